This is an optimization exercise on Yosys and OpenROAD, whose aim is small area, not a production implementation.
RTL that was checked went through simulation tests only; none was proved equivalent to the original.
Order is by start time. A run may have started before the one above it ended, and the first run may already hold edits.
Some runs may be left out. An edit can pass the tests and still lose a function that they never use.
No functional check of the RTL was part of runs 2, 16 and 19.
No activity file was given, so power comes from the tool's default toggle rates.

==> design/flow/design.v <==
module Adder #
(
	parameter data_width = 32
)
(
	output reg [data_width-1:0] out,
	input wire [data_width-1:0] A,B
);
	always @(A or B) begin
		out <= A + B;
	end
endmodule
module Multiplier #
(
	parameter data_width = 32
)
(
	output reg [data_width-1:0] out,
	input wire [data_width-1:0] A,B
);
	always @(A or B) begin
		out <= A * B;
	end
endmodule
module RTL_Register #(
	parameter data_width = 8
)
(
	input wire clk,load,rst,
	input wire [data_width-1:0] d,
	output reg [data_width-1:0] q
);
	always @(posedge clk or posedge rst) begin
		if (rst) q <= 0;
		else if (load) q <= d;
	end
endmodule
module Datapath #(
	parameter a = 2,
	parameter b = 4,
	parameter c = 6,
	parameter data_width = 16
)
(
	output wire [data_width-1:0] y,
	input wire clk,rst,
	input wire load0,load1,load2,
	input wire [data_width-1:0] x
);
	wire [data_width-1:0] x_rtl;
	RTL_Register #(data_width) rtl0 (.clk(clk),.load(load0),.rst(rst),.d(x),.q(x_rtl));
	wire [data_width-1:0] ax;
	wire [data_width-1:0] x1,y1;
	wire [data_width-1:0] x1_rtl,y1_rtl;
	Multiplier #(data_width) mult1(.out(ax),.A(a),.B(x_rtl));						 
	Adder #(data_width) adder1(.out(y1),.A(ax),.B(b));									 
	RTL_Register #(data_width) rtlx1 (.clk(clk),.load(load1),.rst(rst),.d(x_rtl),.q(x1_rtl));
	RTL_Register #(data_width) rtly1 (.clk(clk),.load(load1),.rst(rst),.d(y1),.q(y1_rtl));
	wire [data_width-1:0] x1y1;
	wire [data_width-1:0] y_wire;
	Multiplier #(data_width) mult2(.out(x1y1),.A(x1_rtl),.B(y1_rtl));				 
	Adder #(data_width) adder2(.out(y_wire),.A(x1y1),.B(c));							 
	RTL_Register #(data_width) rtly (.clk(clk),.load(load2),.rst(rst),.d(y_wire),.q(y));
endmodule
module Controller(
	input wire clk,rst,in_valid,
	output reg load0,load1,load2,out_valid,
	output reg [1:0] state
);
	parameter state0 = 2'd0;	 
	parameter state1 = 2'd1;	 
	parameter state2 = 2'd2;	 
	parameter on = 1'd1;
	parameter off = 1'd0;
	always @(posedge clk) begin
		if (rst) begin
			state <= state0;
			load0 <= on;
			load1 <= off;
			load2 <= off;
			out_valid <= off;
		end
		else begin
			case(state)
				state0: begin
						load0 <= on;
						load1 <= off;
						load2 <= off;
						out_valid <= off;
					if (in_valid) begin
						state <= state1;
						load1 <= on;
					end
				end
				state1: begin
					load0 <= on;
					load1 <= on;
					load2 <= off;
					out_valid <= off;
					if (in_valid) begin
						state <= state2;
						load2 <= on;
					end
					else begin
						state <= state0;
					end
				end
				state2: begin
					load0 <= on;
					load1 <= on;
					load2 <= on;
					out_valid <= on;
					if (in_valid) begin
						state <= state2;
					end
					else begin
						state <= state0;
						out_valid <= off;
					end
				end
			endcase
		end
	end
endmodule
module poly_top #(
	parameter a = 2,
	parameter b = 4,
	parameter c = 6,
	parameter data_width = 32
)
(
	input wire clk,rst,
	input wire [data_width-1:0] x,
	input wire in_valid,
	output wire [data_width-1:0] y,
	output wire out_valid,
	output wire [1:0] state
);
	wire load0,load1,load2;
	Controller ctrl(.clk(clk),.rst(rst),.in_valid(in_valid),.load0(load0),.load1(load1),.load2(load2),.out_valid(out_valid),.state(state));
	Datapath #(a,b,c,data_width) dtp(.clk(clk),.rst(rst),.load0(load0),.load1(load1),.load2(load2),.x(x),.y(y));
endmodule
==> design/flow/run.sh <==
#!/bin/bash
# synth_recipe.tcl (not shown) runs the flow's synth.tcl, then flattens the netlist and writes it again
# the make line also repeats each setting of config.mk as NAME=value (left out here)
make -C /OpenROAD-flow-scripts/flow DESIGN_CONFIG=/design/flow/config.mk WORK_HOME=/design/flow/orfs CLKGATE_MAP_FILE= SYNTH_SCRIPT=/design/flow/synth_recipe.tcl finish
==> design/flow/config.mk <==
export PLATFORM = sky130hd
export DESIGN_NAME = poly_top
export DESIGN_NICKNAME = poly_top
export VERILOG_FILES = /design/flow/design.v
export SDC_FILE = /design/flow/constraint.sdc
export NUM_CORES = 4
export LEC_CHECK = 0
export CAP_MARGIN = 20
export CORE_MARGIN = 2
export CORE_UTILIZATION = 40
export SLEW_MARGIN = 20
==> design/flow/constraint.sdc <==
create_clock -name core_clock -period 9.0 [get_ports {clk}]
set_input_delay 1.8000 -clock core_clock [delete_from_list [all_inputs] [get_ports {clk}]]
set_output_delay 1.8000 -clock core_clock [all_outputs]
set_load 0.01 [all_outputs]
==> reports/results.ini, run 1 <==
[cells_and_area]
mostFrequentLayoutCells=inv_1, fa_1, and2_1
seqCellArea_sq_mm=0.00318
drive_gt1_frac=0.0580
final_cells=2879
fin_nets=2763
layout_commonest_cell=inv_1
multi_input_area_sq_mm=0.0151
diodes=0
fill_cells=4782
area_growth_pct=9.87

[sta]
slew_headroom=0.359
hold_viol_final=0
rsz0062_at_grt=false
finalSetupViolations=0
fin_crit_ns=7.49
fin_crit_sh=0.833
setup_tns_ns=0
finalClockSkew_ns=0.0127
fmax_mhz=133
final_max_slew_viol_count=0
worstMarginPinSlew_ns=0.962

[synth]
seq_area_frac_synth=0.155
synth_area_sq_mm=0.0205
synth.area.mux_share=0.0285
synth-compound-area-share=0.0383
syn-num-nets=2751
synth-simple-area-share=0.157
synthXorXnorAreaFrac=0.0451
synth_top_family_by_area=adder cells
avgSynthCellArea_sq_um=9.40
syn_inst=2182
ys_types=57
async_reset_ff_frac=0.961
synth_adder_area_share=0.465
synth-main-ff-cell=dfrtp_1
synth-seq-cells=128
yosys_warnings=4
synth-edff-count=0

[worst_setup_path]
worstSetupStartpointType=flop
worstSetupEndpointType=flop
path_class=reg2reg
worst-endpoint-required_ns=9.32
reg2reg_to=dtp.rtly.q[31]$_DFFE_PP0P_
critical_path_arrival_ns=7.81
ff2ff_setup_slack_ns=1.51
r2r_cells=25
r2r-start=dtp.rtly1.q[8]$_DFFE_PP0P_
critPathMaxFanout=16
startpoint=dtp.rtly1.q[8]$_DFFE_PP0P_

[global_routing]
antenna_found_initial=1
grt-ovfl-total=0
grt_pass1_vias=15129
grt_max_degree=88
grt_pass1_wl_microns=82500
grt.total_usage=0.200

[routing]
vias_per_cell=4.83
firstDrtPassIters=5
routedWlPerCell_microns=17.2
finalWirelength_microns=49600
drt_iter0_markers=775
drc_errors=0
antenna_left=0
num_vias=13893

[flow_run]
max_cap_viol_count=0

[cts]
clockBufferDepth=2
holdBufCountCts=0
h-tree-depth=4
tritoncts.num_buffers=17
clk_pin_slew_ns=0.07
ctsResizeCount=0
root_buffer=clkbuf_16
cts_setup_buffers=0
clk_latency_ns=0.46
clkSinkCount=128
cts_tree=yes

[die]
core-area_sq_mm=0.0504
fp.dieH_microns=230
start_util=0.407
die-area_sq_mm=0.0531
die_x_microns=230
rows=82
num_io_pins=70

[worst_hold_path]
hold_path_startpoint=ctrl.load1$_SDFFE_PP0P_
min_path_type=reg2reg
holdPathEnd=dtp.rtly1.q[7]$_DFFE_PP0P_
min_path_cells=1

[place]
port_buffers=67
dp_hpwl_microns=40000
globalplace.congestion=0.857
placed_cells=2847

[status]
status=no timing/DRC/antenna violations

-- worst max path at each step --
| stage | to | slack, ns | depth (start not counted) |
|---|---|---|---|
| global placement | dtp.rtly.q[31]$_DFFE_PP0P_ | 1.52 | 25 |
| finish | dtp.rtly.q[31]$_DFFE_PP0P_ | 1.51 | 25 |
| floorplan | dtp.rtly.q[31]$_DFFE_PP0P_ | 1.97 | 25 |
| detailed placement | dtp.rtly.q[31]$_DFFE_PP0P_ | 1.44 | 25 |
| global route | dtp.rtly.q[31]$_DFFE_PP0P_ | 1.11 | 25 |
| CTS | dtp.rtly.q[31]$_DFFE_PP0P_ | 1.44 | 25 |
-- registers in the layout (all words and copies together), names as in the netlist --
register,flops
ctrl.load1,1
ctrl.load2,1
ctrl.out_valid,1
ctrl.state,2
dtp.rtl0.q,31
dtp.rtlx1.q,31
dtp.rtly.q,31
dtp.rtly1.q,30
-- cell families after synthesis --
family | after synthesis
AO/OA/AOI/OAI | 115
flip-flops | 128
XOR/XNOR | 104
AND/OR/NAND/NOR | 645
buffers and inverters | 603
adder cells (fa/ha/maj) | 534
multiplexers | 52
other | 1
-- routing by layer --
layer	wire length, microns	track usage	vias to the layer above
met5	0	0	-
met4	1040	0.0504	0
met3	2410	0.0279	54
met2	22800	0.324	329
met1	23300	0.282	7082
li1	-	-	6428
-- area by class of cell --
cell class / count / share of cell area
multi-input cells: 1451 / 0.668
clock buffers: 17 / 0.0189
well taps: 672 / 0.0373
repair buffers: 96 / 0.0400
clock inverters: 15 / 0.0108
flip-flops and latches: 128 / 0.141
inverters: 500 / 0.0834
-- synth_stat cells (9+ instances only) --
master    instances  area (sq um)
inv_1           500          1880
mux2_2           51           574
xor2_1           30           263
nor2_1           60           225
ha_1            153          1910
xnor2_1          73           639
nand3_1          15          75.1
nand2_1         261           980
a21oi_1          49           245
and2_1          271          1700
and3_1           12          75.1
dfrtp_1         123          3080
clkbuf_1        101           379
o21ai_0           9          45.0
fa_1            381          7630
-- metrics by stage --
stage	hold slack (ns)	setup WS (ns)	area (sq um)	utilization
finish	0.461	1.51	22500	0.447
global route	0.495	1.11	22500	0.447
CTS	0.462	1.44	22500	0.447
detailed placement	0.463	1.44	21900	0.434
global placement	0.452	1.52	21900	0.434
floorplan	0.454	1.97	20500	-
-- critical path: stages, from the launching register on --
cell and delay [ns]:
dfrtp_1 0.81, nand2_1 0.18, fa_1 0.44, inv_1 0.07, fa_1 0.43, fa_1 0.51, inv_1 0.05, fa_1 0.49
inv_1 0.06, fa_1 0.50, inv_1 0.05, fa_1 0.53, inv_1 0.05, fa_1 0.47, inv_1 0.05, fa_1 0.47
inv_1 0.04, ha_1 0.36, a211oi_2 0.21, nor2_1 0.09, or4_4 0.46, a311oi_4 0.31, a21oi_2 0.14, o311ai_4 0.31
and3_1 0.21, o31ai_2 0.06
Power of run 1 is not shown: default switching activity piles up to over one toggle a cycle in this logic, so the estimate is an artifact.
==> run 2, diff against run 1 <==
==> design/flow/design.v (replaced) <==
module Multiplier (
	input wire [29:0] u,
	output wire [30:0] sq
);
	wire n1 = u[1] & ~u[0];
	wire n2 = u[0] & u[1];
	wire n3 = u[2] & ~u[1];
	wire n4 = u[1] & u[2];
	wire n5 = u[3] & ~u[2];
	wire n6 = u[2] & u[3];
	wire n7 = u[4] & ~u[3];
	wire n8 = u[3] & u[4];
	wire n9 = u[5] & ~u[4];
	wire n10 = u[4] & u[5];
	wire n11 = u[6] & ~u[5];
	wire n12 = u[5] & u[6];
	wire n13 = u[7] & ~u[6];
	wire n14 = u[6] & u[7];
	wire n15 = u[8] & ~u[7];
	wire n16 = u[7] & u[8];
	wire n17 = u[9] & ~u[8];
	wire n18 = u[8] & u[9];
	wire n19 = u[10] & ~u[9];
	wire n20 = u[9] & u[10];
	wire n21 = u[11] & ~u[10];
	wire n22 = u[10] & u[11];
	wire n23 = u[12] & ~u[11];
	wire n24 = u[11] & u[12];
	wire n25 = u[13] & ~u[12];
	wire n26 = u[12] & u[13];
	wire n27 = u[14] & ~u[13];
	wire n28 = u[13] & u[14];
	wire n29 = u[15] & ~u[14];
	wire n30 = u[0] & u[2];
	wire n31 = u[0] & u[3];
	wire n32 = u[0] & u[4];
	wire n33 = u[0] & u[5];
	wire n34 = u[0] & u[6];
	wire n35 = u[0] & u[7];
	wire n36 = u[0] & u[8];
	wire n37 = u[0] & u[9];
	wire n38 = u[0] & u[10];
	wire n39 = u[0] & u[11];
	wire n40 = u[0] & u[12];
	wire n41 = u[0] & u[13];
	wire n42 = u[0] & u[14];
	wire n43 = u[0] & u[15];
	wire n44 = u[0] & u[16];
	wire n45 = u[0] & u[17];
	wire n46 = u[0] & u[18];
	wire n47 = u[0] & u[19];
	wire n48 = u[0] & u[20];
	wire n49 = u[0] & u[21];
	wire n50 = u[0] & u[22];
	wire n51 = u[0] & u[23];
	wire n52 = u[0] & u[24];
	wire n53 = u[0] & u[25];
	wire n54 = u[0] & u[26];
	wire n55 = u[0] & u[27];
	wire n56 = u[0] & u[28];
	wire n57 = u[0] & u[29];
	wire n58 = u[1] & u[3];
	wire n59 = u[1] & u[4];
	wire n60 = u[1] & u[5];
	wire n61 = u[1] & u[6];
	wire n62 = u[1] & u[7];
	wire n63 = u[1] & u[8];
	wire n64 = u[1] & u[9];
	wire n65 = u[1] & u[10];
	wire n66 = u[1] & u[11];
	wire n67 = u[1] & u[12];
	wire n68 = u[1] & u[13];
	wire n69 = u[1] & u[14];
	wire n70 = u[1] & u[15];
	wire n71 = u[1] & u[16];
	wire n72 = u[1] & u[17];
	wire n73 = u[1] & u[18];
	wire n74 = u[1] & u[19];
	wire n75 = u[1] & u[20];
	wire n76 = u[1] & u[21];
	wire n77 = u[1] & u[22];
	wire n78 = u[1] & u[23];
	wire n79 = u[1] & u[24];
	wire n80 = u[1] & u[25];
	wire n81 = u[1] & u[26];
	wire n82 = u[1] & u[27];
	wire n83 = u[1] & u[28];
	wire n84 = u[2] & u[4];
	wire n85 = u[2] & u[5];
	wire n86 = u[2] & u[6];
	wire n87 = u[2] & u[7];
	wire n88 = u[2] & u[8];
	wire n89 = u[2] & u[9];
	wire n90 = u[2] & u[10];
	wire n91 = u[2] & u[11];
	wire n92 = u[2] & u[12];
	wire n93 = u[2] & u[13];
	wire n94 = u[2] & u[14];
	wire n95 = u[2] & u[15];
	wire n96 = u[2] & u[16];
	wire n97 = u[2] & u[17];
	wire n98 = u[2] & u[18];
	wire n99 = u[2] & u[19];
	wire n100 = u[2] & u[20];
	wire n101 = u[2] & u[21];
	wire n102 = u[2] & u[22];
	wire n103 = u[2] & u[23];
	wire n104 = u[2] & u[24];
	wire n105 = u[2] & u[25];
	wire n106 = u[2] & u[26];
	wire n107 = u[2] & u[27];
	wire n108 = u[3] & u[5];
	wire n109 = u[3] & u[6];
	wire n110 = u[3] & u[7];
	wire n111 = u[3] & u[8];
	wire n112 = u[3] & u[9];
	wire n113 = u[3] & u[10];
	wire n114 = u[3] & u[11];
	wire n115 = u[3] & u[12];
	wire n116 = u[3] & u[13];
	wire n117 = u[3] & u[14];
	wire n118 = u[3] & u[15];
	wire n119 = u[3] & u[16];
	wire n120 = u[3] & u[17];
	wire n121 = u[3] & u[18];
	wire n122 = u[3] & u[19];
	wire n123 = u[3] & u[20];
	wire n124 = u[3] & u[21];
	wire n125 = u[3] & u[22];
	wire n126 = u[3] & u[23];
	wire n127 = u[3] & u[24];
	wire n128 = u[3] & u[25];
	wire n129 = u[3] & u[26];
	wire n130 = u[4] & u[6];
	wire n131 = u[4] & u[7];
	wire n132 = u[4] & u[8];
	wire n133 = u[4] & u[9];
	wire n134 = u[4] & u[10];
	wire n135 = u[4] & u[11];
	wire n136 = u[4] & u[12];
	wire n137 = u[4] & u[13];
	wire n138 = u[4] & u[14];
	wire n139 = u[4] & u[15];
	wire n140 = u[4] & u[16];
	wire n141 = u[4] & u[17];
	wire n142 = u[4] & u[18];
	wire n143 = u[4] & u[19];
	wire n144 = u[4] & u[20];
	wire n145 = u[4] & u[21];
	wire n146 = u[4] & u[22];
	wire n147 = u[4] & u[23];
	wire n148 = u[4] & u[24];
	wire n149 = u[4] & u[25];
	wire n150 = u[5] & u[7];
	wire n151 = u[5] & u[8];
	wire n152 = u[5] & u[9];
	wire n153 = u[5] & u[10];
	wire n154 = u[5] & u[11];
	wire n155 = u[5] & u[12];
	wire n156 = u[5] & u[13];
	wire n157 = u[5] & u[14];
	wire n158 = u[5] & u[15];
	wire n159 = u[5] & u[16];
	wire n160 = u[5] & u[17];
	wire n161 = u[5] & u[18];
	wire n162 = u[5] & u[19];
	wire n163 = u[5] & u[20];
	wire n164 = u[5] & u[21];
	wire n165 = u[5] & u[22];
	wire n166 = u[5] & u[23];
	wire n167 = u[5] & u[24];
	wire n168 = u[6] & u[8];
	wire n169 = u[6] & u[9];
	wire n170 = u[6] & u[10];
	wire n171 = u[6] & u[11];
	wire n172 = u[6] & u[12];
	wire n173 = u[6] & u[13];
	wire n174 = u[6] & u[14];
	wire n175 = u[6] & u[15];
	wire n176 = u[6] & u[16];
	wire n177 = u[6] & u[17];
	wire n178 = u[6] & u[18];
	wire n179 = u[6] & u[19];
	wire n180 = u[6] & u[20];
	wire n181 = u[6] & u[21];
	wire n182 = u[6] & u[22];
	wire n183 = u[6] & u[23];
	wire n184 = u[7] & u[9];
	wire n185 = u[7] & u[10];
	wire n186 = u[7] & u[11];
	wire n187 = u[7] & u[12];
	wire n188 = u[7] & u[13];
	wire n189 = u[7] & u[14];
	wire n190 = u[7] & u[15];
	wire n191 = u[7] & u[16];
	wire n192 = u[7] & u[17];
	wire n193 = u[7] & u[18];
	wire n194 = u[7] & u[19];
	wire n195 = u[7] & u[20];
	wire n196 = u[7] & u[21];
	wire n197 = u[7] & u[22];
	wire n198 = u[8] & u[10];
	wire n199 = u[8] & u[11];
	wire n200 = u[8] & u[12];
	wire n201 = u[8] & u[13];
	wire n202 = u[8] & u[14];
	wire n203 = u[8] & u[15];
	wire n204 = u[8] & u[16];
	wire n205 = u[8] & u[17];
	wire n206 = u[8] & u[18];
	wire n207 = u[8] & u[19];
	wire n208 = u[8] & u[20];
	wire n209 = u[8] & u[21];
	wire n210 = u[9] & u[11];
	wire n211 = u[9] & u[12];
	wire n212 = u[9] & u[13];
	wire n213 = u[9] & u[14];
	wire n214 = u[9] & u[15];
	wire n215 = u[9] & u[16];
	wire n216 = u[9] & u[17];
	wire n217 = u[9] & u[18];
	wire n218 = u[9] & u[19];
	wire n219 = u[9] & u[20];
	wire n220 = u[10] & u[12];
	wire n221 = u[10] & u[13];
	wire n222 = u[10] & u[14];
	wire n223 = u[10] & u[15];
	wire n224 = u[10] & u[16];
	wire n225 = u[10] & u[17];
	wire n226 = u[10] & u[18];
	wire n227 = u[10] & u[19];
	wire n228 = u[11] & u[13];
	wire n229 = u[11] & u[14];
	wire n230 = u[11] & u[15];
	wire n231 = u[11] & u[16];
	wire n232 = u[11] & u[17];
	wire n233 = u[11] & u[18];
	wire n234 = u[12] & u[14];
	wire n235 = u[12] & u[15];
	wire n236 = u[12] & u[16];
	wire n237 = u[12] & u[17];
	wire n238 = u[13] & u[15];
	wire n239 = u[13] & u[16];
	wire s240 = n26 ^ n54;
	wire c241 = n26 & n54;
	wire s242 = n27 ^ n55 ^ n81;
	wire c243 = (n27 & n55) | (n27 & n81) | (n55 & n81);
	wire s244 = n28 ^ n56 ^ n82;
	wire c245 = (n28 & n56) | (n28 & n82) | (n56 & n82);
	wire s246 = n106 ^ n128;
	wire c247 = n106 & n128;
	wire s248 = n29 ^ n57 ^ n83;
	wire c249 = (n29 & n57) | (n29 & n83) | (n57 & n83);
	wire s250 = n107 ^ n129 ^ n149;
	wire c251 = (n107 & n129) | (n107 & n149) | (n129 & n149);
	wire s252 = n18 ^ n46;
	wire c253 = n18 & n46;
	wire s254 = n19 ^ n47 ^ n73;
	wire c255 = (n19 & n47) | (n19 & n73) | (n47 & n73);
	wire s256 = n20 ^ n48 ^ n74;
	wire c257 = (n20 & n48) | (n20 & n74) | (n48 & n74);
	wire s258 = n98 ^ n120;
	wire c259 = n98 & n120;
	wire s260 = n21 ^ n49 ^ n75;
	wire c261 = (n21 & n49) | (n21 & n75) | (n49 & n75);
	wire s262 = n99 ^ n121 ^ n141;
	wire c263 = (n99 & n121) | (n99 & n141) | (n121 & n141);
	wire s264 = n22 ^ n50 ^ n76;
	wire c265 = (n22 & n50) | (n22 & n76) | (n50 & n76);
	wire s266 = n100 ^ n122 ^ n142;
	wire c267 = (n100 & n122) | (n100 & n142) | (n122 & n142);
	wire s268 = n160 ^ n176;
	wire c269 = n160 & n176;
	wire s270 = n23 ^ n51 ^ n77;
	wire c271 = (n23 & n51) | (n23 & n77) | (n51 & n77);
	wire s272 = n101 ^ n123 ^ n143;
	wire c273 = (n101 & n123) | (n101 & n143) | (n123 & n143);
	wire s274 = n161 ^ n177 ^ n191;
	wire c275 = (n161 & n177) | (n161 & n191) | (n177 & n191);
	wire s276 = n24 ^ n52 ^ n78;
	wire c277 = (n24 & n52) | (n24 & n78) | (n52 & n78);
	wire s278 = n102 ^ n124 ^ n144;
	wire c279 = (n102 & n124) | (n102 & n144) | (n124 & n144);
	wire s280 = n162 ^ n178 ^ n192;
	wire c281 = (n162 & n178) | (n162 & n192) | (n178 & n192);
	wire s282 = n204 ^ n214;
	wire c283 = n204 & n214;
	wire s284 = n25 ^ n53 ^ n79;
	wire c285 = (n25 & n53) | (n25 & n79) | (n53 & n79);
	wire s286 = n103 ^ n125 ^ n145;
	wire c287 = (n103 & n125) | (n103 & n145) | (n125 & n145);
	wire s288 = n163 ^ n179 ^ n193;
	wire c289 = (n163 & n179) | (n163 & n193) | (n179 & n193);
	wire s290 = n205 ^ n215 ^ n223;
	wire c291 = (n205 & n215) | (n205 & n223) | (n215 & n223);
	wire s292 = n80 ^ n104 ^ n126;
	wire c293 = (n80 & n104) | (n80 & n126) | (n104 & n126);
	wire s294 = n146 ^ n164 ^ n180;
	wire c295 = (n146 & n164) | (n146 & n180) | (n164 & n180);
	wire s296 = n194 ^ n206 ^ n216;
	wire c297 = (n194 & n206) | (n194 & n216) | (n206 & n216);
	wire s298 = n224 ^ n230 ^ n234;
	wire c299 = (n224 & n230) | (n224 & n234) | (n230 & n234);
	wire s300 = n105 ^ n127 ^ n147;
	wire c301 = (n105 & n127) | (n105 & n147) | (n127 & n147);
	wire s302 = n165 ^ n181 ^ n195;
	wire c303 = (n165 & n181) | (n165 & n195) | (n181 & n195);
	wire s304 = n207 ^ n217 ^ n225;
	wire c305 = (n207 & n217) | (n207 & n225) | (n217 & n225);
	wire s306 = n231 ^ n235 ^ c241;
	wire c307 = (n231 & n235) | (n231 & c241) | (n235 & c241);
	wire s308 = n148 ^ n166 ^ n182;
	wire c309 = (n148 & n166) | (n148 & n182) | (n166 & n182);
	wire s310 = n196 ^ n208 ^ n218;
	wire c311 = (n196 & n208) | (n196 & n218) | (n208 & n218);
	wire s312 = n226 ^ n232 ^ n236;
	wire c313 = (n226 & n232) | (n226 & n236) | (n232 & n236);
	wire s314 = n238 ^ c243 ^ s244;
	wire c315 = (n238 & c243) | (n238 & s244) | (c243 & s244);
	wire s316 = n167 ^ n183 ^ n197;
	wire c317 = (n167 & n183) | (n167 & n197) | (n183 & n197);
	wire s318 = n209 ^ n219 ^ n227;
	wire c319 = (n209 & n219) | (n209 & n227) | (n219 & n227);
	wire s320 = n233 ^ n237 ^ n239;
	wire c321 = (n233 & n237) | (n233 & n239) | (n237 & n239);
	wire s322 = c245 ^ c247 ^ s248;
	wire c323 = (c245 & c247) | (c245 & s248) | (c247 & s248);
	wire s324 = n12 ^ n40;
	wire c325 = n12 & n40;
	wire s326 = n13 ^ n41 ^ n67;
	wire c327 = (n13 & n41) | (n13 & n67) | (n41 & n67);
	wire s328 = n14 ^ n42 ^ n68;
	wire c329 = (n14 & n42) | (n14 & n68) | (n42 & n68);
	wire s330 = n92 ^ n114;
	wire c331 = n92 & n114;
	wire s332 = n15 ^ n43 ^ n69;
	wire c333 = (n15 & n43) | (n15 & n69) | (n43 & n69);
	wire s334 = n93 ^ n115 ^ n135;
	wire c335 = (n93 & n115) | (n93 & n135) | (n115 & n135);
	wire s336 = n16 ^ n44 ^ n70;
	wire c337 = (n16 & n44) | (n16 & n70) | (n44 & n70);
	wire s338 = n94 ^ n116 ^ n136;
	wire c339 = (n94 & n116) | (n94 & n136) | (n116 & n136);
	wire s340 = n154 ^ n170;
	wire c341 = n154 & n170;
	wire s342 = n17 ^ n45 ^ n71;
	wire c343 = (n17 & n45) | (n17 & n71) | (n45 & n71);
	wire s344 = n95 ^ n117 ^ n137;
	wire c345 = (n95 & n117) | (n95 & n137) | (n117 & n137);
	wire s346 = n155 ^ n171 ^ n185;
	wire c347 = (n155 & n171) | (n155 & n185) | (n171 & n185);
	wire s348 = n72 ^ n96 ^ n118;
	wire c349 = (n72 & n96) | (n72 & n118) | (n96 & n118);
	wire s350 = n138 ^ n156 ^ n172;
	wire c351 = (n138 & n156) | (n138 & n172) | (n156 & n172);
	wire s352 = n186 ^ n198 ^ s252;
	wire c353 = (n186 & n198) | (n186 & s252) | (n198 & s252);
	wire s354 = n97 ^ n119 ^ n139;
	wire c355 = (n97 & n119) | (n97 & n139) | (n119 & n139);
	wire s356 = n157 ^ n173 ^ n187;
	wire c357 = (n157 & n173) | (n157 & n187) | (n173 & n187);
	wire s358 = n199 ^ c253 ^ s254;
	wire c359 = (n199 & c253) | (n199 & s254) | (c253 & s254);
	wire s360 = n140 ^ n158 ^ n174;
	wire c361 = (n140 & n158) | (n140 & n174) | (n158 & n174);
	wire s362 = n188 ^ n200 ^ n210;
	wire c363 = (n188 & n200) | (n188 & n210) | (n200 & n210);
	wire s364 = c255 ^ s256 ^ s258;
	wire c365 = (c255 & s256) | (c255 & s258) | (s256 & s258);
	wire s366 = n159 ^ n175 ^ n189;
	wire c367 = (n159 & n175) | (n159 & n189) | (n175 & n189);
	wire s368 = n201 ^ n211 ^ c257;
	wire c369 = (n201 & n211) | (n201 & c257) | (n211 & c257);
	wire s370 = c259 ^ s260 ^ s262;
	wire c371 = (c259 & s260) | (c259 & s262) | (s260 & s262);
	wire s372 = n190 ^ n202 ^ n212;
	wire c373 = (n190 & n202) | (n190 & n212) | (n202 & n212);
	wire s374 = n220 ^ c261 ^ c263;
	wire c375 = (n220 & c261) | (n220 & c263) | (c261 & c263);
	wire s376 = s264 ^ s266 ^ s268;
	wire c377 = (s264 & s266) | (s264 & s268) | (s266 & s268);
	wire s378 = n203 ^ n213 ^ n221;
	wire c379 = (n203 & n213) | (n203 & n221) | (n213 & n221);
	wire s380 = c265 ^ c267 ^ c269;
	wire c381 = (c265 & c267) | (c265 & c269) | (c267 & c269);
	wire s382 = s270 ^ s272 ^ s274;
	wire c383 = (s270 & s272) | (s270 & s274) | (s272 & s274);
	wire s384 = n222 ^ n228 ^ c271;
	wire c385 = (n222 & n228) | (n222 & c271) | (n228 & c271);
	wire s386 = c273 ^ c275 ^ s276;
	wire c387 = (c273 & c275) | (c273 & s276) | (c275 & s276);
	wire s388 = s278 ^ s280 ^ s282;
	wire c389 = (s278 & s280) | (s278 & s282) | (s280 & s282);
	wire s390 = n229 ^ c277 ^ c279;
	wire c391 = (n229 & c277) | (n229 & c279) | (c277 & c279);
	wire s392 = c281 ^ c283 ^ s284;
	wire c393 = (c281 & c283) | (c281 & s284) | (c283 & s284);
	wire s394 = s286 ^ s288 ^ s290;
	wire c395 = (s286 & s288) | (s286 & s290) | (s288 & s290);
	wire s396 = s240 ^ c285 ^ c287;
	wire c397 = (s240 & c285) | (s240 & c287) | (c285 & c287);
	wire s398 = c289 ^ c291 ^ s292;
	wire c399 = (c289 & c291) | (c289 & s292) | (c291 & s292);
	wire s400 = s294 ^ s296 ^ s298;
	wire c401 = (s294 & s296) | (s294 & s298) | (s296 & s298);
	wire s402 = s242 ^ c293 ^ c295;
	wire c403 = (s242 & c293) | (s242 & c295) | (c293 & c295);
	wire s404 = c297 ^ c299 ^ s300;
	wire c405 = (c297 & c299) | (c297 & s300) | (c299 & s300);
	wire s406 = s302 ^ s304 ^ s306;
	wire c407 = (s302 & s304) | (s302 & s306) | (s304 & s306);
	wire s408 = s246 ^ c301 ^ c303;
	wire c409 = (s246 & c301) | (s246 & c303) | (c301 & c303);
	wire s410 = c305 ^ c307 ^ s308;
	wire c411 = (c305 & c307) | (c305 & s308) | (c307 & s308);
	wire s412 = s310 ^ s312 ^ s314;
	wire c413 = (s310 & s312) | (s310 & s314) | (s312 & s314);
	wire s414 = s250 ^ c309 ^ c311;
	wire c415 = (s250 & c309) | (s250 & c311) | (c309 & c311);
	wire s416 = c313 ^ c315 ^ s316;
	wire c417 = (c313 & c315) | (c313 & s316) | (c315 & s316);
	wire s418 = s318 ^ s320 ^ s322;
	wire c419 = (s318 & s320) | (s318 & s322) | (s320 & s322);
	wire s420 = n8 ^ n36;
	wire c421 = n8 & n36;
	wire s422 = n9 ^ n37 ^ n63;
	wire c423 = (n9 & n37) | (n9 & n63) | (n37 & n63);
	wire s424 = n10 ^ n38 ^ n64;
	wire c425 = (n10 & n38) | (n10 & n64) | (n38 & n64);
	wire s426 = n88 ^ n110;
	wire c427 = n88 & n110;
	wire s428 = n11 ^ n39 ^ n65;
	wire c429 = (n11 & n39) | (n11 & n65) | (n39 & n65);
	wire s430 = n89 ^ n111 ^ n131;
	wire c431 = (n89 & n111) | (n89 & n131) | (n111 & n131);
	wire s432 = n66 ^ n90 ^ n112;
	wire c433 = (n66 & n90) | (n66 & n112) | (n90 & n112);
	wire s434 = n132 ^ n150 ^ s324;
	wire c435 = (n132 & n150) | (n132 & s324) | (n150 & s324);
	wire s436 = n91 ^ n113 ^ n133;
	wire c437 = (n91 & n113) | (n91 & n133) | (n113 & n133);
	wire s438 = n151 ^ c325 ^ s326;
	wire c439 = (n151 & c325) | (n151 & s326) | (c325 & s326);
	wire s440 = n134 ^ n152 ^ n168;
	wire c441 = (n134 & n152) | (n134 & n168) | (n152 & n168);
	wire s442 = c327 ^ s328 ^ s330;
	wire c443 = (c327 & s328) | (c327 & s330) | (s328 & s330);
	wire s444 = n153 ^ n169 ^ c329;
	wire c445 = (n153 & n169) | (n153 & c329) | (n169 & c329);
	wire s446 = c331 ^ s332 ^ s334;
	wire c447 = (c331 & s332) | (c331 & s334) | (s332 & s334);
	wire s448 = n184 ^ c333 ^ c335;
	wire c449 = (n184 & c333) | (n184 & c335) | (c333 & c335);
	wire s450 = s336 ^ s338 ^ s340;
	wire c451 = (s336 & s338) | (s336 & s340) | (s338 & s340);
	wire s452 = c337 ^ c339 ^ c341;
	wire c453 = (c337 & c339) | (c337 & c341) | (c339 & c341);
	wire s454 = s342 ^ s344 ^ s346;
	wire c455 = (s342 & s344) | (s342 & s346) | (s344 & s346);
	wire s456 = c343 ^ c345 ^ c347;
	wire c457 = (c343 & c345) | (c343 & c347) | (c345 & c347);
	wire s458 = s348 ^ s350 ^ s352;
	wire c459 = (s348 & s350) | (s348 & s352) | (s350 & s352);
	wire s460 = c349 ^ c351 ^ c353;
	wire c461 = (c349 & c351) | (c349 & c353) | (c351 & c353);
	wire s462 = s354 ^ s356 ^ s358;
	wire c463 = (s354 & s356) | (s354 & s358) | (s356 & s358);
	wire s464 = c355 ^ c357 ^ c359;
	wire c465 = (c355 & c357) | (c355 & c359) | (c357 & c359);
	wire s466 = s360 ^ s362 ^ s364;
	wire c467 = (s360 & s362) | (s360 & s364) | (s362 & s364);
	wire s468 = c361 ^ c363 ^ c365;
	wire c469 = (c361 & c363) | (c361 & c365) | (c363 & c365);
	wire s470 = s366 ^ s368 ^ s370;
	wire c471 = (s366 & s368) | (s366 & s370) | (s368 & s370);
	wire s472 = c367 ^ c369 ^ c371;
	wire c473 = (c367 & c369) | (c367 & c371) | (c369 & c371);
	wire s474 = s372 ^ s374 ^ s376;
	wire c475 = (s372 & s374) | (s372 & s376) | (s374 & s376);
	wire s476 = c373 ^ c375 ^ c377;
	wire c477 = (c373 & c375) | (c373 & c377) | (c375 & c377);
	wire s478 = s378 ^ s380 ^ s382;
	wire c479 = (s378 & s380) | (s378 & s382) | (s380 & s382);
	wire s480 = c379 ^ c381 ^ c383;
	wire c481 = (c379 & c381) | (c379 & c383) | (c381 & c383);
	wire s482 = s384 ^ s386 ^ s388;
	wire c483 = (s384 & s386) | (s384 & s388) | (s386 & s388);
	wire s484 = c385 ^ c387 ^ c389;
	wire c485 = (c385 & c387) | (c385 & c389) | (c387 & c389);
	wire s486 = s390 ^ s392 ^ s394;
	wire c487 = (s390 & s392) | (s390 & s394) | (s392 & s394);
	wire s488 = c391 ^ c393 ^ c395;
	wire c489 = (c391 & c393) | (c391 & c395) | (c393 & c395);
	wire s490 = s396 ^ s398 ^ s400;
	wire c491 = (s396 & s398) | (s396 & s400) | (s398 & s400);
	wire s492 = c397 ^ c399 ^ c401;
	wire c493 = (c397 & c399) | (c397 & c401) | (c399 & c401);
	wire s494 = s402 ^ s404 ^ s406;
	wire c495 = (s402 & s404) | (s402 & s406) | (s404 & s406);
	wire s496 = c403 ^ c405 ^ c407;
	wire c497 = (c403 & c405) | (c403 & c407) | (c405 & c407);
	wire s498 = s408 ^ s410 ^ s412;
	wire c499 = (s408 & s410) | (s408 & s412) | (s410 & s412);
	wire s500 = c409 ^ c411 ^ c413;
	wire c501 = (c409 & c411) | (c409 & c413) | (c411 & c413);
	wire s502 = s414 ^ s416 ^ s418;
	wire c503 = (s414 & s416) | (s414 & s418) | (s416 & s418);
	wire s504 = n6 ^ n34;
	wire c505 = n6 & n34;
	wire s506 = n7 ^ n35 ^ n61;
	wire c507 = (n7 & n35) | (n7 & n61) | (n35 & n61);
	wire s508 = n62 ^ n86 ^ n108;
	wire c509 = (n62 & n86) | (n62 & n108) | (n86 & n108);
	wire s510 = n87 ^ n109 ^ c421;
	wire c511 = (n87 & n109) | (n87 & c421) | (n109 & c421);
	wire s512 = n130 ^ c423 ^ s424;
	wire c513 = (n130 & c423) | (n130 & s424) | (c423 & s424);
	wire s514 = c425 ^ c427 ^ s428;
	wire c515 = (c425 & c427) | (c425 & s428) | (c427 & s428);
	wire s516 = c429 ^ c431 ^ s432;
	wire c517 = (c429 & c431) | (c429 & s432) | (c431 & s432);
	wire s518 = c433 ^ c435 ^ s436;
	wire c519 = (c433 & c435) | (c433 & s436) | (c435 & s436);
	wire s520 = c437 ^ c439 ^ s440;
	wire c521 = (c437 & c439) | (c437 & s440) | (c439 & s440);
	wire s522 = c441 ^ c443 ^ s444;
	wire c523 = (c441 & c443) | (c441 & s444) | (c443 & s444);
	wire s524 = c445 ^ c447 ^ s448;
	wire c525 = (c445 & c447) | (c445 & s448) | (c447 & s448);
	wire s526 = c449 ^ c451 ^ s452;
	wire c527 = (c449 & c451) | (c449 & s452) | (c451 & s452);
	wire s528 = c453 ^ c455 ^ s456;
	wire c529 = (c453 & c455) | (c453 & s456) | (c455 & s456);
	wire s530 = c457 ^ c459 ^ s460;
	wire c531 = (c457 & c459) | (c457 & s460) | (c459 & s460);
	wire s532 = c461 ^ c463 ^ s464;
	wire c533 = (c461 & c463) | (c461 & s464) | (c463 & s464);
	wire s534 = c465 ^ c467 ^ s468;
	wire c535 = (c465 & c467) | (c465 & s468) | (c467 & s468);
	wire s536 = c469 ^ c471 ^ s472;
	wire c537 = (c469 & c471) | (c469 & s472) | (c471 & s472);
	wire s538 = c473 ^ c475 ^ s476;
	wire c539 = (c473 & c475) | (c473 & s476) | (c475 & s476);
	wire s540 = c477 ^ c479 ^ s480;
	wire c541 = (c477 & c479) | (c477 & s480) | (c479 & s480);
	wire s542 = c481 ^ c483 ^ s484;
	wire c543 = (c481 & c483) | (c481 & s484) | (c483 & s484);
	wire s544 = c485 ^ c487 ^ s488;
	wire c545 = (c485 & c487) | (c485 & s488) | (c487 & s488);
	wire s546 = c489 ^ c491 ^ s492;
	wire c547 = (c489 & c491) | (c489 & s492) | (c491 & s492);
	wire s548 = c493 ^ c495 ^ s496;
	wire c549 = (c493 & c495) | (c493 & s496) | (c495 & s496);
	wire s550 = c497 ^ c499 ^ s500;
	wire c551 = (c497 & c499) | (c497 & s500) | (c499 & s500);
	wire s552 = n4 ^ n32;
	wire c553 = n4 & n32;
	wire s554 = n5 ^ n33 ^ n59;
	wire c555 = (n5 & n33) | (n5 & n59) | (n33 & n59);
	wire s556 = n60 ^ n84 ^ s504;
	wire c557 = (n60 & n84) | (n60 & s504) | (n84 & s504);
	wire s558 = n85 ^ c505 ^ s506;
	wire c559 = (n85 & c505) | (n85 & s506) | (c505 & s506);
	wire s560 = s420 ^ c507 ^ s508;
	wire c561 = (s420 & c507) | (s420 & s508) | (c507 & s508);
	wire s562 = s422 ^ c509 ^ s510;
	wire c563 = (s422 & c509) | (s422 & s510) | (c509 & s510);
	wire s564 = s426 ^ c511 ^ s512;
	wire c565 = (s426 & c511) | (s426 & s512) | (c511 & s512);
	wire s566 = s430 ^ c513 ^ s514;
	wire c567 = (s430 & c513) | (s430 & s514) | (c513 & s514);
	wire s568 = s434 ^ c515 ^ s516;
	wire c569 = (s434 & c515) | (s434 & s516) | (c515 & s516);
	wire s570 = s438 ^ c517 ^ s518;
	wire c571 = (s438 & c517) | (s438 & s518) | (c517 & s518);
	wire s572 = s442 ^ c519 ^ s520;
	wire c573 = (s442 & c519) | (s442 & s520) | (c519 & s520);
	wire s574 = s446 ^ c521 ^ s522;
	wire c575 = (s446 & c521) | (s446 & s522) | (c521 & s522);
	wire s576 = s450 ^ c523 ^ s524;
	wire c577 = (s450 & c523) | (s450 & s524) | (c523 & s524);
	wire s578 = s454 ^ c525 ^ s526;
	wire c579 = (s454 & c525) | (s454 & s526) | (c525 & s526);
	wire s580 = s458 ^ c527 ^ s528;
	wire c581 = (s458 & c527) | (s458 & s528) | (c527 & s528);
	wire s582 = s462 ^ c529 ^ s530;
	wire c583 = (s462 & c529) | (s462 & s530) | (c529 & s530);
	wire s584 = s466 ^ c531 ^ s532;
	wire c585 = (s466 & c531) | (s466 & s532) | (c531 & s532);
	wire s586 = s470 ^ c533 ^ s534;
	wire c587 = (s470 & c533) | (s470 & s534) | (c533 & s534);
	wire s588 = s474 ^ c535 ^ s536;
	wire c589 = (s474 & c535) | (s474 & s536) | (c535 & s536);
	wire s590 = s478 ^ c537 ^ s538;
	wire c591 = (s478 & c537) | (s478 & s538) | (c537 & s538);
	wire s592 = s482 ^ c539 ^ s540;
	wire c593 = (s482 & c539) | (s482 & s540) | (c539 & s540);
	wire s594 = s486 ^ c541 ^ s542;
	wire c595 = (s486 & c541) | (s486 & s542) | (c541 & s542);
	wire s596 = s490 ^ c543 ^ s544;
	wire c597 = (s490 & c543) | (s490 & s544) | (c543 & s544);
	wire s598 = s494 ^ c545 ^ s546;
	wire c599 = (s494 & c545) | (s494 & s546) | (c545 & s546);
	wire s600 = s498 ^ c547 ^ s548;
	wire c601 = (s498 & c547) | (s498 & s548) | (c547 & s548);
	wire s602 = s502 ^ c549 ^ s550;
	wire c603 = (s502 & c549) | (s502 & s550) | (c549 & s550);
	wire s604 = n2 ^ n30;
	wire c605 = n2 & n30;
	wire s606 = n3 ^ n31 ^ c605;
	wire c607 = (n3 & n31) | (n3 & c605) | (n31 & c605);
	wire s608 = n58 ^ s552 ^ c607;
	wire c609 = (n58 & s552) | (n58 & c607) | (s552 & c607);
	wire s610 = c553 ^ s554 ^ c609;
	wire c611 = (c553 & s554) | (c553 & c609) | (s554 & c609);
	wire s612 = c555 ^ s556 ^ c611;
	wire c613 = (c555 & s556) | (c555 & c611) | (s556 & c611);
	wire s614 = c557 ^ s558 ^ c613;
	wire c615 = (c557 & s558) | (c557 & c613) | (s558 & c613);
	wire s616 = c559 ^ s560 ^ c615;
	wire c617 = (c559 & s560) | (c559 & c615) | (s560 & c615);
	wire s618 = c561 ^ s562 ^ c617;
	wire c619 = (c561 & s562) | (c561 & c617) | (s562 & c617);
	wire s620 = c563 ^ s564 ^ c619;
	wire c621 = (c563 & s564) | (c563 & c619) | (s564 & c619);
	wire s622 = c565 ^ s566 ^ c621;
	wire c623 = (c565 & s566) | (c565 & c621) | (s566 & c621);
	wire s624 = c567 ^ s568 ^ c623;
	wire c625 = (c567 & s568) | (c567 & c623) | (s568 & c623);
	wire s626 = c569 ^ s570 ^ c625;
	wire c627 = (c569 & s570) | (c569 & c625) | (s570 & c625);
	wire s628 = c571 ^ s572 ^ c627;
	wire c629 = (c571 & s572) | (c571 & c627) | (s572 & c627);
	wire s630 = c573 ^ s574 ^ c629;
	wire c631 = (c573 & s574) | (c573 & c629) | (s574 & c629);
	wire s632 = c575 ^ s576 ^ c631;
	wire c633 = (c575 & s576) | (c575 & c631) | (s576 & c631);
	wire s634 = c577 ^ s578 ^ c633;
	wire c635 = (c577 & s578) | (c577 & c633) | (s578 & c633);
	wire s636 = c579 ^ s580 ^ c635;
	wire c637 = (c579 & s580) | (c579 & c635) | (s580 & c635);
	wire s638 = c581 ^ s582 ^ c637;
	wire c639 = (c581 & s582) | (c581 & c637) | (s582 & c637);
	wire s640 = c583 ^ s584 ^ c639;
	wire c641 = (c583 & s584) | (c583 & c639) | (s584 & c639);
	wire s642 = c585 ^ s586 ^ c641;
	wire c643 = (c585 & s586) | (c585 & c641) | (s586 & c641);
	wire s644 = c587 ^ s588 ^ c643;
	wire c645 = (c587 & s588) | (c587 & c643) | (s588 & c643);
	wire s646 = c589 ^ s590 ^ c645;
	wire c647 = (c589 & s590) | (c589 & c645) | (s590 & c645);
	wire s648 = c591 ^ s592 ^ c647;
	wire c649 = (c591 & s592) | (c591 & c647) | (s592 & c647);
	wire s650 = c593 ^ s594 ^ c649;
	wire c651 = (c593 & s594) | (c593 & c649) | (s594 & c649);
	wire s652 = c595 ^ s596 ^ c651;
	wire c653 = (c595 & s596) | (c595 & c651) | (s596 & c651);
	wire s654 = c597 ^ s598 ^ c653;
	wire c655 = (c597 & s598) | (c597 & c653) | (s598 & c653);
	wire s656 = c599 ^ s600 ^ c655;
	wire c657 = (c599 & s600) | (c599 & c655) | (s600 & c655);
	wire s658 = c601 ^ s602 ^ c657;
	wire c659 = (c601 & s602) | (c601 & c657) | (s602 & c657);
	assign sq = {s658, s656, s654, s652, s650, s648, s646, s644, s642, s640, s638, s636, s634, s632, s630, s628, s626, s624, s622, s620, s618, s616, s614, s612, s610, s608, s606, s604, n1, 1'b0, u[0]};
endmodule
module Datapath (
	input wire clk,
	input wire [29:0] x,
	output wire [31:0] y
);
	reg [29:0] u0, u1;
	reg [29:0] r;
	wire [30:0] sq;
	Multiplier sqr (.u(u1), .sq(sq));
	always @(posedge clk) begin
		u0 <= x + 30'd1;
		u1 <= u0;
		r <= {sq[30:2], sq[0]};
	end
	assign y = {r[29:1], 1'b1, r[0], 1'b0};
endmodule
module Controller (
	input wire clk, rst, in_valid,
	output wire out_valid,
	output wire [1:0] state
);
	reg [1:0] q;
	always @(posedge clk) begin
		if (rst | ~in_valid) q <= 2'b00;
		else q <= {q[1] | q[0], q[1] | ~q[0]};
	end
	assign state = {q[1], q[0] & ~q[1]};
	assign out_valid = q[1] & q[0];
endmodule
module poly_top #(
	parameter a = 2,
	parameter b = 4,
	parameter c = 6,
	parameter data_width = 32
)
(
	input wire clk,rst,
	input wire [data_width-1:0] x,
	input wire in_valid,
	output wire [data_width-1:0] y,
	output wire out_valid,
	output wire [1:0] state
);
	Controller ctrl (.clk(clk), .rst(rst), .in_valid(in_valid), .out_valid(out_valid), .state(state));
	Datapath dtp (.clk(clk), .x(x[29:0]), .y(y));
endmodule
==> run 2 against run 1 <==
  * The layout now fails its checks (setup timing)
  * Synthesized cell count decreased by 62%
  * Via count down 61%
  * Global-route usage fell by 1.8 points
  * First-iteration DRC count decreased by 63%
  * Sequential share of layout area increased by 4.2 points
  * Routed wire length shrank 62%
  * Non-clock buffer count is the same
  * Flip-flop and latch count shrank 36
  * Synthesized area fell by 58%
  * Utilization up 3.3 points
  * Die area decreased by 57%
==> reports/results.ini, run 2 <==
[worst_setup_path]
startpoint=dtp.u1[0]$_DFF_P_
reg2reg_to=dtp.r[29]$_DFF_P_
path_common_cell=fa_2
worstSetupStartpointType=flop
worst-endpoint-required_ns=9.23
crit_slowest_cell=fa_1
worstSetupEndpointType=flop
r2r_cells=33
critical_path_arrival_ns=10.73
path_class=reg2reg
cp-endpoint=dtp.r[29]$_DFF_P_
critPathMaxFanout=8
cpPeakStageDelay_ns=0.49
ff2ff_setup_slack_ns=-1.50
r2r-start=dtp.u1[0]$_DFF_P_

[die]
die-area_sq_mm=0.0228
num_io_pins=70
core-area_sq_mm=0.0211
start_util=0.409
rows=53
fp.dieH_microns=151
die_x_microns=151

[global_routing]
grt_pass1_vias=5883
antenna_found_initial=0
grt_max_degree=24
grt.total_usage=0.182
grt-ovfl-total=0
grt_pass1_wl_microns=30900

[synth]
avgSynthCellArea_sq_um=10.3
async_reset_ff_frac=0
syn_inst=837
synthXorXnorAreaFrac=0.0609
seq_area_frac_synth=0.213
synth_adder_area_share=0.444
synth.most_common_cell=fa_1
synth-edff-count=0
yosys_warnings=2
synth.area.top_cells=fa_1, dfxtp_1, and2_1, inv_1, xnor2_1
synth_top_cell_by_area=fa_1
syn-num-nets=1069
synth-main-ff-cell=dfxtp_1
synth-compound-area-share=0
yosys-top-cells-count=fa_1, and2_1, inv_1
synth.area.mux_share=0
synth_top_family_by_area=adder cells
synth_area_sq_mm=0.00863
synth-simple-area-share=0.192
synth.top_cell.area_share=0.422
ys_types=28
synth-seq-cells=92

[sta]
finalSetupViolations=3
final_max_slew_viol_count=0
worstMarginPinSlew_ns=0.527
fin_crit_sh=1.17
fin_crit_ns=10.50
hold_viol_final=0
rsz0062_at_grt=true
fin_ws_ns=-1.50
fmax_mhz=95.3
whs_ns=0.313
slew_headroom=0.648
finalClockSkew_ns=0.0131

[cts]
h-tree-depth=3
clockBufferDepth=2
clk_pin_slew_ns=0.08
cts_tree=yes
tritoncts.num_buffers=9
clkSinkCount=92
holdBufCountCts=0
root_buffer=clkbuf_16
clk_latency_ns=0.36

[cells_and_area]
layout_commonest_cell=and2_1
drive_gt1_frac=0.106
mostFrequentLayoutCells=and2_1, inv_1, fa_1
area_growth_pct=17.4
final_core_util=0.480
reg_top3=dtp.r x30, dtp.u0 x30, dtp.u1 x30
diodes=0
fill_cells=1995
fin_nets=1138

[power_and_ir_drop]
internal-power_mw=1.58
peakVddDrop_mv=0.144
combPwrFrac=0.627
power_frac_seq=0.216
p_leak_nw=4.48
switching_share=0.391
power.density_mw_per_mm2=256
p_sw_mw=1.01
clkPwrFrac=0.157

[status]
check.faults=setup timing
status=finished with violations

[worst_hold_path]
min_path_cells=0
min_path_type=reg2reg

[place]
globalplace.congestion=0.812
dp_hpwl_microns=14000
port_buffers=65

[routing]
num_vias=5454
firstDrtPassIters=5
vias_per_cell=4.60
antenna_left=0
routedWlPerCell_microns=15.7
drt_iter0_markers=284
finalWirelength_microns=18600
drc_errors=0

[flow_run]
max_cap_viol_count=0

-- run 2: changes by cell type in the layout (fill, tap and decap cells not counted), sizes merged, moves of 12 or more --
cell,before,now
o21ai,12,0
dfxtp,5,92
dfrtp,123,0
xor2,30,10
ha,153,15
nor2,60,7
nand2,261,70
and2,271,167
fa,381,182
xnor2,73,44
inv,507,165
mux2,51,0
a21oi,52,0
-- run 2: cell type report --
type                    count  area (sq um)  area share
inverters                 164           616      0.0608
clock inverters             4          55.1     0.00543
clock buffers              12           256      0.0253
repair buffers             96           881      0.0870
multi-input cells         543          6120       0.604
flip-flops and latches     92          1860       0.183
well taps                 275           344      0.0340
-- run 2: repair_timing --
action,4_1_cts,5_1_grt
pin swaps,1,5
resized for setup,7,10
gates cloned,0,0
buffers inserted,3,0
endpoints found under the setup margin,4,4
-- run 2: worst min path at each step --
stage,start,end,slack (ns)
2_1_floorplan,dtp.u0[2]$_DFF_P_,dtp.u1[2]$_DFF_P_,0.31
3_3_place_gp,dtp.u0[21]$_DFF_P_,dtp.u1[21]$_DFF_P_,0.31
3_5_place_dp,dtp.u0[18]$_DFF_P_,dtp.u1[18]$_DFF_P_,0.31
4_1_cts,dtp.u0[19]$_DFF_P_,dtp.u1[19]$_DFF_P_,0.32
5_1_grt,dtp.u0[19]$_DFF_P_,dtp.u1[19]$_DFF_P_,0.31
6_report,dtp.u0[19]$_DFF_P_,dtp.u1[19]$_DFF_P_,0.31
-- run 2: worst max-delay path: cells and delay by family, from the launching register on --
| kind | cells | cell delay, ns |
|---|---|---|
| AND/OR/NAND/NOR | 1 | 0.14 |
| buffers and inverters | 2 | 0.07 |
| flip-flops | 1 | 0.37 |
| XOR/XNOR | 5 | 0.88 |
| adder cells (fa/ha/maj) | 25 | 8.91 |
-- run 2: logic make-up (layout without fill, tap and decap cells) --
| kind of cell | count (synthesis) | in the layout |
|---|---|---|
| fa+ha+maj | 197 | 197 |
| other cells | 2 | 2 |
| buf+inv | 202 | 276 |
| simple gates | 289 | 289 |
| flops | 92 | 92 |
| xor+xnor | 55 | 55 |
-- run 2: power by group through the flow --
stage                     sequential, mW  clock (mW)  combinational [mW]
after floorplan                    0.592           0                1.14
after global placement             0.571           0                1.69
after detailed placement           0.571           0                1.71
after CTS                          0.561       0.417                1.72
after global routing               0.568       0.432                1.91
final                              0.559       0.407                1.63
-- run 2: metrics by stage --
step	std cells	setup slack [ns]	TNS, ns	cell area, sq um	total power [mW]
floorplan	837	-1.43	-2.19	8740	1.73
global placement	1167	-1.61	-2.64	9760	2.26
detailed placement	1167	-1.70	-2.86	9760	2.28
CTS	1186	-1.64	-2.65	10100	2.70
global route	1186	-1.82	-3.46	10100	2.91
finish	1186	-1.50	-2.55	10100	2.59
-- run 2: metal layers --
metal  wire length (microns)  global-route usage  vias up
li1                        -                   -     2515
met5                       0                   0        -
met1                    8540               0.247     2805
met2                    8880               0.300      113
met3                     863              0.0367       21
met4                     359              0.0449        0
==> run 3, diff against run 2 <==
==> design/flow/design.v (replaced) <==
module FA (
	input wire a, b, c,
	output wire s, co
);
	assign s = a ^ b ^ c;
	assign co = (a & b) | (a & c) | (b & c);
endmodule
module HA (
	input wire a, b,
	output wire s, co
);
	assign s = a ^ b;
	assign co = a & b;
endmodule
module Multiplier (
	input wire [29:0] x,
	output wire [18:0] lo,
	output wire [11:0] hi,
	output wire ck
);
	wire [29:0] un = ~x;
	wire u0 = un[0];
	wire u1 = un[1];
	wire u2 = un[2];
	wire u3 = un[3];
	wire u4 = un[4];
	wire u5 = un[5];
	wire u6 = un[6];
	wire u7 = un[7];
	wire u8 = un[8];
	wire u9 = un[9];
	wire u10 = un[10];
	wire u11 = un[11];
	wire u12 = un[12];
	wire u13 = un[13];
	wire u14 = un[14];
	wire u15 = un[15];
	wire u16 = un[16];
	wire u17 = un[17];
	wire u18 = un[18];
	wire u19 = un[19];
	wire u20 = un[20];
	wire u21 = un[21];
	wire u22 = un[22];
	wire u23 = un[23];
	wire u24 = un[24];
	wire u25 = un[25];
	wire u26 = un[26];
	wire u27 = un[27];
	wire u28 = un[28];
	wire u29 = un[29];
	wire p1 = u1 & ~u0;
	wire p2 = u0 & u1;
	wire p3 = u2 & ~u1;
	wire p4 = u1 & u2;
	wire p5 = u3 & ~u2;
	wire p6 = u2 & u3;
	wire p7 = u4 & ~u3;
	wire p8 = u3 & u4;
	wire p9 = u5 & ~u4;
	wire p10 = u4 & u5;
	wire p11 = u6 & ~u5;
	wire p12 = u5 & u6;
	wire p13 = u7 & ~u6;
	wire p14 = u6 & u7;
	wire p15 = u8 & ~u7;
	wire p16 = u7 & u8;
	wire p17 = u9 & ~u8;
	wire p18 = u8 & u9;
	wire p19 = u10 & ~u9;
	wire p20 = u9 & u10;
	wire p21 = u11 & ~u10;
	wire p22 = u10 & u11;
	wire p23 = u12 & ~u11;
	wire p24 = u11 & u12;
	wire p25 = u13 & ~u12;
	wire p26 = u12 & u13;
	wire p27 = u14 & ~u13;
	wire p28 = u13 & u14;
	wire p29 = u15 & ~u14;
	wire p30 = u0 & u2;
	wire p31 = u0 & u3;
	wire p32 = u0 & u4;
	wire p33 = u0 & u5;
	wire p34 = u0 & u6;
	wire p35 = u0 & u7;
	wire p36 = u0 & u8;
	wire p37 = u0 & u9;
	wire p38 = u0 & u10;
	wire p39 = u0 & u11;
	wire p40 = u0 & u12;
	wire p41 = u0 & u13;
	wire p42 = u0 & u14;
	wire p43 = u0 & u15;
	wire p44 = u0 & u16;
	wire p45 = u0 & u17;
	wire p46 = u0 & u18;
	wire p47 = u0 & u19;
	wire p48 = u0 & u20;
	wire p49 = u0 & u21;
	wire p50 = u0 & u22;
	wire p51 = u0 & u23;
	wire p52 = u0 & u24;
	wire p53 = u0 & u25;
	wire p54 = u0 & u26;
	wire p55 = u0 & u27;
	wire p56 = u0 & u28;
	wire p57 = u0 & u29;
	wire p58 = u1 & u3;
	wire p59 = u1 & u4;
	wire p60 = u1 & u5;
	wire p61 = u1 & u6;
	wire p62 = u1 & u7;
	wire p63 = u1 & u8;
	wire p64 = u1 & u9;
	wire p65 = u1 & u10;
	wire p66 = u1 & u11;
	wire p67 = u1 & u12;
	wire p68 = u1 & u13;
	wire p69 = u1 & u14;
	wire p70 = u1 & u15;
	wire p71 = u1 & u16;
	wire p72 = u1 & u17;
	wire p73 = u1 & u18;
	wire p74 = u1 & u19;
	wire p75 = u1 & u20;
	wire p76 = u1 & u21;
	wire p77 = u1 & u22;
	wire p78 = u1 & u23;
	wire p79 = u1 & u24;
	wire p80 = u1 & u25;
	wire p81 = u1 & u26;
	wire p82 = u1 & u27;
	wire p83 = u1 & u28;
	wire p84 = u2 & u4;
	wire p85 = u2 & u5;
	wire p86 = u2 & u6;
	wire p87 = u2 & u7;
	wire p88 = u2 & u8;
	wire p89 = u2 & u9;
	wire p90 = u2 & u10;
	wire p91 = u2 & u11;
	wire p92 = u2 & u12;
	wire p93 = u2 & u13;
	wire p94 = u2 & u14;
	wire p95 = u2 & u15;
	wire p96 = u2 & u16;
	wire p97 = u2 & u17;
	wire p98 = u2 & u18;
	wire p99 = u2 & u19;
	wire p100 = u2 & u20;
	wire p101 = u2 & u21;
	wire p102 = u2 & u22;
	wire p103 = u2 & u23;
	wire p104 = u2 & u24;
	wire p105 = u2 & u25;
	wire p106 = u2 & u26;
	wire p107 = u2 & u27;
	wire p108 = u3 & u5;
	wire p109 = u3 & u6;
	wire p110 = u3 & u7;
	wire p111 = u3 & u8;
	wire p112 = u3 & u9;
	wire p113 = u3 & u10;
	wire p114 = u3 & u11;
	wire p115 = u3 & u12;
	wire p116 = u3 & u13;
	wire p117 = u3 & u14;
	wire p118 = u3 & u15;
	wire p119 = u3 & u16;
	wire p120 = u3 & u17;
	wire p121 = u3 & u18;
	wire p122 = u3 & u19;
	wire p123 = u3 & u20;
	wire p124 = u3 & u21;
	wire p125 = u3 & u22;
	wire p126 = u3 & u23;
	wire p127 = u3 & u24;
	wire p128 = u3 & u25;
	wire p129 = u3 & u26;
	wire p130 = u4 & u6;
	wire p131 = u4 & u7;
	wire p132 = u4 & u8;
	wire p133 = u4 & u9;
	wire p134 = u4 & u10;
	wire p135 = u4 & u11;
	wire p136 = u4 & u12;
	wire p137 = u4 & u13;
	wire p138 = u4 & u14;
	wire p139 = u4 & u15;
	wire p140 = u4 & u16;
	wire p141 = u4 & u17;
	wire p142 = u4 & u18;
	wire p143 = u4 & u19;
	wire p144 = u4 & u20;
	wire p145 = u4 & u21;
	wire p146 = u4 & u22;
	wire p147 = u4 & u23;
	wire p148 = u4 & u24;
	wire p149 = u4 & u25;
	wire p150 = u5 & u7;
	wire p151 = u5 & u8;
	wire p152 = u5 & u9;
	wire p153 = u5 & u10;
	wire p154 = u5 & u11;
	wire p155 = u5 & u12;
	wire p156 = u5 & u13;
	wire p157 = u5 & u14;
	wire p158 = u5 & u15;
	wire p159 = u5 & u16;
	wire p160 = u5 & u17;
	wire p161 = u5 & u18;
	wire p162 = u5 & u19;
	wire p163 = u5 & u20;
	wire p164 = u5 & u21;
	wire p165 = u5 & u22;
	wire p166 = u5 & u23;
	wire p167 = u5 & u24;
	wire p168 = u6 & u8;
	wire p169 = u6 & u9;
	wire p170 = u6 & u10;
	wire p171 = u6 & u11;
	wire p172 = u6 & u12;
	wire p173 = u6 & u13;
	wire p174 = u6 & u14;
	wire p175 = u6 & u15;
	wire p176 = u6 & u16;
	wire p177 = u6 & u17;
	wire p178 = u6 & u18;
	wire p179 = u6 & u19;
	wire p180 = u6 & u20;
	wire p181 = u6 & u21;
	wire p182 = u6 & u22;
	wire p183 = u6 & u23;
	wire p184 = u7 & u9;
	wire p185 = u7 & u10;
	wire p186 = u7 & u11;
	wire p187 = u7 & u12;
	wire p188 = u7 & u13;
	wire p189 = u7 & u14;
	wire p190 = u7 & u15;
	wire p191 = u7 & u16;
	wire p192 = u7 & u17;
	wire p193 = u7 & u18;
	wire p194 = u7 & u19;
	wire p195 = u7 & u20;
	wire p196 = u7 & u21;
	wire p197 = u7 & u22;
	wire p198 = u8 & u10;
	wire p199 = u8 & u11;
	wire p200 = u8 & u12;
	wire p201 = u8 & u13;
	wire p202 = u8 & u14;
	wire p203 = u8 & u15;
	wire p204 = u8 & u16;
	wire p205 = u8 & u17;
	wire p206 = u8 & u18;
	wire p207 = u8 & u19;
	wire p208 = u8 & u20;
	wire p209 = u8 & u21;
	wire p210 = u9 & u11;
	wire p211 = u9 & u12;
	wire p212 = u9 & u13;
	wire p213 = u9 & u14;
	wire p214 = u9 & u15;
	wire p215 = u9 & u16;
	wire p216 = u9 & u17;
	wire p217 = u9 & u18;
	wire p218 = u9 & u19;
	wire p219 = u9 & u20;
	wire p220 = u10 & u12;
	wire p221 = u10 & u13;
	wire p222 = u10 & u14;
	wire p223 = u10 & u15;
	wire p224 = u10 & u16;
	wire p225 = u10 & u17;
	wire p226 = u10 & u18;
	wire p227 = u10 & u19;
	wire p228 = u11 & u13;
	wire p229 = u11 & u14;
	wire p230 = u11 & u15;
	wire p231 = u11 & u16;
	wire p232 = u11 & u17;
	wire p233 = u11 & u18;
	wire p234 = u12 & u14;
	wire p235 = u12 & u15;
	wire p236 = u12 & u16;
	wire p237 = u12 & u17;
	wire p238 = u13 & u15;
	wire p239 = u13 & u16;
	wire s240, c241;
	HA hs240 (.a(p26), .b(p54), .s(s240), .co(c241));
	wire s242, c243;
	FA fs242 (.a(p27), .b(p55), .c(p81), .s(s242), .co(c243));
	wire s244, c245;
	FA fs244 (.a(p28), .b(p56), .c(p82), .s(s244), .co(c245));
	wire s246, c247;
	HA hs246 (.a(p106), .b(p128), .s(s246), .co(c247));
	wire s248 = p29 ^ p57 ^ p83;
	wire s249 = p107 ^ p129 ^ p149;
	wire s250, c251;
	HA hs250 (.a(p18), .b(p46), .s(s250), .co(c251));
	wire s252, c253;
	FA fs252 (.a(p19), .b(p47), .c(p73), .s(s252), .co(c253));
	wire s254, c255;
	FA fs254 (.a(p20), .b(p48), .c(p74), .s(s254), .co(c255));
	wire s256, c257;
	HA hs256 (.a(p98), .b(p120), .s(s256), .co(c257));
	wire s258, c259;
	FA fs258 (.a(p21), .b(p49), .c(p75), .s(s258), .co(c259));
	wire s260, c261;
	FA fs260 (.a(p99), .b(p121), .c(p141), .s(s260), .co(c261));
	wire s262, c263;
	FA fs262 (.a(p22), .b(p50), .c(p76), .s(s262), .co(c263));
	wire s264, c265;
	FA fs264 (.a(p100), .b(p122), .c(p142), .s(s264), .co(c265));
	wire s266, c267;
	HA hs266 (.a(p160), .b(p176), .s(s266), .co(c267));
	wire s268, c269;
	FA fs268 (.a(p23), .b(p51), .c(p77), .s(s268), .co(c269));
	wire s270, c271;
	FA fs270 (.a(p101), .b(p123), .c(p143), .s(s270), .co(c271));
	wire s272, c273;
	FA fs272 (.a(p161), .b(p177), .c(p191), .s(s272), .co(c273));
	wire s274, c275;
	FA fs274 (.a(p24), .b(p52), .c(p78), .s(s274), .co(c275));
	wire s276, c277;
	FA fs276 (.a(p102), .b(p124), .c(p144), .s(s276), .co(c277));
	wire s278, c279;
	FA fs278 (.a(p162), .b(p178), .c(p192), .s(s278), .co(c279));
	wire s280, c281;
	HA hs280 (.a(p204), .b(p214), .s(s280), .co(c281));
	wire s282, c283;
	FA fs282 (.a(p25), .b(p53), .c(p79), .s(s282), .co(c283));
	wire s284, c285;
	FA fs284 (.a(p103), .b(p125), .c(p145), .s(s284), .co(c285));
	wire s286, c287;
	FA fs286 (.a(p163), .b(p179), .c(p193), .s(s286), .co(c287));
	wire s288, c289;
	FA fs288 (.a(p205), .b(p215), .c(p223), .s(s288), .co(c289));
	wire s290, c291;
	FA fs290 (.a(p80), .b(p104), .c(p126), .s(s290), .co(c291));
	wire s292, c293;
	FA fs292 (.a(p146), .b(p164), .c(p180), .s(s292), .co(c293));
	wire s294, c295;
	FA fs294 (.a(p194), .b(p206), .c(p216), .s(s294), .co(c295));
	wire s296, c297;
	FA fs296 (.a(p224), .b(p230), .c(p234), .s(s296), .co(c297));
	wire s298, c299;
	FA fs298 (.a(p105), .b(p127), .c(p147), .s(s298), .co(c299));
	wire s300, c301;
	FA fs300 (.a(p165), .b(p181), .c(p195), .s(s300), .co(c301));
	wire s302, c303;
	FA fs302 (.a(p207), .b(p217), .c(p225), .s(s302), .co(c303));
	wire s304, c305;
	FA fs304 (.a(p231), .b(p235), .c(c241), .s(s304), .co(c305));
	wire s306, c307;
	FA fs306 (.a(p148), .b(p166), .c(p182), .s(s306), .co(c307));
	wire s308, c309;
	FA fs308 (.a(p196), .b(p208), .c(p218), .s(s308), .co(c309));
	wire s310, c311;
	FA fs310 (.a(p226), .b(p232), .c(p236), .s(s310), .co(c311));
	wire s312, c313;
	FA fs312 (.a(p238), .b(c243), .c(s244), .s(s312), .co(c313));
	wire s314 = p167 ^ p183 ^ p197;
	wire s315 = p209 ^ p219 ^ p227;
	wire s316 = p233 ^ p237 ^ p239;
	wire s317 = c245 ^ c247 ^ s248;
	wire s318, c319;
	HA hs318 (.a(p12), .b(p40), .s(s318), .co(c319));
	wire s320, c321;
	FA fs320 (.a(p13), .b(p41), .c(p67), .s(s320), .co(c321));
	wire s322, c323;
	FA fs322 (.a(p14), .b(p42), .c(p68), .s(s322), .co(c323));
	wire s324, c325;
	HA hs324 (.a(p92), .b(p114), .s(s324), .co(c325));
	wire s326, c327;
	FA fs326 (.a(p15), .b(p43), .c(p69), .s(s326), .co(c327));
	wire s328, c329;
	FA fs328 (.a(p93), .b(p115), .c(p135), .s(s328), .co(c329));
	wire s330, c331;
	FA fs330 (.a(p16), .b(p44), .c(p70), .s(s330), .co(c331));
	wire s332, c333;
	FA fs332 (.a(p94), .b(p116), .c(p136), .s(s332), .co(c333));
	wire s334, c335;
	HA hs334 (.a(p154), .b(p170), .s(s334), .co(c335));
	wire s336, c337;
	FA fs336 (.a(p17), .b(p45), .c(p71), .s(s336), .co(c337));
	wire s338, c339;
	FA fs338 (.a(p95), .b(p117), .c(p137), .s(s338), .co(c339));
	wire s340, c341;
	FA fs340 (.a(p155), .b(p171), .c(p185), .s(s340), .co(c341));
	wire s342, c343;
	FA fs342 (.a(p72), .b(p96), .c(p118), .s(s342), .co(c343));
	wire s344, c345;
	FA fs344 (.a(p138), .b(p156), .c(p172), .s(s344), .co(c345));
	wire s346, c347;
	FA fs346 (.a(p186), .b(p198), .c(s250), .s(s346), .co(c347));
	wire s348, c349;
	FA fs348 (.a(p97), .b(p119), .c(p139), .s(s348), .co(c349));
	wire s350, c351;
	FA fs350 (.a(p157), .b(p173), .c(p187), .s(s350), .co(c351));
	wire s352, c353;
	FA fs352 (.a(p199), .b(c251), .c(s252), .s(s352), .co(c353));
	wire s354, c355;
	FA fs354 (.a(p140), .b(p158), .c(p174), .s(s354), .co(c355));
	wire s356, c357;
	FA fs356 (.a(p188), .b(p200), .c(p210), .s(s356), .co(c357));
	wire s358, c359;
	FA fs358 (.a(c253), .b(s254), .c(s256), .s(s358), .co(c359));
	wire s360, c361;
	FA fs360 (.a(p159), .b(p175), .c(p189), .s(s360), .co(c361));
	wire s362, c363;
	FA fs362 (.a(p201), .b(p211), .c(c255), .s(s362), .co(c363));
	wire s364, c365;
	FA fs364 (.a(c257), .b(s258), .c(s260), .s(s364), .co(c365));
	wire s366, c367;
	FA fs366 (.a(p190), .b(p202), .c(p212), .s(s366), .co(c367));
	wire s368, c369;
	FA fs368 (.a(p220), .b(c259), .c(c261), .s(s368), .co(c369));
	wire s370, c371;
	FA fs370 (.a(s262), .b(s264), .c(s266), .s(s370), .co(c371));
	wire s372, c373;
	FA fs372 (.a(p203), .b(p213), .c(p221), .s(s372), .co(c373));
	wire s374, c375;
	FA fs374 (.a(c263), .b(c265), .c(c267), .s(s374), .co(c375));
	wire s376, c377;
	FA fs376 (.a(s268), .b(s270), .c(s272), .s(s376), .co(c377));
	wire s378, c379;
	FA fs378 (.a(p222), .b(p228), .c(c269), .s(s378), .co(c379));
	wire s380, c381;
	FA fs380 (.a(c271), .b(c273), .c(s274), .s(s380), .co(c381));
	wire s382, c383;
	FA fs382 (.a(s276), .b(s278), .c(s280), .s(s382), .co(c383));
	wire s384, c385;
	FA fs384 (.a(p229), .b(c275), .c(c277), .s(s384), .co(c385));
	wire s386, c387;
	FA fs386 (.a(c279), .b(c281), .c(s282), .s(s386), .co(c387));
	wire s388, c389;
	FA fs388 (.a(s284), .b(s286), .c(s288), .s(s388), .co(c389));
	wire s390, c391;
	FA fs390 (.a(s240), .b(c283), .c(c285), .s(s390), .co(c391));
	wire s392, c393;
	FA fs392 (.a(c287), .b(c289), .c(s290), .s(s392), .co(c393));
	wire s394, c395;
	FA fs394 (.a(s292), .b(s294), .c(s296), .s(s394), .co(c395));
	wire s396, c397;
	FA fs396 (.a(s242), .b(c291), .c(c293), .s(s396), .co(c397));
	wire s398, c399;
	FA fs398 (.a(c295), .b(c297), .c(s298), .s(s398), .co(c399));
	wire s400, c401;
	FA fs400 (.a(s300), .b(s302), .c(s304), .s(s400), .co(c401));
	wire s402, c403;
	FA fs402 (.a(s246), .b(c299), .c(c301), .s(s402), .co(c403));
	wire s404, c405;
	FA fs404 (.a(c303), .b(c305), .c(s306), .s(s404), .co(c405));
	wire s406, c407;
	FA fs406 (.a(s308), .b(s310), .c(s312), .s(s406), .co(c407));
	wire s408 = s249 ^ c307 ^ c309;
	wire s409 = c311 ^ c313 ^ s314;
	wire s410 = s315 ^ s316 ^ s317;
	wire s411, c412;
	HA hs411 (.a(p8), .b(p36), .s(s411), .co(c412));
	wire s413, c414;
	FA fs413 (.a(p9), .b(p37), .c(p63), .s(s413), .co(c414));
	wire s415, c416;
	FA fs415 (.a(p10), .b(p38), .c(p64), .s(s415), .co(c416));
	wire s417, c418;
	HA hs417 (.a(p88), .b(p110), .s(s417), .co(c418));
	wire s419, c420;
	FA fs419 (.a(p11), .b(p39), .c(p65), .s(s419), .co(c420));
	wire s421, c422;
	FA fs421 (.a(p89), .b(p111), .c(p131), .s(s421), .co(c422));
	wire s423, c424;
	FA fs423 (.a(p66), .b(p90), .c(p112), .s(s423), .co(c424));
	wire s425, c426;
	FA fs425 (.a(p132), .b(p150), .c(s318), .s(s425), .co(c426));
	wire s427, c428;
	FA fs427 (.a(p91), .b(p113), .c(p133), .s(s427), .co(c428));
	wire s429, c430;
	FA fs429 (.a(p151), .b(c319), .c(s320), .s(s429), .co(c430));
	wire s431, c432;
	FA fs431 (.a(p134), .b(p152), .c(p168), .s(s431), .co(c432));
	wire s433, c434;
	FA fs433 (.a(c321), .b(s322), .c(s324), .s(s433), .co(c434));
	wire s435, c436;
	FA fs435 (.a(p153), .b(p169), .c(c323), .s(s435), .co(c436));
	wire s437, c438;
	FA fs437 (.a(c325), .b(s326), .c(s328), .s(s437), .co(c438));
	wire s439, c440;
	FA fs439 (.a(p184), .b(c327), .c(c329), .s(s439), .co(c440));
	wire s441, c442;
	FA fs441 (.a(s330), .b(s332), .c(s334), .s(s441), .co(c442));
	wire s443, c444;
	FA fs443 (.a(c331), .b(c333), .c(c335), .s(s443), .co(c444));
	wire s445, c446;
	FA fs445 (.a(s336), .b(s338), .c(s340), .s(s445), .co(c446));
	wire s447, c448;
	FA fs447 (.a(c337), .b(c339), .c(c341), .s(s447), .co(c448));
	wire s449, c450;
	FA fs449 (.a(s342), .b(s344), .c(s346), .s(s449), .co(c450));
	wire s451, c452;
	FA fs451 (.a(c343), .b(c345), .c(c347), .s(s451), .co(c452));
	wire s453, c454;
	FA fs453 (.a(s348), .b(s350), .c(s352), .s(s453), .co(c454));
	wire s455, c456;
	FA fs455 (.a(c349), .b(c351), .c(c353), .s(s455), .co(c456));
	wire s457, c458;
	FA fs457 (.a(s354), .b(s356), .c(s358), .s(s457), .co(c458));
	wire s459, c460;
	FA fs459 (.a(c355), .b(c357), .c(c359), .s(s459), .co(c460));
	wire s461, c462;
	FA fs461 (.a(s360), .b(s362), .c(s364), .s(s461), .co(c462));
	wire s463, c464;
	FA fs463 (.a(c361), .b(c363), .c(c365), .s(s463), .co(c464));
	wire s465, c466;
	FA fs465 (.a(s366), .b(s368), .c(s370), .s(s465), .co(c466));
	wire s467, c468;
	FA fs467 (.a(c367), .b(c369), .c(c371), .s(s467), .co(c468));
	wire s469, c470;
	FA fs469 (.a(s372), .b(s374), .c(s376), .s(s469), .co(c470));
	wire s471, c472;
	FA fs471 (.a(c373), .b(c375), .c(c377), .s(s471), .co(c472));
	wire s473, c474;
	FA fs473 (.a(s378), .b(s380), .c(s382), .s(s473), .co(c474));
	wire s475, c476;
	FA fs475 (.a(c379), .b(c381), .c(c383), .s(s475), .co(c476));
	wire s477, c478;
	FA fs477 (.a(s384), .b(s386), .c(s388), .s(s477), .co(c478));
	wire s479, c480;
	FA fs479 (.a(c385), .b(c387), .c(c389), .s(s479), .co(c480));
	wire s481, c482;
	FA fs481 (.a(s390), .b(s392), .c(s394), .s(s481), .co(c482));
	wire s483, c484;
	FA fs483 (.a(c391), .b(c393), .c(c395), .s(s483), .co(c484));
	wire s485, c486;
	FA fs485 (.a(s396), .b(s398), .c(s400), .s(s485), .co(c486));
	wire s487, c488;
	FA fs487 (.a(c397), .b(c399), .c(c401), .s(s487), .co(c488));
	wire s489, c490;
	FA fs489 (.a(s402), .b(s404), .c(s406), .s(s489), .co(c490));
	wire s491 = c403 ^ c405 ^ c407;
	wire s492 = s408 ^ s409 ^ s410;
	wire s493, c494;
	HA hs493 (.a(p6), .b(p34), .s(s493), .co(c494));
	wire s495, c496;
	FA fs495 (.a(p7), .b(p35), .c(p61), .s(s495), .co(c496));
	wire s497, c498;
	FA fs497 (.a(p62), .b(p86), .c(p108), .s(s497), .co(c498));
	wire s499, c500;
	FA fs499 (.a(p87), .b(p109), .c(c412), .s(s499), .co(c500));
	wire s501, c502;
	FA fs501 (.a(p130), .b(c414), .c(s415), .s(s501), .co(c502));
	wire s503, c504;
	FA fs503 (.a(c416), .b(c418), .c(s419), .s(s503), .co(c504));
	wire s505, c506;
	FA fs505 (.a(c420), .b(c422), .c(s423), .s(s505), .co(c506));
	wire s507, c508;
	FA fs507 (.a(c424), .b(c426), .c(s427), .s(s507), .co(c508));
	wire s509, c510;
	FA fs509 (.a(c428), .b(c430), .c(s431), .s(s509), .co(c510));
	wire s511, c512;
	FA fs511 (.a(c432), .b(c434), .c(s435), .s(s511), .co(c512));
	wire s513, c514;
	FA fs513 (.a(c436), .b(c438), .c(s439), .s(s513), .co(c514));
	wire s515, c516;
	FA fs515 (.a(c440), .b(c442), .c(s443), .s(s515), .co(c516));
	wire s517, c518;
	FA fs517 (.a(c444), .b(c446), .c(s447), .s(s517), .co(c518));
	wire s519, c520;
	FA fs519 (.a(c448), .b(c450), .c(s451), .s(s519), .co(c520));
	wire s521, c522;
	FA fs521 (.a(c452), .b(c454), .c(s455), .s(s521), .co(c522));
	wire s523, c524;
	FA fs523 (.a(c456), .b(c458), .c(s459), .s(s523), .co(c524));
	wire s525, c526;
	FA fs525 (.a(c460), .b(c462), .c(s463), .s(s525), .co(c526));
	wire s527, c528;
	FA fs527 (.a(c464), .b(c466), .c(s467), .s(s527), .co(c528));
	wire s529, c530;
	FA fs529 (.a(c468), .b(c470), .c(s471), .s(s529), .co(c530));
	wire s531, c532;
	FA fs531 (.a(c472), .b(c474), .c(s475), .s(s531), .co(c532));
	wire s533, c534;
	FA fs533 (.a(c476), .b(c478), .c(s479), .s(s533), .co(c534));
	wire s535, c536;
	FA fs535 (.a(c480), .b(c482), .c(s483), .s(s535), .co(c536));
	wire s537, c538;
	FA fs537 (.a(c484), .b(c486), .c(s487), .s(s537), .co(c538));
	wire s539 = c488 ^ c490 ^ s491;
	wire s540, c541;
	HA hs540 (.a(p4), .b(p32), .s(s540), .co(c541));
	wire s542, c543;
	FA fs542 (.a(p5), .b(p33), .c(p59), .s(s542), .co(c543));
	wire s544, c545;
	FA fs544 (.a(p60), .b(p84), .c(s493), .s(s544), .co(c545));
	wire s546, c547;
	FA fs546 (.a(p85), .b(c494), .c(s495), .s(s546), .co(c547));
	wire s548, c549;
	FA fs548 (.a(s411), .b(c496), .c(s497), .s(s548), .co(c549));
	wire s550, c551;
	FA fs550 (.a(s413), .b(c498), .c(s499), .s(s550), .co(c551));
	wire s552, c553;
	FA fs552 (.a(s417), .b(c500), .c(s501), .s(s552), .co(c553));
	wire s554, c555;
	FA fs554 (.a(s421), .b(c502), .c(s503), .s(s554), .co(c555));
	wire s556, c557;
	FA fs556 (.a(s425), .b(c504), .c(s505), .s(s556), .co(c557));
	wire s558, c559;
	FA fs558 (.a(s429), .b(c506), .c(s507), .s(s558), .co(c559));
	wire s560, c561;
	FA fs560 (.a(s433), .b(c508), .c(s509), .s(s560), .co(c561));
	wire s562, c563;
	FA fs562 (.a(s437), .b(c510), .c(s511), .s(s562), .co(c563));
	wire s564, c565;
	FA fs564 (.a(s441), .b(c512), .c(s513), .s(s564), .co(c565));
	wire s566, c567;
	FA fs566 (.a(s445), .b(c514), .c(s515), .s(s566), .co(c567));
	wire s568, c569;
	FA fs568 (.a(s449), .b(c516), .c(s517), .s(s568), .co(c569));
	wire s570, c571;
	FA fs570 (.a(s453), .b(c518), .c(s519), .s(s570), .co(c571));
	wire s572, c573;
	FA fs572 (.a(s457), .b(c520), .c(s521), .s(s572), .co(c573));
	wire s574, c575;
	FA fs574 (.a(s461), .b(c522), .c(s523), .s(s574), .co(c575));
	wire s576, c577;
	FA fs576 (.a(s465), .b(c524), .c(s525), .s(s576), .co(c577));
	wire s578, c579;
	FA fs578 (.a(s469), .b(c526), .c(s527), .s(s578), .co(c579));
	wire s580, c581;
	FA fs580 (.a(s473), .b(c528), .c(s529), .s(s580), .co(c581));
	wire s582, c583;
	FA fs582 (.a(s477), .b(c530), .c(s531), .s(s582), .co(c583));
	wire s584, c585;
	FA fs584 (.a(s481), .b(c532), .c(s533), .s(s584), .co(c585));
	wire s586, c587;
	FA fs586 (.a(s485), .b(c534), .c(s535), .s(s586), .co(c587));
	wire s588, c589;
	FA fs588 (.a(s489), .b(c536), .c(s537), .s(s588), .co(c589));
	wire s590 = s492 ^ c538 ^ s539;
	wire s591, c592;
	HA hs591 (.a(p2), .b(p30), .s(s591), .co(c592));
	wire s593, c594;
	FA fs593 (.a(p3), .b(p31), .c(c592), .s(s593), .co(c594));
	wire s595, c596;
	FA fs595 (.a(p58), .b(s540), .c(c594), .s(s595), .co(c596));
	wire s597, c598;
	FA fs597 (.a(c541), .b(s542), .c(c596), .s(s597), .co(c598));
	wire s599, c600;
	FA fs599 (.a(c543), .b(s544), .c(c598), .s(s599), .co(c600));
	wire s601, c602;
	FA fs601 (.a(c545), .b(s546), .c(c600), .s(s601), .co(c602));
	wire s603, c604;
	FA fs603 (.a(c547), .b(s548), .c(c602), .s(s603), .co(c604));
	wire s605, c606;
	FA fs605 (.a(c549), .b(s550), .c(c604), .s(s605), .co(c606));
	wire s607, c608;
	FA fs607 (.a(c551), .b(s552), .c(c606), .s(s607), .co(c608));
	wire s609, c610;
	FA fs609 (.a(c553), .b(s554), .c(c608), .s(s609), .co(c610));
	wire s611, c612;
	FA fs611 (.a(c555), .b(s556), .c(c610), .s(s611), .co(c612));
	wire s613, c614;
	FA fs613 (.a(c557), .b(s558), .c(c612), .s(s613), .co(c614));
	wire s615, c616;
	FA fs615 (.a(c559), .b(s560), .c(c614), .s(s615), .co(c616));
	wire s617, c618;
	FA fs617 (.a(c561), .b(s562), .c(c616), .s(s617), .co(c618));
	wire s619, c620;
	FA fs619 (.a(c563), .b(s564), .c(c618), .s(s619), .co(c620));
	wire s621, c622;
	FA fs621 (.a(c565), .b(s566), .c(c620), .s(s621), .co(c622));
	wire s623, c624;
	HA hs623 (.a(c567), .b(s568), .s(s623), .co(c624));
	wire s625, c626;
	FA fs625 (.a(c569), .b(s570), .c(c624), .s(s625), .co(c626));
	wire s627, c628;
	FA fs627 (.a(c571), .b(s572), .c(c626), .s(s627), .co(c628));
	wire s629, c630;
	FA fs629 (.a(c573), .b(s574), .c(c628), .s(s629), .co(c630));
	wire s631, c632;
	FA fs631 (.a(c575), .b(s576), .c(c630), .s(s631), .co(c632));
	wire s633, c634;
	FA fs633 (.a(c577), .b(s578), .c(c632), .s(s633), .co(c634));
	wire s635, c636;
	FA fs635 (.a(c579), .b(s580), .c(c634), .s(s635), .co(c636));
	wire s637, c638;
	FA fs637 (.a(c581), .b(s582), .c(c636), .s(s637), .co(c638));
	wire s639, c640;
	FA fs639 (.a(c583), .b(s584), .c(c638), .s(s639), .co(c640));
	wire s641, c642;
	FA fs641 (.a(c585), .b(s586), .c(c640), .s(s641), .co(c642));
	wire s643, c644;
	FA fs643 (.a(c587), .b(s588), .c(c642), .s(s643), .co(c644));
	wire s645 = c589 ^ s590 ^ c644;
	assign lo = {s621, s619, s617, s615, s613, s611, s609, s607, s605, s603, s601, s599, s597, s595, s593, s591, p1, 1'b0, u0};
	assign hi = {s645, s643, s641, s639, s637, s635, s633, s631, s629, s627, s625, s623};
	assign ck = c622;
endmodule
module poly_top #(
	parameter a = 2,
	parameter b = 4,
	parameter c = 6,
	parameter data_width = 32
)
(
	input wire clk,rst,
	input wire [data_width-1:0] x,
	input wire in_valid,
	output wire [data_width-1:0] y,
	output wire out_valid,
	output wire [1:0] state
);
	localparam K = 19;
	reg [1:0] q;
	always @(posedge clk) begin
		if (rst | ~in_valid) q <= 2'b00;
		else q <= {q[1] | q[0], q[1] | ~q[0]};
	end
	assign state = {q[1], q[0] & ~q[1]};
	assign out_valid = q[1] & q[0];
	reg [29:0] x0, x1;
	reg [K-1:0] rlo;
	reg [30-K:0] rhi;
	reg rck;
	wire [K-1:0] lo;
	wire [30-K:0] hi;
	wire ck;
	Multiplier sqr (.x(x1), .lo(lo), .hi(hi), .ck(ck));
	always @(posedge clk) begin
		x0 <= x[29:0];
		x1 <= x0;
		rlo <= lo;
		rhi <= hi;
		rck <= ck;
	end
	wire [30-K:0] shi = rhi + rck;
	assign y = {shi, rlo[K-1:2], 1'b1, rlo[0], 1'b0};
endmodule
--- a/design/flow/config.mk
+++ b/design/flow/config.mk
@@ -10,2 +10,4 @@
 export CORE_UTILIZATION = 40
 export SLEW_MARGIN = 20
+export SYNTH_HIERARCHICAL = 1
+export SYNTH_MINIMUM_KEEP_SIZE = 0
==> run 3 against run 2 <==
  * Now clean on timing, DRC and antenna
  * Utilization shrank 1.9 points
  * Combinational power shrank 19%
  * Clock skew shrank 0.0016 ns
  * Die area shrank 11%
  * Sequential share of layout area grew 3.3 points
  * Final cell count shrank 21%
  * Worst hold slack gained 0.0059 ns
  * Count of clock-buffer cells in the layout shrank 3
  * Synthesized area shrank 12%
  * Largest cell class unchanged
  * Highest routed layer unchanged
==> reports/results.ini, run 3 <==
[die]
die-area_sq_mm=0.0202
core-area_sq_mm=0.0187
fp.dieH_microns=142
num_io_pins=70
die_x_microns=142
start_util=0.407
rows=50

[global_routing]
grt.total_usage=0.182
grt_pass1_vias=5353
grt-ovfl-total=0
grt_max_degree=26
grt_pass1_wl_microns=27800
antenna_found_initial=0

[routing]
drt_iter0_markers=375
drc_errors=0
routedWlPerCell_microns=18.1
antenna_left=0
firstDrtPassIters=5
vias_per_cell=5.09
finalWirelength_microns=16900
num_vias=4757

[place]
place_ws_ns=0.577
globalplace.congestion=0.879
port_buffers=65
dp_hpwl_microns=13000

[cts]
clk_latency_ns=0.36
clockBufferDepth=2
h-tree-depth=3
clkSinkCount=93
root_buffer=clkbuf_16
holdBufCountCts=0
tritoncts.num_buffers=9
cts_tree=yes
clk_pin_slew_ns=0.07
cts_setup_buffers=0
ctsResizeCount=0

[worst_setup_path]
worstSetupStartpointType=flop
critPathMaxFanout=12
worst-endpoint-required_ns=9.22
r2r_cells=21
path_class=reg2reg
critical_path_arrival_ns=8.59
worstSetupEndpointType=flop

[sta]
final_max_slew_viol_count=0
fmax_mhz=120
fin_crit_sh=0.930
fin_crit_ns=8.37
fin_ws_ns=0.632
rsz0062_at_grt=false
worstMarginPinSlew_ns=0.591
setup_tns_ns=0
hold_viol_final=0
finalClockSkew_ns=0.0115
finalSetupViolations=0
slew_headroom=0.605

[cells_and_area]
area_growth_pct=13.2
reg_top3=x0 x30, x1 x30, rlo x18
diodes=0
fin_nets=930
drive_gt1_frac=0.0756
mostFrequentLayoutCells=nor2_1, fa_1, dfxtp_1
fill_cells=1695
layout_commonest_cell=nor2_1
final_core_util=0.461

[flow_run]
max_cap_viol_count=0

[synth]
syn-num-nets=904
yosys_warnings=7
synth_area_sq_mm=0.00761
avgSynthCellArea_sq_um=11.4
syn_inst=670

[worst_hold_path]
min_path_type=reg2reg
min_path_cells=0

[power_and_ir_drop]
p_leak_nw=3.76
peakVddDrop_mv=0.207
power.density_mw_per_mm2=264
power_mw=2.27

[status]
status=no timing/DRC/antenna violations

-- run 3: path summary, 6_finish.rpt --
kind | start | end | slack (ns)
setup / recovery | x1[8]$_DFF_P_ | rhi[11]$_DFF_P_ | 0.63
hold / removal | x0[24]$_DFF_P_ | x1[24]$_DFF_P_ | 0.32
setup reg to reg | x1[8]$_DFF_P_ | rhi[11]$_DFF_P_ | 0.63
hold reg to reg | x0[24]$_DFF_P_ | x1[24]$_DFF_P_ | 0.32
-- run 3: layer usage --
layer / global-route usage / wire length [microns] / up-vias
met3: 0.0434 / 1220 / 37
met5: 0 / 0 / -
li1: - / - / 2018
met2: 0.306 / 8410 / 239
met1: 0.232 / 6830 / 2463
met4: 0.0663 / 445 / 0
-- run 3: worst max-delay path: stages (launching register included) --
cell	delay (ns)
dfxtp_1	0.70
nor2b_1	0.26
fa_1	0.46
fa_1	0.47
fa_1	0.55
fa_1	0.44
ha_1	0.21
fa_1	0.38
fa_1	0.41
fa_1	0.41
fa_1	0.39
fa_1	0.38
fa_1	0.39
fa_1	0.40
fa_1	0.39
fa_1	0.39
fa_1	0.42
xnor2_1	0.21
xnor2_1	0.11
xnor2_1	0.22
xnor2_1	0.16
xnor3_1	0.48
-- run 3: cell type report --
class	instances	area [sq um]	area share
clock buffers	9	225	0.0261
clock inverters	7	73.8	0.00856
inverters	3	11.3	0.00131
multi-input cells	498	5310	0.616
flip-flops and latches	93	1860	0.216
well taps	234	293	0.0340
repair buffers	91	846	0.0981
-- run 3: stage by stage --
step | std cells | hold slack (ns) | area [sq um]
after global placement | 919 | 0.310 | 8320
after detailed placement | 919 | 0.312 | 8320
after floorplan | 670 | 0.310 | 7610
after CTS | 935 | 0.316 | 8620
final | 935 | 0.319 | 8620
after global routing | 935 | 0.323 | 8620
-- run 3: power by group --
part | internal (mW) | leakage [nW] | switching (mW) | total (mW)
clock network | 0.196 | 0.147 | 0.183 | 0.379
registers | 0.518 | 0.784 | 0.0583 | 0.576
logic | 0.686 | 2.83 | 0.631 | 1.32
==> run 4, diff against run 3 <==
--- a/design/flow/config.mk
+++ b/design/flow/config.mk
@@ -6,8 +6,11 @@
 export NUM_CORES = 4
 export LEC_CHECK = 0
-export CAP_MARGIN = 20
+export CAP_MARGIN = 0
 export CORE_MARGIN = 2
-export CORE_UTILIZATION = 40
-export SLEW_MARGIN = 20
+export CORE_UTILIZATION = 60
+export CTS_BUF_LIST = sky130_fd_sc_hd__clkbuf_8
+export CTS_CLUSTER_SIZE = 20
+export GPL_TIMING_DRIVEN = 0
+export SLEW_MARGIN = 0
 export SYNTH_HIERARCHICAL = 1
 export SYNTH_MINIMUM_KEEP_SIZE = 0
==> run 4 against run 3 <==
  * Clock skew is 0.0012 ns higher
  * Final cell count down 1.8%
  * Clock power is 23% lower
  * Register-to-register slack worse by 0.30 ns
  * Via count is 2.8% higher
  * Critical endpoint unchanged
  * Worst hold slack better by 0.013 ns
  * Critical path depth is 2 higher
  * Setup slack worse by 0.30 ns
  * Sequential share of layout area is 0.14 points lower
  * Total power increased by 15%
==> reports/results.ini, run 4 <==
[die]
die_x_microns=117
fp.dieH_microns=117
core-area_sq_mm=0.0125
rows=41
die-area_sq_mm=0.0136
num_io_pins=70
start_util=0.608

[global_routing]
antenna_found_initial=0
grt.total_usage=0.265
grt-ovfl-total=0
grt_pass1_wl_microns=26600
grt_pass1_vias=5261
grt_max_degree=21

[worst_setup_path]
path_class=reg2reg
worstSetupStartpointType=flop
crit_chain=clkbuf_1, nor2_1, fa_1, fa_1, fa_1, fa_1, ha_1, fa_1, fa_1, fa_1, fa_1, fa_1, fa_1, fa_1, fa_1, fa_1, fa_1, xnor2_1, xnor2_1, xnor2_1, xnor2_1, xnor3_1, buf_4
worstSetupEndpointType=flop
cp_top_family=adder cells
ff2ff_setup_slack_ns=0.33
crit_buf_inv=2
path_common_cell=fa_1
cpPeakStageDelay_ns=0.54
crit_slowest_cell=dfxtp_1
critPathMaxFanout=10
critical_path_arrival_ns=8.97
worst-endpoint-required_ns=9.30

[sta]
fin_crit_ns=8.67
slew_headroom=0.576
rsz0062_at_grt=false
fin_crit_sh=0.963
finalSetupViolations=0
setup_tns_ns=0
hold_viol_final=0
worstMarginPinSlew_ns=0.637
finalClockSkew_ns=0.0127
final_max_slew_viol_count=0
fmax_mhz=115

[cts]
ctsResizeCount=0
clk_latency_ns=0.39
cts_tree=yes
root_buffer=clkbuf_8
clk_pin_slew_ns=0.11
h-tree-depth=3
cts_setup_buffers=0
clockBufferDepth=2
tritoncts.num_buffers=9
holdBufCountCts=0
clkSinkCount=93

[synth]
syn-num-nets=904
synth_area_sq_mm=0.00761
avgSynthCellArea_sq_um=11.4
syn_inst=670
yosys_warnings=7

[cells_and_area]
drive_gt1_frac=0.0992
layout_commonest_cell=nor2_1
fin_area_sq_mm=0.00868
mostFrequentLayoutCells=nor2_1, fa_1, dfxtp_1
area_growth_pct=14.1
reg_top3=x0 x30, x1 x30, rlo x18
fin_nets=975
fill_cells=994
diodes=0

[routing]
finalWirelength_microns=16000
num_vias=4889
drc_errors=0
firstDrtPassIters=5
antenna_left=0
drt_iter0_markers=296
vias_per_cell=5.33
routedWlPerCell_microns=17.5

[flow_run]
max_cap_viol_count=0

[place]
globalplace.congestion=0.920
port_buffers=65
dpl_cell_area_sq_mm=0.00848
dp_hpwl_microns=12700

[power_and_ir_drop]
combPwrFrac=0.671
peakVddDrop_mv=0.265
p_leak_nw=3.84
power_mw=2.62
internal-power_mw=1.68
clkPwrFrac=0.111
power_frac_seq=0.218
switching_share=0.359
p_sw_uw=939
power.density_mw_per_mm2=301

[status]
status=no timing/DRC/antenna violations

[worst_hold_path]
min_path_type=reg2reg

## run 4: worst paths after layout
kind | start | to | depth (start not counted)
setup reg to reg | x1[16]$_DFF_P_ | rhi[11]$_DFF_P_ | 23
hold reg to reg | x0[26]$_DFF_P_ | x1[26]$_DFF_P_ | 0
setup / recovery | x1[16]$_DFF_P_ | rhi[11]$_DFF_P_ | 23
hold / removal | x0[26]$_DFF_P_ | x1[26]$_DFF_P_ | 0
## run 4: area by class of cell
type | instances | area, sq um | area share
Tap cell | 172 | 215 | 0.0248
Inverter | 3 | 11.3 | 0.00130
Multi-Input combinational cell | 498 | 5310 | 0.612
Timing Repair Buffer | 65 | 651 | 0.0749
Buffer | 71 | 419 | 0.0483
Sequential cell | 93 | 1860 | 0.215
Clock inverter | 7 | 88.8 | 0.0102
Clock buffer | 9 | 124 | 0.0143
## run 4: per-stage QoR
stage	setup WS, ns	hold slack (ns)	util	cells
floorplan	0.987	0.310	-	670
global placement	0.0589	0.310	0.677	907
detailed placement	0.0330	0.312	0.677	907
CTS	0.000139	0.336	0.694	923
global route	0.00542	0.337	0.694	918
finish	0.331	0.332	0.694	918
## run 4: metal layers
metal	vias up	routed length, microns	global-route usage
met5	-	0	0
met1	2511	6410	0.353
met3	30	1330	0.0721
li1	2107	-	-
met4	0	419	0.0910
met2	241	7880	0.427
## run 4: power by group through the flow
stage / clock [mW] / sequential [mW] / combinational, mW
finish: 0.290 / 0.572 / 1.76
global route: 0.317 / 0.582 / 1.98
CTS: 0.302 / 0.569 / 1.80
detailed placement: 0 / 0.578 / 1.80
global placement: 0 / 0.576 / 1.75
floorplan: 0 / 0.585 / 1.34
==> run 5, diff against run 4 <==
--- a/design/flow/design.v
+++ b/design/flow/design.v
@@ -736,5 +736,14 @@
 		rck <= ck;
 	end
-	wire [30-K:0] shi = rhi + rck;
+	wire [30-K:0] shi;
+	wire [31-K:0] inc;
+	assign inc[0] = rck;
+	genvar i;
+	generate
+		for (i = 0; i < 30 - K; i = i + 1) begin : incr
+			HA h (.a(rhi[i]), .b(inc[i]), .s(shi[i]), .co(inc[i+1]));
+		end
+	endgenerate
+	assign shi[30-K] = rhi[30-K] ^ inc[30-K];
 	assign y = {shi, rlo[K-1:2], 1'b1, rlo[0], 1'b0};
 endmodule
==> design/flow/flow/run.sh (new file) <==
#!/bin/bash
# The standard layout (standard.sh, with the standard synthesis) with two changes:
# the port buffers use the smallest buffer cell, and clock tree synthesis adds no
# dummy loads.  Each make run's full output goes to its own log file here.
set -euo pipefail
bash standard.sh synth > synth.log 2>&1
bash standard.sh \
	"BUFFER_PORTS_ARGS=-buffer_cell sky130_fd_sc_hd__buf_1" \
	"CTS_ARGS=-sink_clustering_enable -repair_clock_nets -sink_clustering_size 20 -buf_list sky130_fd_sc_hd__clkbuf_8 -dont_use_dummy_load" \
	finish > layout.log 2>&1
==> design/flow/standard.sh (new file) <==
#!/bin/bash
# synth_recipe.tcl (not shown) runs the flow's synth.tcl, then flattens the netlist and writes it again
# the make line also repeats each setting of config.mk as NAME=value (left out here)
make -C /OpenROAD-flow-scripts/flow DESIGN_CONFIG=/design/flow/config.mk WORK_HOME=/design/flow/orfs CLKGATE_MAP_FILE= SYNTH_SCRIPT=/design/flow/synth_recipe.tcl "${@:-finish}"
--- a/design/flow/config.mk
+++ b/design/flow/config.mk
@@ -11,5 +11,4 @@
 export CTS_BUF_LIST = sky130_fd_sc_hd__clkbuf_8
 export CTS_CLUSTER_SIZE = 20
-export GPL_TIMING_DRIVEN = 0
 export SLEW_MARGIN = 0
 export SYNTH_HIERARCHICAL = 1
removed: design/flow/run.sh
==> run 5 against run 4 <==
  * Die area down 1.1%
  * Utilization shrank 4.3 points
  * Critical path type unchanged
  * Sequential share of layout area up 2.2 points
  * Synthesized cell count is 2.7% lower
  * Count of clock-buffer cells in the layout is the same
  * Non-clock buffer count decreased by 44
  * Sequential power shrank 3%
  * Largest power group unchanged
  * Combinational power down 36%
  * Total power decreased by 27%
  * Synthesized area is 1.1% lower
  * Highest routed layer unchanged
  * Critical endpoint unchanged
  * Via count down 8.6%
  * Flip-flop and latch count unchanged
==> reports/results.ini, run 5 <==
[status]
status=no timing/DRC/antenna violations

[worst_setup_path]
critPathMaxFanout=14
crit_slowest_cell=dfxtp_1
crit_buf_inv=0
crit_chain=nor2_1, fa_1, fa_1, fa_1, fa_1, ha_1, fa_1, fa_1, fa_1, fa_1, fa_1, fa_1, fa_1, fa_1, fa_1, fa_1, xnor2_1, xnor2_1, xnor2_1, xnor2_1, xnor3_1
reg2reg_to=rhi[11]$_DFF_P_
path_class=reg2reg
r2r_cells=21
worstSetupEndpointType=flop
cpPeakStageDelay_ns=0.75
cp_top_family=adder cells
path_common_cell=fa_1
ff2ff_setup_slack_ns=0.80
critical_path_arrival_ns=8.45
worstSetupStartpointType=flop
worst-endpoint-required_ns=9.25
r2r-start=x1[4]$_DFF_P_

[routing]
num_vias=4468
firstDrtPassIters=4
drc_errors=0
finalWirelength_microns=15300
antenna_left=0
routedWlPerCell_microns=18.1
vias_per_cell=5.29
drt_iter0_markers=308

[sta]
worstMarginPinSlew_ns=0.650
hold_viol_final=0
setup_tns_ns=0
fin_crit_ns=8.20
rsz0062_at_grt=false
finalClockSkew_ns=0.0289
fin_ws_ns=0.799
finalSetupViolations=0
fmax_mhz=122
slew_headroom=0.566
final_max_slew_viol_count=0
fin_crit_sh=0.911

[cts]
clkSinkCount=93
holdBufCountCts=0
clockBufferDepth=2
tritoncts.num_buffers=9
cts_tree=yes
clk_latency_ns=0.39
root_buffer=clkbuf_8
ctsResizeCount=0
h-tree-depth=3
clk_pin_slew_ns=0.10
cts_setup_buffers=0

[power_and_ir_drop]
p_sw_uw=738
combPwrFrac=0.592
switching_share=0.386
power_frac_seq=0.292
p_leak_nw=3.52
internal-power_mw=1.17
power.density_mw_per_mm2=243
peakVddDrop_mv=0.171
clkPwrFrac=0.117

[cells_and_area]
diodes=0
area_growth_pct=4.67
drive_gt1_frac=0.0694
layout_commonest_cell=nor2_1
final_core_util=0.651
reg_top3=x0 x30, x1 x30, rlo x18
fin_nets=921
mostFrequentLayoutCells=nor2_1, fa_1, dfxtp_1

[synth]
yosys_warnings=7
avgSynthCellArea_sq_um=11.5
syn_inst=652
syn-num-nets=894
synth_area_sq_mm=0.00753

[place]
place_ws_ns=0.778
dp_hpwl_microns=12200
globalplace.congestion=0.892
port_buffers=65

[die]
fp.dieH_microns=116
start_util=0.622
die-area_sq_mm=0.0135
num_io_pins=70
rows=40
core-area_sq_mm=0.0121
die_x_microns=116

[global_routing]
antenna_found_initial=0
grt-ovfl-total=0
grt_pass1_vias=4912
grt_pass1_wl_microns=25300
grt_max_degree=23
grt.total_usage=0.257

[worst_hold_path]
hold_path_startpoint=x0[17]$_DFF_P_
holdPathEnd=x1[17]$_DFF_P_
min_path_cells=0
min_path_type=reg2reg

[flow_run]
max_cap_viol_count=0

-- run 5: area by class of cell --
class	instances	area, sq um
Clock buffer	9	124
Fill cell	995	4230
Inverter	1	3.75
Multi-Input combinational cell	482	5230
Sequential cell	93	1860
Tap cell	168	210
Timing Repair Buffer	92	447
-- run 5: per-layer routing --
metal,GRT usage,share of wire,vias to the layer above
li1,-,-,1954
met2,0.408,0.49,189
met5,0,0,-
met1,0.360,0.42,2296
met3,0.0418,0.068,29
met4,0.104,0.028,0
-- run 5: worst reg2reg max path, stage by stage (launching register included) --
cell	delay (ns)
dfxtp_1	0.75
nor2_1	0.14
fa_1	0.49
fa_1	0.43
fa_1	0.53
fa_1	0.41
ha_1	0.21
fa_1	0.39
fa_1	0.40
fa_1	0.39
fa_1	0.38
fa_1	0.39
fa_1	0.41
fa_1	0.40
fa_1	0.40
fa_1	0.39
fa_1	0.45
xnor2_1	0.16
xnor2_1	0.20
xnor2_1	0.17
xnor2_1	0.16
xnor3_1	0.41
-- run 5: worst max-delay path by stage --
stage,start,end,cells after the start
final,x1[4]$_DFF_P_,rhi[11]$_DFF_P_,21
after floorplan,x1[2]$_DFF_P_,rhi[11]$_DFF_P_,24
after detailed placement,x1[0]$_DFF_P_,rhi[11]$_DFF_P_,21
after CTS,x1[4]$_DFF_P_,rhi[11]$_DFF_P_,21
after global placement,x1[0]$_DFF_P_,rhi[11]$_DFF_P_,21
after global routing,x1[0]$_DFF_P_,rhi[11]$_DFF_P_,21
-- run 5: power by group through the flow --
stage / clock, mW / combinational, mW / sequential (mW)
after global routing: 0.250 / 1.32 / 0.566
final: 0.223 / 1.13 / 0.557
after detailed placement: 0 / 1.17 / 0.568
after global placement: 0 / 1.13 / 0.566
after floorplan: 0 / 1.32 / 0.566
after CTS: 0.232 / 1.18 / 0.558
-- run 5: through the flow --
step	hold WS, ns	total power, mW	instances	cell area (sq um)
2_1_floorplan	0.310	1.89	652	7530
3_3_place_gp	0.310	1.70	836	7760
3_5_place_dp	0.312	1.74	836	7760
4_1_cts	0.328	1.97	845	7880
5_1_grt	0.336	2.13	845	7880
6_report	0.329	1.91	845	7880
==> run 6, diff against run 5 <==
==> design/flow/run.sh (new file) <==
#!/bin/bash
# synth_recipe.tcl (not shown) runs the flow's synth.tcl, then flattens the netlist and writes it again
# the make line also repeats each setting of config.mk as NAME=value (left out here)
make -C /OpenROAD-flow-scripts/flow DESIGN_CONFIG=/design/flow/config.mk WORK_HOME=/design/flow/orfs CLKGATE_MAP_FILE= SYNTH_SCRIPT=/design/flow/synth_recipe.tcl finish
removed: design/flow/flow/run.sh
removed: design/flow/standard.sh
==> run 6 against run 5 <==
  * Design area rose by 6.2%
  * Setup slack improved by 0.027 ns
  * Global-route usage rose by 0.37 points
  * Register-to-register slack improved by 0.03 ns
  * Critical endpoint unchanged
  * Largest cell class unchanged
  * Largest power group unchanged
==> reports/results.ini, run 6 <==
[status]
status=no timing/DRC/antenna violations

[sta]
fmax_mhz=122
fin_ws_ns=0.826
finalClockSkew_ns=0.0124
hold_viol_final=0
setup_tns_ns=0
finalSetupViolations=0
rsz0062_at_grt=false
slew_headroom=0.557
fin_crit_sh=0.908
fin_crit_ns=8.17
worstMarginPinSlew_ns=0.663
final_max_slew_viol_count=0

[worst_setup_path]
worstSetupEndpointType=flop
crit_slowest_cell=dfxtp_1
critPathMaxFanout=14
cpPeakStageDelay_ns=0.76
crit_buf_inv=0
crit_chain=nor2_1, fa_1, fa_1, fa_1, fa_1, ha_1, fa_1, fa_1, fa_1, fa_1, fa_1, fa_1, fa_1, fa_1, fa_1, fa_1, xnor2_1, xnor2_1, xnor2_1, xnor2_1, xnor3_1
cp_top_family=adder cells
critical_path_arrival_ns=8.45
path_common_cell=fa_1
worst-endpoint-required_ns=9.27
path_class=reg2reg
worstSetupStartpointType=flop

[power_and_ir_drop]
p_sw_uw=791
power_frac_seq=0.268
switching_share=0.380
clkPwrFrac=0.142
p_leak_nw=3.73
internal-power_mw=1.29
combPwrFrac=0.591
peakVddDrop_mv=0.156
power.density_mw_per_mm2=249

[cts]
cts_setup_buffers=0
clkSinkCount=93
clk_latency_ns=0.38
ctsResizeCount=0
clk_pin_slew_ns=0.11
holdBufCountCts=0
clockBufferDepth=2
h-tree-depth=3
tritoncts.num_buffers=9
cts_tree=yes
root_buffer=clkbuf_8

[routing]
drc_errors=0
num_vias=4535
drt_iter0_markers=344
finalWirelength_microns=15500
firstDrtPassIters=5
routedWlPerCell_microns=18.2
antenna_left=0
vias_per_cell=5.33

[cells_and_area]
fin_area_sq_mm=0.00837
layout_commonest_cell=nor2_1
reg_top3=x0 x30, x1 x30, rlo x18
diodes=0
fin_nets=920
mostFrequentLayoutCells=nor2_1, fa_1, dfxtp_1
drive_gt1_frac=0.0776
final_core_util=0.691
area_growth_pct=11.2

[synth]
syn_inst=652
syn-num-nets=894
synth_area_sq_mm=0.00753
yosys_warnings=7
avgSynthCellArea_sq_um=11.5

[global_routing]
grt.total_usage=0.261
grt_pass1_wl_microns=25800
antenna_found_initial=0
grt_max_degree=23
grt_pass1_vias=5044
grt-ovfl-total=0

[die]
die_x_microns=116
start_util=0.622
core-area_sq_mm=0.0121
num_io_pins=70
rows=40
fp.dieH_microns=116
die-area_sq_mm=0.0135

[place]
port_buffers=65
dp_hpwl_microns=12300
dpl_cell_area_sq_mm=0.00816
place_ws_ns=0.792
globalplace.congestion=0.892

[flow_run]
max_cap_viol_count=0

[worst_hold_path]
min_path_type=reg2reg

## run 6: per-stage QoR
stage                     hold WS (ns)  std cells  power (mW)
final                            0.335        851        2.08
after global routing             0.344        851        2.29
after CTS                        0.335        851        2.13
after detailed placement         0.312        835        1.83
after global placement           0.310        835        1.79
after floorplan                  0.310        652        1.89
## run 6: final timing paths
check / from / endpoint / slack, ns / depth (start not counted)
worst max-delay path: x1[1]$_DFF_P_ / rhi[11]$_DFF_P_ / 0.83 / 21
worst min-delay path: x0[3]$_DFF_P_ / x1[3]$_DFF_P_ / 0.33 / 0
worst max register to register: x1[1]$_DFF_P_ / rhi[11]$_DFF_P_ / 0.83 / 21
worst min register to register: x0[3]$_DFF_P_ / x1[3]$_DFF_P_ / 0.33 / 0
## run 6: area by class of cell
class | count | area [sq um]
clock buffers | 9 | 124
clock inverters | 7 | 91.3
fillers | 947 | 3740
inverters | 1 | 3.75
multi-input cells | 482 | 5230
flip-flops and latches | 93 | 1860
well taps | 168 | 210
repair buffers | 91 | 846
## run 6: routing by layer
layer / global-route usage / wire [microns] / part of all wire
met5: 0 / 0 / 0
met3: 0.0502 / 1200 / 0.078
met2: 0.422 / 7710 / 0.50
met4: 0.102 / 423 / 0.027
met1: 0.354 / 6190 / 0.40
## run 6: power groups by stage
| stage | combinational [mW] | sequential, mW | clock, mW |
|---|---|---|---|
| final | 1.23 | 0.557 | 0.295 |
| after global routing | 1.41 | 0.565 | 0.320 |
| after CTS | 1.27 | 0.557 | 0.303 |
| after detailed placement | 1.26 | 0.567 | 0 |
| after global placement | 1.22 | 0.565 | 0 |
| after floorplan | 1.32 | 0.566 | 0 |
==> run 7, diff against run 6 <==
==> design/flow/flow/run.sh (new file) <==
#!/bin/bash
# The standard layout (standard.sh, with the standard synthesis) with two changes:
# the port buffers use the smallest buffer cell, and clock tree synthesis adds no
# dummy loads.  Each make run's full output goes to its own log file here.
set -euo pipefail
bash standard.sh synth > synth.log 2>&1
bash standard.sh \
	"BUFFER_PORTS_ARGS=-buffer_cell sky130_fd_sc_hd__buf_1" \
	"CTS_ARGS=-sink_clustering_enable -repair_clock_nets -sink_clustering_size 30 -buf_list sky130_fd_sc_hd__clkbuf_8 -dont_use_dummy_load" \
	finish > layout.log 2>&1
==> design/flow/standard.sh (new file) <==
#!/bin/bash
# synth_recipe.tcl (not shown) runs the flow's synth.tcl, then flattens the netlist and writes it again
# the make line also repeats each setting of config.mk as NAME=value (left out here)
make -C /OpenROAD-flow-scripts/flow DESIGN_CONFIG=/design/flow/config.mk WORK_HOME=/design/flow/orfs CLKGATE_MAP_FILE= SYNTH_SCRIPT=/design/flow/synth_recipe.tcl "${@:-finish}"
--- a/design/flow/config.mk
+++ b/design/flow/config.mk
@@ -8,5 +8,5 @@
 export CAP_MARGIN = 0
 export CORE_MARGIN = 2
-export CORE_UTILIZATION = 60
+export CORE_UTILIZATION = 75
 export CTS_BUF_LIST = sky130_fd_sc_hd__clkbuf_8
 export CTS_CLUSTER_SIZE = 20
removed: design/flow/run.sh
==> run 7 against run 6 <==
  * Utilization increased by 11 points
  * Routed wire length increased by 1.1%
  * Register-to-register slack got worse by 0.14 ns
  * Largest power group unchanged
  * Clock power decreased by 26%
  * Count of clock-buffer cells in the layout unchanged
==> reports/results.ini, run 7 <==
[cts]
tritoncts.num_buffers=9
clkSinkCount=93
clk_latency_ns=0.35
root_buffer=clkbuf_8
ctsResizeCount=0
clockBufferDepth=2
cts_setup_buffers=0
cts_tree=yes
clk_pin_slew_ns=0.08
h-tree-depth=3
holdBufCountCts=0

[sta]
hold_viol_final=0
setup_tns_ns=0
fin_crit_sh=0.924
finalClockSkew_ns=0.0247
fin_crit_ns=8.31
fin_ws_ns=0.688
rsz0062_at_grt=false
slew_headroom=0.585
finalSetupViolations=0
worstMarginPinSlew_ns=0.622
fmax_mhz=120
final_max_slew_viol_count=0

[worst_hold_path]
min_path_type=reg2reg
holdPathEnd=x1[23]$_DFF_P_
hold_path_startpoint=x0[23]$_DFF_P_
min_path_cells=0

[power_and_ir_drop]
power.density_mw_per_mm2=246
peakVddDrop_mv=0.328
p_leak_nw=3.51

[synth]
syn-num-nets=894
syn_inst=652
avgSynthCellArea_sq_um=11.5
yosys_warnings=7
synth_area_sq_mm=0.00753

[die]
die-area_sq_mm=0.0109
core-area_sq_mm=0.00977
fp.dieH_microns=104
die_x_microns=104
rows=36
num_io_pins=70
start_util=0.770

[global_routing]
grt-ovfl-total=0
grt_max_degree=25
grt_pass1_vias=5452
antenna_found_initial=0
grt.total_usage=0.324
grt_pass1_wl_microns=26500

[cells_and_area]
final_cells=808
area_growth_pct=3.89
drive_gt1_frac=0.0667
mostFrequentLayoutCells=nor2_1, fa_1, dfxtp_1
reg_top3=x0 x30, x1 x30, rlo x18
fin_area_sq_mm=0.00782
final_core_util=0.800
layout_commonest_cell=nor2_1
fill_cells=636
fin_nets=919
multi_input_area_sq_mm=0.00523
diodes=0
seqCellArea_sq_mm=0.00186

[worst_setup_path]
r2r_cells=21
worstSetupStartpointType=flop
r2r-start=x1[7]$_DFF_P_
reg2reg_to=rhi[11]$_DFF_P_
critical_path_arrival_ns=8.55
path_class=reg2reg
worstSetupEndpointType=flop
ff2ff_setup_slack_ns=0.69
worst-endpoint-required_ns=9.24
critPathMaxFanout=13

[place]
globalplace.congestion=0.944
dpl_cell_area_sq_mm=0.00770
place_ws_ns=0.737
port_buffers=65
placed_cells=799
dp_hpwl_microns=12300

[routing]
num_vias=4713
drc_errors=0
antenna_left=0
routedWlPerCell_microns=19.4
vias_per_cell=5.83
finalWirelength_microns=15700
drt_iter0_markers=286
firstDrtPassIters=6

[flow_run]
max_cap_viol_count=0

[status]
status=no timing/DRC/antenna violations

==> run 7: cell type report <==
class	instances	area share
inverter	1	0.000480
clock buffer	9	0.0158
timing repair buffer	90	0.0552
sequential	93	0.238
tap	133	0.0213
multi-input combinational	482	0.669
==> run 7: routing by layer <==
metal	wire length, microns	global-route usage	vias to the layer above	part of all wire
met3	1490	0.0890	72	0.095
met5	0	0	-	0
met4	665	0.154	0	0.042
li1	-	-	1949	-
met2	7870	0.524	296	0.50
met1	5660	0.411	2396	0.36
==> run 7: how the worst max path moves through the flow <==
stage | from | end | depth (start not counted)
6_report | x1[7]$_DFF_P_ | rhi[11]$_DFF_P_ | 21
2_1_floorplan | x1[2]$_DFF_P_ | rhi[11]$_DFF_P_ | 24
4_1_cts | x1[7]$_DFF_P_ | rhi[11]$_DFF_P_ | 21
3_5_place_dp | x1[7]$_DFF_P_ | rhi[11]$_DFF_P_ | 21
5_1_grt | x1[7]$_DFF_P_ | rhi[11]$_DFF_P_ | 21
3_3_place_gp | x1[7]$_DFF_P_ | rhi[11]$_DFF_P_ | 21
==> run 7: critical path, cell delays in order (launching register included) <==
cell and delay, ns:
dfxtp_1 0.67, nor2_1 0.15, fa_1 0.51, fa_1 0.50, fa_1 0.57, fa_1 0.41, ha_1 0.21, fa_1 0.38
fa_1 0.39, fa_1 0.38, fa_1 0.38, fa_1 0.39, fa_1 0.40, fa_1 0.39, fa_1 0.39, fa_1 0.39
fa_1 0.42, xnor2_1 0.16, xnor2_1 0.30, xnor2_1 0.15, xnor2_1 0.23, xnor3_1 0.42
==> run 7: through the flow <==
step           hold slack (ns)  total power [mW]
2_1_floorplan            0.310              1.89
3_3_place_gp             0.311              1.67
3_5_place_dp             0.312              1.74
4_1_cts                  0.318              1.96
5_1_grt                  0.322              2.16
6_report                 0.314              1.93
==> run 7: where the power goes <==
group / internal, mW / switching [mW] / total [mW] / leakage [nW]
logic: 0.569 / 0.584 / 1.15 / 2.66
clock network: 0.0898 / 0.127 / 0.217 / 0.0647
registers: 0.517 / 0.0387 / 0.556 / 0.784
total: 1.18 / 0.750 / 1.93 / 3.51
==> run 8, diff against run 7 <==
==> design/flow/flow/run.sh (replaced) <==
#!/bin/bash
# The standard layout (standard.sh, with the standard synthesis) with three changes:
# the port buffers use the smallest buffer cell, clock tree synthesis adds no
# dummy loads, and the flip-flops of x1 get a stronger drive before placement.
# Each make run's full output goes to its own log file here.
set -euo pipefail
bash standard.sh synth > synth.log 2>&1
bash standard.sh \
	"POST_FLOORPLAN_TCL=$PWD/flow/upsize.tcl" \
	"BUFFER_PORTS_ARGS=-buffer_cell sky130_fd_sc_hd__buf_1" \
	"CTS_ARGS=-sink_clustering_enable -repair_clock_nets -sink_clustering_size 20 -buf_list sky130_fd_sc_hd__clkbuf_8 -dont_use_dummy_load" \
	finish > layout.log 2>&1
==> design/flow/flow/upsize.tcl (new file) <==
foreach inst [get_cells {x1*}] {
  replace_cell $inst sky130_fd_sc_hd__dfxtp_2
}
--- a/design/flow/config.mk
+++ b/design/flow/config.mk
@@ -8,5 +8,5 @@
 export CAP_MARGIN = 0
 export CORE_MARGIN = 2
-export CORE_UTILIZATION = 75
+export CORE_UTILIZATION = 60
 export CTS_BUF_LIST = sky130_fd_sc_hd__clkbuf_8
 export CTS_CLUSTER_SIZE = 20
==> run 8 against run 7 <==
  * Clock power grew 2%
  * Register-to-register slack better by 0.18 ns
  * Utilization shrank 15 points
  * Synthesized cell count did not move
  * First-iteration DRC count is 13% lower
  * Critical path type unchanged
  * Largest power group unchanged
  * Via count fell by 5.5%
  * Design area up 0.46%
  * Worst hold slack got worse by 0.015 ns
  * Highest routed layer unchanged
  * Still clean on timing, DRC and antenna
  * Routed wire length is 1.6% lower
==> reports/results.ini, run 8 <==
[cts]
clockBufferDepth=2
clkSinkCount=93
holdBufCountCts=0
cts_setup_buffers=0
root_buffer=clkbuf_8
tritoncts.num_buffers=9
ctsResizeCount=0
clk_latency_ns=0.38
clk_pin_slew_ns=0.11
cts_tree=yes
h-tree-depth=3

[sta]
finalClockSkew_ns=0.0309
rsz0062_at_grt=false
setup_tns_ns=0
fin_crit_sh=0.904
fin_crit_ns=8.13
hold_viol_final=0
finalSetupViolations=0
final_max_slew_viol_count=0
fmax_mhz=123

[place]
port_buffers=65
placed_cells=828
dp_hpwl_microns=11900
globalplace.congestion=0.891

[synth]
avgSynthCellArea_sq_um=11.5
synth_area_sq_mm=0.00753
syn-num-nets=894
yosys_warnings=7
syn_inst=652

[die]
die_x_microns=116
start_util=0.622
fp.dieH_microns=116
rows=40
num_io_pins=70
core-area_sq_mm=0.0121
die-area_sq_mm=0.0135

[worst_setup_path]
path_class=reg2reg
critPathMaxFanout=16
worst-endpoint-required_ns=9.23
worstSetupEndpointType=flop
worstSetupStartpointType=flop
critical_path_arrival_ns=8.36

[routing]
num_vias=4454
vias_per_cell=5.32
antenna_left=0
drc_errors=0
firstDrtPassIters=5
drt_iter0_markers=248
finalWirelength_microns=15400
routedWlPerCell_microns=18.4

[flow_run]
max_cap_viol_count=0

[global_routing]
grt-ovfl-total=0
grt_pass1_wl_microns=25500
grt_max_degree=23
grt_pass1_vias=5055
grt.total_usage=0.258
antenna_found_initial=0

[worst_hold_path]
min_path_type=reg2reg

[power_and_ir_drop]
peakVddDrop_mv=0.199
p_leak_nw=3.48
power.density_mw_per_mm2=248

[cells_and_area]
mostFrequentLayoutCells=nor2_1, fa_1, buf_1
final_cells=837
fin_nets=913
layout_commonest_cell=nor2_1
area_growth_pct=4.37
diodes=0
final_core_util=0.649
drive_gt1_frac=0.103
reg_top3=x0 x30, x1 x30, rlo x18

[status]
status=no timing/DRC/antenna violations

## run 8: area by class of cell
type	instances	area, sq um
clock buffers	9	124
fillers	970	4250
inverters	1	3.75
multi-input cells	482	5230
flip-flops and latches	93	1900
well taps	168	210
repair buffers	84	387
## run 8: metal layers
metal  wire length (microns)  part of all wire  track usage
met4                     261             0.017       0.0905
met2                    7840              0.51        0.433
met1                    6070              0.39        0.343
met3                    1270             0.082       0.0481
met5                       0                 0            0
## run 8: worst paths after layout
check                    end  depth (start not counted)     startpoint  slack [ns]
max          rhi[11]$_DFF_P_                         21  x1[8]$_DFF_P_        0.87
max reg2reg  rhi[11]$_DFF_P_                         21  x1[8]$_DFF_P_        0.87
min            x1[3]$_DFF_P_                          0  x0[3]$_DFF_P_        0.30
min reg2reg    x1[3]$_DFF_P_                          0  x0[3]$_DFF_P_        0.30
## run 8: stage by stage
| step | worst slack, ns | power, mW | cell area, sq um | hold slack [ns] |
|---|---|---|---|---|
| global route | 0.566 | 2.18 | 7860 | 0.311 |
| finish | 0.866 | 1.95 | 7860 | 0.299 |
| detailed placement | 0.788 | 1.78 | 7730 | 0.312 |
| floorplan | 0.987 | 1.89 | 7530 | 0.310 |
| CTS | 0.785 | 2.01 | 7860 | 0.304 |
| global placement | 0.830 | 1.73 | 7730 | 0.309 |
## run 8: where the power goes
group	total [mW]	internal [mW]	switching, mW
clock network	0.222	0.0898	0.132
registers	0.562	0.519	0.0426
logic	1.16	0.577	0.587
## run 8: critical path, stage by stage (launching register included)
cell	delay (ns)
dfxtp_2	0.59
nor2b_1	0.26
fa_1	0.44
fa_1	0.46
fa_1	0.54
fa_1	0.42
ha_1	0.21
fa_1	0.38
fa_1	0.39
fa_1	0.38
fa_1	0.40
fa_1	0.39
fa_1	0.39
fa_1	0.39
fa_1	0.39
fa_1	0.39
fa_1	0.42
xnor2_1	0.21
xnor2_1	0.16
xnor2_1	0.15
xnor2_1	0.15
xnor3_1	0.47
==> run 9, diff against run 8 <==
--- a/design/flow/flow/run.sh
+++ b/design/flow/flow/run.sh
@@ -7,5 +7,5 @@
 bash standard.sh synth > synth.log 2>&1
 bash standard.sh \
-	"POST_FLOORPLAN_TCL=$PWD/flow/upsize.tcl" \
+	"POST_FLOORPLAN_TCL=$PWD/flow/upsize.tcl" "GPL_KEEP_OVERFLOW=0" "RECOVER_POWER=100" \
 	"BUFFER_PORTS_ARGS=-buffer_cell sky130_fd_sc_hd__buf_1" \
 	"CTS_ARGS=-sink_clustering_enable -repair_clock_nets -sink_clustering_size 20 -buf_list sky130_fd_sc_hd__clkbuf_8 -dont_use_dummy_load" \
==> run 9 against run 8 <==
  * Still clean
  * Total power is 1.6% lower
  * Clock skew is 0.0019 ns higher
  * Largest power group unchanged
  * Sequential share of layout area is 0.48 points higher
  * Worst hold slack better by 0.028 ns
  * Via count is 1.5% lower
  * Critical path type unchanged
==> reports/results.ini, run 9 <==
[routing]
wl_met1_microns=6040
finalWirelength_microns=14700
wl_met2_microns=7460
num_vias=4389
routedWlPerCell_microns=18.0
antenna_left=0
drt_iter0_markers=239
wl_met3_microns=863
vias_per_cell=5.37
firstDrtPassIters=4
top_layer=met4
drc_errors=0

[sta]
worstMarginPinSlew_ns=0.702
setup_tns_ns=0
fin_crit_ns=8.33
rsz0062_at_grt=false
slew_headroom=0.532
finalSetupViolations=0
hold_viol_final=0
fmax_mhz=120
fin_crit_sh=0.926
final_max_slew_viol_count=0
finalClockSkew_ns=0.0328

[power_and_ir_drop]
p_leak_nw=3.39
peakVddDrop_mv=0.299
power.density_mw_per_mm2=249
power_mw=1.92

[status]
status=no timing/DRC/antenna violations

[global_routing]
grt_max_degree=31
grt_pass1_wl_microns=24800
grt.total_usage=0.250
grt-ovfl-total=0
antenna_found_initial=0
grt_pass1_vias=4913

[worst_hold_path]
min_path_type=reg2reg
min_path_cells=0

[cts]
cts_setup_buffers=0
cts_tree=yes
tritoncts.num_buffers=9
clockBufferDepth=2
root_buffer=clkbuf_8
clkSinkCount=93
clk_latency_ns=0.38
holdBufCountCts=0
ctsResizeCount=0
clk_pin_slew_ns=0.11
h-tree-depth=3

[worst_setup_path]
cpPeakStageDelay_ns=0.79
reg2reg_to=rhi[11]$_DFF_P_
ff2ff_setup_slack_ns=0.67
worstSetupEndpointType=flop
path_common_cell=fa_1
worst-endpoint-required_ns=9.21
cp-endpoint=rhi[11]$_DFF_P_
crit_slowest_cell=dfxtp_2
worstSetupStartpointType=flop
critical_path_arrival_ns=8.54
startpoint=x1[2]$_DFF_P_
critPathMaxFanout=29
r2r_cells=21
crit_chain=nor2_1, fa_1, fa_1, fa_1, fa_1, ha_1, fa_1, fa_1, fa_1, fa_1, fa_1, fa_1, fa_1, fa_1, fa_1, fa_1, xnor2_1, xnor2_1, xnor2_1, xnor2_1, xnor3_1
path_class=reg2reg
r2r-start=x1[2]$_DFF_P_

[cells_and_area]
layout_commonest_cell=nor2_1
final_core_util=0.636
diodes=0
fin_nets=894
area_growth_pct=2.34
drive_gt1_frac=0.0738
reg_top3=x0 x30, x1 x30, rlo x18
fin_area_sq_mm=0.00770
mostFrequentLayoutCells=nor2_1, fa_1, buf_1

[synth]
yosys_warnings=7
synth_area_sq_mm=0.00753
avgSynthCellArea_sq_um=11.5
syn_inst=652
syn-num-nets=894

[die]
die-area_sq_mm=0.0135
core-area_sq_mm=0.0121
rows=40
num_io_pins=70
die_x_microns=116
fp.dieH_microns=116
start_util=0.622

[place]
dpl_cell_area_sq_mm=0.00759
dp_hpwl_microns=10500
port_buffers=65
globalplace.congestion=0.837

[flow_run]
max_cap_viol_count=0

-- run 9: metal layers --
metal / track usage / vias up
li1: - / 1898
met1: 0.333 / 2312
met2: 0.418 / 158
met3: 0.0387 / 21
met4: 0.102 / 0
met5: 0 / -
-- run 9: worst min-delay path by stage --
stage | from | endpoint | slack, ns
after floorplan | x0[0]$_DFF_P_ | x1[0]$_DFF_P_ | 0.31
after global placement | x0[11]$_DFF_P_ | x1[11]$_DFF_P_ | 0.31
after detailed placement | x0[0]$_DFF_P_ | x1[0]$_DFF_P_ | 0.31
after CTS | x0[21]$_DFF_P_ | x1[21]$_DFF_P_ | 0.33
after global routing | x0[7]$_DFF_P_ | x1[7]$_DFF_P_ | 0.33
final | x0[21]$_DFF_P_ | x1[21]$_DFF_P_ | 0.33
-- run 9: worst max-delay path, delay by kind of cell (launching register included) --
family	cells	cell delay (ns)
adders and majority gates	15	6.05
DFF	1	0.79
xor gates and xnor gates	5	1.13
and+or+nand+nor	1	0.14
-- run 9: cell type report --
cell class	instances	area (sq um)
clock buffer	9	124
sequential	93	1900
timing repair buffer	65	244
multi-input combinational	482	5220
inverter	1	3.75
fill	1004	4410
tap	168	210
-- run 9: power by group --
part	internal, mW	leakage, nW	total, mW	switching (mW)
clock network	0.0897	0.0647	0.214	0.124
registers	0.519	0.784	0.580	0.0613
logic	0.564	2.54	1.12	0.557
total	1.17	3.39	1.92	0.743
-- run 9: through the flow --
stage	cells	setup WS, ns	hold WS, ns
finish	818	0.666	0.327
floorplan	652	0.987	0.310
CTS	818	0.589	0.327
global placement	809	0.676	0.310
global route	818	0.380	0.332
detailed placement	809	0.647	0.312
==> run 10, diff against run 9 <==
--- a/design/flow/flow/run.sh
+++ b/design/flow/flow/run.sh
@@ -7,5 +7,5 @@
 bash standard.sh synth > synth.log 2>&1
 bash standard.sh \
-	"POST_FLOORPLAN_TCL=$PWD/flow/upsize.tcl" "GPL_KEEP_OVERFLOW=0" "RECOVER_POWER=100" \
+	"GPL_KEEP_OVERFLOW=0" "RECOVER_POWER=100" \
 	"BUFFER_PORTS_ARGS=-buffer_cell sky130_fd_sc_hd__buf_1" \
 	"CTS_ARGS=-sink_clustering_enable -repair_clock_nets -sink_clustering_size 20 -buf_list sky130_fd_sc_hd__clkbuf_8 -dont_use_dummy_load" \
removed: design/flow/flow/upsize.tcl
==> run 10 against run 9 <==
  * Flip-flop and latch count unchanged
  * Sequential share of layout area down 0.28 points
  * Synthesized area unchanged
  * Combinational power barely moved
  * Non-clock buffer count stayed put
  * Register-to-register slack got worse by 0.32 ns
  * Highest routed layer unchanged
==> reports/results.ini, run 10 <==
[status]
status=no timing/DRC/antenna violations

[cts]
clockBufferDepth=2
root_buffer=clkbuf_8
clkSinkCount=93
cts_tree=yes
holdBufCountCts=0
clk_latency_ns=0.39
clk_pin_slew_ns=0.10
h-tree-depth=3
tritoncts.num_buffers=9

[worst_setup_path]
critPathMaxFanout=27
critical_path_arrival_ns=8.91
r2r_cells=21
crit_slowest_cell=dfxtp_1
path_common_cell=fa_1
worstSetupStartpointType=flop
reg2reg_to=rhi[11]$_DFF_P_
cpPeakStageDelay_ns=1.20
path_class=reg2reg
startpoint=x1[4]$_DFF_P_
worst-endpoint-required_ns=9.26
crit_chain=nor2_1, fa_1, fa_1, fa_1, fa_1, ha_1, fa_1, fa_1, fa_1, fa_1, fa_1, fa_1, fa_1, fa_1, fa_1, fa_1, xnor2_1, xnor2_1, xnor2_1, xnor2_1, xnor3_1
r2r-start=x1[4]$_DFF_P_
worstSetupEndpointType=flop
ff2ff_setup_slack_ns=0.35

[sta]
rsz0062_at_grt=false
finalClockSkew_ns=0.0286
final_max_slew_viol_count=0
fin_crit_ns=8.65
worstMarginPinSlew_ns=1.29
fin_ws_ns=0.351
setup_tns_ns=0
fmax_mhz=116
fin_crit_sh=0.961
hold_viol_final=0
finalSetupViolations=0
slew_headroom=0.137

[place]
dp_hpwl_microns=10900
dpl_cell_area_sq_mm=0.00755
placed_cells=809
place_ws_ns=0.218
port_buffers=65
globalplace.congestion=0.856

[cells_and_area]
layout_commonest_cell=nor2_1
reg_top3=x0 x30, x1 x30, rlo x18
final_cells=818
mostFrequentLayoutCells=nor2_1, fa_1, dfxtp_1
diodes=0
fin_area_sq_mm=0.00767
fin_nets=894
drive_gt1_frac=0.0338
final_core_util=0.633
area_growth_pct=1.83

[global_routing]
grt_pass1_vias=5175
grt_max_degree=31
grt-ovfl-total=0
grt_pass1_wl_microns=26300
antenna_found_initial=0
grt.total_usage=0.268

[flow_run]
max_cap_viol_count=0

[power_and_ir_drop]
p_leak_nw=3.38
power.density_mw_per_mm2=251
peakVddDrop_mv=0.233

[routing]
routedWlPerCell_microns=19.2
finalWirelength_microns=15700
num_vias=4415
drt_iter0_markers=273
firstDrtPassIters=4
drc_errors=0
vias_per_cell=5.40
antenna_left=0

[die]
die-area_sq_mm=0.0135
start_util=0.622
die_x_microns=116
num_io_pins=70
fp.dieH_microns=116
rows=40
core-area_sq_mm=0.0121

[synth]
syn-num-nets=894
syn_inst=652
avgSynthCellArea_sq_um=11.5
synth_area_sq_mm=0.00753
yosys_warnings=7

[worst_hold_path]
min_path_type=reg2reg
hold_path_startpoint=x0[28]$_DFF_P_
min_path_cells=0
holdPathEnd=x1[28]$_DFF_P_

-- run 10: worst max-delay path by stage --
stage,endpoint,slack (ns),cells after the start
floorplan,rhi[11]$_DFF_P_,0.99,24
global route,rhi[11]$_DFF_P_,0.008,21
finish,rhi[11]$_DFF_P_,0.35,21
detailed placement,rhi[11]$_DFF_P_,0.22,21
global placement,rhi[11]$_DFF_P_,0.32,21
CTS,rhi[11]$_DFF_P_,0.19,21
-- run 10: critical path: cells and delay by family, from the launching register on --
| family | cells | cell delay, ns |
|---|---|---|
| xor+xnor | 5 | 1.13 |
| fa+ha+maj | 15 | 5.99 |
| simple gates | 1 | 0.17 |
| flops | 1 | 1.20 |
-- run 10: through the flow --
| stage | total power, mW | hold WS (ns) |
|---|---|---|
| finish | 1.93 | 0.312 |
| CTS | 1.99 | 0.312 |
| detailed placement | 1.76 | 0.312 |
| global route | 2.14 | 0.325 |
| global placement | 1.70 | 0.310 |
| floorplan | 1.89 | 0.310 |
-- run 10: layout make-up --
class / count / area (sq um)
fill: 1008 / 4450
multi-input combinational: 482 / 5220
tap: 168 / 210
inverter: 1 / 3.75
timing repair buffer: 65 / 244
clock buffer: 9 / 124
sequential: 93 / 1870
-- run 10: layer usage --
| layer | wire length (microns) | vias to the layer above | GRT usage |
|---|---|---|---|
| met5 | 0 | - | 0 |
| met4 | 399 | 0 | 0.118 |
| met2 | 8010 | 172 | 0.453 |
| met1 | 6190 | 2314 | 0.350 |
| met3 | 1100 | 29 | 0.0377 |
| li1 | - | 1900 | - |
-- run 10: what timing repair did --
action                     4_1_cts  5_1_grt
gates resized for setup          0        5
buffers inserted                 0        0
setup endpoints to repair        0        1
-- run 10: power breakdown --
group | switching [mW] | internal [mW]
clock network | 0.136 | 0.0898
logic | 0.551 | 0.569
registers | 0.0638 | 0.517
total | 0.751 | 1.18
==> run 11, diff against run 10 <==
--- a/design/flow/flow/run.sh
+++ b/design/flow/flow/run.sh
@@ -9,4 +9,4 @@
 	"GPL_KEEP_OVERFLOW=0" "RECOVER_POWER=100" \
 	"BUFFER_PORTS_ARGS=-buffer_cell sky130_fd_sc_hd__buf_1" \
-	"CTS_ARGS=-sink_clustering_enable -repair_clock_nets -sink_clustering_size 20 -buf_list sky130_fd_sc_hd__clkbuf_8 -dont_use_dummy_load" \
+	"CTS_ARGS=-sink_clustering_enable -repair_clock_nets -sink_clustering_size 60 -sink_clustering_max_diameter 300 -buf_list sky130_fd_sc_hd__clkbuf_8 -dont_use_dummy_load" \
 	finish > layout.log 2>&1
==> run 11 against run 10 <==
  * Still clean
  * Via count stayed put
  * Sequential share of layout area is the same
  * Routed wire length did not move
  * Die area stayed put
  * Non-clock buffer count did not move
  * Clock skew did not move
  * Synthesized cell count is the same
  * Critical path depth unchanged
  * Setup slack stayed put
  * Final cell count stayed put
  * Combinational power about the same
  * Register-to-register slack about the same
  * Largest power group unchanged
  * Highest routed layer unchanged
==> reports/results.ini, run 11 <==
[die]
start_util=0.622
rows=40
num_io_pins=70
die-area_sq_mm=0.0135
fp.dieH_microns=116
die_x_microns=116
core-area_sq_mm=0.0121

[global_routing]
antenna_found_initial=0
grt_pass1_wl_microns=26300
grt_max_degree=31
grt_pass1_vias=5175
grt.total_usage=0.268
grt-ovfl-total=0

[cells_and_area]
drive_gt1_frac=0.0338
layout_commonest_cell=nor2_1
reg_top3=x0 x30, x1 x30, rlo x18
area_growth_pct=1.83
fin_nets=894
fin_area_sq_mm=0.00767
diodes=0
mostFrequentLayoutCells=nor2_1, fa_1, dfxtp_1

[sta]
slew_headroom=0.137
finalClockSkew_ns=0.0286
fin_crit_sh=0.961
rsz0062_at_grt=false
worstMarginPinSlew_ns=1.29
fmax_mhz=116
hold_viol_final=0
final_max_slew_viol_count=0
finalSetupViolations=0
setup_tns_ns=0
fin_crit_ns=8.65

[worst_setup_path]
worst-endpoint-required_ns=9.26
worstSetupStartpointType=flop
path_common_cell=fa_1
worstSetupEndpointType=flop
cp_top_family=adder cells
critPathMaxFanout=27
path_class=reg2reg
crit_slowest_cell=dfxtp_1
cpPeakStageDelay_ns=1.20
critical_path_arrival_ns=8.91
crit_chain=nor2_1, fa_1, fa_1, fa_1, fa_1, ha_1, fa_1, fa_1, fa_1, fa_1, fa_1, fa_1, fa_1, fa_1, fa_1, fa_1, xnor2_1, xnor2_1, xnor2_1, xnor2_1, xnor3_1
crit_buf_inv=0

[routing]
finalWirelength_microns=15700
drc_errors=0
firstDrtPassIters=4
routedWlPerCell_microns=19.2
vias_per_cell=5.40
antenna_left=0
drt_iter0_markers=273
num_vias=4415

[power_and_ir_drop]
p_leak_nw=3.38
power.density_mw_per_mm2=251
peakVddDrop_mv=0.233

[cts]
h-tree-depth=3
cts_tree=yes
holdBufCountCts=0
clk_pin_slew_ns=0.10
clockBufferDepth=2
clkSinkCount=93
clk_latency_ns=0.39
ctsResizeCount=0
root_buffer=clkbuf_8
cts_setup_buffers=0
tritoncts.num_buffers=9

[synth]
avgSynthCellArea_sq_um=11.5
synth_area_sq_mm=0.00753
syn-num-nets=894
syn_inst=652
yosys_warnings=7

[place]
globalplace.congestion=0.856
port_buffers=65
dp_hpwl_microns=10900
dpl_cell_area_sq_mm=0.00755

[status]
status=no timing/DRC/antenna violations

[worst_hold_path]
min_path_type=reg2reg

[flow_run]
max_cap_viol_count=0

run 11: through the flow:
stage / worst slack, ns / total power, mW / instances / utilization / hold WS [ns]
after global placement: 0.317 / 1.70 / 809 / 0.624 / 0.310
after CTS: 0.188 / 1.99 / 818 / 0.634 / 0.312
after detailed placement: 0.218 / 1.76 / 809 / 0.624 / 0.312
after floorplan: 0.987 / 1.89 / 652 / - / 0.310
after global routing: 0.00780 / 2.14 / 818 / 0.633 / 0.325
final: 0.351 / 1.93 / 818 / 0.633 / 0.312
run 11: worst paths after layout:
| path | endpoint | start | cells past startpoint | slack (ns) |
|---|---|---|---|---|
| max | rhi[11]$_DFF_P_ | x1[4]$_DFF_P_ | 21 | 0.35 |
| min | x1[28]$_DFF_P_ | x0[28]$_DFF_P_ | 0 | 0.31 |
| max reg2reg | rhi[11]$_DFF_P_ | x1[4]$_DFF_P_ | 21 | 0.35 |
| min reg2reg | x1[28]$_DFF_P_ | x0[28]$_DFF_P_ | 0 | 0.31 |
run 11: report_power, final:
group	leakage [nW]	switching [mW]	total (mW)	internal [mW]
Clock	0.0647	0.136	0.226	0.0898
Sequential	0.784	0.0638	0.581	0.517
Combinational	2.54	0.551	1.12	0.569
run 11: routing by layer:
| layer | vias to the layer above | routed length [microns] | GRT usage |
|---|---|---|---|
| met2 | 172 | 8010 | 0.453 |
| met5 | - | 0 | 0 |
| met3 | 29 | 1100 | 0.0377 |
| met4 | 0 | 399 | 0.118 |
| li1 | 1900 | - | - |
| met1 | 2314 | 6190 | 0.350 |
run 11: area by class of cell:
type / count / area, sq um
Sequential cell: 93 / 1870
Clock buffer: 9 / 124
Inverter: 1 / 3.75
Timing Repair Buffer: 65 / 244
Fill cell: 1008 / 4450
Multi-Input combinational cell: 482 / 5220
Tap cell: 168 / 210
==> run 12, diff against run 11 <==
--- a/design/flow/flow/run.sh
+++ b/design/flow/flow/run.sh
@@ -9,4 +9,4 @@
 	"GPL_KEEP_OVERFLOW=0" "RECOVER_POWER=100" \
 	"BUFFER_PORTS_ARGS=-buffer_cell sky130_fd_sc_hd__buf_1" \
-	"CTS_ARGS=-sink_clustering_enable -repair_clock_nets -sink_clustering_size 60 -sink_clustering_max_diameter 300 -buf_list sky130_fd_sc_hd__clkbuf_8 -dont_use_dummy_load" \
+	"CTS_ARGS=-sink_clustering_enable -repair_clock_nets -sink_clustering_size 100 -sink_clustering_max_diameter 500 -buf_list sky130_fd_sc_hd__clkbuf_16 -dont_use_dummy_load" \
 	finish > layout.log 2>&1
==> run 12 against run 11 <==
  * Still clean on timing, DRC and antenna
  * Utilization up 0.83 points
  * Global-route usage decreased by 0.15 points
  * Setup slack worse by 0.034 ns
  * Sequential power hardly changed
  * Critical path depth stayed put
  * Critical endpoint unchanged
==> reports/results.ini, run 12 <==
[cells_and_area]
layout_commonest_cell=nor2_1
fin_nets=894
mostFrequentLayoutCells=nor2_1, fa_1, dfxtp_1
drive_gt1_frac=0.0323
area_growth_pct=3.16
reg_top3=x0 x30, x1 x30, rlo x18
diodes=0

[power_and_ir_drop]
power_mw=2.03
internal-power_mw=1.26
peakVddDrop_mv=0.234
power_frac_seq=0.287
p_leak_nw=3.43
power.density_mw_per_mm2=261
p_sw_uw=762
combPwrFrac=0.554
switching_share=0.376
clkPwrFrac=0.159

[worst_setup_path]
path_class=reg2reg
worst-endpoint-required_ns=9.22
critPathMaxFanout=26
worstSetupEndpointType=flop
r2r_cells=21
worstSetupStartpointType=flop
critical_path_arrival_ns=8.90

[routing]
vias_per_cell=5.40
drt_iter0_markers=217
drc_errors=0
antenna_left=0
num_vias=4419
firstDrtPassIters=4
finalWirelength_microns=15700
routedWlPerCell_microns=19.2

[sta]
fmax_mhz=115
slew_headroom=0.140
rsz0062_at_grt=false
fin_crit_ns=8.68
worstMarginPinSlew_ns=1.29
fin_ws_ns=0.317
hold_viol_final=0
finalClockSkew_ns=0.0184
setup_tns_ns=0
finalSetupViolations=0
final_max_slew_viol_count=0
fin_crit_sh=0.965
whs_ns=0.316

[cts]
clk_pin_slew_ns=0.07
clkSinkCount=93
clk_latency_ns=0.35
cts_tree=yes
clockBufferDepth=2
tritoncts.num_buffers=9
root_buffer=clkbuf_16
holdBufCountCts=0
h-tree-depth=3
cts_setup_buffers=0

[synth]
syn_inst=652
synth_area_sq_mm=0.00753
yosys_warnings=7
avgSynthCellArea_sq_um=11.5
syn-num-nets=894

[worst_hold_path]
min_path_cells=0
min_path_type=reg2reg

[global_routing]
grt_max_degree=31
antenna_found_initial=0
grt-ovfl-total=0
grt_pass1_vias=5178
grt.total_usage=0.267
grt_pass1_wl_microns=26400

[die]
fp.dieH_microns=116
die_x_microns=116
rows=40
core-area_sq_mm=0.0121
start_util=0.622
die-area_sq_mm=0.0135
num_io_pins=70

[flow_run]
max_cap_viol_count=0

[place]
globalplace.congestion=0.856
dp_hpwl_microns=10900
place_ws_ns=0.218
port_buffers=65

[status]
status=no timing/DRC/antenna violations

run 12: final timing paths:
check,endpoint,from,slack [ns]
worst max-delay path,rhi[11]$_DFF_P_,x1[5]$_DFF_P_,0.32
worst min-delay path,x1[28]$_DFF_P_,x0[28]$_DFF_P_,0.32
worst max register to register,rhi[11]$_DFF_P_,x1[5]$_DFF_P_,0.32
worst min register to register,x1[28]$_DFF_P_,x0[28]$_DFF_P_,0.32
run 12: power by group through the flow:
stage | logic [mW] | registers [mW] | clock network [mW]
after floorplan | 1.32 | 0.566 | 0
after global placement | 1.11 | 0.589 | 0
after detailed placement | 1.17 | 0.590 | 0
after CTS | 1.17 | 0.581 | 0.331
after global routing | 1.30 | 0.590 | 0.345
final | 1.12 | 0.582 | 0.322
run 12: stage by stage:
step,util,cells,cell area (sq um)
global placement,0.624,809,7550
CTS,0.642,818,7780
floorplan,-,652,7530
detailed placement,0.624,809,7550
global route,0.641,818,7770
finish,0.641,818,7770
run 12: per-layer routing:
layer  part of all wire  track usage
met4              0.019        0.107
met1               0.41        0.350
met2               0.52        0.455
met3              0.059       0.0350
met5                  0            0
run 12: repair_timing:
action,CTS,global route
hold endpoints to repair,0,0
endpoints found under the setup margin,0,1
resized for setup,0,4
run 12: final cells by class:
cell class | instances | area [sq um]
well taps | 168 | 210
clock buffers | 9 | 225
multi-input cells | 482 | 5220
repair buffers | 65 | 244
fillers | 993 | 4350
inverters | 1 | 3.75
flip-flops and latches | 93 | 1870
run 12: worst max-delay path, stage by stage (launching register included):
cell	delay [ns]
dfxtp_1	1.16
nor2_1	0.18
fa_1	0.56
fa_1	0.41
fa_1	0.53
fa_1	0.41
ha_1	0.21
fa_1	0.39
fa_1	0.39
fa_1	0.38
fa_1	0.39
fa_1	0.38
fa_1	0.39
fa_1	0.39
fa_1	0.39
fa_1	0.38
fa_1	0.43
xnor2_1	0.16
xnor2_1	0.21
xnor2_1	0.11
xnor2_1	0.23
xnor3_1	0.42
==> run 13, diff against run 12 <==
==> design/flow/design.v (replaced) <==
module FA (
	input wire a, b, c,
	output wire s, co
);
	assign s = a ^ b ^ c;
	assign co = (a & b) | (a & c) | (b & c);
endmodule
module HA (
	input wire a, b,
	output wire s, co
);
	assign s = a ^ b;
	assign co = a & b;
endmodule
module Multiplier (
	input wire [29:0] x,
	output wire [18:0] lo,
	output wire [11:0] hi,
	output wire ck
);
	wire [29:0] un = ~x;
	wire u0 = un[0];
	wire u1 = un[1];
	wire u2 = un[2];
	wire u3 = un[3];
	wire u4 = un[4];
	wire u5 = un[5];
	wire u6 = un[6];
	wire u7 = un[7];
	wire u8 = un[8];
	wire u9 = un[9];
	wire u10 = un[10];
	wire u11 = un[11];
	wire u12 = un[12];
	wire u13 = un[13];
	wire u14 = un[14];
	wire u15 = un[15];
	wire u16 = un[16];
	wire u17 = un[17];
	wire u18 = un[18];
	wire u19 = un[19];
	wire u20 = un[20];
	wire u21 = un[21];
	wire u22 = un[22];
	wire u23 = un[23];
	wire u24 = un[24];
	wire u25 = un[25];
	wire u26 = un[26];
	wire u27 = un[27];
	wire u28 = un[28];
	wire u29 = un[29];
	wire e1 = ~x[0] | x[1];
	wire e2 = ~x[1];
	wire e3 = ~x[0];
	wire e4 = ~e1;
	wire p5;
	BSEL0 sp5 (.one_n(x[0]), .xf(x[2]), .neg(e2), .pp(p5));
	wire p6;
	BSEL sp6 (.one_n(x[0]), .two_n(e1), .xf(x[3]), .xf1(x[2]), .neg(e2), .pp(p6));
	wire p7;
	BSEL sp7 (.one_n(x[0]), .two_n(e1), .xf(x[4]), .xf1(x[3]), .neg(e2), .pp(p7));
	wire p8;
	BSEL sp8 (.one_n(x[0]), .two_n(e1), .xf(x[5]), .xf1(x[4]), .neg(e2), .pp(p8));
	wire p9;
	BSEL sp9 (.one_n(x[0]), .two_n(e1), .xf(x[6]), .xf1(x[5]), .neg(e2), .pp(p9));
	wire p10;
	BSEL sp10 (.one_n(x[0]), .two_n(e1), .xf(x[7]), .xf1(x[6]), .neg(e2), .pp(p10));
	wire p11;
	BSEL sp11 (.one_n(x[0]), .two_n(e1), .xf(x[8]), .xf1(x[7]), .neg(e2), .pp(p11));
	wire p12;
	BSEL sp12 (.one_n(x[0]), .two_n(e1), .xf(x[9]), .xf1(x[8]), .neg(e2), .pp(p12));
	wire p13;
	BSEL sp13 (.one_n(x[0]), .two_n(e1), .xf(x[10]), .xf1(x[9]), .neg(e2), .pp(p13));
	wire p14;
	BSEL sp14 (.one_n(x[0]), .two_n(e1), .xf(x[11]), .xf1(x[10]), .neg(e2), .pp(p14));
	wire p15;
	BSEL sp15 (.one_n(x[0]), .two_n(e1), .xf(x[12]), .xf1(x[11]), .neg(e2), .pp(p15));
	wire p16;
	BSEL sp16 (.one_n(x[0]), .two_n(e1), .xf(x[13]), .xf1(x[12]), .neg(e2), .pp(p16));
	wire p17;
	BSEL sp17 (.one_n(x[0]), .two_n(e1), .xf(x[14]), .xf1(x[13]), .neg(e2), .pp(p17));
	wire p18;
	BSEL sp18 (.one_n(x[0]), .two_n(e1), .xf(x[15]), .xf1(x[14]), .neg(e2), .pp(p18));
	wire p19;
	BSEL sp19 (.one_n(x[0]), .two_n(e1), .xf(x[16]), .xf1(x[15]), .neg(e2), .pp(p19));
	wire p20;
	BSEL sp20 (.one_n(x[0]), .two_n(e1), .xf(x[17]), .xf1(x[16]), .neg(e2), .pp(p20));
	wire p21;
	BSEL sp21 (.one_n(x[0]), .two_n(e1), .xf(x[18]), .xf1(x[17]), .neg(e2), .pp(p21));
	wire p22;
	BSEL sp22 (.one_n(x[0]), .two_n(e1), .xf(x[19]), .xf1(x[18]), .neg(e2), .pp(p22));
	wire p23;
	BSEL sp23 (.one_n(x[0]), .two_n(e1), .xf(x[20]), .xf1(x[19]), .neg(e2), .pp(p23));
	wire p24;
	BSEL sp24 (.one_n(x[0]), .two_n(e1), .xf(x[21]), .xf1(x[20]), .neg(e2), .pp(p24));
	wire p25;
	BSEL sp25 (.one_n(x[0]), .two_n(e1), .xf(x[22]), .xf1(x[21]), .neg(e2), .pp(p25));
	wire p26;
	BSEL sp26 (.one_n(x[0]), .two_n(e1), .xf(x[23]), .xf1(x[22]), .neg(e2), .pp(p26));
	wire p27;
	BSEL sp27 (.one_n(x[0]), .two_n(e1), .xf(x[24]), .xf1(x[23]), .neg(e2), .pp(p27));
	wire p28;
	BSEL sp28 (.one_n(x[0]), .two_n(e1), .xf(x[25]), .xf1(x[24]), .neg(e2), .pp(p28));
	wire p29;
	BSEL sp29 (.one_n(x[0]), .two_n(e1), .xf(x[26]), .xf1(x[25]), .neg(e2), .pp(p29));
	wire p30;
	BSEL sp30 (.one_n(x[0]), .two_n(e1), .xf(x[27]), .xf1(x[26]), .neg(e2), .pp(p30));
	wire p31;
	BSEL sp31 (.one_n(x[0]), .two_n(e1), .xf(x[28]), .xf1(x[27]), .neg(e2), .pp(p31));
	wire p32;
	BSEL sp32 (.one_n(x[0]), .two_n(e1), .xf(x[29]), .xf1(x[28]), .neg(e2), .pp(p32));
	wire onen33, twon34, neg35, zn36;
	ONEN o1 (.xa(x[2]), .xb(x[1]), .y(onen33));
	TWON t1 (.xa(x[2]), .xb(x[1]), .xc(x[3]), .y(twon34));
	NEG n1 (.xa(x[2]), .xb(x[1]), .xc(x[3]), .y(neg35));
	ZN z1 (.xa(x[2]), .xb(x[1]), .xc(x[3]), .y(zn36));
	wire e37 = ~onen33;
	wire e38 = ~twon34;
	wire p39;
	BSEL0 sp39 (.one_n(onen33), .xf(x[4]), .neg(neg35), .pp(p39));
	wire p40;
	BSEL sp40 (.one_n(onen33), .two_n(twon34), .xf(x[5]), .xf1(x[4]), .neg(neg35), .pp(p40));
	wire p41;
	BSEL sp41 (.one_n(onen33), .two_n(twon34), .xf(x[6]), .xf1(x[5]), .neg(neg35), .pp(p41));
	wire p42;
	BSEL sp42 (.one_n(onen33), .two_n(twon34), .xf(x[7]), .xf1(x[6]), .neg(neg35), .pp(p42));
	wire p43;
	BSEL sp43 (.one_n(onen33), .two_n(twon34), .xf(x[8]), .xf1(x[7]), .neg(neg35), .pp(p43));
	wire p44;
	BSEL sp44 (.one_n(onen33), .two_n(twon34), .xf(x[9]), .xf1(x[8]), .neg(neg35), .pp(p44));
	wire p45;
	BSEL sp45 (.one_n(onen33), .two_n(twon34), .xf(x[10]), .xf1(x[9]), .neg(neg35), .pp(p45));
	wire p46;
	BSEL sp46 (.one_n(onen33), .two_n(twon34), .xf(x[11]), .xf1(x[10]), .neg(neg35), .pp(p46));
	wire p47;
	BSEL sp47 (.one_n(onen33), .two_n(twon34), .xf(x[12]), .xf1(x[11]), .neg(neg35), .pp(p47));
	wire p48;
	BSEL sp48 (.one_n(onen33), .two_n(twon34), .xf(x[13]), .xf1(x[12]), .neg(neg35), .pp(p48));
	wire p49;
	BSEL sp49 (.one_n(onen33), .two_n(twon34), .xf(x[14]), .xf1(x[13]), .neg(neg35), .pp(p49));
	wire p50;
	BSEL sp50 (.one_n(onen33), .two_n(twon34), .xf(x[15]), .xf1(x[14]), .neg(neg35), .pp(p50));
	wire p51;
	BSEL sp51 (.one_n(onen33), .two_n(twon34), .xf(x[16]), .xf1(x[15]), .neg(neg35), .pp(p51));
	wire p52;
	BSEL sp52 (.one_n(onen33), .two_n(twon34), .xf(x[17]), .xf1(x[16]), .neg(neg35), .pp(p52));
	wire p53;
	BSEL sp53 (.one_n(onen33), .two_n(twon34), .xf(x[18]), .xf1(x[17]), .neg(neg35), .pp(p53));
	wire p54;
	BSEL sp54 (.one_n(onen33), .two_n(twon34), .xf(x[19]), .xf1(x[18]), .neg(neg35), .pp(p54));
	wire p55;
	BSEL sp55 (.one_n(onen33), .two_n(twon34), .xf(x[20]), .xf1(x[19]), .neg(neg35), .pp(p55));
	wire p56;
	BSEL sp56 (.one_n(onen33), .two_n(twon34), .xf(x[21]), .xf1(x[20]), .neg(neg35), .pp(p56));
	wire p57;
	BSEL sp57 (.one_n(onen33), .two_n(twon34), .xf(x[22]), .xf1(x[21]), .neg(neg35), .pp(p57));
	wire p58;
	BSEL sp58 (.one_n(onen33), .two_n(twon34), .xf(x[23]), .xf1(x[22]), .neg(neg35), .pp(p58));
	wire p59;
	BSEL sp59 (.one_n(onen33), .two_n(twon34), .xf(x[24]), .xf1(x[23]), .neg(neg35), .pp(p59));
	wire p60;
	BSEL sp60 (.one_n(onen33), .two_n(twon34), .xf(x[25]), .xf1(x[24]), .neg(neg35), .pp(p60));
	wire p61;
	BSEL sp61 (.one_n(onen33), .two_n(twon34), .xf(x[26]), .xf1(x[25]), .neg(neg35), .pp(p61));
	wire p62;
	BSEL sp62 (.one_n(onen33), .two_n(twon34), .xf(x[27]), .xf1(x[26]), .neg(neg35), .pp(p62));
	wire onen63, twon64, neg65, zn66;
	ONEN o2 (.xa(x[4]), .xb(x[3]), .y(onen63));
	TWON t2 (.xa(x[4]), .xb(x[3]), .xc(x[5]), .y(twon64));
	NEG n2 (.xa(x[4]), .xb(x[3]), .xc(x[5]), .y(neg65));
	ZN z2 (.xa(x[4]), .xb(x[3]), .xc(x[5]), .y(zn66));
	wire e67 = ~onen63;
	wire e68 = ~twon64;
	wire p69;
	BSEL0 sp69 (.one_n(onen63), .xf(x[6]), .neg(neg65), .pp(p69));
	wire p70;
	BSEL sp70 (.one_n(onen63), .two_n(twon64), .xf(x[7]), .xf1(x[6]), .neg(neg65), .pp(p70));
	wire p71;
	BSEL sp71 (.one_n(onen63), .two_n(twon64), .xf(x[8]), .xf1(x[7]), .neg(neg65), .pp(p71));
	wire p72;
	BSEL sp72 (.one_n(onen63), .two_n(twon64), .xf(x[9]), .xf1(x[8]), .neg(neg65), .pp(p72));
	wire p73;
	BSEL sp73 (.one_n(onen63), .two_n(twon64), .xf(x[10]), .xf1(x[9]), .neg(neg65), .pp(p73));
	wire p74;
	BSEL sp74 (.one_n(onen63), .two_n(twon64), .xf(x[11]), .xf1(x[10]), .neg(neg65), .pp(p74));
	wire p75;
	BSEL sp75 (.one_n(onen63), .two_n(twon64), .xf(x[12]), .xf1(x[11]), .neg(neg65), .pp(p75));
	wire p76;
	BSEL sp76 (.one_n(onen63), .two_n(twon64), .xf(x[13]), .xf1(x[12]), .neg(neg65), .pp(p76));
	wire p77;
	BSEL sp77 (.one_n(onen63), .two_n(twon64), .xf(x[14]), .xf1(x[13]), .neg(neg65), .pp(p77));
	wire p78;
	BSEL sp78 (.one_n(onen63), .two_n(twon64), .xf(x[15]), .xf1(x[14]), .neg(neg65), .pp(p78));
	wire p79;
	BSEL sp79 (.one_n(onen63), .two_n(twon64), .xf(x[16]), .xf1(x[15]), .neg(neg65), .pp(p79));
	wire p80;
	BSEL sp80 (.one_n(onen63), .two_n(twon64), .xf(x[17]), .xf1(x[16]), .neg(neg65), .pp(p80));
	wire p81;
	BSEL sp81 (.one_n(onen63), .two_n(twon64), .xf(x[18]), .xf1(x[17]), .neg(neg65), .pp(p81));
	wire p82;
	BSEL sp82 (.one_n(onen63), .two_n(twon64), .xf(x[19]), .xf1(x[18]), .neg(neg65), .pp(p82));
	wire p83;
	BSEL sp83 (.one_n(onen63), .two_n(twon64), .xf(x[20]), .xf1(x[19]), .neg(neg65), .pp(p83));
	wire p84;
	BSEL sp84 (.one_n(onen63), .two_n(twon64), .xf(x[21]), .xf1(x[20]), .neg(neg65), .pp(p84));
	wire p85;
	BSEL sp85 (.one_n(onen63), .two_n(twon64), .xf(x[22]), .xf1(x[21]), .neg(neg65), .pp(p85));
	wire p86;
	BSEL sp86 (.one_n(onen63), .two_n(twon64), .xf(x[23]), .xf1(x[22]), .neg(neg65), .pp(p86));
	wire p87;
	BSEL sp87 (.one_n(onen63), .two_n(twon64), .xf(x[24]), .xf1(x[23]), .neg(neg65), .pp(p87));
	wire p88;
	BSEL sp88 (.one_n(onen63), .two_n(twon64), .xf(x[25]), .xf1(x[24]), .neg(neg65), .pp(p88));
	wire onen89, twon90, neg91, zn92;
	ONEN o3 (.xa(x[6]), .xb(x[5]), .y(onen89));
	TWON t3 (.xa(x[6]), .xb(x[5]), .xc(x[7]), .y(twon90));
	NEG n3 (.xa(x[6]), .xb(x[5]), .xc(x[7]), .y(neg91));
	ZN z3 (.xa(x[6]), .xb(x[5]), .xc(x[7]), .y(zn92));
	wire e93 = ~onen89;
	wire e94 = ~twon90;
	wire p95;
	BSEL0 sp95 (.one_n(onen89), .xf(x[8]), .neg(neg91), .pp(p95));
	wire p96;
	BSEL sp96 (.one_n(onen89), .two_n(twon90), .xf(x[9]), .xf1(x[8]), .neg(neg91), .pp(p96));
	wire p97;
	BSEL sp97 (.one_n(onen89), .two_n(twon90), .xf(x[10]), .xf1(x[9]), .neg(neg91), .pp(p97));
	wire p98;
	BSEL sp98 (.one_n(onen89), .two_n(twon90), .xf(x[11]), .xf1(x[10]), .neg(neg91), .pp(p98));
	wire p99;
	BSEL sp99 (.one_n(onen89), .two_n(twon90), .xf(x[12]), .xf1(x[11]), .neg(neg91), .pp(p99));
	wire p100;
	BSEL sp100 (.one_n(onen89), .two_n(twon90), .xf(x[13]), .xf1(x[12]), .neg(neg91), .pp(p100));
	wire p101;
	BSEL sp101 (.one_n(onen89), .two_n(twon90), .xf(x[14]), .xf1(x[13]), .neg(neg91), .pp(p101));
	wire p102;
	BSEL sp102 (.one_n(onen89), .two_n(twon90), .xf(x[15]), .xf1(x[14]), .neg(neg91), .pp(p102));
	wire p103;
	BSEL sp103 (.one_n(onen89), .two_n(twon90), .xf(x[16]), .xf1(x[15]), .neg(neg91), .pp(p103));
	wire p104;
	BSEL sp104 (.one_n(onen89), .two_n(twon90), .xf(x[17]), .xf1(x[16]), .neg(neg91), .pp(p104));
	wire p105;
	BSEL sp105 (.one_n(onen89), .two_n(twon90), .xf(x[18]), .xf1(x[17]), .neg(neg91), .pp(p105));
	wire p106;
	BSEL sp106 (.one_n(onen89), .two_n(twon90), .xf(x[19]), .xf1(x[18]), .neg(neg91), .pp(p106));
	wire p107;
	BSEL sp107 (.one_n(onen89), .two_n(twon90), .xf(x[20]), .xf1(x[19]), .neg(neg91), .pp(p107));
	wire p108;
	BSEL sp108 (.one_n(onen89), .two_n(twon90), .xf(x[21]), .xf1(x[20]), .neg(neg91), .pp(p108));
	wire p109;
	BSEL sp109 (.one_n(onen89), .two_n(twon90), .xf(x[22]), .xf1(x[21]), .neg(neg91), .pp(p109));
	wire p110;
	BSEL sp110 (.one_n(onen89), .two_n(twon90), .xf(x[23]), .xf1(x[22]), .neg(neg91), .pp(p110));
	wire onen111, twon112, neg113, zn114;
	ONEN o4 (.xa(x[8]), .xb(x[7]), .y(onen111));
	TWON t4 (.xa(x[8]), .xb(x[7]), .xc(x[9]), .y(twon112));
	NEG n4 (.xa(x[8]), .xb(x[7]), .xc(x[9]), .y(neg113));
	ZN z4 (.xa(x[8]), .xb(x[7]), .xc(x[9]), .y(zn114));
	wire e115 = ~onen111;
	wire e116 = ~twon112;
	wire p117;
	BSEL0 sp117 (.one_n(onen111), .xf(x[10]), .neg(neg113), .pp(p117));
	wire p118;
	BSEL sp118 (.one_n(onen111), .two_n(twon112), .xf(x[11]), .xf1(x[10]), .neg(neg113), .pp(p118));
	wire p119;
	BSEL sp119 (.one_n(onen111), .two_n(twon112), .xf(x[12]), .xf1(x[11]), .neg(neg113), .pp(p119));
	wire p120;
	BSEL sp120 (.one_n(onen111), .two_n(twon112), .xf(x[13]), .xf1(x[12]), .neg(neg113), .pp(p120));
	wire p121;
	BSEL sp121 (.one_n(onen111), .two_n(twon112), .xf(x[14]), .xf1(x[13]), .neg(neg113), .pp(p121));
	wire p122;
	BSEL sp122 (.one_n(onen111), .two_n(twon112), .xf(x[15]), .xf1(x[14]), .neg(neg113), .pp(p122));
	wire p123;
	BSEL sp123 (.one_n(onen111), .two_n(twon112), .xf(x[16]), .xf1(x[15]), .neg(neg113), .pp(p123));
	wire p124;
	BSEL sp124 (.one_n(onen111), .two_n(twon112), .xf(x[17]), .xf1(x[16]), .neg(neg113), .pp(p124));
	wire p125;
	BSEL sp125 (.one_n(onen111), .two_n(twon112), .xf(x[18]), .xf1(x[17]), .neg(neg113), .pp(p125));
	wire p126;
	BSEL sp126 (.one_n(onen111), .two_n(twon112), .xf(x[19]), .xf1(x[18]), .neg(neg113), .pp(p126));
	wire p127;
	BSEL sp127 (.one_n(onen111), .two_n(twon112), .xf(x[20]), .xf1(x[19]), .neg(neg113), .pp(p127));
	wire p128;
	BSEL sp128 (.one_n(onen111), .two_n(twon112), .xf(x[21]), .xf1(x[20]), .neg(neg113), .pp(p128));
	wire onen129, twon130, neg131, zn132;
	ONEN o5 (.xa(x[10]), .xb(x[9]), .y(onen129));
	TWON t5 (.xa(x[10]), .xb(x[9]), .xc(x[11]), .y(twon130));
	NEG n5 (.xa(x[10]), .xb(x[9]), .xc(x[11]), .y(neg131));
	ZN z5 (.xa(x[10]), .xb(x[9]), .xc(x[11]), .y(zn132));
	wire e133 = ~onen129;
	wire e134 = ~twon130;
	wire p135;
	BSEL0 sp135 (.one_n(onen129), .xf(x[12]), .neg(neg131), .pp(p135));
	wire p136;
	BSEL sp136 (.one_n(onen129), .two_n(twon130), .xf(x[13]), .xf1(x[12]), .neg(neg131), .pp(p136));
	wire p137;
	BSEL sp137 (.one_n(onen129), .two_n(twon130), .xf(x[14]), .xf1(x[13]), .neg(neg131), .pp(p137));
	wire p138;
	BSEL sp138 (.one_n(onen129), .two_n(twon130), .xf(x[15]), .xf1(x[14]), .neg(neg131), .pp(p138));
	wire p139;
	BSEL sp139 (.one_n(onen129), .two_n(twon130), .xf(x[16]), .xf1(x[15]), .neg(neg131), .pp(p139));
	wire p140;
	BSEL sp140 (.one_n(onen129), .two_n(twon130), .xf(x[17]), .xf1(x[16]), .neg(neg131), .pp(p140));
	wire p141;
	BSEL sp141 (.one_n(onen129), .two_n(twon130), .xf(x[18]), .xf1(x[17]), .neg(neg131), .pp(p141));
	wire p142;
	BSEL sp142 (.one_n(onen129), .two_n(twon130), .xf(x[19]), .xf1(x[18]), .neg(neg131), .pp(p142));
	wire onen143, twon144, neg145, zn146;
	ONEN o6 (.xa(x[12]), .xb(x[11]), .y(onen143));
	TWON t6 (.xa(x[12]), .xb(x[11]), .xc(x[13]), .y(twon144));
	NEG n6 (.xa(x[12]), .xb(x[11]), .xc(x[13]), .y(neg145));
	ZN z6 (.xa(x[12]), .xb(x[11]), .xc(x[13]), .y(zn146));
	wire e147 = ~onen143;
	wire e148 = ~twon144;
	wire p149;
	BSEL0 sp149 (.one_n(onen143), .xf(x[14]), .neg(neg145), .pp(p149));
	wire p150;
	BSEL sp150 (.one_n(onen143), .two_n(twon144), .xf(x[15]), .xf1(x[14]), .neg(neg145), .pp(p150));
	wire p151;
	BSEL sp151 (.one_n(onen143), .two_n(twon144), .xf(x[16]), .xf1(x[15]), .neg(neg145), .pp(p151));
	wire p152;
	BSEL sp152 (.one_n(onen143), .two_n(twon144), .xf(x[17]), .xf1(x[16]), .neg(neg145), .pp(p152));
	wire y153 = u14 ^ u13;
	wire y154 = u15 ^ u13;
	wire p155 = y154 & ~y153;
	wire s156 = ~p22;
	wire s157 = ~p23;
	wire s158;
	XNOR2 xs158 (.a(p24), .b(p54), .y(s158));
	wire c159;
	OR2 oc159 (.a(p24), .b(p54), .y(c159));
	wire s160, c161;
	FA fs160 (.a(p25), .b(p55), .c(p81), .s(s160), .co(c161));
	wire s162;
	XNOR2 xs162 (.a(p26), .b(p56), .y(s162));
	wire c163;
	OR2 oc163 (.a(p26), .b(p56), .y(c163));
	wire s164, c165;
	HA hs164 (.a(p82), .b(p104), .s(s164), .co(c165));
	wire s166;
	XNOR2 xs166 (.a(p27), .b(p57), .y(s166));
	wire c167;
	OR2 oc167 (.a(p27), .b(p57), .y(c167));
	wire s168, c169;
	HA hs168 (.a(p83), .b(p105), .s(s168), .co(c169));
	wire s170;
	XNOR2 xs170 (.a(p28), .b(p58), .y(s170));
	wire c171;
	OR2 oc171 (.a(p28), .b(p58), .y(c171));
	wire s172, c173;
	FA fs172 (.a(p84), .b(p106), .c(p124), .s(s172), .co(c173));
	wire s174, c175;
	FA fs174 (.a(p29), .b(p59), .c(p85), .s(s174), .co(c175));
	wire s176, c177;
	FA fs176 (.a(p107), .b(p125), .c(p139), .s(s176), .co(c177));
	wire s178;
	XNOR2 xs178 (.a(p30), .b(p60), .y(s178));
	wire c179;
	OR2 oc179 (.a(p30), .b(p60), .y(c179));
	wire s180, c181;
	FA fs180 (.a(p86), .b(p108), .c(p126), .s(s180), .co(c181));
	wire s182, c183;
	HA hs182 (.a(p140), .b(p150), .s(s182), .co(c183));
	wire s184;
	XNOR2 xs184 (.a(p31), .b(p61), .y(s184));
	wire c185;
	OR2 oc185 (.a(p31), .b(p61), .y(c185));
	wire s186, c187;
	FA fs186 (.a(p87), .b(p109), .c(p127), .s(s186), .co(c187));
	wire s188, c189;
	HA hs188 (.a(p141), .b(p151), .s(s188), .co(c189));
	wire s190;
	XNOR2 xs190 (.a(p32), .b(p62), .y(s190));
	wire s191 = p88 ^ p110 ^ p128;
	wire s192 = p142 ^ p152 ^ p155;
	wire s193 = ~p14;
	wire s194 = ~p15;
	wire s195;
	XNOR2 xs195 (.a(p16), .b(p46), .y(s195));
	wire c196;
	OR2 oc196 (.a(p16), .b(p46), .y(c196));
	wire s197, c198;
	FA fs197 (.a(p17), .b(p47), .c(p73), .s(s197), .co(c198));
	wire s199;
	XNOR2 xs199 (.a(p18), .b(p48), .y(s199));
	wire c200;
	OR2 oc200 (.a(p18), .b(p48), .y(c200));
	wire s201, c202;
	HA hs201 (.a(p74), .b(p96), .s(s201), .co(c202));
	wire s203;
	XNOR2 xs203 (.a(p19), .b(p49), .y(s203));
	wire c204;
	OR2 oc204 (.a(p19), .b(p49), .y(c204));
	wire s205, c206;
	HA hs205 (.a(p75), .b(p97), .s(s205), .co(c206));
	wire s207;
	XNOR2 xs207 (.a(p20), .b(p50), .y(s207));
	wire c208;
	OR2 oc208 (.a(p20), .b(p50), .y(c208));
	wire s209, c210;
	FA fs209 (.a(p76), .b(p98), .c(e116), .s(s209), .co(c210));
	wire s211, c212;
	FA fs211 (.a(p21), .b(p51), .c(p77), .s(s211), .co(c212));
	wire s213, c214;
	FA fs213 (.a(p99), .b(zn114), .c(p117), .s(s213), .co(c214));
	wire s215, c216;
	FA fs215 (.a(p52), .b(p78), .c(p100), .s(s215), .co(c216));
	wire s217, c218;
	FA fs217 (.a(p118), .b(e133), .c(s156), .s(s217), .co(c218));
	wire s219, c220;
	FA fs219 (.a(p53), .b(p79), .c(p101), .s(s219), .co(c220));
	wire s221, c222;
	FA fs221 (.a(p119), .b(p22), .c(s157), .s(s221), .co(c222));
	wire s223, c224;
	FA fs223 (.a(p80), .b(p102), .c(p120), .s(s223), .co(c224));
	wire s225, c226;
	FA fs225 (.a(e134), .b(p23), .c(s158), .s(s225), .co(c226));
	wire s227, c228;
	FA fs227 (.a(p103), .b(p121), .c(zn132), .s(s227), .co(c228));
	wire s229, c230;
	FA fs229 (.a(p135), .b(c159), .c(s160), .s(s229), .co(c230));
	wire s231, c232;
	FA fs231 (.a(p122), .b(p136), .c(e147), .s(s231), .co(c232));
	wire s233, c234;
	FA fs233 (.a(c161), .b(s162), .c(s164), .s(s233), .co(c234));
	wire s235, c236;
	FA fs235 (.a(p123), .b(p137), .c(c163), .s(s235), .co(c236));
	wire s237, c238;
	FA fs237 (.a(c165), .b(s166), .c(s168), .s(s237), .co(c238));
	wire s239, c240;
	FA fs239 (.a(p138), .b(e148), .c(c167), .s(s239), .co(c240));
	wire s241, c242;
	FA fs241 (.a(c169), .b(s170), .c(s172), .s(s241), .co(c242));
	wire s243, c244;
	FA fs243 (.a(zn146), .b(p149), .c(c171), .s(s243), .co(c244));
	wire s245, c246;
	FA fs245 (.a(c173), .b(s174), .c(s176), .s(s245), .co(c246));
	wire s247, c248;
	FA fs247 (.a(y153), .b(c175), .c(c177), .s(s247), .co(c248));
	wire s249, c250;
	FA fs249 (.a(s178), .b(s180), .c(s182), .s(s249), .co(c250));
	wire s251, c252;
	FA fs251 (.a(c179), .b(c181), .c(c183), .s(s251), .co(c252));
	wire s253, c254;
	FA fs253 (.a(s184), .b(s186), .c(s188), .s(s253), .co(c254));
	wire s255 = c185 ^ c187 ^ c189;
	wire s256 = s190 ^ s191 ^ s192;
	wire s257 = ~p10;
	wire s258 = ~p11;
	wire s259;
	XNOR2 xs259 (.a(p12), .b(p42), .y(s259));
	wire c260;
	OR2 oc260 (.a(p12), .b(p42), .y(c260));
	wire s261, c262;
	FA fs261 (.a(p13), .b(p43), .c(zn66), .s(s261), .co(c262));
	wire s263, c264;
	FA fs263 (.a(p44), .b(p70), .c(e93), .s(s263), .co(c264));
	wire s265, c266;
	FA fs265 (.a(p45), .b(p71), .c(p14), .s(s265), .co(c266));
	wire s267, c268;
	FA fs267 (.a(p72), .b(e94), .c(p15), .s(s267), .co(c268));
	wire s269, c270;
	FA fs269 (.a(zn92), .b(p95), .c(c196), .s(s269), .co(c270));
	wire s271, c272;
	FA fs271 (.a(e115), .b(c198), .c(s199), .s(s271), .co(c272));
	wire s273, c274;
	FA fs273 (.a(c200), .b(c202), .c(s203), .s(s273), .co(c274));
	wire s275, c276;
	FA fs275 (.a(c204), .b(c206), .c(s207), .s(s275), .co(c276));
	wire s277, c278;
	FA fs277 (.a(c208), .b(c210), .c(s211), .s(s277), .co(c278));
	wire s279, c280;
	FA fs279 (.a(c212), .b(c214), .c(s215), .s(s279), .co(c280));
	wire s281, c282;
	FA fs281 (.a(c216), .b(c218), .c(s219), .s(s281), .co(c282));
	wire s283, c284;
	FA fs283 (.a(c220), .b(c222), .c(s223), .s(s283), .co(c284));
	wire s285, c286;
	FA fs285 (.a(c224), .b(c226), .c(s227), .s(s285), .co(c286));
	wire s287, c288;
	FA fs287 (.a(c228), .b(c230), .c(s231), .s(s287), .co(c288));
	wire s289, c290;
	FA fs289 (.a(c232), .b(c234), .c(s235), .s(s289), .co(c290));
	wire s291, c292;
	FA fs291 (.a(c236), .b(c238), .c(s239), .s(s291), .co(c292));
	wire s293, c294;
	FA fs293 (.a(c240), .b(c242), .c(s243), .s(s293), .co(c294));
	wire s295, c296;
	FA fs295 (.a(c244), .b(c246), .c(s247), .s(s295), .co(c296));
	wire s297, c298;
	FA fs297 (.a(c248), .b(c250), .c(s251), .s(s297), .co(c298));
	wire s299 = c252 ^ c254 ^ s255;
	wire s300 = ~e1;
	wire s301;
	XNOR2 xs301 (.a(p6), .b(e37), .y(s301));
	wire c302;
	OR2 oc302 (.a(p6), .b(e37), .y(c302));
	wire s303 = ~p7;
	wire s304;
	XNOR2 xs304 (.a(p8), .b(e38), .y(s304));
	wire c305;
	OR2 oc305 (.a(p8), .b(e38), .y(c305));
	wire s306, c307;
	FA fs306 (.a(p9), .b(zn36), .c(p39), .s(s306), .co(c307));
	wire s308, c309;
	FA fs308 (.a(p40), .b(e67), .c(s257), .s(s308), .co(c309));
	wire s310, c311;
	FA fs310 (.a(p41), .b(p10), .c(s258), .s(s310), .co(c311));
	wire s312, c313;
	FA fs312 (.a(e68), .b(p11), .c(s259), .s(s312), .co(c313));
	wire s314, c315;
	FA fs314 (.a(p69), .b(c260), .c(s261), .s(s314), .co(c315));
	wire s316, c317;
	FA fs316 (.a(s193), .b(c262), .c(s263), .s(s316), .co(c317));
	wire s318, c319;
	FA fs318 (.a(s194), .b(c264), .c(s265), .s(s318), .co(c319));
	wire s320, c321;
	FA fs320 (.a(s195), .b(c266), .c(s267), .s(s320), .co(c321));
	wire s322, c323;
	FA fs322 (.a(s197), .b(c268), .c(s269), .s(s322), .co(c323));
	wire s324, c325;
	FA fs324 (.a(s201), .b(c270), .c(s271), .s(s324), .co(c325));
	wire s326, c327;
	FA fs326 (.a(s205), .b(c272), .c(s273), .s(s326), .co(c327));
	wire s328, c329;
	FA fs328 (.a(s209), .b(c274), .c(s275), .s(s328), .co(c329));
	wire s330, c331;
	FA fs330 (.a(s213), .b(c276), .c(s277), .s(s330), .co(c331));
	wire s332, c333;
	FA fs332 (.a(s217), .b(c278), .c(s279), .s(s332), .co(c333));
	wire s334, c335;
	FA fs334 (.a(s221), .b(c280), .c(s281), .s(s334), .co(c335));
	wire s336, c337;
	FA fs336 (.a(s225), .b(c282), .c(s283), .s(s336), .co(c337));
	wire s338, c339;
	FA fs338 (.a(s229), .b(c284), .c(s285), .s(s338), .co(c339));
	wire s340, c341;
	FA fs340 (.a(s233), .b(c286), .c(s287), .s(s340), .co(c341));
	wire s342, c343;
	FA fs342 (.a(s237), .b(c288), .c(s289), .s(s342), .co(c343));
	wire s344, c345;
	FA fs344 (.a(s241), .b(c290), .c(s291), .s(s344), .co(c345));
	wire s346, c347;
	FA fs346 (.a(s245), .b(c292), .c(s293), .s(s346), .co(c347));
	wire s348, c349;
	FA fs348 (.a(s249), .b(c294), .c(s295), .s(s348), .co(c349));
	wire s350, c351;
	FA fs350 (.a(s253), .b(c296), .c(s297), .s(s350), .co(c351));
	wire s352 = s256 ^ c298 ^ s299;
	wire s353, c354;
	HA hs353 (.a(p5), .b(s300), .s(s353), .co(c354));
	wire s355, c356;
	FA fs355 (.a(e1), .b(s301), .c(c354), .s(s355), .co(c356));
	wire s357, c358;
	FA fs357 (.a(c302), .b(s303), .c(c356), .s(s357), .co(c358));
	wire s359, c360;
	FA fs359 (.a(p7), .b(s304), .c(c358), .s(s359), .co(c360));
	wire s361, c362;
	FA fs361 (.a(c305), .b(s306), .c(c360), .s(s361), .co(c362));
	wire s363, c364;
	FA fs363 (.a(c307), .b(s308), .c(c362), .s(s363), .co(c364));
	wire s365, c366;
	FA fs365 (.a(c309), .b(s310), .c(c364), .s(s365), .co(c366));
	wire s367, c368;
	FA fs367 (.a(c311), .b(s312), .c(c366), .s(s367), .co(c368));
	wire s369, c370;
	FA fs369 (.a(c313), .b(s314), .c(c368), .s(s369), .co(c370));
	wire s371, c372;
	FA fs371 (.a(c315), .b(s316), .c(c370), .s(s371), .co(c372));
	wire s373, c374;
	FA fs373 (.a(c317), .b(s318), .c(c372), .s(s373), .co(c374));
	wire s375, c376;
	FA fs375 (.a(c319), .b(s320), .c(c374), .s(s375), .co(c376));
	wire s377, c378;
	FA fs377 (.a(c321), .b(s322), .c(c376), .s(s377), .co(c378));
	wire s379, c380;
	FA fs379 (.a(c323), .b(s324), .c(c378), .s(s379), .co(c380));
	wire s381, c382;
	FA fs381 (.a(c325), .b(s326), .c(c380), .s(s381), .co(c382));
	wire s383, c384;
	FA fs383 (.a(c327), .b(s328), .c(c382), .s(s383), .co(c384));
	wire s385, c386;
	HA hs385 (.a(c329), .b(s330), .s(s385), .co(c386));
	wire s387, c388;
	FA fs387 (.a(c331), .b(s332), .c(c386), .s(s387), .co(c388));
	wire s389, c390;
	FA fs389 (.a(c333), .b(s334), .c(c388), .s(s389), .co(c390));
	wire s391, c392;
	FA fs391 (.a(c335), .b(s336), .c(c390), .s(s391), .co(c392));
	wire s393, c394;
	FA fs393 (.a(c337), .b(s338), .c(c392), .s(s393), .co(c394));
	wire s395, c396;
	FA fs395 (.a(c339), .b(s340), .c(c394), .s(s395), .co(c396));
	wire s397, c398;
	FA fs397 (.a(c341), .b(s342), .c(c396), .s(s397), .co(c398));
	wire s399, c400;
	FA fs399 (.a(c343), .b(s344), .c(c398), .s(s399), .co(c400));
	wire s401, c402;
	FA fs401 (.a(c345), .b(s346), .c(c400), .s(s401), .co(c402));
	wire s403, c404;
	FA fs403 (.a(c347), .b(s348), .c(c402), .s(s403), .co(c404));
	wire s405, c406;
	FA fs405 (.a(c349), .b(s350), .c(c404), .s(s405), .co(c406));
	wire s407 = c351 ^ s352 ^ c406;
	assign lo = {s383, s381, s379, s377, s375, s373, s371, s369, s367, s365, s363, s361, s359, s357, s355, s353, e4, 1'b0, e3};
	assign hi = {s407, s405, s403, s401, s399, s397, s395, s393, s391, s389, s387, s385};
	assign ck = c384;
endmodule
module ONEN (input wire xa, xb, output wire y);
	assign y = ~(xa ^ xb);
endmodule
module TWON (input wire xa, xb, xc, output wire y);
	assign y = ~((xa & xb & ~xc) | (~xa & ~xb & xc));
endmodule
module NEG (input wire xa, xb, xc, output wire y);
	assign y = ~xc & (xa | xb);
endmodule
module ZN (input wire xa, xb, xc, output wire y);
	assign y = ~(xa & xb & ~xc);
endmodule
module BSEL (input wire one_n, two_n, xf, xf1, neg, output wire pp);
	assign pp = ~((one_n | xf) & (two_n | xf1)) ^ neg;
endmodule
module BSEL0 (input wire one_n, xf, neg, output wire pp);
	assign pp = ~(one_n | xf) ^ neg;
endmodule
module XNOR2 (input wire a, b, output wire y);
	assign y = ~(a ^ b);
endmodule
module OR2 (input wire a, b, output wire y);
	assign y = a | b;
endmodule
module poly_top #(
	parameter a = 2,
	parameter b = 4,
	parameter c = 6,
	parameter data_width = 32
)
(
	input wire clk,rst,
	input wire [data_width-1:0] x,
	input wire in_valid,
	output wire [data_width-1:0] y,
	output wire out_valid,
	output wire [1:0] state
);
	localparam K = 19;
	reg [1:0] q;
	always @(posedge clk) begin
		if (rst | ~in_valid) q <= 2'b00;
		else q <= {q[1] | q[0], q[1] | ~q[0]};
	end
	assign state = {q[1], q[0] & ~q[1]};
	assign out_valid = q[1] & q[0];
	reg [29:0] x0, x1;
	reg [K-1:0] rlo;
	reg [30-K:0] rhi;
	reg rck;
	wire [K-1:0] lo;
	wire [30-K:0] hi;
	wire ck;
	Multiplier sqr (.x(x1), .lo(lo), .hi(hi), .ck(ck));
	always @(posedge clk) begin
		x0 <= x[29:0];
		x1 <= x0;
		rlo <= lo;
		rhi <= hi;
		rck <= ck;
	end
	wire [30-K:0] shi;
	wire [31-K:0] inc;
	assign inc[0] = rck;
	genvar i;
	generate
		for (i = 0; i < 30 - K; i = i + 1) begin : incr
			HA h (.a(rhi[i]), .b(inc[i]), .s(shi[i]), .co(inc[i+1]));
		end
	endgenerate
	assign shi[30-K] = rhi[30-K] ^ inc[30-K];
	assign y = {shi, rlo[K-1:2], 1'b1, rlo[0], 1'b0};
endmodule
--- a/design/flow/flow/run.sh
+++ b/design/flow/flow/run.sh
@@ -9,4 +9,4 @@
 	"GPL_KEEP_OVERFLOW=0" "RECOVER_POWER=100" \
 	"BUFFER_PORTS_ARGS=-buffer_cell sky130_fd_sc_hd__buf_1" \
-	"CTS_ARGS=-sink_clustering_enable -repair_clock_nets -sink_clustering_size 100 -sink_clustering_max_diameter 500 -buf_list sky130_fd_sc_hd__clkbuf_16 -dont_use_dummy_load" \
+	"CTS_ARGS=-sink_clustering_enable -repair_clock_nets -sink_clustering_size 20 -buf_list sky130_fd_sc_hd__clkbuf_8 -dont_use_dummy_load" \
 	finish > layout.log 2>&1
==> run 13 against run 12 <==
  * Routed wire length is 3.7% lower
  * Design area grew 1.3%
  * Final cell count fell by 5.4%
  * Non-clock buffer count increased by 7
  * Count of clock-buffer cells in the layout did not move
  * First-iteration DRC count is 17% higher
  * Synthesized cell count fell by 11%
  * Sequential power up 2%
  * Critical path depth increased by 1
  * Sequential share of layout area shrank 0.36 points
  * Critical path type unchanged
  * Critical endpoint unchanged
  * Highest routed layer unchanged
==> reports/results.ini, run 13 <==
[synth]
syn_inst=578
syn-num-nets=729
synth_area_sq_mm=0.00738
yosys_warnings=7
avgSynthCellArea_sq_um=12.8

[status]
status=no timing/DRC/antenna violations

[place]
port_buffers=65
place_ws_ns=-0.475
dp_hpwl_microns=10800
globalplace.congestion=0.815

[die]
fp.dieH_microns=115
rows=40
num_io_pins=70
die-area_sq_mm=0.0132
core-area_sq_mm=0.0120
start_util=0.614
die_x_microns=115

[cts]
holdBufCountCts=0
cts_tree=yes
clkSinkCount=93
tritoncts.num_buffers=9
clockBufferDepth=2
clk_latency_ns=0.37
clk_pin_slew_ns=0.08
root_buffer=clkbuf_8
h-tree-depth=3

[global_routing]
grt-ovfl-total=0
grt_max_degree=31
grt_pass1_wl_microns=25100
grt_pass1_vias=4782
antenna_found_initial=0
grt.total_usage=0.250

[worst_setup_path]
startpoint=x1[5]$_DFF_P_
worstSetupStartpointType=flop
r2r-start=x1[5]$_DFF_P_
critPathMaxFanout=20
critical_path_arrival_ns=8.79
worstSetupEndpointType=flop
worst-endpoint-required_ns=9.26
path_class=reg2reg

[sta]
fin_ws_ns=0.469
slew_headroom=0.0721
hold_viol_final=0
fin_crit_sh=0.948
fin_crit_ns=8.53
fmax_mhz=117
worstMarginPinSlew_ns=1.38
final_max_slew_viol_count=0
whs_ns=0.301
setup_tns_ns=0
rsz0062_at_grt=false
finalClockSkew_ns=0.0242
finalSetupViolations=0

[routing]
firstDrtPassIters=4
drt_iter0_markers=254
routedWlPerCell_microns=19.5
antenna_left=0
drc_errors=0
vias_per_cell=5.76
finalWirelength_microns=15100
num_vias=4461

[cells_and_area]
fin_nets=780
drive_gt1_frac=0.214
diodes=0
mostFrequentLayoutCells=xor2_1, o22ai_2, fa_1
reg_top3=x0 x30, x1 x30, rlo x18
area_growth_pct=6.63
layout_commonest_cell=xor2_1

[power_and_ir_drop]
p_sw_uw=937
switching_share=0.407
power_mw=2.30
peakVddDrop_mv=0.510
clkPwrFrac=0.097
p_leak_nw=3.24
combPwrFrac=0.645
power_frac_seq=0.258
power.density_mw_per_mm2=293
internal-power_mw=1.36

[flow_run]
max_cap_viol_count=0

[worst_hold_path]
hold_path_startpoint=x0[22]$_DFF_P_
min_path_type=reg2reg

[run 13: per-layer routing]
metal  track usage  part of all wire
met1         0.330              0.44
met2         0.428              0.51
met3        0.0369             0.038
met4        0.0755             0.015
met5             0                 0
[run 13: through the flow]
stage,instances,util,cell area [sq um]
finish,774,0.655,7870
global route,774,0.655,7870
CTS,773,0.656,7880
detailed placement,764,0.645,7750
global placement,757,0.630,7570
floorplan,578,-,7390
[run 13: worst paths after layout]
check | to | slack (ns) | cells after the start
max | rhi[11]$_DFF_P_ | 0.47 | 22
min | x1[22]$_DFF_P_ | 0.30 | 0
min reg2reg | x1[22]$_DFF_P_ | 0.30 | 0
max reg2reg | rhi[11]$_DFF_P_ | 0.47 | 22
[run 13: critical path, stage by stage, from the launching register on]
cell and delay (ns):
dfxtp_1 0.68, and3b_1 0.27, a21oi_4 0.68, o22ai_1 0.18
xor2_1 0.21, fa_1 0.55, fa_1 0.43, fa_1 0.44
ha_1 0.20, fa_1 0.38, fa_1 0.39, fa_1 0.39
fa_1 0.39, fa_1 0.40, fa_1 0.39, fa_1 0.38
fa_1 0.39, fa_1 0.41, fa_1 0.40, xnor2_1 0.15
xnor2_1 0.23, xnor3_1 0.36, xnor2_1 0.13
[run 13: power groups by stage]
stage	Clock, mW	Combinational (mW)	Sequential [mW]
final	0.223	1.49	0.594
after detailed placement	0	1.53	0.604
after CTS	0.233	1.54	0.594
after floorplan	0	1.76	0.610
after global placement	0	1.46	0.600
after global routing	0.246	1.73	0.604
[run 13: cell type report]
| cell class | count | area, sq um |
|---|---|---|
| clock buffer | 9 | 124 |
| fill | 941 | 4140 |
| inverter | 22 | 86.3 |
| multi-input combinational | 430 | 5240 |
| sequential | 93 | 1860 |
| tap | 147 | 184 |
| timing repair buffer | 72 | 370 |
| timing repair inverter | 1 | 5.00 |
[run 13: what timing repair did]
item | 4_1_cts | 5_1_grt
setup buffers | 0 | 0
endpoints found under the setup margin | 3 | 3
resized for setup | 2 | 1
cloned | 0 | 1
==> run 14, diff against run 13 <==
==> design/flow/flow/run.sh (replaced) <==
#!/bin/bash
# The standard layout (standard.sh, with the standard synthesis) with these changes:
# - after floorplan, every cell is set to its lowest drive strength (downsize.tcl);
#   timing repair upsizes the cells that need it;
# - global placement keeps none of its timing-driven buffering (GPL_KEEP_OVERFLOW=0);
# - power recovery downsizes cells with slack to spare after global routing;
# - the port buffers use the smallest buffer cell;
# - clock tree synthesis uses clkbuf_8 and adds no dummy loads.
# Each make run's full output goes to its own log file here.
set -euo pipefail
bash standard.sh synth > synth.log 2>&1
bash standard.sh \
	"POST_FLOORPLAN_TCL=$PWD/flow/downsize.tcl" \
	"GPL_KEEP_OVERFLOW=0" "RECOVER_POWER=100" \
	"BUFFER_PORTS_ARGS=-buffer_cell sky130_fd_sc_hd__buf_1" \
	"CTS_ARGS=-sink_clustering_enable -repair_clock_nets -sink_clustering_size 20 -buf_list sky130_fd_sc_hd__clkbuf_8 -dont_use_dummy_load" \
	finish > layout.log 2>&1
==> design/flow/flow/downsize.tcl (new file) <==
# Before placement, give every cell the lowest drive strength of its kind
# (name ending _1); timing repair later upsizes the cells that need it.
set n 0
foreach inst [get_cells *] {
  set master [get_property $inst ref_name]
  if { [regexp {^(sky130_fd_sc_hd__\w+)_([0-9]+)$} $master -> base drive] && $drive > 1 } {
    set target ${base}_1
    if { [llength [get_lib_cells -quiet $target]] > 0 } {
      replace_cell $inst $target
      incr n
    }
  }
}
puts "downsize.tcl: $n cells set to drive strength 1"
==> run 14 against run 13 <==
  * Setup slack gained 0.015 ns
  * Synthesized area is the same
  * Design area shrank 9.2%
  * Routed wire length shrank 7.1%
  * Non-clock buffer count shrank 1
  * Utilization shrank 6.1 points
  * Sequential power shrank 2%
  * Critical path depth is the same
  * First-iteration DRC count shrank 12%
  * Via count shrank 0.16%
  * Critical path type unchanged
==> reports/results.ini, run 14 <==
[cts]
cts_tree=yes
clk_latency_ns=0.38
root_buffer=clkbuf_8
h-tree-depth=3
clkSinkCount=93
holdBufCountCts=0
tritoncts.num_buffers=9
clk_pin_slew_ns=0.08
clockBufferDepth=2

[die]
start_util=0.614
core-area_sq_mm=0.0120
rows=40
die-area_sq_mm=0.0132
fp.dieH_microns=115
num_io_pins=70
die_x_microns=115

[routing]
routedWlPerCell_microns=18.2
drc_errors=0
firstDrtPassIters=5
antenna_left=0
num_vias=4454
vias_per_cell=5.76
drt_iter0_markers=224
finalWirelength_microns=14000

[global_routing]
antenna_found_initial=0
grt_pass1_vias=4563
grt_max_degree=31
grt-ovfl-total=0
grt_pass1_wl_microns=23100
grt.total_usage=0.229

[synth]
syn_inst=578
avgSynthCellArea_sq_um=12.8
yosys_warnings=7
synth_area_sq_mm=0.00738
syn-num-nets=729

[sta]
hold_viol_final=0
slew_headroom=0.0948
final_max_slew_viol_count=0
fin_crit_sh=0.946
fmax_mhz=117
finalClockSkew_ns=0.0208
rsz0062_at_grt=false
worstMarginPinSlew_ns=1.36
fin_crit_ns=8.52
finalSetupViolations=0

[worst_setup_path]
worst-endpoint-required_ns=9.25
path_class=reg2reg
critical_path_arrival_ns=8.76
worstSetupEndpointType=flop
worstSetupStartpointType=flop
critPathMaxFanout=29
ff2ff_setup_slack_ns=0.48

[cells_and_area]
layout_commonest_cell=xor2_1
drive_gt1_frac=0.0431
diodes=0
area_growth_pct=-3.22
fin_area_sq_mm=0.00714
reg_top3=x0 x30, x1 x30, rlo x18
final_cells=773
mostFrequentLayoutCells=xor2_1, o22ai_1, fa_1
fin_nets=779

[power_and_ir_drop]
power.density_mw_per_mm2=309
power_mw=2.21
peakVddDrop_mv=0.262
p_leak_nw=2.99

[place]
dpl_cell_area_sq_mm=0.00700
placed_cells=763
globalplace.congestion=0.852
port_buffers=65
dp_hpwl_microns=9960

[worst_hold_path]
min_path_type=reg2reg

[status]
status=no timing/DRC/antenna violations

[flow_run]
max_cap_viol_count=0

## run 14: final cells by class
class	instances	area [sq um]
clock buffer	9	124
inverter	22	86.3
multi-input combinational	430	4560
timing repair inverter	1	5.00
sequential	93	1860
timing repair buffer	71	323
fill	1025	4870
tap	147	184
## run 14: through the flow
step | util | setup WS [ns] | hold WS, ns | TNS, ns
floorplan | - | 0.105 | 0.310 | 0
global placement | 0.573 | -0.678 | 0.310 | -1.34
detailed placement | 0.583 | -0.704 | 0.312 | -1.45
CTS | 0.594 | 0.113 | 0.317 | 0
global route | 0.595 | 0.116 | 0.332 | 0
finish | 0.595 | 0.484 | 0.315 | 0
## run 14: worst paths after layout
path                                startpoint         endpoint  cells past startpoint
worst max-delay path             x1[1]$_DFF_P_  rhi[11]$_DFF_P_                     22
worst min-delay path            x0[29]$_DFF_P_   x1[29]$_DFF_P_                      0
worst max register to register   x1[1]$_DFF_P_  rhi[11]$_DFF_P_                     22
worst min register to register  x0[29]$_DFF_P_   x1[29]$_DFF_P_                      0
## run 14: report_power, final
group          leakage (nW)  internal, mW  switching, mW
Combinational          2.14         0.692          0.717
Sequential            0.784         0.537         0.0455
Clock                0.0647        0.0896          0.126
Total                  2.99          1.32          0.889
## run 14: metal layers
metal / global-route usage / wire length [microns]
met4: 0.0851 / 294
met2: 0.376 / 6860
met1: 0.290 / 5990
met3: 0.0633 / 903
met5: 0 / 0
## run 14: what timing repair did
action                     in CTS  in global routing
setup endpoints to repair       4                  1
resized for setup               3                  2
pin swaps                       0                  0
buffers inserted                0                  0
cloned                          0                  1
## run 14: critical path, stage by stage, from the launching register on
cell        delay, ns
dfxtp_1          0.56
clkinvlp_4       0.53
nand2_4          0.46
o22ai_1          0.14
xor2_1           0.19
fa_1             0.58
fa_1             0.43
fa_1             0.44
ha_1             0.20
fa_1             0.38
fa_1             0.40
fa_1             0.39
fa_1             0.38
fa_1             0.46
fa_1             0.41
fa_1             0.42
fa_1             0.39
fa_1             0.38
fa_1             0.39
xnor2_1          0.15
xnor2_1          0.21
xnor3_1          0.35
xnor2_1          0.14
==> run 15, diff against run 14 <==
--- a/design/flow/config.mk
+++ b/design/flow/config.mk
@@ -8,5 +8,5 @@
 export CAP_MARGIN = 0
 export CORE_MARGIN = 2
-export CORE_UTILIZATION = 60
+export CORE_UTILIZATION = 72
 export CTS_BUF_LIST = sky130_fd_sc_hd__clkbuf_8
 export CTS_CLUSTER_SIZE = 20
==> run 15 against run 14 <==
  * Still clean
  * Design area is 0.58% lower
  * Count of clock-buffer cells in the layout is the same
  * Clock skew grew 0.0022 ns
  * Combinational power up 4%
  * Total power increased by 2.5%
  * Non-clock buffer count down 2
  * Die area fell by 16%
  * Highest routed layer unchanged
==> reports/results.ini, run 15 <==
[sta]
fin_ws_ns=0.271
worstMarginPinSlew_ns=1.38
slew_headroom=0.0810
final_max_slew_viol_count=0
hold_viol_final=0
fin_crit_ns=8.73
fin_crit_sh=0.970
finalClockSkew_ns=0.0230
finalSetupViolations=0
rsz0062_at_grt=false
whs_ns=0.307
fmax_mhz=115

[worst_setup_path]
worst-endpoint-required_ns=9.24
worstSetupEndpointType=flop
path_class=reg2reg
worstSetupStartpointType=flop
critical_path_arrival_ns=8.97
critPathMaxFanout=17

[cells_and_area]
drive_gt1_frac=0.0385
reg_top3=x0 x30, x1 x30, rlo x18
fin_nets=777
area_growth_pct=-3.78
seqCellArea_sq_mm=0.00186
layout_commonest_cell=xor2_1
mostFrequentLayoutCells=xor2_1, o22ai_1, fa_1
fill_cells=732
multi_input_area_sq_mm=0.00456
fin_area_sq_mm=0.00710
diodes=0

[place]
globalplace.congestion=0.919
port_buffers=65
dpl_cell_area_sq_mm=0.00695
dp_hpwl_microns=9920
place_ws_ns=-0.702

[power_and_ir_drop]
internal-power_mw=1.34
power_mw=2.26
p_leak_nw=2.98
p_sw_uw=925
clkPwrFrac=0.097
power_frac_seq=0.258
switching_share=0.409
combPwrFrac=0.645
peakVddDrop_mv=0.242
power.density_mw_per_mm2=319

[routing]
num_vias=4491
antenna_left=0
routedWlPerCell_microns=18.6
drt_iter0_markers=321
firstDrtPassIters=8
drc_errors=0
finalWirelength_microns=14100
vias_per_cell=5.93

[die]
fp.dieH_microns=105
start_util=0.748
rows=36
core-area_sq_mm=0.00986
num_io_pins=70
die-area_sq_mm=0.0111
die_x_microns=105

[flow_run]
max_cap_viol_count=0

[cts]
clk_latency_ns=0.36
tritoncts.num_buffers=9
root_buffer=clkbuf_8
clockBufferDepth=2
cts_setup_buffers=0
holdBufCountCts=0
clk_pin_slew_ns=0.09
h-tree-depth=3
cts_tree=yes
clkSinkCount=93

[global_routing]
grt_pass1_wl_microns=22900
grt.total_usage=0.266
grt-ovfl-total=0
grt_pass1_vias=4657
antenna_found_initial=0
grt_max_degree=31

[worst_hold_path]
min_path_type=reg2reg

[synth]
syn-num-nets=729
avgSynthCellArea_sq_um=12.8
yosys_warnings=7
syn_inst=578
synth_area_sq_mm=0.00738

[status]
status=no timing/DRC/antenna violations

-- run 15: changes by cell type in the layout (fill, tap and decap cells not counted), sizes merged --
cell and delta:
buf -2
-- run 15: path summary, 6_finish.rpt --
check        cells after the start           start               to  slack, ns
max                             21   x1[9]$_DFF_P_  rhi[11]$_DFF_P_       0.27
min                              0  x0[25]$_DFF_P_   x1[25]$_DFF_P_       0.31
max reg2reg                     21   x1[9]$_DFF_P_  rhi[11]$_DFF_P_       0.27
min reg2reg                      0  x0[25]$_DFF_P_   x1[25]$_DFF_P_       0.31
-- run 15: cell type report --
cell class	instances	area share
Tap cell	133	0.0234
Clock buffer	9	0.0174
Timing Repair Buffer	69	0.0418
Multi-Input combinational cell	430	0.642
Inverter	22	0.0122
Sequential cell	93	0.262
Timing Repair inverter	1	0.000705
-- run 15: per-stage QoR --
stage / std cells / setup TNS, ns / util
global placement: 743 / -1.20 / 0.696
detailed placement: 747 / -1.46 / 0.705
global route: 757 / 0 / 0.720
finish: 757 / 0 / 0.720
CTS: 756 / 0 / 0.719
floorplan: 578 / 0 / -
-- run 15: repair_timing --
item | 4_1_cts | 5_1_grt
gates cloned | 0 | 1
setup endpoints to repair | 4 | 1
pin swaps | 0 | 0
gates resized for setup | 3 | 0
-- run 15: worst max-delay path, cell delays in order, from the launching register on --
cell and delay, ns:
dfxtp_1 0.74, and3b_1 0.25, a21oi_1 1.00, inv_1 0.17, fa_1 0.45, fa_1 0.53, fa_1 0.41, ha_1 0.20
fa_1 0.37, fa_1 0.39, fa_1 0.40, fa_1 0.41, fa_1 0.44, fa_1 0.41, fa_1 0.41, fa_1 0.40
fa_1 0.38, fa_1 0.38, xnor2_1 0.14, xnor2_1 0.21, xnor3_1 0.35, xnor2_1 0.15
-- run 15: power by group through the flow --
stage	sequential [mW]	clock [mW]	combinational (mW)
2_1_floorplan	0.610	0	1.76
3_3_place_gp	0.588	0	1.40
3_5_place_dp	0.592	0	1.49
4_1_cts	0.583	0.224	1.50
5_1_grt	0.591	0.242	1.69
6_report	0.584	0.219	1.46
-- run 15: routing by layer --
metal / wire (microns) / vias up / global-route usage
met3: 1270 / 45 / 0.0606
li1: - / 2033 / -
met5: 0 / - / 0
met4: 381 / 0 / 0.0886
met1: 5680 / 2150 / 0.344
met2: 6790 / 263 / 0.443
==> run 16, diff against run 15 <==
--- a/design/flow/design.v
+++ b/design/flow/design.v
@@ -369,240 +369,234 @@
 	wire s188, c189;
 	HA hs188 (.a(p141), .b(p151), .s(s188), .co(c189));
-	wire s190;
-	XNOR2 xs190 (.a(p32), .b(p62), .y(s190));
-	wire s191 = p88 ^ p110 ^ p128;
-	wire s192 = p142 ^ p152 ^ p155;
-	wire s193 = ~p14;
-	wire s194 = ~p15;
-	wire s195;
-	XNOR2 xs195 (.a(p16), .b(p46), .y(s195));
-	wire c196;
-	OR2 oc196 (.a(p16), .b(p46), .y(c196));
-	wire s197, c198;
-	FA fs197 (.a(p17), .b(p47), .c(p73), .s(s197), .co(c198));
-	wire s199;
-	XNOR2 xs199 (.a(p18), .b(p48), .y(s199));
-	wire c200;
-	OR2 oc200 (.a(p18), .b(p48), .y(c200));
-	wire s201, c202;
-	HA hs201 (.a(p74), .b(p96), .s(s201), .co(c202));
-	wire s203;
-	XNOR2 xs203 (.a(p19), .b(p49), .y(s203));
-	wire c204;
-	OR2 oc204 (.a(p19), .b(p49), .y(c204));
-	wire s205, c206;
-	HA hs205 (.a(p75), .b(p97), .s(s205), .co(c206));
-	wire s207;
-	XNOR2 xs207 (.a(p20), .b(p50), .y(s207));
-	wire c208;
-	OR2 oc208 (.a(p20), .b(p50), .y(c208));
-	wire s209, c210;
-	FA fs209 (.a(p76), .b(p98), .c(e116), .s(s209), .co(c210));
-	wire s211, c212;
-	FA fs211 (.a(p21), .b(p51), .c(p77), .s(s211), .co(c212));
-	wire s213, c214;
-	FA fs213 (.a(p99), .b(zn114), .c(p117), .s(s213), .co(c214));
-	wire s215, c216;
-	FA fs215 (.a(p52), .b(p78), .c(p100), .s(s215), .co(c216));
-	wire s217, c218;
-	FA fs217 (.a(p118), .b(e133), .c(s156), .s(s217), .co(c218));
-	wire s219, c220;
-	FA fs219 (.a(p53), .b(p79), .c(p101), .s(s219), .co(c220));
-	wire s221, c222;
-	FA fs221 (.a(p119), .b(p22), .c(s157), .s(s221), .co(c222));
-	wire s223, c224;
-	FA fs223 (.a(p80), .b(p102), .c(p120), .s(s223), .co(c224));
-	wire s225, c226;
-	FA fs225 (.a(e134), .b(p23), .c(s158), .s(s225), .co(c226));
-	wire s227, c228;
-	FA fs227 (.a(p103), .b(p121), .c(zn132), .s(s227), .co(c228));
-	wire s229, c230;
-	FA fs229 (.a(p135), .b(c159), .c(s160), .s(s229), .co(c230));
-	wire s231, c232;
-	FA fs231 (.a(p122), .b(p136), .c(e147), .s(s231), .co(c232));
-	wire s233, c234;
-	FA fs233 (.a(c161), .b(s162), .c(s164), .s(s233), .co(c234));
-	wire s235, c236;
-	FA fs235 (.a(p123), .b(p137), .c(c163), .s(s235), .co(c236));
-	wire s237, c238;
-	FA fs237 (.a(c165), .b(s166), .c(s168), .s(s237), .co(c238));
-	wire s239, c240;
-	FA fs239 (.a(p138), .b(e148), .c(c167), .s(s239), .co(c240));
-	wire s241, c242;
-	FA fs241 (.a(c169), .b(s170), .c(s172), .s(s241), .co(c242));
-	wire s243, c244;
-	FA fs243 (.a(zn146), .b(p149), .c(c171), .s(s243), .co(c244));
-	wire s245, c246;
-	FA fs245 (.a(c173), .b(s174), .c(s176), .s(s245), .co(c246));
-	wire s247, c248;
-	FA fs247 (.a(y153), .b(c175), .c(c177), .s(s247), .co(c248));
-	wire s249, c250;
-	FA fs249 (.a(s178), .b(s180), .c(s182), .s(s249), .co(c250));
-	wire s251, c252;
-	FA fs251 (.a(c179), .b(c181), .c(c183), .s(s251), .co(c252));
-	wire s253, c254;
-	FA fs253 (.a(s184), .b(s186), .c(s188), .s(s253), .co(c254));
-	wire s255 = c185 ^ c187 ^ c189;
-	wire s256 = s190 ^ s191 ^ s192;
-	wire s257 = ~p10;
-	wire s258 = ~p11;
-	wire s259;
-	XNOR2 xs259 (.a(p12), .b(p42), .y(s259));
-	wire c260;
-	OR2 oc260 (.a(p12), .b(p42), .y(c260));
-	wire s261, c262;
-	FA fs261 (.a(p13), .b(p43), .c(zn66), .s(s261), .co(c262));
-	wire s263, c264;
-	FA fs263 (.a(p44), .b(p70), .c(e93), .s(s263), .co(c264));
-	wire s265, c266;
-	FA fs265 (.a(p45), .b(p71), .c(p14), .s(s265), .co(c266));
-	wire s267, c268;
-	FA fs267 (.a(p72), .b(e94), .c(p15), .s(s267), .co(c268));
-	wire s269, c270;
-	FA fs269 (.a(zn92), .b(p95), .c(c196), .s(s269), .co(c270));
-	wire s271, c272;
-	FA fs271 (.a(e115), .b(c198), .c(s199), .s(s271), .co(c272));
-	wire s273, c274;
-	FA fs273 (.a(c200), .b(c202), .c(s203), .s(s273), .co(c274));
-	wire s275, c276;
-	FA fs275 (.a(c204), .b(c206), .c(s207), .s(s275), .co(c276));
-	wire s277, c278;
-	FA fs277 (.a(c208), .b(c210), .c(s211), .s(s277), .co(c278));
-	wire s279, c280;
-	FA fs279 (.a(c212), .b(c214), .c(s215), .s(s279), .co(c280));
-	wire s281, c282;
-	FA fs281 (.a(c216), .b(c218), .c(s219), .s(s281), .co(c282));
-	wire s283, c284;
-	FA fs283 (.a(c220), .b(c222), .c(s223), .s(s283), .co(c284));
-	wire s285, c286;
-	FA fs285 (.a(c224), .b(c226), .c(s227), .s(s285), .co(c286));
-	wire s287, c288;
-	FA fs287 (.a(c228), .b(c230), .c(s231), .s(s287), .co(c288));
-	wire s289, c290;
-	FA fs289 (.a(c232), .b(c234), .c(s235), .s(s289), .co(c290));
-	wire s291, c292;
-	FA fs291 (.a(c236), .b(c238), .c(s239), .s(s291), .co(c292));
-	wire s293, c294;
-	FA fs293 (.a(c240), .b(c242), .c(s243), .s(s293), .co(c294));
-	wire s295, c296;
-	FA fs295 (.a(c244), .b(c246), .c(s247), .s(s295), .co(c296));
-	wire s297, c298;
-	FA fs297 (.a(c248), .b(c250), .c(s251), .s(s297), .co(c298));
-	wire s299 = c252 ^ c254 ^ s255;
-	wire s300 = ~e1;
-	wire s301;
-	XNOR2 xs301 (.a(p6), .b(e37), .y(s301));
-	wire c302;
-	OR2 oc302 (.a(p6), .b(e37), .y(c302));
-	wire s303 = ~p7;
-	wire s304;
-	XNOR2 xs304 (.a(p8), .b(e38), .y(s304));
-	wire c305;
-	OR2 oc305 (.a(p8), .b(e38), .y(c305));
+	wire s190 = ~p14;
+	wire s191 = ~p15;
+	wire s192;
+	XNOR2 xs192 (.a(p16), .b(p46), .y(s192));
+	wire c193;
+	OR2 oc193 (.a(p16), .b(p46), .y(c193));
+	wire s194, c195;
+	FA fs194 (.a(p17), .b(p47), .c(p73), .s(s194), .co(c195));
+	wire s196;
+	XNOR2 xs196 (.a(p18), .b(p48), .y(s196));
+	wire c197;
+	OR2 oc197 (.a(p18), .b(p48), .y(c197));
+	wire s198, c199;
+	HA hs198 (.a(p74), .b(p96), .s(s198), .co(c199));
+	wire s200;
+	XNOR2 xs200 (.a(p19), .b(p49), .y(s200));
+	wire c201;
+	OR2 oc201 (.a(p19), .b(p49), .y(c201));
+	wire s202, c203;
+	HA hs202 (.a(p75), .b(p97), .s(s202), .co(c203));
+	wire s204;
+	XNOR2 xs204 (.a(p20), .b(p50), .y(s204));
+	wire c205;
+	OR2 oc205 (.a(p20), .b(p50), .y(c205));
+	wire s206, c207;
+	FA fs206 (.a(p76), .b(p98), .c(e116), .s(s206), .co(c207));
+	wire s208, c209;
+	FA fs208 (.a(p21), .b(p51), .c(p77), .s(s208), .co(c209));
+	wire s210, c211;
+	FA fs210 (.a(p99), .b(zn114), .c(p117), .s(s210), .co(c211));
+	wire s212, c213;
+	FA fs212 (.a(p52), .b(p78), .c(p100), .s(s212), .co(c213));
+	wire s214, c215;
+	FA fs214 (.a(p118), .b(e133), .c(s156), .s(s214), .co(c215));
+	wire s216, c217;
+	FA fs216 (.a(p53), .b(p79), .c(p101), .s(s216), .co(c217));
+	wire s218, c219;
+	FA fs218 (.a(p119), .b(p22), .c(s157), .s(s218), .co(c219));
+	wire s220, c221;
+	FA fs220 (.a(p80), .b(p102), .c(p120), .s(s220), .co(c221));
+	wire s222, c223;
+	FA fs222 (.a(e134), .b(p23), .c(s158), .s(s222), .co(c223));
+	wire s224, c225;
+	FA fs224 (.a(p103), .b(p121), .c(zn132), .s(s224), .co(c225));
+	wire s226, c227;
+	FA fs226 (.a(p135), .b(c159), .c(s160), .s(s226), .co(c227));
+	wire s228, c229;
+	FA fs228 (.a(p122), .b(p136), .c(e147), .s(s228), .co(c229));
+	wire s230, c231;
+	FA fs230 (.a(c161), .b(s162), .c(s164), .s(s230), .co(c231));
+	wire s232, c233;
+	FA fs232 (.a(p123), .b(p137), .c(c163), .s(s232), .co(c233));
+	wire s234, c235;
+	FA fs234 (.a(c165), .b(s166), .c(s168), .s(s234), .co(c235));
+	wire s236, c237;
+	FA fs236 (.a(p138), .b(e148), .c(c167), .s(s236), .co(c237));
+	wire s238, c239;
+	FA fs238 (.a(c169), .b(s170), .c(s172), .s(s238), .co(c239));
+	wire s240, c241;
+	FA fs240 (.a(zn146), .b(p149), .c(c171), .s(s240), .co(c241));
+	wire s242, c243;
+	FA fs242 (.a(c173), .b(s174), .c(s176), .s(s242), .co(c243));
+	wire s244, c245;
+	FA fs244 (.a(y153), .b(c175), .c(c177), .s(s244), .co(c245));
+	wire s246, c247;
+	FA fs246 (.a(s178), .b(s180), .c(s182), .s(s246), .co(c247));
+	wire s248, c249;
+	FA fs248 (.a(c179), .b(c181), .c(c183), .s(s248), .co(c249));
+	wire s250, c251;
+	FA fs250 (.a(s184), .b(s186), .c(s188), .s(s250), .co(c251));
+	wire s252 = ~p10;
+	wire s253 = ~p11;
+	wire s254;
+	XNOR2 xs254 (.a(p12), .b(p42), .y(s254));
+	wire c255;
+	OR2 oc255 (.a(p12), .b(p42), .y(c255));
+	wire s256, c257;
+	FA fs256 (.a(p13), .b(p43), .c(zn66), .s(s256), .co(c257));
+	wire s258, c259;
+	FA fs258 (.a(p44), .b(p70), .c(e93), .s(s258), .co(c259));
+	wire s260, c261;
+	FA fs260 (.a(p45), .b(p71), .c(p14), .s(s260), .co(c261));
+	wire s262, c263;
+	FA fs262 (.a(p72), .b(e94), .c(p15), .s(s262), .co(c263));
+	wire s264, c265;
+	FA fs264 (.a(zn92), .b(p95), .c(c193), .s(s264), .co(c265));
+	wire s266, c267;
+	FA fs266 (.a(e115), .b(c195), .c(s196), .s(s266), .co(c267));
+	wire s268, c269;
+	FA fs268 (.a(c197), .b(c199), .c(s200), .s(s268), .co(c269));
+	wire s270, c271;
+	FA fs270 (.a(c201), .b(c203), .c(s204), .s(s270), .co(c271));
+	wire s272, c273;
+	FA fs272 (.a(c205), .b(c207), .c(s208), .s(s272), .co(c273));
+	wire s274, c275;
+	FA fs274 (.a(c209), .b(c211), .c(s212), .s(s274), .co(c275));
+	wire s276, c277;
+	FA fs276 (.a(c213), .b(c215), .c(s216), .s(s276), .co(c277));
+	wire s278, c279;
+	FA fs278 (.a(c217), .b(c219), .c(s220), .s(s278), .co(c279));
+	wire s280, c281;
+	FA fs280 (.a(c221), .b(c223), .c(s224), .s(s280), .co(c281));
+	wire s282, c283;
+	FA fs282 (.a(c225), .b(c227), .c(s228), .s(s282), .co(c283));
+	wire s284, c285;
+	FA fs284 (.a(c229), .b(c231), .c(s232), .s(s284), .co(c285));
+	wire s286, c287;
+	FA fs286 (.a(c233), .b(c235), .c(s236), .s(s286), .co(c287));
+	wire s288, c289;
+	FA fs288 (.a(c237), .b(c239), .c(s240), .s(s288), .co(c289));
+	wire s290, c291;
+	FA fs290 (.a(c241), .b(c243), .c(s244), .s(s290), .co(c291));
+	wire s292, c293;
+	FA fs292 (.a(c245), .b(c247), .c(s248), .s(s292), .co(c293));
+	wire s294 = ~e1;
+	wire s295;
+	XNOR2 xs295 (.a(p6), .b(e37), .y(s295));
+	wire c296;
+	OR2 oc296 (.a(p6), .b(e37), .y(c296));
+	wire s297 = ~p7;
+	wire s298;
+	XNOR2 xs298 (.a(p8), .b(e38), .y(s298));
+	wire c299;
+	OR2 oc299 (.a(p8), .b(e38), .y(c299));
+	wire s300, c301;
+	FA fs300 (.a(p9), .b(zn36), .c(p39), .s(s300), .co(c301));
+	wire s302, c303;
+	FA fs302 (.a(p40), .b(e67), .c(s252), .s(s302), .co(c303));
+	wire s304, c305;
+	FA fs304 (.a(p41), .b(p10), .c(s253), .s(s304), .co(c305));
 	wire s306, c307;
-	FA fs306 (.a(p9), .b(zn36), .c(p39), .s(s306), .co(c307));
+	FA fs306 (.a(e68), .b(p11), .c(s254), .s(s306), .co(c307));
 	wire s308, c309;
-	FA fs308 (.a(p40), .b(e67), .c(s257), .s(s308), .co(c309));
+	FA fs308 (.a(p69), .b(c255), .c(s256), .s(s308), .co(c309));
 	wire s310, c311;
-	FA fs310 (.a(p41), .b(p10), .c(s258), .s(s310), .co(c311));
+	FA fs310 (.a(s190), .b(c257), .c(s258), .s(s310), .co(c311));
 	wire s312, c313;
-	FA fs312 (.a(e68), .b(p11), .c(s259), .s(s312), .co(c313));
+	FA fs312 (.a(s191), .b(c259), .c(s260), .s(s312), .co(c313));
 	wire s314, c315;
-	FA fs314 (.a(p69), .b(c260), .c(s261), .s(s314), .co(c315));
+	FA fs314 (.a(s192), .b(c261), .c(s262), .s(s314), .co(c315));
 	wire s316, c317;
-	FA fs316 (.a(s193), .b(c262), .c(s263), .s(s316), .co(c317));
+	FA fs316 (.a(s194), .b(c263), .c(s264), .s(s316), .co(c317));
 	wire s318, c319;
-	FA fs318 (.a(s194), .b(c264), .c(s265), .s(s318), .co(c319));
+	FA fs318 (.a(s198), .b(c265), .c(s266), .s(s318), .co(c319));
 	wire s320, c321;
-	FA fs320 (.a(s195), .b(c266), .c(s267), .s(s320), .co(c321));
+	FA fs320 (.a(s202), .b(c267), .c(s268), .s(s320), .co(c321));
 	wire s322, c323;
-	FA fs322 (.a(s197), .b(c268), .c(s269), .s(s322), .co(c323));
+	FA fs322 (.a(s206), .b(c269), .c(s270), .s(s322), .co(c323));
 	wire s324, c325;
-	FA fs324 (.a(s201), .b(c270), .c(s271), .s(s324), .co(c325));
+	FA fs324 (.a(s210), .b(c271), .c(s272), .s(s324), .co(c325));
 	wire s326, c327;
-	FA fs326 (.a(s205), .b(c272), .c(s273), .s(s326), .co(c327));
+	FA fs326 (.a(s214), .b(c273), .c(s274), .s(s326), .co(c327));
 	wire s328, c329;
-	FA fs328 (.a(s209), .b(c274), .c(s275), .s(s328), .co(c329));
+	FA fs328 (.a(s218), .b(c275), .c(s276), .s(s328), .co(c329));
 	wire s330, c331;
-	FA fs330 (.a(s213), .b(c276), .c(s277), .s(s330), .co(c331));
+	FA fs330 (.a(s222), .b(c277), .c(s278), .s(s330), .co(c331));
 	wire s332, c333;
-	FA fs332 (.a(s217), .b(c278), .c(s279), .s(s332), .co(c333));
+	FA fs332 (.a(s226), .b(c279), .c(s280), .s(s332), .co(c333));
 	wire s334, c335;
-	FA fs334 (.a(s221), .b(c280), .c(s281), .s(s334), .co(c335));
+	FA fs334 (.a(s230), .b(c281), .c(s282), .s(s334), .co(c335));
 	wire s336, c337;
-	FA fs336 (.a(s225), .b(c282), .c(s283), .s(s336), .co(c337));
+	FA fs336 (.a(s234), .b(c283), .c(s284), .s(s336), .co(c337));
 	wire s338, c339;
-	FA fs338 (.a(s229), .b(c284), .c(s285), .s(s338), .co(c339));
+	FA fs338 (.a(s238), .b(c285), .c(s286), .s(s338), .co(c339));
 	wire s340, c341;
-	FA fs340 (.a(s233), .b(c286), .c(s287), .s(s340), .co(c341));
+	FA fs340 (.a(s242), .b(c287), .c(s288), .s(s340), .co(c341));
 	wire s342, c343;
-	FA fs342 (.a(s237), .b(c288), .c(s289), .s(s342), .co(c343));
+	FA fs342 (.a(s246), .b(c289), .c(s290), .s(s342), .co(c343));
 	wire s344, c345;
-	FA fs344 (.a(s241), .b(c290), .c(s291), .s(s344), .co(c345));
+	FA fs344 (.a(s250), .b(c291), .c(s292), .s(s344), .co(c345));
 	wire s346, c347;
-	FA fs346 (.a(s245), .b(c292), .c(s293), .s(s346), .co(c347));
+	HA hs346 (.a(p5), .b(s294), .s(s346), .co(c347));
 	wire s348, c349;
-	FA fs348 (.a(s249), .b(c294), .c(s295), .s(s348), .co(c349));
+	FA fs348 (.a(e1), .b(s295), .c(c347), .s(s348), .co(c349));
 	wire s350, c351;
-	FA fs350 (.a(s253), .b(c296), .c(s297), .s(s350), .co(c351));
-	wire s352 = s256 ^ c298 ^ s299;
-	wire s353, c354;
-	HA hs353 (.a(p5), .b(s300), .s(s353), .co(c354));
-	wire s355, c356;
-	FA fs355 (.a(e1), .b(s301), .c(c354), .s(s355), .co(c356));
-	wire s357, c358;
-	FA fs357 (.a(c302), .b(s303), .c(c356), .s(s357), .co(c358));
-	wire s359, c360;
-	FA fs359 (.a(p7), .b(s304), .c(c358), .s(s359), .co(c360));
-	wire s361, c362;
-	FA fs361 (.a(c305), .b(s306), .c(c360), .s(s361), .co(c362));
-	wire s363, c364;
-	FA fs363 (.a(c307), .b(s308), .c(c362), .s(s363), .co(c364));
-	wire s365, c366;
-	FA fs365 (.a(c309), .b(s310), .c(c364), .s(s365), .co(c366));
-	wire s367, c368;
-	FA fs367 (.a(c311), .b(s312), .c(c366), .s(s367), .co(c368));
-	wire s369, c370;
-	FA fs369 (.a(c313), .b(s314), .c(c368), .s(s369), .co(c370));
-	wire s371, c372;
-	FA fs371 (.a(c315), .b(s316), .c(c370), .s(s371), .co(c372));
-	wire s373, c374;
-	FA fs373 (.a(c317), .b(s318), .c(c372), .s(s373), .co(c374));
-	wire s375, c376;
-	FA fs375 (.a(c319), .b(s320), .c(c374), .s(s375), .co(c376));
-	wire s377, c378;
-	FA fs377 (.a(c321), .b(s322), .c(c376), .s(s377), .co(c378));
-	wire s379, c380;
-	FA fs379 (.a(c323), .b(s324), .c(c378), .s(s379), .co(c380));
-	wire s381, c382;
-	FA fs381 (.a(c325), .b(s326), .c(c380), .s(s381), .co(c382));
-	wire s383, c384;
-	FA fs383 (.a(c327), .b(s328), .c(c382), .s(s383), .co(c384));
-	wire s385, c386;
-	HA hs385 (.a(c329), .b(s330), .s(s385), .co(c386));
-	wire s387, c388;
-	FA fs387 (.a(c331), .b(s332), .c(c386), .s(s387), .co(c388));
-	wire s389, c390;
-	FA fs389 (.a(c333), .b(s334), .c(c388), .s(s389), .co(c390));
-	wire s391, c392;
-	FA fs391 (.a(c335), .b(s336), .c(c390), .s(s391), .co(c392));
-	wire s393, c394;
-	FA fs393 (.a(c337), .b(s338), .c(c392), .s(s393), .co(c394));
-	wire s395, c396;
-	FA fs395 (.a(c339), .b(s340), .c(c394), .s(s395), .co(c396));
-	wire s397, c398;
-	FA fs397 (.a(c341), .b(s342), .c(c396), .s(s397), .co(c398));
-	wire s399, c400;
-	FA fs399 (.a(c343), .b(s344), .c(c398), .s(s399), .co(c400));
-	wire s401, c402;
-	FA fs401 (.a(c345), .b(s346), .c(c400), .s(s401), .co(c402));
-	wire s403, c404;
-	FA fs403 (.a(c347), .b(s348), .c(c402), .s(s403), .co(c404));
-	wire s405, c406;
-	FA fs405 (.a(c349), .b(s350), .c(c404), .s(s405), .co(c406));
-	wire s407 = c351 ^ s352 ^ c406;
-	assign lo = {s383, s381, s379, s377, s375, s373, s371, s369, s367, s365, s363, s361, s359, s357, s355, s353, e4, 1'b0, e3};
-	assign hi = {s407, s405, s403, s401, s399, s397, s395, s393, s391, s389, s387, s385};
-	assign ck = c384;
+	FA fs350 (.a(c296), .b(s297), .c(c349), .s(s350), .co(c351));
+	wire s352, c353;
+	FA fs352 (.a(p7), .b(s298), .c(c351), .s(s352), .co(c353));
+	wire s354, c355;
+	FA fs354 (.a(c299), .b(s300), .c(c353), .s(s354), .co(c355));
+	wire s356, c357;
+	FA fs356 (.a(c301), .b(s302), .c(c355), .s(s356), .co(c357));
+	wire s358, c359;
+	FA fs358 (.a(c303), .b(s304), .c(c357), .s(s358), .co(c359));
+	wire s360, c361;
+	FA fs360 (.a(c305), .b(s306), .c(c359), .s(s360), .co(c361));
+	wire s362, c363;
+	FA fs362 (.a(c307), .b(s308), .c(c361), .s(s362), .co(c363));
+	wire s364, c365;
+	FA fs364 (.a(c309), .b(s310), .c(c363), .s(s364), .co(c365));
+	wire s366, c367;
+	FA fs366 (.a(c311), .b(s312), .c(c365), .s(s366), .co(c367));
+	wire s368, c369;
+	FA fs368 (.a(c313), .b(s314), .c(c367), .s(s368), .co(c369));
+	wire s370, c371;
+	FA fs370 (.a(c315), .b(s316), .c(c369), .s(s370), .co(c371));
+	wire s372, c373;
+	FA fs372 (.a(c317), .b(s318), .c(c371), .s(s372), .co(c373));
+	wire s374, c375;
+	FA fs374 (.a(c319), .b(s320), .c(c373), .s(s374), .co(c375));
+	wire s376, c377;
+	FA fs376 (.a(c321), .b(s322), .c(c375), .s(s376), .co(c377));
+	wire s378, c379;
+	HA hs378 (.a(c323), .b(s324), .s(s378), .co(c379));
+	wire s380, c381;
+	FA fs380 (.a(c325), .b(s326), .c(c379), .s(s380), .co(c381));
+	wire s382, c383;
+	FA fs382 (.a(c327), .b(s328), .c(c381), .s(s382), .co(c383));
+	wire s384, c385;
+	FA fs384 (.a(c329), .b(s330), .c(c383), .s(s384), .co(c385));
+	wire s386, c387;
+	FA fs386 (.a(c331), .b(s332), .c(c385), .s(s386), .co(c387));
+	wire s388, c389;
+	FA fs388 (.a(c333), .b(s334), .c(c387), .s(s388), .co(c389));
+	wire s390, c391;
+	FA fs390 (.a(c335), .b(s336), .c(c389), .s(s390), .co(c391));
+	wire s392, c393;
+	FA fs392 (.a(c337), .b(s338), .c(c391), .s(s392), .co(c393));
+	wire s394, c395;
+	FA fs394 (.a(c339), .b(s340), .c(c393), .s(s394), .co(c395));
+	wire s396, c397;
+	FA fs396 (.a(c341), .b(s342), .c(c395), .s(s396), .co(c397));
+	wire s398, c399;
+	FA fs398 (.a(c343), .b(s344), .c(c397), .s(s398), .co(c399));
+	wire s400 = 1'b1 ^ p32 ^ p62 ^ p88 ^ p110 ^ p128 ^ p142 ^ p152 ^ p155 ^ c185 ^ c187 ^ c189 ^ c249 ^ c251 ^ c293 ^ c345;
+	wire s401;
+	XOR2 xs401 (.a(s400), .b(c399), .y(s401));
+	assign lo = {s376, s374, s372, s370, s368, s366, s364, s362, s360, s358, s356, s354, s352, s350, s348, s346, e4, 1'b0, e3};
+	assign hi = {s401, s398, s396, s394, s392, s390, s388, s386, s384, s382, s380, s378};
+	assign ck = c377;
 endmodule
 module ONEN (input wire xa, xb, output wire y);
@@ -624,4 +618,7 @@
 	assign pp = ~(one_n | xf) ^ neg;
 endmodule
+module XOR2 (input wire a, b, output wire y);
+	assign y = a ^ b;
+endmodule
 module XNOR2 (input wire a, b, output wire y);
 	assign y = ~(a ^ b);
==> run 16 against run 15 <==
  * Via count up 2.4%
  * Flip-flop and latch count unchanged
  * Critical endpoint is now rlo[18]$_DFF_P_
  * Still clean on timing, DRC and antenna
  * Design area up 0.11%
  * First-iteration DRC count up 5.6%
  * Largest power group unchanged
  * Worst hold slack worse by 0.0042 ns
  * Critical path type unchanged
==> reports/results.ini, run 16 <==
[worst_setup_path]
critical_path_arrival_ns=8.82
worstSetupEndpointType=flop
r2r-start=x1[1]$_DFF_P_
startpoint=x1[1]$_DFF_P_
path_class=reg2reg
worst-endpoint-required_ns=9.25
worstSetupStartpointType=flop
critPathMaxFanout=29

[cells_and_area]
mostFrequentLayoutCells=xor2_1, o22ai_1, fa_1
diodes=0
fin_area_sq_mm=0.00711
reg_top3=x0 x30, x1 x30, rlo x18
seqCellArea_sq_mm=0.00186
fill_cells=753
fin_nets=777
layout_commonest_cell=xor2_1
multi_input_area_sq_mm=0.00455
final_core_util=0.721
area_growth_pct=-3.68
drive_gt1_frac=0.0369

[sta]
fin_crit_sh=0.952
slew_headroom=0.113
fin_crit_ns=8.57
finalClockSkew_ns=0.0282
fmax_mhz=117
hold_viol_final=0
worstMarginPinSlew_ns=1.33
whs_ns=0.302
final_max_slew_viol_count=0
finalSetupViolations=0
rsz0062_at_grt=false
fin_ws_ns=0.432

[synth]
syn-num-nets=729
avgSynthCellArea_sq_um=12.8
synth_area_sq_mm=0.00738
yosys_warnings=7
syn_inst=578

[routing]
finalWirelength_microns=14100
antenna_left=0
drt_iter0_markers=339
firstDrtPassIters=5
vias_per_cell=6.08
num_vias=4600
drc_errors=0
routedWlPerCell_microns=18.7

[die]
die-area_sq_mm=0.0111
rows=36
die_x_microns=105
core-area_sq_mm=0.00986
num_io_pins=70
fp.dieH_microns=105
start_util=0.748

[worst_hold_path]
hold_path_startpoint=x0[18]$_DFF_P_
min_path_type=reg2reg

[cts]
clk_pin_slew_ns=0.09
root_buffer=clkbuf_8
holdBufCountCts=0
cts_tree=yes
h-tree-depth=3
clockBufferDepth=2
clk_latency_ns=0.38
clkSinkCount=93
tritoncts.num_buffers=9

[global_routing]
grt_max_degree=31
grt-ovfl-total=0
antenna_found_initial=0
grt.total_usage=0.274
grt_pass1_wl_microns=23300
grt_pass1_vias=4914

[status]
status=no timing/DRC/antenna violations

[place]
globalplace.congestion=0.883
port_buffers=65
dp_hpwl_microns=10300
place_ws_ns=-0.171
dpl_cell_area_sq_mm=0.00698

[power_and_ir_drop]
p_leak_nw=2.99
power.density_mw_per_mm2=303
power_mw=2.15
peakVddDrop_mv=0.212

[flow_run]
max_cap_viol_count=0

[run 16: metal layers]
layer / global-route usage / share of wire
met5: 0 / 0
met4: 0.129 / 0.032
met3: 0.0637 / 0.082
met2: 0.460 / 0.50
met1: 0.335 / 0.39
[run 16: timing repair]
action / 4_1_cts / 5_1_grt
endpoints found under the setup margin: 2 / 2
endpoints found under the hold margin: 0 / 0
setup buffers: 0 / 0
pin swaps: 0 / 0
resized for setup: 1 / 1
[run 16: where the power goes]
part	switching (mW)	leakage, nW	total [mW]	internal, mW
sequential	0.0448	0.784	0.582	0.537
clock	0.119	0.0647	0.209	0.0894
combinational	0.709	2.14	1.36	0.653
total	0.873	2.99	2.15	1.28
[run 16: final timing paths]
kind	end	depth (start not counted)	slack, ns
setup / recovery	rlo[18]$_DFF_P_	20	0.43
hold reg to reg	x1[18]$_DFF_P_	0	0.30
setup reg to reg	rlo[18]$_DFF_P_	20	0.43
hold / removal	x1[18]$_DFF_P_	0	0.30
[run 16: critical path: stages (launching register included)]
cell and delay (ns):
dfxtp_1 0.38, inv_1 0.67, nand2_2 0.66, o22ai_1 0.36, xor2_1 0.24, xnor2_1 0.13
fa_1 0.42, fa_1 0.41, fa_1 0.39, fa_1 0.42, fa_1 0.41, fa_1 0.41
fa_1 0.40, fa_1 0.42, fa_1 0.39, fa_1 0.38, fa_1 0.39, fa_1 0.39
fa_1 0.39, fa_1 0.39, fa_1 0.42
[run 16: area by class of cell]
type / instances / share of cell area
Inverter: 22 / 0.0116
Timing Repair Buffer: 70 / 0.0456
Tap cell: 133 / 0.0234
Clock buffer: 9 / 0.0174
Sequential cell: 93 / 0.262
Multi-Input combinational cell: 430 / 0.640
[run 16: metrics by stage]
step           cells  TNS (ns)
5_1_grt          757         0
3_3_place_gp     743     -1.08
6_report         757         0
4_1_cts          757         0
3_5_place_dp     748    -0.279
2_1_floorplan    578         0
==> run 17, diff against run 16 <==
==> design/flow/design.v (replaced) <==
module FA (
	input wire a, b, c,
	output wire s, co
);
	assign s = a ^ b ^ c;
	assign co = (a & b) | (a & c) | (b & c);
endmodule
module HA (
	input wire a, b,
	output wire s, co
);
	assign s = a ^ b;
	assign co = a & b;
endmodule
module Multiplier (
	input wire [29:0] x,
	output wire [18:0] lo,
	output wire [11:0] hi,
	output wire ck
);
	wire [29:0] un = ~x;
	wire u0 = un[0];
	wire u1 = un[1];
	wire u2 = un[2];
	wire u3 = un[3];
	wire u4 = un[4];
	wire u5 = un[5];
	wire u6 = un[6];
	wire u7 = un[7];
	wire u8 = un[8];
	wire u9 = un[9];
	wire u10 = un[10];
	wire u11 = un[11];
	wire u12 = un[12];
	wire u13 = un[13];
	wire u14 = un[14];
	wire u15 = un[15];
	wire u16 = un[16];
	wire u17 = un[17];
	wire u18 = un[18];
	wire u19 = un[19];
	wire u20 = un[20];
	wire u21 = un[21];
	wire u22 = un[22];
	wire u23 = un[23];
	wire u24 = un[24];
	wire u25 = un[25];
	wire u26 = un[26];
	wire u27 = un[27];
	wire u28 = un[28];
	wire u29 = un[29];
	wire e1 = ~x[0] | x[1];
	wire e2 = ~x[1];
	wire e3 = ~x[0];
	wire e4 = ~e1;
	wire p5;
	BSEL0 sp5 (.one_n(x[0]), .xf(x[2]), .neg(e2), .pp(p5));
	wire p6;
	BSEL sp6 (.one_n(x[0]), .two_n(e1), .xf(x[3]), .xf1(x[2]), .neg(e2), .pp(p6));
	wire p7;
	BSEL sp7 (.one_n(x[0]), .two_n(e1), .xf(x[4]), .xf1(x[3]), .neg(e2), .pp(p7));
	wire p8;
	BSEL sp8 (.one_n(x[0]), .two_n(e1), .xf(x[5]), .xf1(x[4]), .neg(e2), .pp(p8));
	wire p9;
	BSEL sp9 (.one_n(x[0]), .two_n(e1), .xf(x[6]), .xf1(x[5]), .neg(e2), .pp(p9));
	wire p10;
	BSEL sp10 (.one_n(x[0]), .two_n(e1), .xf(x[7]), .xf1(x[6]), .neg(e2), .pp(p10));
	wire p11;
	BSEL sp11 (.one_n(x[0]), .two_n(e1), .xf(x[8]), .xf1(x[7]), .neg(e2), .pp(p11));
	wire p12;
	BSEL sp12 (.one_n(x[0]), .two_n(e1), .xf(x[9]), .xf1(x[8]), .neg(e2), .pp(p12));
	wire p13;
	BSEL sp13 (.one_n(x[0]), .two_n(e1), .xf(x[10]), .xf1(x[9]), .neg(e2), .pp(p13));
	wire p14;
	BSEL sp14 (.one_n(x[0]), .two_n(e1), .xf(x[11]), .xf1(x[10]), .neg(e2), .pp(p14));
	wire p15;
	BSEL sp15 (.one_n(x[0]), .two_n(e1), .xf(x[12]), .xf1(x[11]), .neg(e2), .pp(p15));
	wire p16;
	BSEL sp16 (.one_n(x[0]), .two_n(e1), .xf(x[13]), .xf1(x[12]), .neg(e2), .pp(p16));
	wire p17;
	BSEL sp17 (.one_n(x[0]), .two_n(e1), .xf(x[14]), .xf1(x[13]), .neg(e2), .pp(p17));
	wire p18;
	BSEL sp18 (.one_n(x[0]), .two_n(e1), .xf(x[15]), .xf1(x[14]), .neg(e2), .pp(p18));
	wire p19;
	BSEL sp19 (.one_n(x[0]), .two_n(e1), .xf(x[16]), .xf1(x[15]), .neg(e2), .pp(p19));
	wire p20;
	BSEL sp20 (.one_n(x[0]), .two_n(e1), .xf(x[17]), .xf1(x[16]), .neg(e2), .pp(p20));
	wire p21;
	BSEL sp21 (.one_n(x[0]), .two_n(e1), .xf(x[18]), .xf1(x[17]), .neg(e2), .pp(p21));
	wire p22;
	BSEL sp22 (.one_n(x[0]), .two_n(e1), .xf(x[19]), .xf1(x[18]), .neg(e2), .pp(p22));
	wire p23;
	BSEL sp23 (.one_n(x[0]), .two_n(e1), .xf(x[20]), .xf1(x[19]), .neg(e2), .pp(p23));
	wire p24;
	BSEL sp24 (.one_n(x[0]), .two_n(e1), .xf(x[21]), .xf1(x[20]), .neg(e2), .pp(p24));
	wire p25;
	BSEL sp25 (.one_n(x[0]), .two_n(e1), .xf(x[22]), .xf1(x[21]), .neg(e2), .pp(p25));
	wire p26;
	BSEL sp26 (.one_n(x[0]), .two_n(e1), .xf(x[23]), .xf1(x[22]), .neg(e2), .pp(p26));
	wire p27;
	BSEL sp27 (.one_n(x[0]), .two_n(e1), .xf(x[24]), .xf1(x[23]), .neg(e2), .pp(p27));
	wire p28;
	BSEL sp28 (.one_n(x[0]), .two_n(e1), .xf(x[25]), .xf1(x[24]), .neg(e2), .pp(p28));
	wire p29;
	BSEL sp29 (.one_n(x[0]), .two_n(e1), .xf(x[26]), .xf1(x[25]), .neg(e2), .pp(p29));
	wire p30;
	BSEL sp30 (.one_n(x[0]), .two_n(e1), .xf(x[27]), .xf1(x[26]), .neg(e2), .pp(p30));
	wire p31;
	BSEL sp31 (.one_n(x[0]), .two_n(e1), .xf(x[28]), .xf1(x[27]), .neg(e2), .pp(p31));
	wire p32;
	BSEL sp32 (.one_n(x[0]), .two_n(e1), .xf(x[29]), .xf1(x[28]), .neg(e2), .pp(p32));
	wire onen33, twon34, neg35;
	ONEN o1 (.xa(x[2]), .xb(x[1]), .y(onen33));
	TWON t1 (.xa(x[2]), .xb(x[1]), .xc(x[3]), .y(twon34));
	NEG n1 (.xa(x[2]), .xb(x[1]), .xc(x[3]), .y(neg35));
	wire e36 = ~onen33;
	wire e37 = ~twon34;
	wire p38;
	BSEL0 sp38 (.one_n(onen33), .xf(x[4]), .neg(neg35), .pp(p38));
	wire p39;
	BSEL sp39 (.one_n(onen33), .two_n(twon34), .xf(x[5]), .xf1(x[4]), .neg(neg35), .pp(p39));
	wire p40;
	BSEL sp40 (.one_n(onen33), .two_n(twon34), .xf(x[6]), .xf1(x[5]), .neg(neg35), .pp(p40));
	wire p41;
	BSEL sp41 (.one_n(onen33), .two_n(twon34), .xf(x[7]), .xf1(x[6]), .neg(neg35), .pp(p41));
	wire p42;
	BSEL sp42 (.one_n(onen33), .two_n(twon34), .xf(x[8]), .xf1(x[7]), .neg(neg35), .pp(p42));
	wire p43;
	BSEL sp43 (.one_n(onen33), .two_n(twon34), .xf(x[9]), .xf1(x[8]), .neg(neg35), .pp(p43));
	wire p44;
	BSEL sp44 (.one_n(onen33), .two_n(twon34), .xf(x[10]), .xf1(x[9]), .neg(neg35), .pp(p44));
	wire p45;
	BSEL sp45 (.one_n(onen33), .two_n(twon34), .xf(x[11]), .xf1(x[10]), .neg(neg35), .pp(p45));
	wire p46;
	BSEL sp46 (.one_n(onen33), .two_n(twon34), .xf(x[12]), .xf1(x[11]), .neg(neg35), .pp(p46));
	wire p47;
	BSEL sp47 (.one_n(onen33), .two_n(twon34), .xf(x[13]), .xf1(x[12]), .neg(neg35), .pp(p47));
	wire p48;
	BSEL sp48 (.one_n(onen33), .two_n(twon34), .xf(x[14]), .xf1(x[13]), .neg(neg35), .pp(p48));
	wire p49;
	BSEL sp49 (.one_n(onen33), .two_n(twon34), .xf(x[15]), .xf1(x[14]), .neg(neg35), .pp(p49));
	wire p50;
	BSEL sp50 (.one_n(onen33), .two_n(twon34), .xf(x[16]), .xf1(x[15]), .neg(neg35), .pp(p50));
	wire p51;
	BSEL sp51 (.one_n(onen33), .two_n(twon34), .xf(x[17]), .xf1(x[16]), .neg(neg35), .pp(p51));
	wire p52;
	BSEL sp52 (.one_n(onen33), .two_n(twon34), .xf(x[18]), .xf1(x[17]), .neg(neg35), .pp(p52));
	wire p53;
	BSEL sp53 (.one_n(onen33), .two_n(twon34), .xf(x[19]), .xf1(x[18]), .neg(neg35), .pp(p53));
	wire p54;
	BSEL sp54 (.one_n(onen33), .two_n(twon34), .xf(x[20]), .xf1(x[19]), .neg(neg35), .pp(p54));
	wire p55;
	BSEL sp55 (.one_n(onen33), .two_n(twon34), .xf(x[21]), .xf1(x[20]), .neg(neg35), .pp(p55));
	wire p56;
	BSEL sp56 (.one_n(onen33), .two_n(twon34), .xf(x[22]), .xf1(x[21]), .neg(neg35), .pp(p56));
	wire p57;
	BSEL sp57 (.one_n(onen33), .two_n(twon34), .xf(x[23]), .xf1(x[22]), .neg(neg35), .pp(p57));
	wire p58;
	BSEL sp58 (.one_n(onen33), .two_n(twon34), .xf(x[24]), .xf1(x[23]), .neg(neg35), .pp(p58));
	wire p59;
	BSEL sp59 (.one_n(onen33), .two_n(twon34), .xf(x[25]), .xf1(x[24]), .neg(neg35), .pp(p59));
	wire p60;
	BSEL sp60 (.one_n(onen33), .two_n(twon34), .xf(x[26]), .xf1(x[25]), .neg(neg35), .pp(p60));
	wire p61;
	BSEL sp61 (.one_n(onen33), .two_n(twon34), .xf(x[27]), .xf1(x[26]), .neg(neg35), .pp(p61));
	wire onen62, twon63, neg64;
	ONEN o2 (.xa(x[4]), .xb(x[3]), .y(onen62));
	TWON t2 (.xa(x[4]), .xb(x[3]), .xc(x[5]), .y(twon63));
	NEG n2 (.xa(x[4]), .xb(x[3]), .xc(x[5]), .y(neg64));
	wire e65 = ~onen62;
	wire e66 = ~twon63;
	wire p67;
	BSEL0 sp67 (.one_n(onen62), .xf(x[6]), .neg(neg64), .pp(p67));
	wire p68;
	BSEL sp68 (.one_n(onen62), .two_n(twon63), .xf(x[7]), .xf1(x[6]), .neg(neg64), .pp(p68));
	wire p69;
	BSEL sp69 (.one_n(onen62), .two_n(twon63), .xf(x[8]), .xf1(x[7]), .neg(neg64), .pp(p69));
	wire p70;
	BSEL sp70 (.one_n(onen62), .two_n(twon63), .xf(x[9]), .xf1(x[8]), .neg(neg64), .pp(p70));
	wire p71;
	BSEL sp71 (.one_n(onen62), .two_n(twon63), .xf(x[10]), .xf1(x[9]), .neg(neg64), .pp(p71));
	wire p72;
	BSEL sp72 (.one_n(onen62), .two_n(twon63), .xf(x[11]), .xf1(x[10]), .neg(neg64), .pp(p72));
	wire p73;
	BSEL sp73 (.one_n(onen62), .two_n(twon63), .xf(x[12]), .xf1(x[11]), .neg(neg64), .pp(p73));
	wire p74;
	BSEL sp74 (.one_n(onen62), .two_n(twon63), .xf(x[13]), .xf1(x[12]), .neg(neg64), .pp(p74));
	wire p75;
	BSEL sp75 (.one_n(onen62), .two_n(twon63), .xf(x[14]), .xf1(x[13]), .neg(neg64), .pp(p75));
	wire p76;
	BSEL sp76 (.one_n(onen62), .two_n(twon63), .xf(x[15]), .xf1(x[14]), .neg(neg64), .pp(p76));
	wire p77;
	BSEL sp77 (.one_n(onen62), .two_n(twon63), .xf(x[16]), .xf1(x[15]), .neg(neg64), .pp(p77));
	wire p78;
	BSEL sp78 (.one_n(onen62), .two_n(twon63), .xf(x[17]), .xf1(x[16]), .neg(neg64), .pp(p78));
	wire p79;
	BSEL sp79 (.one_n(onen62), .two_n(twon63), .xf(x[18]), .xf1(x[17]), .neg(neg64), .pp(p79));
	wire p80;
	BSEL sp80 (.one_n(onen62), .two_n(twon63), .xf(x[19]), .xf1(x[18]), .neg(neg64), .pp(p80));
	wire p81;
	BSEL sp81 (.one_n(onen62), .two_n(twon63), .xf(x[20]), .xf1(x[19]), .neg(neg64), .pp(p81));
	wire p82;
	BSEL sp82 (.one_n(onen62), .two_n(twon63), .xf(x[21]), .xf1(x[20]), .neg(neg64), .pp(p82));
	wire p83;
	BSEL sp83 (.one_n(onen62), .two_n(twon63), .xf(x[22]), .xf1(x[21]), .neg(neg64), .pp(p83));
	wire p84;
	BSEL sp84 (.one_n(onen62), .two_n(twon63), .xf(x[23]), .xf1(x[22]), .neg(neg64), .pp(p84));
	wire p85;
	BSEL sp85 (.one_n(onen62), .two_n(twon63), .xf(x[24]), .xf1(x[23]), .neg(neg64), .pp(p85));
	wire p86;
	BSEL sp86 (.one_n(onen62), .two_n(twon63), .xf(x[25]), .xf1(x[24]), .neg(neg64), .pp(p86));
	wire onen87, twon88, neg89;
	ONEN o3 (.xa(x[6]), .xb(x[5]), .y(onen87));
	TWON t3 (.xa(x[6]), .xb(x[5]), .xc(x[7]), .y(twon88));
	NEG n3 (.xa(x[6]), .xb(x[5]), .xc(x[7]), .y(neg89));
	wire e90 = ~onen87;
	wire e91 = ~twon88;
	wire p92;
	BSEL0 sp92 (.one_n(onen87), .xf(x[8]), .neg(neg89), .pp(p92));
	wire p93;
	BSEL sp93 (.one_n(onen87), .two_n(twon88), .xf(x[9]), .xf1(x[8]), .neg(neg89), .pp(p93));
	wire p94;
	BSEL sp94 (.one_n(onen87), .two_n(twon88), .xf(x[10]), .xf1(x[9]), .neg(neg89), .pp(p94));
	wire p95;
	BSEL sp95 (.one_n(onen87), .two_n(twon88), .xf(x[11]), .xf1(x[10]), .neg(neg89), .pp(p95));
	wire p96;
	BSEL sp96 (.one_n(onen87), .two_n(twon88), .xf(x[12]), .xf1(x[11]), .neg(neg89), .pp(p96));
	wire p97;
	BSEL sp97 (.one_n(onen87), .two_n(twon88), .xf(x[13]), .xf1(x[12]), .neg(neg89), .pp(p97));
	wire p98;
	BSEL sp98 (.one_n(onen87), .two_n(twon88), .xf(x[14]), .xf1(x[13]), .neg(neg89), .pp(p98));
	wire p99;
	BSEL sp99 (.one_n(onen87), .two_n(twon88), .xf(x[15]), .xf1(x[14]), .neg(neg89), .pp(p99));
	wire p100;
	BSEL sp100 (.one_n(onen87), .two_n(twon88), .xf(x[16]), .xf1(x[15]), .neg(neg89), .pp(p100));
	wire p101;
	BSEL sp101 (.one_n(onen87), .two_n(twon88), .xf(x[17]), .xf1(x[16]), .neg(neg89), .pp(p101));
	wire p102;
	BSEL sp102 (.one_n(onen87), .two_n(twon88), .xf(x[18]), .xf1(x[17]), .neg(neg89), .pp(p102));
	wire p103;
	BSEL sp103 (.one_n(onen87), .two_n(twon88), .xf(x[19]), .xf1(x[18]), .neg(neg89), .pp(p103));
	wire p104;
	BSEL sp104 (.one_n(onen87), .two_n(twon88), .xf(x[20]), .xf1(x[19]), .neg(neg89), .pp(p104));
	wire p105;
	BSEL sp105 (.one_n(onen87), .two_n(twon88), .xf(x[21]), .xf1(x[20]), .neg(neg89), .pp(p105));
	wire p106;
	BSEL sp106 (.one_n(onen87), .two_n(twon88), .xf(x[22]), .xf1(x[21]), .neg(neg89), .pp(p106));
	wire p107;
	BSEL sp107 (.one_n(onen87), .two_n(twon88), .xf(x[23]), .xf1(x[22]), .neg(neg89), .pp(p107));
	wire onen108, twon109, neg110;
	ONEN o4 (.xa(x[8]), .xb(x[7]), .y(onen108));
	TWON t4 (.xa(x[8]), .xb(x[7]), .xc(x[9]), .y(twon109));
	NEG n4 (.xa(x[8]), .xb(x[7]), .xc(x[9]), .y(neg110));
	wire e111 = ~onen108;
	wire e112 = ~twon109;
	wire p113;
	BSEL0 sp113 (.one_n(onen108), .xf(x[10]), .neg(neg110), .pp(p113));
	wire p114;
	BSEL sp114 (.one_n(onen108), .two_n(twon109), .xf(x[11]), .xf1(x[10]), .neg(neg110), .pp(p114));
	wire p115;
	BSEL sp115 (.one_n(onen108), .two_n(twon109), .xf(x[12]), .xf1(x[11]), .neg(neg110), .pp(p115));
	wire p116;
	BSEL sp116 (.one_n(onen108), .two_n(twon109), .xf(x[13]), .xf1(x[12]), .neg(neg110), .pp(p116));
	wire p117;
	BSEL sp117 (.one_n(onen108), .two_n(twon109), .xf(x[14]), .xf1(x[13]), .neg(neg110), .pp(p117));
	wire p118;
	BSEL sp118 (.one_n(onen108), .two_n(twon109), .xf(x[15]), .xf1(x[14]), .neg(neg110), .pp(p118));
	wire p119;
	BSEL sp119 (.one_n(onen108), .two_n(twon109), .xf(x[16]), .xf1(x[15]), .neg(neg110), .pp(p119));
	wire p120;
	BSEL sp120 (.one_n(onen108), .two_n(twon109), .xf(x[17]), .xf1(x[16]), .neg(neg110), .pp(p120));
	wire p121;
	BSEL sp121 (.one_n(onen108), .two_n(twon109), .xf(x[18]), .xf1(x[17]), .neg(neg110), .pp(p121));
	wire p122;
	BSEL sp122 (.one_n(onen108), .two_n(twon109), .xf(x[19]), .xf1(x[18]), .neg(neg110), .pp(p122));
	wire p123;
	BSEL sp123 (.one_n(onen108), .two_n(twon109), .xf(x[20]), .xf1(x[19]), .neg(neg110), .pp(p123));
	wire p124;
	BSEL sp124 (.one_n(onen108), .two_n(twon109), .xf(x[21]), .xf1(x[20]), .neg(neg110), .pp(p124));
	wire onen125, twon126, neg127;
	ONEN o5 (.xa(x[10]), .xb(x[9]), .y(onen125));
	TWON t5 (.xa(x[10]), .xb(x[9]), .xc(x[11]), .y(twon126));
	NEG n5 (.xa(x[10]), .xb(x[9]), .xc(x[11]), .y(neg127));
	wire e128 = ~onen125;
	wire e129 = ~twon126;
	wire p130;
	BSEL0 sp130 (.one_n(onen125), .xf(x[12]), .neg(neg127), .pp(p130));
	wire p131;
	BSEL sp131 (.one_n(onen125), .two_n(twon126), .xf(x[13]), .xf1(x[12]), .neg(neg127), .pp(p131));
	wire p132;
	BSEL sp132 (.one_n(onen125), .two_n(twon126), .xf(x[14]), .xf1(x[13]), .neg(neg127), .pp(p132));
	wire p133;
	BSEL sp133 (.one_n(onen125), .two_n(twon126), .xf(x[15]), .xf1(x[14]), .neg(neg127), .pp(p133));
	wire p134;
	BSEL sp134 (.one_n(onen125), .two_n(twon126), .xf(x[16]), .xf1(x[15]), .neg(neg127), .pp(p134));
	wire p135;
	BSEL sp135 (.one_n(onen125), .two_n(twon126), .xf(x[17]), .xf1(x[16]), .neg(neg127), .pp(p135));
	wire p136;
	BSEL sp136 (.one_n(onen125), .two_n(twon126), .xf(x[18]), .xf1(x[17]), .neg(neg127), .pp(p136));
	wire p137;
	BSEL sp137 (.one_n(onen125), .two_n(twon126), .xf(x[19]), .xf1(x[18]), .neg(neg127), .pp(p137));
	wire onen138, twon139, neg140;
	ONEN o6 (.xa(x[12]), .xb(x[11]), .y(onen138));
	TWON t6 (.xa(x[12]), .xb(x[11]), .xc(x[13]), .y(twon139));
	NEG n6 (.xa(x[12]), .xb(x[11]), .xc(x[13]), .y(neg140));
	wire e141 = ~onen138;
	wire e142 = ~twon139;
	wire p143;
	BSEL0 sp143 (.one_n(onen138), .xf(x[14]), .neg(neg140), .pp(p143));
	wire p144;
	BSEL sp144 (.one_n(onen138), .two_n(twon139), .xf(x[15]), .xf1(x[14]), .neg(neg140), .pp(p144));
	wire p145;
	BSEL sp145 (.one_n(onen138), .two_n(twon139), .xf(x[16]), .xf1(x[15]), .neg(neg140), .pp(p145));
	wire p146;
	BSEL sp146 (.one_n(onen138), .two_n(twon139), .xf(x[17]), .xf1(x[16]), .neg(neg140), .pp(p146));
	wire y147 = u14 ^ u13;
	wire y148 = u15 ^ u13;
	wire p149 = y148 & ~y147;
	wire s150, c151;
	HA hs150 (.a(p26), .b(p55), .s(s150), .co(c151));
	wire s152, c153;
	HA hs152 (.a(p27), .b(p56), .s(s152), .co(c153));
	wire s154, c155;
	FA fs154 (.a(p28), .b(p57), .c(p82), .s(s154), .co(c155));
	wire s156, c157;
	FA fs156 (.a(p29), .b(p58), .c(p83), .s(s156), .co(c157));
	wire s158, c159;
	FA fs158 (.a(p30), .b(p59), .c(p84), .s(s158), .co(c159));
	wire s160, c161;
	HA hs160 (.a(p105), .b(p122), .s(s160), .co(c161));
	wire s162, c163;
	FA fs162 (.a(p31), .b(p60), .c(p85), .s(s162), .co(c163));
	wire s164, c165;
	HA hs164 (.a(p106), .b(p123), .s(s164), .co(c165));
	wire s166, c167;
	HA hs166 (.a(p18), .b(p47), .s(s166), .co(c167));
	wire s168, c169;
	HA hs168 (.a(p19), .b(p48), .s(s168), .co(c169));
	wire s170, c171;
	FA fs170 (.a(p20), .b(p49), .c(p74), .s(s170), .co(c171));
	wire s172, c173;
	FA fs172 (.a(p21), .b(p50), .c(p75), .s(s172), .co(c173));
	wire s174, c175;
	FA fs174 (.a(p22), .b(p51), .c(p76), .s(s174), .co(c175));
	wire s176, c177;
	HA hs176 (.a(p97), .b(p114), .s(s176), .co(c177));
	wire s178, c179;
	FA fs178 (.a(p23), .b(p52), .c(p77), .s(s178), .co(c179));
	wire s180, c181;
	HA hs180 (.a(p98), .b(p115), .s(s180), .co(c181));
	wire s182, c183;
	FA fs182 (.a(p24), .b(p53), .c(p78), .s(s182), .co(c183));
	wire s184, c185;
	FA fs184 (.a(p99), .b(p116), .c(e129), .s(s184), .co(c185));
	wire s186, c187;
	FA fs186 (.a(p25), .b(p54), .c(p79), .s(s186), .co(c187));
	wire s188, c189;
	FA fs188 (.a(p100), .b(p117), .c(p130), .s(s188), .co(c189));
	wire s190, c191;
	FA fs190 (.a(p80), .b(p101), .c(p118), .s(s190), .co(c191));
	wire s192, c193;
	FA fs192 (.a(p131), .b(e141), .c(s150), .s(s192), .co(c193));
	wire s194, c195;
	FA fs194 (.a(p81), .b(p102), .c(p119), .s(s194), .co(c195));
	wire s196, c197;
	FA fs196 (.a(p132), .b(c151), .c(s152), .s(s196), .co(c197));
	wire s198, c199;
	FA fs198 (.a(p103), .b(p120), .c(p133), .s(s198), .co(c199));
	wire s200, c201;
	FA fs200 (.a(e142), .b(c153), .c(s154), .s(s200), .co(c201));
	wire s202, c203;
	FA fs202 (.a(p104), .b(p121), .c(p134), .s(s202), .co(c203));
	wire s204, c205;
	FA fs204 (.a(p143), .b(c155), .c(s156), .s(s204), .co(c205));
	wire s206, c207;
	FA fs206 (.a(p135), .b(p144), .c(y147), .s(s206), .co(c207));
	wire s208, c209;
	FA fs208 (.a(c157), .b(s158), .c(s160), .s(s208), .co(c209));
	wire s210, c211;
	FA fs210 (.a(p136), .b(p145), .c(c159), .s(s210), .co(c211));
	wire s212, c213;
	FA fs212 (.a(c161), .b(s162), .c(s164), .s(s212), .co(c213));
	wire s214, c215;
	HA hs214 (.a(p14), .b(p43), .s(s214), .co(c215));
	wire s216, c217;
	HA hs216 (.a(p15), .b(p44), .s(s216), .co(c217));
	wire s218, c219;
	FA fs218 (.a(p16), .b(p45), .c(p70), .s(s218), .co(c219));
	wire s220, c221;
	FA fs220 (.a(p17), .b(p46), .c(p71), .s(s220), .co(c221));
	wire s222, c223;
	FA fs222 (.a(p72), .b(p93), .c(e111), .s(s222), .co(c223));
	wire s224, c225;
	FA fs224 (.a(p73), .b(p94), .c(c167), .s(s224), .co(c225));
	wire s226, c227;
	FA fs226 (.a(p95), .b(e112), .c(c169), .s(s226), .co(c227));
	wire s228, c229;
	FA fs228 (.a(p96), .b(p113), .c(c171), .s(s228), .co(c229));
	wire s230, c231;
	FA fs230 (.a(e128), .b(c173), .c(s174), .s(s230), .co(c231));
	wire s232, c233;
	FA fs232 (.a(c175), .b(c177), .c(s178), .s(s232), .co(c233));
	wire s234, c235;
	FA fs234 (.a(c179), .b(c181), .c(s182), .s(s234), .co(c235));
	wire s236, c237;
	FA fs236 (.a(c183), .b(c185), .c(s186), .s(s236), .co(c237));
	wire s238, c239;
	FA fs238 (.a(c187), .b(c189), .c(s190), .s(s238), .co(c239));
	wire s240, c241;
	FA fs240 (.a(c191), .b(c193), .c(s194), .s(s240), .co(c241));
	wire s242, c243;
	FA fs242 (.a(c195), .b(c197), .c(s198), .s(s242), .co(c243));
	wire s244, c245;
	FA fs244 (.a(c199), .b(c201), .c(s202), .s(s244), .co(c245));
	wire s246, c247;
	FA fs246 (.a(c203), .b(c205), .c(s206), .s(s246), .co(c247));
	wire s248, c249;
	FA fs248 (.a(c207), .b(c209), .c(s210), .s(s248), .co(c249));
	wire s250, c251;
	HA hs250 (.a(p10), .b(p39), .s(s250), .co(c251));
	wire s252, c253;
	HA hs252 (.a(p11), .b(p40), .s(s252), .co(c253));
	wire s254, c255;
	FA fs254 (.a(p12), .b(p41), .c(e66), .s(s254), .co(c255));
	wire s256, c257;
	FA fs256 (.a(p13), .b(p42), .c(p67), .s(s256), .co(c257));
	wire s258, c259;
	FA fs258 (.a(p68), .b(e90), .c(s214), .s(s258), .co(c259));
	wire s260, c261;
	FA fs260 (.a(p69), .b(c215), .c(s216), .s(s260), .co(c261));
	wire s262, c263;
	FA fs262 (.a(e91), .b(c217), .c(s218), .s(s262), .co(c263));
	wire s264, c265;
	FA fs264 (.a(p92), .b(c219), .c(s220), .s(s264), .co(c265));
	wire s266, c267;
	FA fs266 (.a(s166), .b(c221), .c(s222), .s(s266), .co(c267));
	wire s268, c269;
	FA fs268 (.a(s168), .b(c223), .c(s224), .s(s268), .co(c269));
	wire s270, c271;
	FA fs270 (.a(s170), .b(c225), .c(s226), .s(s270), .co(c271));
	wire s272, c273;
	FA fs272 (.a(s172), .b(c227), .c(s228), .s(s272), .co(c273));
	wire s274, c275;
	FA fs274 (.a(s176), .b(c229), .c(s230), .s(s274), .co(c275));
	wire s276, c277;
	FA fs276 (.a(s180), .b(c231), .c(s232), .s(s276), .co(c277));
	wire s278, c279;
	FA fs278 (.a(s184), .b(c233), .c(s234), .s(s278), .co(c279));
	wire s280, c281;
	FA fs280 (.a(s188), .b(c235), .c(s236), .s(s280), .co(c281));
	wire s282, c283;
	FA fs282 (.a(s192), .b(c237), .c(s238), .s(s282), .co(c283));
	wire s284, c285;
	FA fs284 (.a(s196), .b(c239), .c(s240), .s(s284), .co(c285));
	wire s286, c287;
	FA fs286 (.a(s200), .b(c241), .c(s242), .s(s286), .co(c287));
	wire s288, c289;
	FA fs288 (.a(s204), .b(c243), .c(s244), .s(s288), .co(c289));
	wire s290, c291;
	FA fs290 (.a(s208), .b(c245), .c(s246), .s(s290), .co(c291));
	wire s292, c293;
	FA fs292 (.a(s212), .b(c247), .c(s248), .s(s292), .co(c293));
	wire s294, c295;
	HA hs294 (.a(p6), .b(e36), .s(s294), .co(c295));
	wire s296, c297;
	HA hs296 (.a(p7), .b(c295), .s(s296), .co(c297));
	wire s298, c299;
	FA fs298 (.a(p8), .b(e37), .c(c297), .s(s298), .co(c299));
	wire s300, c301;
	FA fs300 (.a(p9), .b(p38), .c(c299), .s(s300), .co(c301));
	wire s302, c303;
	FA fs302 (.a(e65), .b(s250), .c(c301), .s(s302), .co(c303));
	wire s304, c305;
	FA fs304 (.a(c251), .b(s252), .c(c303), .s(s304), .co(c305));
	wire s306, c307;
	FA fs306 (.a(c253), .b(s254), .c(c305), .s(s306), .co(c307));
	wire s308, c309;
	FA fs308 (.a(c255), .b(s256), .c(c307), .s(s308), .co(c309));
	wire s310, c311;
	FA fs310 (.a(c257), .b(s258), .c(c309), .s(s310), .co(c311));
	wire s312, c313;
	FA fs312 (.a(c259), .b(s260), .c(c311), .s(s312), .co(c313));
	wire s314, c315;
	FA fs314 (.a(c261), .b(s262), .c(c313), .s(s314), .co(c315));
	wire s316, c317;
	FA fs316 (.a(c263), .b(s264), .c(c315), .s(s316), .co(c317));
	wire s318, c319;
	FA fs318 (.a(c265), .b(s266), .c(c317), .s(s318), .co(c319));
	wire s320, c321;
	FA fs320 (.a(c267), .b(s268), .c(c319), .s(s320), .co(c321));
	wire s322, c323;
	FA fs322 (.a(c269), .b(s270), .c(c321), .s(s322), .co(c323));
	wire s324, c325;
	HA hs324 (.a(c271), .b(s272), .s(s324), .co(c325));
	wire s326, c327;
	FA fs326 (.a(c273), .b(s274), .c(c325), .s(s326), .co(c327));
	wire s328, c329;
	FA fs328 (.a(c275), .b(s276), .c(c327), .s(s328), .co(c329));
	wire s330, c331;
	FA fs330 (.a(c277), .b(s278), .c(c329), .s(s330), .co(c331));
	wire s332, c333;
	FA fs332 (.a(c279), .b(s280), .c(c331), .s(s332), .co(c333));
	wire s334, c335;
	FA fs334 (.a(c281), .b(s282), .c(c333), .s(s334), .co(c335));
	wire s336, c337;
	FA fs336 (.a(c283), .b(s284), .c(c335), .s(s336), .co(c337));
	wire s338, c339;
	FA fs338 (.a(c285), .b(s286), .c(c337), .s(s338), .co(c339));
	wire s340, c341;
	FA fs340 (.a(c287), .b(s288), .c(c339), .s(s340), .co(c341));
	wire s342, c343;
	FA fs342 (.a(c289), .b(s290), .c(c341), .s(s342), .co(c343));
	wire s344, c345;
	FA fs344 (.a(c291), .b(s292), .c(c343), .s(s344), .co(c345));
	wire s346 = p32 ^ p61 ^ p86 ^ p107 ^ p124 ^ p137 ^ p146 ^ p149 ^ c163 ^ c165 ^ c211 ^ c213 ^ c249 ^ c293;
	wire s347;
	XOR2 xs347 (.a(s346), .b(c345), .y(s347));
	assign lo = {s322, s320, s318, s316, s314, s312, s310, s308, s306, s304, s302, s300, s298, s296, s294, p5, e4, 1'b0, e3};
	assign hi = {s347, s344, s342, s340, s338, s336, s334, s332, s330, s328, s326, s324};
	assign ck = c323;
endmodule
module ONEN (input wire xa, xb, output wire y);
	assign y = ~(xa ^ xb);
endmodule
module TWON (input wire xa, xb, xc, output wire y);
	assign y = ~((xa & xb & ~xc) | (~xa & ~xb & xc));
endmodule
module NEG (input wire xa, xb, xc, output wire y);
	assign y = ~xc & (xa | xb);
endmodule
module BSEL (input wire one_n, two_n, xf, xf1, neg, output wire pp);
	assign pp = ~((one_n | xf) & (two_n | xf1)) ^ neg;
endmodule
module BSEL0 (input wire one_n, xf, neg, output wire pp);
	assign pp = ~one_n & (~xf ^ neg);
endmodule
module XOR2 (input wire a, b, output wire y);
	assign y = a ^ b;
endmodule
module XNOR2 (input wire a, b, output wire y);
	assign y = ~(a ^ b);
endmodule
module OR2 (input wire a, b, output wire y);
	assign y = a | b;
endmodule
module poly_top #(
	parameter a = 2,
	parameter b = 4,
	parameter c = 6,
	parameter data_width = 32
)
(
	input wire clk,rst,
	input wire [data_width-1:0] x,
	input wire in_valid,
	output wire [data_width-1:0] y,
	output wire out_valid,
	output wire [1:0] state
);
	localparam K = 19;
	reg [1:0] q;
	always @(posedge clk) begin
		if (rst | ~in_valid) q <= 2'b00;
		else q <= {q[1] | q[0], q[1] | ~q[0]};
	end
	assign state = {q[1], q[0] & ~q[1]};
	assign out_valid = q[1] & q[0];
	reg [29:0] x0, x1;
	reg [K-1:0] rlo;
	reg [30-K:0] rhi;
	reg rck;
	wire [K-1:0] lo;
	wire [30-K:0] hi;
	wire ck;
	Multiplier sqr (.x(x1), .lo(lo), .hi(hi), .ck(ck));
	always @(posedge clk) begin
		x0 <= x[29:0];
		x1 <= x0;
		rlo <= lo;
		rhi <= hi;
		rck <= ck;
	end
	wire [30-K:0] shi;
	wire [31-K:0] inc;
	assign inc[0] = rck;
	genvar i;
	generate
		for (i = 0; i < 30 - K; i = i + 1) begin : incr
			HA h (.a(rhi[i]), .b(inc[i]), .s(shi[i]), .co(inc[i+1]));
		end
	endgenerate
	assign shi[30-K] = rhi[30-K] ^ inc[30-K];
	assign y = {shi, rlo[K-1:2], 1'b1, rlo[0], 1'b0};
endmodule
--- a/design/flow/config.mk
+++ b/design/flow/config.mk
@@ -6,10 +6,10 @@
 export NUM_CORES = 4
 export LEC_CHECK = 0
-export CAP_MARGIN = 0
+export CAP_MARGIN = 10
 export CORE_MARGIN = 2
 export CORE_UTILIZATION = 72
 export CTS_BUF_LIST = sky130_fd_sc_hd__clkbuf_8
 export CTS_CLUSTER_SIZE = 20
-export SLEW_MARGIN = 0
+export SLEW_MARGIN = 10
 export SYNTH_HIERARCHICAL = 1
 export SYNTH_MINIMUM_KEEP_SIZE = 0
==> run 17 against run 16 <==
  * Still clean
  * Combinational power fell by about 20%
  * First-iteration DRC count up 12%
  * Worst hold slack gained 0.0077 ns
  * Synthesized cell count is 8.1% lower
  * Via count shrank 6.4%
  * Routed wire length decreased by 7.7%
  * Non-clock buffer count unchanged
  * Flip-flop and latch count is the same
  * Setup slack improved by 0.16 ns
  * Sequential share of layout area increased by 1.9 points
  * Sequential power down 2%
==> reports/results.ini, run 17 <==
[routing]
drc_errors=0
routedWlPerCell_microns=18.5
antenna_left=0
drt_iter0_markers=379
num_vias=4307
firstDrtPassIters=5
finalWirelength_microns=13100
vias_per_cell=6.10

[sta]
fin_crit_ns=8.41
fin_ws_ns=0.589
fin_crit_sh=0.935
hold_viol_final=0
rsz0062_at_grt=false
whs_ns=0.310
setup_tns_ns=0
slew_headroom=0.137
fmax_mhz=119
worstMarginPinSlew_ns=1.30
finalSetupViolations=0
finalClockSkew_ns=0.0401
final_max_slew_viol_count=0

[place]
port_buffers=65
globalplace.congestion=0.866
place_ws_ns=0.657
dp_hpwl_microns=9130
dpl_cell_area_sq_mm=0.00648
placed_cells=697

[cts]
tritoncts.num_buffers=9
clk_pin_slew_ns=0.11
cts_tree=yes
root_buffer=clkbuf_8
ctsResizeCount=0
cts_setup_buffers=0
clockBufferDepth=2
holdBufCountCts=0
h-tree-depth=3
clkSinkCount=93
clk_latency_ns=0.36

[cells_and_area]
mostFrequentLayoutCells=xor2_1, o22ai_1, dfxtp_1
diodes=0
drive_gt1_frac=0.0399
fin_nets=723
reg_top3=x0 x30, x1 x30, rlo x18
layout_commonest_cell=xor2_1
area_growth_pct=-4.39
final_cells=706
fin_area_sq_mm=0.00662
final_core_util=0.713

[die]
rows=35
core-area_sq_mm=0.00928
die_x_microns=102
start_util=0.745
num_io_pins=70
die-area_sq_mm=0.0104
fp.dieH_microns=102

[synth]
yosys_warnings=7
syn_inst=531
synth_area_sq_mm=0.00692
avgSynthCellArea_sq_um=13.0
syn-num-nets=675

[worst_setup_path]
worstSetupStartpointType=flop
critical_path_arrival_ns=8.65
worst-endpoint-required_ns=9.23
path_class=reg2reg
worstSetupEndpointType=flop
critPathMaxFanout=30

[global_routing]
antenna_found_initial=0
grt_pass1_vias=4263
grt_max_degree=31
grt_pass1_wl_microns=20900
grt-ovfl-total=0
grt.total_usage=0.262

[power_and_ir_drop]
peakVddDrop_mv=0.207
p_leak_nw=2.88
power.density_mw_per_mm2=283
power_mw=1.87

[status]
status=no timing/DRC/antenna violations

[worst_hold_path]
min_path_type=reg2reg

[flow_run]
max_cap_viol_count=0

-- run 17: path summary, 6_finish.rpt --
check                     start               to  slack, ns  cells after the start
setup / recovery  x1[0]$_DFF_P_  rhi[11]$_DFF_P_       0.59                     18
hold / removal    x0[2]$_DFF_P_    x1[2]$_DFF_P_       0.31                      0
setup reg to reg  x1[0]$_DFF_P_  rhi[11]$_DFF_P_       0.59                     18
hold reg to reg   x0[2]$_DFF_P_    x1[2]$_DFF_P_       0.31                      0
-- run 17: power breakdown --
part           switching, mW  total (mW)  internal, mW
combinational          0.571        1.09         0.519
clock                  0.125       0.215        0.0899
sequential            0.0442       0.568         0.524
total                  0.740        1.87          1.13
-- run 17: cell type report --
| type | count | area [sq um] |
|---|---|---|
| tap | 129 | 161 |
| multi-input combinational | 390 | 4110 |
| fill | 726 | 2670 |
| timing repair buffer | 70 | 300 |
| inverter | 15 | 56.3 |
| clock buffer | 9 | 124 |
| sequential | 93 | 1860 |
-- run 17: worst max-delay path, stage by stage, from the launching register on --
cell and delay, ns:
dfxtp_1 1.11, nand2_1 0.94, o22ai_1 0.42, xor2_1 0.15, fa_1 0.48, fa_1 0.52, fa_1 0.43, ha_1 0.21
fa_1 0.39, fa_1 0.39, fa_1 0.38, fa_1 0.38, fa_1 0.38, fa_1 0.38, fa_1 0.39, fa_1 0.38
fa_1 0.40, fa_1 0.38, xor2_1 0.16
-- run 17: routing by layer --
| layer | vias up | part of all wire | GRT usage |
|---|---|---|---|
| met3 | 45 | 0.075 | 0.0472 |
| met2 | 224 | 0.50 | 0.439 |
| met1 | 2128 | 0.40 | 0.343 |
| met4 | 0 | 0.027 | 0.0954 |
| li1 | 1910 | - | - |
| met5 | - | 0 | 0 |
==> run 18, diff against run 17 <==
--- a/design/flow/config.mk
+++ b/design/flow/config.mk
@@ -8,5 +8,5 @@
 export CAP_MARGIN = 10
 export CORE_MARGIN = 2
-export CORE_UTILIZATION = 72
+export CORE_UTILIZATION = 60
 export CTS_BUF_LIST = sky130_fd_sc_hd__clkbuf_8
 export CTS_CLUSTER_SIZE = 20
==> run 18 against run 17 <==
  * Still clean
  * Register-to-register slack is essentially flat
  * Clock power grew 3%
  * Final cell count grew 2.0%
  * Setup slack gained 0.0012 ns
  * Synthesized cell count is the same
  * Fmax is essentially flat
  * Synthesized area is the same
  * Non-clock buffer count is the same
  * Global-route usage shrank 4.3 points
  * Die area grew 19%
  * Worst hold slack gained 0.011 ns
  * Sequential power is essentially flat
  * Critical path type unchanged
  * Critical endpoint is now rlo[18]$_DFF_P_
==> reports/results.ini, run 18 <==
[status]
status=no timing/DRC/antenna violations

[cells_and_area]
area_growth_pct=-3.98
fin_nets=723
reg_top3=x0 x30, x1 x30, rlo x18
final_core_util=0.587
layout_commonest_cell=xor2_1
drive_gt1_frac=0.0416
diodes=0
fin_area_sq_mm=0.00665
final_cells=720
mostFrequentLayoutCells=xor2_1, o22ai_1, dfxtp_1

[routing]
firstDrtPassIters=5
wl_met1_microns=5480
num_vias=4169
wl_met3_microns=794
vias_per_cell=5.79
finalWirelength_microns=12800
antenna_left=0
routedWlPerCell_microns=17.8
drc_errors=0
drt_iter0_markers=279
wl_met2_microns=6260
top_layer=met4

[cts]
holdBufCountCts=0
clk_pin_slew_ns=0.11
clockBufferDepth=2
clk_latency_ns=0.38
cts_tree=yes
root_buffer=clkbuf_8
ctsResizeCount=0
clkSinkCount=93
cts_setup_buffers=0
tritoncts.num_buffers=9
h-tree-depth=3

[synth]
syn-num-nets=675
avgSynthCellArea_sq_um=13.0
synth_area_sq_mm=0.00692
yosys_warnings=7
syn_inst=531

[global_routing]
grt_pass1_vias=4381
grt.total_usage=0.219
grt-ovfl-total=0
grt_max_degree=31
grt_pass1_wl_microns=21700
antenna_found_initial=0

[place]
port_buffers=65
globalplace.congestion=0.832
dpl_cell_area_sq_mm=0.00652
dp_hpwl_microns=8890
place_ws_ns=0.666
placed_cells=711

[worst_setup_path]
r2r_cells=18
critPathMaxFanout=30
worst-endpoint-required_ns=9.24
worstSetupStartpointType=flop
path_class=reg2reg
startpoint=x1[0]$_DFF_P_
r2r-start=x1[0]$_DFF_P_
critical_path_arrival_ns=8.65
worstSetupEndpointType=flop

[sta]
fin_crit_sh=0.934
fin_crit_ns=8.41
slew_headroom=0.190
whs_ns=0.321
finalClockSkew_ns=0.0321
setup_tns_ns=0
rsz0062_at_grt=false
hold_viol_final=0
fin_ws_ns=0.590
finalSetupViolations=0
fmax_mhz=119
final_max_slew_viol_count=0
worstMarginPinSlew_ns=1.21

[power_and_ir_drop]
p_leak_nw=2.88
power_frac_seq=0.301
p_sw_uw=745
clkPwrFrac=0.118
combPwrFrac=0.581
internal-power_mw=1.14
power_mw=1.88
power.density_mw_per_mm2=283
peakVddDrop_mv=0.187
switching_share=0.396

[worst_hold_path]
hold_path_startpoint=x0[22]$_DFF_P_
min_path_cells=0
min_path_type=reg2reg

[die]
num_io_pins=70
die_x_microns=111
rows=39
fp.dieH_microns=111
die-area_sq_mm=0.0124
start_util=0.611
core-area_sq_mm=0.0113

[flow_run]
max_cap_viol_count=0

run 18: changes by cell type in the layout (fill, tap and decap cells not counted):
cell	delta
buf_8	+2
a21oi_1	-1
a21oi_2	+1
buf_6	-2
and2_0	+1
and2_1	-1
run 18: power by group through the flow:
stage | logic (mW) | registers [mW] | clock network, mW
final | 1.09 | 0.566 | 0.221
after CTS | 1.14 | 0.567 | 0.233
after detailed placement | 1.14 | 0.576 | 0
after floorplan | 1.39 | 0.593 | 0
after global placement | 1.09 | 0.573 | 0
after global routing | 1.28 | 0.575 | 0.247
run 18: worst paths after layout:
| path | endpoint | slack (ns) |
|---|---|---|
| worst min-delay path | x1[22]$_DFF_P_ | 0.32 |
| worst max-delay path | rlo[18]$_DFF_P_ | 0.59 |
| worst min register to register | x1[22]$_DFF_P_ | 0.32 |
| worst max register to register | rlo[18]$_DFF_P_ | 0.59 |
run 18: worst max-delay path, cell delays in order (launching register included):
cell and delay (ns):
dfxtp_1 1.12, nand2_1 0.94, o22ai_1 0.40, xor2_1 0.12
ha_1 0.24, ha_1 0.20, fa_1 0.41, fa_1 0.41
fa_1 0.40, fa_1 0.41, fa_1 0.39, fa_1 0.42
fa_1 0.41, fa_1 0.40, fa_1 0.39, fa_1 0.39
fa_1 0.40, fa_1 0.40, fa_1 0.42
run 18: metal layers:
metal,up-vias,GRT usage
li1,1904,-
met1,2075,0.293
met2,171,0.361
met3,19,0.0408
met4,0,0.0790
met5,-,0
run 18: area by class of cell:
class	instances	area, sq um
fill	986	4680
multi-input combinational	390	4120
sequential	93	1860
timing repair buffer	70	308
tap	143	179
clock buffer	9	124
inverter	15	56.3
==> run 19, diff against run 18 <==
--- a/design/flow/design.v
+++ b/design/flow/design.v
@@ -15,6 +15,6 @@
 module Multiplier (
 	input wire [29:0] x,
-	output wire [18:0] lo,
-	output wire [11:0] hi,
+	output wire [19:0] lo,
+	output wire [10:0] hi,
 	output wire ck
 );
@@ -492,7 +492,7 @@
 	FA fs322 (.a(c269), .b(s270), .c(c321), .s(s322), .co(c323));
 	wire s324, c325;
-	HA hs324 (.a(c271), .b(s272), .s(s324), .co(c325));
+	FA fs324 (.a(c271), .b(s272), .c(c323), .s(s324), .co(c325));
 	wire s326, c327;
-	FA fs326 (.a(c273), .b(s274), .c(c325), .s(s326), .co(c327));
+	HA hs326 (.a(c273), .b(s274), .s(s326), .co(c327));
 	wire s328, c329;
 	FA fs328 (.a(c275), .b(s276), .c(c327), .s(s328), .co(c329));
@@ -516,7 +516,7 @@
 	wire s347;
 	XOR2 xs347 (.a(s346), .b(c345), .y(s347));
-	assign lo = {s322, s320, s318, s316, s314, s312, s310, s308, s306, s304, s302, s300, s298, s296, s294, p5, e4, 1'b0, e3};
-	assign hi = {s347, s344, s342, s340, s338, s336, s334, s332, s330, s328, s326, s324};
-	assign ck = c323;
+	assign lo = {s324, s322, s320, s318, s316, s314, s312, s310, s308, s306, s304, s302, s300, s298, s296, s294, p5, e4, 1'b0, e3};
+	assign hi = {s347, s344, s342, s340, s338, s336, s334, s332, s330, s328, s326};
+	assign ck = c325;
 endmodule
 module ONEN (input wire xa, xb, output wire y);
@@ -558,5 +558,5 @@
 	output wire [1:0] state
 );
-	localparam K = 19;
+	localparam K = 20;
 	reg [1:0] q;
 	always @(posedge clk) begin
==> run 19 against run 18 <==
  * Still clean
  * Clock skew down 0.010 ns
  * Sequential power barely moved
  * First-iteration DRC count shrank 2.9%
  * Critical path depth rose by 1
  * Die area down 0.17%
  * Largest cell class unchanged
  * Largest power group unchanged
==> reports/results.ini, run 19 <==
[status]
status=no timing/DRC/antenna violations

[cells_and_area]
fin_nets=722
mostFrequentLayoutCells=xor2_1, o22ai_1, dfxtp_1
area_growth_pct=-4.00
layout_commonest_cell=xor2_1
fill_cells=986
final_core_util=0.586
reg_top3=x0 x30, x1 x30, rlo x19
fin_area_sq_mm=0.00663
final_cells=720
diodes=0
drive_gt1_frac=0.0416

[cts]
holdBufCountCts=0
clockBufferDepth=2
h-tree-depth=3
tritoncts.num_buffers=9
clk_pin_slew_ns=0.09
cts_tree=yes
root_buffer=clkbuf_8
clkSinkCount=93
clk_latency_ns=0.38

[synth]
synth_area_sq_mm=0.00691
yosys_warnings=7
syn-num-nets=673
syn_inst=530
avgSynthCellArea_sq_um=13.0

[worst_hold_path]
min_path_type=reg2reg
hold_path_startpoint=x0[28]$_DFF_P_

[sta]
finalClockSkew_ns=0.0218
fin_crit_ns=8.43
hold_viol_final=0
worstMarginPinSlew_ns=1.23
fin_crit_sh=0.937
finalSetupViolations=0
final_max_slew_viol_count=0
rsz0062_at_grt=false
slew_headroom=0.177
fmax_mhz=119

[routing]
drt_iter0_markers=271
antenna_left=0
num_vias=4187
routedWlPerCell_microns=17.6
wl_met3_microns=766
firstDrtPassIters=5
finalWirelength_microns=12700
top_layer=met4
vias_per_cell=5.82
drc_errors=0
wl_met1_microns=5470
wl_met2_microns=6190

[global_routing]
grt.total_usage=0.216
grt_max_degree=31
grt_pass1_wl_microns=21200
antenna_found_initial=0
grt-ovfl-total=0
grt_pass1_vias=4234

[worst_setup_path]
crit_buf_inv=0
critical_path_arrival_ns=8.67
crit_slowest_cell=dfxtp_1
r2r-start=x1[0]$_DFF_P_
worstSetupEndpointType=flop
path_class=reg2reg
crit_chain=nand2_2, o22ai_1, xor2_1, ha_1, ha_1, fa_1, fa_1, fa_1, fa_1, fa_1, fa_1, fa_1, fa_1, fa_1, fa_1, fa_1, fa_1, fa_1, fa_1
path_common_cell=fa_1
cpPeakStageDelay_ns=1.11
critPathMaxFanout=30
worstSetupStartpointType=flop
cp_top_family=adder cells
startpoint=x1[0]$_DFF_P_
worst-endpoint-required_ns=9.24

[die]
fp.dieH_microns=111
num_io_pins=70
die_x_microns=111
start_util=0.610
rows=39
core-area_sq_mm=0.0113
die-area_sq_mm=0.0124

[power_and_ir_drop]
p_leak_nw=2.87
peakVddDrop_mv=0.165
power.density_mw_per_mm2=280

[place]
placed_cells=711
dp_hpwl_microns=8980
globalplace.congestion=0.839
dpl_cell_area_sq_mm=0.00650
port_buffers=65

[flow_run]
max_cap_viol_count=0

-- run 19: routing by layer --
metal | vias up | GRT usage
met2 | 161 | 0.350
met1 | 2094 | 0.288
li1 | 1906 | -
met3 | 26 | 0.0487
met5 | - | 0
met4 | 0 | 0.0790
-- run 19: cell type report --
type	count	area (sq um)	share of cell area
multi-input cells	389	4100	0.618
inverters	15	56.3	0.00849
well taps	143	179	0.0270
flip-flops and latches	93	1860	0.281
clock buffers	9	124	0.0187
repair buffers	71	315	0.0475
-- run 19: path summary, 6_finish.rpt --
| path | endpoint | slack (ns) | depth (start not counted) |
|---|---|---|---|
| setup / recovery | rlo[19]$_DFF_P_ | 0.57 | 19 |
| setup reg to reg | rlo[19]$_DFF_P_ | 0.57 | 19 |
| hold reg to reg | x1[28]$_DFF_P_ | 0.33 | 0 |
| hold / removal | x1[28]$_DFF_P_ | 0.33 | 0 |
-- run 19: what timing repair did --
action,in CTS,in global routing
gates resized for setup,0,1
setup endpoints to repair,0,2
setup buffers,0,0
-- run 19: power breakdown --
| group | switching, mW | total [mW] | internal [mW] |
|---|---|---|---|
| logic | 0.563 | 1.08 | 0.514 |
| clock network | 0.124 | 0.214 | 0.0896 |
| registers | 0.0422 | 0.566 | 0.524 |
| total | 0.730 | 1.86 | 1.13 |
-- run 19: through the flow --
| step | total power [mW] | setup TNS [ns] | worst slack [ns] | hold WS (ns) |
|---|---|---|---|---|
| after detailed placement | 1.70 | 0 | 0.331 | 0.312 |
| after global placement | 1.66 | -0.0322 | -0.0322 | 0.310 |
| after floorplan | 1.98 | 0 | 0.493 | 0.310 |
| after CTS | 1.92 | 0 | 0.271 | 0.329 |
| final | 1.86 | 0 | 0.567 | 0.326 |
| after global routing | 2.10 | 0 | 0.182 | 0.334 |
==> run 20, diff against run 19 <==
--- a/design/flow/design.v
+++ b/design/flow/design.v
@@ -15,6 +15,6 @@
 module Multiplier (
 	input wire [29:0] x,
-	output wire [19:0] lo,
-	output wire [10:0] hi,
+	output wire [18:0] lo,
+	output wire [11:0] hi,
 	output wire ck
 );
@@ -492,7 +492,7 @@
 	FA fs322 (.a(c269), .b(s270), .c(c321), .s(s322), .co(c323));
 	wire s324, c325;
-	FA fs324 (.a(c271), .b(s272), .c(c323), .s(s324), .co(c325));
+	HA hs324 (.a(c271), .b(s272), .s(s324), .co(c325));
 	wire s326, c327;
-	HA hs326 (.a(c273), .b(s274), .s(s326), .co(c327));
+	FA fs326 (.a(c273), .b(s274), .c(c325), .s(s326), .co(c327));
 	wire s328, c329;
 	FA fs328 (.a(c275), .b(s276), .c(c327), .s(s328), .co(c329));
@@ -516,7 +516,7 @@
 	wire s347;
 	XOR2 xs347 (.a(s346), .b(c345), .y(s347));
-	assign lo = {s324, s322, s320, s318, s316, s314, s312, s310, s308, s306, s304, s302, s300, s298, s296, s294, p5, e4, 1'b0, e3};
-	assign hi = {s347, s344, s342, s340, s338, s336, s334, s332, s330, s328, s326};
-	assign ck = c325;
+	assign lo = {s322, s320, s318, s316, s314, s312, s310, s308, s306, s304, s302, s300, s298, s296, s294, p5, e4, 1'b0, e3};
+	assign hi = {s347, s344, s342, s340, s338, s336, s334, s332, s330, s328, s326, s324};
+	assign ck = c323;
 endmodule
 module ONEN (input wire xa, xb, output wire y);
@@ -558,5 +558,5 @@
 	output wire [1:0] state
 );
-	localparam K = 20;
+	localparam K = 19;
 	reg [1:0] q;
 	always @(posedge clk) begin
--- a/design/flow/flow/run.sh
+++ b/design/flow/flow/run.sh
@@ -14,4 +14,4 @@
 	"GPL_KEEP_OVERFLOW=0" "RECOVER_POWER=100" \
 	"BUFFER_PORTS_ARGS=-buffer_cell sky130_fd_sc_hd__buf_1" \
-	"CTS_ARGS=-sink_clustering_enable -repair_clock_nets -sink_clustering_size 20 -buf_list sky130_fd_sc_hd__clkbuf_8 -dont_use_dummy_load" \
+	"CTS_ARGS=-sink_clustering_enable -repair_clock_nets -sink_clustering_size 20 -root_buf sky130_fd_sc_hd__clkbuf_8 -buf_list {sky130_fd_sc_hd__clkbuf_4 sky130_fd_sc_hd__clkbuf_8} -dont_use_dummy_load" \
 	finish > layout.log 2>&1
==> run 20 against run 19 <==
  * Count of clock-buffer cells in the layout is the same
  * Combinational power about the same
  * First-iteration DRC count grew 3.0%
  * Register-to-register slack improved by 0.02 ns
  * Die area rose by 0.17%
==> reports/results.ini, run 20 <==
[worst_setup_path]
path_common_cell=fa_1
cp.depth=18
worst-endpoint-required_ns=9.24
r2r_cells=18
worstSetupEndpointType=flop
path_class=reg2reg
ff2ff_setup_slack_ns=0.59
r2r-start=x1[0]$_DFF_P_
cpPeakStageDelay_ns=1.12
cp_top_family=adder cells
crit_slowest_cell=dfxtp_1
startpoint=x1[0]$_DFF_P_
critical_path_arrival_ns=8.65
crit_buf_inv=0
reg2reg_to=rlo[18]$_DFF_P_
critPathMaxFanout=30
worstSetupStartpointType=flop
crit_chain=nand2_1, o22ai_1, xor2_1, ha_1, ha_1, fa_1, fa_1, fa_1, fa_1, fa_1, fa_1, fa_1, fa_1, fa_1, fa_1, fa_1, fa_1, fa_1
cp-endpoint=rlo[18]$_DFF_P_

[cells_and_area]
mostFrequentLayoutCells=xor2_1, o22ai_1, dfxtp_1
multi_input_area_sq_mm=0.00412
diodes=0
reg_top3=x0 x30, x1 x30, rlo x18
layout_commonest_cell=xor2_1
fin_nets=723
fill_cells=986
area_growth_pct=-3.98
drive_gt1_frac=0.0416
final_cells=720
seqCellArea_sq_mm=0.00186

[synth]
avgSynthCellArea_sq_um=13.0
yosys_warnings=7
synth_area_sq_mm=0.00692
syn-num-nets=675
syn_inst=531

[sta]
rsz0062_at_grt=false
slew_headroom=0.190
fin_crit_ns=8.41
finalSetupViolations=0
hold_viol_final=0
fmax_mhz=119
final_max_slew_viol_count=0
finalClockSkew_ns=0.0321
fin_ws_ns=0.590
setup_tns_ns=0
fin_crit_sh=0.934
worstMarginPinSlew_ns=1.21

[place]
placed_cells=711
globalplace.congestion=0.832
place_ws_ns=0.666
port_buffers=65
dp_hpwl_microns=8890

[cts]
clk_pin_slew_ns=0.11
clockBufferDepth=2
clk_latency_ns=0.38
h-tree-depth=3
root_buffer=clkbuf_8
holdBufCountCts=0
cts_tree=yes
ctsResizeCount=0
tritoncts.num_buffers=9
clkSinkCount=93
cts_setup_buffers=0

[global_routing]
grt.total_usage=0.219
grt_max_degree=31
antenna_found_initial=0
grt_pass1_wl_microns=21700
grt_pass1_vias=4381
grt-ovfl-total=0

[die]
fp.dieH_microns=111
die-area_sq_mm=0.0124
start_util=0.611
core-area_sq_mm=0.0113
rows=39
num_io_pins=70
die_x_microns=111

[routing]
vias_per_cell=5.79
num_vias=4169
firstDrtPassIters=5
drc_errors=0
finalWirelength_microns=12800
antenna_left=0
routedWlPerCell_microns=17.8
drt_iter0_markers=279

[worst_hold_path]
min_path_type=reg2reg

[power_and_ir_drop]
power.density_mw_per_mm2=283
p_leak_nw=2.88
power_mw=1.88
peakVddDrop_mv=0.187

[status]
status=no timing/DRC/antenna violations

[flow_run]
max_cap_viol_count=0

## run 20: cell count changes in the layout (fill, tap and decap cells not counted), sizes merged
cell	delta
buf	-1
ha	+1
## run 20: cell type report
class | count | share of cell area
repair buffers | 70 | 0.0463
well taps | 143 | 0.0269
flip-flops and latches | 93 | 0.280
multi-input cells | 390 | 0.619
inverters | 15 | 0.00847
clock buffers | 9 | 0.0186
## run 20: stage by stage
step / instance area (sq um) / util / hold slack (ns)
finish: 6650 / 0.587 / 0.321
global route: 6650 / 0.587 / 0.328
CTS: 6640 / 0.587 / 0.317
detailed placement: 6520 / 0.576 / 0.312
global placement: 6410 / 0.566 / 0.310
floorplan: 6920 / - / 0.310
## run 20: report_power, final
group	switching (mW)	internal [mW]	total (mW)	leakage (nW)
sequential	0.0425	0.524	0.566	0.784
clock	0.131	0.0898	0.221	0.0647
combinational	0.572	0.522	1.09	2.03
## run 20: worst min path at each step
stage | startpoint | end | slack, ns | cells past startpoint
floorplan | x0[0]$_DFF_P_ | x1[0]$_DFF_P_ | 0.31 | 0
global placement | x0[27]$_DFF_P_ | x1[27]$_DFF_P_ | 0.31 | 0
detailed placement | x0[13]$_DFF_P_ | x1[13]$_DFF_P_ | 0.31 | 0
CTS | x0[18]$_DFF_P_ | x1[18]$_DFF_P_ | 0.32 | 0
global route | x0[18]$_DFF_P_ | x1[18]$_DFF_P_ | 0.33 | 0
finish | x0[22]$_DFF_P_ | x1[22]$_DFF_P_ | 0.32 | 0
## run 20: metal layers
| metal | routed length [microns] | global-route usage |
|---|---|---|
| met1 | 5480 | 0.293 |
| met4 | 270 | 0.0790 |
| met3 | 794 | 0.0408 |
| met5 | 0 | 0 |
| met2 | 6260 | 0.361 |
==> run 21, diff against run 20 <==
--- a/design/flow/design.v
+++ b/design/flow/design.v
@@ -15,6 +15,6 @@
 module Multiplier (
 	input wire [29:0] x,
-	output wire [18:0] lo,
-	output wire [11:0] hi,
+	output wire [20:0] lo,
+	output wire [9:0] hi,
 	output wire ck
 );
@@ -492,9 +492,9 @@
 	FA fs322 (.a(c269), .b(s270), .c(c321), .s(s322), .co(c323));
 	wire s324, c325;
-	HA hs324 (.a(c271), .b(s272), .s(s324), .co(c325));
+	FA fs324 (.a(c271), .b(s272), .c(c323), .s(s324), .co(c325));
 	wire s326, c327;
 	FA fs326 (.a(c273), .b(s274), .c(c325), .s(s326), .co(c327));
 	wire s328, c329;
-	FA fs328 (.a(c275), .b(s276), .c(c327), .s(s328), .co(c329));
+	HA hs328 (.a(c275), .b(s276), .s(s328), .co(c329));
 	wire s330, c331;
 	FA fs330 (.a(c277), .b(s278), .c(c329), .s(s330), .co(c331));
@@ -516,7 +516,7 @@
 	wire s347;
 	XOR2 xs347 (.a(s346), .b(c345), .y(s347));
-	assign lo = {s322, s320, s318, s316, s314, s312, s310, s308, s306, s304, s302, s300, s298, s296, s294, p5, e4, 1'b0, e3};
-	assign hi = {s347, s344, s342, s340, s338, s336, s334, s332, s330, s328, s326, s324};
-	assign ck = c323;
+	assign lo = {s326, s324, s322, s320, s318, s316, s314, s312, s310, s308, s306, s304, s302, s300, s298, s296, s294, p5, e4, 1'b0, e3};
+	assign hi = {s347, s344, s342, s340, s338, s336, s334, s332, s330, s328};
+	assign ck = c327;
 endmodule
 module ONEN (input wire xa, xb, output wire y);
@@ -558,5 +558,5 @@
 	output wire [1:0] state
 );
-	localparam K = 19;
+	localparam K = 21;
 	reg [1:0] q;
 	always @(posedge clk) begin
--- a/design/flow/flow/run.sh
+++ b/design/flow/flow/run.sh
@@ -14,4 +14,4 @@
 	"GPL_KEEP_OVERFLOW=0" "RECOVER_POWER=100" \
 	"BUFFER_PORTS_ARGS=-buffer_cell sky130_fd_sc_hd__buf_1" \
-	"CTS_ARGS=-sink_clustering_enable -repair_clock_nets -sink_clustering_size 20 -root_buf sky130_fd_sc_hd__clkbuf_8 -buf_list {sky130_fd_sc_hd__clkbuf_4 sky130_fd_sc_hd__clkbuf_8} -dont_use_dummy_load" \
+	"CTS_ARGS=-sink_clustering_enable -repair_clock_nets -sink_clustering_size 20 -buf_list sky130_fd_sc_hd__clkbuf_8 -dont_use_dummy_load" \
 	finish > layout.log 2>&1
==> run 21 against run 20 <==
  * Global-route usage is 0.63 points lower
  * First-iteration DRC count is 2.2% lower
  * Sequential share of layout area grew 0.069 points
  * Combinational power barely moved
  * Worst hold slack improved by 0.00097 ns
  * Critical path type unchanged
  * Critical endpoint is now rlo[20]$_DFF_P_
  * Largest cell class unchanged
  * Highest routed layer unchanged
==> reports/results.ini, run 21 <==
[cells_and_area]
reg_top3=x0 x30, x1 x30, rlo x20
diodes=0
final_core_util=0.586
area_growth_pct=-3.86
mostFrequentLayoutCells=xor2_1, o22ai_1, dfxtp_1
drive_gt1_frac=0.0451
layout_commonest_cell=xor2_1
fin_area_sq_mm=0.00663
fin_nets=720

[worst_hold_path]
hold_path_startpoint=x0[10]$_DFF_P_
min_path_type=reg2reg

[sta]
worstMarginPinSlew_ns=1.24
fin_crit_sh=0.935
hold_viol_final=0
finalSetupViolations=0
whs_ns=0.322
final_max_slew_viol_count=0
fmax_mhz=119
rsz0062_at_grt=false
finalClockSkew_ns=0.0226
slew_headroom=0.176
fin_crit_ns=8.41

[worst_setup_path]
path_class=reg2reg
r2r_cells=20
critical_path_arrival_ns=8.65
worstSetupStartpointType=flop
cp-endpoint=rlo[20]$_DFF_P_
ff2ff_setup_slack_ns=0.59
worst-endpoint-required_ns=9.24
startpoint=x1[0]$_DFF_P_
reg2reg_to=rlo[20]$_DFF_P_
worstSetupEndpointType=flop
r2r-start=x1[0]$_DFF_P_
critPathMaxFanout=30

[place]
port_buffers=65
dpl_cell_area_sq_mm=0.00648
dp_hpwl_microns=8920
globalplace.congestion=0.841

[routing]
drt_iter0_markers=273
antenna_left=0
routedWlPerCell_microns=17.2
finalWirelength_microns=12400
vias_per_cell=5.77
drc_errors=0
firstDrtPassIters=5
num_vias=4148

[global_routing]
busiest_layer=met2
antenna_found_initial=0
grt_max_degree=31
grt.total_usage=0.213
grt_use_met1=0.284
grt_pass1_wl_microns=21100
grt_pass1_vias=4216
grtUsageMet3=0.0465
grt-ovfl-total=0
use_met2=0.346

[cts]
cts_setup_buffers=0
root_buffer=clkbuf_8
cts_tree=yes
tritoncts.num_buffers=9
clk_pin_slew_ns=0.09
clockBufferDepth=2
clk_latency_ns=0.37
clkSinkCount=93
h-tree-depth=3

[synth]
avgSynthCellArea_sq_um=13.0
syn_inst=529
yosys_warnings=7
syn-num-nets=671
synth_area_sq_mm=0.00690

[power_and_ir_drop]
peakVddDrop_mv=0.202
p_leak_nw=2.86
power.density_mw_per_mm2=281
power_mw=1.86

[die]
start_util=0.609
rows=39
fp.dieH_microns=111
die-area_sq_mm=0.0124
die_x_microns=111
core-area_sq_mm=0.0113
num_io_pins=70

[status]
status=no timing/DRC/antenna violations

[flow_run]
max_cap_viol_count=0

==> run 21: changes by cell type in the layout (fill, tap and decap cells not counted) <==
cell / delta
and2_0: -1
and2_1: +1
buf_6: +2
buf_8: -2
clkinvlp_2: +1
clkinvlp_4: +1
ha_1: -2
inv_2: -1
nand2_1: -1
nand2_4: +1
==> run 21: power by group <==
part	internal [mW]	leakage (nW)	total, mW	switching (mW)
combinational	0.520	2.01	1.09	0.566
sequential	0.524	0.784	0.567	0.0427
clock	0.0895	0.0647	0.212	0.123
total	1.13	2.86	1.86	0.731
==> run 21: worst min-delay path by stage <==
| stage | end | cells after the start |
|---|---|---|
| finish | x1[10]$_DFF_P_ | 0 |
| global route | x1[28]$_DFF_P_ | 0 |
| CTS | x1[10]$_DFF_P_ | 0 |
| detailed placement | x1[2]$_DFF_P_ | 0 |
| global placement | x1[27]$_DFF_P_ | 0 |
| floorplan | x1[0]$_DFF_P_ | 0 |
==> run 21: routing by layer <==
metal	vias up	wire length (microns)
met5	-	0
met4	0	179
met3	16	762
met2	162	6140
met1	2067	5290
li1	1903	-
==> run 21: area by class of cell <==
class	instances	area, sq um
timing repair inverter	1	5.00
multi-input combinational	388	4100
fill	1013	4690
sequential	93	1860
tap	143	179
timing repair buffer	70	300
clock buffer	9	124
inverter	15	60.1
==> run 21: repair_timing <==
item / 4_1_cts / 5_1_grt
hold buffers: 0 / 0
pin swaps: 0 / 0
setup endpoints to repair: 3 / 2
resized for setup: 2 / 1
cloned: 0 / 1
==> run 21: critical path, stage by stage (launching register included) <==
cell and delay, ns:
dfxtp_1 1.07, nand2_4 0.38, o22ai_1 0.26, xor2_1 0.10, ha_1 0.21, ha_1 0.20, fa_1 0.41, fa_1 0.40
fa_1 0.40, fa_1 0.41, fa_1 0.40, fa_1 0.41, fa_1 0.40, fa_1 0.40, fa_1 0.40, fa_1 0.40
fa_1 0.40, fa_1 0.40, fa_1 0.39, fa_1 0.41, fa_1 0.43
==> run 21: through the flow <==
| stage | setup TNS (ns) | worst slack, ns | instances |
|---|---|---|---|
| after detailed placement | -0.767 | -0.420 | 709 |
| after global routing | 0 | 0.247 | 719 |
| final | 0 | 0.589 | 719 |
| after CTS | 0 | 0.149 | 718 |
| after global placement | -0.511 | -0.287 | 704 |
| after floorplan | 0 | 0.113 | 529 |
==> run 22, diff against run 21 <==
--- a/design/flow/config.mk
+++ b/design/flow/config.mk
@@ -8,5 +8,5 @@
 export CAP_MARGIN = 10
 export CORE_MARGIN = 2
-export CORE_UTILIZATION = 60
+export CORE_UTILIZATION = 72
 export CTS_BUF_LIST = sky130_fd_sc_hd__clkbuf_8
 export CTS_CLUSTER_SIZE = 20
==> run 22 against run 21 <==
  * Sequential power is essentially flat
  * Routed wire length up 1.0%
  * Critical path depth is 1 higher
  * Clock skew is 0.018 ns higher
  * Register-to-register slack got worse by 0.24 ns
  * First-iteration DRC count increased by 6.6%
  * Via count fell by 0.12%
  * Still clean on timing, DRC and antenna
  * Die area is 16% lower
  * Global-route usage grew 4.8 points
==> reports/results.ini, run 22 <==
[cts]
clockBufferDepth=2
cts_tree=yes
clk_latency_ns=0.36
clkSinkCount=93
holdBufCountCts=0
h-tree-depth=3
root_buffer=clkbuf_8
clk_pin_slew_ns=0.11
tritoncts.num_buffers=9

[die]
rows=35
fp.dieH_microns=102
start_util=0.743
core-area_sq_mm=0.00928
die_x_microns=102
die-area_sq_mm=0.0104
num_io_pins=70

[synth]
yosys_warnings=7
avgSynthCellArea_sq_um=13.0
synth_area_sq_mm=0.00690
syn_inst=529
syn-num-nets=671

[power_and_ir_drop]
peakVddDrop_mv=0.252
switching_share=0.395
p_sw_uw=740
power_frac_seq=0.302
power.density_mw_per_mm2=284
p_leak_nw=2.86
clkPwrFrac=0.116
combPwrFrac=0.582
internal-power_mw=1.13

[place]
globalplace.congestion=0.888
placed_cells=695
dpl_cell_area_sq_mm=0.00647
place_ws_ns=-0.0302
port_buffers=65
dp_hpwl_microns=9030

[cells_and_area]
drive_gt1_frac=0.0435
reg_top3=x0 x30, x1 x30, rlo x20
diodes=0
fill_cells=726
fin_nets=719
final_cells=704
area_growth_pct=-4.25
layout_commonest_cell=xor2_1
multi_input_area_sq_mm=0.00409
seqCellArea_sq_mm=0.00186
mostFrequentLayoutCells=xor2_1, o22ai_1, dfxtp_1
final_core_util=0.711
fin_area_sq_mm=0.00660

[worst_setup_path]
worst-endpoint-required_ns=9.22
startpoint=x1[1]$_DFF_P_
critical_path_arrival_ns=8.86
cp-endpoint=rlo[20]$_DFF_P_
worstSetupEndpointType=flop
cpPeakStageDelay_ns=0.58
crit_chain=inv_2, nand2_2, o22ai_1, xor2_1, ha_1, ha_1, fa_1, fa_1, fa_1, fa_1, fa_1, fa_1, fa_1, fa_1, fa_1, fa_1, fa_1, fa_1, fa_1, fa_1, fa_1
path_class=reg2reg
path_common_cell=fa_1
crit_slowest_cell=inv_2
critPathMaxFanout=29
r2r-start=x1[1]$_DFF_P_
worstSetupStartpointType=flop
r2r_cells=21
ff2ff_setup_slack_ns=0.35
reg2reg_to=rlo[20]$_DFF_P_

[global_routing]
grt-ovfl-total=0
grt_pass1_vias=4202
antenna_found_initial=0
grt_max_degree=31
grt_pass1_wl_microns=20700
grt.total_usage=0.261

[flow_run]
max_cap_viol_count=0

[sta]
fin_crit_ns=8.65
rsz0062_at_grt=false
finalSetupViolations=0
fmax_mhz=116
fin_crit_sh=0.961
fin_ws_ns=0.352
slew_headroom=0.170
setup_tns_ns=0
final_max_slew_viol_count=0
finalClockSkew_ns=0.0409
hold_viol_final=0
worstMarginPinSlew_ns=1.25

[routing]
drc_errors=0
num_vias=4143
firstDrtPassIters=5
drt_iter0_markers=291
vias_per_cell=5.88
finalWirelength_microns=12500
antenna_left=0
routedWlPerCell_microns=17.8

[worst_hold_path]
min_path_type=reg2reg

[status]
status=no timing/DRC/antenna violations

[run 22: power groups by stage]
| stage | logic [mW] | clock network (mW) | registers [mW] |
|---|---|---|---|
| final | 1.09 | 0.218 | 0.566 |
| after global routing | 1.28 | 0.242 | 0.577 |
| after CTS | 1.13 | 0.227 | 0.566 |
| after detailed placement | 1.12 | 0 | 0.576 |
| after global placement | 1.07 | 0 | 0.572 |
| after floorplan | 1.38 | 0 | 0.596 |
[run 22: timing repair]
| item | 4_1_cts | 5_1_grt |
|---|---|---|
| setup buffers | 0 | 0 |
| setup endpoints to repair | 2 | 2 |
| resized for setup | 1 | 1 |
[run 22: per-stage QoR]
stage / power, mW / hold WS, ns
floorplan: 1.97 / 0.310
global placement: 1.64 / 0.310
detailed placement: 1.70 / 0.312
CTS: 1.92 / 0.312
global route: 2.10 / 0.312
finish: 1.87 / 0.310
[run 22: area by class of cell]
type,count,share of cell area
multi-input cells,388,0.619
flip-flops and latches,93,0.282
repair buffers,70,0.0466
well taps,129,0.0244
clock buffers,9,0.0188
inverters,15,0.00853
[run 22: critical path: cells and delay by family (launching register included)]
| family | cells | cell delay, ns |
|---|---|---|
| adders and majority gates | 17 | 6.58 |
| DFF | 1 | 0.38 |
| AOI/OAI and AO/OA | 1 | 0.29 |
| buffers and inverters | 1 | 0.58 |
| xor gates and xnor gates | 1 | 0.10 |
| and+or+nand+nor | 1 | 0.56 |
[run 22: worst min-delay path by stage]
stage | end | slack (ns) | cells after the start | from
detailed placement | x1[3]$_DFF_P_ | 0.31 | 0 | x0[3]$_DFF_P_
global placement | x1[0]$_DFF_P_ | 0.31 | 0 | x0[0]$_DFF_P_
CTS | x1[10]$_DFF_P_ | 0.31 | 0 | x0[10]$_DFF_P_
floorplan | x1[0]$_DFF_P_ | 0.31 | 0 | x0[0]$_DFF_P_
finish | x1[0]$_DFF_P_ | 0.31 | 0 | x0[0]$_DFF_P_
global route | x1[15]$_DFF_P_ | 0.31 | 0 | x0[15]$_DFF_P_
[run 22: layer usage]
| layer | vias to the layer above | share of wire | global-route usage |
|---|---|---|---|
| met2 | 191 | 0.51 | 0.440 |
| met4 | 0 | 0.011 | 0.0769 |
| met5 | - | 0 | 0 |
| li1 | 1902 | - | - |
| met1 | 2038 | 0.40 | 0.340 |
| met3 | 12 | 0.073 | 0.0581 |
==> run 23, diff against run 22 <==
--- a/design/flow/flow/run.sh
+++ b/design/flow/flow/run.sh
@@ -14,4 +14,4 @@
 	"GPL_KEEP_OVERFLOW=0" "RECOVER_POWER=100" \
 	"BUFFER_PORTS_ARGS=-buffer_cell sky130_fd_sc_hd__buf_1" \
-	"CTS_ARGS=-sink_clustering_enable -repair_clock_nets -sink_clustering_size 20 -buf_list sky130_fd_sc_hd__clkbuf_8 -dont_use_dummy_load" \
+	"CTS_ARGS=-sink_clustering_enable -repair_clock_nets -sink_clustering_size 20 -root_buf sky130_fd_sc_hd__clkbuf_8 -buf_list sky130_fd_sc_hd__clkbuf_4 -dont_use_dummy_load" \
 	finish > layout.log 2>&1
==> run 23 against run 22 <==
  * Design area stayed put
  * Via count stayed put
  * Final cell count stayed put
  * Largest power group unchanged
  * Highest routed layer unchanged
==> reports/results.ini, run 23 <==
[sta]
slew_headroom=0.170
rsz0062_at_grt=false
fin_crit_ns=8.65
finalClockSkew_ns=0.0409
worstMarginPinSlew_ns=1.25
whs_ns=0.310
finalSetupViolations=0
fmax_mhz=116
hold_viol_final=0
fin_ws_ns=0.352
fin_crit_sh=0.961
final_max_slew_viol_count=0

[power_and_ir_drop]
peakVddDrop_mv=0.252
p_leak_nw=2.86
power_frac_seq=0.302
internal-power_mw=1.13
clkPwrFrac=0.116
power_mw=1.87
power.density_mw_per_mm2=284
p_sw_uw=740
combPwrFrac=0.582
switching_share=0.395

[cells_and_area]
final_cells=704
reg_top3=x0 x30, x1 x30, rlo x20
fill_cells=726
drive_gt1_frac=0.0435
fin_nets=719
area_growth_pct=-4.25
final_core_util=0.711
mostFrequentLayoutCells=xor2_1, o22ai_1, dfxtp_1
diodes=0
layout_commonest_cell=xor2_1

[routing]
drc_errors=0
vias_per_cell=5.88
finalWirelength_microns=12500
num_vias=4143
routedWlPerCell_microns=17.8
firstDrtPassIters=5
antenna_left=0
drt_iter0_markers=291

[cts]
cts_setup_buffers=0
clk_latency_ns=0.36
clockBufferDepth=2
tritoncts.num_buffers=9
clk_pin_slew_ns=0.11
clkSinkCount=93
cts_tree=yes
root_buffer=clkbuf_8
h-tree-depth=3

[synth]
yosys_warnings=7
syn-num-nets=671
synth_area_sq_mm=0.00690
syn_inst=529
avgSynthCellArea_sq_um=13.0

[flow_run]
max_cap_viol_count=0

[worst_setup_path]
worstSetupStartpointType=flop
path_common_cell=fa_1
critPathMaxFanout=29
crit_slowest_cell=inv_2
worstSetupEndpointType=flop
ff2ff_setup_slack_ns=0.35
worst-endpoint-required_ns=9.22
cp-endpoint=rlo[20]$_DFF_P_
r2r_cells=21
r2r-start=x1[1]$_DFF_P_
path_class=reg2reg
crit_chain=inv_2, nand2_2, o22ai_1, xor2_1, ha_1, ha_1, fa_1, fa_1, fa_1, fa_1, fa_1, fa_1, fa_1, fa_1, fa_1, fa_1, fa_1, fa_1, fa_1, fa_1, fa_1
critical_path_arrival_ns=8.86
startpoint=x1[1]$_DFF_P_
cpPeakStageDelay_ns=0.58
reg2reg_to=rlo[20]$_DFF_P_

[place]
place_ws_ns=-0.0302
port_buffers=65
dp_hpwl_microns=9030
placed_cells=695
globalplace.congestion=0.888

[global_routing]
grt_pass1_wl_microns=20700
antenna_found_initial=0
grt_max_degree=31
grt.total_usage=0.261
grt-ovfl-total=0
grt_pass1_vias=4202

[die]
die_x_microns=102
fp.dieH_microns=102
num_io_pins=70
rows=35
die-area_sq_mm=0.0104
core-area_sq_mm=0.00928
start_util=0.743

[status]
status=no timing/DRC/antenna violations

[worst_hold_path]
min_path_type=reg2reg

run 23: repair_timing:
| action | in CTS | in global routing |
|---|---|---|
| hold buffers | 0 | 0 |
| setup endpoints to repair | 2 | 2 |
| gates resized for setup | 1 | 1 |
run 23: worst max-delay path, delay by kind of cell, from the launching register on:
kind | cells | cell delay [ns]
xor gates and xnor gates | 1 | 0.10
and+or+nand+nor | 1 | 0.56
AOI/OAI and AO/OA | 1 | 0.29
adders and majority gates | 17 | 6.58
buffers and inverters | 1 | 0.58
DFF | 1 | 0.38
run 23: power groups by stage:
stage	Clock (mW)	Sequential [mW]	Combinational, mW
detailed placement	0	0.576	1.12
global placement	0	0.572	1.07
finish	0.218	0.566	1.09
floorplan	0	0.596	1.38
global route	0.242	0.577	1.28
CTS	0.227	0.566	1.13
run 23: how the worst min path moves through the flow:
stage                    from        endpoint  slack (ns)  depth (start not counted)
2_1_floorplan   x0[0]$_DFF_P_   x1[0]$_DFF_P_        0.31                          0
3_3_place_gp    x0[0]$_DFF_P_   x1[0]$_DFF_P_        0.31                          0
3_5_place_dp    x0[3]$_DFF_P_   x1[3]$_DFF_P_        0.31                          0
4_1_cts        x0[10]$_DFF_P_  x1[10]$_DFF_P_        0.31                          0
5_1_grt        x0[15]$_DFF_P_  x1[15]$_DFF_P_        0.31                          0
6_report        x0[0]$_DFF_P_   x1[0]$_DFF_P_        0.31                          0
run 23: through the flow:
stage | TNS [ns] | instance area, sq um
floorplan | 0 | 6900
global placement | -0.633 | 6370
detailed placement | -0.0302 | 6470
CTS | 0 | 6590
global route | 0 | 6600
finish | 0 | 6600
run 23: cell type report:
| class | count | area [sq um] | share of cell area |
|---|---|---|---|
| multi-input combinational | 388 | 4090 | 0.619 |
| inverter | 15 | 56.3 | 0.00853 |
| timing repair buffer | 70 | 308 | 0.0466 |
| tap | 129 | 161 | 0.0244 |
| clock buffer | 9 | 124 | 0.0188 |
| sequential | 93 | 1860 | 0.282 |
run 23: per-layer routing:
metal | GRT usage | vias to the layer above | routed length [microns]
met5 | 0 | - | 0
met4 | 0.0769 | 0 | 136
met3 | 0.0581 | 12 | 911
met2 | 0.440 | 191 | 6400
met1 | 0.340 | 2038 | 5050
li1 | - | 1902 | -
==> run 24, diff against run 23 <==
--- a/design/flow/design.v
+++ b/design/flow/design.v
@@ -112,5 +112,5 @@
 	wire onen33, twon34, neg35;
 	ONEN o1 (.xa(x[2]), .xb(x[1]), .y(onen33));
-	TWON t1 (.xa(x[2]), .xb(x[1]), .xc(x[3]), .y(twon34));
+	TWON t1 (.one_n(onen33), .xa(x[2]), .xc(x[3]), .y(twon34));
 	NEG n1 (.xa(x[2]), .xb(x[1]), .xc(x[3]), .y(neg35));
 	wire e36 = ~onen33;
@@ -166,5 +166,5 @@
 	wire onen62, twon63, neg64;
 	ONEN o2 (.xa(x[4]), .xb(x[3]), .y(onen62));
-	TWON t2 (.xa(x[4]), .xb(x[3]), .xc(x[5]), .y(twon63));
+	TWON t2 (.one_n(onen62), .xa(x[4]), .xc(x[5]), .y(twon63));
 	NEG n2 (.xa(x[4]), .xb(x[3]), .xc(x[5]), .y(neg64));
 	wire e65 = ~onen62;
@@ -212,5 +212,5 @@
 	wire onen87, twon88, neg89;
 	ONEN o3 (.xa(x[6]), .xb(x[5]), .y(onen87));
-	TWON t3 (.xa(x[6]), .xb(x[5]), .xc(x[7]), .y(twon88));
+	TWON t3 (.one_n(onen87), .xa(x[6]), .xc(x[7]), .y(twon88));
 	NEG n3 (.xa(x[6]), .xb(x[5]), .xc(x[7]), .y(neg89));
 	wire e90 = ~onen87;
@@ -250,5 +250,5 @@
 	wire onen108, twon109, neg110;
 	ONEN o4 (.xa(x[8]), .xb(x[7]), .y(onen108));
-	TWON t4 (.xa(x[8]), .xb(x[7]), .xc(x[9]), .y(twon109));
+	TWON t4 (.one_n(onen108), .xa(x[8]), .xc(x[9]), .y(twon109));
 	NEG n4 (.xa(x[8]), .xb(x[7]), .xc(x[9]), .y(neg110));
 	wire e111 = ~onen108;
@@ -280,5 +280,5 @@
 	wire onen125, twon126, neg127;
 	ONEN o5 (.xa(x[10]), .xb(x[9]), .y(onen125));
-	TWON t5 (.xa(x[10]), .xb(x[9]), .xc(x[11]), .y(twon126));
+	TWON t5 (.one_n(onen125), .xa(x[10]), .xc(x[11]), .y(twon126));
 	NEG n5 (.xa(x[10]), .xb(x[9]), .xc(x[11]), .y(neg127));
 	wire e128 = ~onen125;
@@ -302,5 +302,5 @@
 	wire onen138, twon139, neg140;
 	ONEN o6 (.xa(x[12]), .xb(x[11]), .y(onen138));
-	TWON t6 (.xa(x[12]), .xb(x[11]), .xc(x[13]), .y(twon139));
+	TWON t6 (.one_n(onen138), .xa(x[12]), .xc(x[13]), .y(twon139));
 	NEG n6 (.xa(x[12]), .xb(x[11]), .xc(x[13]), .y(neg140));
 	wire e141 = ~onen138;
@@ -523,9 +523,9 @@
 	assign y = ~(xa ^ xb);
 endmodule
-module TWON (input wire xa, xb, xc, output wire y);
-	assign y = ~((xa & xb & ~xc) | (~xa & ~xb & xc));
+module TWON (input wire one_n, xa, xc, output wire y);
+	assign y = ~(one_n & (xa ^ xc));
 endmodule
 module NEG (input wire xa, xb, xc, output wire y);
-	assign y = ~xc & (xa | xb);
+	assign y = ~(xc | ~(xa | xb));
 endmodule
 module BSEL (input wire one_n, two_n, xf, xf1, neg, output wire pp);
--- a/design/flow/flow/run.sh
+++ b/design/flow/flow/run.sh
@@ -14,4 +14,4 @@
 	"GPL_KEEP_OVERFLOW=0" "RECOVER_POWER=100" \
 	"BUFFER_PORTS_ARGS=-buffer_cell sky130_fd_sc_hd__buf_1" \
-	"CTS_ARGS=-sink_clustering_enable -repair_clock_nets -sink_clustering_size 20 -root_buf sky130_fd_sc_hd__clkbuf_8 -buf_list sky130_fd_sc_hd__clkbuf_4 -dont_use_dummy_load" \
+	"CTS_ARGS=-sink_clustering_enable -repair_clock_nets -sink_clustering_size 20 -buf_list sky130_fd_sc_hd__clkbuf_8 -dont_use_dummy_load" \
 	finish > layout.log 2>&1
==> run 24 against run 23 <==
  * Critical endpoint unchanged
  * Critical path type unchanged
  * Sequential share of layout area is 0.19 points higher
  * Clock power grew 2%
  * Flip-flop and latch count is the same
  * Still clean on timing, DRC and antenna
==> reports/results.ini, run 24 <==
[routing]
vias_per_cell=5.93
drt_iter0_markers=328
finalWirelength_microns=12600
num_vias=4135
antenna_left=0
firstDrtPassIters=5
drc_errors=0
routedWlPerCell_microns=18.0

[worst_hold_path]
hold_path_startpoint=x0[20]$_DFF_P_
min_path_cells=0
holdPathEnd=x1[20]$_DFF_P_
min_path_type=reg2reg

[worst_setup_path]
crit_slowest_cell=inv_1
r2r-start=x1[1]$_DFF_P_
worst-endpoint-required_ns=9.22
crit_buf_inv=1
critPathMaxFanout=28
worstSetupEndpointType=flop
r2r_cells=21
critical_path_arrival_ns=8.82
reg2reg_to=rlo[20]$_DFF_P_
ff2ff_setup_slack_ns=0.40
worstSetupStartpointType=flop
crit_chain=inv_1, nand2_2, o22ai_1, xor2_1, ha_1, ha_1, fa_1, fa_1, fa_1, fa_1, fa_1, fa_1, fa_1, fa_1, fa_1, fa_1, fa_1, fa_1, fa_1, fa_1, fa_1
path_class=reg2reg
cpPeakStageDelay_ns=0.55
path_common_cell=fa_1
cp_top_family=adder cells

[sta]
finalClockSkew_ns=0.0394
fmax_mhz=116
worstMarginPinSlew_ns=1.21
final_max_slew_viol_count=0
whs_ns=0.301
fin_crit_ns=8.60
finalSetupViolations=0
rsz0062_at_grt=false
setup_tns_ns=0
hold_viol_final=0
fin_crit_sh=0.955
slew_headroom=0.189

[global_routing]
grt_pass1_wl_microns=20600
grt.total_usage=0.260
antenna_found_initial=0
grt_max_degree=31
grt-ovfl-total=0
grt_pass1_vias=4162

[cells_and_area]
diodes=0
drive_gt1_frac=0.0335
fill_cells=704
seqCellArea_sq_mm=0.00186
reg_top3=x0 x30, x1 x30, rlo x20
area_growth_pct=-4.47
mostFrequentLayoutCells=xor2_1, o22ai_1, dfxtp_1
fin_nets=712
layout_commonest_cell=xor2_1
multi_input_area_sq_mm=0.00404
final_core_util=0.710

[power_and_ir_drop]
peakVddDrop_mv=0.319
power.density_mw_per_mm2=297
p_leak_nw=2.83

[die]
num_io_pins=70
fp.dieH_microns=102
rows=35
core-area_sq_mm=0.00924
die_x_microns=102
die-area_sq_mm=0.0103
start_util=0.743

[synth]
syn_inst=523
syn-num-nets=665
synth_area_sq_mm=0.00687
avgSynthCellArea_sq_um=13.1
yosys_warnings=7

[place]
globalplace.congestion=0.904
port_buffers=65
dp_hpwl_microns=8660

[cts]
clockBufferDepth=2
root_buffer=clkbuf_8
cts_tree=yes
clkSinkCount=93
clk_latency_ns=0.37
clk_pin_slew_ns=0.11
tritoncts.num_buffers=9
h-tree-depth=3

[flow_run]
max_cap_viol_count=0

[status]
status=no timing/DRC/antenna violations

run 24: cell types whose count changed in the layout (fill, tap and decap cells not counted), sizes merged:
| cell | previous run | this run |
|---|---|---|
| nor2 | 16 | 10 |
| and3b | 6 | 0 |
| nand2 | 2 | 8 |
| a21oi | 6 | 0 |
| buf | 70 | 69 |
| xor2 | 117 | 123 |
run 24: area by class of cell:
class	count	share of cell area
well taps	129	0.0246
clock buffers	9	0.0189
inverters	15	0.00858
repair buffers	69	0.0477
flip-flops and latches	93	0.284
multi-input cells	382	0.616
run 24: worst max path at each step:
stage                  start         endpoint  depth (start not counted)
2_1_floorplan  x1[0]$_DFF_P_  rlo[20]$_DFF_P_                         21
3_3_place_gp   x1[1]$_DFF_P_  rlo[20]$_DFF_P_                         21
3_5_place_dp   x1[0]$_DFF_P_  rlo[20]$_DFF_P_                         20
4_1_cts        x1[0]$_DFF_P_  rlo[20]$_DFF_P_                         20
5_1_grt        x1[1]$_DFF_P_  rlo[20]$_DFF_P_                         21
6_report       x1[1]$_DFF_P_  rlo[20]$_DFF_P_                         21
run 24: metrics by stage:
stage / total power [mW] / instance area (sq um) / std cells / setup WS, ns
finish: 1.95 / 6560 / 697 / 0.403
global route: 2.18 / 6560 / 697 / 0.105
CTS: 2.00 / 6570 / 697 / 0.207
detailed placement: 1.77 / 6440 / 688 / 0.0265
global placement: 1.72 / 6340 / 684 / -0.272
floorplan: 2.07 / 6870 / 523 / 0.113
run 24: layer usage:
| metal | part of all wire | track usage |
|---|---|---|
| met1 | 0.42 | 0.362 |
| met2 | 0.51 | 0.421 |
| met3 | 0.053 | 0.0352 |
| met4 | 0.015 | 0.0873 |
| met5 | 0 | 0 |
run 24: what timing repair did:
item / 4_1_cts / 5_1_grt
resized for setup: 1 / 1
buffers inserted: 0 / 0
hold buffers: 0 / 0
setup endpoints to repair: 2 / 2
run 24: power by group:
group,internal (mW),switching [mW]
clock,0.0900,0.133
sequential,0.527,0.0411
combinational,0.549,0.607
==> run 25, diff against run 24 <==
--- a/design/flow/config.mk
+++ b/design/flow/config.mk
@@ -8,5 +8,5 @@
 export CAP_MARGIN = 10
 export CORE_MARGIN = 2
-export CORE_UTILIZATION = 72
+export CORE_UTILIZATION = 80
 export CTS_BUF_LIST = sky130_fd_sc_hd__clkbuf_8
 export CTS_CLUSTER_SIZE = 20
==> run 25 against run 24 <==
  * Synthesized area is the same
  * Clock skew shrank 0.0058 ns
  * Register-to-register slack gained 0.096 ns
  * Still clean
  * Flip-flop and latch count is the same
  * Largest cell class unchanged
==> reports/results.ini, run 25 <==
[status]
status=no timing/DRC/antenna violations

[die]
die_x_microns=96.6
start_util=0.831
fp.dieH_microns=96.6
die-area_sq_mm=0.00934
num_io_pins=70
rows=33
core-area_sq_mm=0.00826

[synth]
syn_inst=523
yosys_warnings=7
syn-num-nets=665
synth_area_sq_mm=0.00687
avgSynthCellArea_sq_um=13.1

[cells_and_area]
final_core_util=0.789
fill_cells=573
fin_area_sq_mm=0.00652
fin_nets=712
mostFrequentLayoutCells=xor2_1, o22ai_1, dfxtp_1
drive_gt1_frac=0.0352
layout_commonest_cell=xor2_1
reg_top3=x0 x30, x1 x30, rlo x20
area_growth_pct=-5.07
diodes=0

[sta]
fin_crit_sh=0.945
finalClockSkew_ns=0.0336
fin_crit_ns=8.50
rsz0062_at_grt=false
setup_tns_ns=0
slew_headroom=0.171
finalSetupViolations=0
final_max_slew_viol_count=0
fmax_mhz=118
worstMarginPinSlew_ns=1.24
hold_viol_final=0

[cts]
clk_pin_slew_ns=0.10
clockBufferDepth=2
root_buffer=clkbuf_8
clkSinkCount=93
holdBufCountCts=0
clk_latency_ns=0.37
cts_tree=yes
h-tree-depth=3
tritoncts.num_buffers=9

[global_routing]
grt_pass1_vias=4315
grt_max_degree=31
antenna_found_initial=0
grt.total_usage=0.287
grt-ovfl-total=0
grt_pass1_wl_microns=21500

[routing]
num_vias=4170
firstDrtPassIters=5
finalWirelength_microns=12800
drc_errors=0
vias_per_cell=6.20
antenna_left=0
routedWlPerCell_microns=19.0
drt_iter0_markers=391

[power_and_ir_drop]
p_sw_uw=790
p_leak_nw=2.82
power_frac_seq=0.290
combPwrFrac=0.599
internal-power_mw=1.17
power.density_mw_per_mm2=301
switching_share=0.403
peakVddDrop_mv=0.407
clkPwrFrac=0.111

[place]
port_buffers=65
dpl_cell_area_sq_mm=0.00637
dp_hpwl_microns=8820
globalplace.congestion=0.862

[worst_setup_path]
path_class=reg2reg
worstSetupStartpointType=flop
critPathMaxFanout=30
worst-endpoint-required_ns=9.22
critical_path_arrival_ns=8.72
worstSetupEndpointType=flop

[flow_run]
max_cap_viol_count=0

[worst_hold_path]
min_path_type=reg2reg

## run 25: layout make-up
cell class	instances	area, sq um	share of cell area
Multi-Input combinational cell	382	4050	0.622
Timing Repair inverter	1	5.00	0.000768
Sequential cell	93	1860	0.286
Timing Repair Buffer	68	282	0.0432
Inverter	15	60.1	0.00921
Clock buffer	9	124	0.0190
Tap cell	105	131	0.0202
## run 25: worst max-delay path, stage by stage (launching register included)
cell and delay, ns:
dfxtp_1 1.09, nand2_4 0.38, o22ai_1 0.25, xor2_1 0.10, ha_1 0.21, ha_1 0.19, fa_1 0.39, fa_1 0.40
fa_1 0.40, fa_1 0.41, fa_1 0.43, fa_1 0.43, fa_1 0.41, fa_1 0.40, fa_1 0.40, fa_1 0.40
fa_1 0.40, fa_1 0.41, fa_1 0.41, fa_1 0.40, fa_1 0.44
## run 25: path summary, 6_finish.rpt
path | endpoint | cells past startpoint | from | slack [ns]
max | rlo[20]$_DFF_P_ | 20 | x1[0]$_DFF_P_ | 0.50
min | x1[14]$_DFF_P_ | 0 | x0[14]$_DFF_P_ | 0.32
max reg2reg | rlo[20]$_DFF_P_ | 20 | x1[0]$_DFF_P_ | 0.50
min reg2reg | x1[14]$_DFF_P_ | 0 | x0[14]$_DFF_P_ | 0.32
## run 25: routing by layer
metal	global-route usage	part of all wire	routed length, microns
met1	0.384	0.39	4990
met5	0	0	0
met3	0.0556	0.077	989
met2	0.475	0.51	6530
met4	0.0943	0.021	268
## run 25: power by group through the flow
| stage | registers, mW | clock network [mW] | logic, mW |
|---|---|---|---|
| 2_1_floorplan | 0.599 | 0 | 1.47 |
| 3_3_place_gp | 0.574 | 0 | 1.14 |
| 3_5_place_dp | 0.578 | 0 | 1.20 |
| 4_1_cts | 0.568 | 0.225 | 1.22 |
| 5_1_grt | 0.575 | 0.239 | 1.38 |
| 6_report | 0.569 | 0.218 | 1.17 |
## run 25: per-stage QoR
step | cells | hold WS, ns | setup WS, ns | total power [mW]
6_report | 673 | 0.315 | 0.498 | 1.96
5_1_grt | 673 | 0.324 | 0.198 | 2.19
3_5_place_dp | 663 | 0.312 | -0.393 | 1.78
4_1_cts | 672 | 0.320 | 0.179 | 2.01
3_3_place_gp | 660 | 0.310 | -0.234 | 1.71
2_1_floorplan | 523 | 0.310 | 0.113 | 2.07
## run 25: what timing repair did
item                       4_1_cts  5_1_grt
setup endpoints to repair        3        2
setup buffers                    0        0
cloned                           0        1
resized for setup                2        1
==> run 26, diff against run 25 <==
--- a/design/flow/config.mk
+++ b/design/flow/config.mk
@@ -8,5 +8,5 @@
 export CAP_MARGIN = 10
 export CORE_MARGIN = 2
-export CORE_UTILIZATION = 80
+export CORE_UTILIZATION = 86
 export CTS_BUF_LIST = sky130_fd_sc_hd__clkbuf_8
 export CTS_CLUSTER_SIZE = 20
==> run 26 against run 25 <==
  * Highest routed layer unchanged
  * Synthesized cell count stayed put
  * Global-route usage rose by 4.7 points
  * Fmax is 0.44% lower
  * Sequential power about the same
  * Non-clock buffer count did not move
  * Routed wire length increased by 7.3%
  * Critical path type unchanged
  * Register-to-register slack lost 0.04 ns
  * Flip-flop and latch count did not move
  * Final cell count down 0.45%
  * First-iteration DRC count up 15%
  * Still clean on timing, DRC and antenna
  * Count of clock-buffer cells in the layout did not move
==> reports/results.ini, run 26 <==
[cells_and_area]
diodes=0
fill_cells=438
layout_commonest_cell=xor2_1
fin_nets=712
reg_top3=x0 x30, x1 x30, rlo x20
final_core_util=0.842
area_growth_pct=-5.18
seqCellArea_sq_mm=0.00186
final_cells=670
multi_input_area_sq_mm=0.00405
drive_gt1_frac=0.0352
mostFrequentLayoutCells=xor2_1, o22ai_1, dfxtp_1

[worst_setup_path]
cpPeakStageDelay_ns=1.12
path_common_cell=fa_1
path_class=reg2reg
worstSetupEndpointType=flop
worst-endpoint-required_ns=9.23
crit_chain=nand2_4, o22ai_1, xor2_1, ha_1, ha_1, fa_1, fa_1, fa_1, fa_1, fa_1, fa_1, fa_1, fa_1, fa_1, fa_1, fa_1, fa_1, fa_1, fa_1, fa_1
worstSetupStartpointType=flop
critical_path_arrival_ns=8.77
crit_slowest_cell=dfxtp_1
critPathMaxFanout=30

[sta]
finalClockSkew_ns=0.0358
whs_ns=0.326
fin_crit_ns=8.54
hold_viol_final=0
rsz0062_at_grt=false
finalSetupViolations=0
fin_crit_sh=0.949
fmax_mhz=117
slew_headroom=0.139
final_max_slew_viol_count=0
fin_ws_ns=0.461
worstMarginPinSlew_ns=1.29

[cts]
root_buffer=clkbuf_8
clk_latency_ns=0.37
holdBufCountCts=0
clkSinkCount=93
cts_tree=yes
clk_pin_slew_ns=0.08
h-tree-depth=3
tritoncts.num_buffers=9
clockBufferDepth=2
cts_setup_buffers=0

[routing]
finalWirelength_microns=13700
num_vias=4332
drc_errors=0
firstDrtPassIters=5
routedWlPerCell_microns=20.5
vias_per_cell=6.47
drt_iter0_markers=450
antenna_left=0

[die]
core-area_sq_mm=0.00773
start_util=0.888
die-area_sq_mm=0.00871
fp.dieH_microns=93.3
num_io_pins=70
rows=32
die_x_microns=93.3

[place]
port_buffers=65
globalplace.congestion=0.867
place_ws_ns=-0.416
dp_hpwl_microns=9600
placed_cells=660

[power_and_ir_drop]
switching_share=0.410
peakVddDrop_mv=0.288
power_frac_seq=0.284
p_sw_uw=823
p_leak_nw=2.82
clkPwrFrac=0.109
combPwrFrac=0.607
internal-power_mw=1.18
power.density_mw_per_mm2=308

[worst_hold_path]
min_path_type=reg2reg

[global_routing]
grt_max_degree=31
grt.total_usage=0.334
antenna_found_initial=0
grt-ovfl-total=0
grt_pass1_vias=4606
grt_pass1_wl_microns=22100

[flow_run]
max_cap_viol_count=0

[synth]
avgSynthCellArea_sq_um=13.1
syn_inst=523
yosys_warnings=7
syn-num-nets=665
synth_area_sq_mm=0.00687

[status]
status=no timing/DRC/antenna violations

-- run 26: cell types whose count changed in the layout (fill, tap and decap cells not counted) --
| cell | before | now |
|---|---|---|
| buf_8 | 1 | 0 |
| buf_6 | 2 | 3 |
-- run 26: metal layers --
layer	share of wire	global-route usage
met5	0	0
met4	0.047	0.197
met3	0.090	0.0637
met2	0.50	0.549
met1	0.36	0.411
-- run 26: final cells by class --
class / instances / area share
inverter: 15 / 0.00923
timing repair inverter: 1 / 0.000769
tap: 102 / 0.0196
multi-input combinational: 382 / 0.623
timing repair buffer: 68 / 0.0427
clock buffer: 9 / 0.0190
sequential: 93 / 0.286
-- run 26: power by group through the flow --
stage          clock [mW]  combinational (mW)  sequential (mW)
5_1_grt             0.235                1.41            0.579
6_report            0.218                1.22            0.570
3_5_place_dp            0                1.24            0.578
3_3_place_gp            0                1.13            0.574
2_1_floorplan           0                1.47            0.599
4_1_cts             0.222                1.25            0.569
-- run 26: path summary, 6_finish.rpt --
kind | start | to | slack (ns) | cells past startpoint
max | x1[0]$_DFF_P_ | rlo[20]$_DFF_P_ | 0.46 | 20
min | x0[21]$_DFF_P_ | x1[21]$_DFF_P_ | 0.33 | 0
max reg2reg | x1[0]$_DFF_P_ | rlo[20]$_DFF_P_ | 0.46 | 20
min reg2reg | x0[21]$_DFF_P_ | x1[21]$_DFF_P_ | 0.33 | 0
-- run 26: critical path: cells and delay by family (launching register included) --
family                     cells  cell delay (ns)
AOI/OAI and AO/OA              1             0.26
and+or+nand+nor                1             0.40
adders and majority gates     17             6.51
xor gates and xnor gates       1             0.12
DFF                            1             1.12
-- run 26: timing repair --
item,in CTS,in global routing
resized for setup,2,1
gates cloned,0,1
pin swaps,0,0
setup endpoints to repair,3,2
endpoints found under the hold margin,0,0
-- run 26: stage by stage --
stage | total power, mW | TNS [ns] | instance area [sq um]
6_report | 2.01 | 0 | 6510
5_1_grt | 2.22 | 0 | 6510
4_1_cts | 2.04 | 0 | 6490
3_5_place_dp | 1.82 | -0.807 | 6360
3_3_place_gp | 1.70 | -0.369 | 6310
2_1_floorplan | 2.07 | 0 | 6870
==> run 27, diff against run 26 <==
--- a/design/flow/config.mk
+++ b/design/flow/config.mk
@@ -6,10 +6,10 @@
 export NUM_CORES = 4
 export LEC_CHECK = 0
-export CAP_MARGIN = 10
+export CAP_MARGIN = 5
 export CORE_MARGIN = 2
-export CORE_UTILIZATION = 86
+export CORE_UTILIZATION = 80
 export CTS_BUF_LIST = sky130_fd_sc_hd__clkbuf_8
 export CTS_CLUSTER_SIZE = 20
-export SLEW_MARGIN = 10
+export SLEW_MARGIN = 5
 export SYNTH_HIERARCHICAL = 1
 export SYNTH_MINIMUM_KEEP_SIZE = 0
==> run 27 against run 26 <==
  * Fmax rose by 0.66%
  * Final cell count rose by 0.60%
  * Largest power group unchanged
  * Total power fell by 2.5%
  * Sequential power barely moved
  * Design area rose by 0.12%
  * Critical path type unchanged
==> reports/results.ini, run 27 <==
[cells_and_area]
seqCellArea_sq_mm=0.00186
fill_cells=562
reg_top3=x0 x30, x1 x30, rlo x20
mostFrequentLayoutCells=xor2_1, o22ai_1, dfxtp_1
drive_gt1_frac=0.0351
diodes=0
fin_nets=713
multi_input_area_sq_mm=0.00405
area_growth_pct=-5.07
layout_commonest_cell=xor2_1
fin_area_sq_mm=0.00652

[worst_setup_path]
worstSetupStartpointType=flop
worstSetupEndpointType=flop
critical_path_arrival_ns=8.70
r2r-start=x1[0]$_DFF_P_
cpPeakStageDelay_ns=1.09
path_common_cell=fa_1
path_class=reg2reg
startpoint=x1[0]$_DFF_P_
r2r_cells=20
crit_slowest_cell=dfxtp_1
critPathMaxFanout=30
cp-endpoint=rlo[20]$_DFF_P_
reg2reg_to=rlo[20]$_DFF_P_
worst-endpoint-required_ns=9.21
ff2ff_setup_slack_ns=0.52
crit_chain=nand2_4, o22ai_1, xor2_1, ha_1, ha_1, fa_1, fa_1, fa_1, fa_1, fa_1, fa_1, fa_1, fa_1, fa_1, fa_1, fa_1, fa_1, fa_1, fa_1, fa_1

[cts]
clkSinkCount=93
holdBufCountCts=0
cts_setup_buffers=0
clockBufferDepth=2
root_buffer=clkbuf_8
clk_pin_slew_ns=0.10
tritoncts.num_buffers=9
clk_latency_ns=0.37
cts_tree=yes
h-tree-depth=3

[routing]
num_vias=4143
antenna_left=0
routedWlPerCell_microns=18.8
drc_errors=0
drt_iter0_markers=414
firstDrtPassIters=5
finalWirelength_microns=12700
vias_per_cell=6.15

[global_routing]
grt_pass1_vias=4313
grt.total_usage=0.282
grt_pass1_wl_microns=21100
grt_max_degree=31
antenna_found_initial=0
grt-ovfl-total=0

[place]
port_buffers=65
globalplace.congestion=0.862
dpl_cell_area_sq_mm=0.00637
place_ws_ns=-0.379
dp_hpwl_microns=8750

[sta]
slew_headroom=0.146
fin_ws_ns=0.517
final_max_slew_viol_count=0
worstMarginPinSlew_ns=1.28
hold_viol_final=0
finalClockSkew_ns=0.0363
fmax_mhz=118
finalSetupViolations=0
fin_crit_sh=0.943
fin_crit_ns=8.48
rsz0062_at_grt=false

[status]
status=no timing/DRC/antenna violations

[die]
rows=33
fp.dieH_microns=96.6
die_x_microns=96.6
num_io_pins=70
die-area_sq_mm=0.00934
start_util=0.831
core-area_sq_mm=0.00826

[flow_run]
max_cap_viol_count=0

[synth]
syn-num-nets=665
yosys_warnings=7
synth_area_sq_mm=0.00687
syn_inst=523
avgSynthCellArea_sq_um=13.1

[power_and_ir_drop]
peakVddDrop_mv=0.404
power.density_mw_per_mm2=300
p_leak_nw=2.82

[worst_hold_path]
min_path_type=reg2reg

[run 27: critical path, delay by kind of cell, from the launching register on]
| kind | cells | cell delay [ns] |
|---|---|---|
| flip-flops | 1 | 1.09 |
| AO/OA/AOI/OAI | 1 | 0.25 |
| XOR/XNOR | 1 | 0.10 |
| AND/OR/NAND/NOR | 1 | 0.38 |
| adder cells (fa/ha/maj) | 17 | 6.52 |
[run 27: timing repair]
item / in CTS / in global routing
setup endpoints to repair: 3 / 2
gates resized for setup: 2 / 1
cloned: 0 / 1
[run 27: metal layers]
metal	vias to the layer above	wire length [microns]	track usage
met3	33	1070	0.0513
met2	234	6420	0.475
met5	-	0	0
met4	0	277	0.0888
met1	2013	4920	0.374
li1	1863	-	-
[run 27: worst min path at each step]
| stage | from | to | slack (ns) | cells after the start |
|---|---|---|---|---|
| after detailed placement | x0[0]$_DFF_P_ | x1[0]$_DFF_P_ | 0.31 | 0 |
| after floorplan | x0[0]$_DFF_P_ | x1[0]$_DFF_P_ | 0.31 | 0 |
| after global routing | x0[2]$_DFF_P_ | x1[2]$_DFF_P_ | 0.33 | 0 |
| after global placement | x0[27]$_DFF_P_ | x1[27]$_DFF_P_ | 0.31 | 0 |
| after CTS | x0[2]$_DFF_P_ | x1[2]$_DFF_P_ | 0.31 | 0 |
| final | x0[2]$_DFF_P_ | x1[2]$_DFF_P_ | 0.31 | 0 |
[run 27: cell type report]
type | count | area share
Timing Repair inverter | 1 | 0.000768
Multi-Input combinational cell | 382 | 0.621
Timing Repair Buffer | 69 | 0.0443
Inverter | 15 | 0.00921
Tap cell | 105 | 0.0202
Clock buffer | 9 | 0.0190
Sequential cell | 93 | 0.286
[run 27: through the flow]
stage | instances | util | setup TNS [ns] | hold WS [ns] | power, mW
after floorplan | 523 | - | 0 | 0.310 | 2.07
after global placement | 660 | 0.764 | -0.406 | 0.310 | 1.71
after detailed placement | 663 | 0.771 | -0.706 | 0.312 | 1.77
after CTS | 672 | 0.787 | 0 | 0.315 | 2.01
after global routing | 674 | 0.789 | 0 | 0.326 | 2.19
final | 674 | 0.789 | 0 | 0.310 | 1.96
[run 27: where the power goes]
group / total, mW / internal (mW) / switching (mW)
combinational: 1.17 / 0.554 / 0.615
sequential: 0.569 / 0.527 / 0.0420
clock: 0.218 / 0.0898 / 0.128
==> run 28, diff against run 27 <==
--- a/design/flow/flow/run.sh
+++ b/design/flow/flow/run.sh
@@ -14,4 +14,4 @@
 	"GPL_KEEP_OVERFLOW=0" "RECOVER_POWER=100" \
 	"BUFFER_PORTS_ARGS=-buffer_cell sky130_fd_sc_hd__buf_1" \
-	"CTS_ARGS=-sink_clustering_enable -repair_clock_nets -sink_clustering_size 20 -buf_list sky130_fd_sc_hd__clkbuf_8 -dont_use_dummy_load" \
+	"CTS_ARGS=-sink_clustering_enable -repair_clock_nets -sink_clustering_size 32 -sink_clustering_max_diameter 150 -sink_clustering_levels 1 -buf_list sky130_fd_sc_hd__clkbuf_8 -dont_use_dummy_load" \
 	finish > layout.log 2>&1
--- a/design/flow/config.mk
+++ b/design/flow/config.mk
@@ -6,10 +6,10 @@
 export NUM_CORES = 4
 export LEC_CHECK = 0
-export CAP_MARGIN = 5
+export CAP_MARGIN = 10
 export CORE_MARGIN = 2
-export CORE_UTILIZATION = 80
+export CORE_UTILIZATION = 86
 export CTS_BUF_LIST = sky130_fd_sc_hd__clkbuf_8
 export CTS_CLUSTER_SIZE = 20
-export SLEW_MARGIN = 5
+export SLEW_MARGIN = 10
 export SYNTH_HIERARCHICAL = 1
 export SYNTH_MINIMUM_KEEP_SIZE = 0
==> run 28 against run 27 <==
  * Largest cell class unchanged
  * Highest routed layer unchanged
  * Still clean on timing, DRC and antenna
  * Utilization grew 5.3 points
  * Count of clock-buffer cells in the layout is the same
  * Final cell count decreased by 0.59%
  * Sequential share of layout area is essentially flat
  * Clock skew fell by 0.00055 ns
  * Global-route usage rose by 5.2 points
  * Routed wire length increased by 8.0%
  * Sequential power barely moved
  * First-iteration DRC count increased by 8.7%
  * Clock power hardly changed
==> reports/results.ini, run 28 <==
[synth]
syn-num-nets=665
avgSynthCellArea_sq_um=13.1
synth_area_sq_mm=0.00687
yosys_warnings=7
syn_inst=523

[routing]
drt_iter0_markers=450
vias_per_cell=6.47
antenna_left=0
firstDrtPassIters=5
finalWirelength_microns=13700
routedWlPerCell_microns=20.5
num_vias=4332
drc_errors=0

[power_and_ir_drop]
power_frac_seq=0.284
internal-power_mw=1.18
p_sw_uw=823
power.density_mw_per_mm2=308
clkPwrFrac=0.109
combPwrFrac=0.607
switching_share=0.410
peakVddDrop_mv=0.288
p_leak_nw=2.82

[worst_setup_path]
crit_slowest_cell=dfxtp_1
path_class=reg2reg
critical_path_arrival_ns=8.77
critPathMaxFanout=30
reg2reg_to=rlo[20]$_DFF_P_
worstSetupEndpointType=flop
worstSetupStartpointType=flop
r2r-start=x1[0]$_DFF_P_
worst-endpoint-required_ns=9.23
crit_buf_inv=0
crit_chain=nand2_4, o22ai_1, xor2_1, ha_1, ha_1, fa_1, fa_1, fa_1, fa_1, fa_1, fa_1, fa_1, fa_1, fa_1, fa_1, fa_1, fa_1, fa_1, fa_1, fa_1
path_common_cell=fa_1
r2r_cells=20
cpPeakStageDelay_ns=1.12
cp_top_family=adder cells
ff2ff_setup_slack_ns=0.46

[place]
port_buffers=65
placed_cells=660
globalplace.congestion=0.867
dp_hpwl_microns=9600

[cells_and_area]
area_growth_pct=-5.18
fin_nets=712
final_core_util=0.842
layout_commonest_cell=xor2_1
mostFrequentLayoutCells=xor2_1, o22ai_1, dfxtp_1
drive_gt1_frac=0.0352
final_cells=670
reg_top3=x0 x30, x1 x30, rlo x20
diodes=0

[worst_hold_path]
holdPathEnd=x1[21]$_DFF_P_
min_path_type=reg2reg
min_path_cells=0
hold_path_startpoint=x0[21]$_DFF_P_

[global_routing]
grt-ovfl-total=0
grt_max_degree=31
grt_pass1_vias=4606
antenna_found_initial=0
grt_pass1_wl_microns=22100
grt.total_usage=0.334

[cts]
root_buffer=clkbuf_8
cts_setup_buffers=0
h-tree-depth=3
cts_tree=yes
clockBufferDepth=2
holdBufCountCts=0
clk_latency_ns=0.37
clk_pin_slew_ns=0.08
clkSinkCount=93
tritoncts.num_buffers=9

[sta]
setup_tns_ns=0
fin_crit_ns=8.54
fmax_mhz=117
hold_viol_final=0
finalClockSkew_ns=0.0358
finalSetupViolations=0
fin_crit_sh=0.949
final_max_slew_viol_count=0
worstMarginPinSlew_ns=1.29
slew_headroom=0.139
rsz0062_at_grt=false

[die]
num_io_pins=70
start_util=0.888
fp.dieH_microns=93.3
die-area_sq_mm=0.00871
core-area_sq_mm=0.00773
die_x_microns=93.3
rows=32

[status]
status=no timing/DRC/antenna violations

[flow_run]
max_cap_viol_count=0

[run 28: worst max path at each step]
| stage | startpoint | cells past startpoint | slack [ns] | to |
|---|---|---|---|---|
| 5_1_grt | x1[0]$_DFF_P_ | 20 | 0.21 | rlo[20]$_DFF_P_ |
| 2_1_floorplan | x1[0]$_DFF_P_ | 21 | 0.11 | rlo[20]$_DFF_P_ |
| 6_report | x1[0]$_DFF_P_ | 20 | 0.46 | rlo[20]$_DFF_P_ |
| 4_1_cts | x1[1]$_DFF_P_ | 21 | 0.16 | rlo[20]$_DFF_P_ |
| 3_5_place_dp | x1[1]$_DFF_P_ | 21 | -0.42 | rlo[20]$_DFF_P_ |
| 3_3_place_gp | x1[1]$_DFF_P_ | 21 | -0.22 | rlo[20]$_DFF_P_ |
[run 28: metal layers]
metal	global-route usage	up-vias	routed length (microns)
met5	0	-	0
met4	0.197	0	645
met3	0.0637	65	1230
met2	0.549	314	6900
met1	0.411	2087	4930
li1	-	1866	-
[run 28: repair_timing]
action,in CTS,in global routing
endpoints found under the setup margin,3,2
pin swaps,0,0
gates resized for setup,2,1
gates cloned,0,1
[run 28: power groups by stage]
stage / Sequential [mW] / Combinational (mW) / Clock [mW]
after floorplan: 0.599 / 1.47 / 0
after global placement: 0.574 / 1.13 / 0
after detailed placement: 0.578 / 1.24 / 0
after CTS: 0.569 / 1.25 / 0.222
after global routing: 0.579 / 1.41 / 0.235
final: 0.570 / 1.22 / 0.218
[run 28: worst reg2reg max path, cell delays in order, from the launching register on]
cell and delay (ns):
dfxtp_1 1.12, nand2_4 0.41, o22ai_1 0.27, xor2_1 0.12, ha_1 0.22, ha_1 0.20, fa_1 0.41, fa_1 0.41
fa_1 0.40, fa_1 0.42, fa_1 0.41, fa_1 0.41, fa_1 0.40, fa_1 0.39, fa_1 0.40, fa_1 0.39
fa_1 0.40, fa_1 0.40, fa_1 0.42, fa_1 0.40, fa_1 0.43
[run 28: cell type report]
| cell class | instances | area, sq um |
|---|---|---|
| inverters | 15 | 60.1 |
| well taps | 102 | 128 |
| repair buffers | 68 | 278 |
| multi-input cells | 382 | 4050 |
| clock buffers | 9 | 124 |
| flip-flops and latches | 93 | 1860 |
| repair inverters | 1 | 5.00 |
| fillers | 438 | 1220 |
[run 28: through the flow]
stage | hold slack (ns) | power [mW] | setup slack, ns | cell area (sq um)
after floorplan | 0.310 | 2.07 | 0.113 | 6870
after global placement | 0.310 | 1.70 | -0.219 | 6310
after detailed placement | 0.312 | 1.82 | -0.416 | 6360
after CTS | 0.329 | 2.04 | 0.156 | 6490
after global routing | 0.334 | 2.22 | 0.210 | 6510
final | 0.326 | 2.01 | 0.461 | 6510
==> run 29, diff against run 28 <==
--- a/design/flow/flow/run.sh
+++ b/design/flow/flow/run.sh
@@ -14,4 +14,4 @@
 	"GPL_KEEP_OVERFLOW=0" "RECOVER_POWER=100" \
 	"BUFFER_PORTS_ARGS=-buffer_cell sky130_fd_sc_hd__buf_1" \
-	"CTS_ARGS=-sink_clustering_enable -repair_clock_nets -sink_clustering_size 32 -sink_clustering_max_diameter 150 -sink_clustering_levels 1 -buf_list sky130_fd_sc_hd__clkbuf_8 -dont_use_dummy_load" \
+	"CTS_ARGS=-repair_clock_nets -buf_list sky130_fd_sc_hd__clkbuf_8 -dont_use_dummy_load" \
 	finish > layout.log 2>&1
==> run 29 against run 28 <==
  * Fmax stayed put
  * Clock power hardly changed
  * First-iteration DRC count stayed put
  * Via count stayed put
  * Global-route usage stayed put
  * Clock skew stayed put
  * Combinational power hardly changed
  * Largest cell class unchanged
  * Largest power group unchanged
  * Highest routed layer unchanged
==> reports/results.ini, run 29 <==
[sta]
finalSetupViolations=0
whs_ns=0.326
fmax_mhz=117
hold_viol_final=0
slew_headroom=0.139
setup_tns_ns=0
rsz0062_at_grt=false
fin_crit_sh=0.949
worstMarginPinSlew_ns=1.29
finalClockSkew_ns=0.0358
fin_crit_ns=8.54
final_max_slew_viol_count=0

[worst_hold_path]
min_path_cells=0
min_path_type=reg2reg
holdPathEnd=x1[21]$_DFF_P_
hold_path_startpoint=x0[21]$_DFF_P_

[power_and_ir_drop]
power_mw=2.01
peakVddDrop_mv=0.288
power.density_mw_per_mm2=308
p_leak_nw=2.82

[global_routing]
grt-ovfl-total=0
grt.total_usage=0.334
grt_pass1_wl_microns=22100
grt_pass1_vias=4606
antenna_found_initial=0
grt_max_degree=31

[worst_setup_path]
worst-endpoint-required_ns=9.23
worstSetupEndpointType=flop
ff2ff_setup_slack_ns=0.46
path_class=reg2reg
r2r_cells=20
critPathMaxFanout=30
worstSetupStartpointType=flop
critical_path_arrival_ns=8.77
reg2reg_to=rlo[20]$_DFF_P_
r2r-start=x1[0]$_DFF_P_

[routing]
vias_per_cell=6.47
num_vias=4332
firstDrtPassIters=5
routedWlPerCell_microns=20.5
antenna_left=0
finalWirelength_microns=13700
drt_iter0_markers=450
drc_errors=0

[synth]
syn_inst=523
syn-num-nets=665
synth_area_sq_mm=0.00687
avgSynthCellArea_sq_um=13.1
yosys_warnings=7

[cells_and_area]
layout_commonest_cell=xor2_1
reg_top3=x0 x30, x1 x30, rlo x20
mostFrequentLayoutCells=xor2_1, o22ai_1, dfxtp_1
drive_gt1_frac=0.0352
diodes=0
area_growth_pct=-5.18
fin_nets=712
final_core_util=0.842

[cts]
cts_tree=yes
clk_pin_slew_ns=0.08
clkSinkCount=93
h-tree-depth=3
clk_latency_ns=0.37
tritoncts.num_buffers=9
root_buffer=clkbuf_8
holdBufCountCts=0
clockBufferDepth=2

[place]
port_buffers=65
dp_hpwl_microns=9600
globalplace.congestion=0.867

[die]
die_x_microns=93.3
start_util=0.888
num_io_pins=70
fp.dieH_microns=93.3
rows=32
die-area_sq_mm=0.00871
core-area_sq_mm=0.00773

[flow_run]
max_cap_viol_count=0

[status]
status=no timing/DRC/antenna violations

## run 29: cell type report
type                       instances  area, sq um
clock buffer                       9          124
fill                             438         1220
inverter                          15         60.1
multi-input combinational        382         4050
sequential                        93         1860
tap                              102          128
timing repair buffer              68          278
timing repair inverter             1         5.00
## run 29: worst max path at each step
stage,start,end,slack (ns)
detailed placement,x1[1]$_DFF_P_,rlo[20]$_DFF_P_,-0.42
CTS,x1[1]$_DFF_P_,rlo[20]$_DFF_P_,0.16
global placement,x1[1]$_DFF_P_,rlo[20]$_DFF_P_,-0.22
global route,x1[0]$_DFF_P_,rlo[20]$_DFF_P_,0.21
finish,x1[0]$_DFF_P_,rlo[20]$_DFF_P_,0.46
floorplan,x1[0]$_DFF_P_,rlo[20]$_DFF_P_,0.11
## run 29: through the flow
step	setup slack [ns]	instances	area [sq um]
2_1_floorplan	0.113	523	6870
3_3_place_gp	-0.219	657	6310
3_5_place_dp	-0.416	660	6360
4_1_cts	0.156	669	6490
5_1_grt	0.210	670	6510
6_report	0.461	670	6510
## run 29: per-layer routing
| layer | share of wire | track usage | wire length [microns] |
|---|---|---|---|
| met4 | 0.047 | 0.197 | 645 |
| met5 | 0 | 0 | 0 |
| met1 | 0.36 | 0.411 | 4930 |
| met2 | 0.50 | 0.549 | 6900 |
| met3 | 0.090 | 0.0637 | 1230 |
## run 29: power by group
group	total, mW	switching [mW]	internal, mW	leakage [nW]
Sequential	0.570	0.0433	0.527	0.784
Combinational	1.22	0.651	0.566	1.97
Clock	0.218	0.128	0.0898	0.0647
## run 29: worst max-delay path, cell delays in order, from the launching register on
cell	delay (ns)
dfxtp_1	1.12
nand2_4	0.40
o22ai_1	0.26
xor2_1	0.12
ha_1	0.22
ha_1	0.20
fa_1	0.41
fa_1	0.41
fa_1	0.40
fa_1	0.42
fa_1	0.41
fa_1	0.41
fa_1	0.40
fa_1	0.39
fa_1	0.40
fa_1	0.39
fa_1	0.40
fa_1	0.40
fa_1	0.42
fa_1	0.40
fa_1	0.43
## run 29: timing repair
item,CTS,global route
gates cloned,0,1
gates resized for setup,2,1
endpoints found under the setup margin,3,2
pin swaps,0,0
buffers inserted,0,0

==> port drivers added, routing unchanged <==
Ports are ideal in the flow. The routed layouts listed here were re-timed in OpenROAD.
Step 1 assumes that a clkbuf_16 drives the clock port and a buf_2 every other input.
Step 2 times the ports against the registers' clock, not the clock port: input delays grow and output delays shrink by t, the midpoint of the rising clock arrivals with the driver on.
Three values: no drivers, after step 1, after step 2; two values: the first two.
run | shift t [ns] | setup WS [ns] | worst setup path after step 2 | cell pins on the clock port's net
run 1 | 0.495 | 1.507 / 1.507 / 1.507 | register to register | 1
run 2 | 0.399 | -1.498 / -1.498 / -1.498 | register to register | 1
run 3 | 0.395 | 0.632 / 0.632 / 0.632 | register to register | 1
run 4 | 0.413 | 0.331 / 0.331 / 0.331 | register to register | 1
run 5 | 0.408 | 0.799 / 0.799 / 0.799 | register to register | 1
run 6 | 0.411 | 0.826 / 0.826 / 0.826 | register to register | 1
run 7 | 0.383 | 0.688 / 0.688 / 0.688 | register to register | 1
run 8 | 0.402 | 0.866 / 0.866 / 0.866 | register to register | 1
run 9 | 0.394 | 0.666 / 0.666 / 0.666 | register to register | 1
run 10 | 0.408 | 0.351 / 0.351 / 0.351 | register to register | 1
run 11 | 0.408 | 0.351 / 0.351 / 0.351 | register to register | 1
run 12 | 0.380 | 0.317 / 0.317 / 0.317 | register to register | 1
run 13 | 0.401 | 0.469 / 0.469 / 0.469 | register to register | 1
run 14 | 0.403 | 0.484 / 0.484 / 0.484 | register to register | 1
run 15 | 0.379 | 0.271 / 0.271 / 0.271 | register to register | 1
run 16 | 0.395 | 0.432 / 0.432 / 0.432 | register to register | 1
run 17 | 0.377 | 0.589 / 0.589 / 0.589 | register to register | 1
run 18 | 0.395 | 0.590 / 0.590 / 0.590 | register to register | 1
run 19 | 0.396 | 0.567 / 0.567 / 0.567 | register to register | 1
run 20 | 0.395 | 0.590 / 0.590 / 0.590 | register to register | 1
run 21 | 0.394 | 0.589 / 0.589 / 0.589 | register to register | 1
run 22 | 0.378 | 0.352 / 0.352 / 0.352 | register to register | 1
run 23 | 0.378 | 0.352 / 0.352 / 0.352 | register to register | 1
run 24 | 0.386 | 0.403 / 0.403 / 0.403 | register to register | 1
run 25 | 0.388 | 0.498 / 0.498 / 0.498 | register to register | 1
run 26 | 0.384 | 0.461 / 0.461 / 0.461 | register to register | 1
run 27 | 0.387 | 0.517 / 0.517 / 0.517 | register to register | 1
run 28 | 0.384 | 0.461 / 0.461 / 0.461 | register to register | 1
run 29 | 0.384 | 0.461 / 0.461 / 0.461 | register to register | 1
